This design comes from an exercise in tuning for small area and a short achievable clock period on the open sky130 flow, not from production work.
Where RTL was checked, it was by simulation tests only, not by an equivalence proof against the original.
The runs stand in the order in which they began. Some may have run side by side, so a run need not build on the results above it, and the first need not be the original design.
Not every run is shown, and edits may drop behaviour that the tests do not exercise.
The RTL of runs 2 to 5, 9 to 15, 17, 21, 22, 24, 25, 31, 35 and 45 was laid out without a check of its function.
The clock cells of runs 11, 22 to 25 and 27 to 49 come from the design's own scripts or RTL, not from TritonCTS.
The flow treats the clock pin as an ideal source. Dropping or thinning the clock tree relies on that and would not hold on a real chip.

===== run.sh =====
#!/bin/bash
# synth_recipe.tcl (not shown) runs the flow's synth.tcl, then flattens the netlist and writes it again
# the make line also repeats each setting of config.mk as NAME=value (left out here)
make -C /OpenROAD-flow-scripts/flow DESIGN_CONFIG=/design/flow/config.mk WORK_HOME=/design/flow/orfs CLKGATE_MAP_FILE= SYNTH_SCRIPT=/design/flow/synth_recipe.tcl finish

===== constraint.sdc =====
create_clock -name core_clock -period 4.0 [get_ports {clk}]
set_input_delay 0.8000 -clock core_clock [delete_from_list [all_inputs] [get_ports {clk}]]
set_output_delay 0.8000 -clock core_clock [all_outputs]
set_load 0.01 [all_outputs]

===== design.v =====
module fifo(
  input clk,
  input rst,
  input [7:0] buf_in,
  input wr_en,
  input rd_en,
  output reg [7:0] buf_out,
  output reg buf_empty,
  output reg buf_full,
  output reg [7:0] fifo_counter
);
  reg [7:0] fifo_counter_next;
  reg [7:0] wr_ptr;
  reg [7:0] rd_ptr;
  reg [7:0] buf_mem [63:0];
  always @(*) begin
    fifo_counter_next = fifo_counter;
    if ((!buf_full && wr_en) && !(!buf_empty && rd_en)) begin
      fifo_counter_next = fifo_counter + 1;
    end else if ((!buf_empty && rd_en) && !(!buf_full && wr_en)) begin
      fifo_counter_next = fifo_counter - 1;
    end
  end
  always @(posedge clk or posedge rst) begin
    if (rst) begin
      fifo_counter <= 0;
      wr_ptr <= 0;
      rd_ptr <= 0;
      buf_out <= 0;
      buf_empty <= 1;
      buf_full <= 0;
    end else begin
      if (wr_en && !buf_full) begin
        wr_ptr <= (wr_ptr == 63) ? 0 : wr_ptr + 1;
      end
      if (rd_en && !buf_empty) begin
        buf_out <= buf_mem[rd_ptr];
        rd_ptr <= (rd_ptr == 63) ? 0 : rd_ptr + 1;
      end
      buf_empty <= (fifo_counter_next == 0);
      buf_full <= (fifo_counter_next == 64);
      fifo_counter <= fifo_counter_next;
    end
  end
  always @(posedge clk) begin
    if (wr_en && !buf_full) begin
      buf_mem[wr_ptr[5:0]] <= buf_in;
    end
  end
endmodule

===== config.mk =====
export PLATFORM = sky130hd
export DESIGN_NAME = fifo
export DESIGN_NICKNAME = fifo
export VERILOG_FILES = /design/flow/design.v
export SDC_FILE = /design/flow/constraint.sdc
export NUM_CORES = 4
export LEC_CHECK = 0
export CAP_MARGIN = 20
export CORE_MARGIN = 2
export CORE_UTILIZATION = 40
export SLEW_MARGIN = 20

==> impl_metrics.tcl, run 1 <==
set metrics [dict create \
    viasPerCell 5.671 \
    grt_busiest_layer "met2" \
    postCtsSetupRepairBufs 0 \
    async_reset_ff_share_pct 6.227 \
    cp.arrival_ns 3.68 \
    ys_seq_elements 546 \
    avgSynthCellArea_sq_um 19.55 \
    status "complete, no violations" \
    ys.flop_type "edfxtp_1" \
    max_cap_viol_count 0 \
    clock.fmax_mhz 313.0 \
    cp_slowest_stage_delay_ns 0.69 \
    synth_most_common_cell "edfxtp_1" \
    grt_pass1_wl_microns 75340 \
    hold_path.class "in -> async" \
    critPathLaunchType "register" \
    grt_util_met3_pct 3.521 \
    drive_gt1_share_pct 24.37 \
    period_needed_ns 3.195 \
    antenna_found_initial 1 \
    required_ns 4.48 \
    cts_num_sinks 546 \
    first_global_vias 11110 \
    syn_nets 1123 \
    cts_resized 0 \
    tightest_slew_ns 1.008 \
    drt_iter0_drc 1220 \
    cts.clk_slew.worst_paths_ns 0.07 \
    dr.pass1.iters 8 \
    seq_area_frac_synth_pct 74.97 \
    synth_compound_area_share_pct 3.370 \
    cp_common_cell "buf_4" \
    grt-ovfl-total 0 \
    final-max-slew-violation-count 0 \
    met2_usage_pct 28.38 \
    yosysTopAreaCell "edfxtp_1" \
    hold_viol 0 \
    core_sq_um 53710 \
    clk_path_buf_depth 3 \
    die_area_sq_um 55990 \
    synth_top_family_by_area "multiplexers" \
    htree_levels 2 \
    track_usage_pct 18.33 \
    worstSkewPairLatency_ns 0.60 \
    synth_warnings 1 \
    grt_max_degree 62 \
    end_kind "register" \
    synthAdderAreaFrac_pct 0.2312 \
    wl_per_cell_microns 25.85 \
    yosys-top-cells-count "edfxtp_1 (512), mux4_2 (108), nor2_1 (89)" \
    setup_slack_ns 0.8050 \
    row_count 85 \
    fp.dieH_microns 236.6 \
    skew_ns 0.02356 \
    drc_errors 0 \
    num_antenna_cells 0 \
    io_pins 30 \
    start_util_pct 40.30 \
    slowest_stage "dfrtp_4" \
    cts_buffers 53 \
    cts_root_buffer "clkbuf_16" \
    final_core_util_pct 46.37 \
    period_share_pct 79.88 \
    finalSetupViolations 0 \
    wl_microns 50870 \
    yosys-mux-area-fraction_pct 14.56 \
    dp_hpwl_microns 32420 \
    setup_tns_ns 0 \
    holdBufCountCts 0 \
    ys_types 55 \
    rsz0062_at_grt "false" \
    synth_edf_count 512 \
    area_delta_synth_final_pct 15.05 \
    vias 11160 \
    gp_congestion 0.8468 \
    io_buffers 29 \
    nets 1244 \
    relSlewSlack_pct 32.63 \
    synth-simple-area-share_pct 4.393 \
    ant_nets 0 \
    syn-cell-area_sq_um 21650 \
    crit_fanout 20 \
    yosysTopAreaCellShare_pct 71.03 \
    cp_cell_sequence "buf_12, buf_4, buf_4, mux4_2, a22oi_1, o21ai_0, o32a_1" \
    cts_tree "done" \
    die_width_microns 236.6 \
    synth-xor-area-share_pct 0.6069 \
    crit_type "reg -> reg" \
    pre_cts_ws_ns 0.8105 \
    netlist_instances 1107 \
    synth_top_cells_by_area "edfxtp_1 (71%), mux4_2 (11%), dfrtp_1 (3.8%), mux2i_1 (2.1%), nor2_1 (1.5%)" \
    met1_usage_pct 26.91 \
]
worst paths after layout:
| path | from | end | slack, ns | cells past startpoint |
|---|---|---|---|---|
| worst max-delay path | rd_ptr[0]$_DFFE_PP0P_ | buf_out[2]$_DFFE_PP0P_ | 0.80 | 7 |
| worst min-delay path | rst | fifo_counter[6]$_DFF_PP0_ | 0.36 | 2 |
| worst max register to register | rd_ptr[0]$_DFFE_PP0P_ | buf_out[2]$_DFFE_PP0P_ | 0.80 | 7 |
| worst min register to register | fifo_counter[7]$_DFF_PP0_ | fifo_counter[7]$_DFF_PP0_ | 0.51 | 1 |
| max in group asynchronous | rst | rd_ptr[2]$_DFFE_PP0P_ | 2.93 | 3 |
| min in group core_clock | fifo_counter[7]$_DFF_PP0_ | fifo_counter[7]$_DFF_PP0_ | 0.51 | 1 |
cell type report:
class | count | area (sq um)
clock buffers | 73 | 1431
clock inverters | 26 | 256.5
fillers | 4449 | 28800
inverters | 11 | 41.29
multi-input cells | 488 | 5022
flip-flops and latches | 546 | 16240
well taps | 696 | 870.8
repair buffers | 128 | 1044
per-layer routing:
layer	up-vias	part of all wire [%]
met3	82	6.8
met4	2	2.2
met1	5878	45
met5	-	0.026
met2	422	46
li1	4777	-
layout by cell type (no fill, tap or decap), drive strengths merged, types with 3 or more instances in the layout:
cell type and instances:
a31oi 4, edfxtp 512, nand4 7, clkdlybuf4s50 21, nor2b 7, bufinv 5, xor2 3, clkinv 18
and3 7, o31ai 5, nand4b 4, mux4 114, a21oi 10, a221oi 6, buf 107, mux2i 46
nand2b 6, ha 4, or3 6, nand2 26, nor3b 4, nand3 13, o221ai 5, mux2 9
o21ai 16, inv 12, a211oi 6, nor4 6, a2111oi 8, nand3b 3, o32a 6, clkbuf 73
xnor2 12, nor2 89, nor3 16, dfrtp 33, a22o 3, o22ai 17, a22oi 5
state kept, by name, summed over array words and instances (netlist names):
| register | count |
|---|---|
| wr_ptr | 8 |
| buf_mem | 512 |
| buf_empty | 1 |
| buf_full | 1 |
| fifo_counter | 8 |
| buf_out | 8 |
| rd_ptr | 8 |
cell families (layout without fill, tap and decap cells):
family | count (synthesis) | in the layout
AO/OA/AOI/OAI | 100 | 100
AND/OR/NAND/NOR | 200 | 200
buffers and inverters | 73 | 238
multiplexers | 169 | 169
XOR/XNOR | 15 | 15
adder cells (fa/ha/maj) | 4 | 4
flip-flops | 546 | 546
critical path, delay by kind of cell, from the launching register on:
kind            cells  cell delay, ns
compound gates      3            0.91
mux                 1            0.57
flops               1            0.69
buf+inv             3            0.85
per-stage QoR:
stage,instance area [sq um],hold slack [ns],instances
after global placement,23220,0.4954,1869
after floorplan,21650,0.4680,1107
after global routing,24900,0.3677,1968
after CTS,24900,0.3268,1968
final,24900,0.3594,1968
after detailed placement,23220,0.5014,1869
Power of run 1 is not shown: the default activity estimate is doubtful for this run.
==> run 2: changes to the inputs <==
==> design.v (replaced) <==
module fifo(
  input clk,
  input rst,
  input [7:0] buf_in,
  input wr_en,
  input rd_en,
  output reg [7:0] buf_out,
  output reg buf_empty,
  output reg buf_full,
  output [7:0] fifo_counter
);
  reg [5:0] wr_ptr;
  reg [5:0] rd_ptr;
  reg [6:0] count;
  reg [7:0] mem [0:63];
  assign fifo_counter = {1'b0, count};
  wire wa = wr_en & ~buf_full;
  wire ra = rd_en & ~buf_empty;
  wire [7:0] wlo_n = ~(8'b1 << wr_ptr[2:0]);
  wire [7:0] whi_n = ~({8{wa}} & (8'b1 << wr_ptr[5:3]));
  wire [63:0] we;
  wire [7:0] rlo_n = ~(8'b1 << rd_ptr[2:0]);
  wire [7:0] rhi_n = ~(8'b1 << rd_ptr[5:3]);
  wire [63:0] rs;
  genvar g, b;
  generate
    for (g = 0; g < 64; g = g + 1) begin : gdec
      fifo_nor2 u_we (.a(wlo_n[g % 8]), .b(whi_n[g / 8]), .y(we[g]));
      fifo_nor2 u_rs (.a(rlo_n[g % 8]), .b(rhi_n[g / 8]), .y(rs[g]));
    end
  endgenerate
  wire [7:0] rdata;
  generate
    for (b = 0; b < 8; b = b + 1) begin : gbit
      wire [63:0] col;
      for (g = 0; g < 64; g = g + 1) begin : gcol
        assign col[g] = mem[g][b];
      end
      fifo_sel64 u_sel (.s(rs), .d(col), .y(rdata[b]));
    end
  endgenerate
  generate
    for (g = 0; g < 64; g = g + 1) begin : gmem
      always @(posedge clk)
        if (we[g])
          mem[g] <= buf_in;
    end
  endgenerate
  always @(posedge clk or posedge rst) begin
    if (rst) begin
      wr_ptr <= 6'd0;
      rd_ptr <= 6'd0;
      count <= 7'd0;
      buf_out <= 8'd0;
      buf_empty <= 1'b1;
      buf_full <= 1'b0;
    end else begin
      if (wa) wr_ptr <= wr_ptr + 6'd1;
      if (ra) begin
        rd_ptr <= rd_ptr + 6'd1;
        buf_out <= rdata;
      end
      if (wa & ~ra) count <= count + 7'd1;
      else if (ra & ~wa) count <= count - 7'd1;
      buf_empty <= ~wa & (ra ? (count == 7'd1) : buf_empty);
      buf_full <= ~ra & (wa ? (count == 7'd63) : buf_full);
    end
  end
endmodule
module fifo_sel64(
  input [63:0] s,
  input [63:0] d,
  output y
);
  wire [21:0] p_n;    
  genvar i;
  generate
    for (i = 0; i < 21; i = i + 1) begin : gaoi
      fifo_aoi222 u (.a1(s[3*i]), .a2(d[3*i]), .b1(s[3*i+1]), .b2(d[3*i+1]),
                     .c1(s[3*i+2]), .c2(d[3*i+2]), .y(p_n[i]));
    end
  endgenerate
  fifo_nand2 u21 (.a(s[63]), .b(d[63]), .y(p_n[21]));
  wire [5:0] q;
  fifo_nand4 n0 (.a(p_n[0]),  .b(p_n[1]),  .c(p_n[2]),  .d(p_n[3]),  .y(q[0]));
  fifo_nand4 n1 (.a(p_n[4]),  .b(p_n[5]),  .c(p_n[6]),  .d(p_n[7]),  .y(q[1]));
  fifo_nand4 n2 (.a(p_n[8]),  .b(p_n[9]),  .c(p_n[10]), .d(p_n[11]), .y(q[2]));
  fifo_nand4 n3 (.a(p_n[12]), .b(p_n[13]), .c(p_n[14]), .d(p_n[15]), .y(q[3]));
  fifo_nand4 n4 (.a(p_n[16]), .b(p_n[17]), .c(p_n[18]), .d(p_n[19]), .y(q[4]));
  fifo_nand2 n5 (.a(p_n[20]), .b(p_n[21]), .y(q[5]));
  wire [2:0] r_n;
  fifo_nor2 o0 (.a(q[0]), .b(q[1]), .y(r_n[0]));
  fifo_nor2 o1 (.a(q[2]), .b(q[3]), .y(r_n[1]));
  fifo_nor2 o2 (.a(q[4]), .b(q[5]), .y(r_n[2]));
  fifo_nand3 o3 (.a(r_n[0]), .b(r_n[1]), .c(r_n[2]), .y(y));
endmodule
module fifo_aoi222(input a1, input a2, input b1, input b2, input c1, input c2, output y);
  assign y = ~((a1 & a2) | (b1 & b2) | (c1 & c2));
endmodule
module fifo_nand4(input a, input b, input c, input d, output y);
  assign y = ~(a & b & c & d);
endmodule
module fifo_nand2(input a, input b, output y);
  assign y = ~(a & b);
endmodule
module fifo_nand3(input a, input b, input c, output y);
  assign y = ~(a & b & c);
endmodule
module fifo_nor2(input a, input b, output y);
  assign y = ~(a | b);
endmodule
--- a/config.mk
+++ b/config.mk
@@ -9,3 +9,5 @@
 export CORE_MARGIN = 2
 export CORE_UTILIZATION = 40
 export SLEW_MARGIN = 20
+export SYNTH_HIERARCHICAL = 1
+export SYNTH_MINIMUM_KEEP_SIZE = 0
==> run 2 against run 1 <==
Against the previous run:
- non-clock buffer count is 88 lower
- worst setup slack improved by 0.0051 ns
- area after synthesis shrank 9.2%
- critical endpoint unchanged
- highest routed layer unchanged
==> impl_metrics.tcl, run 2 <==
set metrics [dict create \
    multi_input_area_sq_um 3440 \
    setup_tns_ns 0 \
    synth_warnings 8 \
    die_area_sq_um 50940 \
    cts_root_buffer "clkbuf_16" \
    io_buffers 28 \
    cp_common_cell "nand2_1" \
    status "complete, no violations" \
    synthAdderAreaFrac_pct 1.018 \
    critPathLaunchType "register" \
    viasPerCell 6.019 \
    period_share_pct 79.75 \
    rr_worst_depth 10 \
    seq_area_frac_synth_pct 81.91 \
    min-delay-start "buf_out[4]$_DFFE_PP0P_" \
    yosys-mux-area-fraction_pct 0.05092 \
    synth_edf_count 512 \
    async_reset_ff_share_pct 5.360 \
    worstSkewPairLatency_ns 0.60 \
    synth-simple-area-share_pct 6.804 \
    avgSynthCellArea_sq_um 18.14 \
    synth_top_cells_by_area "edfxtp_1 (78%), a222oi_1 (8.6%), dfrtp_1 (3.6%), nor2_1 (3.0%), nand4_1 (1.5%)" \
    vias 11250 \
    yosysTopAreaCellShare_pct 78.21 \
    num_antenna_cells 0 \
    grt_max_degree 65 \
    cp_slowest_stage_delay_ns 0.60 \
    hold_viol 0 \
    yosysTopAreaCell "edfxtp_1" \
    antenna_found_initial 1 \
    cts_tree "done" \
    cts_buffers 51 \
    seqCellArea_sq_um 16100 \
    start_util_pct 40.33 \
    io_pins 30 \
    row_count 81 \
    drive_gt1_share_pct 8.631 \
    timing.rr.start "rd_ptr[0]$_DFFE_PP0P_" \
    ys_seq_elements 541 \
    r2r_slack_ns 0.81 \
    synth-xor-area-share_pct 0.6683 \
    setup_slack_ns 0.8101 \
    netlist_instances 1084 \
    htree_levels 2 \
    cp_cell_sequence "inv_1, ha_1, nand2_1, nor2_1, a222oi_1, nand4_1, nor2_1, nand3_1, nand2_1, nand2_1" \
    track_usage_pct 19.91 \
    drc_errors 0 \
    nets 1192 \
    yosys-top-cells-count "edfxtp_1 (512), a222oi_1 (168), nor2_1 (158)" \
    clock.fmax_mhz 313.5 \
    holdBufCountCts 0 \
    crit_fanout 8 \
    cts_num_sinks 541 \
    dp_hpwl_microns 30750 \
    synth_compound_area_share_pct 8.936 \
    relSlewSlack_pct 38.28 \
    first_global_vias 10980 \
    ant_nets 0 \
    max_cap_viol_count 0 \
    cp.arrival_ns 3.68 \
    cts.clk_slew.worst_paths_ns 0.06 \
    end_kind "register" \
    hold_depth 2 \
    min_to "buf_out[4]$_DFFE_PP0P_" \
    r2r_end "buf_out[2]$_DFFE_PP0P_" \
    largest_reg_flops 512 \
    final-max-slew-violation-count 0 \
    crit_type "reg -> reg" \
    clk_path_buf_depth 3 \
    cts_resized 0 \
    ys.flop_type "edfxtp_1" \
    period_needed_ns 3.190 \
    slowest_stage "nand2_1" \
    skew_ns 0.01726 \
    final_cell_area_sq_um 22490 \
    layout_commonest_cell "edfxtp_1" \
    area_delta_synth_final_pct 14.42 \
    postCtsSetupRepairBufs 0 \
    pre_cts_ws_ns 0.5870 \
    gp_congestion 0.8835 \
    hold_path.class "reg -> reg" \
    core_sq_um 48750 \
    die_width_microns 225.7 \
    dpl-instance-area_sq_um 20790 \
    grt_pass1_wl_microns 72770 \
    nFillCells 4086 \
    finalSetupViolations 0 \
    tightest_slew_ns 0.9201 \
    ys_types 36 \
    synth_top_family_by_area "compound AO/OA/AOI/OAI gates" \
    syn_nets 1112 \
    dr.pass1.iters 8 \
    drt_iter0_drc 1949 \
    crit_family "simple AND/OR/NAND/NOR gates" \
    fp.dieH_microns 225.7 \
    cp_num_buf_inv 1 \
    rsz0062_at_grt "false" \
    wl_per_cell_microns 27.04 \
    final_cell_mix "edfxtp_1 (512), a222oi_1 (168), nor2_1 (158), nand2_1 (64), clkbuf_16 (53)" \
    syn-cell-area_sq_um 19660 \
    synth_most_common_cell "edfxtp_1" \
    grt-ovfl-total 0 \
    required_ns 4.49 \
    wl_microns 50540 \
    reg_top3 "mem x512, buf_out x8, count x7" \
]
run 2: worst register-to-register path: stages, from the launching register on:
cell      delay, ns
dfrtp_1        0.39
inv_1          0.10
ha_1           0.22
nand2_1        0.60
nor2_1         0.30
a222oi_1       0.59
nand4_1        0.26
nor2_1         0.33
nand3_1        0.13
nand2_1        0.10
nand2_1        0.05
run 2: kinds of logic (layout without fill, tap and decap cells):
logic type               after synthesis  after routing
AND/OR/NAND/NOR                      302            302
adder cells (fa/ha/maj)               16             16
other                                  1              1
flip-flops                           541            541
AO/OA/AOI/OAI                        179            179
multiplexers                           1              1
XOR/XNOR                              15             15
buffers and inverters                 29            150
run 2: layer usage:
metal / global-route usage (%) / part of all wire [%] / wire [microns]
met3: 4.176 / 9.8 / 4959
met4: 7.883 / 3.9 / 1974
met5: 0 / 0.026 / 13
met1: 26.58 / 39 / 19570
met2: 32.05 / 48 / 24010
run 2: area by class of cell:
cell class                 instances  area share, %
sequential                       541          71.59
multi-input combinational        514          15.29
clock buffer                      63          6.152
tap                              664          3.694
timing repair buffer              40          1.580
clock inverter                    31          1.430
inverter                          16         0.2670
run 2: how the worst max path moves through the flow:
stage | from | endpoint | cells after the start
6_report | rd_ptr[0]$_DFFE_PP0P_ | buf_out[2]$_DFFE_PP0P_ | 10
3_3_place_gp | wr_en | mem[46][4]$_DFFE_PP_ | 5
3_5_place_dp | wr_en | mem[43][5]$_DFFE_PP_ | 5
4_1_cts | rd_ptr[0]$_DFFE_PP0P_ | buf_out[6]$_DFFE_PP0P_ | 10
2_1_floorplan | rd_en | count[5]$_DFFE_PP0P_ | 9
5_1_grt | rd_ptr[0]$_DFFE_PP0P_ | buf_out[0]$_DFFE_PP0P_ | 10
run 2: per-stage QoR:
step           util, %  hold WS [ns]  std cells
2_1_floorplan        -        0.5139       1084
3_3_place_gp     42.64        0.4630       1775
3_5_place_dp     42.64        0.4644       1775
4_1_cts          46.14        0.4830       1869
5_1_grt          46.14        0.5089       1869
6_report         46.14        0.4806       1869
run 2: modules after synthesis, one instance, submodules excluded, a selection:
| module | times used | cells | flops+latches | area, sq um |
|---|---|---|---|---|
| fifo_nor2 | 152 | 1 | 0 | 3.754 |
| fifo | 1 | 700 | 541 | 17060 |
| fifo_aoi222 | 168 | 1 | 0 | 10.01 |
| fifo_nand2 | 16 | 1 | 0 | 3.754 |
| fifo_nand4 | 40 | 1 | 0 | 6.256 |
| fifo_nand3 | 8 | 1 | 0 | 5.005 |
Power of run 2 is not shown: the default activity estimate is doubtful for this run.
==> run 3: changes to the inputs <==
--- a/config.mk
+++ b/config.mk
@@ -7,7 +7,8 @@
 export LEC_CHECK = 0
 export CAP_MARGIN = 20
 export CORE_MARGIN = 2
-export CORE_UTILIZATION = 40
+export CORE_UTILIZATION = 60
+export SETUP_SLACK_MARGIN = 2.0
 export SLEW_MARGIN = 20
 export SYNTH_HIERARCHICAL = 1
 export SYNTH_MINIMUM_KEEP_SIZE = 0
==> run 3 against run 2 <==
Against the previous run:
- maximum frequency is 24% higher
- critical path depth is 1 higher
- die area is 33% lower
- first-iteration DRC count is 17% higher
- cell area is 4.5% higher
- critical path type unchanged
- critical endpoint is now buf_out[6]$_DFFE_PP0P_
- highest routed layer is now met4
==> impl_metrics.tcl, run 3 <==
set metrics [dict create \
    status "complete, no violations" \
    seq_area_frac_synth_pct 81.91 \
    first_global_vias 11330 \
    layout_commonest_cell "edfxtp_1" \
    seqCellArea_sq_um 16120 \
    wl_met2_microns 23520 \
    skew_ns 0.01581 \
    clk_path_buf_depth 3 \
    yosys-top-cells-count "edfxtp_1 (512), a222oi_1 (168), nor2_1 (158)" \
    htree_levels 2 \
    rsz0062_at_grt "true" \
    hold_viol 0 \
    cp.arrival_ns 3.01 \
    reg_top3 "mem x512, buf_out x8, count x7" \
    dr_wl_met3_microns 5677 \
    place_inst 1561 \
    hold_path.class "reg -> reg" \
    io_pins 30 \
    final_cell_mix "edfxtp_1 (512), a222oi_1 (168), nor2_4 (71), buf_4 (60), clkbuf_16 (53)" \
    ys_seq_elements 541 \
    cts_tree "done" \
    cts_num_sinks 541 \
    setup_tns_ns 0 \
    viasPerCell 6.978 \
    crit_fanout 8 \
    yosysTopAreaCell "edfxtp_1" \
    cts_buffers 52 \
    grt-ovfl-total 0 \
    clock.fmax_mhz 389.9 \
    largest_reg_flops 512 \
    wl_microns 51440 \
    drt-met1-wl_microns 20760 \
    synth_edf_count 512 \
    synth_top_cells_by_area "edfxtp_1 (78%), a222oi_1 (8.6%), dfrtp_1 (3.6%), nor2_1 (3.0%), nand4_1 (1.5%)" \
    gp_congestion 0.8836 \
    area_delta_synth_final_pct 19.61 \
    r2r_slack_ns 1.44 \
    relSlewSlack_pct 36.59 \
    netlist_instances 1084 \
    cts.clk_slew.worst_paths_ns 0.06 \
    synth_warnings 8 \
    nFillCells 2072 \
    wl_per_cell_microns 30.19 \
    start_util_pct 60.73 \
    die_width_microns 185.0 \
    syn_nets 1112 \
    ys_types 36 \
    holdWs_ns 0.4894 \
    cts_root_buffer "clkbuf_16" \
    finalSetupViolations 0 \
    num_antenna_cells 0 \
    nets 1250 \
    ant_nets 0 \
    worstSkewPairLatency_ns 0.56 \
    drt_iter0_drc 2283 \
    end_kind "register" \
    tightest_slew_ns 0.9512 \
    vias 11890 \
    antenna_found_initial 0 \
    grt_max_degree 65 \
    period_needed_ns 2.565 \
    row_count 66 \
    multi_input_area_sq_um 4352 \
    drive_gt1_share_pct 26.62 \
    final_cells 1704 \
    die_area_sq_um 34230 \
    dr.pass1.iters 10 \
    io_buffers 28 \
    ys.flop_type "edfxtp_1" \
    required_ns 4.44 \
    period_share_pct 64.12 \
    final-max-slew-violation-count 0 \
    final_core_util_pct 72.64 \
    fp.dieH_microns 185.0 \
    syn-cell-area_sq_um 19660 \
    track_usage_pct 30.53 \
    dp_hpwl_microns 31090 \
    grt_pass1_wl_microns 74510 \
    max_cap_viol_count 0 \
    synth_most_common_cell "edfxtp_1" \
    core_sq_um 32370 \
    crit_type "reg -> reg" \
    drc_errors 0 \
    critPathLaunchType "register" \
    yosysTopAreaCellShare_pct 78.21 \
    avgSynthCellArea_sq_um 18.14 \
    top_layer "met4" \
    async_reset_ff_share_pct 5.360 \
]
-- run 3: cell types whose count changed in the layout (fill, tap and decap cells not counted), sizes merged --
cell and delta:
clkbuf +8, buf +71, clkdlybuf4s15 +3, inv -7, clkdlybuf4s50 -19, bufinv -3
clkinv +2, dlygate4sd2 +1, clkinvlp +1
-- run 3: final timing paths --
kind                                   startpoint                     end  depth (start not counted)
min in group asynchronous                     rst  buf_out[1]$_DFFE_PP0P_                          3
hold reg to reg            buf_out[6]$_DFFE_PP0P_  buf_out[6]$_DFFE_PP0P_                          2
setup reg to reg            rd_ptr[0]$_DFFE_PP0P_  buf_out[6]$_DFFE_PP0P_                         11
setup / recovery            rd_ptr[0]$_DFFE_PP0P_  buf_out[6]$_DFFE_PP0P_                         11
hold / removal             buf_out[6]$_DFFE_PP0P_  buf_out[6]$_DFFE_PP0P_                          2
max in group asynchronous                     rst    count[1]$_DFFE_PP0P_                          3
-- run 3: timing repair --
action | CTS | global route
buffers inserted | 41 | 8
hold buffers | 0 | 0
setup endpoints to repair | 514 | 123
resized for setup | 211 | 47
pin swaps | 78 | 39
-- run 3: kinds of logic after synthesis --
| kind of cell | count (synthesis) | share of synthesized area (%) |
|---|---|---|
| and+or+nand+nor | 302 | 6.804 |
| adders and majority gates | 16 | 1.018 |
| AOI/OAI and AO/OA | 179 | 8.936 |
| DFF | 541 | 81.91 |
| other | 1 | 0.01908 |
| buffers and inverters | 29 | 0.5982 |
| xor gates and xnor gates | 15 | 0.6682 |
| muxes | 1 | 0.05092 |
-- run 3: per-layer routing --
metal	GRT usage, %	up-vias
met3	4.719	102
li1	-	4930
met4	9.619	0
met1	46.63	6042
met5	0	-
met2	46.02	816
-- run 3: cell type report --
class | count | share of cell area [%]
sequential | 541 | 68.54
multi-input combinational | 514 | 18.51
clock buffer | 70 | 5.954
timing repair buffer | 97 | 3.464
tap | 442 | 2.352
clock inverter | 24 | 0.7928
inverter | 16 | 0.3938
-- run 3: metrics by stage --
| step | area [sq um] | setup slack (ns) |
|---|---|---|
| 2_1_floorplan | 19970 | 1.563 |
| 3_3_place_gp | 20840 | 0.8540 |
| 3_5_place_dp | 20840 | 0.8367 |
| 4_1_cts | 23310 | 1.560 |
| 5_1_grt | 23510 | 1.408 |
| 6_report | 23510 | 1.435 |
-- run 3: worst max-delay path, stage by stage, from the launching register on --
cell        delay [ns]
dfrtp_2           0.45
ha_4              0.20
ha_4              0.16
clkinvlp_4        0.11
buf_12            0.12
nor2_4            0.05
a222oi_1          0.53
nand4_1           0.33
nor2_4            0.23
nand3_2           0.12
nand2_2           0.08
nand2_1           0.05
Power of run 3 is not shown: the default activity estimate is doubtful for this run.
==> run 4: changes to the inputs <==
--- a/design.v
+++ b/design.v
@@ -5,22 +5,23 @@
   input wr_en,
   input rd_en,
   output reg [7:0] buf_out,
-  output reg buf_empty,
+  output buf_empty,
   output reg buf_full,
   output [7:0] fifo_counter
 );
   reg [5:0] wr_ptr;
-  reg [5:0] rd_ptr;
+  reg [7:0] rlo_n;
+  reg [7:0] rhi_n;
   reg [6:0] count;
+  reg not_empty;
   reg [7:0] mem [0:63];
   assign fifo_counter = {1'b0, count};
+  assign buf_empty = ~not_empty;
   wire wa = wr_en & ~buf_full;
-  wire ra = rd_en & ~buf_empty;
+  wire ra = rd_en & not_empty;
   wire [7:0] wlo_n = ~(8'b1 << wr_ptr[2:0]);
   wire [7:0] whi_n = ~({8{wa}} & (8'b1 << wr_ptr[5:3]));
   wire [63:0] we;
-  wire [7:0] rlo_n = ~(8'b1 << rd_ptr[2:0]);
-  wire [7:0] rhi_n = ~(8'b1 << rd_ptr[5:3]);
   wire [63:0] rs;
   genvar g, b;
   generate
@@ -49,20 +50,22 @@
   always @(posedge clk or posedge rst) begin
     if (rst) begin
       wr_ptr <= 6'd0;
-      rd_ptr <= 6'd0;
+      rlo_n <= 8'b11111110;
+      rhi_n <= 8'b11111110;
       count <= 7'd0;
       buf_out <= 8'd0;
-      buf_empty <= 1'b1;
+      not_empty <= 1'b0;
       buf_full <= 1'b0;
     end else begin
       if (wa) wr_ptr <= wr_ptr + 6'd1;
       if (ra) begin
-        rd_ptr <= rd_ptr + 6'd1;
+        rlo_n <= {rlo_n[6:0], rlo_n[7]};
+        if (!rlo_n[7]) rhi_n <= {rhi_n[6:0], rhi_n[7]};
         buf_out <= rdata;
       end
       if (wa & ~ra) count <= count + 7'd1;
       else if (ra & ~wa) count <= count - 7'd1;
-      buf_empty <= ~wa & (ra ? (count == 7'd1) : buf_empty);
+      not_empty <= wa | (ra ? (count != 7'd1) : not_empty);
       buf_full <= ~ra & (wa ? (count == 7'd63) : buf_full);
     end
   end
@@ -100,11 +103,11 @@
 module fifo_nand4(input a, input b, input c, input d, output y);
   assign y = ~(a & b & c & d);
 endmodule
+module fifo_nand3(input a, input b, input c, output y);
+  assign y = ~(a & b & c);
+endmodule
 module fifo_nand2(input a, input b, output y);
   assign y = ~(a & b);
-endmodule
-module fifo_nand3(input a, input b, input c, output y);
-  assign y = ~(a & b & c);
 endmodule
 module fifo_nor2(input a, input b, output y);
   assign y = ~(a | b);
--- a/config.mk
+++ b/config.mk
@@ -8,6 +8,8 @@
 export CAP_MARGIN = 20
 export CORE_MARGIN = 2
 export CORE_UTILIZATION = 60
+export CTS_CLUSTER_DIAMETER = 80
+export CTS_CLUSTER_SIZE = 30
 export SETUP_SLACK_MARGIN = 2.0
 export SLEW_MARGIN = 20
 export SYNTH_HIERARCHICAL = 1
==> run 4 against run 3 <==
Against the previous run:
- cell area is 3.3% lower
- via count is 4.8% lower
- first-iteration DRC count fell by 11%
- worst setup slack worse by 0.055 ns
- largest cell class unchanged
==> impl_metrics.tcl, run 4 <==
set metrics [dict create \
    cts.clk_slew.worst_paths_ns 0.11 \
    cts_root_buffer "clkbuf_16" \
    core_sq_um 32540 \
    grt_pass1_wl_microns 72390 \
    synth_top_cells_by_area "edfxtp_1 (77%), a222oi_1 (8.5%), dfrtp_1 (3.2%), nor2_1 (2.9%), dfstp_2 (1.9%)" \
    grt_max_degree 65 \
    syn-cell-area_sq_um 19850 \
    tightest_slew_ns 0.9156 \
    rsz0062_at_grt "true" \
    viasPerCell 7.002 \
    synth_edf_count 512 \
    min-delay-start "buf_out[3]$_DFFE_PP0P_" \
    skew_ns 0.02645 \
    fp.dieH_microns 185.9 \
    yosysTopAreaCellShare_pct 77.45 \
    io_pins 30 \
    die_width_microns 185.9 \
    seq_area_frac_synth_pct 82.45 \
    clock.fmax_mhz 381.7 \
    layout_commonest_cell "edfxtp_1" \
    pre_cts_ws_ns 0.6934 \
    clk_path_buf_depth 3 \
    yosys-mux-area-fraction_pct 1.361 \
    worstSkewPairLatency_ns 0.58 \
    crit_fanout 8 \
    cts_tree "done" \
    max_cap_viol_count 0 \
    largest_reg_flops 512 \
    area_delta_synth_final_pct 14.49 \
    slowest_stage "dfstp_4" \
    syn_nets 1076 \
    setup_slack_ns 1.380 \
    period_needed_ns 2.620 \
    hold_viol 0 \
    antenna_found_initial 0 \
    critPathLaunchType "register" \
    cp.arrival_ns 3.09 \
    wl_microns 51140 \
    setup_tns_ns 0 \
    crit_type "reg -> reg" \
    cp_common_cell "nor2_2" \
    die_area_sq_um 34560 \
    final-max-slew-violation-count 0 \
    dr.pass1.iters 12 \
    drive_gt1_share_pct 23.51 \
    dp_hpwl_microns 29330 \
    synth-simple-area-share_pct 5.811 \
    netlist_instances 1054 \
    timing.rr.start "rlo_n[2]$_DFFE_PP1P_" \
    grt-ovfl-total 0 \
    dpl-instance-area_sq_um 20780 \
    cts_buffers 25 \
    cp_slowest_stage_delay_ns 0.70 \
    relSlewSlack_pct 38.96 \
    yosysTopAreaCell "edfxtp_1" \
    synth_top_family_by_area "compound AO/OA/AOI/OAI gates" \
    required_ns 4.47 \
    end_kind "register" \
    vias 11320 \
    io_buffers 28 \
    finalSetupViolations 0 \
    row_count 66 \
    drt_iter0_drc 2031 \
    worstSetupStartpoint "rlo_n[2]$_DFFE_PP1P_" \
    hold_path.class "reg -> reg" \
    cp_cell_sequence "buf_4, buf_12, nor2_2, a222oi_1, nand4_1, nor2_2, nand3_2, mux2_2" \
    ys.flop_type "edfxtp_1" \
    num_antenna_cells 0 \
    status "complete, no violations" \
    synth_warnings 8 \
    period_share_pct 65.49 \
    gp_congestion 0.8799 \
    track_usage_pct 29.98 \
    drc_errors 0 \
    synth-xor-area-share_pct 0.4853 \
    ys_seq_elements 551 \
    htree_levels 1 \
    avgSynthCellArea_sq_um 18.83 \
    ys_types 38 \
    first_global_vias 10430 \
    wl_per_cell_microns 31.64 \
    synthAdderAreaFrac_pct 0.6303 \
    ant_nets 0 \
    nets 1178 \
    synth_most_common_cell "edfxtp_1" \
    final_cell_mix "edfxtp_1 (512), a222oi_1 (168), nor2_4 (68), nor2_1 (61), buf_4 (47)" \
    async_reset_ff_share_pct 7.078 \
    synth_compound_area_share_pct 8.811 \
    final_cell_area_sq_um 22730 \
    cts_num_sinks 551 \
    start_util_pct 61.01 \
    yosys-top-cells-count "edfxtp_1 (512), a222oi_1 (168), nor2_1 (156)" \
]
## run 4: worst max-delay path: cells and delay by family, from the launching register on
family / cells / cell delay (ns)
compound gates: 1 / 0.58
flops: 1 / 0.70
mux: 1 / 0.27
buf+inv: 2 / 0.26
simple gates: 4 / 0.70
## run 4: kinds of logic (layout without fill, tap and decap cells)
group	count (synthesis)	after routing
AOI/OAI and AO/OA	178	178
muxes	24	24
xor gates and xnor gates	11	11
buffers and inverters	19	139
DFF	551	551
and+or+nand+nor	260	260
other	1	1
adders and majority gates	10	10
## run 4: cell type report
type,count,area [sq um]
sequential,551,16410
fill,2146,9808
multi-input combinational,484,4140
timing repair buffer,84,742.0
clock buffer,35,663.1
tap,442,553.0
clock inverter,10,170.2
inverter,10,52.55
## run 4: path summary, 6_finish.rpt
path / slack (ns) / cells past startpoint / to
worst max-delay path: 1.38 / 8 / buf_out[5]$_DFFE_PP0P_
worst min-delay path: 0.51 / 1 / buf_out[3]$_DFFE_PP0P_
worst max register to register: 1.38 / 8 / buf_out[5]$_DFFE_PP0P_
worst min register to register: 0.51 / 1 / buf_out[3]$_DFFE_PP0P_
max in group asynchronous: 2.95 / 3 / rhi_n[0]$_DFFE_PP0P_
min in group asynchronous: 0.63 / 3 / buf_full$_DFF_PP0_
## run 4: per-module statistics from Yosys (local to each module, per instance), excerpt
module | cell area (sq um) | cells inside | flip-flops and latches | times used
fifo_aoi222 | 10.01 | 1 | 0 | 168
fifo_nand3 | 5.005 | 1 | 0 | 8
fifo | 17250 | 670 | 551 | 1
fifo_nand4 | 6.256 | 1 | 0 | 40
fifo_nor2 | 3.754 | 1 | 0 | 152
fifo_nand2 | 3.754 | 1 | 0 | 16
## run 4: repair_timing
item                                   in CTS  in global routing
gates resized for setup                   222                 29
gates cloned                                0                  0
buffers inserted                           43                 12
hold buffers                                0                  0
endpoints found under the hold margin       0                  0
pin swaps                                  56                 53
setup endpoints to repair                 539                397
## run 4: through the flow
stage          hold WS [ns]  instances  utilization, %
2_1_floorplan        0.5191       1054               -
3_3_place_gp         0.4887       1516           63.87
3_5_place_dp         0.4971       1516           63.87
4_1_cts              0.5148       1604           69.22
5_1_grt              0.5376       1616           69.85
6_report             0.5116       1616           69.85
## run 4: per-layer routing
metal	track usage [%]	vias up	wire length (microns)	share of wire [%]
li1	-	4771	-	-
met1	43.58	5631	19800	39
met2	47.55	808	24120	47
met3	4.931	105	5167	10
met4	8.850	0	2052	4.0
met5	0	-	0	0
Power of run 4 is not shown: the default activity estimate is doubtful for this run.
==> run 5: changes to the inputs <==
--- a/config.mk
+++ b/config.mk
@@ -8,8 +8,6 @@
 export CAP_MARGIN = 20
 export CORE_MARGIN = 2
 export CORE_UTILIZATION = 60
-export CTS_CLUSTER_DIAMETER = 80
-export CTS_CLUSTER_SIZE = 30
 export SETUP_SLACK_MARGIN = 2.0
 export SLEW_MARGIN = 20
 export SYNTH_HIERARCHICAL = 1
==> run 5 against run 4 <==
Against the previous run:
- still clean on timing, DRC and antenna
- clock skew increased by 0.00069 ns
- worst setup slack gained 0.11 ns
- die area unchanged
- first-iteration DRC count down 1.1%
- critical path depth is 1 lower
- maximum frequency rose by 4.6%
- global-route usage is 1.0 points higher
==> impl_metrics.tcl, run 5 <==
set metrics [dict create \
    status "complete, no violations" \
    antenna_found_initial 0 \
    cts_buffers 52 \
    dr.pass1.iters 9 \
    crit_type "reg -> reg" \
    fp.dieH_microns 185.9 \
    cts_root_buffer "clkbuf_16" \
    setup_tns_ns 0 \
    io_pins 30 \
    top_layer "met4" \
    htree_levels 2 \
    timing.rr.start "rlo_n[2]$_DFFE_PP1P_" \
    io_buffers 28 \
    die_area_sq_um 34560 \
    dp_hpwl_microns 29330 \
    relSlewSlack_pct 39.31 \
    nFillCells 2044 \
    yosysTopAreaCellShare_pct 77.45 \
    dr_wl_met3_microns 5619 \
    nets 1204 \
    finalSetupViolations 0 \
    grt_max_degree 65 \
    max_cap_viol_count 0 \
    crit_fanout 8 \
    drt-met1-wl_microns 19940 \
    pre_cts_ws_ns 0.6934 \
    first_global_vias 11020 \
    cts.clk_slew.worst_paths_ns 0.06 \
    die_width_microns 185.9 \
    rsz0062_at_grt "true" \
    drc_errors 0 \
    layout_commonest_cell "edfxtp_1" \
    required_ns 4.46 \
    syn_nets 1076 \
    r2r_end "buf_out[5]$_DFFE_PP0P_" \
    clk_path_buf_depth 3 \
    worstSkewPairLatency_ns 0.59 \
    async_reset_ff_share_pct 7.078 \
    ys.flop_type "edfxtp_1" \
    critical_path.endpoint "buf_out[5]$_DFFE_PP0P_" \
    final_core_util_pct 72.57 \
    wl_met2_microns 24480 \
    period_share_pct 62.62 \
    cts_tree "done" \
    netlist_instances 1054 \
    end_kind "register" \
    row_count 66 \
    critPathLaunchType "register" \
    tightest_slew_ns 0.9104 \
    wl_microns 52140 \
    setup_slack_ns 1.495 \
    final_cells 1663 \
    synth_most_common_cell "edfxtp_1" \
    hold_viol 0 \
    synth_warnings 8 \
    gp_congestion 0.8799 \
    place_inst 1516 \
    start_util_pct 61.01 \
    avgSynthCellArea_sq_um 18.83 \
    synth_edf_count 512 \
    synth_top_cells_by_area "edfxtp_1 (77%), a222oi_1 (8.5%), dfrtp_1 (3.2%), nor2_1 (2.9%), dfstp_2 (1.9%)" \
    r2r_slack_ns 1.50 \
    final-max-slew-violation-count 0 \
    hold_path.class "reg -> reg" \
    grt-ovfl-total 0 \
    core_sq_um 32540 \
    final_cell_mix "edfxtp_1 (512), a222oi_1 (168), nor2_4 (74), nor2_1 (64), clkbuf_16 (53)" \
    largest_reg_flops 512 \
    wl_per_cell_microns 31.36 \
    seq_area_frac_synth_pct 82.45 \
    period_needed_ns 2.505 \
    drive_gt1_share_pct 25.55 \
    viasPerCell 6.918 \
    ys_seq_elements 551 \
    cts_num_sinks 551 \
    grt_pass1_wl_microns 74820 \
    yosys-top-cells-count "edfxtp_1 (512), a222oi_1 (168), nor2_1 (156)" \
    drt_iter0_drc 2009 \
    cp.arrival_ns 2.97 \
    track_usage_pct 31.02 \
    area_delta_synth_final_pct 18.93 \
    vias 11500 \
    num_antenna_cells 0 \
    rr_worst_depth 7 \
    clock.fmax_mhz 399.3 \
    skew_ns 0.02714 \
    yosysTopAreaCell "edfxtp_1" \
    syn-cell-area_sq_um 19850 \
    worstSetupStartpoint "rlo_n[2]$_DFFE_PP1P_" \
    ant_nets 0 \
    ys_types 38 \
    min-delay-start "buf_out[1]$_DFFE_PP0P_" \
]
-- run 5: layout make-up --
cell class	instances	area, sq um	area share [%]
Multi-Input combinational cell	484	4154	17.59
Clock buffer	70	1450	6.142
Sequential cell	551	16410	69.49
Inverter	10	52.55	0.2226
Tap cell	442	553.0	2.342
Timing Repair Buffer	83	728.2	3.084
Clock inverter	23	265.3	1.123
-- run 5: per-stage QoR --
stage               cell area, sq um  hold WS [ns]
floorplan                      20040        0.5191
global placement               20780        0.4887
detailed placement             20780        0.4971
CTS                            23570        0.5058
global route                   23610        0.5244
finish                         23610        0.5062
-- run 5: per-module statistics from Yosys (local to each module, per instance), a selection --
module       area, sq um  cells inside  copies in the design  flip-flops and latches
fifo               17250           670                     1                     551
fifo_aoi222        10.01             1                   168                       0
fifo_nand2         3.754             1                    16                       0
fifo_nand3         5.005             1                     8                       0
fifo_nand4         6.256             1                    40                       0
fifo_nor2          3.754             1                   152                       0
-- run 5: worst max-delay path, cell delays in order, from the launching register on --
cell and delay (ns):
dfstp_4 0.70, buf_12 0.15, nor2_4 0.05, a222oi_1 0.52, nand4_1 0.33, nor2_2 0.25, nand3_2 0.11, mux2_2 0.27
-- run 5: how the worst min path moves through the flow --
stage                                         to  slack (ns)  cells past startpoint
after global placement    buf_out[1]$_DFFE_PP0P_        0.49                      1
after floorplan            wr_ptr[5]$_DFFE_PP0P_        0.52                      1
after global routing      buf_out[1]$_DFFE_PP0P_        0.52                      1
after detailed placement  buf_out[1]$_DFFE_PP0P_        0.50                      1
final                     buf_out[1]$_DFFE_PP0P_        0.51                      1
after CTS                 buf_out[1]$_DFFE_PP0P_        0.51                      1
-- run 5: per-layer routing --
metal	vias to the layer above	global-route usage [%]
li1	4836	-
met1	5682	44.10
met2	848	48.52
met3	138	5.654
met4	0	12.00
met5	-	0
-- run 5: logic make-up after synthesis --
kind of cell    share of synthesized area (%)
buf+inv                                0.4286
mux                                     1.361
flops                                   82.45
fa+ha+maj                              0.6303
xor+xnor                               0.4854
simple gates                            5.811
other cells                           0.01889
compound gates                          8.811
-- run 5: what timing repair did --
| item | in CTS | in global routing |
|---|---|---|
| pin swaps | 90 | 33 |
| gates resized for setup | 228 | 16 |
| buffers inserted | 52 | 2 |
| hold buffers | 0 | 0 |
| endpoints found under the setup margin | 539 | 80 |
| endpoints found under the hold margin | 0 | 0 |
Power of run 5 is not shown: the default activity estimate is doubtful for this run.
==> run 6: changes to the inputs <==
==> design.v (replaced) <==
module fifo(
  input clk,
  input rst,
  input [7:0] buf_in,
  input wr_en,
  input rd_en,
  output reg [7:0] buf_out,
  output buf_empty,
  output reg buf_full,
  output [7:0] fifo_counter
);
  reg [5:0] wr_ptr;
  reg [7:0] rlo;
  reg [7:0] rhi;
  reg [6:0] count;
  reg not_empty;
  reg [7:0] mem_n [0:63];
  assign fifo_counter = {1'b0, count};
  assign buf_empty = ~not_empty;
  wire wa = wr_en & ~buf_full;
  wire ra = rd_en & not_empty;
  wire [7:0] wlo_n = ~(8'b1 << wr_ptr[2:0]);
  wire [7:0] whi = 8'b1 << wr_ptr[5:3];
  wire [7:0] whi_n;
  wire [63:0] we;
  wire [63:0] rs_n;
  genvar g, b;
  generate
    for (g = 0; g < 8; g = g + 1) begin : gwhi
      fifo_nand3b u (.a_n(buf_full), .b(wr_en), .c(whi[g]), .y(whi_n[g]));
    end
    for (g = 0; g < 64; g = g + 1) begin : gdec
      fifo_nor2 u_we (.a(wlo_n[g % 8]), .b(whi_n[g / 8]), .y(we[g]));
      fifo_nand2 u_rs (.a(rlo[g % 8]), .b(rhi[g / 8]), .y(rs_n[g]));
    end
  endgenerate
  wire [7:0] rdata;
  generate
    for (b = 0; b < 8; b = b + 1) begin : gbit
      wire [63:0] col_n;
      for (g = 0; g < 64; g = g + 1) begin : gcol
        assign col_n[g] = mem_n[g][b];
      end
      fifo_sel64 u_sel (.s_n(rs_n), .d_n(col_n), .y(rdata[b]));
    end
  endgenerate
  wire [7:0] buf_in_n = ~buf_in;
  generate
    for (g = 0; g < 64; g = g + 1) begin : gmem
      always @(posedge clk)
        if (we[g])
          mem_n[g] <= buf_in_n;
    end
  endgenerate
  always @(posedge clk or posedge rst) begin
    if (rst) begin
      wr_ptr <= 6'd0;
      rlo <= 8'b00000001;
      rhi <= 8'b00000001;
      count <= 7'd0;
      buf_out <= 8'd0;
      not_empty <= 1'b0;
      buf_full <= 1'b0;
    end else begin
      if (wa) wr_ptr <= wr_ptr + 6'd1;
      if (ra) begin
        rlo <= {rlo[6:0], rlo[7]};
        if (rlo[7]) rhi <= {rhi[6:0], rhi[7]};
        buf_out <= rdata;
      end
      if (wa & ~ra) count <= count + 7'd1;
      else if (ra & ~wa) count <= count - 7'd1;
      not_empty <= wr_en | (not_empty & (~rd_en | (count != 7'd1)));
      buf_full <= ~rd_en & (buf_full | (wr_en & (count == 7'd63)));
    end
  end
endmodule
module fifo_sel64(
  input [63:0] s_n,
  input [63:0] d_n,
  output y
);
  wire [31:0] p;      
  wire [15:0] q_n;
  wire [3:0] r;
  wire [1:0] t_n;
  genvar i;
  generate
    for (i = 0; i < 32; i = i + 1) begin : gp
      fifo_oai22 u (.a1(s_n[2*i]), .a2(d_n[2*i]), .b1(s_n[2*i+1]), .b2(d_n[2*i+1]), .y(p[i]));
    end
    for (i = 0; i < 16; i = i + 1) begin : gq
      fifo_nor2 u (.a(p[2*i]), .b(p[2*i+1]), .y(q_n[i]));
    end
    for (i = 0; i < 4; i = i + 1) begin : gr
      fifo_nand4 u (.a(q_n[4*i]), .b(q_n[4*i+1]), .c(q_n[4*i+2]), .d(q_n[4*i+3]), .y(r[i]));
    end
  endgenerate
  fifo_nor2 t0 (.a(r[0]), .b(r[1]), .y(t_n[0]));
  fifo_nor2 t1 (.a(r[2]), .b(r[3]), .y(t_n[1]));
  fifo_nand2 t2 (.a(t_n[0]), .b(t_n[1]), .y(y));
endmodule
module fifo_oai22(input a1, input a2, input b1, input b2, output y);
  assign y = ~((a1 | a2) & (b1 | b2));
endmodule
module fifo_nand4(input a, input b, input c, input d, output y);
  assign y = ~(a & b & c & d);
endmodule
module fifo_nand3b(input a_n, input b, input c, output y);
  assign y = ~(~a_n & b & c);
endmodule
module fifo_nand2(input a, input b, output y);
  assign y = ~(a & b);
endmodule
module fifo_nor2(input a, input b, output y);
  assign y = ~(a | b);
endmodule
--- a/config.mk
+++ b/config.mk
@@ -8,7 +8,9 @@
 export CAP_MARGIN = 20
 export CORE_MARGIN = 2
 export CORE_UTILIZATION = 60
-export SETUP_SLACK_MARGIN = 2.0
+export CTS_CLUSTER_DIAMETER = 80
+export CTS_CLUSTER_SIZE = 30
+export SETUP_SLACK_MARGIN = 2.2
 export SLEW_MARGIN = 20
 export SYNTH_HIERARCHICAL = 1
 export SYNTH_MINIMUM_KEEP_SIZE = 0
==> run 6 against run 5 <==
Against the previous run:
- still clean
- non-clock buffer count rose by 52
- synthesized cell count grew 19%
- core utilization increased by 2.6 points
- wire length is 7.5% higher
- first-iteration DRC count decreased by 38%
- sequential share of layout area decreased by 4.0 points
- maximum frequency up 22%
- count of clock-buffer cells in the layout fell by 35
- worst hold slack improved by 0.054 ns
- area after synthesis increased by 1.7%
- worst setup slack improved by 0.44 ns
- flip-flop and latch count stayed put
- largest cell class unchanged
==> impl_metrics.tcl, run 6 <==
set metrics [dict create \
    status "complete, no violations" \
    grt_max_degree 65 \
    place_inst 1730 \
    skew_ns 0.02323 \
    cp_cell_sequence "clkdlybuf4s15_1" \
    pre_cts_ws_ns 0.7065 \
    first_global_vias 11790 \
    synth_most_common_cell "edfxtp_1" \
    setup_slack_ns 1.939 \
    core_sq_um 33360 \
    holdWs_ns 0.5601 \
    worstSkewPairLatency_ns 0.58 \
    dr.pass1.iters 6 \
    cp.arrival_ns 1.26 \
    dp_hpwl_microns 31070 \
    final-max-slew-violation-count 0 \
    final_cell_mix "edfxtp_1 (512), o22ai_1 (214), nor2_1 (103), nor2_4 (71), buf_4 (55)" \
    period_needed_ns 2.061 \
    io_buffers 28 \
    wl_microns 56050 \
    finalSetupViolations 0 \
    yosysTopAreaCell "edfxtp_1" \
    crit_type "reg -> out" \
    drt_iter0_drc 1239 \
    io_pins 30 \
    dpl-instance-area_sq_um 21160 \
    die_width_microns 187.4 \
    layout_commonest_cell "edfxtp_1" \
    viasPerCell 6.544 \
    antenna_found_initial 1 \
    drive_gt1_share_pct 32.35 \
    max_cap_viol_count 0 \
    start_util_pct 60.49 \
    setup_tns_ns 0 \
    final_cells 1870 \
    ant_nets 0 \
    vias 12240 \
    largest_reg_flops 512 \
    area_delta_synth_final_pct 24.33 \
    cts_root_buffer "clkbuf_16" \
    final_core_util_pct 75.21 \
    row_count 67 \
    die_area_sq_um 35120 \
    yosysTopAreaCellShare_pct 76.18 \
    synth_top_cells_by_area "edfxtp_1 (76%), o22ai_1 (7.9%), dfrtp_1 (4.6%), nor2_1 (3.9%), nand2_1 (1.6%)" \
    syn-cell-area_sq_um 20180 \
    final_cell_area_sq_um 25090 \
    synth_warnings 8 \
    cts.clk_slew.worst_paths_ns 0.11 \
    synth_edf_count 512 \
    fp.dieH_microns 187.4 \
    critPathLaunchType "register" \
    grt-ovfl-total 0 \
    wl_per_cell_microns 29.97 \
    end_kind "output pin" \
    track_usage_pct 31.90 \
    ys_types 38 \
    yosys-top-cells-count "edfxtp_1 (512), o22ai_1 (256), nor2_1 (210)" \
    cp_num_buf_inv 1 \
    ys.flop_type "edfxtp_1" \
    slowest_stage "dfrtp_2" \
    htree_levels 1 \
    avgSynthCellArea_sq_um 16.15 \
    grt_pass1_wl_microns 79630 \
    tightest_slew_ns 0.8772 \
    clock.fmax_mhz 485.3 \
    cts_buffers 23 \
    seq_area_frac_synth_pct 81.03 \
    holdBufCountCts 0 \
    hold_viol 0 \
    hold_path.class "reg -> reg" \
    netlist_instances 1250 \
    ys_seq_elements 551 \
    period_share_pct 51.52 \
    required_ns 3.20 \
    nFillCells 1978 \
    drc_errors 0 \
    num_antenna_cells 0 \
    relSlewSlack_pct 41.44 \
    nets 1427 \
    gp_congestion 0.9220 \
    clk_path_buf_depth 3 \
    cp_slowest_stage_delay_ns 0.45 \
    crit_family "flip-flops" \
    async_reset_ff_share_pct 7.078 \
    crit_fanout 2 \
    cts_num_sinks 551 \
    r2r_slack_ns 1.99 \
    syn_nets 1272 \
    cts_tree "done" \
    rsz0062_at_grt "true" \
]
[run 6: cell count changes in the layout (fill, tap and decap cells not counted), sizes merged, moves of 9 or more]
cell,delta
clkinvlp,+12
nand2,+55
clkbuf,-36
a222oi,-168
o22ai,+256
clkinv,-11
dfrtp,+12
nand3,-11
dfstp,-12
nand4,-9
buf,+46
nor2,+54
[run 6: final timing paths]
path                                       from                endpoint  depth (start not counted)
max                          buf_full$_DFF_PP0_                buf_full                          1
min                        count[5]$_DFFE_PP0P_    count[5]$_DFFE_PP0P_                          2
min in group asynchronous                   rst    count[3]$_DFFE_PP0P_                          2
min reg2reg                count[5]$_DFFE_PP0P_    count[5]$_DFFE_PP0P_                          2
max reg2reg                  rlo[6]$_DFFE_PP0P_  buf_out[6]$_DFFE_PP0P_                          8
max in group asynchronous                   rst      rlo[3]$_DFFE_PP0P_                          2
[run 6: final cells by class]
type / instances / area [sq um] / share of cell area [%]
clock buffers: 35 / 651.9 / 2.598
clock inverters: 7 / 65.06 / 0.2593
inverters: 17 / 113.9 / 0.4538
multi-input cells: 673 / 5749 / 22.91
flip-flops and latches: 551 / 16430 / 65.48
well taps: 448 / 560.5 / 2.234
repair buffers: 135 / 1491 / 5.944
repair inverters: 4 / 30.03 / 0.1197
[run 6: Yosys stat by module (local to each module, per instance), excerpt]
module / flops+latches / area [sq um] / cells
fifo_nor2: 0 / 3.754 / 1
fifo: 551 / 17270 / 674
fifo_oai22: 0 / 6.256 / 1
fifo_nand3b: 0 / 7.507 / 1
fifo_nand2: 0 / 3.754 / 1
fifo_nand4: 0 / 6.256 / 1
[run 6: repair_timing]
action / 4_1_cts / 5_1_grt
setup endpoints to repair: 868 / 593
buffers inserted: 82 / 12
gates resized for setup: 516 / 104
gates cloned: 4 / 0
pin swaps: 92 / 84
[run 6: cells by family (layout without fill, tap and decap cells)]
| family | Yosys count | in the layout | share of synthesized area (%) |
|---|---|---|---|
| AND/OR/NAND/NOR | 362 | 362 | 7.694 |
| multiplexers | 24 | 24 | 1.333 |
| XOR/XNOR | 11 | 11 | 0.4774 |
| flip-flops | 551 | 551 | 81.03 |
| buffers and inverters | 26 | 198 | 0.5579 |
| other | 1 | 1 | 0.01858 |
| AO/OA/AOI/OAI | 265 | 265 | 8.270 |
| adder cells (fa/ha/maj) | 10 | 10 | 0.6200 |
[run 6: routing by layer]
layer  vias to the layer above  share of wire (%)  track usage, %
met2                       705                 48           51.20
met1                      6152                 39           44.88
met4                         0                3.5           10.66
met3                       115                9.5           6.135
li1                       5266                  -               -
met5                         -                  0               0
Power of run 6 is not shown: the default activity estimate is doubtful for this run.
==> run 7: changes to the inputs <==
--- a/config.mk
+++ b/config.mk
@@ -10,7 +10,7 @@
 export CORE_UTILIZATION = 60
 export CTS_CLUSTER_DIAMETER = 80
 export CTS_CLUSTER_SIZE = 30
-export SETUP_SLACK_MARGIN = 2.2
+export SETUP_SLACK_MARGIN = 1.7
 export SLEW_MARGIN = 20
 export SYNTH_HIERARCHICAL = 1
 export SYNTH_MINIMUM_KEEP_SIZE = 0
==> run 7 against run 6 <==
Against the previous run:
- wire length fell by 10%
- die area unchanged
- first-iteration DRC count rose by 27%
- sequential share of layout area grew 8.1 points
- critical path type is now reg -> reg
- worst hold slack got worse by 0.031 ns
- worst setup slack got worse by 0.36 ns
- global-route usage fell by 3.2 points
- clock skew is 0.0046 ns lower
- critical path depth increased by 3
- cell area down 11%
- register-to-register slack got worse by 0.41 ns
- synthesized cell count stayed put
==> impl_metrics.tcl, run 7 <==
set metrics [dict create \
    ys_seq_elements 551 \
    track_usage_pct 28.67 \
    ys.flop_type "edfxtp_1" \
    tightest_slew_ns 1.127 \
    relSlewSlack_pct 24.70 \
    clock.fmax_mhz 412.7 \
    period_needed_ns 2.423 \
    cts_buffers 24 \
    fp.dieH_microns 187.4 \
    worstSkewPairLatency_ns 0.58 \
    die_area_sq_um 35120 \
    start_util_pct 60.49 \
    holdWs_ns 0.5293 \
    first_global_vias 11080 \
    area_delta_synth_final_pct 10.20 \
    vias 11440 \
    critPathLaunchType "register" \
    final_cell_mix "edfxtp_1 (512), o22ai_1 (256), nor2_1 (148), nand2_1 (82), nor2_2 (51)" \
    nFillCells 2398 \
    grt_max_degree 65 \
    synth_warnings 8 \
    ant_nets 0 \
    wl_microns 50270 \
    dpl-instance-area_sq_um 21050 \
    final_cell_area_sq_um 22240 \
    place_inst 1726 \
    dp_hpwl_microns 30100 \
    dr.pass1.iters 5 \
    max_cap_viol_count 0 \
    num_antenna_cells 0 \
    drive_gt1_share_pct 13.88 \
    cts.clk_slew.worst_paths_ns 0.11 \
    die_width_microns 187.4 \
    syn-cell-area_sq_um 20180 \
    yosysTopAreaCellShare_pct 76.18 \
    final_cells 1795 \
    setup_slack_ns 1.577 \
    cts_tree "done" \
    synth_edf_count 512 \
    cts_num_sinks 551 \
    htree_levels 1 \
    period_share_pct 60.58 \
    yosysTopAreaCell "edfxtp_1" \
    slowest_stage "nand2_1" \
    clk_path_buf_depth 3 \
    largest_reg_flops 512 \
    grt-ovfl-total 0 \
    setup_tns_ns 0 \
    rsz0062_at_grt "true" \
    final-max-slew-violation-count 0 \
    synth_most_common_cell "edfxtp_1" \
    core_sq_um 33360 \
    crit_type "reg -> reg" \
    final_core_util_pct 66.66 \
    crit_fanout 8 \
    cts_root_buffer "clkbuf_16" \
    async_reset_ff_share_pct 7.078 \
    wl_per_cell_microns 28.01 \
    hold_viol 0 \
    io_buffers 28 \
    antenna_found_initial 0 \
    cp_slowest_stage_delay_ns 0.65 \
    netlist_instances 1250 \
    skew_ns 0.01860 \
    nets 1352 \
    pre_cts_ws_ns 0.6519 \
    finalSetupViolations 0 \
    syn_nets 1272 \
    status "complete, no violations" \
    drt_iter0_drc 1568 \
    required_ns 4.23 \
    drc_errors 0 \
    cp.arrival_ns 2.65 \
    io_pins 30 \
    seq_area_frac_synth_pct 81.03 \
    gp_congestion 0.9081 \
    viasPerCell 6.375 \
    avgSynthCellArea_sq_um 16.15 \
    synth_top_cells_by_area "edfxtp_1 (76%), o22ai_1 (7.9%), dfrtp_1 (4.6%), nor2_1 (3.9%), nand2_1 (1.6%)" \
    yosys-top-cells-count "edfxtp_1 (512), o22ai_1 (256), nor2_1 (210)" \
    ys_types 38 \
    cp_cell_sequence "inv_1, ha_1, nand2_1, nor2_2" \
    end_kind "register" \
    hold_path.class "reg -> reg" \
    row_count 67 \
    layout_commonest_cell "edfxtp_1" \
    grt_pass1_wl_microns 72640 \
]
run 7: cell count changes in the layout (fill, tap and decap cells not counted), sizes merged:
cell           before  now
clkinvlp           15    0
dlymetal6s2s        0    2
clkdlybuf4s50       9   11
buf               124   35
inv                 9   14
clkdlybuf4s15       1    0
clkinv              4   12
dlygate4sd2         1   14
run 7: modules after synthesis (local to each module, per instance), excerpt:
module,cells inside,cell area [sq um],flops+latches
fifo,674,17270,551
fifo_nor2,1,3.754,0
fifo_nand4,1,6.256,0
fifo_nand3b,1,7.507,0
fifo_oai22,1,6.256,0
fifo_nand2,1,3.754,0
run 7: path summary, 6_finish.rpt:
kind / startpoint / endpoint / slack, ns / depth (start not counted)
max in group asynchronous: rst / rlo[7]$_DFFE_PP0P_ / 2.70 / 2
min reg2reg: buf_out[0]$_DFFE_PP0P_ / buf_out[0]$_DFFE_PP0P_ / 0.53 / 1
max reg2reg: wr_ptr[0]$_DFFE_PP0P_ / mem_n[18][4]$_DFFE_PP_ / 1.58 / 4
min in group asynchronous: rst / count[5]$_DFFE_PP0P_ / 0.69 / 2
min: buf_out[0]$_DFFE_PP0P_ / buf_out[0]$_DFFE_PP0P_ / 0.53 / 1
max: wr_ptr[0]$_DFFE_PP0P_ / mem_n[18][4]$_DFFE_PP_ / 1.58 / 4
run 7: cells by family (layout without fill, tap and decap cells):
family                   count (synthesis)  after routing  synth area share, %
flip-flops                             551            551                81.03
adder cells (fa/ha/maj)                 10             10               0.6200
AO/OA/AOI/OAI                          265            265                8.270
XOR/XNOR                                11             11               0.4774
multiplexers                            24             24                1.333
buffers and inverters                   26            123               0.5579
other                                    1              1              0.01858
AND/OR/NAND/NOR                        362            362                7.694
run 7: critical path, delay by kind of cell (launching register included):
family | cells | cell delay (ns)
adders and majority gates | 1 | 0.19
DFF | 1 | 0.42
buffers and inverters | 1 | 0.16
and+or+nand+nor | 2 | 1.30
run 7: metal layers:
metal	vias up	global-route usage (%)	wire length, microns
met5	-	0	0
met4	0	9.297	1792
met3	99	3.096	3872
met2	555	45.85	23820
met1	5667	42.29	20790
li1	5123	-	-
run 7: layout make-up:
class	count	area (sq um)	area share, %
multi-input cells	673	3944	17.73
well taps	448	560.5	2.520
repair buffers	63	538.0	2.419
inverters	17	73.82	0.3319
clock buffers	34	659.4	2.965
flip-flops and latches	551	16370	73.60
clock inverters	9	96.34	0.4332
run 7: repair_timing:
action	CTS	global route
gates resized for setup	84	26
hold buffers	0	0
setup endpoints to repair	538	356
setup buffers	18	8
pin swaps	4	4
Power of run 7 is not shown: the default activity estimate is doubtful for this run.
==> run 8: changes to the inputs <==
--- a/config.mk
+++ b/config.mk
@@ -10,7 +10,7 @@
 export CORE_UTILIZATION = 60
 export CTS_CLUSTER_DIAMETER = 80
 export CTS_CLUSTER_SIZE = 30
-export SETUP_SLACK_MARGIN = 1.7
+export SETUP_SLACK_MARGIN = 1.9
 export SLEW_MARGIN = 20
 export SYNTH_HIERARCHICAL = 1
 export SYNTH_MINIMUM_KEEP_SIZE = 0
==> run 8 against run 7 <==
Against the previous run:
- largest cell class unchanged
- count of clock-buffer cells in the layout did not move
- via count rose by 2.6%
- cell area rose by 1.3%
- worst hold slack improved by 0.045 ns
- critical path type unchanged
==> impl_metrics.tcl, run 8 <==
set metrics [dict create \
    status "complete, no violations" \
    worstSkewPairLatency_ns 0.57 \
    area_delta_synth_final_pct 11.67 \
    hold_path.class "reg -> reg" \
    nets 1356 \
    final-max-slew-violation-count 0 \
    track_usage_pct 28.98 \
    gp_congestion 0.9490 \
    drc_errors 0 \
    synth_most_common_cell "edfxtp_1" \
    dr.pass1.iters 6 \
    io_pins 30 \
    rsz0062_at_grt "true" \
    syn-cell-area_sq_um 20180 \
    period_needed_ns 2.107 \
    ant_nets 0 \
    dp_hpwl_microns 31220 \
    final_cell_mix "edfxtp_1 (512), o22ai_1 (256), nor2_1 (136), nand2_2 (55), nor2_2 (51)" \
    tightest_slew_ns 0.8938 \
    cp.arrival_ns 2.57 \
    synth_top_cells_by_area "edfxtp_1 (76%), o22ai_1 (7.9%), dfrtp_1 (4.6%), nor2_1 (3.9%), nand2_1 (1.6%)" \
    cts_tree "done" \
    crit_type "reg -> reg" \
    antenna_found_initial 0 \
    max_cap_viol_count 0 \
    avgSynthCellArea_sq_um 16.15 \
    setup_tns_ns 0 \
    wl_microns 50900 \
    relSlewSlack_pct 40.41 \
    num_antenna_cells 0 \
    cts.clk_slew.worst_paths_ns 0.11 \
    yosysTopAreaCellShare_pct 76.18 \
    io_buffers 28 \
    largest_reg_flops 512 \
    row_count 67 \
    netlist_instances 1250 \
    timing.rr.start "rlo[1]$_DFFE_PP0P_" \
    grt_max_degree 65 \
    r2r_slack_ns 1.89 \
    drt_iter0_drc 1344 \
    grt_pass1_wl_microns 73750 \
    wl_per_cell_microns 28.31 \
    drive_gt1_share_pct 19.78 \
    required_ns 4.46 \
    yosys-top-cells-count "edfxtp_1 (512), o22ai_1 (256), nor2_1 (210)" \
    hold_depth 2 \
    die_width_microns 187.4 \
    synth_edf_count 512 \
    hold_viol 0 \
    yosysTopAreaCell "edfxtp_1" \
    worstSetupStartpoint "rlo[1]$_DFFE_PP0P_" \
    grt-ovfl-total 0 \
    viasPerCell 6.529 \
    clock.fmax_mhz 474.5 \
    cts_buffers 23 \
    skew_ns 0.02431 \
    async_reset_ff_share_pct 7.078 \
    vias 11740 \
    core_sq_um 33360 \
    layout_commonest_cell "edfxtp_1" \
    ys.flop_type "edfxtp_1" \
    ys_types 38 \
    start_util_pct 60.49 \
    period_share_pct 52.68 \
    die_area_sq_um 35120 \
    holdBufCountCts 0 \
    cts_num_sinks 551 \
    first_global_vias 11570 \
    cts_root_buffer "clkbuf_16" \
    min-delay-start "not_empty$_DFF_PP0_" \
    htree_levels 1 \
    seq_area_frac_synth_pct 81.03 \
    clk_path_buf_depth 3 \
    rr_worst_depth 8 \
    finalSetupViolations 0 \
    critPathLaunchType "register" \
    synth_warnings 8 \
    end_kind "register" \
    ys_seq_elements 551 \
    syn_nets 1272 \
    fp.dieH_microns 187.4 \
    crit_fanout 8 \
]
run 8: changes by cell type in the layout (fill, tap and decap cells not counted), sizes merged, moves of 4 or more:
cell	delta
clkinv	-10
buf	+4
clkdlybuf4s15	+8
clkbuf	+7
inv	+4
dlygate4sd2	-12
run 8: area by class of cell:
cell class,instances,area (sq um)
multi-input cells,673,4192
inverters,17,67.56
fillers,2354,10830
clock inverters,7,83.83
well taps,448,560.5
clock buffers,34,616.8
repair buffers,68,628.1
flip-flops and latches,551,16390
run 8: critical path, cell delays in order (launching register included):
cell and delay (ns):
dfrtp_4 0.60, buf_4 0.22, nand2_2 0.15, o22ai_1 0.10
nor2_1 0.18, nand4_1 0.18, nor2_2 0.22, nand2_1 0.08
mux2_2 0.26
run 8: metrics by stage:
step / utilization [%] / hold slack [ns] / instances / area [sq um] / setup slack (ns)
after detailed placement: 63.38 / 0.5177 / 1730 / 21150 / 0.7242
after CTS: 66.71 / 0.5596 / 1790 / 22260 / 1.631
after floorplan: - / 0.4903 / 1250 / 20230 / 1.795
after global routing: 67.55 / 0.5869 / 1798 / 22540 / 1.837
final: 67.55 / 0.5741 / 1798 / 22540 / 1.893
after global placement: 63.38 / 0.5191 / 1730 / 21150 / 0.7040
run 8: repair_timing:
action	CTS	global route
pin swaps	9	1
buffers inserted	19	8
endpoints found under the setup margin	545	214
gates resized for setup	138	82
run 8: worst paths after layout:
path / endpoint
min in group asynchronous: buf_out[1]$_DFFE_PP0P_
hold / removal: not_empty$_DFF_PP0_
setup / recovery: buf_out[7]$_DFFE_PP0P_
setup reg to reg: buf_out[7]$_DFFE_PP0P_
max in group asynchronous: rlo[2]$_DFFE_PP0P_
hold reg to reg: not_empty$_DFF_PP0_
run 8: per-module statistics from Yosys, one instance, submodules excluded, a selection:
module	flops+latches	area, sq um	cells inside	copies in the design
fifo_oai22	0	6.256	1	256
fifo_nor2	0	3.754	1	208
fifo_nand4	0	6.256	1	32
fifo_nand2	0	3.754	1	72
fifo	551	17270	674	1
fifo_nand3b	0	7.507	1	8
run 8: kinds of logic (layout without fill, tap and decap cells):
| group | Yosys count | count (layout) | synth area share [%] |
|---|---|---|---|
| compound gates | 265 | 265 | 8.270 |
| xor+xnor | 11 | 11 | 0.4774 |
| fa+ha+maj | 10 | 10 | 0.6200 |
| buf+inv | 26 | 126 | 0.5579 |
| flops | 551 | 551 | 81.03 |
| mux | 24 | 24 | 1.333 |
| other cells | 1 | 1 | 0.01858 |
| simple gates | 362 | 362 | 7.694 |
run 8: routing by layer:
layer | vias to the layer above | global-route usage (%) | part of all wire, %
met2 | 640 | 45.81 | 47
met4 | 0 | 10.60 | 3.4
li1 | 5125 | - | -
met1 | 5885 | 41.94 | 40
met3 | 90 | 4.240 | 9.5
met5 | - | 0 | 0
Power of run 8 is not shown: the default activity estimate is doubtful for this run.
==> run 9: changes to the inputs <==
--- a/design.v
+++ b/design.v
@@ -19,8 +19,10 @@
   assign buf_empty = ~not_empty;
   wire wa = wr_en & ~buf_full;
   wire ra = rd_en & not_empty;
-  wire [7:0] wlo_n = ~(8'b1 << wr_ptr[2:0]);
-  wire [7:0] whi = 8'b1 << wr_ptr[5:3];
+  wire [7:0] wlo_n;
+  wire [7:0] whi;
+  fifo_dec3n u_wlo (.a(wr_ptr[2:0]), .y_n(wlo_n));
+  fifo_dec3 u_whi (.a(wr_ptr[5:3]), .y(whi));
   wire [7:0] whi_n;
   wire [63:0] we;
   wire [63:0] rs_n;
@@ -52,6 +54,17 @@
           mem_n[g] <= buf_in_n;
     end
   endgenerate
+  wire up = wa & ~ra;
+  wire dn = ra & ~wa;
+  wire [6:0] cnt_inc = count + 7'd1;
+  wire [6:0] cnt_dec = count - 7'd1;
+  wire [6:0] count_next;
+  generate
+    for (g = 0; g < 7; g = g + 1) begin : gcnt
+      fifo_mux4 u (.a(count[g]), .b(cnt_dec[g]), .c(cnt_inc[g]), .d(cnt_inc[g]),
+                   .s0(dn), .s1(up), .y(count_next[g]));
+    end
+  endgenerate
   always @(posedge clk or posedge rst) begin
     if (rst) begin
       wr_ptr <= 6'd0;
@@ -68,8 +81,7 @@
         if (rlo[7]) rhi <= {rhi[6:0], rhi[7]};
         buf_out <= rdata;
       end
-      if (wa & ~ra) count <= count + 7'd1;
-      else if (ra & ~wa) count <= count - 7'd1;
+      count <= count_next;
       not_empty <= wr_en | (not_empty & (~rd_en | (count != 7'd1)));
       buf_full <= ~rd_en & (buf_full | (wr_en & (count == 7'd63)));
     end
@@ -115,3 +127,12 @@
 module fifo_nor2(input a, input b, output y);
   assign y = ~(a | b);
 endmodule
+module fifo_dec3n(input [2:0] a, output [7:0] y_n);
+  assign y_n = ~(8'b1 << a);
+endmodule
+module fifo_dec3(input [2:0] a, output [7:0] y);
+  assign y = 8'b1 << a;
+endmodule
+module fifo_mux4(input a, input b, input c, input d, input s0, input s1, output y);
+  assign y = s1 ? (s0 ? d : c) : (s0 ? b : a);
+endmodule
==> run 9 against run 8 <==
Against the previous run:
- register-to-register slack about the same
- count of clock-buffer cells in the layout unchanged
- cell area about the same
- highest routed layer unchanged
- sequential share of layout area about the same
- synthesized cell count down 0.80%
- worst setup slack better by 0.0085 ns
- largest cell class unchanged
==> impl_metrics.tcl, run 9 <==
set metrics [dict create \
    status "complete, no violations" \
    required_ns 4.46 \
    ys_seq_elements 551 \
    ant_nets 0 \
    cts_root_buffer "clkbuf_16" \
    drt_iter0_drc 1611 \
    vias 11670 \
    place_inst 1722 \
    end_kind "register" \
    worstSkewPairLatency_ns 0.58 \
    setup_slack_ns 1.901 \
    grt_pass1_wl_microns 74120 \
    die_width_microns 187.7 \
    cp.arrival_ns 2.56 \
    io_buffers 28 \
    largest_reg_flops 512 \
    dpl-instance-area_sq_um 21160 \
    cts_buffers 24 \
    setup_tns_ns 0 \
    netlist_instances 1240 \
    final-max-slew-violation-count 0 \
    area_delta_synth_final_pct 11.23 \
    clock.fmax_mhz 476.4 \
    cts.clk_slew.worst_paths_ns 0.11 \
    cts_num_sinks 551 \
    track_usage_pct 29.18 \
    grt-ovfl-total 0 \
    antenna_found_initial 0 \
    synth_most_common_cell "edfxtp_1" \
    syn-cell-area_sq_um 20240 \
    finalSetupViolations 0 \
    final_cell_area_sq_um 22520 \
    holdBufCountCts 0 \
    yosysTopAreaCellShare_pct 75.95 \
    seq_area_frac_synth_pct 80.78 \
    crit_fanout 10 \
    clk_path_buf_depth 3 \
    core_sq_um 33360 \
    synth_top_cells_by_area "edfxtp_1 (76%), o22ai_1 (7.9%), dfrtp_1 (4.6%), nor2_1 (3.9%), nand2_1 (1.4%)" \
    hold_viol 0 \
    syn_nets 1256 \
    critPathLaunchType "register" \
    tightest_slew_ns 0.9272 \
    r2r_end "buf_out[7]$_DFFE_PP0P_" \
    fp.dieH_microns 187.7 \
    dr_wl_met3_microns 4696 \
    hold_path.class "in -> async" \
    nets 1343 \
    ys_types 38 \
    period_share_pct 52.47 \
    gp_congestion 0.8547 \
    relSlewSlack_pct 38.18 \
    skew_ns 0.02649 \
    layout_commonest_cell "edfxtp_1" \
    rsz0062_at_grt "true" \
    avgSynthCellArea_sq_um 16.33 \
    dr.pass1.iters 5 \
    wl_met2_microns 23480 \
    pre_cts_ws_ns 0.7003 \
    num_antenna_cells 0 \
    cts_tree "done" \
    first_global_vias 11290 \
    drive_gt1_share_pct 19.41 \
    crit_type "reg -> reg" \
    final_cell_mix "edfxtp_1 (512), o22ai_1 (256), nor2_1 (140), nor2_2 (62), nand2_1 (40)" \
    rr_worst_depth 7 \
    final_cells 1793 \
    top_layer "met4" \
    synth_edf_count 512 \
    period_needed_ns 2.099 \
    start_util_pct 60.68 \
    yosysTopAreaCell "edfxtp_1" \
    timing.rr.start "rlo[4]$_DFFE_PP0P_" \
    row_count 67 \
    wl_microns 50920 \
    max_cap_viol_count 0 \
    drc_errors 0 \
    die_area_sq_um 35230 \
    synth_warnings 8 \
    dp_hpwl_microns 29870 \
    htree_levels 1 \
    async_reset_ff_share_pct 7.078 \
    ys.flop_type "edfxtp_1" \
    wl_per_cell_microns 28.40 \
    drt-met1-wl_microns 20970 \
    worstSetupStartpoint "rlo[4]$_DFFE_PP0P_" \
    yosys-top-cells-count "edfxtp_1 (512), o22ai_1 (256), nor2_1 (211)" \
    io_pins 30 \
    grt_max_degree 65 \
    r2r_slack_ns 1.90 \
    viasPerCell 6.510 \
]
-- run 9: cell count changes after synthesis, moves of 4 or more --
cell | previous run | this run
mux4_2 | 0 | 7
nand2_1 | 86 | 78
xnor2_1 | 5 | 10
ha_1 | 10 | 4
inv_1 | 17 | 13
-- run 9: worst max-delay path, cell delays in order, from the launching register on --
cell     delay (ns)
dfrtp_2        0.63
nand2_2        0.24
o22ai_1        0.12
nor2_1         0.18
nand4_1        0.24
nor2_2         0.24
nand2_1        0.07
mux2_2         0.26
-- run 9: area by class of cell --
type                            count  area [sq um]
Tap cell                          448         560.5
Fill cell                        2359         10850
Multi-Input combinational cell    672          4163
Clock buffer                       34         659.4
Clock inverter                     10         106.4
Inverter                           13         56.30
Sequential cell                   551         16390
Timing Repair Buffer               65         586.8
-- run 9: routing by layer --
layer  vias up  GRT usage (%)
met2       645          45.43
met5         -              0
met3        96          4.473
met4         0          9.782
met1      5801          43.12
li1       5131              -
-- run 9: kinds of logic after synthesis --
family | after synthesis | synth area share, %
AOI/OAI and AO/OA | 259 | 8.010
xor gates and xnor gates | 14 | 0.6056
adders and majority gates | 4 | 0.2472
buffers and inverters | 17 | 0.3770
DFF | 551 | 80.78
muxes | 31 | 2.114
other | 1 | 0.01852
and+or+nand+nor | 363 | 7.849
-- run 9: worst max-delay path by stage --
stage	slack, ns	cells after the start	end
final	1.90	7	buf_out[7]$_DFFE_PP0P_
after detailed placement	0.70	3	mem_n[58][5]$_DFFE_PP_
after floorplan	1.97	4	count[0]$_DFF_PP0_
after global routing	1.87	2	mem_n[55][0]$_DFFE_PP_
after CTS	1.69	1	buf_full
after global placement	0.73	3	mem_n[62][0]$_DFFE_PP_
-- run 9: metrics by stage --
stage | hold WS (ns) | util (%)
after floorplan | 0.4903 | -
after global placement | 0.4891 | 63.42
after detailed placement | 0.5064 | 63.42
after CTS | 0.4697 | 67.18
after global routing | 0.5084 | 67.49
final | 0.4668 | 67.49
-- run 9: modules after synthesis (local to each module, per instance), a selection --
module / copies in the design / cells
fifo: 1 / 641
fifo_dec3: 1 / 8
fifo_dec3n: 1 / 8
fifo_mux4: 7 / 1
fifo_nand2: 72 / 1
fifo_nand3b: 8 / 1
fifo_nand4: 32 / 1
fifo_oai22: 256 / 1
-- run 9: what timing repair did --
action,CTS,global route
setup buffers,25,2
gates resized for setup,141,50
pin swaps,10,0
setup endpoints to repair,545,153
Power of run 9 is not shown: the default activity estimate is doubtful for this run.
==> run 10: changes to the inputs <==
==> flow/run.sh (new file) <==
#!/bin/bash
# Standard ORFS layout with three changes to how it is made:
#  - ports are buffered with buf_2 cells instead of the slow delay-cell default
#  - CTS clusters 30 sinks within 80 um and inserts no dummy loads
# Every tool's output goes to a log file of its own in this folder.
set -euo pipefail
export BUFFER_PORTS_ARGS="-buffer_cell sky130_fd_sc_hd__buf_2"
export CTS_ARGS="-sink_clustering_enable -repair_clock_nets -sink_clustering_size 30 -sink_clustering_max_diameter 80 -dont_use_dummy_load"
bash standard.sh > standard.log 2>&1
==> standard.sh (new file) <==
#!/bin/bash
# synth_recipe.tcl (not shown) runs the flow's synth.tcl, then flattens the netlist and writes it again
# the make line also repeats each setting of config.mk as NAME=value (left out here)
make -C /OpenROAD-flow-scripts/flow DESIGN_CONFIG=/design/flow/config.mk WORK_HOME=/design/flow/orfs CLKGATE_MAP_FILE= SYNTH_SCRIPT=/design/flow/synth_recipe.tcl "${@:-finish}"
removed: run.sh
==> run 10 against run 9 <==
Against the previous run:
- via count fell by 0.85%
- critical path depth did not move
- count of clock-buffer cells in the layout fell by 11
- non-clock buffer count fell by 2
- flip-flop and latch count did not move
- first-iteration DRC count fell by 20%
- area after synthesis did not move
- synthesized cell count did not move
- critical path type unchanged
- largest cell class unchanged
- highest routed layer unchanged
==> impl_metrics.tcl, run 10 <==
set metrics [dict create \
    hold_viol 0 \
    die_width_microns 187.7 \
    wl_microns 50340 \
    period_needed_ns 2.120 \
    dr.pass1.iters 5 \
    netlist_instances 1240 \
    grt_max_degree 65 \
    core_sq_um 33360 \
    clock.fmax_mhz 471.6 \
    cp.arrival_ns 2.60 \
    crit_fanout 10 \
    vias 11570 \
    yosysTopAreaCell "edfxtp_1" \
    dp_hpwl_microns 30750 \
    final_cell_mix "edfxtp_1 (512), o22ai_1 (256), nor2_1 (143), nor2_2 (49), nand2_2 (44)" \
    avgSynthCellArea_sq_um 16.33 \
    ys_seq_elements 551 \
    critPathLaunchType "register" \
    htree_levels 1 \
    cts.clk_slew.worst_paths_ns 0.11 \
    wl_per_cell_microns 28.44 \
    track_usage_pct 28.94 \
    crit_type "reg -> reg" \
    drc_errors 0 \
    synth_warnings 8 \
    worstSkewPairLatency_ns 0.58 \
    slowest_stage "dfrtp_2" \
    finalSetupViolations 0 \
    largest_reg_flops 512 \
    viasPerCell 6.539 \
    drive_gt1_share_pct 20.42 \
    relSlewSlack_pct 39.20 \
    required_ns 4.48 \
    layout_commonest_cell "edfxtp_1" \
    r2r_end "buf_out[5]$_DFFE_PP0P_" \
    num_antenna_cells 0 \
    ys_types 38 \
    gp_congestion 0.9018 \
    seqCellArea_sq_um 16390 \
    clk_path_buf_depth 3 \
    timing.rr.start "rlo[1]$_DFFE_PP0P_" \
    holdWs_ns 0.3197 \
    max_cap_viol_count 0 \
    setup_tns_ns 0 \
    seq_area_frac_synth_pct 80.78 \
    ys.flop_type "edfxtp_1" \
    grt-ovfl-total 0 \
    synth_top_cells_by_area "edfxtp_1 (76%), o22ai_1 (7.9%), dfrtp_1 (4.6%), nor2_1 (3.9%), nand2_1 (1.4%)" \
    drt_iter0_drc 1285 \
    rsz0062_at_grt "true" \
    cts_tree "done" \
    area_delta_synth_final_pct 9.901 \
    io_pins 30 \
    cp_slowest_stage_delay_ns 0.61 \
    io_buffers 28 \
    syn-cell-area_sq_um 20240 \
    syn_nets 1256 \
    r2r_slack_ns 1.88 \
    cts_buffers 23 \
    cts_num_sinks 551 \
    nFillCells 2349 \
    start_util_pct 60.68 \
    async_reset_ff_share_pct 7.078 \
    skew_ns 0.06142 \
    rr_worst_depth 7 \
    antenna_found_initial 0 \
    yosys-top-cells-count "edfxtp_1 (512), o22ai_1 (256), nor2_1 (211)" \
    die_area_sq_um 35230 \
    cp_cell_sequence "nand2_2, o22ai_1, nor2_1, nand4_1, nor2_1, nand2_1, mux2_2" \
    grt_pass1_wl_microns 73890 \
    ant_nets 0 \
    final-max-slew-violation-count 0 \
    period_share_pct 53.01 \
    hold_path.class "in -> async" \
    synth_most_common_cell "edfxtp_1" \
    cts_root_buffer "clkbuf_16" \
    nets 1340 \
    yosysTopAreaCellShare_pct 75.95 \
    synth_edf_count 512 \
    row_count 67 \
    first_global_vias 11280 \
    holdBufCountCts 0 \
    fp.dieH_microns 187.7 \
    cp_common_cell "nor2_1" \
    tightest_slew_ns 0.9121 \
    multi_input_area_sq_um 4218 \
    end_kind "register" \
    status "complete, no violations" \
]
==> run 10: cell count changes in the layout (fill, tap and decap cells not counted), moves of 3 or more <==
cell             delta
clkdlybuf4s50_1    -10
nor2_1              +3
clkbuf_1            -9
nor2_4             +10
nand2_2             +6
nor2_2             -13
buf_2              +28
clkinv_2            -5
inv_2               +3
clkbuf_2            -5
nand2_1             -5
clkdlybuf4s15_1     -9
==> run 10: repair_timing <==
item	4_1_cts	5_1_grt
setup buffers	14	9
endpoints found under the setup margin	525	275
gates resized for setup	112	51
pin swaps	0	0
==> run 10: through the flow <==
step | utilization (%) | setup slack [ns] | std cells | instance area (sq um)
3_5_place_dp | 63.00 | 1.411 | 1724 | 21020
5_1_grt | 66.68 | 1.875 | 1770 | 22250
4_1_cts | 66.05 | 1.769 | 1761 | 22040
6_report | 66.68 | 1.880 | 1770 | 22250
3_3_place_gp | 63.00 | 1.455 | 1724 | 21020
2_1_floorplan | - | 1.969 | 1240 | 20250
==> run 10: worst max-delay path by stage <==
stage,start,cells after the start,endpoint,slack [ns]
finish,rlo[1]$_DFFE_PP0P_,7,buf_out[5]$_DFFE_PP0P_,1.88
global route,rlo[7]$_DFFE_PP0P_,7,buf_out[0]$_DFFE_PP0P_,1.88
CTS,wr_ptr[4]$_DFFE_PP0P_,3,mem_n[22][0]$_DFFE_PP_,1.77
detailed placement,wr_en,3,mem_n[60][4]$_DFFE_PP_,1.41
global placement,wr_en,4,count[5]$_DFF_PP0_,1.45
floorplan,rd_en,4,count[0]$_DFF_PP0_,1.97
==> run 10: final cells by class <==
class / count / share of cell area (%)
multi-input combinational: 672 / 18.96
tap: 448 / 2.519
inverter: 13 / 0.2362
sequential: 551 / 73.66
clock buffer: 23 / 2.587
timing repair buffer: 63 / 2.036
==> run 10: critical path, delay by kind of cell, from the launching register on <==
| kind | cells | cell delay (ns) |
|---|---|---|
| compound gates | 1 | 0.13 |
| mux | 1 | 0.26 |
| simple gates | 5 | 1.02 |
| flops | 1 | 0.61 |
==> run 10: logic make-up after synthesis <==
kind of cell / Yosys count / share of synthesized area [%]
AO/OA/AOI/OAI: 259 / 8.010
buffers and inverters: 17 / 0.3770
multiplexers: 31 / 2.114
other: 1 / 0.01852
adder cells (fa/ha/maj): 4 / 0.2472
AND/OR/NAND/NOR: 363 / 7.849
flip-flops: 551 / 80.78
XOR/XNOR: 14 / 0.6056
==> run 10: layer usage <==
metal	GRT usage (%)	up-vias	routed length (microns)
met5	0	-	0
met4	10.72	0	2074
met3	4.922	108	4563
met2	44.12	593	22780
met1	42.83	5776	20920
li1	-	5097	-
Power of run 10 is not shown: the default activity estimate is doubtful for this run.
==> run 11: changes to the inputs <==
==> flow/run.sh (replaced) <==
#!/bin/bash
# Standard ORFS layout (standard.sh) with two changes to how it is made:
#  - ports are buffered with buf_2 cells instead of the slow delay-cell default
#  - the clock tree is a balanced two-level tree of clkbuf_16 (flow/my_cts.tcl),
#    built in place of TritonCTS through ORFS's PRE_CTS_TCL hook
# Each ORFS step writes its full log under orfs/logs; make's output goes to standard.log.
set -euo pipefail
export BUFFER_PORTS_ARGS="-buffer_cell sky130_fd_sc_hd__buf_2"
export PRE_CTS_TCL="$PWD/flow/pre_cts.tcl"
bash standard.sh > standard.log 2>&1
==> flow/my_cts.tcl (new file) <==
# Two-level clock tree: the clock port drives one root clkbuf_16, which
# drives one clkbuf_16 per cluster of flip-flops. Clusters come from
# recursive bisection of the flip-flop locations (alternating x and y at the
# median), so they are compact and of equal size.
proc mycts_bisect {pts depth axis} {
  if {$depth == 0 || [llength $pts] < 2} { return [list $pts] }
  set s [lsort -integer -index $axis $pts]
  set h [expr {[llength $s] / 2}]
  set a [lrange $s 0 [expr {$h - 1}]]
  set b [lrange $s $h end]
  set na [expr {1 - $axis}]
  return [concat [mycts_bisect $a [expr {$depth - 1}] $na] [mycts_bisect $b [expr {$depth - 1}] $na]]
}

proc mycts_build {clk_name depth leaf_master root_master} {
  set db [ord::get_db]
  set block [ord::get_db_block]
  set net [$block findNet $clk_name]
  set leafm [$db findMaster $leaf_master]
  set rootm [$db findMaster $root_master]
  set pts {}
  foreach it [$net getITerms] {
    set b [[$it getInst] getBBox]
    lappend pts [list [expr {([$b xMin] + [$b xMax]) / 2}] [expr {([$b yMin] + [$b yMax]) / 2}] $it]
  }
  set die [$block getDieArea]
  set axis [expr {([$die dx] >= [$die dy]) ? 0 : 1}]
  set clusters [mycts_bisect $pts $depth $axis]
  set rootnet [odb::dbNet_create $block clknet_root]
  $rootnet setSigType CLOCK
  set root [odb::dbInst_create $block $rootm clkbuf_root]
  set sx 0; set sy 0; set n 0
  set k 0
  foreach c $clusters {
    set cx 0; set cy 0
    foreach p $c { set cx [expr {$cx + [lindex $p 0]}]; set cy [expr {$cy + [lindex $p 1]}] }
    set cx [expr {$cx / [llength $c]}]; set cy [expr {$cy / [llength $c]}]
    set leaf [odb::dbInst_create $block $leafm clkbuf_leaf_$k]
    set lnet [odb::dbNet_create $block clknet_leaf_$k]
    $lnet setSigType CLOCK
    $leaf setLocation $cx $cy
    $leaf setPlacementStatus PLACED
    [$leaf findITerm A] connect $rootnet
    [$leaf findITerm X] connect $lnet
    foreach p $c {
      set it [lindex $p 2]
      $it disconnect
      $it connect $lnet
    }
    set sx [expr {$sx + $cx}]; set sy [expr {$sy + $cy}]; incr n
    incr k
  }
  $root setLocation [expr {$sx / $n}] [expr {$sy / $n}]
  $root setPlacementStatus PLACED
  [$root findITerm A] connect $net
  [$root findITerm X] connect $rootnet
  puts "mycts: [llength $pts] sinks in $k clusters"
}
==> flow/pre_cts.tcl (new file) <==
# Sourced by ORFS's cts.tcl before it calls clock_tree_synthesis: replaces
# TritonCTS with the two-level tree of my_cts.tcl.
source [file join [file dirname [info script]] my_cts.tcl]
rename clock_tree_synthesis orig_clock_tree_synthesis
proc clock_tree_synthesis {args} {
  set port [[ord::get_db_block] findBTerm clk]
  mycts_build [[$port getNet] getName] 4 sky130_fd_sc_hd__clkbuf_16 sky130_fd_sc_hd__clkbuf_16
  set_propagated_clock [all_clocks]
}
==> run 11 against run 10 <==
Against the previous run:
- sequential share of layout area up 0.087 points
- die area unchanged
- core utilization down 0.079 points
- via count up 1.2%
- worst setup slack got worse by 0.083 ns
==> impl_metrics.tcl, run 11 <==
set metrics [dict create \
    status "complete, no violations" \
    hold_viol 0 \
    synth_warnings 8 \
    place_inst 1724 \
    final_cell_mix "edfxtp_1 (512), o22ai_1 (256), nor2_1 (141), nand2_2 (44), buf_4 (40)" \
    cp.arrival_ns 2.42 \
    required_ns 4.21 \
    grt_pass1_wl_microns 73520 \
    cts.clk_slew.worst_paths_ns 0.12 \
    slowest_stage "or3b_2" \
    r2r_slack_ns 1.80 \
    yosysTopAreaCellShare_pct 75.95 \
    synth_top_cells_by_area "edfxtp_1 (76%), o22ai_1 (7.9%), dfrtp_1 (4.6%), nor2_1 (3.9%), nand2_1 (1.4%)" \
    final_cells 1773 \
    grt-ovfl-total 0 \
    avgSynthCellArea_sq_um 16.33 \
    wl_microns 50570 \
    worstSkewPairLatency_ns 0.54 \
    num_antenna_cells 0 \
    drt_iter0_drc 1367 \
    period_share_pct 55.08 \
    start_util_pct 60.68 \
    ys_types 38 \
    io_buffers 28 \
    syn-cell-area_sq_um 20240 \
    dr.pass1.iters 5 \
    first_global_vias 11190 \
    tightest_slew_ns 0.9133 \
    largest_reg_flops 512 \
    critPathLaunchType "register" \
    fp.dieH_microns 187.7 \
    row_count 67 \
    netlist_instances 1240 \
    r2r_end "mem_n[57][0]$_DFFE_PP_" \
    yosysTopAreaCell "edfxtp_1" \
    die_width_microns 187.7 \
    io_pins 30 \
    drc_errors 0 \
    die_area_sq_um 35230 \
    clock.fmax_mhz 453.9 \
    rsz0062_at_grt "true" \
    cp_slowest_stage_delay_ns 0.82 \
    nets 1343 \
    skew_ns 0.01212 \
    dpl-instance-area_sq_um 21020 \
    viasPerCell 6.606 \
    track_usage_pct 28.55 \
    max_cap_viol_count 0 \
    nFillCells 2351 \
    async_reset_ff_share_pct 7.078 \
    grt_max_degree 65 \
    hold_path.class "in -> async" \
    setup_tns_ns 0 \
    relSlewSlack_pct 39.11 \
    ys.flop_type "edfxtp_1" \
    end_kind "register" \
    ys_seq_elements 551 \
    seq_area_frac_synth_pct 80.78 \
    final_core_util_pct 66.61 \
    dp_hpwl_microns 30750 \
    rr_worst_depth 2 \
    ant_nets 0 \
    final_cell_area_sq_um 22220 \
    syn_nets 1256 \
    core_sq_um 33360 \
    vias 11710 \
    synth_edf_count 512 \
    final-max-slew-violation-count 0 \
    synth_most_common_cell "edfxtp_1" \
    gp_congestion 0.9018 \
    period_needed_ns 2.203 \
    area_delta_synth_final_pct 9.772 \
    yosys-top-cells-count "edfxtp_1 (512), o22ai_1 (256), nor2_1 (211)" \
    finalSetupViolations 0 \
    crit_type "reg -> reg" \
    timing.rr.start "wr_ptr[0]$_DFFE_PP0P_" \
    drive_gt1_share_pct 20.68 \
    antenna_found_initial 0 \
    cp_cell_sequence "or3b_2, nor2_2" \
    layout_commonest_cell "edfxtp_1" \
    wl_per_cell_microns 28.52 \
    crit_fanout 12 \
]
[run 11: worst max-delay path, delay by kind of cell (launching register included)]
kind             cells  cell delay, ns
DFF                  1            0.62
and+or+nand+nor      2            1.26
[run 11: Yosys stat by module, one instance, submodules excluded, excerpt]
module | cells | flip-flops and latches
fifo_nand3b | 1 | 0
fifo_oai22 | 1 | 0
fifo_dec3n | 8 | 0
fifo | 641 | 551
fifo_dec3 | 8 | 0
fifo_nand2 | 1 | 0
fifo_nand4 | 1 | 0
fifo_nor2 | 1 | 0
fifo_mux4 | 1 | 0
[run 11: area by class of cell]
cell class                      instances  area, sq um  share of cell area (%)
Buffer                                 17        425.4                   1.914
Timing Repair Buffer                   72        505.5                   2.275
Inverter                               13        52.55                  0.2365
Sequential cell                       551        16390                   73.75
Multi-Input combinational cell        672         4289                   19.30
Tap cell                              448        560.5                   2.522
[run 11: routing by layer]
metal / GRT usage, % / up-vias / wire (microns)
met3: 3.556 / 98 / 4700
met2: 43.85 / 668 / 23250
li1: - / 5095 / -
met5: 0 / - / 0
met4: 9.479 / 0 / 1806
met1: 43.38 / 5852 / 20820
[run 11: cells by family (layout without fill, tap and decap cells)]
family,count (synthesis),in the layout,synth area share [%]
buffers and inverters,17,102,0.3770
DFF,551,551,80.78
muxes,31,31,2.114
other,1,1,0.01852
and+or+nand+nor,363,363,7.849
xor gates and xnor gates,14,14,0.6056
adders and majority gates,4,4,0.2472
AOI/OAI and AO/OA,259,259,8.010
[run 11: metrics by stage]
| stage | setup slack [ns] | hold WS, ns |
|---|---|---|
| final | 1.797 | 0.3560 |
| after global routing | 1.736 | 0.4094 |
| after CTS | 1.641 | 0.3607 |
| after detailed placement | 1.411 | 0.4880 |
| after global placement | 1.455 | 0.4857 |
| after floorplan | 1.969 | 0.4903 |
[run 11: worst max-delay path by stage]
stage                                         to                  start  cells after the start
final                     mem_n[57][0]$_DFFE_PP_  wr_ptr[0]$_DFFE_PP0P_                      2
after global routing      mem_n[57][6]$_DFFE_PP_  wr_ptr[0]$_DFFE_PP0P_                      2
after CTS                 mem_n[52][6]$_DFFE_PP_  wr_ptr[5]$_DFFE_PP0P_                      3
after detailed placement  mem_n[60][4]$_DFFE_PP_                  wr_en                      3
after global placement        count[5]$_DFF_PP0_                  wr_en                      4
after floorplan               count[0]$_DFF_PP0_                  rd_en                      4
[run 11: what timing repair did]
| action | in CTS | in global routing |
|---|---|---|
| hold buffers | 0 | 0 |
| buffers inserted | 12 | 20 |
| setup endpoints to repair | 524 | 476 |
| pin swaps | 0 | 0 |
| resized for setup | 102 | 75 |
Power of run 11 is not shown: the default activity estimate is doubtful for this run.
==> run 12: changes to the inputs <==
==> flow/run.sh (replaced) <==
#!/bin/bash
# Standard ORFS layout with three changes to how it is made:
#  - ports are buffered with buf_2 cells instead of the slow delay-cell default
#  - CTS clusters 30 sinks within 80 um and inserts no dummy loads
# Every tool's output goes to a log file of its own in this folder.
set -euo pipefail
export BUFFER_PORTS_ARGS="-buffer_cell sky130_fd_sc_hd__buf_2"
export CTS_ARGS="-sink_clustering_enable -repair_clock_nets -sink_clustering_size 30 -sink_clustering_max_diameter 80 -dont_use_dummy_load"
bash standard.sh > standard.log 2>&1
--- a/config.mk
+++ b/config.mk
@@ -7,10 +7,10 @@
 export LEC_CHECK = 0
 export CAP_MARGIN = 20
 export CORE_MARGIN = 2
-export CORE_UTILIZATION = 60
+export CORE_UTILIZATION = 70
 export CTS_CLUSTER_DIAMETER = 80
 export CTS_CLUSTER_SIZE = 30
-export SETUP_SLACK_MARGIN = 1.9
+export SETUP_SLACK_MARGIN = 2.1
 export SLEW_MARGIN = 20
 export SYNTH_HIERARCHICAL = 1
 export SYNTH_MINIMUM_KEEP_SIZE = 0
removed: flow/my_cts.tcl
removed: flow/pre_cts.tcl
==> run 12 against run 11 <==
Against the previous run:
- sequential share of layout area is 4.2 points lower
- flip-flop and latch count unchanged
- worst setup slack better by 0.18 ns
- wire length up 4.3%
- synthesized cell count is the same
- die area down 14%
- cell area is 6.2% higher
- area after synthesis did not move
- maximum frequency grew 8.9%
- clock skew up 0.018 ns
==> impl_metrics.tcl, run 12 <==
set metrics [dict create \
    critPathLaunchType "register" \
    crit_fanout 8 \
    synth_top_cells_by_area "edfxtp_1 (76%), o22ai_1 (7.9%), dfrtp_1 (4.6%), nor2_1 (3.9%), nand2_1 (1.4%)" \
    largest_reg_flops 512 \
    status "complete, no violations" \
    multi_input_area_sq_um 5024 \
    seq_area_frac_synth_pct 80.78 \
    start_util_pct 70.72 \
    setup_slack_ns 1.977 \
    slowest_stage "dfrtp_4" \
    timing.rr.start "rlo[2]$_DFFE_PP0P_" \
    drive_gt1_share_pct 28.45 \
    cp.arrival_ns 2.44 \
    worstSkewPairLatency_ns 0.55 \
    relSlewSlack_pct 32.88 \
    nFillCells 1320 \
    finalSetupViolations 0 \
    die_area_sq_um 30300 \
    place_inst 1663 \
    htree_levels 1 \
    setup_tns_ns 0 \
    max_cap_viol_count 0 \
    ys_seq_elements 551 \
    antenna_found_initial 0 \
    pre_cts_ws_ns 1.399 \
    cts.clk_slew.worst_paths_ns 0.11 \
    hold_viol 0 \
    grt-ovfl-total 0 \
    synth_warnings 8 \
    nets 1389 \
    grt_busiest_layer "met2" \
    synth_most_common_cell "edfxtp_1" \
    final_core_util_pct 82.48 \
    rsz0062_at_grt "true" \
    cts_root_buffer "clkbuf_16" \
    dp_hpwl_microns 29900 \
    ys_types 38 \
    viasPerCell 7.083 \
    num_antenna_cells 0 \
    first_global_vias 11800 \
    io_pins 30 \
    final-max-slew-violation-count 0 \
    grt_pass1_wl_microns 76470 \
    met2_usage_pct 53.83 \
    end_kind "register" \
    core_sq_um 28630 \
    yosys-top-cells-count "edfxtp_1 (512), o22ai_1 (256), nor2_1 (211)" \
    avgSynthCellArea_sq_um 16.33 \
    io_buffers 28 \
    area_delta_synth_final_pct 16.62 \
    syn-cell-area_sq_um 20240 \
    synth_edf_count 512 \
    clk_path_buf_depth 3 \
    cts_buffers 22 \
    track_usage_pct 34.88 \
    final_cell_mix "edfxtp_1 (512), o22ai_1 (238), nor2_1 (123), buf_4 (60), nor2_4 (54)" \
    hold_path.class "in -> async" \
    gp_congestion 0.8791 \
    final_cells 1755 \
    cp_slowest_stage_delay_ns 0.53 \
    crit_family "simple AND/OR/NAND/NOR gates" \
    seqCellArea_sq_um 16420 \
    ys.flop_type "edfxtp_1" \
    yosysTopAreaCell "edfxtp_1" \
    wl_per_cell_microns 30.07 \
    cts_num_sinks 551 \
    async_reset_ff_share_pct 7.078 \
    cp_num_buf_inv 1 \
    cts_tree "done" \
    holdBufCountCts 0 \
    tightest_slew_ns 1.005 \
    grt_util_met3_pct 6.977 \
    crit_type "reg -> reg" \
    fp.dieH_microns 174.1 \
    drt_iter0_drc 1715 \
    grt_max_degree 65 \
    vias 12430 \
    skew_ns 0.02969 \
    period_share_pct 50.58 \
    die_width_microns 174.1 \
    period_needed_ns 2.023 \
    drc_errors 0 \
    ant_nets 0 \
    worstSetupStartpoint "rlo[2]$_DFFE_PP0P_" \
    wl_microns 52770 \
    syn_nets 1256 \
    row_count 62 \
    cp_cell_sequence "buf_12, nand2_4, o22ai_1, nor2_1, nand4_1, nor2_2, nand2_1, mux2_2" \
    clock.fmax_mhz 494.3 \
    required_ns 4.41 \
    layout_commonest_cell "edfxtp_1" \
    dr.pass1.iters 6 \
    yosysTopAreaCellShare_pct 75.95 \
    met1_usage_pct 50.92 \
    netlist_instances 1240 \
]
## run 12: cell counts after synthesis
Identical to the previous run, type by type.
## run 12: cell families (layout without fill, tap and decap cells)
logic type | Yosys count | count (layout) | share of synthesized area [%]
flops | 551 | 551 | 80.78
simple gates | 363 | 363 | 7.849
compound gates | 259 | 259 | 8.010
mux | 31 | 31 | 2.114
buf+inv | 17 | 148 | 0.3770
xor+xnor | 14 | 14 | 0.6056
fa+ha+maj | 4 | 4 | 0.2472
other cells | 1 | 1 | 0.01852
## run 12: metal layers
metal	routed length [microns]	share of wire [%]
met3	5995	11
met4	2613	5.0
met1	19870	38
met2	24290	46
met5	0	0
## run 12: layout make-up
cell class,count,area share [%]
tap,384,2.035
clock buffer,22,2.332
inverter,13,0.2067
multi-input combinational,672,21.28
sequential,551,69.56
timing repair buffer,113,4.590
## run 12: worst paths after layout
| path | endpoint | slack (ns) | depth (start not counted) |
|---|---|---|---|
| setup / recovery | buf_out[1]$_DFFE_PP0P_ | 1.98 | 8 |
| hold / removal | count[3]$_DFF_PP0_ | 0.35 | 3 |
| setup reg to reg | buf_out[1]$_DFFE_PP0P_ | 1.98 | 8 |
| hold reg to reg | buf_out[4]$_DFFE_PP0P_ | 0.55 | 1 |
| max in group asynchronous | rhi[7]$_DFFE_PP0P_ | 3.20 | 3 |
| min in group core_clock | buf_full$_DFF_PP0_ | 0.48 | 2 |
## run 12: per-module statistics from Yosys, one instance, submodules excluded, a selection
module / times used / flip-flops and latches / area, sq um
fifo: 1 / 551 / 17050
fifo_dec3n: 1 / 0 / 60.06
fifo_mux4: 7 / 0 / 22.52
fifo_nand3b: 8 / 0 / 7.507
fifo_nand4: 32 / 0 / 6.256
fifo_oai22: 256 / 0 / 6.256
## run 12: repair_timing
item / 4_1_cts / 5_1_grt
pin swaps: 46 / 30
setup endpoints to repair: 551 / 398
gates resized for setup: 303 / 79
buffers inserted: 59 / 11
## run 12: metrics by stage
step                      instance area, sq um  hold WS, ns
after floorplan                          20260       0.4903
after global placement                   20960       0.4855
after detailed placement                 20960       0.4966
after CTS                                23130       0.3489
after global routing                     23610       0.3834
final                                    23610       0.3486
## run 12: worst min-delay path, cell delays in order
cell and delay (ns):
buf_2 0.10, clkinv_1 0.03, buf_4 0.43
Power of run 12 is not shown: the default activity estimate is doubtful for this run.
==> run 13: changes to the inputs <==
--- a/design.v
+++ b/design.v
@@ -9,7 +9,8 @@
   output reg buf_full,
   output [7:0] fifo_counter
 );
-  reg [5:0] wr_ptr;
+  reg [7:0] wlo_n;
+  reg [7:0] whi;
   reg [7:0] rlo;
   reg [7:0] rhi;
   reg [6:0] count;
@@ -19,10 +20,6 @@
   assign buf_empty = ~not_empty;
   wire wa = wr_en & ~buf_full;
   wire ra = rd_en & not_empty;
-  wire [7:0] wlo_n;
-  wire [7:0] whi;
-  fifo_dec3n u_wlo (.a(wr_ptr[2:0]), .y_n(wlo_n));
-  fifo_dec3 u_whi (.a(wr_ptr[5:3]), .y(whi));
   wire [7:0] whi_n;
   wire [63:0] we;
   wire [63:0] rs_n;
@@ -67,7 +64,8 @@
   endgenerate
   always @(posedge clk or posedge rst) begin
     if (rst) begin
-      wr_ptr <= 6'd0;
+      wlo_n <= 8'b11111110;
+      whi <= 8'b00000001;
       rlo <= 8'b00000001;
       rhi <= 8'b00000001;
       count <= 7'd0;
@@ -75,7 +73,10 @@
       not_empty <= 1'b0;
       buf_full <= 1'b0;
     end else begin
-      if (wa) wr_ptr <= wr_ptr + 6'd1;
+      if (wa) begin
+        wlo_n <= {wlo_n[6:0], wlo_n[7]};
+        if (!wlo_n[7]) whi <= {whi[6:0], whi[7]};
+      end
       if (ra) begin
         rlo <= {rlo[6:0], rlo[7]};
         if (rlo[7]) rhi <= {rhi[6:0], rhi[7]};
@@ -127,12 +128,6 @@
 module fifo_nor2(input a, input b, output y);
   assign y = ~(a | b);
 endmodule
-module fifo_dec3n(input [2:0] a, output [7:0] y_n);
-  assign y_n = ~(8'b1 << a);
-endmodule
-module fifo_dec3(input [2:0] a, output [7:0] y);
-  assign y = 8'b1 << a;
-endmodule
 module fifo_mux4(input a, input b, input c, input d, input s0, input s1, output y);
   assign y = s1 ? (s0 ? d : c) : (s0 ? b : a);
 endmodule
==> run 13 against run 12 <==
Against the previous run:
- still clean
- register-to-register slack worse by 0.04 ns
- synthesized cell count about the same
- core utilization down 0.20 points
- first-iteration DRC count down 0.99%
- critical path depth down 6
- wire length down 1.6%
- final cell count up 0.40%
- area after synthesis up 1.1%
- worst hold slack worse by 0.15 ns
- count of clock-buffer cells in the layout unchanged
- via count down 1.2%
- highest routed layer unchanged
==> impl_metrics.tcl, run 13 <==
set metrics [dict create \
    skew_ns 0.01997 \
    drc_errors 0 \
    yosysTopAreaCellShare_pct 75.12 \
    cts_buffers 22 \
    final_cell_mix "edfxtp_1 (512), o22ai_1 (232), nor2_1 (135), nor2_2 (67), buf_4 (60)" \
    ys.flop_type "edfxtp_1" \
    grt-ovfl-total 0 \
    synth_most_common_cell "edfxtp_1" \
    cts_num_sinks 561 \
    tightest_slew_ns 1.040 \
    area_delta_synth_final_pct 15.69 \
    htree_levels 1 \
    finalSetupViolations 0 \
    viasPerCell 6.973 \
    nets 1395 \
    dr.pass1.iters 6 \
    rsz0062_at_grt "true" \
    netlist_instances 1241 \
    drt_iter0_drc 1698 \
    clock.fmax_mhz 481.7 \
    cp.arrival_ns 1.28 \
    setup_tns_ns 0 \
    r2r_end "buf_out[3]$_DFFE_PP0P_" \
    worstSetupStartpoint "buf_full$_DFF_PP0_" \
    synth_warnings 8 \
    crit_fanout 6 \
    met2_usage_pct 51.89 \
    slowest_stage "dfrtp_2" \
    wl_per_cell_microns 29.46 \
    grt_busiest_layer "met2" \
    die_width_microns 175.0 \
    dp_hpwl_microns 29460 \
    path_depth 2 \
    ys_types 32 \
    io_buffers 28 \
    cp_slowest_stage_delay_ns 0.44 \
    critical_path.endpoint "buf_full" \
    num_antenna_cells 0 \
    max_cap_viol_count 0 \
    critPathLaunchType "register" \
    ys_seq_elements 561 \
    cp_num_buf_inv 2 \
    die_area_sq_um 30620 \
    antenna_found_initial 0 \
    worstSkewPairLatency_ns 0.56 \
    yosysTopAreaCell "edfxtp_1" \
    relSlewSlack_pct 30.68 \
    async_reset_ff_share_pct 8.734 \
    syn-cell-area_sq_um 20470 \
    track_usage_pct 34.04 \
    drive_gt1_share_pct 28.88 \
    period_share_pct 51.90 \
    crit_family "flip-flops" \
    avgSynthCellArea_sq_um 16.49 \
    fp.dieH_microns 175.0 \
    gp_congestion 0.9505 \
    cts_tree "done" \
    crit_type "reg -> out" \
    holdBufCountCts 0 \
    grt_util_met3_pct 5.548 \
    synth_top_cells_by_area "edfxtp_1 (75%), o22ai_1 (7.8%), dfrtp_1 (4.8%), nor2_1 (3.9%), mux2_2 (2.0%)" \
    core_sq_um 28780 \
    rr_worst_depth 8 \
    final_core_util_pct 82.28 \
    hold_path.class "in -> async" \
    hold_viol 0 \
    wl_microns 51900 \
    first_global_vias 11520 \
    start_util_pct 71.12 \
    timing.rr.start "rlo[7]$_DFFE_PP0P_" \
    met1_usage_pct 51.74 \
    cts_root_buffer "clkbuf_16" \
    syn_nets 1256 \
    io_pins 30 \
    status "complete, no violations" \
    grt_pass1_wl_microns 74950 \
    grt_max_degree 65 \
    clk_path_buf_depth 3 \
    largest_reg_flops 512 \
    cp_cell_sequence "buf_12, buf_2" \
    ant_nets 0 \
    required_ns 3.20 \
    seq_area_frac_synth_pct 81.17 \
    r2r_slack_ns 1.94 \
    end_kind "output pin" \
    cts.clk_slew.worst_paths_ns 0.10 \
    row_count 62 \
    period_needed_ns 2.076 \
    final-max-slew-violation-count 0 \
    synth_edf_count 512 \
    layout_commonest_cell "edfxtp_1" \
    yosys-top-cells-count "edfxtp_1 (512), o22ai_1 (256), nor2_1 (210)" \
    vias 12290 \
]
-- run 13: changes by cell type in the layout (fill, tap and decap cells not counted), sizes merged, moves of 4 or more --
cell and delta:
mux2 +13, dfstp +8, buf +5, xnor2 -4
-- run 13: worst min-delay path by stage --
stage	to	from	slack, ns	cells past startpoint
global route	buf_full$_DFF_PP0_	rst	0.21	2
detailed placement	buf_out[1]$_DFFE_PP0P_	buf_out[1]$_DFFE_PP0P_	0.50	1
floorplan	rlo[0]$_DFFE_PP1P_	rlo[0]$_DFFE_PP1P_	0.49	2
global placement	buf_out[3]$_DFFE_PP0P_	buf_out[3]$_DFFE_PP0P_	0.49	1
CTS	buf_full$_DFF_PP0_	rst	0.48	2
finish	buf_full$_DFF_PP0_	rst	0.20	2
-- run 13: Yosys stat by module, one instance, submodules excluded, a selection --
module,cells,copies in the design,area [sq um]
fifo,658,1,17400
fifo_mux4,1,7,22.52
fifo_nand2,1,72,3.754
fifo_nand3b,1,8,7.507
fifo_nand4,1,32,6.256
fifo_nor2,1,208,3.754
fifo_oai22,1,256,6.256
-- run 13: metrics by stage --
step           instances  worst slack (ns)  cell area [sq um]  hold WS, ns
2_1_floorplan       1241             2.069              20500       0.4903
3_3_place_gp        1663             1.500              21190       0.4855
3_5_place_dp        1663             1.407              21190       0.4980
4_1_cts             1727             1.925              22850       0.4822
5_1_grt             1762             1.885              23680       0.2080
6_report            1762             1.924              23680       0.1991
-- run 13: area by class of cell --
class / instances / area, sq um
Timing Repair Buffer: 119 / 1116
Tap cell: 384 / 480.5
Sequential cell: 561 / 16680
Fill cell: 1380 / 5101
Clock buffer: 22 / 550.5
Inverter: 14 / 56.30
Multi-Input combinational cell: 662 / 4796
-- run 13: logic make-up after synthesis --
| group | Yosys count | synth area share, % |
|---|---|---|
| AOI/OAI and AO/OA | 262 | 7.996 |
| buffers and inverters | 18 | 0.3974 |
| adders and majority gates | 3 | 0.1834 |
| xor gates and xnor gates | 9 | 0.3852 |
| DFF | 561 | 81.17 |
| and+or+nand+nor | 343 | 7.043 |
| muxes | 44 | 2.806 |
| other | 1 | 0.01832 |
-- run 13: repair_timing --
| item | 4_1_cts | 5_1_grt |
|---|---|---|
| resized for setup | 230 | 102 |
| hold endpoints to repair | 0 | 0 |
| setup endpoints to repair | 514 | 416 |
| buffers inserted | 42 | 34 |
| pin swaps | 52 | 58 |
-- run 13: per-layer routing --
layer / share of wire (%) / wire length [microns] / up-vias
li1: - / - / 5195
met1: 37 / 19300 / 5939
met2: 47 / 24190 / 991
met3: 12 / 6301 / 161
met4: 4.1 / 2115 / 0
met5: 0 / 0 / -
Power of run 13 is not shown: the default activity estimate is doubtful for this run.
==> run 14: changes to the inputs <==
--- a/design.v
+++ b/design.v
@@ -14,11 +14,14 @@
   reg [7:0] rlo;
   reg [7:0] rhi;
   reg [6:0] count;
+  reg full;
   reg not_empty;
+  reg [6:0] count_o;
+  reg not_empty_o;
   reg [7:0] mem_n [0:63];
-  assign fifo_counter = {1'b0, count};
-  assign buf_empty = ~not_empty;
-  wire wa = wr_en & ~buf_full;
+  assign fifo_counter = {1'b0, count_o};
+  assign buf_empty = ~not_empty_o;
+  wire wa = wr_en & ~full;
   wire ra = rd_en & not_empty;
   wire [7:0] whi_n;
   wire [63:0] we;
@@ -26,7 +29,7 @@
   genvar g, b;
   generate
     for (g = 0; g < 8; g = g + 1) begin : gwhi
-      fifo_nand3b u (.a_n(buf_full), .b(wr_en), .c(whi[g]), .y(whi_n[g]));
+      fifo_nand3b u (.a_n(full), .b(wr_en), .c(whi[g]), .y(whi_n[g]));
     end
     for (g = 0; g < 64; g = g + 1) begin : gdec
       fifo_nor2 u_we (.a(wlo_n[g % 8]), .b(whi_n[g / 8]), .y(we[g]));
@@ -56,12 +59,22 @@
   wire [6:0] cnt_inc = count + 7'd1;
   wire [6:0] cnt_dec = count - 7'd1;
   wire [6:0] count_next;
+  wire [6:0] count_o_next;
   generate
     for (g = 0; g < 7; g = g + 1) begin : gcnt
       fifo_mux4 u (.a(count[g]), .b(cnt_dec[g]), .c(cnt_inc[g]), .d(cnt_inc[g]),
                    .s0(dn), .s1(up), .y(count_next[g]));
+      fifo_mux4 u_o (.a(count[g]), .b(cnt_dec[g]), .c(cnt_inc[g]), .d(cnt_inc[g]),
+                     .s0(dn), .s1(up), .y(count_o_next[g]));
     end
   endgenerate
+  wire c63 = (count == 7'd63);
+  wire ne1 = (count != 7'd1);
+  wire full_next, ne_next, full_o_next, ne_o_next;
+  fifo_flags u_flags (.wr_en(wr_en), .rd_en(rd_en), .full(full), .ne(not_empty),
+                      .c63(c63), .ne1(ne1), .full_next(full_next), .ne_next(ne_next));
+  fifo_flags u_flags_o (.wr_en(wr_en), .rd_en(rd_en), .full(full), .ne(not_empty),
+                        .c63(c63), .ne1(ne1), .full_next(full_o_next), .ne_next(ne_o_next));
   always @(posedge clk or posedge rst) begin
     if (rst) begin
       wlo_n <= 8'b11111110;
@@ -69,8 +82,11 @@
       rlo <= 8'b00000001;
       rhi <= 8'b00000001;
       count <= 7'd0;
+      count_o <= 7'd0;
       buf_out <= 8'd0;
       not_empty <= 1'b0;
+      not_empty_o <= 1'b0;
+      full <= 1'b0;
       buf_full <= 1'b0;
     end else begin
       if (wa) begin
@@ -83,8 +99,11 @@
         buf_out <= rdata;
       end
       count <= count_next;
-      not_empty <= wr_en | (not_empty & (~rd_en | (count != 7'd1)));
-      buf_full <= ~rd_en & (buf_full | (wr_en & (count == 7'd63)));
+      count_o <= count_o_next;
+      not_empty <= ne_next;
+      not_empty_o <= ne_o_next;
+      full <= full_next;
+      buf_full <= full_o_next;
     end
   end
 endmodule
@@ -131,3 +150,8 @@
 module fifo_mux4(input a, input b, input c, input d, input s0, input s1, output y);
   assign y = s1 ? (s0 ? d : c) : (s0 ? b : a);
 endmodule
+module fifo_flags(input wr_en, input rd_en, input full, input ne, input c63, input ne1,
+                  output full_next, output ne_next);
+  assign full_next = ~rd_en & (full | (wr_en & c63));
+  assign ne_next = wr_en | (ne & (~rd_en | ne1));
+endmodule
--- a/config.mk
+++ b/config.mk
@@ -10,7 +10,7 @@
 export CORE_UTILIZATION = 70
 export CTS_CLUSTER_DIAMETER = 80
 export CTS_CLUSTER_SIZE = 30
-export SETUP_SLACK_MARGIN = 2.1
+export SETUP_SLACK_MARGIN = 2.0
 export SLEW_MARGIN = 20
 export SYNTH_HIERARCHICAL = 1
 export SYNTH_MINIMUM_KEEP_SIZE = 0
==> run 14 against run 13 <==
Against the previous run:
- critical path type is now reg -> reg
- die area up 2.0%
- sequential share of layout area up 1.3 points
- cell area down 0.55%
- final cell count down 0.51%
- via count up 2.0%
==> impl_metrics.tcl, run 14 <==
set metrics [dict create \
    grt_max_degree 59 \
    htree_levels 1 \
    status "complete, no violations" \
    first_global_vias 11390 \
    clk_path_buf_depth 3 \
    synth_edf_count 512 \
    die_area_sq_um 31230 \
    vias 12530 \
    synth_top_cells_by_area "edfxtp_1 (74%), o22ai_1 (7.7%), dfrtp_1 (5.8%), nor2_1 (3.8%), mux4_2 (1.5%)" \
    slowest_stage "dfrtp_4" \
    worstSkewPairLatency_ns 0.57 \
    max_cap_viol_count 0 \
    seqCellArea_sq_um 16890 \
    cp_slowest_stage_delay_ns 0.57 \
    row_count 63 \
    crit_fanout 8 \
    io_pins 30 \
    clock.fmax_mhz 479.3 \
    track_usage_pct 32.92 \
    drt_iter0_drc 2140 \
    syn_nets 1277 \
    final-max-slew-violation-count 0 \
    ys.flop_type "edfxtp_1" \
    skew_ns 0.03604 \
    avgSynthCellArea_sq_um 16.55 \
    antenna_found_initial 0 \
    wl_microns 53210 \
    nFillCells 1563 \
    cts_tree "done" \
    yosysTopAreaCell "edfxtp_1" \
    relSlewSlack_pct 37.33 \
    start_util_pct 70.83 \
    dr.pass1.iters 5 \
    setup_tns_ns 0 \
    num_antenna_cells 0 \
    seq_area_frac_synth_pct 80.64 \
    cts.clk_slew.worst_paths_ns 0.11 \
    syn-cell-area_sq_um 20880 \
    dp_hpwl_microns 31390 \
    end_kind "register" \
    ant_nets 0 \
    hold_path.class "in -> async" \
    critPathLaunchType "register" \
    synth_most_common_cell "edfxtp_1" \
    die_width_microns 176.7 \
    cts_root_buffer "clkbuf_16" \
    multi_input_area_sq_um 4790 \
    fp.dieH_microns 176.7 \
    tightest_slew_ns 0.9400 \
    required_ns 4.45 \
    final_cell_mix "edfxtp_1 (512), o22ai_1 (248), nor2_1 (149), nor2_2 (59), buf_4 (35)" \
    netlist_instances 1262 \
    hold_viol 0 \
    period_needed_ns 2.087 \
    grt-ovfl-total 0 \
    dpl-instance-area_sq_um 21630 \
    yosysTopAreaCellShare_pct 73.63 \
    nets 1380 \
    io_buffers 28 \
    holdWs_ns 0.4649 \
    finalSetupViolations 0 \
    viasPerCell 7.146 \
    yosys-top-cells-count "edfxtp_1 (512), o22ai_1 (256), nor2_1 (213)" \
    period_share_pct 52.16 \
    final_core_util_pct 79.88 \
    cp.arrival_ns 2.54 \
    final_cell_area_sq_um 23550 \
    async_reset_ff_share_pct 10.18 \
    gp_congestion 1.014 \
    grt_pass1_wl_microns 73270 \
    largest_reg_flops 512 \
    ys_seq_elements 570 \
    core_sq_um 29480 \
    holdBufCountCts 0 \
    synth_warnings 8 \
    rsz0062_at_grt "true" \
    cp_cell_sequence "buf_12, nand2_8, o22ai_1, nor2_1, nand4_1, nor2_2, nand2_1, mux2_4" \
    drive_gt1_share_pct 23.33 \
    cts_num_sinks 570 \
    layout_commonest_cell "edfxtp_1" \
    cts_buffers 23 \
    crit_type "reg -> reg" \
    area_delta_synth_final_pct 12.78 \
    drc_errors 0 \
    ys_types 29 \
    wl_per_cell_microns 30.35 \
]
## run 14: changes by cell type after synthesis, sizes merged, moves of 2 or more
cell / before / now
dfrtp: 39 / 48
mux2: 37 / 39
mux4: 7 / 14
nand2b: 1 / 4
nor2: 212 / 214
nor3: 0 / 2
xnor2: 6 / 4
xor2: 3 / 5
## run 14: per-stage QoR
stage	instances	setup slack [ns]
floorplan	1262	1.871
global placement	1691	1.408
detailed placement	1691	1.350
CTS	1718	1.912
global route	1753	1.839
finish	1753	1.913
## run 14: critical path: cells and delay by family, from the launching register on
kind / cells / cell delay, ns
buffers and inverters: 1 / 0.18
AO/OA/AOI/OAI: 1 / 0.11
flip-flops: 1 / 0.57
AND/OR/NAND/NOR: 5 / 0.82
multiplexers: 1 / 0.29
## run 14: worst paths after layout
path                               startpoint                endpoint  slack (ns)  depth (start not counted)
min                                       rst    count_o[6]$_DFF_PP0_        0.46                          3
min reg2reg                whi[2]$_DFFE_PP0P_      whi[3]$_DFFE_PP0P_        0.56                          1
max                        rlo[3]$_DFFE_PP0P_  buf_out[5]$_DFFE_PP0P_        1.91                          8
max reg2reg                rlo[3]$_DFFE_PP0P_  buf_out[5]$_DFFE_PP0P_        1.91                          8
max in group asynchronous                 rst      rlo[5]$_DFFE_PP0P_        2.97                          3
min in group core_clock    whi[2]$_DFFE_PP0P_      whi[3]$_DFFE_PP0P_        0.56                          1
## run 14: per-layer routing
| layer | global-route usage (%) | wire length, microns | part of all wire (%) | up-vias |
|---|---|---|---|---|
| met3 | 6.379 | 6192 | 12 | 148 |
| met4 | 8.196 | 1885 | 3.5 | 0 |
| met1 | 48.34 | 19750 | 37 | 6210 |
| met2 | 52.38 | 25380 | 48 | 955 |
| li1 | - | - | - | 5214 |
| met5 | 0 | 0 | 0 | - |
## run 14: timing repair
item	CTS	global route
pin swaps	6	58
endpoints found under the setup margin	534	492
gates resized for setup	80	176
buffers inserted	4	35
## run 14: modules after synthesis, one instance, submodules excluded, a selection
module      flops+latches  cells inside  cell area, sq um  times used
fifo_flags              0             4             22.52           2
fifo_mux4               0             1             22.52          14
fifo_nand4              0             1             6.256          32
fifo_oai22              0             1             6.256         256
fifo_nand2              0             1             3.754          72
fifo_nor2               0             1             3.754         208
## run 14: cell type report
class	instances	share of cell area, %
Tap cell	390	2.072
Timing Repair Buffer	83	3.193
Clock buffer	23	2.444
Sequential cell	570	71.72
Inverter	13	0.2285
Multi-Input combinational cell	674	20.34
## run 14: logic make-up (layout without fill, tap and decap cells)
kind of cell,count (synthesis),after routing,share of synthesized area (%)
compound gates,262,262,7.838
xor+xnor,9,9,0.3775
fa+ha+maj,3,3,0.1798
buf+inv,18,119,0.4255
flops,570,570,80.64
mux,53,53,3.613
other cells,1,1,0.01796
simple gates,346,346,6.903
Power of run 14 is not shown: the default activity estimate is doubtful for this run.
==> run 15: changes to the inputs <==
--- a/config.mk
+++ b/config.mk
@@ -10,7 +10,7 @@
 export CORE_UTILIZATION = 70
 export CTS_CLUSTER_DIAMETER = 80
 export CTS_CLUSTER_SIZE = 30
-export SETUP_SLACK_MARGIN = 2.0
+export SETUP_SLACK_MARGIN = 2.2
 export SLEW_MARGIN = 20
 export SYNTH_HIERARCHICAL = 1
 export SYNTH_MINIMUM_KEEP_SIZE = 0
==> run 15 against run 14 <==
Against the previous run:
- sequential share of layout area shrank 4.2 points
- core utilization grew 5.1 points
- clock skew shrank 0.0046 ns
- critical path depth is the same
- register-to-register slack is essentially flat
- non-clock buffer count grew 49
- die area is the same
==> impl_metrics.tcl, run 15 <==
set metrics [dict create \
    status "complete, no violations" \
    cp_common_cell "nor2_2" \
    vias 12880 \
    cts.clk_slew.worst_paths_ns 0.11 \
    tightest_slew_ns 1.196 \
    core_sq_um 29480 \
    synth_warnings 8 \
    start_util_pct 70.83 \
    max_cap_viol_count 0 \
    first_global_vias 12110 \
    nets 1431 \
    nFillCells 1306 \
    clk_path_buf_depth 3 \
    track_usage_pct 33.65 \
    slowest_stage "dfrtp_4" \
    yosysTopAreaCellShare_pct 73.63 \
    syn-cell-area_sq_um 20880 \
    final_cells 1804 \
    cp.arrival_ns 2.54 \
    finalSetupViolations 0 \
    place_inst 1685 \
    final_cell_mix "edfxtp_1 (512), o22ai_1 (200), nor2_1 (99), nor2_2 (96), buf_4 (60)" \
    critPathLaunchType "register" \
    cp_slowest_stage_delay_ns 0.58 \
    cts_buffers 23 \
    crit_type "reg -> reg" \
    ant_nets 0 \
    fp.dieH_microns 176.7 \
    pre_cts_ws_ns 1.404 \
    end_kind "register" \
    ys_types 29 \
    met2_usage_pct 54.38 \
    antenna_found_initial 0 \
    seqCellArea_sq_um 16900 \
    synth_top_cells_by_area "edfxtp_1 (74%), o22ai_1 (7.7%), dfrtp_1 (5.8%), nor2_1 (3.8%), mux4_2 (1.5%)" \
    htree_levels 1 \
    wl_per_cell_microns 30.48 \
    dp_hpwl_microns 29860 \
    wl_microns 54990 \
    grt_max_degree 65 \
    viasPerCell 7.137 \
    cts_num_sinks 570 \
    yosys-top-cells-count "edfxtp_1 (512), o22ai_1 (256), nor2_1 (213)" \
    ys.flop_type "edfxtp_1" \
    relSlewSlack_pct 20.26 \
    yosysTopAreaCell "edfxtp_1" \
    setup_slack_ns 1.923 \
    ys_seq_elements 570 \
    period_share_pct 51.93 \
    setup_tns_ns 0 \
    hold_path.class "in -> async" \
    largest_reg_flops 512 \
    area_delta_synth_final_pct 19.92 \
    seq_area_frac_synth_pct 80.64 \
    period_needed_ns 2.077 \
    num_antenna_cells 0 \
    grt_pass1_wl_microns 75200 \
    syn_nets 1277 \
    skew_ns 0.03149 \
    io_buffers 28 \
    avgSynthCellArea_sq_um 16.55 \
    drive_gt1_share_pct 33.80 \
    synth_most_common_cell "edfxtp_1" \
    netlist_instances 1262 \
    holdBufCountCts 0 \
    grt_util_met3_pct 5.434 \
    cts_tree "done" \
    rsz0062_at_grt "true" \
    worstSkewPairLatency_ns 0.57 \
    cp_cell_sequence "buf_12, nand2_8, o22ai_2, nor2_2, nand4_1, nor2_2, nand2_1, mux2_4" \
    io_pins 30 \
    hold_viol 0 \
    met1_usage_pct 46.66 \
    layout_commonest_cell "edfxtp_1" \
    row_count 63 \
    multi_input_area_sq_um 5633 \
    drt_iter0_drc 1957 \
    async_reset_ff_share_pct 10.18 \
    synth_edf_count 512 \
    grt-ovfl-total 0 \
    cts_root_buffer "clkbuf_16" \
    crit_fanout 8 \
    clock.fmax_mhz 481.5 \
    dr.pass1.iters 5 \
    drc_errors 0 \
    die_width_microns 176.7 \
    gp_congestion 0.9018 \
    final-max-slew-violation-count 0 \
    required_ns 4.46 \
    die_area_sq_um 31230 \
    grt_busiest_layer "met2" \
]
-- run 15: cell counts after synthesis --
No cell type changed its count.
-- run 15: layout make-up --
class,count,area share (%)
multi-input combinational,674,22.50
timing repair inverter,2,0.04997
clock buffer,23,2.299
tap,390,1.949
inverter,13,0.3298
sequential,570,67.50
timing repair buffer,132,5.376
-- run 15: what timing repair did --
item | 4_1_cts | 5_1_grt
gates cloned | 2 | 0
endpoints found under the setup margin | 594 | 365
endpoints found under the hold margin | 0 | 0
pin swaps | 65 | 81
gates resized for setup | 302 | 154
buffers inserted | 47 | 47
-- run 15: final timing paths --
path                                    startpoint                     end  slack, ns  depth (start not counted)
worst max-delay path            rhi[7]$_DFFE_PP0P_  buf_out[3]$_DFFE_PP0P_       1.92                          8
worst min-delay path                           rst   not_empty_o$_DFF_PP0_       0.41                          2
worst max register to register  rhi[7]$_DFFE_PP0P_  buf_out[3]$_DFFE_PP0P_       1.92                          8
worst min register to register  whi[5]$_DFFE_PP0P_      whi[6]$_DFFE_PP0P_       0.53                          1
max in group asynchronous                      rst    wlo_n[1]$_DFFE_PP1P_       2.78                          3
min in group core_clock         whi[5]$_DFFE_PP0P_      whi[6]$_DFFE_PP0P_       0.53                          1
-- run 15: metrics by stage --
step | hold WS, ns | area, sq um | utilization (%)
after floorplan | 0.4903 | 20960 | -
after global placement | 0.4897 | 21610 | 73.31
after detailed placement | 0.4924 | 21610 | 73.31
after CTS | 0.4334 | 23790 | 80.69
after global routing | 0.4771 | 25040 | 84.94
final | 0.4116 | 25040 | 84.94
-- run 15: cell families (layout without fill, tap and decap cells) --
kind of cell	count (synthesis)	count (layout)	synth area share [%]
other	1	1	0.01796
AOI/OAI and AO/OA	262	262	7.838
muxes	53	53	3.613
xor gates and xnor gates	9	9	0.3775
adders and majority gates	3	3	0.1798
buffers and inverters	18	170	0.4255
DFF	570	570	80.64
and+or+nand+nor	346	346	6.903
-- run 15: critical path: cells and delay by family (launching register included) --
kind | cells | cell delay [ns]
AO/OA/AOI/OAI | 1 | 0.09
buffers and inverters | 1 | 0.19
flip-flops | 1 | 0.58
multiplexers | 1 | 0.28
AND/OR/NAND/NOR | 5 | 0.82
-- run 15: per-module statistics from Yosys (local to each module, per instance), a selection --
module	copies in the design	flip-flops and latches	cell area [sq um]
fifo	1	570	17610
fifo_flags	2	0	22.52
fifo_mux4	14	0	22.52
fifo_nand3b	8	0	7.507
fifo_nand4	32	0	6.256
fifo_oai22	256	0	6.256
fifo_nand2	72	0	3.754
fifo_nor2	208	0	3.754
-- run 15: per-layer routing --
metal / vias up / wire (microns)
met3: 209 / 6298
met2: 961 / 26380
met5: - / 0
met4: 0 / 3312
li1: 5318 / -
met1: 6388 / 19000
Power of run 15 is not shown: the default activity estimate is doubtful for this run.
==> run 16: changes to the inputs <==
==> design.v: back to that of run 6 <==
--- a/config.mk
+++ b/config.mk
@@ -7,10 +7,10 @@
 export LEC_CHECK = 0
 export CAP_MARGIN = 20
 export CORE_MARGIN = 2
-export CORE_UTILIZATION = 70
+export CORE_UTILIZATION = 60
 export CTS_CLUSTER_DIAMETER = 80
 export CTS_CLUSTER_SIZE = 30
-export SETUP_SLACK_MARGIN = 2.2
+export SETUP_SLACK_MARGIN = 1.9
 export SLEW_MARGIN = 20
 export SYNTH_HIERARCHICAL = 1
 export SYNTH_MINIMUM_KEEP_SIZE = 0
==> run 16 against run 15 <==
Against the previous run:
- still clean
- worst hold slack worse by 0.077 ns
- worst setup slack got worse by 0.18 ns
- cell area is 10% lower
- flip-flop and latch count decreased by 19
- critical path depth fell by 5
- via count decreased by 9.2%
- non-clock buffer count down 46
- wire length is 8.6% lower
- clock skew is 0.0069 ns higher
==> impl_metrics.tcl, run 16 <==
set metrics [dict create \
    status "complete, no violations" \
    gp_congestion 0.8921 \
    ant_nets 0 \
    grt_max_degree 65 \
    cp_num_buf_inv 0 \
    final_cell_mix "edfxtp_1 (512), o22ai_1 (256), nor2_1 (138), nand2_2 (54)" \
    tightest_slew_ns 0.9847 \
    ys.flop_type "edfxtp_1" \
    slowest_stage "nor2_1" \
    dpl-instance-area_sq_um 20970 \
    vias 11700 \
    max_cap_viol_count 0 \
    cts_root_buffer "clkbuf_16" \
    hold_viol 0 \
    dp_hpwl_microns 31040 \
    layout_commonest_cell "edfxtp_1" \
    grt_pass1_wl_microns 72220 \
    relSlewSlack_pct 34.28 \
    antenna_found_initial 0 \
    rsz0062_at_grt "true" \
    seqCellArea_sq_um 16390 \
    wl_per_cell_microns 27.97 \
    die_width_microns 187.4 \
    cp.arrival_ns 2.47 \
    ys_types 38 \
    yosysTopAreaCellShare_pct 76.18 \
    first_global_vias 11130 \
    skew_ns 0.03843 \
    grt-ovfl-total 0 \
    syn_nets 1272 \
    drt_iter0_drc 1356 \
    num_antenna_cells 0 \
    cp_slowest_stage_delay_ns 0.68 \
    synth_most_common_cell "edfxtp_1" \
    seq_area_frac_synth_pct 81.03 \
    io_pins 30 \
    final_cells 1798 \
    async_reset_ff_share_pct 7.078 \
    synth_top_family_by_area "compound AO/OA/AOI/OAI gates" \
    area_delta_synth_final_pct 11.45 \
    start_util_pct 60.49 \
    holdBufCountCts 0 \
    required_ns 4.21 \
    core_sq_um 33360 \
    drc_errors 0 \
    dr.pass1.iters 5 \
    io_buffers 28 \
    clk_path_buf_depth 3 \
    period_share_pct 56.38 \
    yosysTopAreaCell "edfxtp_1" \
    finalSetupViolations 0 \
    crit_type "reg -> reg" \
    fp.dieH_microns 187.4 \
    avgSynthCellArea_sq_um 16.15 \
    cts.clk_slew.worst_paths_ns 0.11 \
    drive_gt1_share_pct 21.93 \
    worstSkewPairLatency_ns 0.57 \
    crit_family "simple AND/OR/NAND/NOR gates" \
    wl_microns 50290 \
    cp_cell_sequence "and3_1, nand3b_1, nor2_1" \
    end_kind "register" \
    netlist_instances 1250 \
    track_usage_pct 28.50 \
    htree_levels 1 \
    ys_seq_elements 551 \
    final_cell_area_sq_um 22490 \
    die_area_sq_um 35120 \
    period_needed_ns 2.255 \
    cts_buffers 23 \
    setup_tns_ns 0 \
    synth_warnings 8 \
    yosys-mux-area-fraction_pct 1.333 \
    synthAdderAreaFrac_pct 0.6200 \
    clock.fmax_mhz 443.4 \
    row_count 67 \
    nFillCells 2408 \
    cts_tree "done" \
    syn-cell-area_sq_um 20180 \
    synth_top_cells_by_area "edfxtp_1 (76%), o22ai_1 (7.9%), dfrtp_1 (4.6%), nor2_1 (3.9%), nand2_1 (1.6%)" \
    place_inst 1732 \
    viasPerCell 6.505 \
    cts_num_sinks 551 \
    synth-simple-area-share_pct 7.694 \
    synth-xor-area-share_pct 0.4774 \
    critPathLaunchType "register" \
    synth_compound_area_share_pct 8.270 \
    multi_input_area_sq_um 4207 \
    crit_fanout 10 \
    yosys-top-cells-count "edfxtp_1 (512), o22ai_1 (256), nor2_1 (210)" \
    final-max-slew-violation-count 0 \
    synth_edf_count 512 \
    largest_reg_flops 512 \
    hold_path.class "in -> async" \
    nets 1374 \
]
[run 16: cell types whose count changed after synthesis, sizes merged, moves of 4 or more]
| cell | change |
|---|---|
| mux4 | -14 |
| dfrtp | -11 |
| dfstp | -8 |
| ha | +7 |
| nand2 | +8 |
| nor2 | -4 |
| inv | +4 |
| mux2 | -16 |
| clkbuf | +4 |
[run 16: Yosys stat by module, one instance, submodules excluded, a selection]
module       cells  times used  flip-flops and latches
fifo_nand3b      1           8                       0
fifo_nand4       1          32                       0
fifo           674           1                     551
fifo_nand2       1          72                       0
fifo_nor2        1         208                       0
fifo_oai22       1         256                       0
[run 16: final timing paths]
kind | from | end | slack (ns) | cells after the start
min in group core_clock | rd_en | buf_full$_DFF_PP0_ | 0.46 | 2
setup reg to reg | wr_ptr[3]$_DFFE_PP0P_ | mem_n[63][3]$_DFFE_PP_ | 1.74 | 3
hold reg to reg | count[5]$_DFFE_PP0P_ | count[5]$_DFFE_PP0P_ | 0.54 | 1
setup / recovery | wr_ptr[3]$_DFFE_PP0P_ | mem_n[63][3]$_DFFE_PP_ | 1.74 | 3
hold / removal | rst | count[4]$_DFFE_PP0P_ | 0.33 | 3
max in group asynchronous | rst | rlo[3]$_DFFE_PP0P_ | 3.22 | 3
[run 16: area by class of cell]
cell class | count | share of cell area, %
sequential | 551 | 72.89
multi-input combinational | 673 | 18.70
timing repair buffer | 86 | 3.059
clock buffer | 23 | 2.559
tap | 448 | 2.492
inverter | 17 | 0.3004
[run 16: what timing repair did]
item | CTS | global route
gates resized for setup | 110 | 73
setup buffers | 0 | 43
pin swaps | 0 | 8
endpoints found under the setup margin | 444 | 468
gates cloned | 0 | 0
[run 16: stage by stage]
step / hold WS, ns / utilization, % / worst slack [ns]
after global placement: 0.5106 / 62.86 / 1.389
after CTS: 0.3522 / 65.44 / 1.702
final: 0.3343 / 67.42 / 1.745
after detailed placement: 0.5173 / 62.86 / 1.355
after global routing: 0.3888 / 67.42 / 1.667
after floorplan: 0.4903 / - / 1.795
[run 16: per-layer routing]
metal	part of all wire (%)	vias to the layer above	global-route usage [%]	routed length, microns
met5	0	-	0	0
met4	3.5	0	9.903	1761
met3	7.5	98	2.908	3756
met2	47	546	45.51	23830
met1	42	5907	41.95	20940
li1	-	5145	-	-
[run 16: cell families (layout without fill, tap and decap cells)]
| kind of cell | Yosys count | in the layout |
|---|---|---|
| AND/OR/NAND/NOR | 362 | 362 |
| adder cells (fa/ha/maj) | 10 | 10 |
| buffers and inverters | 26 | 126 |
| multiplexers | 24 | 24 |
| AO/OA/AOI/OAI | 265 | 265 |
| other | 1 | 1 |
| flip-flops | 551 | 551 |
| XOR/XNOR | 11 | 11 |
Power of run 16 is not shown: the default activity estimate is doubtful for this run.
==> run 17: changes to the inputs <==
==> design.v: back to that of run 14 <==
==> run.sh (new file) <==
#!/bin/bash
# synth_recipe.tcl (not shown) runs the flow's synth.tcl, then flattens the netlist and writes it again
# the make line also repeats each setting of config.mk as NAME=value (left out here)
make -C /OpenROAD-flow-scripts/flow DESIGN_CONFIG=/design/flow/config.mk WORK_HOME=/design/flow/orfs CLKGATE_MAP_FILE= SYNTH_SCRIPT=/design/flow/synth_recipe.tcl finish
removed: flow/run.sh
removed: standard.sh
==> run 17 against run 16 <==
Against the previous run:
- still clean on timing, DRC and antenna
- via count up 1.6%
- maximum frequency up 5.0%
- worst setup slack better by 0.11 ns
- register-to-register slack better by 0.11 ns
- die area up 3.4%
- count of clock-buffer cells in the layout up 10
- non-clock buffer count down 9
- final cell count up 2.1%
- core utilization up 1.0 points
- largest cell class unchanged
==> impl_metrics.tcl, run 17 <==
set metrics [dict create \
    critPathLaunchType "register" \
    clock.fmax_mhz 465.8 \
    hold_viol 0 \
    die_width_microns 190.5 \
    holdBufCountCts 0 \
    dr.pass1.iters 5 \
    dp_hpwl_microns 31390 \
    async_reset_ff_share_pct 10.18 \
    ys_seq_elements 570 \
    die_area_sq_um 36310 \
    clk_path_buf_depth 3 \
    min_to "buf_out[2]$_DFFE_PP0P_" \
    wl_microns 52350 \
    pre_cts_ws_ns 0.9980 \
    htree_levels 1 \
    core_sq_um 34370 \
    cts_root_buffer "clkbuf_16" \
    num_antenna_cells 0 \
    syn_nets 1277 \
    yosys-top-cells-count "edfxtp_1 (512), o22ai_1 (256), nor2_1 (213)" \
    period_needed_ns 2.147 \
    io_buffers 28 \
    hold_depth 1 \
    end_kind "register" \
    yosysTopAreaCell "edfxtp_1" \
    required_ns 4.48 \
    fp.dieH_microns 190.5 \
    min-delay-start "buf_out[2]$_DFFE_PP0P_" \
    start_util_pct 60.75 \
    rsz0062_at_grt "true" \
    period_share_pct 53.67 \
    avgSynthCellArea_sq_um 16.55 \
    ys.flop_type "edfxtp_1" \
    io_pins 30 \
    wl_per_cell_microns 28.53 \
    seq_area_frac_synth_pct 80.64 \
    max_cap_viol_count 0 \
    area_delta_synth_final_pct 12.69 \
    relSlewSlack_pct 30.07 \
    antenna_found_initial 0 \
    cts_num_sinks 570 \
    netlist_instances 1262 \
    final_cell_mix "edfxtp_1 (512), o22ai_1 (256), nor2_1 (136), nor2_2 (60), nand2_2 (43)" \
    drt_iter0_drc 1491 \
    yosysTopAreaCellShare_pct 73.63 \
    setup_tns_ns 0 \
    synth_most_common_cell "edfxtp_1" \
    first_global_vias 11350 \
    finalSetupViolations 0 \
    rr_worst_depth 7 \
    cts_buffers 26 \
    hold_path.class "reg -> reg" \
    drive_gt1_share_pct 21.30 \
    r2r_end "buf_out[7]$_DFFE_PP0P_" \
    r2r_slack_ns 1.85 \
    crit_type "reg -> reg" \
    ys_types 29 \
    synth_top_cells_by_area "edfxtp_1 (74%), o22ai_1 (7.7%), dfrtp_1 (5.8%), nor2_1 (3.8%), mux4_2 (1.5%)" \
    status "complete, no violations" \
    tightest_slew_ns 1.049 \
    grt_pass1_wl_microns 74480 \
    worstSkewPairLatency_ns 0.60 \
    nets 1377 \
    gp_congestion 0.9333 \
    ant_nets 0 \
    setup_slack_ns 1.853 \
    cts_tree "done" \
    drc_errors 0 \
    track_usage_pct 28.92 \
    grt-ovfl-total 0 \
    cts.clk_slew.worst_paths_ns 0.11 \
    synth_edf_count 512 \
    grt_max_degree 65 \
    final-max-slew-violation-count 0 \
    crit_fanout 10 \
    cp.arrival_ns 2.63 \
    largest_reg_flops 512 \
    skew_ns 0.01982 \
    syn-cell-area_sq_um 20880 \
    row_count 68 \
    synth_warnings 8 \
    layout_commonest_cell "edfxtp_1" \
    viasPerCell 6.478 \
    vias 11890 \
    timing.rr.start "rlo[5]$_DFFE_PP0P_" \
]
==> run 17: cell types whose count changed in the layout (fill, tap and decap cells not counted), sizes merged, moves of 10 or more <==
cell           before  now
clkinv              1   13
clkdlybuf4s50       0   10
buf                85   50
dfrtp              37   48
clkbuf             24   35
mux4                0   14
mux2               23   39
==> run 17: logic make-up (layout without fill, tap and decap cells) <==
logic type,count (synthesis),in the layout,share of synthesized area [%]
buf+inv,18,136,0.4255
simple gates,346,346,6.903
flops,570,570,80.64
compound gates,262,262,7.838
fa+ha+maj,3,3,0.1798
mux,53,53,3.613
other cells,1,1,0.01796
xor+xnor,9,9,0.3775
==> run 17: layout make-up <==
| type | instances | area [sq um] |
|---|---|---|
| inverter | 13 | 65.06 |
| timing repair buffer | 77 | 719.4 |
| clock inverter | 13 | 148.9 |
| tap | 455 | 569.3 |
| multi-input combinational | 674 | 4461 |
| clock buffer | 33 | 698.2 |
| sequential | 570 | 16870 |
| fill | 2349 | 10840 |
==> run 17: how the worst max path moves through the flow <==
stage	from	cells after the start	end	slack (ns)
detailed placement	rd_en	4	count[3]$_DFF_PP0_	1.0
floorplan	wr_en	4	count[0]$_DFF_PP0_	1.87
CTS	wr_en	4	mem_n[21][2]$_DFFE_PP_	1.67
global placement	rd_en	4	count_o[4]$_DFF_PP0_	1.06
finish	rlo[5]$_DFFE_PP0P_	7	buf_out[7]$_DFFE_PP0P_	1.85
global route	rlo[5]$_DFFE_PP0P_	7	buf_out[0]$_DFFE_PP0P_	1.85
==> run 17: critical path, cell delays in order (launching register included) <==
cell	delay (ns)
dfrtp_2	0.63
nand2_2	0.24
o22ai_1	0.14
nor2_1	0.20
nand4_1	0.20
nor2_4	0.23
nand2_2	0.09
mux2_1	0.29
==> run 17: metrics by stage <==
step                      cells  hold WS [ns]  util [%]  area (sq um)
after floorplan            1262        0.4903         -         20930
after global placement     1752        0.4991     63.54         21840
after detailed placement   1752        0.4872     63.54         21840
after CTS                  1803        0.5157     66.66         22910
after global routing       1835        0.5596     68.45         23530
final                      1835        0.5187     68.45         23530
==> run 17: repair_timing <==
item	in CTS	in global routing
resized for setup	103	113
endpoints found under the setup margin	562	492
setup buffers	5	32
pin swaps	3	26
cloned	0	0
==> run 17: routing by layer <==
layer / track usage [%] / vias up / part of all wire [%] / wire, microns
met3: 4.711 / 97 / 8.7 / 4552
met1: 41.93 / 5922 / 40 / 21140
met5: 0 / - / 0 / 0
met4: 8.527 / 0 / 3.2 / 1682
li1: - / 5234 / - / -
met2: 46.11 / 634 / 48 / 24980
Power of run 17 is not shown: the default activity estimate is doubtful for this run.
==> run 18: changes to the inputs <==
==> design.v: back to that of run 6 <==
==> flow/run.sh (new file) <==
#!/bin/bash
# Standard ORFS layout (standard.sh) with these changes to how it is made:
#  - ports are buffered with buf_2 cells instead of the slow delay-cell default
#  - CTS clusters 30 sinks within 80 um and inserts no dummy loads
#  - after the timing repair in CTS and in global routing, an area-recovery
#    pass (flow/downsize.tcl) swaps each cell for the smallest drive strength
#    that keeps the worst setup slack
# Each ORFS step writes its full log under orfs/logs; make's output goes to standard.log.
set -euo pipefail
export BUFFER_PORTS_ARGS="-buffer_cell sky130_fd_sc_hd__buf_2"
export CTS_ARGS="-sink_clustering_enable -repair_clock_nets -sink_clustering_size 30 -sink_clustering_max_diameter 80 -dont_use_dummy_load"
export POST_CTS_TCL="$PWD/flow/post_cts.tcl"
export POST_GLOBAL_ROUTE_TCL="$PWD/flow/post_grt.tcl"
bash standard.sh > standard.log 2>&1
==> flow/downsize.tcl (new file) <==
# Area recovery: visit every logic cell, largest first, and swap it for the
# smallest cell of the same function (same name stem, other drive strength)
# that keeps the worst setup slack and adds no slew or capacitance
# violation. Clock-tree cells and flip-flops are left alone.
proc dn_area {} {
  set a 0
  foreach i [[ord::get_db_block] getInsts] {
    set n [[$i getMaster] getName]
    if {[string match *tapvpwr* $n] || [string match *fill* $n] || [string match *decap* $n]} continue
    set a [expr {$a + [[$i getMaster] getArea] / 1e6}]
  }
  return $a
}

proc dn_run {{eps 0.001}} {
  set db [ord::get_db]
  set block [ord::get_db_block]
  # group library cells by stem
  set stems [dict create]
  foreach lib [$db getLibs] {
    foreach m [$lib getMasters] {
      set n [$m getName]
      if {[regexp {^(sky130_fd_sc_hd__[a-z0-9]+)_([0-9]+)$} $n -> stem sz]} {
        if {[llength [get_lib_cells -quiet $n]] == 0} continue
        if {[get_property [get_lib_cells $n] dont_use]} continue
        dict lappend stems $stem [list [$m getArea] $n]
      }
    }
  }
  set wns0 [worst_slack -max]
  set slew0 [sta::max_slew_violation_count]
  set cap0 [sta::max_capacitance_violation_count]
  set limit [expr {$wns0 - $eps}]
  set a0 [dn_area]
  set insts {}
  foreach i [$block getInsts] {
    set m [$i getMaster]
    set n [$m getName]
    if {![regexp {^(sky130_fd_sc_hd__[a-z0-9]+)_([0-9]+)$} $n -> stem sz]} continue
    if {[string match sky130_fd_sc_hd__clk* $n] || [string match sky130_fd_sc_hd__df* $n] || [string match sky130_fd_sc_hd__edf* $n]} continue
    if {[string match *tapvpwr* $n] || [string match *fill* $n] || [string match *decap* $n] || [string match *conb* $n]} continue
    if {[$i isDoNotTouch]} continue
    set onclk 0
    foreach it [$i getITerms] {
      set net [$it getNet]
      if {$net != "NULL" && [$net getSigType] == "CLOCK"} { set onclk 1 }
    }
    if {$onclk} continue
    lappend insts [list [$m getArea] [$i getName] $stem $n]
  }
  set changed 0
  foreach rec [lsort -integer -decreasing -index 0 $insts] {
    lassign $rec area name stem cur
    if {![dict exists $stems $stem]} continue
    set cands [lsort -integer -index 0 [dict get $stems $stem]]
    foreach c $cands {
      lassign $c carea cname
      if {$carea >= $area} break
      replace_cell $name $cname
      if {[worst_slack -max] >= $limit && [sta::max_slew_violation_count] <= $slew0 && [sta::max_capacitance_violation_count] <= $cap0} {
        incr changed
        set area -1
        break
      }
      replace_cell $name $cur
    }
  }
  puts "downsize: $changed cells smaller, area [format %.1f $a0] -> [format %.1f [dn_area]], wns [format %.4f $wns0] -> [format %.4f [worst_slack -max]]"
}
==> flow/post_cts.tcl (new file) <==
# Sourced by ORFS's cts.tcl after its timing repair: recover the area of
# cells the repair made larger than the worst slack needs.
source [file join [file dirname [info script]] downsize.tcl]
dn_run
==> flow/post_grt.tcl (new file) <==
# Sourced by ORFS's global_route.tcl after its timing repair: recover area
# as after CTS, reroute the nets of the resized cells, and rewrite the guides.
source [file join [file dirname [info script]] downsize.tcl]
global_route -start_incremental
dn_run
global_route -end_incremental
estimate_parasitics -global_routing
write_guides $::env(RESULTS_DIR)/route.guide
==> standard.sh (new file) <==
#!/bin/bash
# synth_recipe.tcl (not shown) runs the flow's synth.tcl, then flattens the netlist and writes it again
# the make line also repeats each setting of config.mk as NAME=value (left out here)
make -C /OpenROAD-flow-scripts/flow DESIGN_CONFIG=/design/flow/config.mk WORK_HOME=/design/flow/orfs CLKGATE_MAP_FILE= SYNTH_SCRIPT=/design/flow/synth_recipe.tcl "${@:-finish}"
--- a/config.mk
+++ b/config.mk
@@ -10,7 +10,7 @@
 export CORE_UTILIZATION = 60
 export CTS_CLUSTER_DIAMETER = 80
 export CTS_CLUSTER_SIZE = 30
-export SETUP_SLACK_MARGIN = 1.9
+export SETUP_SLACK_MARGIN = 2.3
 export SLEW_MARGIN = 20
 export SYNTH_HIERARCHICAL = 1
 export SYNTH_MINIMUM_KEEP_SIZE = 0
removed: run.sh
==> run 18 against run 17 <==
Against the previous run:
- die area is 3.3% lower
- critical path type unchanged
- critical endpoint is now mem_n[45][0]$_DFFE_PP_
- synthesized cell count down 0.95%
- non-clock buffer count rose by 120
- still clean
- worst hold slack worse by 0.12 ns
==> impl_metrics.tcl, run 18 <==
set metrics [dict create \
    status "complete, no violations" \
    setup_tns_ns 0 \
    place_inst 1736 \
    dr.pass1.iters 6 \
    track_usage_pct 31.36 \
    yosysTopAreaCell "edfxtp_1" \
    row_count 67 \
    hold_path.class "in -> async" \
    first_global_vias 11780 \
    timing.rr.start "wr_ptr[0]$_DFFE_PP0P_" \
    crit_fanout 8 \
    ys_types 38 \
    setup_slack_ns 1.487 \
    area_delta_synth_final_pct 12.03 \
    antenna_found_initial 0 \
    start_util_pct 60.49 \
    dp_hpwl_microns 32500 \
    syn_nets 1272 \
    slowest_stage "nor2_1" \
    drc_errors 0 \
    ys.flop_type "edfxtp_1" \
    async_reset_ff_share_pct 7.078 \
    layout_commonest_cell "edfxtp_1" \
    syn-cell-area_sq_um 20180 \
    required_ns 4.21 \
    largest_reg_flops 512 \
    clock.fmax_mhz 398.0 \
    final_cell_mix "edfxtp_1 (512), o22ai_1 (255), buf_1 (159), nor2_1 (149), nor2_2 (48)" \
    synth_top_family_by_area "compound AO/OA/AOI/OAI gates" \
    hold_viol 0 \
    cp_common_cell "buf_1" \
    period_share_pct 62.82 \
    seq_area_frac_synth_pct 81.03 \
    wl_microns 58090 \
    critPathLaunchType "register" \
    cts_tree "done" \
    synth_compound_area_share_pct 8.270 \
    num_antenna_cells 0 \
    cts.clk_slew.worst_paths_ns 0.10 \
    nets 1495 \
    synthAdderAreaFrac_pct 0.6200 \
    synth_edf_count 512 \
    grt_max_degree 43 \
    io_buffers 28 \
    core_sq_um 33360 \
    viasPerCell 6.594 \
    crit_type "reg -> reg" \
    cp_slowest_stage_delay_ns 0.56 \
    ant_nets 0 \
    synth-xor-area-share_pct 0.4774 \
    drive_gt1_share_pct 16.32 \
    relSlewSlack_pct 8.874 \
    pre_cts_ws_ns 1.224 \
    worstSkewPairLatency_ns 0.57 \
    grt-ovfl-total 0 \
    netlist_instances 1250 \
    cts_num_sinks 551 \
    die_area_sq_um 35120 \
    final-max-slew-violation-count 0 \
    synth_most_common_cell "edfxtp_1" \
    avgSynthCellArea_sq_um 16.15 \
    fp.dieH_microns 187.4 \
    yosysTopAreaCellShare_pct 76.18 \
    worstSetupStartpoint "wr_ptr[0]$_DFFE_PP0P_" \
    yosys-top-cells-count "edfxtp_1 (512), o22ai_1 (256), nor2_1 (210)" \
    synth-simple-area-share_pct 7.694 \
    period_needed_ns 2.513 \
    skew_ns 0.03648 \
    synth_top_cells_by_area "edfxtp_1 (76%), o22ai_1 (7.9%), dfrtp_1 (4.6%), nor2_1 (3.9%), nand2_1 (1.6%)" \
    final_cells 1919 \
    wl_per_cell_microns 30.27 \
    drt_iter0_drc 1816 \
    die_width_microns 187.4 \
    tightest_slew_ns 1.367 \
    cp.arrival_ns 2.73 \
    synth_warnings 8 \
    yosys-mux-area-fraction_pct 1.333 \
    cp_cell_sequence "buf_1, buf_1, ha_1, nand2_1, buf_1, nor2_1" \
    io_pins 30 \
    vias 12650 \
    final_core_util_pct 67.76 \
    finalSetupViolations 0 \
    gp_congestion 0.9308 \
    max_cap_viol_count 0 \
    grt_pass1_wl_microns 78600 \
    end_kind "register" \
    ys_seq_elements 551 \
]
## run 18: area by class of cell
type,count,area (sq um)
clock buffer,24,600.6
sequential,551,16430
timing repair buffer,197,802.0
fill,2463,10760
inverter,17,105.1
timing repair inverter,9,55.05
multi-input combinational,673,4058
tap,448,560.5
## run 18: critical path, delay by kind of cell, from the launching register on
family	cells	cell delay (ns)
AND/OR/NAND/NOR	2	0.91
buffers and inverters	3	0.69
flip-flops	1	0.37
adder cells (fa/ha/maj)	1	0.19
## run 18: modules after synthesis (local to each module, per instance), excerpt
| module | cells | area, sq um | times used |
|---|---|---|---|
| fifo_nand2 | 1 | 3.754 | 72 |
| fifo_oai22 | 1 | 6.256 | 256 |
| fifo_nand4 | 1 | 6.256 | 32 |
| fifo_nand3b | 1 | 7.507 | 8 |
| fifo | 674 | 17270 | 1 |
| fifo_nor2 | 1 | 3.754 | 208 |
## run 18: through the flow
stage	hold slack (ns)	area, sq um
floorplan	0.4903	20640
global placement	0.4864	21400
detailed placement	0.5021	21410
finish	0.3986	22610
## run 18: worst paths after layout
| kind | endpoint | slack (ns) | depth (start not counted) |
|---|---|---|---|
| worst max-delay path | mem_n[45][0]$_DFFE_PP_ | 1.49 | 6 |
| worst max register to register | mem_n[45][0]$_DFFE_PP_ | 1.49 | 6 |
| min in group core_clock | buf_full$_DFF_PP0_ | 0.55 | 2 |
| worst min register to register | buf_out[5]$_DFFE_PP0P_ | 0.55 | 1 |
| max in group asynchronous | rlo[4]$_DFFE_PP0P_ | 2.92 | 2 |
| worst min-delay path | count[0]$_DFFE_PP0P_ | 0.40 | 2 |
## run 18: cell families after synthesis
logic type                 after synthesis
buffers and inverters                   26
AOI/OAI and AO/OA                      265
xor gates and xnor gates                11
other                                    1
muxes                                   24
adders and majority gates               10
and+or+nand+nor                        362
DFF                                    551
## run 18: per-layer routing
metal | vias to the layer above | wire [microns] | GRT usage (%)
met5 | - | 0 | 0
met4 | 0 | 2248 | 12.90
met3 | 134 | 6141 | 4.203
met2 | 781 | 27470 | 48.94
met1 | 6359 | 22230 | 45.68
li1 | 5379 | - | -
Power of run 18 is not shown: the default activity estimate is doubtful for this run.
==> run 19: changes to the inputs <==
==> flow/run.sh (replaced) <==
#!/bin/bash
# Standard ORFS layout (standard.sh) with these changes to how it is made:
#  - ports are buffered with buf_2 cells instead of the slow delay-cell default
#  - CTS clusters 30 sinks within 80 um and inserts no dummy loads
set -euo pipefail
export BUFFER_PORTS_ARGS="-buffer_cell sky130_fd_sc_hd__buf_2"
export CTS_ARGS="-sink_clustering_enable -repair_clock_nets -sink_clustering_size 30 -sink_clustering_max_diameter 80 -dont_use_dummy_load"
export POST_CTS_TCL="$PWD/flow/post_cts.tcl"
export POST_GLOBAL_ROUTE_TCL="$PWD/flow/post_grt.tcl"
bash standard.sh > standard.log 2>&1
--- a/flow/downsize.tcl
+++ b/flow/downsize.tcl
@@ -12,7 +12,14 @@
   return $a
 }
 
+# Cell swaps invalidate the wire parasitics of the nets they touch, so
+# every swap is followed by a fresh placement-based estimate.
+proc dn_update {} {
+  estimate_parasitics -placement
+}
+
 proc dn_run {{eps 0.001}} {
+  dn_update
   set db [ord::get_db]
   set block [ord::get_db_block]
   # group library cells by stem
@@ -57,12 +64,14 @@
       lassign $c carea cname
       if {$carea >= $area} break
       replace_cell $name $cname
+      dn_update
       if {[worst_slack -max] >= $limit && [sta::max_slew_violation_count] <= $slew0 && [sta::max_capacitance_violation_count] <= $cap0} {
         incr changed
         set area -1
         break
       }
       replace_cell $name $cur
+      dn_update
     }
   }
   puts "downsize: $changed cells smaller, area [format %.1f $a0] -> [format %.1f [dn_area]], wns [format %.4f $wns0] -> [format %.4f [worst_slack -max]]"
==> flow/post_cts.tcl (replaced) <==
source [file join [file dirname [info script]] downsize.tcl]
source [file join [file dirname [info script]] upsize.tcl]
dn_run
up_run 4.0 60
dn_run
detailed_placement
check_placement -verbose
==> flow/post_grt.tcl (replaced) <==
# Sourced by ORFS's global_route.tcl after its timing repair: the same
# sizing as after CTS, on global-routing parasitics; then legalise, reroute
# the changed nets and rewrite the route guides.
source [file join [file dirname [info script]] downsize.tcl]
source [file join [file dirname [info script]] upsize.tcl]
global_route -start_incremental
dn_run
up_run 4.0 60
dn_run
detailed_placement
global_route -end_incremental
estimate_parasitics -global_routing
check_placement -verbose
write_guides $::env(RESULTS_DIR)/route.guide
==> flow/upsize.tcl (new file) <==
proc up_stems {} {
  set db [ord::get_db]
  set stems [dict create]
  foreach lib [$db getLibs] {
    foreach m [$lib getMasters] {
      set n [$m getName]
      if {[regexp {^(sky130_fd_sc_hd__[a-z0-9]+)_([0-9]+)$} $n -> stem sz]} {
        if {[llength [get_lib_cells -quiet $n]] == 0} continue
        if {[get_property [get_lib_cells $n] dont_use]} continue
        dict lappend stems $stem [list [$m getArea] $n]
      }
    }
  }
  return $stems
}

proc up_run {period iters {npaths 4}} {
  dn_update
  set stems [up_stems]
  set block [ord::get_db_block]
  set a [dn_area]
  set w [worst_slack -max]
  set n 0
  for {set it 0} {$it < $iters} {incr it} {
    set insts [dict create]
    foreach pe [find_timing_paths -path_delay max -path_group core_clock -group_path_count $npaths -endpoint_path_count 1 -sort_by_slack] {
      foreach pt [get_property $pe points] {
        set pin [get_property $pt pin]
        if {[get_property $pin direction] != "output"} continue
        set inst [get_property $pin full_name]
        set inst [file dirname $inst]
        if {$inst == "."} continue
        dict set insts $inst 1
      }
    }
    set best ""
    set bestv [expr {$a * ($period - $w)}]
    foreach name [dict keys $insts] {
      set i [$block findInst $name]
      if {$i == "NULL"} continue
      set cur [[$i getMaster] getName]
      if {[string match sky130_fd_sc_hd__clk* $cur]} continue
      if {![regexp {^(sky130_fd_sc_hd__[a-z0-9]+)_([0-9]+)$} $cur -> stem sz]} continue
      if {![dict exists $stems $stem]} continue
      set carea [[$i getMaster] getArea]
      foreach c [lsort -integer -index 0 [dict get $stems $stem]] {
        lassign $c ar cn
        if {$ar <= $carea} continue
        replace_cell $name $cn
        dn_update
        set w2 [worst_slack -max]
        set a2 [expr {$a + ($ar - $carea) / 1e6}]
        set v [expr {$a2 * ($period - $w2)}]
        if {$v < $bestv - 1e-6 && [sta::max_slew_violation_count] == 0 && [sta::max_capacitance_violation_count] == 0} {
          set bestv $v; set best [list $name $cn $a2 $w2]
        }
        replace_cell $name $cur
        dn_update
      }
    }
    if {$best == ""} break
    lassign $best name cn a w
    replace_cell $name $cn
    dn_update
    incr n
  }
  puts "upsize: $n changes, area [format %.1f $a], wns [format %.4f [worst_slack -max]]"
}
==> run 19 against run 18 <==
Against the previous run:
- still clean on timing, DRC and antenna
- area after synthesis unchanged
- worst setup slack improved by 0.40 ns
- final cell count decreased by 0.42%
- count of clock-buffer cells in the layout unchanged
- critical path type is now in -> reg
- flip-flop and latch count unchanged
- maximum frequency increased by 19%
- critical endpoint is now mem_n[22][0]$_DFFE_PP_
- critical path depth decreased by 2
- via count increased by 0.76%
==> impl_metrics.tcl, run 19 <==
set metrics [dict create \
    setup_tns_ns 0 \
    cts_num_sinks 551 \
    cp_common_cell "buf_1" \
    viasPerCell 6.671 \
    drive_gt1_share_pct 21.26 \
    skew_ns 0.03730 \
    io_pins 30 \
    antenna_found_initial 0 \
    first_global_vias 11780 \
    holdWs_ns 0.4016 \
    crit_fanout 11 \
    syn-cell-area_sq_um 20180 \
    area_delta_synth_final_pct 13.44 \
    relSlewSlack_pct 15.83 \
    gp_congestion 0.9308 \
    finalSetupViolations 0 \
    row_count 67 \
    tightest_slew_ns 1.263 \
    end_kind "register" \
    wl_per_cell_microns 30.79 \
    status "complete, no violations" \
    die_width_microns 187.4 \
    final_core_util_pct 68.62 \
    hold_viol 0 \
    grt-ovfl-total 0 \
    synth_most_common_cell "edfxtp_1" \
    largest_reg_flops 512 \
    start_util_pct 60.49 \
    nets 1487 \
    ys.flop_type "edfxtp_1" \
    yosys-top-cells-count "edfxtp_1 (512), o22ai_1 (256), nor2_1 (210)" \
    seq_area_frac_synth_pct 81.03 \
    avgSynthCellArea_sq_um 16.15 \
    period_share_pct 52.82 \
    track_usage_pct 31.34 \
    cp_cell_sequence "clkbuf_2, clkinvlp_4, buf_1, buf_1" \
    num_antenna_cells 0 \
    ys_types 38 \
    dp_hpwl_microns 32500 \
    synth_top_cells_by_area "edfxtp_1 (76%), o22ai_1 (7.9%), dfrtp_1 (4.6%), nor2_1 (3.9%), nand2_1 (1.6%)" \
    grt_max_degree 43 \
    final_cell_mix "edfxtp_1 (512), o22ai_1 (254), nor2_1 (129), buf_1 (109), nor2_2 (50)" \
    period_needed_ns 2.113 \
    yosysTopAreaCell "edfxtp_1" \
    crit_family "buffers and inverters" \
    cp.arrival_ns 2.36 \
    vias 12750 \
    grt_pass1_wl_microns 78470 \
    async_reset_ff_share_pct 7.078 \
    fp.dieH_microns 187.4 \
    synth_edf_count 512 \
    cp_num_buf_inv 4 \
    cts.clk_slew.worst_paths_ns 0.10 \
    required_ns 4.25 \
    critPathLaunchType "primary input" \
    wl_microns 58830 \
    worstSkewPairLatency_ns 0.57 \
    cts_tree "done" \
    io_buffers 28 \
    max_cap_viol_count 0 \
    synth_warnings 8 \
    clock.fmax_mhz 473.3 \
    crit_type "in -> reg" \
    core_sq_um 33360 \
    hold_path.class "in -> async" \
    slowest_stage "buf_1" \
    cp_slowest_stage_delay_ns 0.65 \
    final-max-slew-violation-count 0 \
    layout_commonest_cell "edfxtp_1" \
    netlist_instances 1250 \
    syn_nets 1272 \
    drc_errors 0 \
    ant_nets 0 \
    drt_iter0_drc 1707 \
    yosysTopAreaCellShare_pct 76.18 \
    dr.pass1.iters 6 \
    die_area_sq_um 35120 \
    ys_seq_elements 551 \
]
-- run 19: cell counts after synthesis --
No cell type changed its count.
-- run 19: modules after synthesis (local to each module, per instance), a selection --
| module | copies in the design | cells | area, sq um |
|---|---|---|---|
| fifo_oai22 | 256 | 1 | 6.256 |
| fifo_nand4 | 32 | 1 | 6.256 |
| fifo_nand2 | 72 | 1 | 3.754 |
| fifo_nor2 | 208 | 1 | 3.754 |
| fifo_nand3b | 8 | 1 | 7.507 |
| fifo | 1 | 674 | 17270 |
-- run 19: cell families (layout without fill, tap and decap cells) --
kind of cell / after synthesis / count (layout) / synth area share (%)
flip-flops: 551 / 551 / 81.03
AND/OR/NAND/NOR: 362 / 362 / 7.694
AO/OA/AOI/OAI: 265 / 265 / 8.270
buffers and inverters: 26 / 239 / 0.5579
multiplexers: 24 / 24 / 1.333
XOR/XNOR: 11 / 11 / 0.4774
adder cells (fa/ha/maj): 10 / 10 / 0.6200
other: 1 / 1 / 0.01858
-- run 19: routing by layer --
metal	up-vias	global-route usage [%]	part of all wire, %	wire, microns
met1	6387	45.36	38	22470
met2	841	49.14	47	27590
met4	0	12.72	4.2	2472
met5	-	0	0	0
met3	148	4.390	11	6295
li1	5373	-	-	-
-- run 19: worst paths after layout --
check,start,end,slack [ns],depth (start not counted)
min reg2reg,buf_out[5]$_DFFE_PP0P_,buf_out[5]$_DFFE_PP0P_,0.52,1
max,buf_in[0],mem_n[22][0]$_DFFE_PP_,1.89,4
max in group asynchronous,rst,rhi[7]$_DFFE_PP0P_,2.91,2
min,rst,count[0]$_DFFE_PP0P_,0.40,2
min in group core_clock,buf_out[5]$_DFFE_PP0P_,buf_out[5]$_DFFE_PP0P_,0.52,1
max reg2reg,rlo[5]$_DFFE_PP0P_,buf_out[7]$_DFFE_PP0P_,1.89,8
-- run 19: area by class of cell --
type / count / area [sq um]
Fill cell: 2449 / 10470
Inverter: 17 / 101.3
Multi-Input combinational cell: 673 / 4252
Timing Repair Buffer: 189 / 893.4
Timing Repair inverter: 9 / 57.56
Sequential cell: 551 / 16430
Clock buffer: 24 / 600.6
Tap cell: 448 / 560.5
-- run 19: stage by stage --
| step | setup WS, ns | std cells | cell area [sq um] |
|---|---|---|---|
| after floorplan | 1.802 | 1250 | 20640 |
| after global placement | 1.251 | 1735 | 21400 |
| after detailed placement | 1.224 | 1736 | 21410 |
| final | 1.887 | 1911 | 22890 |
Power of run 19 is not shown: the default activity estimate is doubtful for this run.
==> run 20: changes to the inputs <==
--- a/flow/run.sh
+++ b/flow/run.sh
@@ -2,6 +2,10 @@
 # Standard ORFS layout (standard.sh) with these changes to how it is made:
 #  - ports are buffered with buf_2 cells instead of the slow delay-cell default
 #  - CTS clusters 30 sinks within 80 um and inserts no dummy loads
+#  - after the timing repair in CTS and in global routing, flow/downsize.tcl
+#    swaps each cell for the smallest drive strength that keeps the worst
+#    setup slack, and repair_design then restores the slew and cap margins
+# Each ORFS step writes its full log under orfs/logs; make's output goes to standard.log.
 set -euo pipefail
 export BUFFER_PORTS_ARGS="-buffer_cell sky130_fd_sc_hd__buf_2"
 export CTS_ARGS="-sink_clustering_enable -repair_clock_nets -sink_clustering_size 30 -sink_clustering_max_diameter 80 -dont_use_dummy_load"
==> flow/post_cts.tcl (replaced) <==
# Sourced by ORFS's cts.tcl after its timing repair: recover the area of
# cells the repair made larger than the worst slack needs, then repair any
# slew or capacitance limit with ORFS's margins, and legalise.
source [file join [file dirname [info script]] downsize.tcl]
dn_run
repair_design -slew_margin $::env(SLEW_MARGIN) -cap_margin $::env(CAP_MARGIN) -match_cell_footprint
detailed_placement
check_placement -verbose
==> flow/post_grt.tcl (replaced) <==
# Sourced by ORFS's global_route.tcl after its timing repair: the same area
# recovery as after CTS (on placement-based parasitics), then the nets are
# rerouted and slew and capacitance limits repaired on global-routing
# parasitics, and the route guides rewritten.
source [file join [file dirname [info script]] downsize.tcl]
global_route -start_incremental
dn_run
detailed_placement
global_route -end_incremental
estimate_parasitics -global_routing
global_route -start_incremental
repair_design -slew_margin $::env(SLEW_MARGIN) -cap_margin $::env(CAP_MARGIN) -match_cell_footprint
detailed_placement
global_route -end_incremental
estimate_parasitics -global_routing
check_placement -verbose
puts "post_grt: wns [worst_slack -max] slew violations [sta::max_slew_violation_count] cap violations [sta::max_capacitance_violation_count]"
write_guides $::env(RESULTS_DIR)/route.guide
--- a/config.mk
+++ b/config.mk
@@ -10,7 +10,7 @@
 export CORE_UTILIZATION = 60
 export CTS_CLUSTER_DIAMETER = 80
 export CTS_CLUSTER_SIZE = 30
-export SETUP_SLACK_MARGIN = 2.3
+export SETUP_SLACK_MARGIN = 2.2
 export SLEW_MARGIN = 20
 export SYNTH_HIERARCHICAL = 1
 export SYNTH_MINIMUM_KEEP_SIZE = 0
removed: flow/upsize.tcl
==> run 20 against run 19 <==
Against the previous run:
- still clean on timing, DRC and antenna
- register-to-register slack better by 0.02 ns
- area after synthesis unchanged
- wire length fell by 4.6%
- non-clock buffer count fell by 49
- worst setup slack improved by 0.020 ns
- sequential share of layout area rose by 0.54 points
- flip-flop and latch count is the same
- global-route usage down 0.48 points
- critical endpoint is now buf_out[3]$_DFFE_PP0P_
==> impl_metrics.tcl, run 20 <==
set metrics [dict create \
    status "complete, no violations" \
    finalSetupViolations 0 \
    required_ns 4.44 \
    viasPerCell 6.571 \
    critPathLaunchType "register" \
    io_buffers 28 \
    multi_input_area_sq_um 4277 \
    grt_busiest_layer "met2" \
    yosys-mux-area-fraction_pct 1.333 \
    area_delta_synth_final_pct 12.51 \
    synth_most_common_cell "edfxtp_1" \
    holdWs_ns 0.3814 \
    seq_area_frac_synth_pct 81.03 \
    final_cell_mix "edfxtp_1 (512), o22ai_1 (254), nor2_1 (142), buf_1 (74)" \
    setup_tns_ns 0 \
    cts_tree "done" \
    period_needed_ns 2.093 \
    crit_type "reg -> reg" \
    r2r_slack_ns 1.91 \
    grt_max_degree 65 \
    antenna_found_initial 1 \
    die_area_sq_um 35120 \
    avgSynthCellArea_sq_um 16.15 \
    wl_per_cell_microns 30.17 \
    synthAdderAreaFrac_pct 0.6200 \
    io_pins 30 \
    gp_congestion 0.9054 \
    wl_microns 56150 \
    netlist_instances 1250 \
    dp_hpwl_microns 31080 \
    nets 1437 \
    start_util_pct 60.49 \
    core_sq_um 33360 \
    grt-ovfl-total 0 \
    met2_usage_pct 49.01 \
    grt_util_met3_pct 4.296 \
    drt_iter0_drc 1490 \
    first_global_vias 11550 \
    drive_gt1_share_pct 19.89 \
    ys_seq_elements 551 \
    syn_nets 1272 \
    async_reset_ff_share_pct 7.078 \
    crit_fanout 5 \
    ant_nets 0 \
    drc_errors 0 \
    vias 12230 \
    dr.pass1.iters 5 \
    cts.clk_slew.worst_paths_ns 0.11 \
    end_kind "register" \
    yosysTopAreaCell "edfxtp_1" \
    final-max-slew-violation-count 0 \
    yosysTopAreaCellShare_pct 76.18 \
    place_inst 1731 \
    track_usage_pct 30.86 \
    nFillCells 2439 \
    largest_reg_flops 512 \
    yosys-top-cells-count "edfxtp_1 (512), o22ai_1 (256), nor2_1 (210)" \
    row_count 67 \
    seqCellArea_sq_um 16420 \
    grt_pass1_wl_microns 77360 \
    hold_path.class "in -> async" \
    clock.fmax_mhz 477.8 \
    hold_viol 0 \
    synth_warnings 8 \
    die_width_microns 187.4 \
    synth-simple-area-share_pct 7.694 \
    syn-cell-area_sq_um 20180 \
    synth-xor-area-share_pct 0.4774 \
    cts_num_sinks 551 \
    cp.arrival_ns 2.54 \
    final_cells 1861 \
    num_antenna_cells 0 \
    synth_edf_count 512 \
    met1_usage_pct 44.30 \
    ys.flop_type "edfxtp_1" \
    synth_compound_area_share_pct 8.270 \
    period_share_pct 52.32 \
    max_cap_viol_count 0 \
    fp.dieH_microns 187.4 \
    ys_types 38 \
    synth_top_family_by_area "compound AO/OA/AOI/OAI gates" \
    synth_top_cells_by_area "edfxtp_1 (76%), o22ai_1 (7.9%), dfrtp_1 (4.6%), nor2_1 (3.9%), nand2_1 (1.6%)" \
    worstSkewPairLatency_ns 0.58 \
    layout_commonest_cell "edfxtp_1" \
    skew_ns 0.03473 \
    relSlewSlack_pct 27.03 \
    tightest_slew_ns 1.095 \
]
## run 20: kinds of logic (layout without fill, tap and decap cells)
kind of cell / Yosys count / after routing
mux: 24 / 24
simple gates: 362 / 362
other cells: 1 / 1
compound gates: 265 / 265
buf+inv: 26 / 189
flops: 551 / 551
fa+ha+maj: 10 / 10
xor+xnor: 11 / 11
## run 20: per-module statistics from Yosys, one instance, submodules excluded, excerpt
module / times used / flops+latches / area, sq um / cells
fifo_nand2: 72 / 0 / 3.754 / 1
fifo: 1 / 551 / 17270 / 674
fifo_nand3b: 8 / 0 / 7.507 / 1
fifo_oai22: 256 / 0 / 6.256 / 1
fifo_nand4: 32 / 0 / 6.256 / 1
fifo_nor2: 208 / 0 / 3.754 / 1
## run 20: metrics by stage
| stage | utilization (%) | cell area [sq um] | worst slack, ns |
|---|---|---|---|
| after detailed placement | 62.96 | 21010 | 1.383 |
| after global placement | 62.96 | 21010 | 1.417 |
| after floorplan | - | 20280 | 1.802 |
| final | 68.06 | 22710 | 1.907 |
## run 20: worst max-delay path, stage by stage (launching register included)
cell and delay [ns]:
dfrtp_4 0.50, buf_2 0.19, nand2_1 0.17, buf_1 0.16
o22ai_1 0.08, nor2_1 0.13, nand4_1 0.19, nor2_2 0.23
nand2_1 0.07, mux2_2 0.26
## run 20: worst paths after layout
kind | endpoint | start | cells after the start
setup / recovery | buf_out[3]$_DFFE_PP0P_ | rlo[1]$_DFFE_PP0P_ | 9
hold / removal | count[1]$_DFFE_PP0P_ | rst | 2
setup reg to reg | buf_out[3]$_DFFE_PP0P_ | rlo[1]$_DFFE_PP0P_ | 9
hold reg to reg | buf_out[3]$_DFFE_PP0P_ | buf_out[3]$_DFFE_PP0P_ | 1
max in group asynchronous | rhi[6]$_DFFE_PP0P_ | rst | 2
min in group core_clock | buf_out[3]$_DFFE_PP0P_ | buf_out[3]$_DFFE_PP0P_ | 1
## run 20: layer usage
layer | up-vias | wire length [microns]
met2 | 711 | 25980
met3 | 160 | 5763
met5 | - | 0
li1 | 5271 | -
met1 | 6086 | 21540
met4 | 0 | 2856
## run 20: area by class of cell
cell class / instances / share of cell area [%]
clock buffer: 24 / 2.645
tap: 448 / 2.469
timing repair inverter: 8 / 0.2204
multi-input combinational: 673 / 18.83
inverter: 17 / 0.4463
sequential: 551 / 72.30
timing repair buffer: 140 / 3.086
Power of run 20 is not shown: the default activity estimate is doubtful for this run.
==> run 21: changes to the inputs <==
==> design.v: back to that of run 14 <==
==> run 21 against run 20 <==
Against the previous run:
- still clean on timing, DRC and antenna
- area after synthesis up 3.5%
- synthesized cell count grew 0.96%
- worst setup slack improved by 0.017 ns
- worst hold slack got worse by 0.078 ns
- non-clock buffer count fell by 23
- critical endpoint is now buf_out[6]$_DFFE_PP0P_
- highest routed layer unchanged
==> impl_metrics.tcl, run 21 <==
set metrics [dict create \
    status "complete, no violations" \
    drc_errors 0 \
    cts_tree "done" \
    finalSetupViolations 0 \
    largest_reg_flops 512 \
    required_ns 4.44 \
    core_sq_um 34370 \
    first_global_vias 11870 \
    cp.arrival_ns 2.52 \
    die_area_sq_um 36310 \
    async_reset_ff_share_pct 10.18 \
    multi_input_area_sq_um 4243 \
    fp.dieH_microns 190.5 \
    worstSkewPairLatency_ns 0.57 \
    clock.fmax_mhz 481.8 \
    dp_hpwl_microns 31380 \
    rr_worst_depth 8 \
    gp_congestion 0.9009 \
    synth_warnings 8 \
    cts.clk_slew.worst_paths_ns 0.11 \
    grt_busiest_layer "met2" \
    row_count 68 \
    yosysTopAreaCellShare_pct 73.63 \
    seqCellArea_sq_um 16910 \
    r2r_end "buf_out[6]$_DFFE_PP0P_" \
    ys_seq_elements 570 \
    period_share_pct 51.88 \
    crit_type "reg -> reg" \
    hold_viol 0 \
    grt_util_met3_pct 4.269 \
    drt_iter0_drc 1441 \
    final-max-slew-violation-count 0 \
    drive_gt1_share_pct 17.01 \
    ys_types 29 \
    antenna_found_initial 0 \
    cts_num_sinks 570 \
    dr.pass1.iters 5 \
    skew_ns 0.04799 \
    nFillCells 2488 \
    area_delta_synth_final_pct 10.69 \
    vias 12180 \
    hold_path.class "in -> async" \
    die_width_microns 190.5 \
    critPathLaunchType "register" \
    slowest_stage "dfrtp_4" \
    syn-cell-area_sq_um 20880 \
    start_util_pct 60.75 \
    cp_num_buf_inv 1 \
    grt-ovfl-total 0 \
    synth_top_cells_by_area "edfxtp_1 (74%), o22ai_1 (7.7%), dfrtp_1 (5.8%), nor2_1 (3.8%), mux4_2 (1.5%)" \
    netlist_instances 1262 \
    final_cells 1854 \
    max_cap_viol_count 0 \
    tightest_slew_ns 0.9396 \
    crit_fanout 8 \
    seq_area_frac_synth_pct 80.64 \
    cp_slowest_stage_delay_ns 0.52 \
    avgSynthCellArea_sq_um 16.55 \
    yosys-top-cells-count "edfxtp_1 (512), o22ai_1 (256), nor2_1 (213)" \
    nets 1416 \
    setup_tns_ns 0 \
    grt_max_degree 65 \
    yosysTopAreaCell "edfxtp_1" \
    crit_family "simple AND/OR/NAND/NOR gates" \
    layout_commonest_cell "edfxtp_1" \
    cp_cell_sequence "buf_6, nand2_1, o22ai_1, nor2_1, nand4_1, nor2_2, nand2_1, mux2_1" \
    period_needed_ns 2.075 \
    syn_nets 1277 \
    timing.rr.start "rlo[2]$_DFFE_PP0P_" \
    met2_usage_pct 48.38 \
    synth_most_common_cell "edfxtp_1" \
    wl_per_cell_microns 29.31 \
    ant_nets 0 \
    num_antenna_cells 0 \
    end_kind "register" \
    grt_pass1_wl_microns 77490 \
    final_cell_mix "edfxtp_1 (512), o22ai_1 (251), nor2_1 (197), buf_1 (47), nand2_2 (34)" \
    io_buffers 28 \
    r2r_slack_ns 1.92 \
    cp_common_cell "nand2_1" \
    track_usage_pct 30.04 \
    relSlewSlack_pct 37.36 \
    met1_usage_pct 42.99 \
    place_inst 1751 \
    viasPerCell 6.572 \
    ys.flop_type "edfxtp_1" \
    io_pins 30 \
    synth_edf_count 512 \
    wl_microns 54330 \
]
-- run 21: cell count changes in the layout (fill, tap and decap cells not counted), sizes merged, moves of 7 or more --
cell / before / now
buf: 122 / 105
mux2: 23 / 39
mux4: 0 / 14
dfrtp: 37 / 48
clkinvlp: 18 / 10
dfstp: 2 / 10
nand2: 86 / 78
ha: 10 / 3
-- run 21: area by class of cell --
cell class / count / area share (%)
clock buffers: 24 / 2.599
inverters: 13 / 0.3573
multi-input cells: 674 / 18.36
flip-flops and latches: 570 / 73.15
well taps: 455 / 2.463
repair buffers: 117 / 3.053
repair inverters: 1 / 0.02165
-- run 21: routing by layer --
layer  vias to the layer above  share of wire (%)
met5                         -                  0
met4                         0                3.5
met3                       107                8.9
met2                       619                 48
met1                      6174                 39
li1                       5284                  -
-- run 21: cell families after synthesis --
logic type | count (synthesis) | synth area share (%)
flip-flops | 570 | 80.64
adder cells (fa/ha/maj) | 3 | 0.1798
other | 1 | 0.01796
buffers and inverters | 18 | 0.4255
AND/OR/NAND/NOR | 346 | 6.903
XOR/XNOR | 9 | 0.3775
multiplexers | 53 | 3.613
AO/OA/AOI/OAI | 262 | 7.838
-- run 21: stage by stage --
stage / instance area, sq um / worst slack [ns] / hold WS (ns) / util, %
floorplan: 20960 / 1.871 / 0.4903 / -
finish: 23110 / 1.925 / 0.3035 / 67.24
detailed placement: 21700 / 1.295 / 0.4799 / 63.13
global placement: 21700 / 1.365 / 0.4704 / 63.13
-- run 21: worst reg2reg max path: stages, from the launching register on --
cell     delay, ns
dfrtp_4       0.52
buf_6         0.16
nand2_1       0.21
o22ai_1       0.13
nor2_1        0.19
nand4_1       0.22
nor2_2        0.19
nand2_1       0.06
mux2_1        0.28
-- run 21: worst max-delay path by stage --
stage | start | endpoint | slack (ns) | cells after the start
finish | rlo[2]$_DFFE_PP0P_ | buf_out[6]$_DFFE_PP0P_ | 1.92 | 8
global placement | wr_en | mem_n[34][3]$_DFFE_PP_ | 1.37 | 3
floorplan | wr_en | count[0]$_DFF_PP0_ | 1.87 | 4
detailed placement | wr_en | mem_n[34][2]$_DFFE_PP_ | 1.29 | 3
-- run 21: Yosys stat by module, one instance, submodules excluded, a selection --
module | area, sq um | flip-flops and latches | cells | copies in the design
fifo | 17610 | 570 | 664 | 1
fifo_mux4 | 22.52 | 0 | 1 | 14
fifo_oai22 | 6.256 | 0 | 1 | 256
fifo_nor2 | 3.754 | 0 | 1 | 208
fifo_flags | 22.52 | 0 | 4 | 2
fifo_nand3b | 7.507 | 0 | 1 | 8
fifo_nand2 | 3.754 | 0 | 1 | 72
fifo_nand4 | 6.256 | 0 | 1 | 32
Power of run 21 is not shown: the default activity estimate is doubtful for this run.
==> run 22: changes to the inputs <==
==> flow/run.sh (replaced) <==
#!/bin/bash
# Standard ORFS layout (standard.sh) with these changes to how it is made:
#  - ports are buffered with buf_2 cells instead of the slow delay-cell default
#  - the clock tree is flow/my_cts.tcl's (built in place of TritonCTS through
#    ORFS's PRE_CTS_TCL hook): 32 equal clusters of flip-flops, each under a
#    clkbuf_16, grouped by quadrant under 4 clkbuf_16 that the clock port drives
#  - after the timing repair in CTS and in global routing, flow/downsize.tcl
#    swaps each cell for the smallest drive strength that keeps the worst
#    setup slack, and repair_design then restores the slew and cap margins
# Each ORFS step writes its full log under orfs/logs; make's output goes to standard.log.
set -euo pipefail
export BUFFER_PORTS_ARGS="-buffer_cell sky130_fd_sc_hd__buf_2"
export PRE_CTS_TCL="$PWD/flow/pre_cts.tcl"
export POST_CTS_TCL="$PWD/flow/post_cts.tcl"
export POST_GLOBAL_ROUTE_TCL="$PWD/flow/post_grt.tcl"
bash standard.sh > standard.log 2>&1
==> flow/my_cts.tcl (new file) <==
# Balanced clock tree built in place of TritonCTS. The flip-flops are split
# by recursive bisection of their locations (alternating x and y at the
# median) into 2^depth equal, compact clusters, each driven by one leaf
# buffer at its centre. With a mid level, the leaves are grouped 2^mid at a
# time (again by bisection) under one buffer each, and one root buffer,
# driven by the clock port, drives those.
proc mycts_bisect {pts depth axis} {
  if {$depth == 0 || [llength $pts] < 2} { return [list $pts] }
  set s [lsort -integer -index $axis $pts]
  set h [expr {[llength $s] / 2}]
  set a [lrange $s 0 [expr {$h - 1}]]
  set b [lrange $s $h end]
  set na [expr {1 - $axis}]
  return [concat [mycts_bisect $a [expr {$depth - 1}] $na] [mycts_bisect $b [expr {$depth - 1}] $na]]
}

proc mycts_centre {c} {
  set cx 0; set cy 0
  foreach p $c { set cx [expr {$cx + [lindex $p 0]}]; set cy [expr {$cy + [lindex $p 1]}] }
  return [list [expr {$cx / [llength $c]}] [expr {$cy / [llength $c]}]]
}

# Create buffer NAME of master M at (x, y) driving a new net NAME_net from
# input net IN; return the new net.
proc mycts_buffer {m name x y in} {
  set block [ord::get_db_block]
  set inst [odb::dbInst_create $block $m $name]
  set net [odb::dbNet_create $block ${name}_net]
  $net setSigType CLOCK
  $inst setLocation [expr {int($x)}] [expr {int($y)}]
  $inst setPlacementStatus PLACED
  [$inst findITerm A] connect $in
  [$inst findITerm X] connect $net
  return $net
}

proc mycts_build {clk_name depth mid master {leaf_master ""}} {
  set db [ord::get_db]
  set block [ord::get_db_block]
  set net [$block findNet $clk_name]
  set m [$db findMaster $master]
  if {$leaf_master == ""} { set leaf_master $master }
  set lm [$db findMaster $leaf_master]
  set pts {}
  foreach it [$net getITerms] {
    set b [[$it getInst] getBBox]
    lappend pts [list [expr {([$b xMin] + [$b xMax]) / 2}] [expr {([$b yMin] + [$b yMax]) / 2}] $it]
  }
  foreach it [$net getITerms] { $it disconnect }
  set die [$block getDieArea]
  set axis [expr {([$die dx] >= [$die dy]) ? 0 : 1}]
  set clusters [mycts_bisect $pts $depth $axis]
  # leaf cluster centres, as points for grouping
  set leaves {}
  set k 0
  foreach c $clusters {
    lassign [mycts_centre $c] cx cy
    lappend leaves [list $cx $cy $k $c]
    incr k
  }
  if {$mid < 0} {
    # no common root: the clock port drives 2^-mid group buffers directly
    set g 0
    foreach grp [mycts_bisect $leaves [expr {-$mid}] $axis] {
      lassign [mycts_centre $grp] gx gy
      set gnet [mycts_buffer $m clkbuf_root_$g $gx $gy $net]
      foreach l $grp {
        lassign $l cx cy idx c
        set lnet [mycts_buffer $lm clkbuf_leaf_$idx $cx $cy $gnet]
        foreach p $c { [lindex $p 2] connect $lnet }
      }
      incr g
    }
    puts "mycts: [llength $pts] sinks, [llength $clusters] leaf buffers, $g root buffers"
    return
  }
  lassign [mycts_centre $leaves] rx ry
  set rootnet [mycts_buffer $m clkbuf_root $rx $ry $net]
  if {$mid > 0} {
    set groups [mycts_bisect $leaves [expr {$depth - $mid}] $axis]
  } else {
    set groups [list $leaves]
  }
  set g 0
  foreach grp $groups {
    if {$mid > 0} {
      lassign [mycts_centre $grp] gx gy
      set gnet [mycts_buffer $m clkbuf_mid_$g $gx $gy $rootnet]
    } else {
      set gnet $rootnet
    }
    foreach l $grp {
      lassign $l cx cy idx c
      set lnet [mycts_buffer $lm clkbuf_leaf_$idx $cx $cy $gnet]
      foreach p $c { [lindex $p 2] connect $lnet }
    }
    incr g
  }
  puts "mycts: [llength $pts] sinks, [llength $clusters] leaf buffers, [llength $groups] groups"
}
==> flow/pre_cts.tcl (new file) <==
# Sourced by ORFS's cts.tcl before it calls clock_tree_synthesis: replaces
# TritonCTS with the tree of my_cts.tcl: 32 equal clusters of flip-flops,
# each driven by a clkbuf_16 at its centre; the leaf buffers are grouped by
# quadrant under 4 clkbuf_16, which the clock port drives.
source [file join [file dirname [info script]] my_cts.tcl]
rename clock_tree_synthesis orig_clock_tree_synthesis
proc clock_tree_synthesis {args} {
  set port [[ord::get_db_block] findBTerm clk]
  mycts_build [[$port getNet] getName] 5 -2 sky130_fd_sc_hd__clkbuf_16 sky130_fd_sc_hd__clkbuf_16
  set_propagated_clock [all_clocks]
}
==> run 22 against run 21 <==
Against the previous run:
- via count down 0.23%
- cell area up 1.6%
- largest cell class unchanged
- core utilization up 1.1 points
- maximum frequency up 1.6%
- first-iteration DRC count up 1.3%
- sequential share of layout area down 1.2 points
- clock skew down 0.035 ns
- worst hold slack better by 0.19 ns
- critical endpoint is now buf_out[0]$_DFFE_PP0P_
- register-to-register slack better by 0.03 ns
- die area unchanged
==> impl_metrics.tcl, run 22 <==
set metrics [dict create \
    status "complete, no violations" \
    required_ns 4.24 \
    clock.fmax_mhz 489.7 \
    crit_fanout 8 \
    wl_microns 53790 \
    hold_path.class "reg -> reg" \
    async_reset_ff_share_pct 10.18 \
    area_delta_synth_final_pct 12.45 \
    hold_viol 0 \
    cts.clk_slew.worst_paths_ns 0.07 \
    cp_slowest_stage_delay_ns 0.51 \
    max_cap_viol_count 0 \
    tightest_slew_ns 1.131 \
    track_usage_pct 30.03 \
    period_share_pct 51.05 \
    drive_gt1_share_pct 17.57 \
    relSlewSlack_pct 24.59 \
    ys_types 29 \
    skew_ns 0.01313 \
    gp_congestion 0.9009 \
    grt-ovfl-total 0 \
    syn_nets 1277 \
    start_util_pct 60.75 \
    first_global_vias 11930 \
    crit_type "reg -> reg" \
    r2r_slack_ns 1.96 \
    avgSynthCellArea_sq_um 16.55 \
    row_count 68 \
    netlist_instances 1262 \
    num_antenna_cells 0 \
    die_area_sq_um 36310 \
    slowest_stage "dfrtp_4" \
    antenna_found_initial 0 \
    ys_seq_elements 570 \
    seq_area_frac_synth_pct 80.64 \
    synth_warnings 8 \
    die_width_microns 190.5 \
    drc_errors 0 \
    critPathLaunchType "register" \
    yosysTopAreaCell "edfxtp_1" \
    synth_most_common_cell "edfxtp_1" \
    multi_input_area_sq_um 4393 \
    yosysTopAreaCellShare_pct 73.63 \
    dp_hpwl_microns 31380 \
    wl_per_cell_microns 29.17 \
    crit_family "simple AND/OR/NAND/NOR gates" \
    end_kind "register" \
    setup_tns_ns 0 \
    grt_pass1_wl_microns 77980 \
    final_core_util_pct 68.31 \
    cp_num_buf_inv 1 \
    nFillCells 2407 \
    worstSkewPairLatency_ns 0.36 \
    layout_commonest_cell "edfxtp_1" \
    ant_nets 0 \
    cp_cell_sequence "buf_12, nand2_8, o22ai_1, nor2_1, nand4_1, nor2_2, nand2_1, mux2_1" \
    dr.pass1.iters 7 \
    viasPerCell 6.592 \
    final_cell_mix "edfxtp_1 (512), o22ai_1 (253), nor2_1 (193), buf_1 (42), clkbuf_16 (36)" \
    synth_top_cells_by_area "edfxtp_1 (74%), o22ai_1 (7.7%), dfrtp_1 (5.8%), nor2_1 (3.8%), mux4_2 (1.5%)" \
    nets 1406 \
    largest_reg_flops 512 \
    synth_edf_count 512 \
    period_needed_ns 2.042 \
    io_buffers 28 \
    cp.arrival_ns 2.29 \
    drt_iter0_drc 1460 \
    io_pins 30 \
    finalSetupViolations 0 \
    yosys-top-cells-count "edfxtp_1 (512), o22ai_1 (256), nor2_1 (213)" \
    ys.flop_type "edfxtp_1" \
    core_sq_um 34370 \
    grt_max_degree 65 \
    fp.dieH_microns 190.5 \
    final-max-slew-violation-count 0 \
    syn-cell-area_sq_um 20880 \
    seqCellArea_sq_um 16890 \
    vias 12160 \
]
## run 22: cell counts after synthesis
Identical to the previous run, type by type.
## run 22: metal layers
| layer | global-route usage [%] | vias up | share of wire (%) |
|---|---|---|---|
| li1 | - | 5256 | - |
| met1 | 44.13 | 6192 | 40 |
| met2 | 48.64 | 618 | 48 |
| met3 | 3.294 | 90 | 8.9 |
| met4 | 8.468 | 0 | 2.8 |
| met5 | 0 | - | 0 |
## run 22: logic make-up (layout without fill, tap and decap cells)
group / count (synthesis) / after routing / synth area share [%]
XOR/XNOR: 9 / 9 / 0.3775
AND/OR/NAND/NOR: 346 / 346 / 6.903
buffers and inverters: 18 / 145 / 0.4255
flip-flops: 570 / 570 / 80.64
AO/OA/AOI/OAI: 262 / 262 / 7.838
other: 1 / 1 / 0.01796
adder cells (fa/ha/maj): 3 / 3 / 0.1798
multiplexers: 53 / 53 / 3.613
## run 22: modules after synthesis, one instance, submodules excluded, a selection
module / copies in the design / cell area (sq um) / cells
fifo_flags: 2 / 22.52 / 4
fifo_nor2: 208 / 3.754 / 1
fifo_nand2: 72 / 3.754 / 1
fifo_oai22: 256 / 6.256 / 1
fifo_nand3b: 8 / 7.507 / 1
fifo: 1 / 17610 / 664
fifo_nand4: 32 / 6.256 / 1
fifo_mux4: 14 / 22.52 / 1
## run 22: layout make-up
class                           count  share of cell area (%)
Timing Repair Buffer               95                   2.691
Multi-Input combinational cell    674                   18.71
Timing Repair inverter              1                 0.03197
Buffer                             36                   3.837
Tap cell                          455                   2.425
Inverter                           13                  0.3517
Sequential cell                   570                   71.95
## run 22: through the flow
stage | area, sq um | std cells | setup WS [ns] | hold slack, ns
floorplan | 20960 | 1262 | 1.871 | 0.4903
global placement | 21700 | 1751 | 1.365 | 0.4704
detailed placement | 21700 | 1751 | 1.295 | 0.4799
finish | 23480 | 1844 | 1.958 | 0.4946
## run 22: final timing paths
check                           cells after the start                   start                endpoint
worst max register to register                      8      rlo[2]$_DFFE_PP0P_  buf_out[0]$_DFFE_PP0P_
worst min register to register                      1  buf_out[1]$_DFFE_PP0P_  buf_out[1]$_DFFE_PP0P_
min in group asynchronous                           2                     rst      buf_full$_DFF_PP0_
worst min-delay path                                1  buf_out[1]$_DFFE_PP0P_  buf_out[1]$_DFFE_PP0P_
worst max-delay path                                8      rlo[2]$_DFFE_PP0P_  buf_out[0]$_DFFE_PP0P_
max in group asynchronous                           3                     rst      rhi[5]$_DFFE_PP0P_
Power of run 22 is not shown: the default activity estimate is doubtful for this run.
==> run 23: changes to the inputs <==
==> design.v: back to that of run 6 <==
==> run 23 against run 22 <==
Against the previous run:
- clock skew is 0.0051 ns higher
- cell area is 2.0% lower
- via count is 2.4% higher
- critical path type unchanged
- register-to-register slack worse by 0.03 ns
- synthesized cell count is 0.95% lower
- sequential share of layout area is 0.58 points lower
- largest cell class unchanged
- core utilization is 0.68 points higher
- flip-flop and latch count is 19 lower
- critical endpoint is now mem_n[56][7]$_DFFE_PP_
- maximum frequency is 1.4% lower
- still clean on timing, DRC and antenna
==> impl_metrics.tcl, run 23 <==
set metrics [dict create \
    antenna_found_initial 0 \
    r2r_slack_ns 1.93 \
    r2r_end "mem_n[56][7]$_DFFE_PP_" \
    final_cell_mix "edfxtp_1 (512), o22ai_1 (256), nor2_1 (132), buf_1 (68), nor2_2 (46)" \
    synth_top_cells_by_area "edfxtp_1 (76%), o22ai_1 (7.9%), dfrtp_1 (4.6%), nor2_1 (3.9%), nand2_1 (1.6%)" \
    nFillCells 2385 \
    grt-ovfl-total 0 \
    clock.fmax_mhz 482.7 \
    row_count 67 \
    hold_depth 1 \
    worstSkewPairLatency_ns 0.37 \
    setup_tns_ns 0 \
    io_pins 30 \
    fp.dieH_microns 187.4 \
    finalSetupViolations 0 \
    yosysTopAreaCellShare_pct 76.18 \
    required_ns 4.04 \
    skew_ns 0.01824 \
    period_needed_ns 2.072 \
    layout_commonest_cell "edfxtp_1" \
    start_util_pct 60.49 \
    vias 12450 \
    wl_per_cell_microns 30.27 \
    syn_nets 1272 \
    seq_area_frac_synth_pct 81.03 \
    final_cell_area_sq_um 23020 \
    drc_errors 0 \
    tightest_slew_ns 0.9417 \
    ant_nets 0 \
    synth_edf_count 512 \
    syn-cell-area_sq_um 20180 \
    num_antenna_cells 0 \
    largest_reg_flops 512 \
    ys.flop_type "edfxtp_1" \
    status "complete, no violations" \
    timing.rr.start "wr_ptr[0]$_DFFE_PP0P_" \
    crit_type "reg -> reg" \
    async_reset_ff_share_pct 7.078 \
    gp_congestion 0.9054 \
    die_width_microns 187.4 \
    min-delay-start "buf_out[3]$_DFFE_PP0P_" \
    drt_iter0_drc 1660 \
    synth_warnings 8 \
    relSlewSlack_pct 37.22 \
    die_area_sq_um 35120 \
    synth_most_common_cell "edfxtp_1" \
    end_kind "register" \
    crit_fanout 8 \
    viasPerCell 6.654 \
    avgSynthCellArea_sq_um 16.15 \
    io_buffers 28 \
    netlist_instances 1250 \
    min_to "buf_out[3]$_DFFE_PP0P_" \
    core_sq_um 33360 \
    critPathLaunchType "register" \
    first_global_vias 11840 \
    nets 1447 \
    grt_max_degree 65 \
    cp.arrival_ns 2.11 \
    grt_pass1_wl_microns 80400 \
    rr_worst_depth 4 \
    hold_path.class "reg -> reg" \
    dp_hpwl_microns 31080 \
    period_share_pct 51.80 \
    yosys-top-cells-count "edfxtp_1 (512), o22ai_1 (256), nor2_1 (210)" \
    cts.clk_slew.worst_paths_ns 0.08 \
    area_delta_synth_final_pct 14.05 \
    yosysTopAreaCell "edfxtp_1" \
    final-max-slew-violation-count 0 \
    dpl-instance-area_sq_um 21010 \
    dr.pass1.iters 6 \
    ys_seq_elements 551 \
    hold_viol 0 \
    max_cap_viol_count 0 \
    track_usage_pct 31.83 \
    ys_types 38 \
    drive_gt1_share_pct 21.57 \
    wl_microns 56640 \
]
==> run 23: cell types whose count changed in the layout (fill, tap and decap cells not counted), moves of 15 or more <==
| cell | previous run | this run |
|---|---|---|
| buf_1 | 42 | 68 |
| buf_2 | 11 | 32 |
| dfrtp_1 | 31 | 12 |
| mux2_1 | 21 | 0 |
| nand2_1 | 17 | 34 |
| nand2_4 | 21 | 6 |
| nor2_1 | 193 | 132 |
| nor2_2 | 18 | 46 |
| nor2_4 | 3 | 32 |
==> run 23: modules after synthesis (local to each module, per instance), excerpt <==
module       copies in the design  cells
fifo_nand2                     72      1
fifo_nand3b                     8      1
fifo_oai22                    256      1
fifo_nand4                     32      1
fifo                            1    674
fifo_nor2                     208      1
==> run 23: critical path, cell delays in order (launching register included) <==
cell     delay, ns
dfrtp_1       0.40
inv_1         0.15
ha_1          0.26
nand2_2       0.48
nor2_4        0.43
==> run 23: worst max path at each step <==
stage	start	endpoint	slack, ns	depth (start not counted)
after detailed placement	wr_en	count[5]$_DFFE_PP0P_	1.38	6
after global placement	wr_en	count[5]$_DFFE_PP0P_	1.42	6
final	wr_ptr[0]$_DFFE_PP0P_	mem_n[56][7]$_DFFE_PP_	1.93	4
after floorplan	wr_en	count[4]$_DFFE_PP0P_	1.80	7
==> run 23: kinds of logic (layout without fill, tap and decap cells) <==
kind of cell,after synthesis,after routing,share of synthesized area (%)
flip-flops,551,551,81.03
AND/OR/NAND/NOR,362,362,7.694
AO/OA/AOI/OAI,265,265,8.270
buffers and inverters,26,199,0.5579
multiplexers,24,24,1.333
XOR/XNOR,11,11,0.4774
adder cells (fa/ha/maj),10,10,0.6200
other,1,1,0.01858
==> run 23: stage by stage <==
| step | util [%] | worst slack (ns) | hold slack [ns] | cells |
|---|---|---|---|---|
| finish | 68.99 | 1.928 | 0.5167 | 1871 |
| global placement | 62.96 | 1.417 | 0.4848 | 1731 |
| floorplan | - | 1.802 | 0.4903 | 1250 |
| detailed placement | 62.96 | 1.383 | 0.4980 | 1731 |
==> run 23: final cells by class <==
cell class              instances  area, sq um  area share [%]
flip-flops and latches        551        16430           71.37
well taps                     448        560.5           2.435
plain buffers                  36        900.9           3.914
repair inverters                8        55.05          0.2392
multi-input cells             673         4234           18.40
repair buffers                138        738.2           3.207
inverters                      17        101.3          0.4403
==> run 23: metal layers <==
layer | track usage (%) | routed length [microns] | part of all wire, %
met4 | 12.14 | 2736 | 4.8
met1 | 45.97 | 21970 | 39
met3 | 3.452 | 5284 | 9.3
met2 | 51.12 | 26640 | 47
met5 | 0 | 0 | 0
Power of run 23 is not shown: the default activity estimate is doubtful for this run.
==> run 24: changes to the inputs <==
==> design.v: back to that of run 14 <==
--- a/config.mk
+++ b/config.mk
@@ -10,7 +10,7 @@
 export CORE_UTILIZATION = 60
 export CTS_CLUSTER_DIAMETER = 80
 export CTS_CLUSTER_SIZE = 30
-export SETUP_SLACK_MARGIN = 2.2
+export SETUP_SLACK_MARGIN = 2.4
 export SLEW_MARGIN = 20
 export SYNTH_HIERARCHICAL = 1
 export SYNTH_MINIMUM_KEEP_SIZE = 0
==> run 24 against run 23 <==
Against the previous run:
- maximum frequency is 3.5% lower
- global-route usage is 1.2 points lower
- cell area is 2.1% higher
- core utilization is 0.60 points lower
- critical path type unchanged
- critical endpoint is now buf_out[7]$_DFFE_PP0P_
==> impl_metrics.tcl, run 24 <==
set metrics [dict create \
    relSlewSlack_pct 23.52 \
    async_reset_ff_share_pct 10.18 \
    period_share_pct 53.68 \
    min_to "whi[4]$_DFFE_PP0P_" \
    viasPerCell 6.530 \
    status "complete, no violations" \
    core_sq_um 34370 \
    cp.arrival_ns 2.39 \
    seq_area_frac_synth_pct 80.64 \
    final_cell_mix "edfxtp_1 (512), o22ai_1 (256), nor2_1 (168), buf_1 (72), nand2_2 (37)" \
    rr_worst_depth 8 \
    io_buffers 28 \
    synth_most_common_cell "edfxtp_1" \
    antenna_found_initial 0 \
    finalSetupViolations 0 \
    grt_max_degree 54 \
    start_util_pct 60.75 \
    num_antenna_cells 0 \
    synth_top_cells_by_area "edfxtp_1 (74%), o22ai_1 (7.7%), dfrtp_1 (5.8%), nor2_1 (3.8%), mux4_2 (1.5%)" \
    first_global_vias 11900 \
    setup_tns_ns 0 \
    vias 12400 \
    max_cap_viol_count 0 \
    grt_pass1_wl_microns 78730 \
    io_pins 30 \
    crit_type "reg -> reg" \
    period_needed_ns 2.147 \
    ant_nets 0 \
    r2r_slack_ns 1.85 \
    avgSynthCellArea_sq_um 16.55 \
    min-delay-start "whi[4]$_DFFE_PP0P_" \
    dp_hpwl_microns 32220 \
    dr.pass1.iters 6 \
    final-max-slew-violation-count 0 \
    tightest_slew_ns 1.147 \
    nets 1461 \
    synth_warnings 8 \
    cts.clk_slew.worst_paths_ns 0.08 \
    ys.flop_type "edfxtp_1" \
    critPathLaunchType "register" \
    clock.fmax_mhz 465.7 \
    wl_per_cell_microns 29.57 \
    required_ns 4.25 \
    syn-cell-area_sq_um 20880 \
    timing.rr.start "rhi[5]$_DFFE_PP0P_" \
    worstSkewPairLatency_ns 0.36 \
    crit_fanout 8 \
    final_core_util_pct 68.39 \
    hold_path.class "reg -> reg" \
    yosysTopAreaCell "edfxtp_1" \
    skew_ns 0.01494 \
    ys_seq_elements 570 \
    yosys-top-cells-count "edfxtp_1 (512), o22ai_1 (256), nor2_1 (213)" \
    end_kind "register" \
    ys_types 29 \
    hold_depth 1 \
    die_width_microns 190.5 \
    drive_gt1_share_pct 19.32 \
    grt-ovfl-total 0 \
    row_count 68 \
    pre_cts_ws_ns 1.190 \
    fp.dieH_microns 190.5 \
    largest_reg_flops 512 \
    netlist_instances 1262 \
    syn_nets 1277 \
    layout_commonest_cell "edfxtp_1" \
    track_usage_pct 30.62 \
    r2r_end "buf_out[7]$_DFFE_PP0P_" \
    drt_iter0_drc 1802 \
    setup_slack_ns 1.853 \
    area_delta_synth_final_pct 12.58 \
    yosysTopAreaCellShare_pct 73.63 \
    gp_congestion 0.8911 \
    wl_microns 56160 \
    hold_viol 0 \
    die_area_sq_um 36310 \
    drc_errors 0 \
    synth_edf_count 512 \
]
run 24: cell count changes after synthesis, moves of 5 or more:
| cell | before | now |
|---|---|---|
| dfrtp_1 | 37 | 48 |
| dfstp_2 | 2 | 10 |
| ha_1 | 10 | 3 |
| mux2_1 | 0 | 21 |
| mux2_2 | 23 | 18 |
| mux4_2 | 0 | 14 |
| nand2_1 | 86 | 78 |
run 24: worst max path at each step:
stage                                   from                     end  slack (ns)  cells after the start
after floorplan                        wr_en      count[0]$_DFF_PP0_        1.87                      4
final                     rhi[5]$_DFFE_PP0P_  buf_out[7]$_DFFE_PP0P_        1.85                      8
after detailed placement               wr_en  mem_n[30][6]$_DFFE_PP_        1.19                      3
after global placement                 wr_en  mem_n[30][2]$_DFFE_PP_        1.24                      3
run 24: critical path: stages, from the launching register on:
cell and delay, ns:
dfrtp_4 0.47, buf_2 0.19, nand2_1 0.24, o22ai_1 0.12, nor2_1 0.12, nand4_1 0.18
nor2_1 0.34, nand2_1 0.08, mux2_1 0.29
run 24: through the flow:
step	area (sq um)	hold slack, ns	std cells
floorplan	21360	0.4903	1262
finish	23510	0.5511	1899
global placement	22160	0.5228	1759
detailed placement	22160	0.5325	1759
run 24: routing by layer:
metal  up-vias  routed length [microns]  global-route usage [%]
met1      6241                    21840                   43.37
met5         -                        0                       0
met4         0                     1849                   9.123
li1       5366                        -                       -
met2       680                    27090                   49.75
met3       114                     5389                   5.153
run 24: logic make-up after synthesis:
logic type,count (synthesis),share of synthesized area [%]
DFF,570,80.64
and+or+nand+nor,346,6.903
AOI/OAI and AO/OA,262,7.838
muxes,53,3.613
buffers and inverters,18,0.4255
xor gates and xnor gates,9,0.3775
adders and majority gates,3,0.1798
other,1,0.01796
run 24: area by class of cell:
type                       count  area [sq um]
inverter                      13         82.58
multi-input combinational    674          4287
sequential                   570         16890
tap                          455         569.3
timing repair inverter         9         67.56
fill                        2450         10870
buffer                        36         900.9
timing repair buffer         142         706.9
run 24: Yosys stat by module (local to each module, per instance), a selection:
module       times used  area [sq um]
fifo                  1         17610
fifo_flags            2         22.52
fifo_mux4            14         22.52
fifo_nand2           72         3.754
fifo_nand3b           8         7.507
fifo_nand4           32         6.256
fifo_nor2           208         3.754
fifo_oai22          256         6.256
Power of run 24 is not shown: the default activity estimate is doubtful for this run.
==> run 25: changes to the inputs <==
--- a/design.v
+++ b/design.v
@@ -13,6 +13,8 @@
   reg [7:0] whi;
   reg [7:0] rlo;
   reg [7:0] rhi;
+  reg [7:0] rlo_b;
+  reg [7:0] rhi_b;
   reg [6:0] count;
   reg full;
   reg not_empty;
@@ -26,6 +28,7 @@
   wire [7:0] whi_n;
   wire [63:0] we;
   wire [63:0] rs_n;
+  wire [63:0] rs_n_b;
   genvar g, b;
   generate
     for (g = 0; g < 8; g = g + 1) begin : gwhi
@@ -34,6 +37,7 @@
     for (g = 0; g < 64; g = g + 1) begin : gdec
       fifo_nor2 u_we (.a(wlo_n[g % 8]), .b(whi_n[g / 8]), .y(we[g]));
       fifo_nand2 u_rs (.a(rlo[g % 8]), .b(rhi[g / 8]), .y(rs_n[g]));
+      fifo_nand2 u_rs_b (.a(rlo_b[g % 8]), .b(rhi_b[g / 8]), .y(rs_n_b[g]));
     end
   endgenerate
   wire [7:0] rdata;
@@ -43,7 +47,7 @@
       for (g = 0; g < 64; g = g + 1) begin : gcol
         assign col_n[g] = mem_n[g][b];
       end
-      fifo_sel64 u_sel (.s_n(rs_n), .d_n(col_n), .y(rdata[b]));
+      fifo_sel64 u_sel (.s_n(b < 4 ? rs_n : rs_n_b), .d_n(col_n), .y(rdata[b]));
     end
   endgenerate
   wire [7:0] buf_in_n = ~buf_in;
@@ -81,6 +85,8 @@
       whi <= 8'b00000001;
       rlo <= 8'b00000001;
       rhi <= 8'b00000001;
+      rlo_b <= 8'b00000001;
+      rhi_b <= 8'b00000001;
       count <= 7'd0;
       count_o <= 7'd0;
       buf_out <= 8'd0;
@@ -96,6 +102,8 @@
       if (ra) begin
         rlo <= {rlo[6:0], rlo[7]};
         if (rlo[7]) rhi <= {rhi[6:0], rhi[7]};
+        rlo_b <= {rlo_b[6:0], rlo_b[7]};
+        if (rlo_b[7]) rhi_b <= {rhi_b[6:0], rhi_b[7]};
         buf_out <= rdata;
       end
       count <= count_next;
==> run 25 against run 24 <==
Against the previous run:
- still clean
- maximum frequency is 4.7% higher
- core utilization is 1.1 points higher
- area after synthesis is 4.0% higher
- flip-flop and latch count is 16 higher
- critical path depth is 1 lower
- synthesized cell count is 7.8% higher
- register-to-register slack better by 0.096 ns
- die area is 3.9% higher
- clock skew is 0.0043 ns lower
==> impl_metrics.tcl, run 25 <==
set metrics [dict create \
    status "complete, no violations" \
    dp_hpwl_microns 35760 \
    crit_fanout 8 \
    seq_area_frac_synth_pct 79.42 \
    core_sq_um 35570 \
    drt_iter0_drc 2174 \
    vias 13910 \
    die_area_sq_um 37720 \
    viasPerCell 6.821 \
    fp.dieH_microns 194.2 \
    worstSetupStartpoint "rlo[7]$_DFFE_PP0P_" \
    row_count 69 \
    synth_warnings 8 \
    layout_commonest_cell "edfxtp_1" \
    synth_most_common_cell "edfxtp_1" \
    start_util_pct 61.03 \
    yosysTopAreaCellShare_pct 70.82 \
    gp_congestion 0.9077 \
    first_global_vias 13520 \
    drc_errors 0 \
    skew_ns 0.01060 \
    end_kind "register" \
    wl_per_cell_microns 31.65 \
    syn-cell-area_sq_um 21710 \
    r2r_slack_ns 1.95 \
    ant_nets 0 \
    async_reset_ff_share_pct 12.63 \
    ys_types 29 \
    grt-ovfl-total 0 \
    relSlewSlack_pct 27.47 \
    hold_path.class "in -> async" \
    critPathLaunchType "register" \
    synth_top_cells_by_area "edfxtp_1 (71%), o22ai_1 (7.4%), dfrtp_1 (7.1%), nor2_1 (3.7%), nand2_1 (2.5%)" \
    holdWs_ns 0.3560 \
    required_ns 4.25 \
    io_pins 30 \
    nFillCells 2439 \
    critical_path.endpoint "buf_out[1]$_DFFE_PP0P_" \
    area_delta_synth_final_pct 13.91 \
    grt_pass1_wl_microns 90640 \
    crit_type "reg -> reg" \
    cts.clk_slew.worst_paths_ns 0.08 \
    die_width_microns 194.2 \
    hold_viol 0 \
    setup_tns_ns 0 \
    syn_nets 1376 \
    yosysTopAreaCell "edfxtp_1" \
    yosys-top-cells-count "edfxtp_1 (512), o22ai_1 (256), nor2_1 (213)" \
    max_cap_viol_count 0 \
    worstSkewPairLatency_ns 0.37 \
    num_antenna_cells 0 \
    period_share_pct 51.28 \
    synth_edf_count 512 \
    dr.pass1.iters 6 \
    final_cells 2040 \
    drive_gt1_share_pct 21.85 \
    r2r_end "buf_out[1]$_DFFE_PP0P_" \
    place_inst 1855 \
    finalSetupViolations 0 \
    cp.arrival_ns 2.30 \
    wl_microns 64570 \
    track_usage_pct 33.58 \
    largest_reg_flops 512 \
    grt_max_degree 42 \
    period_needed_ns 2.051 \
    ys_seq_elements 586 \
    ys.flop_type "edfxtp_1" \
    final_cell_mix "edfxtp_1 (512), o22ai_1 (255), nor2_1 (144), nand2_1 (93), buf_1 (82)" \
    nets 1596 \
    rr_worst_depth 7 \
    final-max-slew-violation-count 0 \
    tightest_slew_ns 1.088 \
    timing.rr.start "rlo[7]$_DFFE_PP0P_" \
    io_buffers 28 \
    avgSynthCellArea_sq_um 15.95 \
    netlist_instances 1361 \
    clock.fmax_mhz 487.5 \
    antenna_found_initial 1 \
]
==> run 25: changes by cell type after synthesis, sizes merged <==
| cell | change |
|---|---|
| nand3 | +1 |
| mux2 | +15 |
| dfstp | +2 |
| dfrtp | +14 |
| buf | +1 |
| nand2 | +66 |
==> run 25: per-stage QoR <==
stage | setup WS [ns] | util [%] | area, sq um
final | 1.949 | 69.52 | 24730
after detailed placement | 1.147 | 64.45 | 22920
after global placement | 1.174 | 64.45 | 22920
after floorplan | 1.871 | - | 22180
==> run 25: how the worst min path moves through the flow <==
stage                            start                  to  slack (ns)  cells past startpoint
detailed placement  whi[1]$_DFFE_PP0P_  whi[1]$_DFFE_PP0P_        0.53                      1
floorplan           whi[2]$_DFFE_PP0P_  whi[2]$_DFFE_PP0P_        0.48                      1
global placement    whi[3]$_DFFE_PP0P_  whi[4]$_DFFE_PP0P_        0.53                      1
finish                             rst  rlo[1]$_DFFE_PP0P_        0.36                      2
==> run 25: routing by layer <==
metal,track usage (%),wire length (microns),vias up
li1,-,-,5754
met1,48.88,24220,7026
met2,52.52,30220,981
met3,5.549,7591,153
met4,11.64,2536,0
met5,0,0,-
==> run 25: critical path, cell delays in order (launching register included) <==
cell,delay (ns)
dfrtp_4,0.59
nand2_1,0.17
o22ai_1,0.08
nor2_1,0.23
nand4_1,0.28
nor2_2,0.24
nand2_1,0.06
mux2_1,0.27
==> run 25: kinds of logic after synthesis <==
family,Yosys count,share of synthesized area [%]
buffers and inverters,19,0.4323
and+or+nand+nor,413,7.804
DFF,586,79.42
other,1,0.01727
AOI/OAI and AO/OA,262,7.538
muxes,68,4.253
xor gates and xnor gates,9,0.3631
adders and majority gates,3,0.1729
==> run 25: area by class of cell <==
type	instances	area, sq um	share of cell area [%]
timing repair buffer	179	947.2	3.830
inverter	13	82.58	0.3339
tap	461	576.8	2.333
sequential	586	17330	70.08
timing repair inverter	8	60.06	0.2429
multi-input combinational	757	4832	19.54
buffer	36	900.9	3.643
==> run 25: Yosys stat by module (local to each module, per instance), excerpt <==
module,times used,cells,flip-flops and latches
fifo_nand4,32,1,0
fifo,1,699,586
fifo_nor2,208,1,0
fifo_nand2,136,1,0
fifo_mux4,14,1,0
fifo_oai22,256,1,0
fifo_flags,2,4,0
fifo_nand3b,8,1,0
Power of run 25 is not shown: the default activity estimate is doubtful for this run.
==> run 26: changes to the inputs <==
--- a/design.v
+++ b/design.v
@@ -13,8 +13,6 @@
   reg [7:0] whi;
   reg [7:0] rlo;
   reg [7:0] rhi;
-  reg [7:0] rlo_b;
-  reg [7:0] rhi_b;
   reg [6:0] count;
   reg full;
   reg not_empty;
@@ -28,7 +26,6 @@
   wire [7:0] whi_n;
   wire [63:0] we;
   wire [63:0] rs_n;
-  wire [63:0] rs_n_b;
   genvar g, b;
   generate
     for (g = 0; g < 8; g = g + 1) begin : gwhi
@@ -37,17 +34,19 @@
     for (g = 0; g < 64; g = g + 1) begin : gdec
       fifo_nor2 u_we (.a(wlo_n[g % 8]), .b(whi_n[g / 8]), .y(we[g]));
       fifo_nand2 u_rs (.a(rlo[g % 8]), .b(rhi[g / 8]), .y(rs_n[g]));
-      fifo_nand2 u_rs_b (.a(rlo_b[g % 8]), .b(rhi_b[g / 8]), .y(rs_n_b[g]));
     end
   endgenerate
-  wire [7:0] rdata;
+  wire [7:0] buf_out_next;
+  wire ra_n = ~ra;
   generate
     for (b = 0; b < 8; b = b + 1) begin : gbit
       wire [63:0] col_n;
       for (g = 0; g < 64; g = g + 1) begin : gcol
         assign col_n[g] = mem_n[g][b];
       end
-      fifo_sel64 u_sel (.s_n(b < 4 ? rs_n : rs_n_b), .d_n(col_n), .y(rdata[b]));
+      wire [3:0] r;
+      fifo_sel64 u_sel (.s_n(rs_n), .d_n(col_n), .r(r));
+      fifo_outsel u_out (.r(r), .ra(ra), .ra_n(ra_n), .q(buf_out[b]), .y(buf_out_next[b]));
     end
   endgenerate
   wire [7:0] buf_in_n = ~buf_in;
@@ -85,8 +84,6 @@
       whi <= 8'b00000001;
       rlo <= 8'b00000001;
       rhi <= 8'b00000001;
-      rlo_b <= 8'b00000001;
-      rhi_b <= 8'b00000001;
       count <= 7'd0;
       count_o <= 7'd0;
       buf_out <= 8'd0;
@@ -102,10 +99,8 @@
       if (ra) begin
         rlo <= {rlo[6:0], rlo[7]};
         if (rlo[7]) rhi <= {rhi[6:0], rhi[7]};
-        rlo_b <= {rlo_b[6:0], rlo_b[7]};
-        if (rlo_b[7]) rhi_b <= {rhi_b[6:0], rhi_b[7]};
-        buf_out <= rdata;
       end
+      buf_out <= buf_out_next;
       count <= count_next;
       count_o <= count_o_next;
       not_empty <= ne_next;
@@ -118,12 +113,10 @@
 module fifo_sel64(
   input [63:0] s_n,
   input [63:0] d_n,
-  output y
+  output [3:0] r
 );
   wire [31:0] p;      
   wire [15:0] q_n;
-  wire [3:0] r;
-  wire [1:0] t_n;
   genvar i;
   generate
     for (i = 0; i < 32; i = i + 1) begin : gp
@@ -136,9 +129,25 @@
       fifo_nand4 u (.a(q_n[4*i]), .b(q_n[4*i+1]), .c(q_n[4*i+2]), .d(q_n[4*i+3]), .y(r[i]));
     end
   endgenerate
-  fifo_nor2 t0 (.a(r[0]), .b(r[1]), .y(t_n[0]));
-  fifo_nor2 t1 (.a(r[2]), .b(r[3]), .y(t_n[1]));
-  fifo_nand2 t2 (.a(t_n[0]), .b(t_n[1]), .y(y));
+endmodule
+module fifo_outsel(
+  input [3:0] r,
+  input ra,
+  input ra_n,
+  input q,
+  output y
+);
+  wire t0_n, t1_n, t2_n;
+  fifo_oai21 u0 (.a1(r[0]), .a2(r[1]), .b1(ra), .y(t0_n));
+  fifo_oai21 u1 (.a1(r[2]), .a2(r[3]), .b1(ra), .y(t1_n));
+  fifo_nand2 u2 (.a(ra_n), .b(q), .y(t2_n));
+  fifo_nand3 u3 (.a(t0_n), .b(t1_n), .c(t2_n), .y(y));
+endmodule
+module fifo_oai21(input a1, input a2, input b1, output y);
+  assign y = ~((a1 | a2) & b1);
+endmodule
+module fifo_nand3(input a, input b, input c, output y);
+  assign y = ~(a & b & c);
 endmodule
 module fifo_oai22(input a1, input a2, input b1, input b2, output y);
   assign y = ~((a1 | a2) & (b1 | b2));
==> run.sh (new file) <==
#!/bin/bash
# synth_recipe.tcl (not shown) runs the flow's synth.tcl, then flattens the netlist and writes it again
# the make line also repeats each setting of config.mk as NAME=value (left out here)
make -C /OpenROAD-flow-scripts/flow DESIGN_CONFIG=/design/flow/config.mk WORK_HOME=/design/flow/orfs CLKGATE_MAP_FILE= SYNTH_SCRIPT=/design/flow/synth_recipe.tcl finish
--- a/config.mk
+++ b/config.mk
@@ -10,7 +10,7 @@
 export CORE_UTILIZATION = 60
 export CTS_CLUSTER_DIAMETER = 80
 export CTS_CLUSTER_SIZE = 30
-export SETUP_SLACK_MARGIN = 2.4
+export SETUP_SLACK_MARGIN = 1.9
 export SLEW_MARGIN = 20
 export SYNTH_HIERARCHICAL = 1
 export SYNTH_MINIMUM_KEEP_SIZE = 0
removed: flow/run.sh
removed: flow/downsize.tcl
removed: flow/my_cts.tcl
removed: flow/post_cts.tcl
removed: flow/post_grt.tcl
removed: flow/pre_cts.tcl
removed: standard.sh
==> run 26 against run 25 <==
Against the previous run:
- still clean
- flip-flop and latch count decreased by 16
- final cell count shrank 11%
- clock skew up 0.0093 ns
- critical path depth shrank 4
- global-route usage decreased by 4.2 points
- sequential share of layout area rose by 3.4 points
- maximum frequency decreased by 2.1%
- cell area decreased by 7.3%
- critical path type is now in -> reg
- critical endpoint is now mem_n[45][6]$_DFFE_PP_
- largest cell class unchanged
==> impl_metrics.tcl, run 26 <==
set metrics [dict create \
    final_cell_mix "edfxtp_1 (512), o22ai_1 (256), nor2_1 (137), nand2_1 (72), nor2_2 (60)" \
    critPathLaunchType "primary input" \
    io_buffers 28 \
    viasPerCell 6.617 \
    yosysTopAreaCell "edfxtp_1" \
    async_reset_ff_share_pct 10.18 \
    nets 1356 \
    end_kind "register" \
    setup_tns_ns 0 \
    grt_util_met3_pct 4.564 \
    synth_edf_count 512 \
    required_ns 4.24 \
    tightest_slew_ns 1.018 \
    seq_area_frac_synth_pct 80.75 \
    clk_path_buf_depth 3 \
    final_core_util_pct 66.68 \
    io_pins 30 \
    die_width_microns 190.4 \
    first_global_vias 11520 \
    hold_path.class "in -> reg" \
    synth_warnings 8 \
    crit_type "in -> reg" \
    cts_buffers 26 \
    cts_tree "done" \
    yosys-top-cells-count "edfxtp_1 (512), o22ai_1 (256), nor2_1 (196)" \
    synth_most_common_cell "edfxtp_1" \
    yosysTopAreaCellShare_pct 73.73 \
    cts.clk_slew.worst_paths_ns 0.11 \
    period_share_pct 52.39 \
    antenna_found_initial 0 \
    gp_congestion 0.9179 \
    synth_top_cells_by_area "edfxtp_1 (74%), o22ai_1 (7.7%), dfrtp_1 (5.8%), nor2_1 (3.5%), mux2_2 (1.7%)" \
    cts_root_buffer "clkbuf_16" \
    final_cell_area_sq_um 22920 \
    layout_commonest_cell "edfxtp_1" \
    relSlewSlack_pct 32.17 \
    holdBufCountCts 0 \
    area_delta_synth_final_pct 9.900 \
    cts_num_sinks 570 \
    worstSkewPairLatency_ns 0.59 \
    core_sq_um 34370 \
    track_usage_pct 29.34 \
    wl_per_cell_microns 28.67 \
    drt_iter0_drc 1476 \
    num_antenna_cells 0 \
    status "complete, no violations" \
    dpl-instance-area_sq_um 21810 \
    finalSetupViolations 0 \
    met2_usage_pct 44.81 \
    drive_gt1_share_pct 16.24 \
    ys_seq_elements 570 \
    pre_cts_ws_ns 0.6507 \
    max_cap_viol_count 0 \
    cp.arrival_ns 2.33 \
    place_inst 1756 \
    netlist_instances 1263 \
    met1_usage_pct 44.25 \
    final-max-slew-violation-count 0 \
    grt_busiest_layer "met2" \
    avgSynthCellArea_sq_um 16.51 \
    hold_viol 0 \
    holdWs_ns 0.5287 \
    dr.pass1.iters 5 \
    skew_ns 0.01994 \
    grt_max_degree 65 \
    grt-ovfl-total 0 \
    die_area_sq_um 36260 \
    start_util_pct 60.67 \
    row_count 68 \
    crit_fanout 10 \
    fp.dieH_microns 190.4 \
    dp_hpwl_microns 31550 \
    setup_slack_ns 1.904 \
    drc_errors 0 \
    ys.flop_type "edfxtp_1" \
    wl_microns 52060 \
    htree_levels 1 \
    ant_nets 0 \
    syn-cell-area_sq_um 20850 \
    clock.fmax_mhz 477.2 \
    final_cells 1816 \
    largest_reg_flops 512 \
    ys_types 30 \
    grt_pass1_wl_microns 75980 \
    syn_nets 1278 \
    rsz0062_at_grt "true" \
    vias 12020 \
    period_needed_ns 2.096 \
]
## run 26: path summary, 6_finish.rpt
kind,slack (ns),start,end,cells past startpoint
max,1.90,wr_en,mem_n[45][6]$_DFFE_PP_,3
min,0.53,rd_en,buf_full$_DFF_PP0_,2
max reg2reg,1.94,rlo[5]$_DFFE_PP0P_,buf_out[6]$_DFF_PP0_,6
min reg2reg,0.55,not_empty$_DFF_PP0_,not_empty$_DFF_PP0_,1
max in group asynchronous,2.50,rst,buf_out[3]$_DFF_PP0_,3
min in group asynchronous,0.76,rst,count_o[5]$_DFF_PP0_,2
## run 26: what timing repair did
action | CTS | global route
gates cloned | 0 | 0
pin swaps | 7 | 0
gates resized for setup | 100 | 21
setup endpoints to repair | 580 | 117
setup buffers | 12 | 0
## run 26: final cells by class
type / instances / area [sq um]
Sequential cell: 570 / 16850
Fill cell: 2368 / 11450
Multi-Input combinational cell: 674 / 4111
Clock buffer: 35 / 684.4
Tap cell: 455 / 569.3
Timing Repair Buffer: 55 / 465.4
Clock inverter: 13 / 167.7
Inverter: 14 / 70.07
## run 26: logic make-up (layout without fill, tap and decap cells)
| kind of cell | count (synthesis) | count (layout) | share of synthesized area (%) |
|---|---|---|---|
| AOI/OAI and AO/OA | 278 | 278 | 8.244 |
| xor gates and xnor gates | 8 | 8 | 0.3360 |
| adders and majority gates | 3 | 3 | 0.1800 |
| buffers and inverters | 19 | 117 | 0.4260 |
| DFF | 570 | 570 | 80.75 |
| muxes | 45 | 45 | 3.186 |
| other | 1 | 1 | 0.01798 |
| and+or+nand+nor | 339 | 339 | 6.864 |
## run 26: worst max-delay path, stage by stage
cell and delay (ns):
clkdlybuf4s15_2 0.46, nand3b_1 0.41, nor2_1 0.65
## run 26: per-layer routing
metal	part of all wire [%]	vias up
li1	-	5201
met5	0	-
met2	45	649
met3	8.8	113
met1	42	6053
met4	3.6	0
## run 26: Yosys stat by module, one instance, submodules excluded, a selection
module       times used  cells inside  cell area [sq um]  flops+latches
fifo_nand4           32             1              6.256              0
fifo_oai21           16             1              5.005              0
fifo_oai22          256             1              6.256              0
fifo_mux4            14             1              22.52              0
fifo_flags            2             4              22.52              0
fifo_nand2           72             1              3.754              0
fifo_nand3b           8             1              7.507              0
fifo_nor2           192             1              3.754              0
fifo                  1           657              17520            570
fifo_nand3            8             1              5.005              0
Power of run 26 is not shown: the default activity estimate is doubtful for this run.
==> run 27: changes to the inputs <==
==> flow/run.sh (new file) <==
#!/bin/bash
# Standard ORFS layout (standard.sh) with these changes to how it is made:
#  - ports are buffered with buf_2 cells instead of the slow delay-cell default
#  - the clock tree is flow/my_cts.tcl's (built in place of TritonCTS through
#    ORFS's PRE_CTS_TCL hook): 32 equal clusters of flip-flops, each under a
#    clkbuf_16, grouped by quadrant under 4 clkbuf_16 that the clock port drives
#  - after the timing repair in CTS and in global routing, flow/downsize.tcl
#    swaps each cell for the smallest drive strength that keeps the worst
#    setup slack, and repair_design then restores the slew and cap margins
# Each ORFS step writes its full log under orfs/logs; make's output goes to standard.log.
set -euo pipefail
export BUFFER_PORTS_ARGS="-buffer_cell sky130_fd_sc_hd__buf_2"
export PRE_CTS_TCL="$PWD/flow/pre_cts.tcl"
export POST_CTS_TCL="$PWD/flow/post_cts.tcl"
export POST_GLOBAL_ROUTE_TCL="$PWD/flow/post_grt.tcl"
bash standard.sh > standard.log 2>&1
==> flow/downsize.tcl: back to that of run 19 <==
==> flow/my_cts.tcl: back to that of run 22 <==
==> flow/post_cts.tcl (new file) <==
# Sourced by ORFS's cts.tcl after its timing repair: recover the area of
# cells the repair made larger than the worst slack needs, then repair any
# slew or capacitance limit with ORFS's margins, and legalise.
source [file join [file dirname [info script]] downsize.tcl]
dn_run
repair_design -slew_margin $::env(SLEW_MARGIN) -cap_margin $::env(CAP_MARGIN) -match_cell_footprint
detailed_placement
check_placement -verbose
==> flow/post_grt.tcl (new file) <==
# Sourced by ORFS's global_route.tcl after its timing repair: the same area
# recovery as after CTS (on placement-based parasitics), then the nets are
# rerouted and slew and capacitance limits repaired on global-routing
# parasitics, and the route guides rewritten.
source [file join [file dirname [info script]] downsize.tcl]
global_route -start_incremental
dn_run
detailed_placement
global_route -end_incremental
estimate_parasitics -global_routing
global_route -start_incremental
repair_design -slew_margin $::env(SLEW_MARGIN) -cap_margin $::env(CAP_MARGIN) -match_cell_footprint
detailed_placement
global_route -end_incremental
estimate_parasitics -global_routing
check_placement -verbose
puts "post_grt: wns [worst_slack -max] slew violations [sta::max_slew_violation_count] cap violations [sta::max_capacitance_violation_count]"
write_guides $::env(RESULTS_DIR)/route.guide
==> flow/pre_cts.tcl (new file) <==
# Sourced by ORFS's cts.tcl before it calls clock_tree_synthesis: replaces
# TritonCTS with the tree of my_cts.tcl: 32 equal clusters of flip-flops,
# each driven by a clkbuf_16 at its centre; the leaf buffers are grouped by
# quadrant under 4 clkbuf_16, which the clock port drives.
source [file join [file dirname [info script]] my_cts.tcl]
rename clock_tree_synthesis orig_clock_tree_synthesis
proc clock_tree_synthesis {args} {
  set port [[ord::get_db_block] findBTerm clk]
  mycts_build [[$port getNet] getName] 5 -2 sky130_fd_sc_hd__clkbuf_16 sky130_fd_sc_hd__clkbuf_16
  set_propagated_clock [all_clocks]
}
==> standard.sh (new file) <==
#!/bin/bash
# synth_recipe.tcl (not shown) runs the flow's synth.tcl, then flattens the netlist and writes it again
# the make line also repeats each setting of config.mk as NAME=value (left out here)
make -C /OpenROAD-flow-scripts/flow DESIGN_CONFIG=/design/flow/config.mk WORK_HOME=/design/flow/orfs CLKGATE_MAP_FILE= SYNTH_SCRIPT=/design/flow/synth_recipe.tcl "${@:-finish}"
--- a/config.mk
+++ b/config.mk
@@ -10,7 +10,7 @@
 export CORE_UTILIZATION = 60
 export CTS_CLUSTER_DIAMETER = 80
 export CTS_CLUSTER_SIZE = 30
-export SETUP_SLACK_MARGIN = 1.9
+export SETUP_SLACK_MARGIN = 2.2
 export SLEW_MARGIN = 20
 export SYNTH_HIERARCHICAL = 1
 export SYNTH_MINIMUM_KEEP_SIZE = 0
removed: run.sh
==> run 27 against run 26 <==
Against the previous run:
- still clean
- core utilization grew 0.37 points
- synthesized cell count is the same
- sequential share of layout area shrank 0.22 points
- cell area grew 0.56%
- flip-flop and latch count is the same
- worst setup slack gained 0.17 ns
- largest cell class unchanged
==> impl_metrics.tcl, run 27 <==
set metrics [dict create \
    status "complete, no violations" \
    io_pins 30 \
    synth_top_cells_by_area "edfxtp_1 (74%), o22ai_1 (7.7%), dfrtp_1 (5.8%), nor2_1 (3.5%), mux2_2 (1.7%)" \
    required_ns 4.23 \
    max_cap_viol_count 0 \
    grt-ovfl-total 0 \
    grt_busiest_layer "met2" \
    avgSynthCellArea_sq_um 16.51 \
    dr.pass1.iters 5 \
    nets 1419 \
    ys.flop_type "edfxtp_1" \
    drive_gt1_share_pct 15.34 \
    num_antenna_cells 0 \
    setup_tns_ns 0 \
    yosys-top-cells-count "edfxtp_1 (512), o22ai_1 (256), nor2_1 (196)" \
    syn_nets 1278 \
    grt_max_degree 49 \
    end_kind "register" \
    yosysTopAreaCellShare_pct 73.73 \
    wl_microns 55230 \
    worstSkewPairLatency_ns 0.36 \
    largest_reg_flops 512 \
    met1_usage_pct 45.26 \
    antenna_found_initial 1 \
    min-delay-start "buf_out[2]$_DFF_PP0_" \
    area_delta_synth_final_pct 10.51 \
    rr_worst_depth 7 \
    finalSetupViolations 0 \
    gp_congestion 0.8655 \
    first_global_vias 11390 \
    skew_ns 0.01445 \
    layout_commonest_cell "edfxtp_1" \
    viasPerCell 6.558 \
    worstSetupStartpoint "rlo[4]$_DFFE_PP0P_" \
    seq_area_frac_synth_pct 80.75 \
    cts.clk_slew.worst_paths_ns 0.08 \
    period_needed_ns 1.926 \
    dp_hpwl_microns 31070 \
    timing.rr.start "rlo[4]$_DFFE_PP0P_" \
    grt_pass1_wl_microns 77960 \
    syn-cell-area_sq_um 20850 \
    hold_path.class "reg -> reg" \
    clock.fmax_mhz 519.1 \
    period_share_pct 48.16 \
    final_cell_mix "edfxtp_1 (512), o22ai_1 (256), nor2_1 (177), nand2_1 (70), buf_1 (49)" \
    wl_per_cell_microns 29.74 \
    ant_nets 0 \
    vias 12180 \
    synth_warnings 8 \
    grt_util_met3_pct 5.337 \
    async_reset_ff_share_pct 10.18 \
    critPathLaunchType "register" \
    crit_fanout 8 \
    final-max-slew-violation-count 0 \
    tightest_slew_ns 1.025 \
    core_sq_um 34370 \
    die_area_sq_um 36260 \
    yosysTopAreaCell "edfxtp_1" \
    die_width_microns 190.4 \
    io_buffers 28 \
    crit_type "reg -> reg" \
    hold_viol 0 \
    netlist_instances 1263 \
    cp.arrival_ns 2.16 \
    drt_iter0_drc 1533 \
    row_count 68 \
    drc_errors 0 \
    ys_types 30 \
    track_usage_pct 30.11 \
    fp.dieH_microns 190.4 \
    met2_usage_pct 45.80 \
    start_util_pct 60.67 \
    synth_most_common_cell "edfxtp_1" \
    ys_seq_elements 570 \
    hold_depth 2 \
    synth_edf_count 512 \
    relSlewSlack_pct 31.68 \
]
-- run 27: cell type report --
type	count	area (sq um)
repair inverters	8	50.05
inverters	14	90.09
flip-flops and latches	570	16890
multi-input cells	674	4033
fillers	2485	11330
repair buffers	100	509.2
plain buffers	36	900.9
well taps	455	569.3
-- run 27: worst max-delay path: stages, from the launching register on --
cell	delay [ns]
dfrtp_4	0.49
buf_2	0.19
nand2_1	0.23
o22ai_1	0.14
nor2_1	0.18
nand4_1	0.23
o21ai_1	0.25
nand3_1	0.09
-- run 27: cell families (layout without fill, tap and decap cells) --
kind of cell / count (synthesis) / in the layout / synth area share [%]
adders and majority gates: 3 / 3 / 0.1800
muxes: 45 / 45 / 3.186
AOI/OAI and AO/OA: 278 / 278 / 8.244
xor gates and xnor gates: 8 / 8 / 0.3360
and+or+nand+nor: 339 / 339 / 6.864
DFF: 570 / 570 / 80.75
buffers and inverters: 19 / 158 / 0.4260
other: 1 / 1 / 0.01798
-- run 27: modules after synthesis, one instance, submodules excluded, excerpt --
| module | times used | cells | cell area, sq um | flip-flops and latches |
|---|---|---|---|---|
| fifo_nand3b | 8 | 1 | 7.507 | 0 |
| fifo_flags | 2 | 4 | 22.52 | 0 |
| fifo_nor2 | 192 | 1 | 3.754 | 0 |
| fifo_mux4 | 14 | 1 | 22.52 | 0 |
| fifo_nand4 | 32 | 1 | 6.256 | 0 |
| fifo_oai21 | 16 | 1 | 5.005 | 0 |
-- run 27: path summary, 6_finish.rpt --
kind	endpoint	slack (ns)
setup / recovery	buf_out[7]$_DFF_PP0_	2.07
hold / removal	buf_out[2]$_DFF_PP0_	0.53
setup reg to reg	buf_out[7]$_DFF_PP0_	2.07
hold reg to reg	buf_out[2]$_DFF_PP0_	0.53
max in group asynchronous	rhi[5]$_DFFE_PP0P_	2.56
min in group asynchronous	rlo[3]$_DFFE_PP0P_	0.54
-- run 27: through the flow --
step / worst slack, ns / cell area (sq um) / std cells / util [%] / hold WS [ns]
after floorplan: 1.862 / 20920 / 1263 / - / 0.4903
after global placement: 1.087 / 21670 / 1752 / 63.03 / 0.4768
after detailed placement: 1.023 / 21670 / 1752 / 63.03 / 0.4975
final: 2.074 / 23050 / 1857 / 67.05 / 0.5335
-- run 27: metal layers --
layer / vias up / part of all wire, %
li1: 5297 / -
met1: 6148 / 41
met2: 641 / 46
met3: 92 / 9.5
met4: 0 / 3.5
met5: - / 0
Power of run 27 is not shown: the default activity estimate is doubtful for this run.
==> run 28: changes to the inputs <==
--- a/config.mk
+++ b/config.mk
@@ -10,7 +10,7 @@
 export CORE_UTILIZATION = 60
 export CTS_CLUSTER_DIAMETER = 80
 export CTS_CLUSTER_SIZE = 30
-export SETUP_SLACK_MARGIN = 2.2
+export SETUP_SLACK_MARGIN = 2.4
 export SLEW_MARGIN = 20
 export SYNTH_HIERARCHICAL = 1
 export SYNTH_MINIMUM_KEEP_SIZE = 0
==> run 28 against run 27 <==
Against the previous run:
- still clean on timing, DRC and antenna
- global-route usage rose by 1.3 points
- via count increased by 4.6%
- core utilization grew 2.4 points
- sequential share of layout area shrank 2.5 points
- area after synthesis unchanged
- flip-flop and latch count did not move
- final cell count is 3.4% higher
- wire length up 4.0%
- die area stayed put
- synthesized cell count unchanged
- clock skew grew 0.0033 ns
- cell area grew 3.6%
==> impl_metrics.tcl, run 28 <==
set metrics [dict create \
    final-max-slew-violation-count 0 \
    fp.dieH_microns 190.4 \
    crit_family "simple AND/OR/NAND/NOR gates" \
    period_needed_ns 1.894 \
    row_count 68 \
    status "complete, no violations" \
    synth_warnings 8 \
    synth_edf_count 512 \
    setup_tns_ns 0 \
    die_width_microns 190.4 \
    cts.clk_slew.worst_paths_ns 0.08 \
    seq_area_frac_synth_pct 80.75 \
    yosys-top-cells-count "edfxtp_1 (512), o22ai_1 (256), nor2_1 (196)" \
    worstSkewPairLatency_ns 0.37 \
    skew_ns 0.01775 \
    drive_gt1_share_pct 24.08 \
    cp.arrival_ns 2.14 \
    area_delta_synth_final_pct 14.44 \
    cp_num_buf_inv 1 \
    grt-ovfl-total 0 \
    io_pins 30 \
    drt-met1-wl_microns 23000 \
    yosysTopAreaCell "edfxtp_1" \
    required_ns 4.25 \
    clock.fmax_mhz 528.1 \
    synth_most_common_cell "edfxtp_1" \
    finalSetupViolations 0 \
    cp_slowest_stage_delay_ns 0.47 \
    synth_top_cells_by_area "edfxtp_1 (74%), o22ai_1 (7.7%), dfrtp_1 (5.8%), nor2_1 (3.5%), mux2_2 (1.7%)" \
    antenna_found_initial 0 \
    dr_wl_met3_microns 5553 \
    syn_nets 1278 \
    start_util_pct 60.67 \
    gp_congestion 0.8829 \
    netlist_instances 1263 \
    grt_max_degree 65 \
    vias 12740 \
    hold_viol 0 \
    top_layer "met4" \
    grt_pass1_wl_microns 81760 \
    setup_slack_ns 2.106 \
    first_global_vias 12160 \
    final_cell_mix "edfxtp_1 (512), o22ai_1 (254), nor2_1 (118), buf_1 (76), nor2_2 (68)" \
    wl_met2_microns 26810 \
    viasPerCell 6.633 \
    pre_cts_ws_ns 0.9789 \
    relSlewSlack_pct 38.05 \
    ys.flop_type "edfxtp_1" \
    max_cap_viol_count 0 \
    period_share_pct 47.34 \
    num_antenna_cells 0 \
    cp_cell_sequence "buf_4, nand2_1, o22ai_1, nor2_1, nand4_1, o21ai_1, nand3_1" \
    avgSynthCellArea_sq_um 16.51 \
    hold_path.class "in -> async" \
    crit_fanout 8 \
    critPathLaunchType "register" \
    syn-cell-area_sq_um 20850 \
    core_sq_um 34370 \
    drc_errors 0 \
    ant_nets 0 \
    ys_types 30 \
    drt_iter0_drc 1658 \
    largest_reg_flops 512 \
    yosysTopAreaCellShare_pct 73.73 \
    dr.pass1.iters 5 \
    slowest_stage "dfrtp_4" \
    dp_hpwl_microns 31770 \
    layout_commonest_cell "edfxtp_1" \
    tightest_slew_ns 0.9293 \
    end_kind "register" \
    wl_per_cell_microns 29.90 \
    crit_type "reg -> reg" \
    wl_microns 57430 \
    die_area_sq_um 36260 \
    ys_seq_elements 570 \
    track_usage_pct 31.36 \
    async_reset_ff_share_pct 10.18 \
    nets 1483 \
    io_buffers 28 \
]
run 28: area by class of cell:
class	count	area [sq um]
flip-flops and latches	570	16910
fillers	2396	10510
multi-input cells	674	4410
repair buffers	166	944.7
plain buffers	36	900.9
well taps	455	569.3
inverters	14	90.09
repair inverters	6	42.54
run 28: cells by family after synthesis:
| kind of cell | synth area share (%) |
|---|---|
| AO/OA/AOI/OAI | 8.244 |
| AND/OR/NAND/NOR | 6.864 |
| adder cells (fa/ha/maj) | 0.1800 |
| other | 0.01798 |
| multiplexers | 3.186 |
| flip-flops | 80.75 |
| buffers and inverters | 0.4260 |
| XOR/XNOR | 0.3360 |
run 28: metrics by stage:
step	instances	hold WS, ns	util [%]	area, sq um
2_1_floorplan	1263	0.4903	-	21320
3_3_place_gp	1754	0.5152	64.24	22080
3_5_place_dp	1754	0.5228	64.24	22080
6_report	1921	0.5330	69.43	23860
run 28: modules after synthesis, one instance, submodules excluded, excerpt:
module       cells inside  area (sq um)
fifo_mux4               1         22.52
fifo_nand2              1         3.754
fifo_nor2               1         3.754
fifo                  657         17520
fifo_nand3              1         5.005
fifo_flags              4         22.52
fifo_nand4              1         6.256
fifo_nand3b             1         7.507
run 28: path summary, 6_finish.rpt:
kind                                          from                   end  slack, ns  cells past startpoint
worst min register to register  whi[5]$_DFFE_PP0P_    whi[6]$_DFFE_PP0P_       0.54                      1
min in group core_clock         whi[5]$_DFFE_PP0P_    whi[6]$_DFFE_PP0P_       0.54                      1
worst max-delay path            rhi[4]$_DFFE_PP0P_  buf_out[7]$_DFF_PP0_       2.11                      7
worst max register to register  rhi[4]$_DFFE_PP0P_  buf_out[7]$_DFF_PP0_       2.11                      7
worst min-delay path                           rst    rhi[1]$_DFFE_PP0P_       0.53                      2
max in group asynchronous                      rst    rlo[0]$_DFFE_PP1P_       2.63                      3
run 28: worst reg2reg max path: stages (launching register included):
cell     delay, ns
dfrtp_4       0.47
buf_4         0.18
nand2_1       0.22
o22ai_1       0.11
nor2_1        0.24
nand4_1       0.24
o21ai_1       0.22
nand3_1       0.10
run 28: routing by layer:
| metal | up-vias | track usage, % |
|---|---|---|
| li1 | 5430 | - |
| met1 | 6438 | 46.58 |
| met2 | 748 | 49.99 |
| met3 | 126 | 4.251 |
| met4 | 0 | 8.199 |
| met5 | - | 0 |
Power of run 28 is not shown: the default activity estimate is doubtful for this run.
==> run 29: changes to the inputs <==
--- a/flow/run.sh
+++ b/flow/run.sh
@@ -3,7 +3,7 @@
 #  - ports are buffered with buf_2 cells instead of the slow delay-cell default
 #  - the clock tree is flow/my_cts.tcl's (built in place of TritonCTS through
 #    ORFS's PRE_CTS_TCL hook): 32 equal clusters of flip-flops, each under a
-#    clkbuf_16, grouped by quadrant under 4 clkbuf_16 that the clock port drives
+#    clkbuf_8, grouped by quadrant under 4 clkbuf_16 that the clock port drives
 #  - after the timing repair in CTS and in global routing, flow/downsize.tcl
 #    swaps each cell for the smallest drive strength that keeps the worst
 #    setup slack, and repair_design then restores the slew and cap margins
==> flow/pre_cts.tcl (replaced) <==
# Sourced by ORFS's cts.tcl before it calls clock_tree_synthesis: replaces
# TritonCTS with the tree of my_cts.tcl: 32 equal clusters of flip-flops,
# each driven by a clkbuf_8 at its centre; the leaf buffers are grouped by
# quadrant under 4 clkbuf_16, which the clock port drives.
source [file join [file dirname [info script]] my_cts.tcl]
rename clock_tree_synthesis orig_clock_tree_synthesis
proc clock_tree_synthesis {args} {
  set port [[ord::get_db_block] findBTerm clk]
  mycts_build [[$port getNet] getName] 5 -2 sky130_fd_sc_hd__clkbuf_16 sky130_fd_sc_hd__clkbuf_8
  set_propagated_clock [all_clocks]
}
--- a/config.mk
+++ b/config.mk
@@ -10,7 +10,7 @@
 export CORE_UTILIZATION = 60
 export CTS_CLUSTER_DIAMETER = 80
 export CTS_CLUSTER_SIZE = 30
-export SETUP_SLACK_MARGIN = 2.4
+export SETUP_SLACK_MARGIN = 2.2
 export SLEW_MARGIN = 20
 export SYNTH_HIERARCHICAL = 1
 export SYNTH_MINIMUM_KEEP_SIZE = 0
==> run 29 against run 28 <==
Against the previous run:
- clock skew is 0.0015 ns higher
- maximum frequency down 2.3%
- register-to-register slack worse by 0.04 ns
- cell area decreased by 4.8%
- flip-flop and latch count did not move
- via count fell by 3.8%
- worst setup slack worse by 0.044 ns
- still clean on timing, DRC and antenna
- first-iteration DRC count shrank 1.1%
==> impl_metrics.tcl, run 29 <==
set metrics [dict create \
    worstSkewPairLatency_ns 0.35 \
    wl_microns 54870 \
    period_needed_ns 1.938 \
    drc_errors 0 \
    async_reset_ff_share_pct 10.18 \
    yosys-top-cells-count "edfxtp_1 (512), o22ai_1 (256), nor2_1 (196)" \
    ys_seq_elements 570 \
    final-max-slew-violation-count 0 \
    io_pins 30 \
    gp_congestion 0.8655 \
    yosysTopAreaCell "edfxtp_1" \
    nFillCells 2535 \
    dr.pass1.iters 7 \
    dp_hpwl_microns 31070 \
    period_share_pct 48.44 \
    cp_cell_sequence "buf_2, nand2_1, o22ai_1, nor2_1, nand4_1, o21ai_2, nand3_1" \
    yosysTopAreaCellShare_pct 73.73 \
    cp_num_buf_inv 1 \
    required_ns 4.23 \
    seqCellArea_sq_um 16900 \
    fp.dieH_microns 190.4 \
    max_cap_viol_count 0 \
    ant_nets 0 \
    track_usage_pct 29.73 \
    synth_top_cells_by_area "edfxtp_1 (74%), o22ai_1 (7.7%), dfrtp_1 (5.8%), nor2_1 (3.5%), mux2_2 (1.7%)" \
    viasPerCell 6.570 \
    netlist_instances 1263 \
    slowest_stage "dfrtp_4" \
    relSlewSlack_pct 37.68 \
    drt_iter0_drc 1639 \
    hold_viol 0 \
    cp_slowest_stage_delay_ns 0.49 \
    crit_fanout 8 \
    largest_reg_flops 512 \
    finalSetupViolations 0 \
    seq_area_frac_synth_pct 80.75 \
    synth_warnings 8 \
    multi_input_area_sq_um 4051 \
    area_delta_synth_final_pct 8.928 \
    die_area_sq_um 36260 \
    syn_nets 1278 \
    row_count 68 \
    critPathLaunchType "register" \
    holdWs_ns 0.5455 \
    ys_types 30 \
    io_buffers 28 \
    vias 12250 \
    tightest_slew_ns 0.9297 \
    synth_edf_count 512 \
    final_cell_mix "edfxtp_1 (512), o22ai_1 (256), nor2_1 (176), nand2_1 (55), buf_1 (52)" \
    grt_max_degree 49 \
    crit_family "simple AND/OR/NAND/NOR gates" \
    drive_gt1_share_pct 16.52 \
    dpl-instance-area_sq_um 21670 \
    status "complete, no violations" \
    syn-cell-area_sq_um 20850 \
    grt_pass1_wl_microns 77140 \
    skew_ns 0.01923 \
    start_util_pct 60.67 \
    ys.flop_type "edfxtp_1" \
    first_global_vias 11320 \
    num_antenna_cells 0 \
    end_kind "register" \
    cp.arrival_ns 2.16 \
    final_core_util_pct 66.09 \
    wl_per_cell_microns 29.42 \
    avgSynthCellArea_sq_um 16.51 \
    synth_most_common_cell "edfxtp_1" \
    antenna_found_initial 4 \
    setup_tns_ns 0 \
    clock.fmax_mhz 516.1 \
    layout_commonest_cell "edfxtp_1" \
    cts.clk_slew.worst_paths_ns 0.11 \
    grt-ovfl-total 0 \
    hold_path.class "in -> async" \
    nets 1427 \
    crit_type "reg -> reg" \
    core_sq_um 34370 \
    die_width_microns 190.4 \
    final_cell_area_sq_um 22720 \
]
run 29: cell types whose count changed in the layout (fill, tap and decap cells not counted), sizes merged:
| cell | previous run | this run |
|---|---|---|
| buf | 142 | 96 |
| clkinvlp | 16 | 19 |
| clkbuf | 60 | 47 |
run 29: kinds of logic (layout without fill, tap and decap cells):
family	count (synthesis)	after routing	share of synthesized area, %
flops	570	570	80.75
xor+xnor	8	8	0.3360
compound gates	278	278	8.244
mux	45	45	3.186
fa+ha+maj	3	3	0.1800
simple gates	339	339	6.864
other cells	1	1	0.01798
buf+inv	19	166	0.4260
run 29: worst paths after layout:
path / start / end / slack, ns / cells past startpoint
worst max-delay path: rlo[4]$_DFFE_PP0P_ / buf_out[5]$_DFF_PP0_ / 2.06 / 7
worst min-delay path: rst / rlo[3]$_DFFE_PP0P_ / 0.55 / 2
worst max register to register: rlo[4]$_DFFE_PP0P_ / buf_out[5]$_DFF_PP0_ / 2.06 / 7
worst min register to register: buf_out[2]$_DFF_PP0_ / buf_out[2]$_DFF_PP0_ / 0.55 / 2
max in group asynchronous: rst / rhi[5]$_DFFE_PP0P_ / 2.55 / 3
min in group core_clock: buf_out[2]$_DFF_PP0_ / buf_out[2]$_DFF_PP0_ / 0.55 / 2
run 29: modules after synthesis (local to each module, per instance), a selection:
module / cell area (sq um) / flops+latches
fifo_nor2: 3.754 / 0
fifo_oai22: 6.256 / 0
fifo_mux4: 22.52 / 0
fifo_nand3: 5.005 / 0
fifo_nand3b: 7.507 / 0
fifo_oai21: 5.005 / 0
fifo_nand2: 3.754 / 0
fifo_flags: 22.52 / 0
fifo_nand4: 6.256 / 0
fifo: 17520 / 570
run 29: metal layers:
layer	up-vias	global-route usage, %	routed length [microns]
met5	-	0	0
met4	0	8.080	1732
met3	88	5.153	4905
met2	663	45.44	25420
met1	6178	45.05	22810
li1	5324	-	-
run 29: stage by stage:
step                      setup slack [ns]  std cells
after floorplan                      1.862       1263
after global placement               1.087       1752
after detailed placement             1.023       1752
final                                2.062       1865
run 29: layout make-up:
| type | count | share of cell area (%) |
|---|---|---|
| repair inverters | 9 | 0.2424 |
| inverters | 14 | 0.3966 |
| multi-input cells | 674 | 17.84 |
| flip-flops and latches | 570 | 74.38 |
| well taps | 455 | 2.506 |
| plain buffers | 36 | 2.380 |
| repair buffers | 107 | 2.264 |
Power of run 29 is not shown: the default activity estimate is doubtful for this run.
==> run 30: changes to the inputs <==
--- a/flow/run.sh
+++ b/flow/run.sh
@@ -3,7 +3,7 @@
 #  - ports are buffered with buf_2 cells instead of the slow delay-cell default
 #  - the clock tree is flow/my_cts.tcl's (built in place of TritonCTS through
 #    ORFS's PRE_CTS_TCL hook): 32 equal clusters of flip-flops, each under a
-#    clkbuf_8, grouped by quadrant under 4 clkbuf_16 that the clock port drives
+#    clkbuf_16, grouped by quadrant under 4 clkbuf_16 that the clock port drives
 #  - after the timing repair in CTS and in global routing, flow/downsize.tcl
 #    swaps each cell for the smallest drive strength that keeps the worst
 #    setup slack, and repair_design then restores the slew and cap margins
==> flow/pre_cts.tcl (replaced) <==
# Sourced by ORFS's cts.tcl before it calls clock_tree_synthesis: replaces
# TritonCTS with the tree of my_cts.tcl: 32 equal clusters of flip-flops,
# each driven by a clkbuf_16 at its centre; the leaf buffers are grouped by
# quadrant under 4 clkbuf_16, which the clock port drives.
source [file join [file dirname [info script]] my_cts.tcl]
rename clock_tree_synthesis orig_clock_tree_synthesis
proc clock_tree_synthesis {args} {
  set port [[ord::get_db_block] findBTerm clk]
  mycts_build [[$port getNet] getName] 5 -2 sky130_fd_sc_hd__clkbuf_16 sky130_fd_sc_hd__clkbuf_16
  set_propagated_clock [all_clocks]
}
--- a/config.mk
+++ b/config.mk
@@ -7,7 +7,7 @@
 export LEC_CHECK = 0
 export CAP_MARGIN = 20
 export CORE_MARGIN = 2
-export CORE_UTILIZATION = 60
+export CORE_UTILIZATION = 70
 export CTS_CLUSTER_DIAMETER = 80
 export CTS_CLUSTER_SIZE = 30
 export SETUP_SLACK_MARGIN = 2.2
==> run 30 against run 29 <==
Against the previous run:
- core utilization rose by 12 points
- critical path type unchanged
- still clean
- largest cell class unchanged
- highest routed layer unchanged
- area after synthesis unchanged
- final cell count fell by 4.6%
==> impl_metrics.tcl, run 30 <==
set metrics [dict create \
    crit_type "reg -> reg" \
    netlist_instances 1263 \
    wl_per_cell_microns 29.68 \
    period_needed_ns 1.912 \
    max_cap_viol_count 0 \
    gp_congestion 0.8988 \
    synth_top_cells_by_area "edfxtp_1 (74%), o22ai_1 (7.7%), dfrtp_1 (5.8%), nor2_1 (3.5%), mux2_2 (1.7%)" \
    die_width_microns 176.6 \
    worstSkewPairLatency_ns 0.36 \
    antenna_found_initial 0 \
    clock.fmax_mhz 522.9 \
    crit_fanout 8 \
    rr_worst_depth 7 \
    critPathLaunchType "register" \
    grt_max_degree 65 \
    skew_ns 0.01784 \
    finalSetupViolations 0 \
    end_kind "register" \
    async_reset_ff_share_pct 10.18 \
    viasPerCell 7.060 \
    r2r_slack_ns 2.09 \
    period_share_pct 47.81 \
    avgSynthCellArea_sq_um 16.51 \
    yosysTopAreaCellShare_pct 73.73 \
    track_usage_pct 32.79 \
    hold_viol 0 \
    synth_edf_count 512 \
    cp.arrival_ns 2.14 \
    ys_seq_elements 570 \
    grt-ovfl-total 0 \
    dp_hpwl_microns 29580 \
    status "complete, no violations" \
    ys_types 30 \
    die_area_sq_um 31190 \
    fp.dieH_microns 176.6 \
    layout_commonest_cell "edfxtp_1" \
    drt_iter0_drc 2040 \
    hold_path.class "in -> async" \
    cts.clk_slew.worst_paths_ns 0.08 \
    final_cell_mix "edfxtp_1 (512), o22ai_1 (256), nor2_1 (157), nand2_1 (45), buf_1 (45)" \
    area_delta_synth_final_pct 10.67 \
    grt_pass1_wl_microns 74110 \
    io_pins 30 \
    syn_nets 1278 \
    syn-cell-area_sq_um 20850 \
    yosysTopAreaCell "edfxtp_1" \
    synth_most_common_cell "edfxtp_1" \
    start_util_pct 70.74 \
    largest_reg_flops 512 \
    seq_area_frac_synth_pct 80.75 \
    dr.pass1.iters 5 \
    timing.rr.start "rlo[6]$_DFFE_PP0P_" \
    drc_errors 0 \
    nets 1406 \
    required_ns 4.23 \
    core_sq_um 29480 \
    io_buffers 28 \
    wl_microns 52830 \
    row_count 63 \
    first_global_vias 11680 \
    vias 12570 \
    ys.flop_type "edfxtp_1" \
    tightest_slew_ns 0.9560 \
    final-max-slew-violation-count 0 \
    synth_warnings 8 \
    relSlewSlack_pct 36.27 \
    ant_nets 0 \
    setup_tns_ns 0 \
    yosys-top-cells-count "edfxtp_1 (512), o22ai_1 (256), nor2_1 (196)" \
    drive_gt1_share_pct 18.07 \
    r2r_end "buf_out[4]$_DFF_PP0_" \
]
-- run 30: cell families (layout without fill, tap and decap cells) --
logic type	after synthesis	count (layout)	share of synthesized area [%]
muxes	45	45	3.186
adders and majority gates	3	3	0.1800
DFF	570	570	80.75
other	1	2	0.01798
buffers and inverters	19	145	0.4260
AOI/OAI and AO/OA	278	278	8.244
xor gates and xnor gates	8	8	0.3360
and+or+nand+nor	339	339	6.864
-- run 30: modules after synthesis (local to each module, per instance), excerpt --
module | flip-flops and latches | area [sq um] | copies in the design
fifo_flags | 0 | 22.52 | 2
fifo_mux4 | 0 | 22.52 | 14
fifo_nand2 | 0 | 3.754 | 72
fifo_nand3 | 0 | 5.005 | 8
fifo_nand3b | 0 | 7.507 | 8
fifo_nand4 | 0 | 6.256 | 32
fifo_oai21 | 0 | 5.005 | 16
fifo_oai22 | 0 | 6.256 | 256
-- run 30: critical path, stage by stage, from the launching register on --
cell and delay (ns):
dfrtp_4 0.49, buf_1 0.21, nand2_4 0.16, o22ai_1 0.12, nor2_1 0.25, nand4_1 0.22
o21ai_1 0.23, nand3_1 0.11
-- run 30: worst max-delay path by stage --
stage / startpoint / to / slack (ns) / depth (start not counted)
2_1_floorplan: wr_en / count[0]$_DFF_PP0_ / 1.86 / 4
3_5_place_dp: rd_en / count[3]$_DFF_PP0_ / 1.05 / 5
6_report: rlo[6]$_DFFE_PP0P_ / buf_out[4]$_DFF_PP0_ / 2.09 / 7
3_3_place_gp: rd_en / count_o[3]$_DFF_PP0_ / 1.09 / 5
-- run 30: stage by stage --
step	worst slack (ns)	area, sq um	hold WS [ns]	cells	util, %
floorplan	1.862	20920	0.4903	1263	-
global placement	1.094	21570	0.5224	1685	73.16
detailed placement	1.051	21570	0.5244	1685	73.16
finish	2.088	23080	0.5451	1780	78.29
-- run 30: layout make-up --
cell class	count	area [sq um]
Multi-Input combinational cell	674	4159
Timing Repair Buffer	95	541.8
Tap cell	390	488.0
Fill cell	1704	6401
Buffer	36	900.9
Antenna cell	1	2.502
Inverter	14	90.09
Sequential cell	570	16900
-- run 30: metal layers --
layer	share of wire [%]	wire length [microns]	global-route usage, %	up-vias
li1	-	-	-	5275
met3	13	6661	5.383	142
met5	0	0	0	-
met1	37	19660	49.41	6190
met2	47	24850	51.86	959
met4	3.1	1660	7.679	0
Power of run 30 is not shown: the default activity estimate is doubtful for this run.
==> run 31: changes to the inputs <==
--- a/design.v
+++ b/design.v
@@ -9,27 +9,27 @@
   output reg buf_full,
   output [7:0] fifo_counter
 );
-  reg [7:0] wlo_n;
-  reg [7:0] whi;
+  reg [5:0] wr_ptr;
   reg [7:0] rlo;
   reg [7:0] rhi;
   reg [6:0] count;
-  reg full;
   reg not_empty;
-  reg [6:0] count_o;
-  reg not_empty_o;
   reg [7:0] mem_n [0:63];
-  assign fifo_counter = {1'b0, count_o};
-  assign buf_empty = ~not_empty_o;
-  wire wa = wr_en & ~full;
+  assign fifo_counter = {1'b0, count};
+  assign buf_empty = ~not_empty;
+  wire wa = wr_en & ~buf_full;
   wire ra = rd_en & not_empty;
+  wire [7:0] wlo_n;
+  wire [7:0] whi;
+  fifo_dec3n u_wlo (.a(wr_ptr[2:0]), .y_n(wlo_n));
+  fifo_dec3 u_whi (.a(wr_ptr[5:3]), .y(whi));
   wire [7:0] whi_n;
   wire [63:0] we;
   wire [63:0] rs_n;
   genvar g, b;
   generate
     for (g = 0; g < 8; g = g + 1) begin : gwhi
-      fifo_nand3b u (.a_n(full), .b(wr_en), .c(whi[g]), .y(whi_n[g]));
+      fifo_nand3b u (.a_n(buf_full), .b(wr_en), .c(whi[g]), .y(whi_n[g]));
     end
     for (g = 0; g < 64; g = g + 1) begin : gdec
       fifo_nor2 u_we (.a(wlo_n[g % 8]), .b(whi_n[g / 8]), .y(we[g]));
@@ -62,51 +62,36 @@
   wire [6:0] cnt_inc = count + 7'd1;
   wire [6:0] cnt_dec = count - 7'd1;
   wire [6:0] count_next;
-  wire [6:0] count_o_next;
   generate
     for (g = 0; g < 7; g = g + 1) begin : gcnt
       fifo_mux4 u (.a(count[g]), .b(cnt_dec[g]), .c(cnt_inc[g]), .d(cnt_inc[g]),
                    .s0(dn), .s1(up), .y(count_next[g]));
-      fifo_mux4 u_o (.a(count[g]), .b(cnt_dec[g]), .c(cnt_inc[g]), .d(cnt_inc[g]),
-                     .s0(dn), .s1(up), .y(count_o_next[g]));
     end
   endgenerate
   wire c63 = (count == 7'd63);
   wire ne1 = (count != 7'd1);
-  wire full_next, ne_next, full_o_next, ne_o_next;
-  fifo_flags u_flags (.wr_en(wr_en), .rd_en(rd_en), .full(full), .ne(not_empty),
+  wire full_next, ne_next;
+  fifo_flags u_flags (.wr_en(wr_en), .rd_en(rd_en), .full(buf_full), .ne(not_empty),
                       .c63(c63), .ne1(ne1), .full_next(full_next), .ne_next(ne_next));
-  fifo_flags u_flags_o (.wr_en(wr_en), .rd_en(rd_en), .full(full), .ne(not_empty),
-                        .c63(c63), .ne1(ne1), .full_next(full_o_next), .ne_next(ne_o_next));
   always @(posedge clk or posedge rst) begin
     if (rst) begin
-      wlo_n <= 8'b11111110;
-      whi <= 8'b00000001;
+      wr_ptr <= 6'd0;
       rlo <= 8'b00000001;
       rhi <= 8'b00000001;
       count <= 7'd0;
-      count_o <= 7'd0;
       buf_out <= 8'd0;
       not_empty <= 1'b0;
-      not_empty_o <= 1'b0;
-      full <= 1'b0;
       buf_full <= 1'b0;
     end else begin
-      if (wa) begin
-        wlo_n <= {wlo_n[6:0], wlo_n[7]};
-        if (!wlo_n[7]) whi <= {whi[6:0], whi[7]};
-      end
+      if (wa) wr_ptr <= wr_ptr + 6'd1;
       if (ra) begin
         rlo <= {rlo[6:0], rlo[7]};
         if (rlo[7]) rhi <= {rhi[6:0], rhi[7]};
       end
       buf_out <= buf_out_next;
       count <= count_next;
-      count_o <= count_o_next;
       not_empty <= ne_next;
-      not_empty_o <= ne_o_next;
-      full <= full_next;
-      buf_full <= full_o_next;
+      buf_full <= full_next;
     end
   end
 endmodule
@@ -172,3 +157,9 @@
   assign full_next = ~rd_en & (full | (wr_en & c63));
   assign ne_next = wr_en | (ne & (~rd_en | ne1));
 endmodule
+module fifo_dec3n(input [2:0] a, output [7:0] y_n);
+  assign y_n = ~(8'b1 << a);
+endmodule
+module fifo_dec3(input [2:0] a, output [7:0] y);
+  assign y = 8'b1 << a;
+endmodule
--- a/flow/run.sh
+++ b/flow/run.sh
@@ -3,7 +3,7 @@
 #  - ports are buffered with buf_2 cells instead of the slow delay-cell default
 #  - the clock tree is flow/my_cts.tcl's (built in place of TritonCTS through
 #    ORFS's PRE_CTS_TCL hook): 32 equal clusters of flip-flops, each under a
-#    clkbuf_16, grouped by quadrant under 4 clkbuf_16 that the clock port drives
+#    clkbuf_8, grouped by quadrant under 4 clkbuf_16 that the clock port drives
 #  - after the timing repair in CTS and in global routing, flow/downsize.tcl
 #    swaps each cell for the smallest drive strength that keeps the worst
 #    setup slack, and repair_design then restores the slew and cap margins
==> flow/pre_cts.tcl (replaced) <==
# Sourced by ORFS's cts.tcl before it calls clock_tree_synthesis: replaces
# TritonCTS with the tree of my_cts.tcl: 32 equal clusters of flip-flops,
# each driven by a clkbuf_8 at its centre; the leaf buffers are grouped by
# quadrant under 4 clkbuf_16, which the clock port drives.
source [file join [file dirname [info script]] my_cts.tcl]
rename clock_tree_synthesis orig_clock_tree_synthesis
proc clock_tree_synthesis {args} {
  set port [[ord::get_db_block] findBTerm clk]
  mycts_build [[$port getNet] getName] 5 -2 sky130_fd_sc_hd__clkbuf_16 sky130_fd_sc_hd__clkbuf_8
  set_propagated_clock [all_clocks]
}
--- a/config.mk
+++ b/config.mk
@@ -7,7 +7,7 @@
 export LEC_CHECK = 0
 export CAP_MARGIN = 20
 export CORE_MARGIN = 2
-export CORE_UTILIZATION = 70
+export CORE_UTILIZATION = 60
 export CTS_CLUSTER_DIAMETER = 80
 export CTS_CLUSTER_SIZE = 30
 export SETUP_SLACK_MARGIN = 2.2
==> run 31 against run 30 <==
Against the previous run:
- sequential share of layout area grew 0.28 points
- core utilization shrank 11 points
- worst hold slack got worse by 0.026 ns
- synthesized cell count is 1.5% lower
- final cell count is 4.2% higher
- flip-flop and latch count down 19
- area after synthesis down 3.0%
- via count shrank 3.6%
- wire length is 3.3% higher
- maximum frequency shrank 3.3%
- die area grew 13%
- register-to-register slack got worse by 0.07 ns
- critical path type unchanged
- highest routed layer unchanged
==> impl_metrics.tcl, run 31 <==
set metrics [dict create \
    status "complete, no violations" \
    largest_reg_flops 512 \
    layout_commonest_cell "edfxtp_1" \
    critPathLaunchType "register" \
    io_pins 30 \
    drt_iter0_drc 1524 \
    setup_tns_ns 0 \
    holdWs_ns 0.5188 \
    grt_pass1_wl_microns 76870 \
    hold_depth 1 \
    finalSetupViolations 0 \
    min-delay-start "not_empty$_DFF_PP0_" \
    dp_hpwl_microns 30950 \
    ys.flop_type "edfxtp_1" \
    setup_slack_ns 2.022 \
    slowest_stage "dfrtp_4" \
    ant_nets 0 \
    avgSynthCellArea_sq_um 16.25 \
    period_share_pct 49.44 \
    num_antenna_cells 0 \
    gp_congestion 0.8991 \
    viasPerCell 6.530 \
    yosys-top-cells-count "edfxtp_1 (512), o22ai_1 (256), nor2_1 (195)" \
    drc_errors 0 \
    worstSkewPairLatency_ns 0.35 \
    row_count 67 \
    crit_fanout 8 \
    core_sq_um 33360 \
    required_ns 4.22 \
    ys_types 39 \
    dr.pass1.iters 6 \
    ys_seq_elements 551 \
    r2r_slack_ns 2.02 \
    synth_warnings 8 \
    die_area_sq_um 35180 \
    synth_top_cells_by_area "edfxtp_1 (76%), o22ai_1 (7.9%), dfrtp_1 (4.6%), nor2_1 (3.6%), nand2_1 (1.5%)" \
    final-max-slew-violation-count 0 \
    clock.fmax_mhz 505.7 \
    drive_gt1_share_pct 19.40 \
    netlist_instances 1244 \
    crit_type "reg -> reg" \
    r2r_end "buf_out[3]$_DFF_PP0_" \
    grt-ovfl-total 0 \
    rr_worst_depth 7 \
    async_reset_ff_share_pct 7.078 \
    cp.arrival_ns 2.20 \
    seq_area_frac_synth_pct 80.88 \
    die_width_microns 187.6 \
    wl_microns 54550 \
    hold_viol 0 \
    cp_cell_sequence "buf_1, nand2_1, o22ai_1, nor2_1, nand4_1, o21ai_1, nand3_1" \
    dr_wl_met3_microns 5915 \
    grt_max_degree 40 \
    first_global_vias 11370 \
    synth_most_common_cell "edfxtp_1" \
    cp_slowest_stage_delay_ns 0.49 \
    relSlewSlack_pct 31.67 \
    vias 12110 \
    period_needed_ns 1.978 \
    tightest_slew_ns 1.025 \
    fp.dieH_microns 187.6 \
    syn-cell-area_sq_um 20220 \
    timing.rr.start "rlo[1]$_DFFE_PP0P_" \
    yosysTopAreaCellShare_pct 76.04 \
    hold_path.class "reg -> reg" \
    wl_met2_microns 24760 \
    wl_per_cell_microns 29.41 \
    max_cap_viol_count 0 \
    skew_ns 0.01447 \
    synth_edf_count 512 \
    area_delta_synth_final_pct 10.45 \
    drt-met1-wl_microns 22070 \
    nets 1425 \
    syn_nets 1260 \
    worstSetupStartpoint "rlo[1]$_DFFE_PP0P_" \
    yosysTopAreaCell "edfxtp_1" \
    final_core_util_pct 66.94 \
    start_util_pct 60.60 \
    end_kind "register" \
    track_usage_pct 30.28 \
    cts.clk_slew.worst_paths_ns 0.10 \
    final_cell_mix "edfxtp_1 (512), o22ai_1 (256), nor2_1 (130), buf_1 (59), nand2_1 (57)" \
    io_buffers 28 \
    antenna_found_initial 0 \
    nFillCells 2460 \
    critical_path.endpoint "buf_out[3]$_DFF_PP0_" \
    pre_cts_ws_ns 1.309 \
    top_layer "met4" \
]
-- run 31: cell count changes in the layout (fill, tap and decap cells not counted), sizes merged, moves of 4 or more --
cell and delta:
buf +19, mux2 -15, dfrtp -11, clkinvlp +9
clkbuf +8, dfstp -8, mux4 -7, xnor2 +4
-- run 31: final cells by class --
cell class              count  area (sq um)  share of cell area (%)
flip-flops and latches    551         16410                   73.49
multi-input cells         674          4110                   18.40
plain buffers              36         540.5                   2.420
repair buffers            122         554.3                   2.482
well taps                 448         560.5                   2.510
inverters                  14         86.33                  0.3866
repair inverters           10         67.56                  0.3025
-- run 31: routing by layer --
| layer | up-vias | GRT usage (%) |
|---|---|---|
| met2 | 705 | 46.87 |
| met4 | 0 | 8.419 |
| met5 | - | 0 |
| li1 | 5274 | - |
| met1 | 6027 | 45.06 |
| met3 | 107 | 5.690 |
-- run 31: kinds of logic after synthesis --
group / count (synthesis) / share of synthesized area [%]
AO/OA/AOI/OAI: 276 / 8.441
XOR/XNOR: 13 / 0.5631
adder cells (fa/ha/maj): 4 / 0.2475
buffers and inverters: 19 / 0.4207
flip-flops: 551 / 80.88
multiplexers: 23 / 1.671
other: 1 / 0.01855
AND/OR/NAND/NOR: 357 / 7.760
-- run 31: worst min-delay path by stage --
| stage | end | slack [ns] |
|---|---|---|
| floorplan | rlo[0]$_DFFE_PP1P_ | 0.49 |
| global placement | not_empty$_DFF_PP0_ | 0.55 |
| finish | not_empty$_DFF_PP0_ | 0.52 |
| detailed placement | not_empty$_DFF_PP0_ | 0.56 |
-- run 31: worst max-delay path: cells and delay by family (launching register included) --
kind | cells | cell delay (ns)
DFF | 1 | 0.49
buffers and inverters | 1 | 0.23
AOI/OAI and AO/OA | 2 | 0.33
and+or+nand+nor | 4 | 0.81
-- run 31: per-stage QoR --
| stage | cell area, sq um | instances |
|---|---|---|
| detailed placement | 21070 | 1733 |
| global placement | 21050 | 1732 |
| floorplan | 20260 | 1244 |
| finish | 22330 | 1855 |
-- run 31: Yosys stat by module (local to each module, per instance), a selection --
module       cell area [sq um]  copies in the design  flops+latches  cells
fifo                     16940                     1            551    633
fifo_dec3                65.06                     1              0      8
fifo_dec3n               60.06                     1              0      8
fifo_flags               22.52                     1              0      4
fifo_mux4                22.52                     7              0      1
fifo_nand3b              7.507                     8              0      1
fifo_nand4               6.256                    32              0      1
fifo_oai22               6.256                   256              0      1
fifo_nand3               5.005                     8              0      1
fifo_oai21               5.005                    16              0      1
fifo_nand2               3.754                    72              0      1
fifo_nor2                3.754                   192              0      1
Power of run 31 is not shown: the default activity estimate is doubtful for this run.
==> run 32: changes to the inputs <==
--- a/design.v
+++ b/design.v
@@ -9,7 +9,8 @@
   output reg buf_full,
   output [7:0] fifo_counter
 );
-  reg [5:0] wr_ptr;
+  reg [7:0] wlo_n;
+  reg [7:0] whi;
   reg [7:0] rlo;
   reg [7:0] rhi;
   reg [6:0] count;
@@ -19,10 +20,6 @@
   assign buf_empty = ~not_empty;
   wire wa = wr_en & ~buf_full;
   wire ra = rd_en & not_empty;
-  wire [7:0] wlo_n;
-  wire [7:0] whi;
-  fifo_dec3n u_wlo (.a(wr_ptr[2:0]), .y_n(wlo_n));
-  fifo_dec3 u_whi (.a(wr_ptr[5:3]), .y(whi));
   wire [7:0] whi_n;
   wire [63:0] we;
   wire [63:0] rs_n;
@@ -75,7 +72,8 @@
                       .c63(c63), .ne1(ne1), .full_next(full_next), .ne_next(ne_next));
   always @(posedge clk or posedge rst) begin
     if (rst) begin
-      wr_ptr <= 6'd0;
+      wlo_n <= 8'b11111110;
+      whi <= 8'b00000001;
       rlo <= 8'b00000001;
       rhi <= 8'b00000001;
       count <= 7'd0;
@@ -83,7 +81,10 @@
       not_empty <= 1'b0;
       buf_full <= 1'b0;
     end else begin
-      if (wa) wr_ptr <= wr_ptr + 6'd1;
+      if (wa) begin
+        wlo_n <= {wlo_n[6:0], wlo_n[7]};
+        if (!wlo_n[7]) whi <= {whi[6:0], whi[7]};
+      end
       if (ra) begin
         rlo <= {rlo[6:0], rlo[7]};
         if (rlo[7]) rhi <= {rhi[6:0], rhi[7]};
@@ -157,9 +158,3 @@
   assign full_next = ~rd_en & (full | (wr_en & c63));
   assign ne_next = wr_en | (ne & (~rd_en | ne1));
 endmodule
-module fifo_dec3n(input [2:0] a, output [7:0] y_n);
-  assign y_n = ~(8'b1 << a);
-endmodule
-module fifo_dec3(input [2:0] a, output [7:0] y);
-  assign y = 8'b1 << a;
-endmodule
==> run 32 against run 31 <==
Against the previous run:
- clock skew up 0.0078 ns
- maximum frequency rose by 3.0%
- still clean
- synthesized cell count about the same
- area after synthesis grew 1.1%
- critical endpoint is now buf_out[5]$_DFF_PP0_
- flip-flop and latch count grew 10
- worst hold slack lost 0.020 ns
- die area rose by 1.1%
- core utilization grew 0.55 points
- register-to-register slack better by 0.06 ns
==> impl_metrics.tcl, run 32 <==
set metrics [dict create \
    status "complete, no violations" \
    skew_ns 0.02232 \
    ys_types 30 \
    io_pins 30 \
    largest_reg_flops 512 \
    crit_fanout 8 \
    slowest_stage "dfrtp_4" \
    viasPerCell 6.638 \
    layout_commonest_cell "edfxtp_1" \
    track_usage_pct 30.76 \
    avgSynthCellArea_sq_um 16.45 \
    dr.pass1.iters 6 \
    yosysTopAreaCell "edfxtp_1" \
    fp.dieH_microns 188.6 \
    max_cap_viol_count 0 \
    wl_per_cell_microns 30.34 \
    start_util_pct 60.98 \
    core_sq_um 33530 \
    grt-ovfl-total 0 \
    cp_num_buf_inv 1 \
    grt_pass1_wl_microns 78400 \
    synth_top_cells_by_area "edfxtp_1 (75%), o22ai_1 (7.8%), dfrtp_1 (4.8%), nor2_1 (3.6%), mux2_2 (1.7%)" \
    nets 1418 \
    yosysTopAreaCellShare_pct 75.19 \
    ys_seq_elements 561 \
    tightest_slew_ns 1.069 \
    clock.fmax_mhz 520.9 \
    gp_congestion 0.9367 \
    finalSetupViolations 0 \
    antenna_found_initial 0 \
    synth_edf_count 512 \
    cp_slowest_stage_delay_ns 0.50 \
    critPathLaunchType "register" \
    end_kind "register" \
    cp.arrival_ns 2.15 \
    final-max-slew-violation-count 0 \
    drc_errors 0 \
    dp_hpwl_microns 31900 \
    die_width_microns 188.6 \
    first_global_vias 11700 \
    yosys-top-cells-count "edfxtp_1 (512), o22ai_1 (256), nor2_1 (195)" \
    final_cell_mix "edfxtp_1 (512), o22ai_1 (256), nor2_1 (128), nor2_2 (68), buf_1 (59)" \
    synth_warnings 8 \
    crit_type "reg -> reg" \
    period_share_pct 47.99 \
    die_area_sq_um 35570 \
    netlist_instances 1243 \
    wl_microns 56100 \
    setup_tns_ns 0 \
    async_reset_ff_share_pct 8.734 \
    synth_most_common_cell "edfxtp_1" \
    grt_max_degree 40 \
    required_ns 4.23 \
    hold_path.class "in -> async" \
    syn_nets 1258 \
    crit_family "simple AND/OR/NAND/NOR gates" \
    hold_viol 0 \
    cts.clk_slew.worst_paths_ns 0.10 \
    ys.flop_type "edfxtp_1" \
    drive_gt1_share_pct 21.41 \
    cp_cell_sequence "buf_4, nand2_1, o22ai_1, nor2_1, nand4_1, o21ai_1, nand3_1" \
    area_delta_synth_final_pct 10.67 \
    worstSkewPairLatency_ns 0.36 \
    period_needed_ns 1.920 \
    row_count 67 \
    io_buffers 28 \
    syn-cell-area_sq_um 20450 \
    drt_iter0_drc 1526 \
    vias 12270 \
    relSlewSlack_pct 28.75 \
    seq_area_frac_synth_pct 81.25 \
    ant_nets 0 \
    num_antenna_cells 0 \
]
-- run 32: changes by cell type in the layout (fill, tap and decap cells not counted), moves of 11 or more --
cell and change:
mux2_2 +15, nor2_4 -11, buf_2 -14, nand2_1 -17, nor2_2 +14
-- run 32: cell type report --
class / instances / area [sq um]
buffer: 36 / 540.5
fill: 2389 / 10900
inverter: 14 / 90.09
multi-input combinational: 663 / 4093
sequential: 561 / 16680
tap: 448 / 560.5
timing repair buffer: 118 / 610.6
timing repair inverter: 9 / 57.56
-- run 32: worst paths after layout --
check / end / start / cells after the start / slack, ns
min in group core_clock: not_empty$_DFF_PP0_ / not_empty$_DFF_PP0_ / 1 / 0.51
worst max-delay path: buf_out[5]$_DFF_PP0_ / rlo[6]$_DFFE_PP0P_ / 7 / 2.08
worst max register to register: buf_out[5]$_DFF_PP0_ / rlo[6]$_DFFE_PP0P_ / 7 / 2.08
worst min register to register: not_empty$_DFF_PP0_ / not_empty$_DFF_PP0_ / 1 / 0.51
worst min-delay path: count[1]$_DFF_PP0_ / rst / 2 / 0.50
max in group asynchronous: rhi[7]$_DFFE_PP0P_ / rst / 3 / 2.54
-- run 32: through the flow --
stage	hold slack, ns	std cells	utilization, %	instance area, sq um	worst slack (ns)
2_1_floorplan	0.4903	1243	-	20520	2.058
6_report	0.4992	1849	67.49	22630	2.080
3_3_place_gp	0.4731	1729	63.49	21290	1.375
3_5_place_dp	0.4812	1729	63.49	21290	1.325
-- run 32: Yosys stat by module (local to each module, per instance), a selection --
| module | area, sq um | times used |
|---|---|---|
| fifo_mux4 | 22.52 | 7 |
| fifo | 17300 | 1 |
| fifo_nand4 | 6.256 | 32 |
| fifo_nor2 | 3.754 | 192 |
| fifo_oai21 | 5.005 | 16 |
| fifo_nand3 | 5.005 | 8 |
| fifo_flags | 22.52 | 1 |
| fifo_oai22 | 6.256 | 256 |
| fifo_nand3b | 7.507 | 8 |
| fifo_nand2 | 3.754 | 72 |
-- run 32: cell families after synthesis --
| family | after synthesis | share of synthesized area [%] |
|---|---|---|
| multiplexers | 38 | 2.478 |
| other | 1 | 0.01834 |
| AO/OA/AOI/OAI | 276 | 8.346 |
| AND/OR/NAND/NOR | 337 | 6.951 |
| buffers and inverters | 19 | 0.4344 |
| adder cells (fa/ha/maj) | 3 | 0.1836 |
| XOR/XNOR | 8 | 0.3426 |
| flip-flops | 561 | 81.25 |
-- run 32: layer usage --
metal / GRT usage (%) / wire, microns / up-vias
met4: 9.946 / 2064 / 0
met2: 47.58 / 25770 / 731
met5: 0 / 0 / -
met1: 46.04 / 22730 / 6162
li1: - / - / 5254
met3: 4.433 / 5540 / 127
Power of run 32 is not shown: the default activity estimate is doubtful for this run.
==> run 33: changes to the inputs <==
--- a/config.mk
+++ b/config.mk
@@ -7,7 +7,7 @@
 export LEC_CHECK = 0
 export CAP_MARGIN = 20
 export CORE_MARGIN = 2
-export CORE_UTILIZATION = 60
+export CORE_UTILIZATION = 70
 export CTS_CLUSTER_DIAMETER = 80
 export CTS_CLUSTER_SIZE = 30
 export SETUP_SLACK_MARGIN = 2.2
==> run 33 against run 32 <==
Against the previous run:
- still clean
- sequential share of layout area rose by 0.65 points
- worst hold slack got worse by 0.090 ns
- die area is 14% lower
- register-to-register slack lost 0.03 ns
- via count rose by 1.5%
- maximum frequency decreased by 1.5%
- global-route usage is 2.8 points higher
- wire length fell by 5.3%
- flip-flop and latch count stayed put
- cell area fell by 0.89%
- critical path depth did not move
- core utilization is 11 points higher
==> impl_metrics.tcl, run 33 <==
set metrics [dict create \
    io_buffers 28 \
    hold_path.class "in -> async" \
    syn-cell-area_sq_um 20450 \
    nFillCells 1629 \
    crit_type "reg -> reg" \
    grt_max_degree 65 \
    synth_most_common_cell "edfxtp_1" \
    yosysTopAreaCellShare_pct 75.19 \
    netlist_instances 1243 \
    skew_ns 0.02251 \
    period_share_pct 48.72 \
    relSlewSlack_pct 40.38 \
    row_count 62 \
    seq_area_frac_synth_pct 81.25 \
    top_layer "met4" \
    crit_fanout 8 \
    drt_iter0_drc 1858 \
    track_usage_pct 33.55 \
    critPathLaunchType "register" \
    start_util_pct 71.24 \
    drive_gt1_share_pct 19.22 \
    viasPerCell 7.067 \
    period_needed_ns 1.949 \
    nets 1396 \
    die_area_sq_um 30600 \
    syn_nets 1258 \
    ys_types 30 \
    yosys-top-cells-count "edfxtp_1 (512), o22ai_1 (256), nor2_1 (195)" \
    setup_tns_ns 0 \
    antenna_found_initial 0 \
    wl_met2_microns 24340 \
    yosysTopAreaCell "edfxtp_1" \
    grt-ovfl-total 0 \
    hold_viol 0 \
    wl_per_cell_microns 30.13 \
    synth_edf_count 512 \
    required_ns 4.24 \
    layout_commonest_cell "edfxtp_1" \
    avgSynthCellArea_sq_um 16.45 \
    vias 12460 \
    drc_errors 0 \
    ys.flop_type "edfxtp_1" \
    fp.dieH_microns 174.9 \
    synth_warnings 8 \
    async_reset_ff_share_pct 8.734 \
    clock.fmax_mhz 513.1 \
    finalSetupViolations 0 \
    core_sq_um 28700 \
    timing.rr.start "rlo[5]$_DFFE_PP0P_" \
    worstSetupStartpoint "rlo[5]$_DFFE_PP0P_" \
    io_pins 30 \
    drt-met1-wl_microns 19210 \
    die_width_microns 174.9 \
    final_cell_mix "edfxtp_1 (512), o22ai_1 (255), nor2_1 (148), buf_1 (57), nor2_2 (48)" \
    cp.arrival_ns 2.19 \
    cts.clk_slew.worst_paths_ns 0.10 \
    dr.pass1.iters 5 \
    final-max-slew-violation-count 0 \
    max_cap_viol_count 0 \
    num_antenna_cells 0 \
    synth_top_cells_by_area "edfxtp_1 (75%), o22ai_1 (7.8%), dfrtp_1 (4.8%), nor2_1 (3.6%), mux2_2 (1.7%)" \
    dr_wl_met3_microns 7131 \
    dp_hpwl_microns 29360 \
    multi_input_area_sq_um 4105 \
    tightest_slew_ns 0.8943 \
    wl_microns 53130 \
    worstSkewPairLatency_ns 0.36 \
    status "complete, no violations" \
    seqCellArea_sq_um 16670 \
    ys_seq_elements 561 \
    end_kind "register" \
    area_delta_synth_final_pct 9.680 \
    largest_reg_flops 512 \
    first_global_vias 11760 \
    ant_nets 0 \
    gp_congestion 0.9281 \
    grt_pass1_wl_microns 74540 \
]
==> run 33: changes by cell type in the layout (fill, tap and decap cells not counted), sizes merged <==
| cell | previous run | this run |
|---|---|---|
| buf | 111 | 96 |
| clkbuf | 43 | 42 |
| clkinvlp | 19 | 13 |
==> run 33: worst paths after layout <==
| kind | slack, ns | cells after the start | to |
|---|---|---|---|
| setup / recovery | 2.05 | 7 | buf_out[2]$_DFF_PP0_ |
| hold / removal | 0.41 | 2 | count[1]$_DFF_PP0_ |
| setup reg to reg | 2.05 | 7 | buf_out[2]$_DFF_PP0_ |
| hold reg to reg | 0.51 | 1 | not_empty$_DFF_PP0_ |
| max in group asynchronous | 2.43 | 3 | rlo[4]$_DFFE_PP0P_ |
| min in group core_clock | 0.51 | 1 | not_empty$_DFF_PP0_ |
==> run 33: kinds of logic after synthesis <==
logic type,Yosys count,share of synthesized area [%]
buffers and inverters,19,0.4344
other,1,0.01834
AND/OR/NAND/NOR,337,6.951
multiplexers,38,2.478
adder cells (fa/ha/maj),3,0.1836
XOR/XNOR,8,0.3426
flip-flops,561,81.25
AO/OA/AOI/OAI,276,8.346
==> run 33: per-module statistics from Yosys, one instance, submodules excluded, excerpt <==
module       flip-flops and latches  cells  times used  area (sq um)
fifo_nand3                        0      1           8         5.005
fifo_nand4                        0      1          32         6.256
fifo_oai21                        0      1          16         5.005
fifo_nor2                         0      1         192         3.754
fifo_nand2                        0      1          72         3.754
fifo_oai22                        0      1         256         6.256
fifo_mux4                         0      1           7         22.52
fifo                            561    648           1         17300
fifo_flags                        0      4           1         22.52
fifo_nand3b                       0      1           8         7.507
==> run 33: final cells by class <==
cell class                 count  share of cell area, %
buffer                        36                  2.410
inverter                      14                 0.4017
timing repair buffer         102                  2.293
multi-input combinational    663                  18.30
sequential                   561                  74.35
timing repair inverter         3                 0.1004
tap                          384                  2.142
==> run 33: worst max-delay path, cell delays in order (launching register included) <==
cell     delay [ns]
dfrtp_4        0.57
buf_6          0.20
nand2_2        0.17
o22ai_1        0.13
nor2_1         0.23
nand4_1        0.19
o21ai_2        0.24
nand3_1        0.10
==> run 33: stage by stage <==
step | util [%] | hold WS [ns] | setup WS (ns) | area [sq um] | instances
2_1_floorplan | - | 0.4903 | 2.058 | 20520 | 1243
3_3_place_gp | 73.76 | 0.4804 | 1.436 | 21170 | 1660
3_5_place_dp | 73.76 | 0.4843 | 1.408 | 21170 | 1660
6_report | 78.14 | 0.4096 | 2.051 | 22430 | 1763
==> run 33: per-layer routing <==
metal | vias up | global-route usage (%)
met3 | 176 | 6.245
met1 | 6050 | 49.89
li1 | 5201 | -
met2 | 1033 | 50.97
met5 | - | 0
met4 | 0 | 12.78
Power of run 33 is not shown: the default activity estimate is doubtful for this run.
==> run 34: changes to the inputs <==
--- a/config.mk
+++ b/config.mk
@@ -7,10 +7,10 @@
 export LEC_CHECK = 0
 export CAP_MARGIN = 20
 export CORE_MARGIN = 2
-export CORE_UTILIZATION = 70
+export CORE_UTILIZATION = 60
 export CTS_CLUSTER_DIAMETER = 80
 export CTS_CLUSTER_SIZE = 30
-export SETUP_SLACK_MARGIN = 2.2
+export SETUP_SLACK_MARGIN = 2.35
 export SLEW_MARGIN = 20
 export SYNTH_HIERARCHICAL = 1
 export SYNTH_MINIMUM_KEEP_SIZE = 0
==> run 34 against run 33 <==
Against the previous run:
- global-route usage is 1.8 points lower
- first-iteration DRC count shrank 18%
- flip-flop and latch count is the same
- area after synthesis did not move
- sequential share of layout area decreased by 1.7 points
- critical path depth is the same
- wire length rose by 6.4%
- maximum frequency grew 4.4%
- cell area up 2.3%
==> impl_metrics.tcl, run 34 <==
set metrics [dict create \
    status "complete, no violations" \
    wl_microns 56530 \
    final-max-slew-violation-count 0 \
    vias 12390 \
    viasPerCell 6.619 \
    grt_max_degree 65 \
    drc_errors 0 \
    end_kind "register" \
    largest_reg_flops 512 \
    pre_cts_ws_ns 1.207 \
    antenna_found_initial 0 \
    seq_area_frac_synth_pct 81.25 \
    synth_most_common_cell "edfxtp_1" \
    crit_family "simple AND/OR/NAND/NOR gates" \
    finalSetupViolations 0 \
    synth_edf_count 512 \
    worstSkewPairLatency_ns 0.35 \
    cp_slowest_stage_delay_ns 0.58 \
    start_util_pct 60.98 \
    setup_tns_ns 0 \
    gp_congestion 0.9024 \
    max_cap_viol_count 0 \
    cp_num_buf_inv 1 \
    clock.fmax_mhz 535.7 \
    syn_nets 1258 \
    io_buffers 28 \
    avgSynthCellArea_sq_um 16.45 \
    first_global_vias 12000 \
    crit_type "reg -> reg" \
    async_reset_ff_share_pct 8.734 \
    yosysTopAreaCell "edfxtp_1" \
    drive_gt1_share_pct 24.30 \
    ys.flop_type "edfxtp_1" \
    required_ns 4.24 \
    layout_commonest_cell "edfxtp_1" \
    num_antenna_cells 0 \
    cts.clk_slew.worst_paths_ns 0.11 \
    setup_slack_ns 2.133 \
    critPathLaunchType "register" \
    hold_path.class "in -> async" \
    dr.pass1.iters 5 \
    tightest_slew_ns 0.9570 \
    netlist_instances 1243 \
    grt_pass1_wl_microns 80300 \
    ys_types 30 \
    dp_hpwl_microns 31730 \
    final_cell_mix "edfxtp_1 (512), o22ai_1 (254), nor2_1 (117), nor2_2 (73), buf_1 (68)" \
    period_share_pct 46.67 \
    yosysTopAreaCellShare_pct 75.19 \
    period_needed_ns 1.867 \
    area_delta_synth_final_pct 12.24 \
    io_pins 30 \
    track_usage_pct 31.71 \
    ant_nets 0 \
    cp_cell_sequence "buf_1, nand2_2, o22ai_1, nor2_1, nand4_1, o21ai_1, nand3_1" \
    hold_viol 0 \
    fp.dieH_microns 188.6 \
    crit_fanout 8 \
    core_sq_um 33530 \
    synth_top_cells_by_area "edfxtp_1 (75%), o22ai_1 (7.8%), dfrtp_1 (4.8%), nor2_1 (3.6%), mux2_2 (1.7%)" \
    wl_per_cell_microns 30.19 \
    cp.arrival_ns 2.10 \
    skew_ns 0.01767 \
    die_width_microns 188.6 \
    relSlewSlack_pct 36.20 \
    synth_warnings 8 \
    syn-cell-area_sq_um 20450 \
    yosys-top-cells-count "edfxtp_1 (512), o22ai_1 (256), nor2_1 (195)" \
    die_area_sq_um 35570 \
    drt_iter0_drc 1528 \
    grt-ovfl-total 0 \
    row_count 67 \
    nets 1441 \
    slowest_stage "dfrtp_4" \
    ys_seq_elements 561 \
]
[run 34: cell counts after synthesis]
No cell type changed its count.
[run 34: worst reg2reg max path, stage by stage (launching register included)]
cell and delay (ns):
dfrtp_4 0.58, buf_1 0.19, nand2_2 0.17, o22ai_1 0.10
nor2_1 0.24, nand4_1 0.18, o21ai_1 0.21, nand3_1 0.09
[run 34: modules after synthesis (local to each module, per instance), a selection]
module       area [sq um]  copies in the design
fifo                17300                     1
fifo_mux4           22.52                     7
fifo_nand3b         7.507                     8
fifo_oai22          6.256                   256
fifo_nand4          6.256                    32
fifo_nand3          5.005                     8
fifo_oai21          5.005                    16
fifo_nand2          3.754                    72
fifo_nor2           3.754                   192
[run 34: kinds of logic (layout without fill, tap and decap cells)]
group	after synthesis	count (layout)	share of synthesized area (%)
AO/OA/AOI/OAI	276	276	8.346
XOR/XNOR	8	8	0.3426
buffers and inverters	19	200	0.4344
adder cells (fa/ha/maj)	3	3	0.1836
flip-flops	561	561	81.25
multiplexers	38	38	2.478
other	1	1	0.01834
AND/OR/NAND/NOR	337	337	6.951
[run 34: through the flow]
stage | hold WS (ns) | utilization [%] | std cells | instance area, sq um
6_report | 0.4593 | 68.45 | 1872 | 22950
3_5_place_dp | 0.5361 | 63.90 | 1729 | 21430
3_3_place_gp | 0.5318 | 63.90 | 1729 | 21430
2_1_floorplan | 0.4903 | - | 1243 | 20660
[run 34: routing by layer]
metal | share of wire (%) | vias up | track usage (%)
met5 | 0 | - | 0
li1 | - | 5311 | -
met2 | 47 | 786 | 50.14
met3 | 10 | 108 | 5.234
met4 | 3.9 | 0 | 11.00
met1 | 39 | 6185 | 45.61
[run 34: worst paths after layout]
path / startpoint / endpoint / slack, ns / depth (start not counted)
setup reg to reg: rlo[4]$_DFFE_PP0P_ / buf_out[7]$_DFF_PP0_ / 2.13 / 7
setup / recovery: rlo[4]$_DFFE_PP0P_ / buf_out[7]$_DFF_PP0_ / 2.13 / 7
hold reg to reg: whi[5]$_DFFE_PP0P_ / whi[6]$_DFFE_PP0P_ / 0.56 / 1
hold / removal: rst / count[3]$_DFF_PP0_ / 0.46 / 2
min in group core_clock: whi[5]$_DFFE_PP0P_ / whi[6]$_DFFE_PP0P_ / 0.56 / 1
max in group asynchronous: rst / rhi[5]$_DFFE_PP0P_ / 2.70 / 3
[run 34: layout make-up]
type / count / area (sq um)
Buffer: 36 / 540.5
Fill cell: 2392 / 10580
Inverter: 14 / 90.09
Multi-Input combinational cell: 663 / 4273
Sequential cell: 561 / 16680
Tap cell: 448 / 560.5
Timing Repair Buffer: 144 / 765.7
Timing Repair inverter: 6 / 40.04
Power of run 34 is not shown: the default activity estimate is doubtful for this run.
==> run 35: changes to the inputs <==
--- a/design.v
+++ b/design.v
@@ -9,8 +9,7 @@
   output reg buf_full,
   output [7:0] fifo_counter
 );
-  reg [7:0] wlo_n;
-  reg [7:0] whi;
+  reg [5:0] wr_ptr;
   reg [7:0] rlo;
   reg [7:0] rhi;
   reg [6:0] count;
@@ -20,6 +19,10 @@
   assign buf_empty = ~not_empty;
   wire wa = wr_en & ~buf_full;
   wire ra = rd_en & not_empty;
+  wire [7:0] wlo_n;
+  wire [7:0] whi;
+  fifo_dec3n u_wlo (.a(wr_ptr[2:0]), .y_n(wlo_n));
+  fifo_dec3 u_whi (.a(wr_ptr[5:3]), .y(whi));
   wire [7:0] whi_n;
   wire [63:0] we;
   wire [63:0] rs_n;
@@ -72,8 +75,7 @@
                       .c63(c63), .ne1(ne1), .full_next(full_next), .ne_next(ne_next));
   always @(posedge clk or posedge rst) begin
     if (rst) begin
-      wlo_n <= 8'b11111110;
-      whi <= 8'b00000001;
+      wr_ptr <= 6'd0;
       rlo <= 8'b00000001;
       rhi <= 8'b00000001;
       count <= 7'd0;
@@ -81,10 +83,7 @@
       not_empty <= 1'b0;
       buf_full <= 1'b0;
     end else begin
-      if (wa) begin
-        wlo_n <= {wlo_n[6:0], wlo_n[7]};
-        if (!wlo_n[7]) whi <= {whi[6:0], whi[7]};
-      end
+      if (wa) wr_ptr <= wr_ptr + 6'd1;
       if (ra) begin
         rlo <= {rlo[6:0], rlo[7]};
         if (rlo[7]) rhi <= {rhi[6:0], rhi[7]};
@@ -158,3 +157,9 @@
   assign full_next = ~rd_en & (full | (wr_en & c63));
   assign ne_next = wr_en | (ne & (~rd_en | ne1));
 endmodule
+module fifo_dec3n(input [2:0] a, output [7:0] y_n);
+  assign y_n = ~(8'b1 << a);
+endmodule
+module fifo_dec3(input [2:0] a, output [7:0] y);
+  assign y = 8'b1 << a;
+endmodule
--- a/config.mk
+++ b/config.mk
@@ -7,10 +7,10 @@
 export LEC_CHECK = 0
 export CAP_MARGIN = 20
 export CORE_MARGIN = 2
-export CORE_UTILIZATION = 60
+export CORE_UTILIZATION = 70
 export CTS_CLUSTER_DIAMETER = 80
 export CTS_CLUSTER_SIZE = 30
-export SETUP_SLACK_MARGIN = 2.35
+export SETUP_SLACK_MARGIN = 2.2
 export SLEW_MARGIN = 20
 export SYNTH_HIERARCHICAL = 1
 export SYNTH_MINIMUM_KEEP_SIZE = 0
==> run 35 against run 34 <==
Against the previous run:
- final cell count shrank 4.5%
- wire length decreased by 12%
- global-route usage rose by 0.13 points
- via count decreased by 1.2%
- clock skew up 0.0049 ns
- worst setup slack lost 0.099 ns
- cell area is 2.8% lower
- sequential share of layout area is 0.91 points higher
- flip-flop and latch count fell by 10
- register-to-register slack lost 0.099 ns
- area after synthesis is 1.1% lower
==> impl_metrics.tcl, run 35 <==
set metrics [dict create \
    drc_errors 0 \
    dr.pass1.iters 5 \
    grt_max_degree 65 \
    synth_edf_count 512 \
    hold_viol 0 \
    final_cell_mix "edfxtp_1 (512), o22ai_1 (256), nor2_1 (126), buf_1 (69), nand2_1 (62)" \
    place_inst 1661 \
    crit_type "reg -> reg" \
    syn_nets 1260 \
    period_share_pct 49.14 \
    num_antenna_cells 0 \
    ys.flop_type "edfxtp_1" \
    hold_path.class "in -> async" \
    avgSynthCellArea_sq_um 16.25 \
    synth_top_cells_by_area "edfxtp_1 (76%), o22ai_1 (7.9%), dfrtp_1 (4.6%), nor2_1 (3.6%), nand2_1 (1.5%)" \
    drive_gt1_share_pct 18.03 \
    final_cells 1787 \
    synth_warnings 8 \
    clock.fmax_mhz 508.8 \
    io_pins 30 \
    first_global_vias 11580 \
    grt-ovfl-total 0 \
    tightest_slew_ns 0.8281 \
    dpl-instance-area_sq_um 20930 \
    yosys-top-cells-count "edfxtp_1 (512), o22ai_1 (256), nor2_1 (195)" \
    crit_fanout 8 \
    row_count 62 \
    fp.dieH_microns 174.0 \
    vias 12240 \
    track_usage_pct 31.83 \
    die_area_sq_um 30260 \
    grt_pass1_wl_microns 71410 \
    wl_per_cell_microns 27.87 \
    critPathLaunchType "register" \
    max_cap_viol_count 0 \
    yosysTopAreaCell "edfxtp_1" \
    wl_microns 49810 \
    die_width_microns 174.0 \
    period_needed_ns 1.966 \
    finalSetupViolations 0 \
    ys_seq_elements 551 \
    required_ns 4.22 \
    setup_tns_ns 0 \
    dp_hpwl_microns 28460 \
    status "complete, no violations" \
    setup_slack_ns 2.034 \
    cp.arrival_ns 2.19 \
    synth_most_common_cell "edfxtp_1" \
    cts.clk_slew.worst_paths_ns 0.11 \
    drt_iter0_drc 1671 \
    final_core_util_pct 78.16 \
    area_delta_synth_final_pct 10.36 \
    final-max-slew-violation-count 0 \
    pre_cts_ws_ns 1.378 \
    viasPerCell 6.851 \
    gp_congestion 0.8573 \
    end_kind "register" \
    worstSkewPairLatency_ns 0.35 \
    skew_ns 0.02257 \
    netlist_instances 1244 \
    syn-cell-area_sq_um 20220 \
    core_sq_um 28550 \
    layout_commonest_cell "edfxtp_1" \
    io_buffers 28 \
    async_reset_ff_share_pct 7.078 \
    ant_nets 0 \
    yosysTopAreaCellShare_pct 76.04 \
    relSlewSlack_pct 44.79 \
    r2r_slack_ns 2.03 \
    antenna_found_initial 0 \
    seq_area_frac_synth_pct 80.88 \
    final_cell_area_sq_um 22310 \
    nets 1421 \
    largest_reg_flops 512 \
    holdWs_ns 0.4531 \
    start_util_pct 70.83 \
    ys_types 39 \
]
run 35: changes by cell type after synthesis, sizes merged, moves of 2 or more:
| cell | previous run | this run |
|---|---|---|
| and3 | 0 | 2 |
| and3b | 0 | 3 |
| buf | 5 | 3 |
| clkbuf | 0 | 2 |
| dfrtp | 39 | 37 |
| dfstp | 10 | 2 |
| mux2 | 31 | 16 |
| nand3b | 9 | 12 |
| nand4 | 32 | 35 |
| nor3b | 0 | 3 |
| or3b | 0 | 3 |
| xnor2 | 4 | 8 |
run 35: path summary, 6_finish.rpt:
| path | from | endpoint | cells past startpoint |
|---|---|---|---|
| worst max-delay path | rhi[4]$_DFFE_PP0P_ | buf_out[3]$_DFF_PP0_ | 7 |
| worst min-delay path | rst | count[3]$_DFF_PP0_ | 2 |
| worst max register to register | rhi[4]$_DFFE_PP0P_ | buf_out[3]$_DFF_PP0_ | 7 |
| worst min register to register | not_empty$_DFF_PP0_ | not_empty$_DFF_PP0_ | 1 |
| max in group asynchronous | rst | rhi[5]$_DFFE_PP0P_ | 4 |
| min in group core_clock | not_empty$_DFF_PP0_ | not_empty$_DFF_PP0_ | 1 |
run 35: modules after synthesis (local to each module, per instance), a selection:
module,cells,times used,flops+latches
fifo_flags,4,1,0
fifo_nor2,1,192,0
fifo_mux4,1,7,0
fifo_nand4,1,32,0
fifo_oai21,1,16,0
fifo_nand3,1,8,0
run 35: layout make-up:
type	instances	area [sq um]
plain buffers	36	540.5
fillers	1726	6233
inverters	14	86.33
multi-input cells	674	4173
flip-flops and latches	551	16420
well taps	384	480.5
repair buffers	128	613.1
run 35: kinds of logic (layout without fill, tap and decap cells):
logic type | Yosys count | in the layout | share of synthesized area, %
AND/OR/NAND/NOR | 357 | 357 | 7.760
XOR/XNOR | 13 | 13 | 0.5631
AO/OA/AOI/OAI | 276 | 276 | 8.441
buffers and inverters | 19 | 178 | 0.4207
other | 1 | 1 | 0.01855
adder cells (fa/ha/maj) | 4 | 4 | 0.2475
multiplexers | 23 | 23 | 1.671
flip-flops | 551 | 551 | 80.88
run 35: worst max-delay path, stage by stage (launching register included):
cell and delay, ns:
dfrtp_4 0.49, buf_2 0.17, nand2_1 0.23, o22ai_1 0.14
nor2_1 0.18, nand4_1 0.27, o21ai_1 0.25, nand3_1 0.10
run 35: per-layer routing:
metal / vias to the layer above / wire [microns] / track usage [%]
met5: - / 0 / 0
met1: 6080 / 18520 / 47.30
li1: 5271 / - / -
met3: 115 / 5483 / 4.090
met4: 0 / 1857 / 9.629
met2: 776 / 23950 / 51.01
Power of run 35 is not shown: the default activity estimate is doubtful for this run.
==> run 36: changes to the inputs <==
--- a/design.v
+++ b/design.v
@@ -9,7 +9,8 @@
   output reg buf_full,
   output [7:0] fifo_counter
 );
-  reg [5:0] wr_ptr;
+  reg [7:0] wlo_n;
+  reg [7:0] whi;
   reg [7:0] rlo;
   reg [7:0] rhi;
   reg [6:0] count;
@@ -19,10 +20,6 @@
   assign buf_empty = ~not_empty;
   wire wa = wr_en & ~buf_full;
   wire ra = rd_en & not_empty;
-  wire [7:0] wlo_n;
-  wire [7:0] whi;
-  fifo_dec3n u_wlo (.a(wr_ptr[2:0]), .y_n(wlo_n));
-  fifo_dec3 u_whi (.a(wr_ptr[5:3]), .y(whi));
   wire [7:0] whi_n;
   wire [63:0] we;
   wire [63:0] rs_n;
@@ -75,7 +72,8 @@
                       .c63(c63), .ne1(ne1), .full_next(full_next), .ne_next(ne_next));
   always @(posedge clk or posedge rst) begin
     if (rst) begin
-      wr_ptr <= 6'd0;
+      wlo_n <= 8'b11111110;
+      whi <= 8'b00000001;
       rlo <= 8'b00000001;
       rhi <= 8'b00000001;
       count <= 7'd0;
@@ -83,7 +81,10 @@
       not_empty <= 1'b0;
       buf_full <= 1'b0;
     end else begin
-      if (wa) wr_ptr <= wr_ptr + 6'd1;
+      if (wa) begin
+        wlo_n <= {wlo_n[6:0], wlo_n[7]};
+        if (!wlo_n[7]) whi <= {whi[6:0], whi[7]};
+      end
       if (ra) begin
         rlo <= {rlo[6:0], rlo[7]};
         if (rlo[7]) rhi <= {rhi[6:0], rhi[7]};
@@ -157,9 +158,3 @@
   assign full_next = ~rd_en & (full | (wr_en & c63));
   assign ne_next = wr_en | (ne & (~rd_en | ne1));
 endmodule
-module fifo_dec3n(input [2:0] a, output [7:0] y_n);
-  assign y_n = ~(8'b1 << a);
-endmodule
-module fifo_dec3(input [2:0] a, output [7:0] y);
-  assign y = 8'b1 << a;
-endmodule
--- a/config.mk
+++ b/config.mk
@@ -7,10 +7,10 @@
 export LEC_CHECK = 0
 export CAP_MARGIN = 20
 export CORE_MARGIN = 2
-export CORE_UTILIZATION = 70
+export CORE_UTILIZATION = 65
 export CTS_CLUSTER_DIAMETER = 80
 export CTS_CLUSTER_SIZE = 30
-export SETUP_SLACK_MARGIN = 2.2
+export SETUP_SLACK_MARGIN = 2.35
 export SLEW_MARGIN = 20
 export SYNTH_HIERARCHICAL = 1
 export SYNTH_MINIMUM_KEEP_SIZE = 0
==> run 36 against run 35 <==
Against the previous run:
- final cell count increased by 2.2%
- first-iteration DRC count decreased by 5.1%
- die area increased by 8.7%
- flip-flop and latch count increased by 10
- sequential share of layout area decreased by 0.50 points
- synthesized cell count about the same
- global-route usage increased by 0.43 points
- maximum frequency increased by 2.8%
- via count increased by 1.5%
==> impl_metrics.tcl, run 36 <==
set metrics [dict create \
    status "complete, no violations" \
    cp_cell_sequence "buf_4, nand2_2, o22ai_1, nor2_1, nand4_1, o21ai_2, nand3_1" \
    core_sq_um 30750 \
    yosys-top-cells-count "edfxtp_1 (512), o22ai_1 (256), nor2_1 (195)" \
    grt_pass1_wl_microns 76900 \
    critPathLaunchType "register" \
    cp_num_buf_inv 1 \
    r2r_slack_ns 2.09 \
    slowest_stage "dfrtp_4" \
    max_cap_viol_count 0 \
    final_cell_mix "edfxtp_1 (512), o22ai_1 (255), nor2_1 (131), buf_1 (81), nor2_2 (60)" \
    rr_worst_depth 7 \
    hold_viol 0 \
    worstSetupStartpoint "rlo[6]$_DFFE_PP0P_" \
    viasPerCell 6.804 \
    multi_input_area_sq_um 4185 \
    first_global_vias 11990 \
    cts.clk_slew.worst_paths_ns 0.11 \
    end_kind "register" \
    min-delay-start "buf_out[3]$_DFF_PP0_" \
    period_needed_ns 1.913 \
    crit_type "reg -> reg" \
    cp.arrival_ns 2.13 \
    hold_path.class "reg -> reg" \
    num_antenna_cells 0 \
    antenna_found_initial 0 \
    synth_most_common_cell "edfxtp_1" \
    avgSynthCellArea_sq_um 16.45 \
    wl_microns 53770 \
    cp_slowest_stage_delay_ns 0.50 \
    ys_types 30 \
    r2r_end "buf_out[2]$_DFF_PP0_" \
    timing.rr.start "rlo[6]$_DFFE_PP0P_" \
    grt-ovfl-total 0 \
    tightest_slew_ns 0.8860 \
    yosysTopAreaCell "edfxtp_1" \
    final-max-slew-violation-count 0 \
    synth_top_cells_by_area "edfxtp_1 (75%), o22ai_1 (7.8%), dfrtp_1 (4.8%), nor2_1 (3.6%), mux2_2 (1.7%)" \
    worstSkewPairLatency_ns 0.36 \
    track_usage_pct 32.26 \
    synth_edf_count 512 \
    async_reset_ff_share_pct 8.734 \
    crit_fanout 8 \
    seq_area_frac_synth_pct 81.25 \
    yosysTopAreaCellShare_pct 75.19 \
    skew_ns 0.02533 \
    row_count 64 \
    clock.fmax_mhz 522.8 \
    drc_errors 0 \
    synth-xor-area-share_pct 0.3427 \
    relSlewSlack_pct 40.93 \
    die_width_microns 181.4 \
    area_delta_synth_final_pct 11.63 \
    crit_family "simple AND/OR/NAND/NOR gates" \
    nFillCells 1965 \
    holdWs_ns 0.5316 \
    seqCellArea_sq_um 16680 \
    synth_compound_area_share_pct 8.346 \
    die_area_sq_um 32890 \
    finalSetupViolations 0 \
    start_util_pct 66.50 \
    path_depth 7 \
    dr.pass1.iters 5 \
    synth-simple-area-share_pct 6.951 \
    hold_depth 2 \
    gp_congestion 0.8493 \
    required_ns 4.22 \
    netlist_instances 1243 \
    layout_commonest_cell "edfxtp_1" \
    ys_seq_elements 561 \
    grt_max_degree 65 \
    drive_gt1_share_pct 22.24 \
    nets 1447 \
    min_to "buf_out[3]$_DFF_PP0_" \
    period_share_pct 47.82 \
    ys.flop_type "edfxtp_1" \
    setup_tns_ns 0 \
    yosys-mux-area-fraction_pct 2.478 \
    synthAdderAreaFrac_pct 0.1836 \
    drt_iter0_drc 1586 \
    synth_top_family_by_area "compound AO/OA/AOI/OAI gates" \
    wl_per_cell_microns 29.44 \
    dp_hpwl_microns 30130 \
    syn-cell-area_sq_um 20450 \
    synth_warnings 8 \
    ant_nets 0 \
    io_buffers 28 \
    io_pins 30 \
    fp.dieH_microns 181.4 \
    largest_reg_flops 512 \
    critical_path.endpoint "buf_out[2]$_DFF_PP0_" \
    vias 12430 \
    syn_nets 1258 \
]
-- run 36: changes by cell type after synthesis, moves of 2 or more --
cell	before	now
xnor2_1	8	4
dfrtp_1	37	39
nand3b_1	12	9
or3b_1	3	0
and3b_2	3	0
nor3b_1	3	0
nand4_1	35	32
dfstp_2	2	10
mux2_2	16	31
-- run 36: cells by family (layout without fill, tap and decap cells) --
kind of cell	count (synthesis)	in the layout
buf+inv	19	206
flops	561	561
compound gates	276	276
mux	38	38
simple gates	337	337
xor+xnor	8	8
other cells	1	1
fa+ha+maj	3	3
-- run 36: worst reg2reg max path, cell delays in order, from the launching register on --
cell and delay [ns]:
dfrtp_4 0.50, buf_4 0.20, nand2_2 0.17, o22ai_1 0.10
nor2_1 0.21, nand4_1 0.23, o21ai_2 0.26, nand3_1 0.11
-- run 36: modules after synthesis, one instance, submodules excluded, excerpt --
| module | copies in the design | flops+latches | cells inside |
|---|---|---|---|
| fifo_nand2 | 72 | 0 | 1 |
| fifo_mux4 | 7 | 0 | 1 |
| fifo_nand4 | 32 | 0 | 1 |
| fifo_nand3b | 8 | 0 | 1 |
| fifo_oai22 | 256 | 0 | 1 |
| fifo_oai21 | 16 | 0 | 1 |
| fifo | 1 | 561 | 648 |
| fifo_flags | 1 | 0 | 4 |
| fifo_nand3 | 8 | 0 | 1 |
| fifo_nor2 | 192 | 0 | 1 |
-- run 36: cell type report --
| class | instances | area share, % |
|---|---|---|
| buffer | 36 | 2.368 |
| sequential | 561 | 73.09 |
| timing repair buffer | 151 | 3.475 |
| inverter | 14 | 0.3947 |
| timing repair inverter | 5 | 0.1644 |
| tap | 396 | 2.171 |
| multi-input combinational | 663 | 18.33 |
-- run 36: routing by layer --
metal | track usage, % | vias to the layer above | wire length [microns]
met1 | 46.36 | 6157 | 20070
met5 | 0 | - | 0
li1 | - | 5315 | -
met4 | 12.07 | 0 | 2009
met2 | 50.27 | 839 | 25470
met3 | 6.309 | 114 | 6215
-- run 36: per-stage QoR --
| step | util [%] | setup slack (ns) | instance area (sq um) | std cells |
|---|---|---|---|---|
| global placement | 69.38 | 1.302 | 21330 | 1673 |
| detailed placement | 69.38 | 1.239 | 21330 | 1673 |
| floorplan | - | 2.058 | 20660 | 1243 |
| finish | 74.24 | 2.087 | 22830 | 1826 |
Power of run 36 is not shown: the default activity estimate is doubtful for this run.
==> run 37: changes to the inputs <==
--- a/config.mk
+++ b/config.mk
@@ -7,10 +7,10 @@
 export LEC_CHECK = 0
 export CAP_MARGIN = 20
 export CORE_MARGIN = 2
-export CORE_UTILIZATION = 65
+export CORE_UTILIZATION = 60
 export CTS_CLUSTER_DIAMETER = 80
 export CTS_CLUSTER_SIZE = 30
-export SETUP_SLACK_MARGIN = 2.35
+export SETUP_SLACK_MARGIN = 2.5
 export SLEW_MARGIN = 20
 export SYNTH_HIERARCHICAL = 1
 export SYNTH_MINIMUM_KEEP_SIZE = 0
==> run 37 against run 36 <==
Against the previous run:
- clock skew down 0.010 ns
- final cell count grew 4.8%
- worst setup slack improved by 0.026 ns
- worst hold slack got worse by 0.054 ns
- synthesized cell count did not move
- via count increased by 0.95%
- cell area rose by 1.5%
- first-iteration DRC count down 2.0%
- global-route usage is 0.79 points lower
- flip-flop and latch count unchanged
- sequential share of layout area down 1.1 points
- wire length is 5.9% higher
==> impl_metrics.tcl, run 37 <==
set metrics [dict create \
    syn_nets 1258 \
    antenna_found_initial 0 \
    netlist_instances 1243 \
    yosysTopAreaCellShare_pct 75.19 \
    cts.clk_slew.worst_paths_ns 0.11 \
    crit_fanout 8 \
    final_cell_mix "edfxtp_1 (512), o22ai_1 (256), nor2_1 (130), buf_1 (101), nand2_2 (49)" \
    io_pins 30 \
    dr_wl_met3_microns 5510 \
    async_reset_ff_share_pct 8.734 \
    seq_area_frac_synth_pct 81.25 \
    num_antenna_cells 0 \
    nFillCells 2331 \
    vias 12540 \
    wl_met2_microns 26520 \
    required_ns 4.23 \
    nets 1482 \
    synth_edf_count 512 \
    clock.fmax_mhz 530.0 \
    hold_viol 0 \
    relSlewSlack_pct 27.94 \
    first_global_vias 11930 \
    r2r_end "buf_out[7]$_DFF_PP0_" \
    ys_seq_elements 561 \
    skew_ns 0.01530 \
    grt_max_degree 44 \
    gp_congestion 0.8927 \
    drt-met1-wl_microns 22760 \
    r2r_slack_ns 2.11 \
    cp.arrival_ns 2.12 \
    setup_tns_ns 0 \
    syn-cell-area_sq_um 20450 \
    grt_pass1_wl_microns 80300 \
    ant_nets 0 \
    yosys-top-cells-count "edfxtp_1 (512), o22ai_1 (256), nor2_1 (195)" \
    timing.rr.start "rlo[6]$_DFFE_PP0P_" \
    die_width_microns 188.6 \
    drc_errors 0 \
    final-max-slew-violation-count 0 \
    yosysTopAreaCell "edfxtp_1" \
    drt_iter0_drc 1554 \
    wl_per_cell_microns 29.75 \
    tightest_slew_ns 1.081 \
    die_area_sq_um 35570 \
    ys_types 30 \
    row_count 67 \
    crit_type "reg -> reg" \
    fp.dieH_microns 188.6 \
    viasPerCell 6.557 \
    largest_reg_flops 512 \
    area_delta_synth_final_pct 13.30 \
    synth_warnings 8 \
    layout_commonest_cell "edfxtp_1" \
    ys.flop_type "edfxtp_1" \
    dr.pass1.iters 5 \
    dp_hpwl_microns 31760 \
    io_buffers 28 \
    avgSynthCellArea_sq_um 16.45 \
    synth_most_common_cell "edfxtp_1" \
    critPathLaunchType "register" \
    status "complete, no violations" \
    hold_path.class "in -> async" \
    drive_gt1_share_pct 22.73 \
    core_sq_um 33530 \
    end_kind "register" \
    top_layer "met4" \
    period_share_pct 47.17 \
    track_usage_pct 31.47 \
    rr_worst_depth 7 \
    worstSkewPairLatency_ns 0.35 \
    wl_microns 56910 \
    period_needed_ns 1.887 \
    start_util_pct 60.98 \
    finalSetupViolations 0 \
    max_cap_viol_count 0 \
    synth_top_cells_by_area "edfxtp_1 (75%), o22ai_1 (7.8%), dfrtp_1 (4.8%), nor2_1 (3.6%), mux2_2 (1.7%)" \
    grt-ovfl-total 0 \
]
run 37: worst max-delay path: stages, from the launching register on:
cell     delay (ns)
dfrtp_4        0.49
buf_4          0.20
nand2_2        0.17
o22ai_1        0.12
nor2_1         0.20
nand4_1        0.26
o21ai_2        0.23
nand3_1        0.09
run 37: kinds of logic after synthesis:
logic type               count (synthesis)  share of synthesized area [%]
multiplexers                            38                          2.478
adder cells (fa/ha/maj)                  3                         0.1836
AO/OA/AOI/OAI                          276                          8.346
other                                    1                        0.01834
buffers and inverters                   19                         0.4344
AND/OR/NAND/NOR                        337                          6.951
XOR/XNOR                                 8                         0.3426
flip-flops                             561                          81.25
run 37: cell type report:
| type | count | area (sq um) | share of cell area, % |
|---|---|---|---|
| Sequential cell | 561 | 16680 | 71.99 |
| Timing Repair Buffer | 185 | 944.7 | 4.078 |
| Tap cell | 448 | 560.5 | 2.420 |
| Timing Repair inverter | 5 | 37.54 | 0.1620 |
| Multi-Input combinational cell | 664 | 4315 | 18.63 |
| Buffer | 36 | 540.5 | 2.333 |
| Inverter | 14 | 90.09 | 0.3889 |
run 37: per-module statistics from Yosys (local to each module, per instance), a selection:
module	flip-flops and latches	copies in the design	cells	area, sq um
fifo_nand3b	0	8	1	7.507
fifo_mux4	0	7	1	22.52
fifo_nor2	0	192	1	3.754
fifo_flags	0	1	4	22.52
fifo_nand2	0	72	1	3.754
fifo	561	1	648	17300
fifo_oai22	0	256	1	6.256
run 37: stage by stage:
step	hold slack [ns]	instances	cell area [sq um]	worst slack [ns]	util, %
after floorplan	0.4903	1243	20690	2.058	-
after global placement	0.4736	1731	21460	1.246	64.00
after detailed placement	0.4757	1731	21460	1.223	64.00
final	0.4779	1913	23170	2.113	69.09
run 37: routing by layer:
metal  up-vias  track usage (%)
met5         -                0
met3       127            4.079
met4         0            9.766
li1       5392                -
met1      6253            46.98
met2       771            49.38
run 37: worst max path at each step:
stage / slack [ns] / endpoint / cells after the start / from
2_1_floorplan: 2.06 / count[0]$_DFF_PP0_ / 4 / wr_en
3_3_place_gp: 1.25 / mem_n[46][4]$_DFFE_PP_ / 3 / wr_en
3_5_place_dp: 1.22 / mem_n[44][1]$_DFFE_PP_ / 3 / wr_en
6_report: 2.11 / buf_out[7]$_DFF_PP0_ / 7 / rlo[6]$_DFFE_PP0P_
Power of run 37 is not shown: the default activity estimate is doubtful for this run.
==> run 38: changes to the inputs <==
--- a/flow/my_cts.tcl
+++ b/flow/my_cts.tcl
@@ -1,9 +1,3 @@
-# Balanced clock tree built in place of TritonCTS. The flip-flops are split
-# by recursive bisection of their locations (alternating x and y at the
-# median) into 2^depth equal, compact clusters, each driven by one leaf
-# buffer at its centre. With a mid level, the leaves are grouped 2^mid at a
-# time (again by bisection) under one buffer each, and one root buffer,
-# driven by the clock port, drives those.
 proc mycts_bisect {pts depth axis} {
   if {$depth == 0 || [llength $pts] < 2} { return [list $pts] }
   set s [lsort -integer -index $axis $pts]
--- a/config.mk
+++ b/config.mk
@@ -10,7 +10,7 @@
 export CORE_UTILIZATION = 60
 export CTS_CLUSTER_DIAMETER = 80
 export CTS_CLUSTER_SIZE = 30
-export SETUP_SLACK_MARGIN = 2.5
+export SETUP_SLACK_MARGIN = 2.35
 export SLEW_MARGIN = 20
 export SYNTH_HIERARCHICAL = 1
 export SYNTH_MINIMUM_KEEP_SIZE = 0
==> run 38 against run 37 <==
Against the previous run:
- still clean
- maximum frequency grew 1.1%
- flip-flop and latch count did not move
- sequential share of layout area rose by 0.69 points
- wire length shrank 0.68%
- final cell count is 2.1% lower
- register-to-register slack better by 0.02 ns
- clock skew grew 0.0024 ns
- core utilization decreased by 0.64 points
- worst hold slack got worse by 0.019 ns
- via count decreased by 1.2%
- critical path type unchanged
- largest cell class unchanged
==> impl_metrics.tcl, run 38 <==
set metrics [dict create \
    status "complete, no violations" \
    grt_pass1_wl_microns 80300 \
    cp_num_buf_inv 1 \
    period_share_pct 46.67 \
    end_kind "register" \
    ant_nets 0 \
    syn_nets 1258 \
    tightest_slew_ns 0.9570 \
    relSlewSlack_pct 36.20 \
    netlist_instances 1243 \
    setup_tns_ns 0 \
    final_cell_mix "edfxtp_1 (512), o22ai_1 (254), nor2_1 (117), nor2_2 (73), buf_1 (68)" \
    dr.pass1.iters 5 \
    ys_seq_elements 561 \
    syn-cell-area_sq_um 20450 \
    setup_slack_ns 2.133 \
    worstSkewPairLatency_ns 0.35 \
    critPathLaunchType "register" \
    num_antenna_cells 0 \
    largest_reg_flops 512 \
    synth_top_family_by_area "compound AO/OA/AOI/OAI gates" \
    drive_gt1_share_pct 24.30 \
    ys_types 30 \
    clock.fmax_mhz 535.7 \
    max_cap_viol_count 0 \
    io_buffers 28 \
    required_ns 4.24 \
    layout_commonest_cell "edfxtp_1" \
    yosysTopAreaCell "edfxtp_1" \
    crit_type "reg -> reg" \
    skew_ns 0.01767 \
    hold_viol 0 \
    synthAdderAreaFrac_pct 0.1836 \
    slowest_stage "dfrtp_4" \
    die_width_microns 188.6 \
    finalSetupViolations 0 \
    synth_warnings 8 \
    cp.arrival_ns 2.10 \
    synth-simple-area-share_pct 6.951 \
    seq_area_frac_synth_pct 81.25 \
    cts.clk_slew.worst_paths_ns 0.11 \
    synth_compound_area_share_pct 8.346 \
    ys.flop_type "edfxtp_1" \
    yosys-mux-area-fraction_pct 2.478 \
    synth_top_cells_by_area "edfxtp_1 (75%), o22ai_1 (7.8%), dfrtp_1 (4.8%), nor2_1 (3.6%), mux2_2 (1.7%)" \
    final-max-slew-violation-count 0 \
    yosysTopAreaCellShare_pct 75.19 \
    period_needed_ns 1.867 \
    synth_edf_count 512 \
    vias 12390 \
    hold_path.class "in -> async" \
    core_sq_um 33530 \
    crit_family "simple AND/OR/NAND/NOR gates" \
    drt_iter0_drc 1528 \
    row_count 67 \
    dp_hpwl_microns 31730 \
    avgSynthCellArea_sq_um 16.45 \
    io_pins 30 \
    die_area_sq_um 35570 \
    cp_cell_sequence "buf_1, nand2_2, o22ai_1, nor2_1, nand4_1, o21ai_1, nand3_1" \
    drc_errors 0 \
    viasPerCell 6.619 \
    cp_slowest_stage_delay_ns 0.58 \
    nets 1441 \
    wl_microns 56530 \
    pre_cts_ws_ns 1.207 \
    first_global_vias 12000 \
    antenna_found_initial 0 \
    crit_fanout 8 \
    grt_max_degree 65 \
    gp_congestion 0.9024 \
    track_usage_pct 31.71 \
    area_delta_synth_final_pct 12.24 \
    fp.dieH_microns 188.6 \
    nFillCells 2392 \
    grt-ovfl-total 0 \
    synth-xor-area-share_pct 0.3427 \
    async_reset_ff_share_pct 8.734 \
    synth_most_common_cell "edfxtp_1" \
    wl_per_cell_microns 30.19 \
    yosys-top-cells-count "edfxtp_1 (512), o22ai_1 (256), nor2_1 (195)" \
    start_util_pct 60.98 \
]
-- run 38: cell counts after synthesis --
No cell type changed its count.
-- run 38: layout make-up --
cell class / count / area [sq um] / share of cell area [%]
Inverter: 14 / 90.09 / 0.3925
Buffer: 36 / 540.5 / 2.355
Multi-Input combinational cell: 663 / 4273 / 18.62
Tap cell: 448 / 560.5 / 2.442
Timing Repair inverter: 6 / 40.04 / 0.1744
Sequential cell: 561 / 16680 / 72.68
Timing Repair Buffer: 144 / 765.7 / 3.336
-- run 38: cell families after synthesis --
kind of cell,after synthesis
flip-flops,561
multiplexers,38
adder cells (fa/ha/maj),3
XOR/XNOR,8
buffers and inverters,19
other,1
AND/OR/NAND/NOR,337
AO/OA/AOI/OAI,276
-- run 38: final timing paths --
path | to | slack [ns] | cells past startpoint | start
hold reg to reg | whi[6]$_DFFE_PP0P_ | 0.56 | 1 | whi[5]$_DFFE_PP0P_
setup reg to reg | buf_out[7]$_DFF_PP0_ | 2.13 | 7 | rlo[4]$_DFFE_PP0P_
hold / removal | count[3]$_DFF_PP0_ | 0.46 | 2 | rst
max in group asynchronous | rhi[5]$_DFFE_PP0P_ | 2.70 | 3 | rst
setup / recovery | buf_out[7]$_DFF_PP0_ | 2.13 | 7 | rlo[4]$_DFFE_PP0P_
min in group core_clock | whi[6]$_DFFE_PP0P_ | 0.56 | 1 | whi[5]$_DFFE_PP0P_
-- run 38: Yosys stat by module, one instance, submodules excluded, a selection --
module       cells inside  copies in the design  flip-flops and latches  area [sq um]
fifo_nand2              1                    72                       0         3.754
fifo_flags              4                     1                       0         22.52
fifo_nor2               1                   192                       0         3.754
fifo_mux4               1                     7                       0         22.52
fifo_oai21              1                    16                       0         5.005
fifo_nand4              1                    32                       0         6.256
fifo_nand3b             1                     8                       0         7.507
fifo                  648                     1                     561         17300
-- run 38: through the flow --
stage                     instances  instance area, sq um  hold WS [ns]  utilization [%]
final                          1872                 22950        0.4593            68.45
after detailed placement       1729                 21430        0.5361            63.90
after global placement         1729                 21430        0.5318            63.90
after floorplan                1243                 20660        0.4903                -
-- run 38: layer usage --
metal	vias to the layer above	wire length (microns)	track usage, %
met3	108	5711	5.234
li1	5311	-	-
met5	-	0	0
met1	6185	22030	45.61
met4	0	2189	11.00
met2	786	26600	50.14
-- run 38: worst reg2reg max path: cells and delay by family (launching register included) --
family,cells,cell delay [ns]
AND/OR/NAND/NOR,4,0.68
flip-flops,1,0.58
AO/OA/AOI/OAI,2,0.31
buffers and inverters,1,0.19
Power of run 38 is not shown: the default activity estimate is doubtful for this run.
==> run 39: changes to the inputs <==
--- a/config.mk
+++ b/config.mk
@@ -10,6 +10,7 @@
 export CORE_UTILIZATION = 60
 export CTS_CLUSTER_DIAMETER = 80
 export CTS_CLUSTER_SIZE = 30
+export PLACE_DENSITY = 0.75
 export SETUP_SLACK_MARGIN = 2.35
 export SLEW_MARGIN = 20
 export SYNTH_HIERARCHICAL = 1
==> run 39 against run 38 <==
Against the previous run:
- synthesized cell count is the same
- still clean
- critical path type unchanged
- wire length fell by 6.7%
- maximum frequency shrank 5.5%
- critical path depth stayed put
==> impl_metrics.tcl, run 39 <==
set metrics [dict create \
    status "complete, no violations" \
    seq_area_frac_synth_pct 81.25 \
    end_kind "register" \
    die_width_microns 188.6 \
    core_sq_um 33530 \
    hold_path.class "in -> async" \
    ant_nets 0 \
    ys_seq_elements 561 \
    max_cap_viol_count 0 \
    critPathLaunchType "register" \
    yosysTopAreaCellShare_pct 75.19 \
    nFillCells 2271 \
    gp_congestion 0.8820 \
    skew_ns 0.01990 \
    r2r_slack_ns 2.02 \
    avgSynthCellArea_sq_um 16.45 \
    antenna_found_initial 0 \
    dr.pass1.iters 6 \
    area_delta_synth_final_pct 11.09 \
    multi_input_area_sq_um 4141 \
    grt_max_degree 65 \
    relSlewSlack_pct 39.95 \
    worstSetupStartpoint "rlo[0]$_DFFE_PP1P_" \
    async_reset_ff_share_pct 8.734 \
    yosysTopAreaCell "edfxtp_1" \
    cp.arrival_ns 2.20 \
    drt_iter0_drc 1811 \
    track_usage_pct 29.20 \
    grt_pass1_wl_microns 76550 \
    start_util_pct 60.98 \
    largest_reg_flops 512 \
    synth_edf_count 512 \
    tightest_slew_ns 0.9007 \
    finalSetupViolations 0 \
    io_pins 30 \
    synth_most_common_cell "edfxtp_1" \
    dp_hpwl_microns 29110 \
    yosys-top-cells-count "edfxtp_1 (512), o22ai_1 (256), nor2_1 (195)" \
    drc_errors 0 \
    synth_top_cells_by_area "edfxtp_1 (75%), o22ai_1 (7.8%), dfrtp_1 (4.8%), nor2_1 (3.6%), mux2_2 (1.7%)" \
    cp_cell_sequence "buf_6, nand2_2, o22ai_1, nor2_1, nand4_1, o21ai_1, nand3_1" \
    viasPerCell 6.700 \
    syn_nets 1258 \
    nets 1423 \
    synth_warnings 8 \
    io_buffers 28 \
    cp_slowest_stage_delay_ns 0.49 \
    die_area_sq_um 35570 \
    num_antenna_cells 0 \
    netlist_instances 1243 \
    slowest_stage "dfstp_4" \
    period_share_pct 49.39 \
    rr_worst_depth 7 \
    final_cell_mix "edfxtp_1 (512), o22ai_1 (255), nor2_1 (125), nor2_2 (63), buf_1 (63)" \
    r2r_end "buf_out[7]$_DFF_PP0_" \
    clock.fmax_mhz 506.2 \
    row_count 67 \
    crit_type "reg -> reg" \
    timing.rr.start "rlo[0]$_DFFE_PP1P_" \
    final-max-slew-violation-count 0 \
    layout_commonest_cell "edfxtp_1" \
    vias 12420 \
    cts.clk_slew.worst_paths_ns 0.11 \
    hold_viol 0 \
    crit_fanout 8 \
    setup_tns_ns 0 \
    period_needed_ns 1.976 \
    drive_gt1_share_pct 21.98 \
    ys_types 30 \
    fp.dieH_microns 188.6 \
    required_ns 4.22 \
    ys.flop_type "edfxtp_1" \
    grt-ovfl-total 0 \
    wl_per_cell_microns 28.45 \
    wl_microns 52740 \
    critical_path.endpoint "buf_out[7]$_DFF_PP0_" \
    syn-cell-area_sq_um 20450 \
    first_global_vias 12010 \
    worstSkewPairLatency_ns 0.35 \
    seqCellArea_sq_um 16680 \
]
## run 39: cell counts after synthesis
No cell type changed its count.
## run 39: worst min-delay path by stage
| stage | start | to | slack, ns | depth (start not counted) |
|---|---|---|---|---|
| after floorplan | rlo[0]$_DFFE_PP1P_ | rlo[0]$_DFFE_PP1P_ | 0.49 | 2 |
| final | rst | rlo[1]$_DFFE_PP0P_ | 0.41 | 2 |
| after global placement | buf_out[0]$_DFF_PP0_ | buf_out[0]$_DFF_PP0_ | 0.48 | 2 |
| after detailed placement | buf_out[0]$_DFF_PP0_ | buf_out[0]$_DFF_PP0_ | 0.49 | 2 |
## run 39: area by class of cell
| type | instances | share of cell area (%) |
|---|---|---|
| flip-flops and latches | 561 | 73.43 |
| multi-input cells | 663 | 18.23 |
| repair buffers | 129 | 2.996 |
| well taps | 448 | 2.468 |
| plain buffers | 36 | 2.379 |
| inverters | 14 | 0.3966 |
| repair inverters | 3 | 0.09914 |
## run 39: cells by family after synthesis
family / after synthesis / share of synthesized area, %
other cells: 1 / 0.01834
mux: 38 / 2.478
simple gates: 337 / 6.951
compound gates: 276 / 8.346
fa+ha+maj: 3 / 0.1836
xor+xnor: 8 / 0.3426
buf+inv: 19 / 0.4344
flops: 561 / 81.25
## run 39: per-layer routing
metal  vias up  track usage [%]  routed length (microns)
met5         -                0                        0
met4         0            10.85                     2339
met3       143            6.091                     6894
met2       921            44.61                    24220
met1      6100            42.28                    19290
li1       5258                -                        -
## run 39: per-module statistics from Yosys (local to each module, per instance), a selection
module,copies in the design,cells inside
fifo,1,648
fifo_mux4,7,1
fifo_nand2,72,1
fifo_nand3,8,1
fifo_nand3b,8,1
fifo_oai21,16,1
## run 39: worst max-delay path, delay by kind of cell (launching register included)
family                 cells  cell delay, ns
flip-flops                 1            0.49
buffers and inverters      1            0.16
AND/OR/NAND/NOR            4            0.77
AO/OA/AOI/OAI              2            0.43
## run 39: metrics by stage
| stage | worst slack (ns) | std cells | hold WS (ns) | util [%] | cell area [sq um] |
|---|---|---|---|---|---|
| 2_1_floorplan | 2.058 | 1243 | 0.4903 | - | 20660 |
| 3_3_place_gp | 1.347 | 1723 | 0.4754 | 63.77 | 21380 |
| 3_5_place_dp | 1.274 | 1723 | 0.4858 | 63.77 | 21380 |
| 6_report | 2.024 | 1854 | 0.4053 | 67.75 | 22720 |
Power of run 39 is not shown: the default activity estimate is doubtful for this run.
==> run 40: changes to the inputs <==
==> flow/post_grt.tcl (replaced) <==
# Sourced by ORFS's global_route.tcl after its timing repair: only report.
puts "post_grt: wns [worst_slack -max] slew violations [sta::max_slew_violation_count] cap violations [sta::max_capacitance_violation_count]"
--- a/config.mk
+++ b/config.mk
@@ -10,7 +10,6 @@
 export CORE_UTILIZATION = 60
 export CTS_CLUSTER_DIAMETER = 80
 export CTS_CLUSTER_SIZE = 30
-export PLACE_DENSITY = 0.75
 export SETUP_SLACK_MARGIN = 2.35
 export SLEW_MARGIN = 20
 export SYNTH_HIERARCHICAL = 1
==> run 40 against run 39 <==
Against the previous run:
- cell area increased by 6.3%
- maximum frequency is 7.9% higher
- global-route usage increased by 2.5 points
- largest cell class unchanged
- first-iteration DRC count down 21%
- still clean
- wire length is 7.2% higher
- flip-flop and latch count did not move
- clock skew decreased by 0.0039 ns
==> impl_metrics.tcl, run 40 <==
set metrics [dict create \
    layout_commonest_cell "edfxtp_1" \
    nFillCells 2176 \
    largest_reg_flops 512 \
    holdWs_ns 0.4591 \
    cp_cell_sequence "buf_4, nand2_4, o22ai_1, nor2_1, nand4_1, o21ai_2, nand3_1" \
    row_count 67 \
    cp_num_buf_inv 1 \
    final-max-slew-violation-count 0 \
    skew_ns 0.01603 \
    drive_gt1_share_pct 30.90 \
    clock.fmax_mhz 546.2 \
    synth_edf_count 512 \
    synth_top_cells_by_area "edfxtp_1 (75%), o22ai_1 (7.8%), dfrtp_1 (4.8%), nor2_1 (3.6%), mux2_2 (1.7%)" \
    met1_usage_pct 45.61 \
    timing.rr.start "rlo[3]$_DFFE_PP0P_" \
    seq_area_frac_synth_pct 81.25 \
    gp_congestion 0.9024 \
    end_kind "register" \
    die_area_sq_um 35570 \
    syn-cell-area_sq_um 20450 \
    start_util_pct 60.98 \
    core_sq_um 33530 \
    ys_seq_elements 561 \
    io_pins 30 \
    period_needed_ns 1.831 \
    yosysTopAreaCell "edfxtp_1" \
    relSlewSlack_pct 47.02 \
    first_global_vias 12000 \
    synth_warnings 8 \
    required_ns 4.23 \
    avgSynthCellArea_sq_um 16.45 \
    syn_nets 1258 \
    drt_iter0_drc 1426 \
    tightest_slew_ns 0.7948 \
    final_cell_mix "edfxtp_1 (512), o22ai_1 (234), nor2_1 (108), nor2_4 (65), buf_4 (39)" \
    cp_slowest_stage_delay_ns 0.62 \
    grt-ovfl-total 0 \
    r2r_end "buf_out[3]$_DFF_PP0_" \
    async_reset_ff_share_pct 8.734 \
    slowest_stage "dfrtp_4" \
    crit_type "reg -> reg" \
    grt_busiest_layer "met2" \
    cp.arrival_ns 2.06 \
    setup_slack_ns 2.169 \
    viasPerCell 6.701 \
    rr_worst_depth 7 \
    status "complete, no violations" \
    dp_hpwl_microns 31730 \
    synth_most_common_cell "edfxtp_1" \
    antenna_found_initial 0 \
    io_buffers 28 \
    die_width_microns 188.6 \
    met2_usage_pct 50.14 \
    hold_path.class "in -> async" \
    dr.pass1.iters 5 \
    vias 12540 \
    wl_per_cell_microns 30.21 \
    crit_fanout 8 \
    num_antenna_cells 0 \
    hold_viol 0 \
    yosys-top-cells-count "edfxtp_1 (512), o22ai_1 (256), nor2_1 (195)" \
    ys.flop_type "edfxtp_1" \
    worstSkewPairLatency_ns 0.35 \
    wl_microns 56550 \
    ant_nets 0 \
    nets 1441 \
    yosysTopAreaCellShare_pct 75.19 \
    setup_tns_ns 0 \
    period_share_pct 45.77 \
    cts.clk_slew.worst_paths_ns 0.11 \
    r2r_slack_ns 2.17 \
    grt_pass1_wl_microns 80300 \
    pre_cts_ws_ns 1.207 \
    area_delta_synth_final_pct 18.05 \
    max_cap_viol_count 0 \
    finalSetupViolations 0 \
    final_core_util_pct 71.99 \
    drc_errors 0 \
    crit_family "flip-flops" \
    grt_max_degree 65 \
    netlist_instances 1243 \
    grt_util_met3_pct 5.234 \
    critPathLaunchType "register" \
    fp.dieH_microns 188.6 \
    ys_types 30 \
    track_usage_pct 31.71 \
]
-- run 40: cell counts after synthesis --
Identical to the previous run, type by type.
-- run 40: area by class of cell --
| class | instances | area (sq um) | share of cell area, % |
|---|---|---|---|
| repair buffers | 144 | 1106 | 4.582 |
| flip-flops and latches | 561 | 16680 | 69.11 |
| repair inverters | 6 | 40.04 | 0.1659 |
| multi-input cells | 663 | 5120 | 21.21 |
| inverters | 14 | 90.09 | 0.3732 |
| well taps | 448 | 560.5 | 2.322 |
| plain buffers | 36 | 540.5 | 2.239 |
-- run 40: layer usage --
layer  vias up  wire length, microns
met1      6321                 22420
li1       5324                     -
met2       774                 26620
met3       125                  5119
met5         -                     0
met4         0                  2384
-- run 40: metrics by stage --
| stage | cells | instance area (sq um) |
|---|---|---|
| 2_1_floorplan | 1243 | 20660 |
| 3_3_place_gp | 1729 | 21430 |
| 3_5_place_dp | 1729 | 21430 |
| 6_report | 1872 | 24140 |
-- run 40: Yosys stat by module, one instance, submodules excluded, excerpt --
module,copies in the design,cells inside,area [sq um]
fifo_oai21,16,1,5.005
fifo_oai22,256,1,6.256
fifo_mux4,7,1,22.52
fifo_flags,1,4,22.52
fifo,1,648,17300
fifo_nand4,32,1,6.256
fifo_nand2,72,1,3.754
fifo_nand3b,8,1,7.507
fifo_nand3,8,1,5.005
fifo_nor2,192,1,3.754
-- run 40: cell families (layout without fill, tap and decap cells) --
logic type / Yosys count / in the layout / synth area share (%)
buf+inv: 19 / 200 / 0.4344
fa+ha+maj: 3 / 3 / 0.1836
simple gates: 337 / 337 / 6.951
flops: 561 / 561 / 81.25
compound gates: 276 / 276 / 8.346
other cells: 1 / 1 / 0.01834
xor+xnor: 8 / 8 / 0.3426
mux: 38 / 38 / 2.478
-- run 40: how the worst max path moves through the flow --
stage	start	to	slack (ns)	depth (start not counted)
final	rlo[3]$_DFFE_PP0P_	buf_out[3]$_DFF_PP0_	2.17	7
after detailed placement	wr_en	mem_n[36][7]$_DFFE_PP_	1.21	3
after global placement	wr_en	mem_n[30][2]$_DFFE_PP_	1.29	3
after floorplan	wr_en	count[0]$_DFF_PP0_	2.06	4
Power of run 40 is not shown: the default activity estimate is doubtful for this run.
==> run 41: changes to the inputs <==
==> flow/post_grt.tcl (replaced) <==
# Sourced by ORFS's global_route.tcl after its timing repair: the same area
# recovery as after CTS (on placement-based parasitics), then the nets are
# rerouted and slew and capacitance limits repaired on global-routing
# parasitics, and the route guides rewritten.
source [file join [file dirname [info script]] downsize.tcl]
source [file join [file dirname [info script]] upsize.tcl]
global_route -start_incremental
dn_run
up_run 4.0 40
dn_run
detailed_placement
global_route -end_incremental
estimate_parasitics -global_routing
global_route -start_incremental
repair_design -slew_margin $::env(SLEW_MARGIN) -cap_margin $::env(CAP_MARGIN) -match_cell_footprint
detailed_placement
global_route -end_incremental
estimate_parasitics -global_routing
check_placement -verbose
puts "post_grt: wns [worst_slack -max] slew violations [sta::max_slew_violation_count] cap violations [sta::max_capacitance_violation_count]"
write_guides $::env(RESULTS_DIR)/route.guide
==> flow/upsize.tcl (new file) <==
proc up_stems {} {
  set db [ord::get_db]
  set stems [dict create]
  foreach lib [$db getLibs] {
    foreach m [$lib getMasters] {
      set n [$m getName]
      if {[regexp {^(sky130_fd_sc_hd__[a-z0-9]+)_([0-9]+)$} $n -> stem sz]} {
        if {[llength [get_lib_cells -quiet $n]] == 0} continue
        if {[get_property [get_lib_cells $n] dont_use]} continue
        dict lappend stems $stem [list [$m getArea] $n]
      }
    }
  }
  return $stems
}

proc up_run {period iters {npaths 4}} {
  dn_update
  set stems [up_stems]
  set block [ord::get_db_block]
  set a [dn_area]
  set w [worst_slack -max]
  set n 0
  for {set it 0} {$it < $iters} {incr it} {
    set insts [dict create]
    foreach pe [find_timing_paths -path_delay max -path_group core_clock -group_path_count $npaths -endpoint_path_count 1 -sort_by_slack] {
      foreach pt [get_property $pe points] {
        set pin [get_property $pt pin]
        if {[get_property $pin direction] != "output"} continue
        set inst [get_property $pin full_name]
        set inst [file dirname $inst]
        if {$inst == "."} continue
        dict set insts $inst 1
      }
    }
    set best ""
    set bestv [expr {$a * ($period - $w)}]
    foreach name [dict keys $insts] {
      set i [$block findInst $name]
      if {$i == "NULL"} continue
      set cur [[$i getMaster] getName]
      if {[string match sky130_fd_sc_hd__clk* $cur]} continue
      if {![regexp {^(sky130_fd_sc_hd__[a-z0-9]+)_([0-9]+)$} $cur -> stem sz]} continue
      if {![dict exists $stems $stem]} continue
      set carea [[$i getMaster] getArea]
      foreach c [lsort -integer -index 0 [dict get $stems $stem]] {
        lassign $c ar cn
        if {$ar <= $carea} continue
        replace_cell $name $cn
        dn_update
        set w2 [worst_slack -max]
        set a2 [expr {$a + ($ar - $carea) / 1e6}]
        set v [expr {$a2 * ($period - $w2)}]
        if {$v < $bestv - 1e-6 && [sta::max_slew_violation_count] == 0 && [sta::max_capacitance_violation_count] == 0} {
          set bestv $v; set best [list $name $cn $a2 $w2]
        }
        replace_cell $name $cur
        dn_update
      }
    }
    if {$best == ""} break
    lassign $best name cn a w
    replace_cell $name $cn
    dn_update
    incr n
  }
  puts "upsize: $n changes, area [format %.1f $a], wns [format %.4f [worst_slack -max]]"
}
==> run 41 against run 40 <==
Against the previous run:
- clock skew increased by 0.0032 ns
- maximum frequency is 1.9% lower
- cell area is 5.2% lower
- register-to-register slack got worse by 0.04 ns
- sequential share of layout area grew 3.8 points
- global-route usage is the same
- synthesized cell count unchanged
- via count shrank 0.79%
- critical endpoint is now buf_out[5]$_DFF_PP0_
- largest cell class unchanged
- highest routed layer unchanged
==> impl_metrics.tcl, run 41 <==
set metrics [dict create \
    status "complete, no violations" \
    ys_seq_elements 561 \
    grt_max_degree 65 \
    area_delta_synth_final_pct 11.87 \
    fp.dieH_microns 188.6 \
    critPathLaunchType "register" \
    setup_tns_ns 0 \
    start_util_pct 60.98 \
    end_kind "register" \
    row_count 67 \
    synth_top_cells_by_area "edfxtp_1 (75%), o22ai_1 (7.8%), dfrtp_1 (4.8%), nor2_1 (3.6%), mux2_2 (1.7%)" \
    netlist_instances 1243 \
    drc_errors 0 \
    synth_edf_count 512 \
    drive_gt1_share_pct 23.81 \
    worstSetupStartpoint "rhi[6]$_DFFE_PP0P_" \
    skew_ns 0.01920 \
    cp_num_buf_inv 1 \
    relSlewSlack_pct 34.98 \
    synth_warnings 8 \
    required_ns 4.23 \
    ys_types 30 \
    ys.flop_type "edfxtp_1" \
    wl_per_cell_microns 30.27 \
    yosysTopAreaCellShare_pct 75.19 \
    yosys-top-cells-count "edfxtp_1 (512), o22ai_1 (256), nor2_1 (195)" \
    cts.clk_slew.worst_paths_ns 0.11 \
    dp_hpwl_microns 31730 \
    seq_area_frac_synth_pct 81.25 \
    ant_nets 0 \
    grt-ovfl-total 0 \
    period_needed_ns 1.866 \
    first_global_vias 12000 \
    async_reset_ff_share_pct 8.734 \
    grt_pass1_wl_microns 80300 \
    final-max-slew-violation-count 0 \
    finalSetupViolations 0 \
    vias 12450 \
    num_antenna_cells 0 \
    layout_commonest_cell "edfxtp_1" \
    dr.pass1.iters 5 \
    crit_fanout 8 \
    period_share_pct 46.65 \
    track_usage_pct 31.71 \
    io_pins 30 \
    core_sq_um 33530 \
    hold_path.class "in -> async" \
    wl_microns 56660 \
    io_buffers 28 \
    die_area_sq_um 35570 \
    cp.arrival_ns 2.10 \
    worstSkewPairLatency_ns 0.35 \
    max_cap_viol_count 0 \
    tightest_slew_ns 0.9752 \
    slowest_stage "dfrtp_4" \
    avgSynthCellArea_sq_um 16.45 \
    hold_viol 0 \
    clock.fmax_mhz 535.9 \
    die_width_microns 188.6 \
    timing.rr.start "rhi[6]$_DFFE_PP0P_" \
    crit_family "simple AND/OR/NAND/NOR gates" \
    final_cell_mix "edfxtp_1 (512), o22ai_1 (256), nor2_1 (120), nor2_2 (74), buf_1 (70)" \
    drt_iter0_drc 1527 \
    nets 1441 \
    syn_nets 1258 \
    gp_congestion 0.9024 \
    syn-cell-area_sq_um 20450 \
    synth_most_common_cell "edfxtp_1" \
    cp_slowest_stage_delay_ns 0.50 \
    crit_type "reg -> reg" \
    largest_reg_flops 512 \
    viasPerCell 6.648 \
    antenna_found_initial 0 \
    cp_cell_sequence "buf_6, nand2_1, o22ai_1, nor2_1, nand4_1, o21ai_2, nand3_1" \
    yosysTopAreaCell "edfxtp_1" \
]
## run 41: cell families (layout without fill, tap and decap cells)
kind of cell	after synthesis	after routing	synth area share, %
AO/OA/AOI/OAI	276	276	8.346
XOR/XNOR	8	8	0.3426
adder cells (fa/ha/maj)	3	3	0.1836
buffers and inverters	19	200	0.4344
flip-flops	561	561	81.25
multiplexers	38	38	2.478
other	1	1	0.01834
AND/OR/NAND/NOR	337	337	6.951
## run 41: stage by stage
step | instance area (sq um) | setup slack [ns] | cells | hold WS [ns] | utilization (%)
global placement | 21430 | 1.285 | 1729 | 0.5318 | 63.90
floorplan | 20660 | 2.058 | 1243 | 0.4903 | -
finish | 22880 | 2.134 | 1872 | 0.4650 | 68.22
detailed placement | 21430 | 1.207 | 1729 | 0.5361 | 63.90
## run 41: final cells by class
cell class | instances | area [sq um]
sequential | 561 | 16680
timing repair inverter | 6 | 40.04
inverter | 14 | 90.09
timing repair buffer | 144 | 758.2
fill | 2406 | 10660
tap | 448 | 560.5
buffer | 36 | 540.5
multi-input combinational | 663 | 4204
## run 41: per-layer routing
layer | part of all wire, % | track usage (%) | routed length (microns) | up-vias
li1 | - | - | - | 5307
met1 | 39 | 45.61 | 22080 | 6237
met2 | 47 | 50.14 | 26720 | 790
met3 | 10 | 5.234 | 5664 | 111
met4 | 3.9 | 11.00 | 2192 | 0
met5 | 0 | 0 | 0 | -
## run 41: final timing paths
kind | endpoint | slack, ns | cells after the start
worst min-delay path | count[3]$_DFF_PP0_ | 0.47 | 2
max in group asynchronous | rhi[5]$_DFFE_PP0P_ | 2.69 | 3
worst max register to register | buf_out[5]$_DFF_PP0_ | 2.13 | 7
min in group core_clock | whi[6]$_DFFE_PP0P_ | 0.56 | 1
worst min register to register | whi[6]$_DFFE_PP0P_ | 0.56 | 1
worst max-delay path | buf_out[5]$_DFF_PP0_ | 2.13 | 7
## run 41: modules after synthesis, one instance, submodules excluded, excerpt
| module | flops+latches | cells inside |
|---|---|---|
| fifo_nand4 | 0 | 1 |
| fifo_flags | 0 | 4 |
| fifo_nand3 | 0 | 1 |
| fifo_oai21 | 0 | 1 |
| fifo_nor2 | 0 | 1 |
| fifo | 561 | 648 |
| fifo_nand2 | 0 | 1 |
| fifo_oai22 | 0 | 1 |
Power of run 41 is not shown: the default activity estimate is doubtful for this run.
==> run 42: changes to the inputs <==
--- a/flow/downsize.tcl
+++ b/flow/downsize.tcl
@@ -18,7 +18,7 @@
   estimate_parasitics -placement
 }
 
-proc dn_run {{eps 0.001}} {
+proc dn_run {{eps 0.001} {period 0}} {
   dn_update
   set db [ord::get_db]
   set block [ord::get_db_block]
@@ -56,6 +56,8 @@
     lappend insts [list [$m getArea] [$i getName] $stem $n]
   }
   set changed 0
+  set a_cur $a0
+  set w_cur $wns0
   foreach rec [lsort -integer -decreasing -index 0 $insts] {
     lassign $rec area name stem cur
     if {![dict exists $stems $stem]} continue
@@ -65,7 +67,15 @@
       if {$carea >= $area} break
       replace_cell $name $cname
       dn_update
-      if {[worst_slack -max] >= $limit && [sta::max_slew_violation_count] <= $slew0 && [sta::max_capacitance_violation_count] <= $cap0} {
+      set w [worst_slack -max]
+      if {$period > 0} {
+        set a_new [expr {$a_cur - ($area - $carea) / 1e6}]
+        set ok [expr {$a_new * ($period - $w) <= $a_cur * ($period - $w_cur)}]
+      } else {
+        set ok [expr {$w >= $limit}]
+      }
+      if {$ok && [sta::max_slew_violation_count] <= $slew0 && [sta::max_capacitance_violation_count] <= $cap0} {
+        if {$period > 0} { set a_cur $a_new; set w_cur $w }
         incr changed
         set area -1
         break
--- a/flow/post_grt.tcl
+++ b/flow/post_grt.tcl
@@ -3,11 +3,8 @@
 # rerouted and slew and capacitance limits repaired on global-routing
 # parasitics, and the route guides rewritten.
 source [file join [file dirname [info script]] downsize.tcl]
-source [file join [file dirname [info script]] upsize.tcl]
 global_route -start_incremental
-dn_run
-up_run 4.0 40
-dn_run
+dn_run 0.001 4.0
 detailed_placement
 global_route -end_incremental
 estimate_parasitics -global_routing
removed: flow/upsize.tcl
==> run 42 against run 41 <==
Against the previous run:
- still clean on timing, DRC and antenna
- die area unchanged
- worst setup slack got worse by 0.0046 ns
- clock skew decreased by 0.0015 ns
- worst hold slack got worse by 0.0040 ns
- first-iteration DRC count increased by 0.13%
- critical path depth unchanged
- critical path type unchanged
- critical endpoint is now buf_out[3]$_DFF_PP0_
==> impl_metrics.tcl, run 42 <==
set metrics [dict create \
    status "complete, no violations" \
    dp_hpwl_microns 31730 \
    critPathLaunchType "register" \
    hold_viol 0 \
    synth_warnings 8 \
    wl_microns 56590 \
    tightest_slew_ns 0.9294 \
    io_buffers 28 \
    nets 1441 \
    grt-ovfl-total 0 \
    final_cell_mix "edfxtp_1 (512), o22ai_1 (254), nor2_1 (119), buf_1 (68), nor2_2 (67)" \
    drt_iter0_drc 1529 \
    ant_nets 0 \
    seq_area_frac_synth_pct 81.25 \
    synth_edf_count 512 \
    cp_cell_sequence "buf_4, nand2_4, o22ai_1, nor2_2, nand4_1, o21ai_1, nand3_1" \
    seqCellArea_sq_um 16680 \
    r2r_slack_ns 2.13 \
    required_ns 4.23 \
    nFillCells 2392 \
    cp.arrival_ns 2.10 \
    die_width_microns 188.6 \
    gp_congestion 0.9024 \
    period_share_pct 46.77 \
    yosysTopAreaCellShare_pct 75.19 \
    fp.dieH_microns 188.6 \
    core_sq_um 33530 \
    ys_types 30 \
    worstSkewPairLatency_ns 0.35 \
    dr.pass1.iters 5 \
    ys.flop_type "edfxtp_1" \
    path_depth 7 \
    crit_fanout 8 \
    io_pins 30 \
    setup_tns_ns 0 \
    die_area_sq_um 35570 \
    max_cap_viol_count 0 \
    finalSetupViolations 0 \
    grt_pass1_wl_microns 80300 \
    relSlewSlack_pct 38.04 \
    antenna_found_initial 0 \
    grt_max_degree 65 \
    wl_per_cell_microns 30.21 \
    cp_slowest_stage_delay_ns 0.52 \
    cts.clk_slew.worst_paths_ns 0.11 \
    cp_num_buf_inv 1 \
    rr_worst_depth 7 \
    async_reset_ff_share_pct 8.734 \
    avgSynthCellArea_sq_um 16.45 \
    netlist_instances 1243 \
    slowest_stage "dfrtp_4" \
    clock.fmax_mhz 534.6 \
    hold_path.class "in -> async" \
    end_kind "register" \
    start_util_pct 60.98 \
    first_global_vias 12000 \
    synth_top_cells_by_area "edfxtp_1 (75%), o22ai_1 (7.8%), dfrtp_1 (4.8%), nor2_1 (3.6%), mux2_2 (1.7%)" \
    crit_family "simple AND/OR/NAND/NOR gates" \
    largest_reg_flops 512 \
    track_usage_pct 31.71 \
    syn_nets 1258 \
    yosys-top-cells-count "edfxtp_1 (512), o22ai_1 (256), nor2_1 (195)" \
    multi_input_area_sq_um 4333 \
    final-max-slew-violation-count 0 \
    row_count 67 \
    vias 12340 \
    syn-cell-area_sq_um 20450 \
    layout_commonest_cell "edfxtp_1" \
    yosysTopAreaCell "edfxtp_1" \
    drive_gt1_share_pct 24.23 \
    skew_ns 0.01767 \
    drc_errors 0 \
    crit_type "reg -> reg" \
    period_needed_ns 1.871 \
    ys_seq_elements 561 \
    area_delta_synth_final_pct 12.60 \
    synth_most_common_cell "edfxtp_1" \
    viasPerCell 6.586 \
]
run 42: cell types whose count changed in the layout (fill, tap and decap cells not counted), moves of 2 or more:
cell     delta
nand2_4     +6
o22ai_2     +2
nor2_2      -7
nor2_4      +8
o22ai_1     -2
buf_1       -2
nand2_1     -4
nand2_8     +3
nand2_2     -5
run 42: through the flow:
stage                     utilization [%]  worst slack [ns]  cell area, sq um  hold slack [ns]  cells
after floorplan                         -             2.058             20660           0.4903   1243
after global placement              63.90             1.285             21430           0.5318   1729
after detailed placement            63.90             1.207             21430           0.5361   1729
final                               68.66             2.129             23020           0.4611   1873
run 42: path summary, 6_finish.rpt:
kind                                          from                    to
worst max register to register  rlo[5]$_DFFE_PP0P_  buf_out[3]$_DFF_PP0_
worst max-delay path            rlo[5]$_DFFE_PP0P_  buf_out[3]$_DFF_PP0_
worst min-delay path                           rst    count[3]$_DFF_PP0_
min in group core_clock         whi[5]$_DFFE_PP0P_    whi[6]$_DFFE_PP0P_
worst min register to register  whi[5]$_DFFE_PP0P_    whi[6]$_DFFE_PP0P_
max in group asynchronous                      rst    rhi[5]$_DFFE_PP0P_
run 42: cells by family after synthesis:
group	after synthesis	synth area share [%]
xor+xnor	8	0.3426
fa+ha+maj	3	0.1836
simple gates	337	6.951
other cells	1	0.01834
flops	561	81.25
compound gates	276	8.346
mux	38	2.478
buf+inv	19	0.4344
run 42: layer usage:
layer,part of all wire [%],global-route usage [%],up-vias
li1,-,-,5304
met1,39,45.61,6192
met2,47,50.14,743
met3,10,5.234,96
met4,3.8,11.00,0
met5,0,0,-
run 42: worst reg2reg max path, stage by stage (launching register included):
cell	delay [ns]
dfrtp_4	0.52
buf_4	0.20
nand2_4	0.12
o22ai_1	0.12
nor2_2	0.18
nand4_1	0.22
o21ai_1	0.29
nand3_1	0.10
run 42: final cells by class:
| type | instances | area share [%] |
|---|---|---|
| plain buffers | 36 | 2.348 |
| well taps | 448 | 2.435 |
| repair buffers | 144 | 3.369 |
| inverters | 14 | 0.3913 |
| multi-input cells | 663 | 18.82 |
| repair inverters | 6 | 0.1739 |
| flip-flops and latches | 561 | 72.45 |
| diodes | 1 | 0.01087 |
run 42: per-module statistics from Yosys (local to each module, per instance), excerpt:
module / copies in the design / area (sq um)
fifo: 1 / 17300
fifo_flags: 1 / 22.52
fifo_mux4: 7 / 22.52
fifo_nand3b: 8 / 7.507
fifo_nand4: 32 / 6.256
fifo_oai22: 256 / 6.256
fifo_nand3: 8 / 5.005
fifo_oai21: 16 / 5.005
fifo_nand2: 72 / 3.754
fifo_nor2: 192 / 3.754
Power of run 42 is not shown: the default activity estimate is doubtful for this run.
==> run 43: changes to the inputs <==
==> flow/post_cts.tcl (replaced) <==
# Sourced by ORFS's cts.tcl after its timing repair: recover the area of
# cells the repair made larger than the worst slack needs, then repair any
# slew or capacitance limit with ORFS's margins, and legalise.
source [file join [file dirname [info script]] downsize.tcl]
dn_run 0.001 4.0
repair_design -slew_margin $::env(SLEW_MARGIN) -cap_margin $::env(CAP_MARGIN) -match_cell_footprint
detailed_placement
check_placement -verbose
==> run 43 against run 42 <==
Against the previous run:
- still clean
- cell area hardly changed
- via count is 0.17% lower
- clock skew is 0.0021 ns higher
- maximum frequency is 0.78% higher
- first-iteration DRC count is 2.3% higher
==> impl_metrics.tcl, run 43 <==
set metrics [dict create \
    status "complete, no violations" \
    end_kind "register" \
    antenna_found_initial 0 \
    synth-simple-area-share_pct 6.951 \
    yosys-top-cells-count "edfxtp_1 (512), o22ai_1 (256), nor2_1 (195)" \
    ys_types 30 \
    cts.clk_slew.worst_paths_ns 0.11 \
    area_delta_synth_final_pct 12.49 \
    finalSetupViolations 0 \
    yosys-mux-area-fraction_pct 2.478 \
    core_sq_um 33530 \
    drive_gt1_share_pct 24.58 \
    critPathLaunchType "register" \
    period_share_pct 46.40 \
    skew_ns 0.01973 \
    num_antenna_cells 0 \
    hold_path.class "in -> async" \
    tightest_slew_ns 0.9341 \
    drt_iter0_drc 1564 \
    dp_hpwl_microns 31730 \
    synth_edf_count 512 \
    synth_top_family_by_area "compound AO/OA/AOI/OAI gates" \
    grt-ovfl-total 0 \
    crit_type "reg -> reg" \
    largest_reg_flops 512 \
    final_cell_mix "edfxtp_1 (512), o22ai_1 (254), nor2_1 (120), nor2_2 (64), buf_1 (62)" \
    die_width_microns 188.6 \
    fp.dieH_microns 188.6 \
    vias 12310 \
    wl_microns 56400 \
    die_area_sq_um 35570 \
    layout_commonest_cell "edfxtp_1" \
    synth_most_common_cell "edfxtp_1" \
    first_global_vias 12010 \
    yosysTopAreaCell "edfxtp_1" \
    required_ns 4.24 \
    grt_pass1_wl_microns 80270 \
    final-max-slew-violation-count 0 \
    wl_per_cell_microns 30.19 \
    worstSkewPairLatency_ns 0.35 \
    start_util_pct 60.98 \
    ys.flop_type "edfxtp_1" \
    synth-xor-area-share_pct 0.3427 \
    track_usage_pct 31.69 \
    drc_errors 0 \
    viasPerCell 6.592 \
    clock.fmax_mhz 538.7 \
    setup_tns_ns 0 \
    nets 1437 \
    r2r_slack_ns 2.14 \
    max_cap_viol_count 0 \
    netlist_instances 1243 \
    synth_compound_area_share_pct 8.346 \
    syn_nets 1258 \
    io_pins 30 \
    yosysTopAreaCellShare_pct 75.19 \
    hold_viol 0 \
    async_reset_ff_share_pct 8.734 \
    ys_seq_elements 561 \
    synthAdderAreaFrac_pct 0.1836 \
    row_count 67 \
    synth_top_cells_by_area "edfxtp_1 (75%), o22ai_1 (7.8%), dfrtp_1 (4.8%), nor2_1 (3.6%), mux2_2 (1.7%)" \
    grt_max_degree 65 \
    seq_area_frac_synth_pct 81.25 \
    relSlewSlack_pct 37.72 \
    dr.pass1.iters 8 \
    period_needed_ns 1.856 \
    gp_congestion 0.9024 \
    ant_nets 0 \
    io_buffers 28 \
    avgSynthCellArea_sq_um 16.45 \
    synth_warnings 8 \
    syn-cell-area_sq_um 20450 \
    crit_fanout 8 \
    cp.arrival_ns 2.10 \
]
## run 43: cell count changes in the layout (fill, tap and decap cells not counted), moves of 4 or more
cell,previous run,this run
buf_1,68,62
nand2_2,30,36
buf_6,14,9
buf_4,12,16
## run 43: metal layers
| metal | up-vias | share of wire [%] | track usage [%] |
|---|---|---|---|
| met3 | 105 | 10 | 5.215 |
| met1 | 6128 | 39 | 45.57 |
| li1 | 5305 | - | - |
| met5 | - | 0 | 0 |
| met2 | 776 | 47 | 49.84 |
| met4 | 0 | 3.5 | 11.63 |
## run 43: cell type report
cell class,count,area (sq um)
multi-input cells,663,4332
well taps,448,560.5
repair inverters,6,40.04
flip-flops and latches,561,16680
repair buffers,140,757.0
inverters,14,90.09
fillers,2382,10530
plain buffers,36,540.5
## run 43: through the flow
| step | hold slack [ns] | setup slack (ns) | std cells | cell area [sq um] | util (%) |
|---|---|---|---|---|---|
| final | 0.4595 | 2.144 | 1868 | 23000 | 68.60 |
| after floorplan | 0.4903 | 2.058 | 1243 | 20660 | - |
| after detailed placement | 0.5361 | 1.207 | 1729 | 21430 | 63.90 |
| after global placement | 0.5318 | 1.285 | 1729 | 21430 | 63.90 |
## run 43: critical path: stages (launching register included)
cell and delay [ns]:
dfrtp_4 0.59, buf_2 0.20, nand2_4 0.12, o22ai_1 0.11
nor2_1 0.19, nand4_1 0.21, o21ai_1 0.23, nand3_1 0.10
## run 43: logic make-up after synthesis
family	after synthesis
AND/OR/NAND/NOR	337
XOR/XNOR	8
buffers and inverters	19
multiplexers	38
other	1
AO/OA/AOI/OAI	276
flip-flops	561
adder cells (fa/ha/maj)	3
## run 43: path summary, 6_finish.rpt
kind	from	depth (start not counted)	to
min in group core_clock	whi[5]$_DFFE_PP0P_	1	whi[6]$_DFFE_PP0P_
max in group asynchronous	rst	3	rhi[5]$_DFFE_PP0P_
hold / removal	rst	2	count[3]$_DFF_PP0_
setup reg to reg	rlo[3]$_DFFE_PP0P_	7	buf_out[3]$_DFF_PP0_
hold reg to reg	whi[5]$_DFFE_PP0P_	1	whi[6]$_DFFE_PP0P_
setup / recovery	rlo[3]$_DFFE_PP0P_	7	buf_out[3]$_DFF_PP0_
## run 43: modules after synthesis, one instance, submodules excluded, excerpt
module | cells inside | area, sq um | times used
fifo_oai22 | 1 | 6.256 | 256
fifo_flags | 4 | 22.52 | 1
fifo_oai21 | 1 | 5.005 | 16
fifo | 648 | 17300 | 1
fifo_nand3b | 1 | 7.507 | 8
fifo_nand2 | 1 | 3.754 | 72
fifo_nand3 | 1 | 5.005 | 8
fifo_nor2 | 1 | 3.754 | 192
fifo_mux4 | 1 | 22.52 | 7
fifo_nand4 | 1 | 6.256 | 32
Power of run 43 is not shown: the default activity estimate is doubtful for this run.
==> run 44: changes to the inputs <==
--- a/config.mk
+++ b/config.mk
@@ -10,7 +10,7 @@
 export CORE_UTILIZATION = 60
 export CTS_CLUSTER_DIAMETER = 80
 export CTS_CLUSTER_SIZE = 30
-export SETUP_SLACK_MARGIN = 2.35
+export SETUP_SLACK_MARGIN = 2.5
 export SLEW_MARGIN = 20
 export SYNTH_HIERARCHICAL = 1
 export SYNTH_MINIMUM_KEEP_SIZE = 0
==> run 44 against run 43 <==
Against the previous run:
- worst hold slack improved by 0.023 ns
- core utilization grew 0.056 points
- area after synthesis unchanged
- critical path depth is the same
- clock skew about the same
- final cell count increased by 2.7%
- via count increased by 2.0%
- synthesized cell count stayed put
==> impl_metrics.tcl, run 44 <==
set metrics [dict create \
    io_buffers 28 \
    drive_gt1_share_pct 21.56 \
    hold_path.class "in -> async" \
    nets 1487 \
    synth_most_common_cell "edfxtp_1" \
    cp.arrival_ns 2.17 \
    worstSkewPairLatency_ns 0.35 \
    netlist_instances 1243 \
    cp_cell_sequence "buf_1, nand2_2, o22ai_1, nor2_1, nand4_1, o21ai_1, nand3_1" \
    ys_seq_elements 561 \
    cts.clk_slew.worst_paths_ns 0.11 \
    finalSetupViolations 0 \
    viasPerCell 6.552 \
    yosys-top-cells-count "edfxtp_1 (512), o22ai_1 (256), nor2_1 (195)" \
    synthAdderAreaFrac_pct 0.1836 \
    grt-ovfl-total 0 \
    clock.fmax_mhz 513.6 \
    dp_hpwl_microns 31760 \
    largest_reg_flops 512 \
    core_sq_um 33530 \
    drc_errors 0 \
    setup_slack_ns 2.053 \
    grt_pass1_wl_microns 80290 \
    place_inst 1731 \
    track_usage_pct 31.47 \
    ant_nets 0 \
    async_reset_ff_share_pct 8.734 \
    die_area_sq_um 35570 \
    synth_compound_area_share_pct 8.346 \
    tightest_slew_ns 1.077 \
    max_cap_viol_count 0 \
    r2r_slack_ns 2.05 \
    period_share_pct 48.67 \
    ys_types 30 \
    seq_area_frac_synth_pct 81.25 \
    dpl-instance-area_sq_um 21460 \
    syn-cell-area_sq_um 20450 \
    die_width_microns 188.6 \
    pre_cts_ws_ns 1.223 \
    relSlewSlack_pct 28.18 \
    antenna_found_initial 0 \
    area_delta_synth_final_pct 12.58 \
    required_ns 4.23 \
    cp_num_buf_inv 1 \
    crit_fanout 8 \
    yosysTopAreaCellShare_pct 75.19 \
    critPathLaunchType "register" \
    avgSynthCellArea_sq_um 16.45 \
    final_cell_area_sq_um 23020 \
    crit_type "reg -> reg" \
    drt_iter0_drc 1651 \
    wl_per_cell_microns 29.88 \
    final-max-slew-violation-count 0 \
    dr.pass1.iters 5 \
    status "complete, no violations" \
    rr_worst_depth 7 \
    first_global_vias 11940 \
    cp_slowest_stage_delay_ns 0.47 \
    wl_microns 57320 \
    period_needed_ns 1.947 \
    slowest_stage "dfrtp_2" \
    synth_top_cells_by_area "edfxtp_1 (75%), o22ai_1 (7.8%), dfrtp_1 (4.8%), nor2_1 (3.6%), mux2_2 (1.7%)" \
    ys.flop_type "edfxtp_1" \
    synth_edf_count 512 \
    skew_ns 0.01982 \
    path_depth 7 \
    grt_max_degree 44 \
    end_kind "register" \
    start_util_pct 60.98 \
    hold_viol 0 \
    synth_warnings 8 \
    synth-xor-area-share_pct 0.3427 \
    gp_congestion 0.8927 \
    row_count 67 \
    fp.dieH_microns 188.6 \
    io_pins 30 \
    synth-simple-area-share_pct 6.951 \
    final_cells 1918 \
    crit_family "simple AND/OR/NAND/NOR gates" \
    vias 12570 \
    final_cell_mix "edfxtp_1 (512), o22ai_1 (255), nor2_1 (134), buf_1 (111), nand2_2 (49)" \
    setup_tns_ns 0 \
    num_antenna_cells 0 \
    layout_commonest_cell "edfxtp_1" \
    yosysTopAreaCell "edfxtp_1" \
    yosys-mux-area-fraction_pct 2.478 \
    syn_nets 1258 \
    synth_top_family_by_area "compound AO/OA/AOI/OAI gates" \
]
-- run 44: cell counts after synthesis --
Identical to the previous run, type by type.
-- run 44: logic make-up after synthesis --
family                   Yosys count
flip-flops                       561
AO/OA/AOI/OAI                    276
other                              1
AND/OR/NAND/NOR                  337
buffers and inverters             19
XOR/XNOR                           8
adder cells (fa/ha/maj)            3
multiplexers                      38
-- run 44: path summary, 6_finish.rpt --
path / startpoint / to
hold reg to reg: buf_out[5]$_DFF_PP0_ / buf_out[5]$_DFF_PP0_
setup / recovery: rhi[1]$_DFFE_PP0P_ / buf_out[7]$_DFF_PP0_
max in group asynchronous: rst / wlo_n[2]$_DFFE_PP1P_
min in group core_clock: buf_out[5]$_DFF_PP0_ / buf_out[5]$_DFF_PP0_
hold / removal: rst / count[0]$_DFF_PP0_
setup reg to reg: rhi[1]$_DFFE_PP0P_ / buf_out[7]$_DFF_PP0_
-- run 44: per-layer routing --
layer  global-route usage, %  vias to the layer above  wire, microns
met5                       0                        -              0
met4                   9.615                        0           1961
met3                   4.060                      105           5380
met2                   49.46                      761          26890
met1                   46.97                     6303          23080
li1                        -                     5397              -
-- run 44: area by class of cell --
cell class	count	area, sq um
inverter	14	90.09
fill	2355	10510
buffer	36	540.5
multi-input combinational	664	4198
timing repair buffer	190	909.6
sequential	561	16680
timing repair inverter	5	37.54
tap	448	560.5
-- run 44: metrics by stage --
step	hold WS, ns	utilization (%)
floorplan	0.4903	-
finish	0.4830	68.65
detailed placement	0.4757	64.00
global placement	0.4736	64.00
-- run 44: Yosys stat by module (local to each module, per instance), a selection --
module	flip-flops and latches	times used	cells
fifo_nand2	0	72	1
fifo_nor2	0	192	1
fifo_mux4	0	7	1
fifo_nand3b	0	8	1
fifo_oai22	0	256	1
fifo_oai21	0	16	1
fifo	561	1	648
fifo_flags	0	1	4
fifo_nand4	0	32	1
fifo_nand3	0	8	1
-- run 44: worst reg2reg max path, delay by kind of cell, from the launching register on --
family | cells | cell delay [ns]
flip-flops | 1 | 0.47
AND/OR/NAND/NOR | 4 | 0.75
AO/OA/AOI/OAI | 2 | 0.38
buffers and inverters | 1 | 0.24
Power of run 44 is not shown: the default activity estimate is doubtful for this run.
==> run 45: changes to the inputs <==
--- a/design.v
+++ b/design.v
@@ -9,8 +9,7 @@
   output reg buf_full,
   output [7:0] fifo_counter
 );
-  reg [7:0] wlo_n;
-  reg [7:0] whi;
+  reg [5:0] wr_ptr;
   reg [7:0] rlo;
   reg [7:0] rhi;
   reg [6:0] count;
@@ -20,6 +19,10 @@
   assign buf_empty = ~not_empty;
   wire wa = wr_en & ~buf_full;
   wire ra = rd_en & not_empty;
+  wire [7:0] wlo_n;
+  wire [7:0] whi;
+  fifo_dec3n u_wlo (.a(wr_ptr[2:0]), .y_n(wlo_n));
+  fifo_dec3 u_whi (.a(wr_ptr[5:3]), .y(whi));
   wire [7:0] whi_n;
   wire [63:0] we;
   wire [63:0] rs_n;
@@ -72,8 +75,7 @@
                       .c63(c63), .ne1(ne1), .full_next(full_next), .ne_next(ne_next));
   always @(posedge clk or posedge rst) begin
     if (rst) begin
-      wlo_n <= 8'b11111110;
-      whi <= 8'b00000001;
+      wr_ptr <= 6'd0;
       rlo <= 8'b00000001;
       rhi <= 8'b00000001;
       count <= 7'd0;
@@ -81,10 +83,7 @@
       not_empty <= 1'b0;
       buf_full <= 1'b0;
     end else begin
-      if (wa) begin
-        wlo_n <= {wlo_n[6:0], wlo_n[7]};
-        if (!wlo_n[7]) whi <= {whi[6:0], whi[7]};
-      end
+      if (wa) wr_ptr <= wr_ptr + 6'd1;
       if (ra) begin
         rlo <= {rlo[6:0], rlo[7]};
         if (rlo[7]) rhi <= {rhi[6:0], rhi[7]};
@@ -158,3 +157,9 @@
   assign full_next = ~rd_en & (full | (wr_en & c63));
   assign ne_next = wr_en | (ne & (~rd_en | ne1));
 endmodule
+module fifo_dec3n(input [2:0] a, output [7:0] y_n);
+  assign y_n = ~(8'b1 << a);
+endmodule
+module fifo_dec3(input [2:0] a, output [7:0] y);
+  assign y = 8'b1 << a;
+endmodule
--- a/flow/run.sh
+++ b/flow/run.sh
@@ -5,8 +5,9 @@
 #    ORFS's PRE_CTS_TCL hook): 32 equal clusters of flip-flops, each under a
 #    clkbuf_8, grouped by quadrant under 4 clkbuf_16 that the clock port drives
 #  - after the timing repair in CTS and in global routing, flow/downsize.tcl
-#    swaps each cell for the smallest drive strength that keeps the worst
-#    setup slack, and repair_design then restores the slew and cap margins
+#    swaps each cell for the smallest drive strength that does not raise
+#    area x (4 ns - worst setup slack), and repair_design then restores the
+#    slew and cap margins
 # Each ORFS step writes its full log under orfs/logs; make's output goes to standard.log.
 set -euo pipefail
 export BUFFER_PORTS_ARGS="-buffer_cell sky130_fd_sc_hd__buf_2"
--- a/flow/downsize.tcl
+++ b/flow/downsize.tcl
@@ -1,7 +1,3 @@
-# Area recovery: visit every logic cell, largest first, and swap it for the
-# smallest cell of the same function (same name stem, other drive strength)
-# that keeps the worst setup slack and adds no slew or capacitance
-# violation. Clock-tree cells and flip-flops are left alone.
 proc dn_area {} {
   set a 0
   foreach i [[ord::get_db_block] getInsts] {
==> flow/post_cts.tcl (replaced) <==
source [file join [file dirname [info script]] downsize.tcl]
dn_run 0.001 4.0
repair_design -slew_margin $::env(SLEW_MARGIN) -cap_margin $::env(CAP_MARGIN) -match_cell_footprint
detailed_placement
check_placement -verbose
--- a/config.mk
+++ b/config.mk
@@ -10,7 +10,7 @@
 export CORE_UTILIZATION = 60
 export CTS_CLUSTER_DIAMETER = 80
 export CTS_CLUSTER_SIZE = 30
-export SETUP_SLACK_MARGIN = 2.5
+export SETUP_SLACK_MARGIN = 2.35
 export SLEW_MARGIN = 20
 export SYNTH_HIERARCHICAL = 1
 export SYNTH_MINIMUM_KEEP_SIZE = 0
==> run 45 against run 44 <==
Against the previous run:
- area after synthesis fell by 1.1%
- maximum frequency rose by 0.56%
- flip-flop and latch count fell by 10
==> impl_metrics.tcl, run 45 <==
set metrics [dict create \
    worstSkewPairLatency_ns 0.35 \
    finalSetupViolations 0 \
    start_util_pct 60.60 \
    seqCellArea_sq_um 16430 \
    vias 13030 \
    cp.arrival_ns 2.17 \
    drive_gt1_share_pct 23.09 \
    ys_seq_elements 551 \
    rr_worst_depth 7 \
    cp_cell_sequence "buf_2, nand2_1, o22ai_1, nor2_1, nand4_1, o21ai_2, nand3_1" \
    io_pins 30 \
    required_ns 4.23 \
    crit_type "reg -> reg" \
    core_sq_um 33360 \
    yosys-top-cells-count "edfxtp_1 (512), o22ai_1 (256), nor2_1 (195)" \
    yosysTopAreaCellShare_pct 76.04 \
    die_width_microns 187.6 \
    synth_most_common_cell "edfxtp_1" \
    antenna_found_initial 0 \
    end_kind "register" \
    ant_nets 0 \
    track_usage_pct 32.96 \
    crit_family "simple AND/OR/NAND/NOR gates" \
    io_buffers 28 \
    period_share_pct 48.40 \
    place_inst 1733 \
    hold_path.class "reg -> reg" \
    wl_microns 60100 \
    first_global_vias 12310 \
    die_area_sq_um 35180 \
    cp_num_buf_inv 1 \
    grt_pass1_wl_microns 82940 \
    synth_top_cells_by_area "edfxtp_1 (76%), o22ai_1 (7.9%), dfrtp_1 (4.6%), nor2_1 (3.6%), nand2_1 (1.5%)" \
    avgSynthCellArea_sq_um 16.25 \
    synth_edf_count 512 \
    area_delta_synth_final_pct 14.78 \
    tightest_slew_ns 0.8651 \
    relSlewSlack_pct 42.21 \
    crit_fanout 8 \
    nets 1525 \
    cts.clk_slew.worst_paths_ns 0.11 \
    seq_area_frac_synth_pct 80.88 \
    num_antenna_cells 0 \
    netlist_instances 1244 \
    viasPerCell 6.666 \
    grt-ovfl-total 0 \
    ys_types 39 \
    max_cap_viol_count 0 \
    drc_errors 0 \
    largest_reg_flops 512 \
    clock.fmax_mhz 516.5 \
    drt_iter0_drc 1746 \
    row_count 67 \
    slowest_stage "dfrtp_4" \
    multi_input_area_sq_um 4400 \
    fp.dieH_microns 187.6 \
    skew_ns 0.02001 \
    layout_commonest_cell "edfxtp_1" \
    final_cells 1955 \
    critPathLaunchType "register" \
    wl_per_cell_microns 30.74 \
    syn_nets 1260 \
    dr.pass1.iters 6 \
    status "complete, no violations" \
    hold_depth 2 \
    final-max-slew-violation-count 0 \
    yosysTopAreaCell "edfxtp_1" \
    gp_congestion 0.8875 \
    async_reset_ff_share_pct 7.078 \
    path_depth 7 \
    period_needed_ns 1.936 \
    hold_viol 0 \
    nFillCells 2433 \
    final_cell_mix "edfxtp_1 (512), o22ai_1 (256), buf_1 (121), nor2_1 (120), nor2_4 (46)" \
    cp_slowest_stage_delay_ns 0.48 \
    dp_hpwl_microns 32270 \
    setup_tns_ns 0 \
    synth_warnings 8 \
    ys.flop_type "edfxtp_1" \
    grt_max_degree 40 \
    syn-cell-area_sq_um 20220 \
]
-- run 45: area by class of cell --
cell class	count	share of cell area, %
multi-input cells	674	18.96
well taps	448	2.415
inverters	14	0.3882
repair buffers	218	4.674
flip-flops and latches	551	70.79
plain buffers	36	2.329
repair inverters	14	0.4421
-- run 45: through the flow --
step | utilization [%] | hold WS, ns | worst slack (ns) | cell area, sq um
floorplan | - | 0.4903 | 2.005 | 20470
global placement | 63.76 | 0.5211 | 1.267 | 21270
finish | 69.56 | 0.5834 | 2.064 | 23210
detailed placement | 63.76 | 0.5395 | 1.246 | 21270
-- run 45: path summary, 6_finish.rpt --
path	from	end	slack, ns
max in group asynchronous	rst	rhi[7]$_DFFE_PP0P_	2.83
hold reg to reg	buf_out[1]$_DFF_PP0_	buf_out[1]$_DFF_PP0_	0.58
setup reg to reg	rhi[4]$_DFFE_PP0P_	buf_out[6]$_DFF_PP0_	2.06
setup / recovery	rhi[4]$_DFFE_PP0P_	buf_out[6]$_DFF_PP0_	2.06
hold / removal	buf_out[1]$_DFF_PP0_	buf_out[1]$_DFF_PP0_	0.58
min in group asynchronous	rst	count[0]$_DFF_PP0_	0.60
-- run 45: per-module statistics from Yosys (local to each module, per instance), excerpt --
module       cells  cell area [sq um]  copies in the design
fifo_oai21       1              5.005                    16
fifo_nand4       1              6.256                    32
fifo_mux4        1              22.52                     7
fifo_nand2       1              3.754                    72
fifo_nand3       1              5.005                     8
fifo_nor2        1              3.754                   192
fifo           633              16940                     1
fifo_dec3        8              65.06                     1
fifo_flags       4              22.52                     1
fifo_dec3n       8              60.06                     1
fifo_oai22       1              6.256                   256
fifo_nand3b      1              7.507                     8
-- run 45: worst min-delay path, delay by kind of cell, from the launching register on --
family	cells	cell delay [ns]
flip-flops	1	0.42
AND/OR/NAND/NOR	2	0.14
-- run 45: kinds of logic after synthesis --
logic type               share of synthesized area, %
flip-flops                                      80.88
AND/OR/NAND/NOR                                 7.760
AO/OA/AOI/OAI                                   8.441
multiplexers                                    1.671
buffers and inverters                          0.4207
XOR/XNOR                                       0.5631
adder cells (fa/ha/maj)                        0.2475
other                                         0.01855
-- run 45: routing by layer --
layer / track usage [%] / wire (microns)
met2: 52.55 / 28510
met5: 0 / 0
met4: 11.24 / 2463
met3: 5.166 / 6259
met1: 47.41 / 22870
Power of run 45 is not shown: the default activity estimate is doubtful for this run.
==> run 46: changes to the inputs <==
--- a/design.v
+++ b/design.v
@@ -9,7 +9,8 @@
   output reg buf_full,
   output [7:0] fifo_counter
 );
-  reg [5:0] wr_ptr;
+  reg [7:0] wlo_n;
+  reg [7:0] whi;
   reg [7:0] rlo;
   reg [7:0] rhi;
   reg [6:0] count;
@@ -19,10 +20,6 @@
   assign buf_empty = ~not_empty;
   wire wa = wr_en & ~buf_full;
   wire ra = rd_en & not_empty;
-  wire [7:0] wlo_n;
-  wire [7:0] whi;
-  fifo_dec3n u_wlo (.a(wr_ptr[2:0]), .y_n(wlo_n));
-  fifo_dec3 u_whi (.a(wr_ptr[5:3]), .y(whi));
   wire [7:0] whi_n;
   wire [63:0] we;
   wire [63:0] rs_n;
@@ -75,7 +72,8 @@
                       .c63(c63), .ne1(ne1), .full_next(full_next), .ne_next(ne_next));
   always @(posedge clk or posedge rst) begin
     if (rst) begin
-      wr_ptr <= 6'd0;
+      wlo_n <= 8'b11111110;
+      whi <= 8'b00000001;
       rlo <= 8'b00000001;
       rhi <= 8'b00000001;
       count <= 7'd0;
@@ -83,7 +81,10 @@
       not_empty <= 1'b0;
       buf_full <= 1'b0;
     end else begin
-      if (wa) wr_ptr <= wr_ptr + 6'd1;
+      if (wa) begin
+        wlo_n <= {wlo_n[6:0], wlo_n[7]};
+        if (!wlo_n[7]) whi <= {whi[6:0], whi[7]};
+      end
       if (ra) begin
         rlo <= {rlo[6:0], rlo[7]};
         if (rlo[7]) rhi <= {rhi[6:0], rhi[7]};
@@ -157,9 +158,3 @@
   assign full_next = ~rd_en & (full | (wr_en & c63));
   assign ne_next = wr_en | (ne & (~rd_en | ne1));
 endmodule
-module fifo_dec3n(input [2:0] a, output [7:0] y_n);
-  assign y_n = ~(8'b1 << a);
-endmodule
-module fifo_dec3(input [2:0] a, output [7:0] y);
-  assign y = 8'b1 << a;
-endmodule
--- a/config.mk
+++ b/config.mk
@@ -10,7 +10,7 @@
 export CORE_UTILIZATION = 60
 export CTS_CLUSTER_DIAMETER = 80
 export CTS_CLUSTER_SIZE = 30
-export SETUP_SLACK_MARGIN = 2.35
+export SETUP_SLACK_MARGIN = 2.2
 export SLEW_MARGIN = 20
 export SYNTH_HIERARCHICAL = 1
 export SYNTH_MINIMUM_KEEP_SIZE = 0
==> run 46 against run 45 <==
Against the previous run:
- largest cell class unchanged
- flip-flop and latch count rose by 10
- maximum frequency up 1.5%
- global-route usage down 2.2 points
- still clean
- critical path type unchanged
- via count is 5.6% lower
- clock skew is 0.0029 ns higher
- die area is 1.1% higher
- critical path depth unchanged
- highest routed layer unchanged
==> impl_metrics.tcl, run 46 <==
set metrics [dict create \
    yosysTopAreaCellShare_pct 75.19 \
    skew_ns 0.02292 \
    r2r_end "buf_out[5]$_DFF_PP0_" \
    holdWs_ns 0.4975 \
    worstSetupStartpoint "rlo[6]$_DFFE_PP0P_" \
    drt_iter0_drc 1560 \
    yosys-top-cells-count "edfxtp_1 (512), o22ai_1 (256), nor2_1 (195)" \
    ys_types 30 \
    viasPerCell 6.655 \
    drc_errors 0 \
    row_count 67 \
    nets 1418 \
    synth_most_common_cell "edfxtp_1" \
    avgSynthCellArea_sq_um 16.45 \
    ys.flop_type "edfxtp_1" \
    r2r_slack_ns 2.09 \
    final_cells 1849 \
    first_global_vias 11700 \
    final-max-slew-violation-count 0 \
    crit_type "reg -> reg" \
    slowest_stage "dfrtp_4" \
    seqCellArea_sq_um 16680 \
    place_inst 1729 \
    period_needed_ns 1.907 \
    synth_edf_count 512 \
    cp_cell_sequence "buf_4, nand2_2, o22ai_1, nor2_1, nand4_1, o21ai_1, nand3_1" \
    seq_area_frac_synth_pct 81.25 \
    crit_family "simple AND/OR/NAND/NOR gates" \
    status "complete, no violations" \
    grt_pass1_wl_microns 78400 \
    synth_warnings 8 \
    cp_num_buf_inv 1 \
    crit_fanout 8 \
    critPathLaunchType "register" \
    io_buffers 28 \
    timing.rr.start "rlo[6]$_DFFE_PP0P_" \
    syn-cell-area_sq_um 20450 \
    wl_per_cell_microns 30.39 \
    die_area_sq_um 35570 \
    cts.clk_slew.worst_paths_ns 0.10 \
    num_antenna_cells 0 \
    tightest_slew_ns 1.069 \
    drive_gt1_share_pct 21.91 \
    fp.dieH_microns 188.6 \
    area_delta_synth_final_pct 10.76 \
    netlist_instances 1243 \
    hold_path.class "in -> async" \
    gp_congestion 0.9367 \
    grt_max_degree 40 \
    die_width_microns 188.6 \
    dp_hpwl_microns 31900 \
    relSlewSlack_pct 28.72 \
    layout_commonest_cell "edfxtp_1" \
    worstSkewPairLatency_ns 0.36 \
    setup_tns_ns 0 \
    ys_seq_elements 561 \
    multi_input_area_sq_um 4110 \
    cp.arrival_ns 2.14 \
    hold_viol 0 \
    largest_reg_flops 512 \
    grt-ovfl-total 0 \
    cp_slowest_stage_delay_ns 0.50 \
    max_cap_viol_count 0 \
    period_share_pct 47.68 \
    start_util_pct 60.98 \
    rr_worst_depth 7 \
    required_ns 4.23 \
    async_reset_ff_share_pct 8.734 \
    wl_microns 56190 \
    synth_top_cells_by_area "edfxtp_1 (75%), o22ai_1 (7.8%), dfrtp_1 (4.8%), nor2_1 (3.6%), mux2_2 (1.7%)" \
    end_kind "register" \
    clock.fmax_mhz 524.3 \
    dr.pass1.iters 5 \
    ant_nets 0 \
    nFillCells 2385 \
    io_pins 30 \
    final_cell_mix "edfxtp_1 (512), o22ai_1 (256), nor2_1 (126), nor2_2 (70), buf_1 (57)" \
    track_usage_pct 30.76 \
    finalSetupViolations 0 \
    core_sq_um 33530 \
    antenna_found_initial 0 \
    yosysTopAreaCell "edfxtp_1" \
    syn_nets 1258 \
    vias 12310 \
]
==> run 46: per-stage QoR <==
stage / util, % / instance area [sq um] / setup WS (ns)
after floorplan: - / 20520 / 2.058
after detailed placement: 63.49 / 21290 / 1.325
final: 67.54 / 22650 / 2.093
after global placement: 63.49 / 21290 / 1.375
==> run 46: per-layer routing <==
| layer | vias up | share of wire, % | GRT usage [%] |
|---|---|---|---|
| met3 | 137 | 9.7 | 4.433 |
| li1 | 5260 | - | - |
| met5 | - | 0 | 0 |
| met1 | 6197 | 40 | 46.04 |
| met4 | 0 | 3.9 | 9.946 |
| met2 | 711 | 46 | 47.58 |
==> run 46: how the worst max path moves through the flow <==
stage	to	slack [ns]	cells after the start
global placement	mem_n[50][7]$_DFFE_PP_	1.38	3
finish	buf_out[5]$_DFF_PP0_	2.09	7
detailed placement	mem_n[52][7]$_DFFE_PP_	1.32	3
floorplan	count[0]$_DFF_PP0_	2.06	4
==> run 46: modules after synthesis, one instance, submodules excluded, a selection <==
| module | cells | cell area, sq um | flip-flops and latches | copies in the design |
|---|---|---|---|---|
| fifo_nor2 | 1 | 3.754 | 0 | 192 |
| fifo_oai22 | 1 | 6.256 | 0 | 256 |
| fifo_nand3b | 1 | 7.507 | 0 | 8 |
| fifo_oai21 | 1 | 5.005 | 0 | 16 |
| fifo_nand3 | 1 | 5.005 | 0 | 8 |
| fifo | 648 | 17300 | 561 | 1 |
| fifo_nand2 | 1 | 3.754 | 0 | 72 |
| fifo_flags | 4 | 22.52 | 0 | 1 |
| fifo_nand4 | 1 | 6.256 | 0 | 32 |
| fifo_mux4 | 1 | 22.52 | 0 | 7 |
==> run 46: cell families (layout without fill, tap and decap cells) <==
kind of cell | count (synthesis) | count (layout) | share of synthesized area (%)
AO/OA/AOI/OAI | 276 | 276 | 8.346
XOR/XNOR | 8 | 8 | 0.3426
adder cells (fa/ha/maj) | 3 | 3 | 0.1836
buffers and inverters | 19 | 177 | 0.4344
flip-flops | 561 | 561 | 81.25
multiplexers | 38 | 38 | 2.478
other | 1 | 1 | 0.01834
AND/OR/NAND/NOR | 337 | 337 | 6.951
==> run 46: final cells by class <==
type	instances	share of cell area, %
flip-flops and latches	561	73.63
inverters	14	0.3977
repair buffers	118	2.707
plain buffers	36	2.386
well taps	448	2.475
repair inverters	9	0.2541
multi-input cells	663	18.15
Power of run 46 is not shown: the default activity estimate is doubtful for this run.
==> run 47: changes to the inputs <==
--- a/config.mk
+++ b/config.mk
@@ -7,10 +7,10 @@
 export LEC_CHECK = 0
 export CAP_MARGIN = 20
 export CORE_MARGIN = 2
-export CORE_UTILIZATION = 60
+export CORE_UTILIZATION = 65
 export CTS_CLUSTER_DIAMETER = 80
 export CTS_CLUSTER_SIZE = 30
-export SETUP_SLACK_MARGIN = 2.2
+export SETUP_SLACK_MARGIN = 2.35
 export SLEW_MARGIN = 20
 export SYNTH_HIERARCHICAL = 1
 export SYNTH_MINIMUM_KEEP_SIZE = 0
==> run 47 against run 46 <==
Against the previous run:
- wire length shrank 4.0%
- final cell count fell by 1.7%
- die area down 7.5%
- critical endpoint is now buf_out[3]$_DFF_PP0_
==> impl_metrics.tcl, run 47 <==
set metrics [dict create \
    first_global_vias 11990 \
    viasPerCell 6.854 \
    grt-ovfl-total 0 \
    antenna_found_initial 1 \
    synth_edf_count 512 \
    yosysTopAreaCell "edfxtp_1" \
    met1_usage_pct 46.36 \
    required_ns 4.23 \
    core_sq_um 30750 \
    skew_ns 0.02318 \
    critPathLaunchType "register" \
    final_cells 1817 \
    min-delay-start "buf_out[3]$_DFF_PP0_" \
    rr_worst_depth 7 \
    ys_types 30 \
    die_width_microns 181.4 \
    ant_nets 0 \
    period_share_pct 48.10 \
    grt_pass1_wl_microns 76890 \
    setup_tns_ns 0 \
    area_delta_synth_final_pct 11.80 \
    synth_warnings 8 \
    syn-cell-area_sq_um 20450 \
    finalSetupViolations 0 \
    period_needed_ns 1.924 \
    final_cell_mix "edfxtp_1 (512), o22ai_1 (255), nor2_1 (135), buf_1 (74), nor2_2 (60)" \
    grt_max_degree 65 \
    pre_cts_ws_ns 1.239 \
    tightest_slew_ns 0.8961 \
    place_inst 1673 \
    hold_depth 2 \
    die_area_sq_um 32890 \
    worstSkewPairLatency_ns 0.36 \
    fp.dieH_microns 181.4 \
    drt_iter0_drc 1660 \
    max_cap_viol_count 0 \
    syn_nets 1258 \
    io_pins 30 \
    status "complete, no violations" \
    synth_top_cells_by_area "edfxtp_1 (75%), o22ai_1 (7.8%), dfrtp_1 (4.8%), nor2_1 (3.6%), mux2_2 (1.7%)" \
    hold_viol 0 \
    vias 12450 \
    grt_util_met3_pct 6.309 \
    yosysTopAreaCellShare_pct 75.19 \
    netlist_instances 1243 \
    synth_most_common_cell "edfxtp_1" \
    end_kind "register" \
    ys.flop_type "edfxtp_1" \
    drive_gt1_share_pct 22.73 \
    crit_type "reg -> reg" \
    setup_slack_ns 2.076 \
    yosys-top-cells-count "edfxtp_1 (512), o22ai_1 (256), nor2_1 (195)" \
    worstSetupStartpoint "rlo[6]$_DFFE_PP0P_" \
    start_util_pct 66.50 \
    r2r_slack_ns 2.08 \
    nets 1438 \
    num_antenna_cells 0 \
    row_count 64 \
    track_usage_pct 32.26 \
    hold_path.class "reg -> reg" \
    timing.rr.start "rlo[6]$_DFFE_PP0P_" \
    relSlewSlack_pct 40.26 \
    io_buffers 28 \
    layout_commonest_cell "edfxtp_1" \
    wl_per_cell_microns 29.68 \
    ys_seq_elements 561 \
    dp_hpwl_microns 30130 \
    crit_fanout 8 \
    cts.clk_slew.worst_paths_ns 0.11 \
    grt_busiest_layer "met2" \
    final-max-slew-violation-count 0 \
    clock.fmax_mhz 519.7 \
    seq_area_frac_synth_pct 81.25 \
    cp.arrival_ns 2.16 \
    async_reset_ff_share_pct 8.734 \
    wl_microns 53920 \
    avgSynthCellArea_sq_um 16.45 \
    largest_reg_flops 512 \
    drc_errors 0 \
    gp_congestion 0.8493 \
    dr.pass1.iters 5 \
    met2_usage_pct 50.24 \
]
-- run 47: worst paths after layout --
check,end
setup / recovery,buf_out[3]$_DFF_PP0_
hold / removal,buf_out[3]$_DFF_PP0_
setup reg to reg,buf_out[3]$_DFF_PP0_
hold reg to reg,buf_out[3]$_DFF_PP0_
max in group asynchronous,rhi[5]$_DFFE_PP0P_
min in group asynchronous,count[6]$_DFF_PP0_
-- run 47: area by class of cell --
cell class / count / area, sq um
Fill cell: 1967 / 7888
Buffer: 36 / 540.5
Tap cell: 396 / 495.5
Timing Repair inverter: 5 / 37.54
Multi-Input combinational cell: 663 / 4247
Timing Repair Buffer: 142 / 767.0
Sequential cell: 561 / 16680
Inverter: 14 / 90.09
-- run 47: metal layers --
metal	wire (microns)	part of all wire, %
met1	20490	38
met2	25390	47
met3	5891	11
met4	2146	4.0
met5	0	0
-- run 47: cells by family (layout without fill, tap and decap cells) --
logic type / after synthesis / count (layout) / share of synthesized area (%)
flip-flops: 561 / 561 / 81.25
AND/OR/NAND/NOR: 337 / 337 / 6.951
AO/OA/AOI/OAI: 276 / 276 / 8.346
multiplexers: 38 / 38 / 2.478
buffers and inverters: 19 / 197 / 0.4344
XOR/XNOR: 8 / 8 / 0.3426
adder cells (fa/ha/maj): 3 / 3 / 0.1836
other: 1 / 1 / 0.01834
-- run 47: Yosys stat by module, one instance, submodules excluded, excerpt --
module       copies in the design  cells inside
fifo_oai22                    256             1
fifo_nand3b                     8             1
fifo_nand2                     72             1
fifo                            1           648
fifo_nand3                      8             1
fifo_flags                      1             4
fifo_nand4                     32             1
fifo_mux4                       7             1
fifo_nor2                     192             1
fifo_oai21                     16             1
-- run 47: worst max-delay path, stage by stage, from the launching register on --
cell     delay (ns)
dfrtp_4        0.51
buf_6          0.16
nand2_2        0.16
o22ai_1        0.10
nor2_1         0.15
nand4_1        0.28
o21ai_4        0.34
nand3_2        0.10
-- run 47: metrics by stage --
step | hold slack, ns | instance area (sq um) | utilization (%)
floorplan | 0.4903 | 20660 | -
global placement | 0.4776 | 21330 | 69.38
detailed placement | 0.4909 | 21330 | 69.38
finish | 0.5293 | 22860 | 74.35
Power of run 47 is not shown: the default activity estimate is doubtful for this run.
==> run 48: changes to the inputs <==
--- a/flow/post_grt.tcl
+++ b/flow/post_grt.tcl
@@ -3,7 +3,10 @@
 # rerouted and slew and capacitance limits repaired on global-routing
 # parasitics, and the route guides rewritten.
 source [file join [file dirname [info script]] downsize.tcl]
+source [file join [file dirname [info script]] upsize.tcl]
 global_route -start_incremental
+dn_run 0.001 4.0
+up_run 4.0 40
 dn_run 0.001 4.0
 detailed_placement
 global_route -end_incremental
==> flow/upsize.tcl (new file) <==
proc up_stems {} {
  set db [ord::get_db]
  set stems [dict create]
  foreach lib [$db getLibs] {
    foreach m [$lib getMasters] {
      set n [$m getName]
      if {[regexp {^(sky130_fd_sc_hd__[a-z0-9]+)_([0-9]+)$} $n -> stem sz]} {
        if {[llength [get_lib_cells -quiet $n]] == 0} continue
        if {[get_property [get_lib_cells $n] dont_use]} continue
        dict lappend stems $stem [list [$m getArea] $n]
      }
    }
  }
  return $stems
}

proc up_run {period iters {npaths 4}} {
  dn_update
  set stems [up_stems]
  set block [ord::get_db_block]
  set a [dn_area]
  set w [worst_slack -max]
  set n 0
  for {set it 0} {$it < $iters} {incr it} {
    set insts [dict create]
    foreach pe [find_timing_paths -path_delay max -path_group core_clock -group_path_count $npaths -endpoint_path_count 1 -sort_by_slack] {
      foreach pt [get_property $pe points] {
        set pin [get_property $pt pin]
        if {[get_property $pin direction] != "output"} continue
        set inst [get_property $pin full_name]
        set inst [file dirname $inst]
        if {$inst == "."} continue
        dict set insts $inst 1
      }
    }
    set best ""
    set bestv [expr {$a * ($period - $w)}]
    foreach name [dict keys $insts] {
      set i [$block findInst $name]
      if {$i == "NULL"} continue
      set cur [[$i getMaster] getName]
      if {[string match sky130_fd_sc_hd__clk* $cur]} continue
      if {![regexp {^(sky130_fd_sc_hd__[a-z0-9]+)_([0-9]+)$} $cur -> stem sz]} continue
      if {![dict exists $stems $stem]} continue
      set carea [[$i getMaster] getArea]
      foreach c [lsort -integer -index 0 [dict get $stems $stem]] {
        lassign $c ar cn
        if {$ar <= $carea} continue
        replace_cell $name $cn
        dn_update
        set w2 [worst_slack -max]
        set a2 [expr {$a + ($ar - $carea) / 1e6}]
        set v [expr {$a2 * ($period - $w2)}]
        if {$v < $bestv - 1e-6 && [sta::max_slew_violation_count] == 0 && [sta::max_capacitance_violation_count] == 0} {
          set bestv $v; set best [list $name $cn $a2 $w2]
        }
        replace_cell $name $cur
        dn_update
      }
    }
    if {$best == ""} break
    lassign $best name cn a w
    replace_cell $name $cn
    dn_update
    incr n
  }
  puts "upsize: $n changes, area [format %.1f $a], wns [format %.4f [worst_slack -max]]"
}
--- a/config.mk
+++ b/config.mk
@@ -7,7 +7,7 @@
 export LEC_CHECK = 0
 export CAP_MARGIN = 20
 export CORE_MARGIN = 2
-export CORE_UTILIZATION = 65
+export CORE_UTILIZATION = 60
 export CTS_CLUSTER_DIAMETER = 80
 export CTS_CLUSTER_SIZE = 30
 export SETUP_SLACK_MARGIN = 2.35
==> run 48 against run 47 <==
Against the previous run:
- still clean on timing, DRC and antenna
- die area grew 8.1%
- register-to-register slack gained 0.07 ns
- global-route usage shrank 0.57 points
- cell area grew 0.38%
- worst hold slack lost 0.067 ns
- core utilization shrank 5.9 points
- clock skew shrank 0.0039 ns
- sequential share of layout area shrank 0.29 points
- largest cell class unchanged
==> impl_metrics.tcl, run 48 <==
set metrics [dict create \
    crit_fanout 8 \
    final_cell_mix "edfxtp_1 (512), o22ai_1 (255), nor2_1 (119), nor2_2 (72), buf_1 (61)" \
    io_buffers 28 \
    synth_most_common_cell "edfxtp_1" \
    hold_path.class "in -> async" \
    fp.dieH_microns 188.6 \
    synth_warnings 8 \
    io_pins 30 \
    netlist_instances 1243 \
    die_area_sq_um 35570 \
    cts.clk_slew.worst_paths_ns 0.11 \
    r2r_end "buf_out[2]$_DFF_PP0_" \
    die_width_microns 188.6 \
    wl_per_cell_microns 30.19 \
    async_reset_ff_share_pct 8.734 \
    max_cap_viol_count 0 \
    ys_types 30 \
    r2r_slack_ns 2.15 \
    yosysTopAreaCell "edfxtp_1" \
    final_core_util_pct 68.44 \
    dp_hpwl_microns 31730 \
    wl_microns 56430 \
    top_layer "met4" \
    end_kind "register" \
    track_usage_pct 31.69 \
    critical_path.endpoint "buf_out[2]$_DFF_PP0_" \
    drc_errors 0 \
    ys_seq_elements 561 \
    clock.fmax_mhz 540.7 \
    dr_wl_met3_microns 5552 \
    layout_commonest_cell "edfxtp_1" \
    ant_nets 0 \
    grt-ovfl-total 0 \
    drt-met1-wl_microns 22050 \
    row_count 67 \
    final-max-slew-violation-count 0 \
    rr_worst_depth 7 \
    hold_viol 0 \
    period_needed_ns 1.849 \
    start_util_pct 60.98 \
    vias 12310 \
    setup_tns_ns 0 \
    path_depth 7 \
    yosys-top-cells-count "edfxtp_1 (512), o22ai_1 (256), nor2_1 (195)" \
    skew_ns 0.01926 \
    ys.flop_type "edfxtp_1" \
    status "complete, no violations" \
    nFillCells 2396 \
    gp_congestion 0.9024 \
    required_ns 4.23 \
    cp_cell_sequence "buf_4, nand2_4, o22ai_1, nor2_1, nand4_1, o21ai_1, nand3_1" \
    pre_cts_ws_ns 1.207 \
    area_delta_synth_final_pct 12.23 \
    largest_reg_flops 512 \
    period_share_pct 46.24 \
    seq_area_frac_synth_pct 81.25 \
    cp.arrival_ns 2.08 \
    cp_num_buf_inv 1 \
    drt_iter0_drc 1581 \
    core_sq_um 33530 \
    grt_max_degree 65 \
    worstSetupStartpoint "rlo[4]$_DFFE_PP0P_" \
    grt_pass1_wl_microns 80270 \
    critPathLaunchType "register" \
    slowest_stage "dfrtp_4" \
    antenna_found_initial 0 \
    setup_slack_ns 2.151 \
    synth_top_cells_by_area "edfxtp_1 (75%), o22ai_1 (7.8%), dfrtp_1 (4.8%), nor2_1 (3.6%), mux2_2 (1.7%)" \
    crit_family "simple AND/OR/NAND/NOR gates" \
    dr.pass1.iters 5 \
    synth_edf_count 512 \
    avgSynthCellArea_sq_um 16.45 \
    tightest_slew_ns 0.9601 \
    relSlewSlack_pct 36.00 \
    syn_nets 1258 \
    finalSetupViolations 0 \
    drive_gt1_share_pct 24.79 \
    cp_slowest_stage_delay_ns 0.58 \
    worstSkewPairLatency_ns 0.35 \
    crit_type "reg -> reg" \
    viasPerCell 6.586 \
    first_global_vias 12010 \
    yosysTopAreaCellShare_pct 75.19 \
    nets 1437 \
    timing.rr.start "rlo[4]$_DFFE_PP0P_" \
    syn-cell-area_sq_um 20450 \
    wl_met2_microns 26810 \
]
[run 48: cell counts after synthesis]
No cell type changed its count.
[run 48: worst reg2reg max path: stages, from the launching register on]
cell,delay (ns)
dfrtp_4,0.58
buf_4,0.19
nand2_4,0.11
o22ai_1,0.11
nor2_1,0.22
nand4_1,0.20
o21ai_1,0.23
nand3_1,0.09
[run 48: cell type report]
cell class	count	area, sq um	area share, %
Tap cell	448	560.5	2.443
Antenna cell	1	2.502	0.01090
Timing Repair Buffer	140	750.7	3.271
Multi-Input combinational cell	663	4282	18.66
Timing Repair inverter	6	40.04	0.1745
Sequential cell	561	16680	72.69
Buffer	36	540.5	2.355
Inverter	14	90.09	0.3926
[run 48: through the flow]
| stage | cells | instance area [sq um] | hold WS (ns) |
|---|---|---|---|
| finish | 1869 | 22950 | 0.4619 |
| detailed placement | 1729 | 21430 | 0.5361 |
| global placement | 1729 | 21430 | 0.5318 |
| floorplan | 1243 | 20660 | 0.4903 |
[run 48: layer usage]
layer | vias to the layer above | global-route usage, %
li1 | 5296 | -
met1 | 6165 | 45.57
met2 | 742 | 49.84
met3 | 106 | 5.215
met4 | 0 | 11.63
met5 | - | 0
[run 48: worst min path at each step]
stage | slack (ns) | from | to
3_3_place_gp | 0.53 | whi[5]$_DFFE_PP0P_ | whi[5]$_DFFE_PP0P_
3_5_place_dp | 0.54 | whi[5]$_DFFE_PP0P_ | whi[6]$_DFFE_PP0P_
2_1_floorplan | 0.49 | rlo[0]$_DFFE_PP1P_ | rlo[0]$_DFFE_PP1P_
6_report | 0.46 | rst | count[3]$_DFF_PP0_
[run 48: modules after synthesis (local to each module, per instance), excerpt]
module       copies in the design  flip-flops and latches
fifo_nand3b                     8                       0
fifo_nand4                     32                       0
fifo                            1                     561
fifo_nor2                     192                       0
fifo_oai21                     16                       0
fifo_oai22                    256                       0
fifo_nand3                      8                       0
fifo_nand2                     72                       0
fifo_flags                      1                       0
fifo_mux4                       7                       0
[run 48: kinds of logic (layout without fill, tap and decap cells)]
family | Yosys count | in the layout | synth area share, %
other | 1 | 2 | 0.01834
adders and majority gates | 3 | 3 | 0.1836
AOI/OAI and AO/OA | 276 | 276 | 8.346
muxes | 38 | 38 | 2.478
buffers and inverters | 19 | 196 | 0.4344
and+or+nand+nor | 337 | 337 | 6.951
xor gates and xnor gates | 8 | 8 | 0.3426
DFF | 561 | 561 | 81.25
Power of run 48 is not shown: the default activity estimate is doubtful for this run.
==> run 49: changes to the inputs <==
==> flow/run.sh (replaced) <==
#!/bin/bash
# Standard ORFS layout (standard.sh) with these changes to how it is made:
#  - ports are buffered with buf_2 cells instead of the slow delay-cell default
#  - the clock tree is flow/my_cts.tcl's (built in place of TritonCTS through
#    ORFS's PRE_CTS_TCL hook): 32 equal clusters of flip-flops, each under a
#    clkbuf_8, grouped by quadrant under 4 clkbuf_16 that the clock port drives
set -euo pipefail
export BUFFER_PORTS_ARGS="-buffer_cell sky130_fd_sc_hd__buf_2"
export PRE_CTS_TCL="$PWD/flow/pre_cts.tcl"
export POST_CTS_TCL="$PWD/flow/post_cts.tcl"
export POST_GLOBAL_ROUTE_TCL="$PWD/flow/post_grt.tcl"
bash standard.sh > standard.log 2>&1
--- a/flow/post_grt.tcl
+++ b/flow/post_grt.tcl
@@ -1,7 +1,3 @@
-# Sourced by ORFS's global_route.tcl after its timing repair: the same area
-# recovery as after CTS (on placement-based parasitics), then the nets are
-# rerouted and slew and capacitance limits repaired on global-routing
-# parasitics, and the route guides rewritten.
 source [file join [file dirname [info script]] downsize.tcl]
 source [file join [file dirname [info script]] upsize.tcl]
 global_route -start_incremental
==> run 49 against run 48 <==
Against the previous run:
- still clean on timing, DRC and antenna
- register-to-register slack about the same
- global-route usage unchanged
- first-iteration DRC count unchanged
- worst hold slack unchanged
- final cell count unchanged
- core utilization unchanged
- worst setup slack unchanged
- via count unchanged
- clock skew unchanged
- wire length unchanged
- highest routed layer unchanged
==> impl_metrics.tcl, run 49 <==
set metrics [dict create \
    setup_tns_ns 0 \
    first_global_vias 12010 \
    multi_input_area_sq_um 4282 \
    max_cap_viol_count 0 \
    fp.dieH_microns 188.6 \
    drc_errors 0 \
    yosysTopAreaCellShare_pct 75.19 \
    syn_nets 1258 \
    synth_warnings 8 \
    cp.arrival_ns 2.08 \
    tightest_slew_ns 0.9601 \
    final-max-slew-violation-count 0 \
    period_share_pct 46.24 \
    io_buffers 28 \
    area_delta_synth_final_pct 12.23 \
    grt_pass1_wl_microns 80270 \
    required_ns 4.23 \
    place_inst 1729 \
    synth-xor-area-share_pct 0.3427 \
    period_needed_ns 1.849 \
    cts.clk_slew.worst_paths_ns 0.11 \
    final_cells 1869 \
    grt-ovfl-total 0 \
    avgSynthCellArea_sq_um 16.45 \
    clock.fmax_mhz 540.7 \
    seqCellArea_sq_um 16680 \
    io_pins 30 \
    synth_edf_count 512 \
    status "complete, no violations" \
    seq_area_frac_synth_pct 81.25 \
    ys.flop_type "edfxtp_1" \
    die_width_microns 188.6 \
    drive_gt1_share_pct 24.79 \
    viasPerCell 6.586 \
    skew_ns 0.01926 \
    largest_reg_flops 512 \
    wl_microns 56430 \
    start_util_pct 60.98 \
    critPathLaunchType "register" \
    layout_commonest_cell "edfxtp_1" \
    dp_hpwl_microns 31730 \
    row_count 67 \
    wl_per_cell_microns 30.19 \
    gp_congestion 0.9024 \
    track_usage_pct 31.69 \
    syn-cell-area_sq_um 20450 \
    hold_path.class "in -> async" \
    synth-simple-area-share_pct 6.951 \
    worstSkewPairLatency_ns 0.35 \
    relSlewSlack_pct 36.00 \
    yosys-top-cells-count "edfxtp_1 (512), o22ai_1 (256), nor2_1 (195)" \
    dr.pass1.iters 5 \
    antenna_found_initial 0 \
    crit_fanout 8 \
    netlist_instances 1243 \
    hold_viol 0 \
    synth_top_cells_by_area "edfxtp_1 (75%), o22ai_1 (7.8%), dfrtp_1 (4.8%), nor2_1 (3.6%), mux2_2 (1.7%)" \
    yosysTopAreaCell "edfxtp_1" \
    end_kind "register" \
    nFillCells 2396 \
    synth_most_common_cell "edfxtp_1" \
    holdWs_ns 0.4619 \
    grt_max_degree 65 \
    finalSetupViolations 0 \
    ys_seq_elements 561 \
    nets 1437 \
    synth_top_family_by_area "compound AO/OA/AOI/OAI gates" \
    synth_compound_area_share_pct 8.346 \
    die_area_sq_um 35570 \
    yosys-mux-area-fraction_pct 2.478 \
    final_cell_mix "edfxtp_1 (512), o22ai_1 (255), nor2_1 (119), nor2_2 (72), buf_1 (61)" \
    core_sq_um 33530 \
    synthAdderAreaFrac_pct 0.1836 \
    async_reset_ff_share_pct 8.734 \
    vias 12310 \
    drt_iter0_drc 1581 \
    ant_nets 0 \
    crit_type "reg -> reg" \
    ys_types 30 \
]
run 49: worst paths after layout:
check,to,slack [ns],cells after the start,from
max,buf_out[2]$_DFF_PP0_,2.15,7,rlo[4]$_DFFE_PP0P_
min,count[3]$_DFF_PP0_,0.46,2,rst
max reg2reg,buf_out[2]$_DFF_PP0_,2.15,7,rlo[4]$_DFFE_PP0P_
min reg2reg,whi[6]$_DFFE_PP0P_,0.56,1,whi[5]$_DFFE_PP0P_
max in group asynchronous,rhi[5]$_DFFE_PP0P_,2.70,3,rst
min in group core_clock,whi[6]$_DFFE_PP0P_,0.56,1,whi[5]$_DFFE_PP0P_
run 49: critical path, stage by stage (launching register included):
cell,delay (ns)
dfrtp_4,0.58
buf_4,0.19
nand2_4,0.10
o22ai_1,0.11
nor2_1,0.22
nand4_1,0.20
o21ai_1,0.23
nand3_1,0.09
run 49: through the flow:
step	utilization [%]	cell area (sq um)	worst slack, ns
after floorplan	-	20660	2.058
after global placement	63.90	21430	1.285
after detailed placement	63.90	21430	1.207
final	68.44	22950	2.151
run 49: kinds of logic after synthesis:
group,Yosys count
buffers and inverters,19
xor gates and xnor gates,8
and+or+nand+nor,337
adders and majority gates,3
other,1
AOI/OAI and AO/OA,276
DFF,561
muxes,38
run 49: layer usage:
| layer | global-route usage [%] | wire length, microns |
|---|---|---|
| met5 | 0 | 0 |
| met4 | 11.63 | 2015 |
| met3 | 5.215 | 5552 |
| met2 | 49.84 | 26810 |
| met1 | 45.57 | 22050 |
run 49: per-module statistics from Yosys (local to each module, per instance), a selection:
| module | times used | flip-flops and latches | cells |
|---|---|---|---|
| fifo | 1 | 561 | 648 |
| fifo_flags | 1 | 0 | 4 |
| fifo_mux4 | 7 | 0 | 1 |
| fifo_nand3b | 8 | 0 | 1 |
| fifo_nand4 | 32 | 0 | 1 |
| fifo_oai22 | 256 | 0 | 1 |
| fifo_nand3 | 8 | 0 | 1 |
| fifo_oai21 | 16 | 0 | 1 |
| fifo_nand2 | 72 | 0 | 1 |
| fifo_nor2 | 192 | 0 | 1 |
run 49: area by class of cell:
cell class              count  area share [%]
flip-flops and latches    561           72.69
multi-input cells         663           18.66
repair buffers            140           3.271
well taps                 448           2.443
plain buffers              36           2.355
inverters                  14          0.3926
repair inverters            6          0.1745
diodes                      1         0.01090
Power of run 49 is not shown: the default activity estimate is doubtful for this run.

[re-timing with driven ports]
The results above use ideal ports. As a check the final layouts listed here were re-extracted and re-timed, cells and wires unchanged.
Step 1 sets driving cells, clkbuf_16 on the clock port and buf_2 on the other inputs (assumed; they add their load-dependent delay and slew).
Step 2 times the ports against the registers' clock, not the clock port: input delays grow and output delays shrink by t, the midpoint of the rising clock arrivals with the driver on.
a / b / c = no drivers / after step 1 / after step 2; a / b = the first two.
run	t, ns	setup slack, ns	worst setup path at the end	worst slew at a driven data input, ns	cell pins on the clock port's net
run 1	0.653	0.805 / 0.805 / 0.805	register to register	0.06	1
run 2	0.641	0.810 / 0.810 / 0.601	input to register	0.04	1
run 3	0.601	1.435 / 1.435 / 1.435	register to register	0.03	1
run 4	0.621	1.380 / 1.380 / 1.380	register to register	0.03	1
run 5	0.629	1.495 / 1.495 / 1.495	register to register	0.03	1
run 6	0.620	1.939 / 1.886 / 1.647	input to register	0.04	1
run 7	0.627	1.577 / 1.577 / 1.232	input to register	0.04	1
run 8	0.611	1.893 / 1.878 / 1.442	input to register	0.03	1
run 9	0.623	1.901 / 1.879 / 1.393	input to register	0.03	1
run 10	0.605	1.880 / 1.880 / 1.454	input to register	0.03	1
run 11	0.587	1.797 / 1.797 / 1.587	input to register	0.03	1
run 12	0.591	1.977 / 1.976 / 1.613	input to register	0.04	1
run 13	0.608	1.924 / 1.870 / 1.498	input to register	0.03	1
run 14	0.604	1.913 / 1.913 / 1.352	input to register	0.04	1
run 15	0.611	1.923 / 1.923 / 1.610	input to register	0.04	1
run 16	0.607	1.745 / 1.745 / 1.382	input to register	0.03	1
run 17	0.638	1.853 / 1.853 / 1.365	input to register	0.04	1
run 18	0.603	1.487 / 1.487 / 1.293	input to register	0.03	1
run 19	0.604	1.887 / 1.892 / 1.314	input to register	0.03	1
run 20	0.611	1.907 / 1.907 / 1.389	input to register	0.03	1
run 21	0.602	1.925 / 1.925 / 1.438	input to register	0.03	1
run 22	0.480	1.958 / 1.958 / 1.669	input to register	0.03	4
run 23	0.480	1.928 / 1.928 / 1.664	input to register	0.03	4
run 24	0.473	1.853 / 1.853 / 1.508	input to register	0.04	4
run 25	0.485	1.949 / 1.949 / 1.654	input to register	0.04	4
run 26	0.635	1.904 / 1.888 / 1.273	input to register	0.05	1
run 27	0.474	2.074 / 2.073 / 1.700	input to register	0.03	4
run 28	0.479	2.106 / 2.091 / 1.806	input to register	0.04	4
run 29	0.460	2.062 / 2.062 / 1.748	input to register	0.04	4
run 30	0.473	2.088 / 2.088 / 1.721	input to register	0.04	4
run 31	0.465	2.022 / 2.022 / 1.718	input to register	0.04	4
run 32	0.464	2.080 / 2.080 / 1.781	input to register	0.04	4
run 33	0.463	2.051 / 2.029 / 1.745	input to register	0.04	4
run 34	0.467	2.133 / 2.119 / 1.809	input to register	0.04	4
run 35	0.451	2.034 / 2.035 / 1.763	input to register	0.03	4
run 36	0.457	2.087 / 2.087 / 1.790	input to register	0.03	4
run 37	0.466	2.113 / 2.085 / 1.731	input to register	0.08	4
run 38	0.467	2.133 / 2.119 / 1.809	input to register	0.04	4
run 39	0.457	2.024 / 2.024 / 1.747	input to register	0.03	4
run 40	0.466	2.169 / 2.116 / 1.956	input to register	0.05	4
run 41	0.468	2.134 / 2.119 / 1.813	input to register	0.04	4
run 42	0.467	2.129 / 2.116 / 1.798	input to register	0.04	4
run 43	0.466	2.144 / 2.113 / 1.824	input to register	0.04	4
run 44	0.466	2.053 / 2.053 / 1.694	input to register	0.07	4
run 45	0.461	2.064 / 2.064 / 1.704	input to register	0.11	4
run 46	0.463	2.093 / 2.093 / 1.743	input to register	0.04	4
run 47	0.459	2.076 / 2.076 / 1.785	input to register	0.03	4
run 48	0.466	2.151 / 2.121 / 1.802	input to register	0.04	4
run 49	0.466	2.151 / 2.121 / 1.802	input to register	0.04	4
After both steps every run listed still meets setup and hold. For run 26, which loses most, drivers alone change the setup slack by -0.016 ns; drivers and shift together by -0.631 ns.
